Source: an optimization exercise on an open RTL-to-GDS flow (aim: small area). Production flows keep margins and buffers that such runs may drop.
The RTL was checked by simulation tests, not by an equivalence proof against the original design.
Order is by start time. A run may have started before the one above it ended, and the first run may already hold edits.
Some runs may be left out. An edit can pass the tests and still lose a function that they never use.
Power is estimated from default activity; no workload was simulated.

--- flow/run.sh ---
#!/bin/bash
# synth_recipe.tcl (not shown) runs the flow's synth.tcl, then flattens the netlist and writes it again
# the make line also repeats each setting of config.mk as NAME=value (left out here)
make -C /OpenROAD-flow-scripts/flow DESIGN_CONFIG=/design/flow/config.mk WORK_HOME=/design/flow/orfs CLKGATE_MAP_FILE= SYNTH_SCRIPT=/design/flow/synth_recipe.tcl finish
--- flow/config.mk ---
export PLATFORM = sky130hd
export DESIGN_NAME = caption_overlay
export DESIGN_NICKNAME = caption_overlay
export VERILOG_FILES = /design/flow/design.v
export SDC_FILE = /design/flow/constraint.sdc
export NUM_CORES = 4
export LEC_CHECK = 0
export ABC_AREA = 1
export CAP_MARGIN = 20
export CORE_MARGIN = 2
export CORE_UTILIZATION = 40
export SLEW_MARGIN = 20
export SYNTH_MEMORY_MAX_BITS = 16384
--- flow/constraint.sdc ---
create_clock -name core_clock -period 10.0 [get_ports {clk}]
set_input_delay 2.0000 -clock core_clock [delete_from_list [all_inputs] [get_ports {clk}]]
set_output_delay 2.0000 -clock core_clock [all_outputs]
set_load 0.01 [all_outputs]
--- flow/design.v ---
module font_rom (
    input  logic [9:0] addr,    
    output logic [7:0] data
);
    always_comb begin
        case (addr)
            10'h108: data = 8'h18;
            10'h109: data = 8'h18;
            10'h10A: data = 8'h18;
            10'h10B: data = 8'h18;
            10'h10C: data = 8'h18;
            10'h10E: data = 8'h18;
            10'h110: data = 8'h6C;
            10'h111: data = 8'h6C;
            10'h112: data = 8'h24;
            10'h118: data = 8'h6C;
            10'h119: data = 8'h6C;
            10'h11A: data = 8'hFE;
            10'h11B: data = 8'h6C;
            10'h11C: data = 8'hFE;
            10'h11D: data = 8'h6C;
            10'h11E: data = 8'h6C;
            10'h164: data = 8'h30;
            10'h165: data = 8'h30;
            10'h166: data = 8'h20;
            10'h16B: data = 8'h7C;
            10'h175: data = 8'h30;
            10'h176: data = 8'h30;
            10'h179: data = 8'h06;
            10'h17A: data = 8'h0C;
            10'h17B: data = 8'h18;
            10'h17C: data = 8'h30;
            10'h17D: data = 8'h60;
            10'h17E: data = 8'hC0;
            10'h180: data = 8'h7C;
            10'h181: data = 8'hC6;
            10'h182: data = 8'hCE;
            10'h183: data = 8'hDE;
            10'h184: data = 8'hF6;
            10'h185: data = 8'hE6;
            10'h186: data = 8'h7C;
            10'h188: data = 8'h30;
            10'h189: data = 8'h70;
            10'h18A: data = 8'h30;
            10'h18B: data = 8'h30;
            10'h18C: data = 8'h30;
            10'h18D: data = 8'h30;
            10'h18E: data = 8'hFC;
            10'h190: data = 8'h78;
            10'h191: data = 8'hCC;
            10'h192: data = 8'h0C;
            10'h193: data = 8'h38;
            10'h194: data = 8'h60;
            10'h195: data = 8'hCC;
            10'h196: data = 8'hFC;
            10'h198: data = 8'h78;
            10'h199: data = 8'hCC;
            10'h19A: data = 8'h0C;
            10'h19B: data = 8'h38;
            10'h19C: data = 8'h0C;
            10'h19D: data = 8'hCC;
            10'h19E: data = 8'h78;
            10'h1A0: data = 8'h1C;
            10'h1A1: data = 8'h3C;
            10'h1A2: data = 8'h6C;
            10'h1A3: data = 8'hCC;
            10'h1A4: data = 8'hFE;
            10'h1A5: data = 8'h0C;
            10'h1A6: data = 8'h1E;
            10'h1A8: data = 8'hFC;
            10'h1A9: data = 8'hC0;
            10'h1AA: data = 8'hF8;
            10'h1AB: data = 8'h0C;
            10'h1AC: data = 8'h0C;
            10'h1AD: data = 8'hCC;
            10'h1AE: data = 8'h78;
            10'h1B0: data = 8'h38;
            10'h1B1: data = 8'h60;
            10'h1B2: data = 8'hC0;
            10'h1B3: data = 8'hF8;
            10'h1B4: data = 8'hCC;
            10'h1B5: data = 8'hCC;
            10'h1B6: data = 8'h78;
            10'h1B8: data = 8'hFC;
            10'h1B9: data = 8'hCC;
            10'h1BA: data = 8'h0C;
            10'h1BB: data = 8'h18;
            10'h1BC: data = 8'h30;
            10'h1BD: data = 8'h30;
            10'h1BE: data = 8'h30;
            10'h1C0: data = 8'h78;
            10'h1C1: data = 8'hCC;
            10'h1C2: data = 8'hCC;
            10'h1C3: data = 8'h78;
            10'h1C4: data = 8'hCC;
            10'h1C5: data = 8'hCC;
            10'h1C6: data = 8'h78;
            10'h1C8: data = 8'h78;
            10'h1C9: data = 8'hCC;
            10'h1CA: data = 8'hCC;
            10'h1CB: data = 8'h7C;
            10'h1CC: data = 8'h0C;
            10'h1CD: data = 8'h18;
            10'h1CE: data = 8'h70;
            10'h1D1: data = 8'h30;
            10'h1D2: data = 8'h30;
            10'h1D5: data = 8'h30;
            10'h1D6: data = 8'h30;
            10'h1F8: data = 8'h78;
            10'h1F9: data = 8'hCC;
            10'h1FA: data = 8'h0C;
            10'h1FB: data = 8'h18;
            10'h1FC: data = 8'h30;
            10'h1FE: data = 8'h30;
            10'h208: data = 8'h10;
            10'h209: data = 8'h38;
            10'h20A: data = 8'h6C;
            10'h20B: data = 8'hC6;
            10'h20C: data = 8'hFE;
            10'h20D: data = 8'hC6;
            10'h20E: data = 8'hC6;
            10'h210: data = 8'hFC;
            10'h211: data = 8'h66;
            10'h212: data = 8'h66;
            10'h213: data = 8'h7C;
            10'h214: data = 8'h66;
            10'h215: data = 8'h66;
            10'h216: data = 8'hFC;
            10'h218: data = 8'h3C;
            10'h219: data = 8'h66;
            10'h21A: data = 8'hC0;
            10'h21B: data = 8'hC0;
            10'h21C: data = 8'hC0;
            10'h21D: data = 8'h66;
            10'h21E: data = 8'h3C;
            10'h220: data = 8'hF8;
            10'h221: data = 8'h6C;
            10'h222: data = 8'h66;
            10'h223: data = 8'h66;
            10'h224: data = 8'h66;
            10'h225: data = 8'h6C;
            10'h226: data = 8'hF8;
            10'h228: data = 8'hFE;
            10'h229: data = 8'h62;
            10'h22A: data = 8'h68;
            10'h22B: data = 8'h78;
            10'h22C: data = 8'h68;
            10'h22D: data = 8'h62;
            10'h22E: data = 8'hFE;
            10'h230: data = 8'hFE;
            10'h231: data = 8'h62;
            10'h232: data = 8'h68;
            10'h233: data = 8'h78;
            10'h234: data = 8'h68;
            10'h235: data = 8'h60;
            10'h236: data = 8'hF0;
            10'h238: data = 8'h3C;
            10'h239: data = 8'h66;
            10'h23A: data = 8'hC0;
            10'h23B: data = 8'hC0;
            10'h23C: data = 8'hCE;
            10'h23D: data = 8'h66;
            10'h23E: data = 8'h3E;
            10'h240: data = 8'hC6;
            10'h241: data = 8'hC6;
            10'h242: data = 8'hC6;
            10'h243: data = 8'hFE;
            10'h244: data = 8'hC6;
            10'h245: data = 8'hC6;
            10'h246: data = 8'hC6;
            10'h248: data = 8'h3C;
            10'h249: data = 8'h18;
            10'h24A: data = 8'h18;
            10'h24B: data = 8'h18;
            10'h24C: data = 8'h18;
            10'h24D: data = 8'h18;
            10'h24E: data = 8'h3C;
            10'h250: data = 8'h1E;
            10'h251: data = 8'h0C;
            10'h252: data = 8'h0C;
            10'h253: data = 8'h0C;
            10'h254: data = 8'hCC;
            10'h255: data = 8'hCC;
            10'h256: data = 8'h78;
            10'h258: data = 8'hE6;
            10'h259: data = 8'h66;
            10'h25A: data = 8'h6C;
            10'h25B: data = 8'h78;
            10'h25C: data = 8'h6C;
            10'h25D: data = 8'h66;
            10'h25E: data = 8'hE6;
            10'h260: data = 8'hF0;
            10'h261: data = 8'h60;
            10'h262: data = 8'h60;
            10'h263: data = 8'h60;
            10'h264: data = 8'h62;
            10'h265: data = 8'h66;
            10'h266: data = 8'hFE;
            10'h268: data = 8'hC6;
            10'h269: data = 8'hEE;
            10'h26A: data = 8'hFE;
            10'h26B: data = 8'hFE;
            10'h26C: data = 8'hD6;
            10'h26D: data = 8'hC6;
            10'h26E: data = 8'hC6;
            10'h270: data = 8'hC6;
            10'h271: data = 8'hE6;
            10'h272: data = 8'hF6;
            10'h273: data = 8'hDE;
            10'h274: data = 8'hCE;
            10'h275: data = 8'hC6;
            10'h276: data = 8'hC6;
            10'h278: data = 8'h38;
            10'h279: data = 8'h6C;
            10'h27A: data = 8'hC6;
            10'h27B: data = 8'hC6;
            10'h27C: data = 8'hC6;
            10'h27D: data = 8'h6C;
            10'h27E: data = 8'h38;
            10'h280: data = 8'hFC;
            10'h281: data = 8'h66;
            10'h282: data = 8'h66;
            10'h283: data = 8'h7C;
            10'h284: data = 8'h60;
            10'h285: data = 8'h60;
            10'h286: data = 8'hF0;
            10'h288: data = 8'h78;
            10'h289: data = 8'hCC;
            10'h28A: data = 8'hCC;
            10'h28B: data = 8'hCC;
            10'h28C: data = 8'hDC;
            10'h28D: data = 8'h78;
            10'h28E: data = 8'h1C;
            10'h290: data = 8'hFC;
            10'h291: data = 8'h66;
            10'h292: data = 8'h66;
            10'h293: data = 8'h7C;
            10'h294: data = 8'h6C;
            10'h295: data = 8'h66;
            10'h296: data = 8'hE6;
            10'h298: data = 8'h78;
            10'h299: data = 8'hCC;
            10'h29A: data = 8'hE0;
            10'h29B: data = 8'h70;
            10'h29C: data = 8'h1C;
            10'h29D: data = 8'hCC;
            10'h29E: data = 8'h78;
            10'h2A0: data = 8'hFC;
            10'h2A1: data = 8'hB4;
            10'h2A2: data = 8'h30;
            10'h2A3: data = 8'h30;
            10'h2A4: data = 8'h30;
            10'h2A5: data = 8'h30;
            10'h2A6: data = 8'h78;
            10'h2A8: data = 8'hCC;
            10'h2A9: data = 8'hCC;
            10'h2AA: data = 8'hCC;
            10'h2AB: data = 8'hCC;
            10'h2AC: data = 8'hCC;
            10'h2AD: data = 8'hCC;
            10'h2AE: data = 8'hFC;
            10'h2B0: data = 8'hCC;
            10'h2B1: data = 8'hCC;
            10'h2B2: data = 8'hCC;
            10'h2B3: data = 8'hCC;
            10'h2B4: data = 8'hCC;
            10'h2B5: data = 8'h78;
            10'h2B6: data = 8'h30;
            10'h2B8: data = 8'hC6;
            10'h2B9: data = 8'hC6;
            10'h2BA: data = 8'hC6;
            10'h2BB: data = 8'hD6;
            10'h2BC: data = 8'hFE;
            10'h2BD: data = 8'hEE;
            10'h2BE: data = 8'hC6;
            10'h2C0: data = 8'hC6;
            10'h2C1: data = 8'hC6;
            10'h2C2: data = 8'h6C;
            10'h2C3: data = 8'h38;
            10'h2C4: data = 8'h38;
            10'h2C5: data = 8'h6C;
            10'h2C6: data = 8'hC6;
            10'h2C8: data = 8'hCC;
            10'h2C9: data = 8'hCC;
            10'h2CA: data = 8'hCC;
            10'h2CB: data = 8'h78;
            10'h2CC: data = 8'h30;
            10'h2CD: data = 8'h30;
            10'h2CE: data = 8'h78;
            10'h2D0: data = 8'hFE;
            10'h2D1: data = 8'hC6;
            10'h2D2: data = 8'h8C;
            10'h2D3: data = 8'h18;
            10'h2D4: data = 8'h32;
            10'h2D5: data = 8'h66;
            10'h2D6: data = 8'hFE;
            10'h30A: data = 8'h78;
            10'h30B: data = 8'h0C;
            10'h30C: data = 8'h7C;
            10'h30D: data = 8'hCC;
            10'h30E: data = 8'h76;
            10'h310: data = 8'hE0;
            10'h311: data = 8'h60;
            10'h312: data = 8'h60;
            10'h313: data = 8'h7C;
            10'h314: data = 8'h66;
            10'h315: data = 8'h66;
            10'h316: data = 8'hDC;
            10'h31A: data = 8'h78;
            10'h31B: data = 8'hCC;
            10'h31C: data = 8'hC0;
            10'h31D: data = 8'hCC;
            10'h31E: data = 8'h78;
            10'h320: data = 8'h1C;
            10'h321: data = 8'h0C;
            10'h322: data = 8'h0C;
            10'h323: data = 8'h7C;
            10'h324: data = 8'hCC;
            10'h325: data = 8'hCC;
            10'h326: data = 8'h76;
            10'h32A: data = 8'h78;
            10'h32B: data = 8'hCC;
            10'h32C: data = 8'hFC;
            10'h32D: data = 8'hC0;
            10'h32E: data = 8'h78;
            10'h330: data = 8'h38;
            10'h331: data = 8'h6C;
            10'h332: data = 8'h60;
            10'h333: data = 8'hF0;
            10'h334: data = 8'h60;
            10'h335: data = 8'h60;
            10'h336: data = 8'hF0;
            10'h33A: data = 8'h76;
            10'h33B: data = 8'hCC;
            10'h33C: data = 8'hCC;
            10'h33D: data = 8'h7C;
            10'h33E: data = 8'h0C;
            10'h33F: data = 8'hF8;
            10'h340: data = 8'hE0;
            10'h341: data = 8'h60;
            10'h342: data = 8'h6C;
            10'h343: data = 8'h76;
            10'h344: data = 8'h66;
            10'h345: data = 8'h66;
            10'h346: data = 8'hE6;
            10'h348: data = 8'h30;
            10'h34A: data = 8'h70;
            10'h34B: data = 8'h30;
            10'h34C: data = 8'h30;
            10'h34D: data = 8'h30;
            10'h34E: data = 8'h78;
            10'h350: data = 8'h0C;
            10'h352: data = 8'h0C;
            10'h353: data = 8'h0C;
            10'h354: data = 8'h0C;
            10'h355: data = 8'hCC;
            10'h356: data = 8'hCC;
            10'h357: data = 8'h78;
            10'h358: data = 8'hE0;
            10'h359: data = 8'h60;
            10'h35A: data = 8'h66;
            10'h35B: data = 8'h6C;
            10'h35C: data = 8'h78;
            10'h35D: data = 8'h6C;
            10'h35E: data = 8'hE6;
            10'h360: data = 8'h70;
            10'h361: data = 8'h30;
            10'h362: data = 8'h30;
            10'h363: data = 8'h30;
            10'h364: data = 8'h30;
            10'h365: data = 8'h30;
            10'h366: data = 8'h78;
            10'h36A: data = 8'hCC;
            10'h36B: data = 8'hFE;
            10'h36C: data = 8'hFE;
            10'h36D: data = 8'hD6;
            10'h36E: data = 8'hC6;
            10'h372: data = 8'hF8;
            10'h373: data = 8'hCC;
            10'h374: data = 8'hCC;
            10'h375: data = 8'hCC;
            10'h376: data = 8'hCC;
            10'h37A: data = 8'h78;
            10'h37B: data = 8'hCC;
            10'h37C: data = 8'hCC;
            10'h37D: data = 8'hCC;
            10'h37E: data = 8'h78;
            10'h382: data = 8'hDC;
            10'h383: data = 8'h66;
            10'h384: data = 8'h66;
            10'h385: data = 8'h7C;
            10'h386: data = 8'h60;
            10'h387: data = 8'hF0;
            10'h38A: data = 8'h76;
            10'h38B: data = 8'hCC;
            10'h38C: data = 8'hCC;
            10'h38D: data = 8'h7C;
            10'h38E: data = 8'h0C;
            10'h38F: data = 8'h1E;
            10'h392: data = 8'hDC;
            10'h393: data = 8'h76;
            10'h394: data = 8'h66;
            10'h395: data = 8'h60;
            10'h396: data = 8'hF0;
            10'h39A: data = 8'h7C;
            10'h39B: data = 8'hC0;
            10'h39C: data = 8'h78;
            10'h39D: data = 8'h0C;
            10'h39E: data = 8'hF8;
            10'h3A0: data = 8'h10;
            10'h3A1: data = 8'h30;
            10'h3A2: data = 8'h7C;
            10'h3A3: data = 8'h30;
            10'h3A4: data = 8'h30;
            10'h3A5: data = 8'h34;
            10'h3A6: data = 8'h18;
            10'h3AA: data = 8'hCC;
            10'h3AB: data = 8'hCC;
            10'h3AC: data = 8'hCC;
            10'h3AD: data = 8'hCC;
            10'h3AE: data = 8'h76;
            10'h3B2: data = 8'hCC;
            10'h3B3: data = 8'hCC;
            10'h3B4: data = 8'hCC;
            10'h3B5: data = 8'h78;
            10'h3B6: data = 8'h30;
            10'h3BA: data = 8'hC6;
            10'h3BB: data = 8'hD6;
            10'h3BC: data = 8'hFE;
            10'h3BD: data = 8'hFE;
            10'h3BE: data = 8'h6C;
            10'h3C2: data = 8'hC6;
            10'h3C3: data = 8'h6C;
            10'h3C4: data = 8'h38;
            10'h3C5: data = 8'h6C;
            10'h3C6: data = 8'hC6;
            10'h3CA: data = 8'hCC;
            10'h3CB: data = 8'hCC;
            10'h3CC: data = 8'hCC;
            10'h3CD: data = 8'h7C;
            10'h3CE: data = 8'h0C;
            10'h3CF: data = 8'hF8;
            10'h3D2: data = 8'hFC;
            10'h3D3: data = 8'h98;
            10'h3D4: data = 8'h30;
            10'h3D5: data = 8'h64;
            10'h3D6: data = 8'hFC;
            default: data = 8'h00;
        endcase
    end
endmodule
module caption_renderer (
    input  logic         clk,
    input  logic         rst_n,
    input  logic [7:0]   pixel_x,
    input  logic [7:0]   pixel_y,
    input  logic         text_load,       
    input  logic [255:0] text_string,
    input  logic [4:0]   text_length,
    input  logic [7:0]   cfg_y_position,
    output logic         box_d1,          
    output logic         lit_d1           
);
    localparam CHARS = 18;
    logic [6:0] line_buffer [0:CHARS-1];
    logic [4:0] line_length;
    always_ff @(posedge clk or negedge rst_n) begin
        if (!rst_n)
            line_length <= 5'd0;
        else if (text_load)
            line_length <= (text_length > 5'd18) ? 5'd18 : text_length;
    end
    always_ff @(posedge clk) begin
        if (text_load)
            for (int c = 0; c < CHARS; c++)
                line_buffer[c] <= text_string[254 - c*8 -: 7];
    end
    logic [8:0] y_off;
    assign y_off = {1'b0, pixel_y} - {1'b0, cfg_y_position};
    wire in_rows = ~y_off[8] & ~y_off[7] & ~y_off[6] & ~y_off[3] &
                   (~y_off[5] | (~y_off[4] & ~y_off[2]));
    wire [2:0] glyph_row = y_off[2:0];
    wire [2:0] start_q = 3'd4 - line_length[2:0];
    logic [6:0] rel;
    assign rel = {1'b0, pixel_x[7:2]} - {4'b0, start_q};
    wire [4:0] char_index = rel[5:1];
    wire in_x = ~rel[6] & (char_index < line_length);
    wire in_box = in_rows & in_x;
    logic [6:0] cur_char;
    always_comb begin
        cur_char = 7'd0;
        for (int c = 0; c < CHARS; c++)
            if (char_index == c[4:0]) cur_char = line_buffer[c];
        if (!in_box) cur_char = 7'd0;
    end
    logic [6:0] char_d1;
    logic [7:0] font_data;
    font_rom u_font_rom (
        .addr ({char_d1, glyph_row}),
        .data (font_data)
    );
    always_ff @(posedge clk) begin
        char_d1 <= cur_char;
        box_d1  <= in_box;
        lit_d1  <= in_box & font_data[~pixel_x[2:0]];
    end
endmodule
module alpha_blender (
    input  logic        clk,
    input  logic        rst_n,
    input  logic [14:0] vid_rgb_in,
    input  logic        vid_de_in,
    input  logic        vid_vs_in,
    input  logic        vid_hs_in,
    input  logic        overlay_alpha,
    input  logic        overlay_lit,
    input  logic [14:0] overlay_color,
    output logic [14:0] vid_rgb_out,
    output logic        vid_de_out,
    output logic        vid_vs_out,
    output logic        vid_hs_out,
    input  logic        cfg_enable
);
    logic [17:0] vid_d1, vid_d2;
    always_ff @(posedge clk) begin
        vid_d1 <= {vid_rgb_in, vid_de_in, vid_vs_in, vid_hs_in};
        vid_d2 <= vid_d1;
    end
    wire show_video = ~(cfg_enable & overlay_alpha);
    wire show_text  = cfg_enable & overlay_lit;
    always_ff @(posedge clk or negedge rst_n) begin
        if (!rst_n) begin
            vid_rgb_out <= 15'h0000;
            vid_de_out  <= 1'b0;
            vid_vs_out  <= 1'b0;
            vid_hs_out  <= 1'b0;
        end else begin
            vid_rgb_out <= ({15{show_text}} & overlay_color) |
                           ({15{show_video}} & vid_d2[17:3]);
            vid_de_out  <= vid_d2[2];
            vid_vs_out  <= vid_d2[1];
            vid_hs_out  <= vid_d2[0];
        end
    end
endmodule
`timescale 1ns / 1ps
module caption_overlay (
    input  logic         clk,
    input  logic         rst_n,
    input  logic [14:0]  vid_rgb_in,
    input  logic         vid_de_in,
    input  logic         vid_vs_in,
    input  logic         vid_hs_in,
    input  logic [7:0]   vid_x,
    input  logic [7:0]   vid_y,
    input  logic         text_valid,
    input  logic [255:0] text_string,
    input  logic [4:0]   text_length,
    input  logic         cfg_enable,
    input  logic         cfg_mode,
    input  logic [14:0]  cfg_caption_color,
    input  logic [7:0]   cfg_caption_y,
    output logic [14:0]  vid_rgb_out,
    output logic         vid_de_out,
    output logic         vid_vs_out,
    output logic         vid_hs_out
);
    wire caption_en = cfg_enable & cfg_mode;
    logic box_d1, lit_d1;
    caption_renderer u_caption_renderer (
        .clk            (clk),
        .rst_n          (rst_n),
        .pixel_x        (vid_x),
        .pixel_y        (vid_y),
        .text_load      (text_valid & caption_en),
        .text_string    (text_string),
        .text_length    (text_length),
        .cfg_y_position (cfg_caption_y),
        .box_d1         (box_d1),
        .lit_d1         (lit_d1)
    );
    logic        caption_alpha, caption_lit;
    logic [14:0] caption_color;
    always_ff @(posedge clk or negedge rst_n) begin
        if (!rst_n) begin
            caption_alpha <= 1'b0;
            caption_lit   <= 1'b0;
        end else begin
            caption_alpha <= caption_en & box_d1;
            caption_lit   <= caption_en & lit_d1;
        end
    end
    always_ff @(posedge clk)
        caption_color <= cfg_caption_color;
    alpha_blender u_alpha_blender (
        .clk           (clk),
        .rst_n         (rst_n),
        .vid_rgb_in    (vid_rgb_in),
        .vid_de_in     (vid_de_in),
        .vid_vs_in     (vid_vs_in),
        .vid_hs_in     (vid_hs_in),
        .overlay_alpha (caption_alpha),
        .overlay_lit   (caption_lit),
        .overlay_color (caption_color),
        .vid_rgb_out   (vid_rgb_out),
        .vid_de_out    (vid_de_out),
        .vid_vs_out    (vid_vs_out),
        .vid_hs_out    (vid_hs_out),
        .cfg_enable    (cfg_enable)
    );
endmodule
==> metrics.cfg, run 1 <==
[run_status]
status = no timing/DRC/antenna violations

[clock_tree]
clockBufferDepth = 3
path_clk_slew_ns = 0.06
cts_tree = yes
cts_buffers = 21
clock-root-buffer = clkbuf_16
cts-htree-levels = 1
cts.sink_count = 211
worstSkewPairLatency_ns = 0.50
cts_resized = 0
post_cts_buffers = 0
hold_buffers = 0

[timing]
fmax_mhz = 168
rsz0062_at_grt = false
final.setup.worst_slack_ns = 4.04
fin_setup_tns_ns = 0
period_share_pct = 59.6
relSlewSlack_pct = 22.2
finalCriticalPeriod_ns = 5.96
skew_ns = 0.00897
tightest_slew_ns = 1.16
drv_slew = 0
finalSetupViolations = 0
hold_violations = 0

[global_routing]
track_usage_pct = 31.0
grt_pass1_wl_um = 67000
grt_start_max_net_pins = 83
grt_pass1_vias = 11000
grt_overflow_total = 0
antenna_found_initial = 1

[synthesis]
ys_types = 48
synth_area_leaders = edfxtp_1 34%, nand2_1 12%, dfxtp_1 11%, dfrtp_1 5.6%, inv_1 4.1%
synthAdderAreaFrac_pct = 3.27
avgSynthCellArea_um2 = 8.21
synth_warnings = 5
synth_mux_area_share_pct = 0
ys_seq_area_share_pct = 50.1
synth_top_flop_cell = edfxtp_1
syn-num-nets = 1714
synth_area_leader_cell = edfxtp_1
syn-instance-count = 1363
synth_top_area_share_pct = 33.8
synthArstFlopShare_pct = 11.8
synth_top_family_by_area = simple AND/OR/NAND/NOR gates
yosys.area_share.xor_xnor_pct = 0.235
synth_compound_area_share_pct = 15.4
synth_area_um2 = 11200
yosys.area_share.simple_pct = 24.2
synth-seq-cells = 211
synth-edff-count = 126

[pwr]
p_comb_share_pct = 28.8
leakage_nw = 5.84
p_per_area_nw_per_um2 = 174
seqPwrFrac_pct = 39.4
ir_drop_v = 0.000151
clkPwrFrac_pct = 31.8
power.share.switching_pct = 33.0
total_power_mw = 2.50
switchingPower_mw = 0.824
intPower_mw = 1.68

[routing]
num_vias = 11200
routed_wl_um = 45500
dr.pass1.iters = 6
vias_per_cell = 5.71
drc_errors = 0
postRouteAntennaNets = 0
first_iter_violations = 1516
wl_per_cell_um = 23.3

[placement]
gp_congestion = 1.04
post-dp-hpwl_um = 34100
placed_cells = 1915
portBuffers = 210
pre_cts_ws_ns = 3.77

[cells_and_area]
mostFrequentLayoutCells = 359 x nand2_1, 210 x clkdlybuf4s50_1, 126 x edfxtp_1, 122 x inv_1, 119 x nor2_1
areaGrowthSynthToFinish_pct = 28.5
nNetsFinal = 1911
instances_no_fill = 1954
finalCoreUtilization_pct = 52.0
layout_commonest_cell = nand2_1
drive_gt1_share_pct = 5.08

[worst_setup_path]
worstPathMaxFanout = 10
critPathLaunchType = input port
end_kind = flip-flop
crit_chain = clkdlybuf4s50_1 > inv_1 > ha_1 > inv_1 > fa_1 > buf_4 > inv_1 > ha_1 > inv_1 > nand2_1 > nand2_1 > nand2_1 > nand2_1 > nand2_1 > nand3_1 > o311ai_1 > nand2_1 > o21ai_1 > nand3_1 > nand2_1 > a21oi_1 > nor2_1
critical_path_required_ns = 10.43
critPathArrivalTime_ns = 6.38
cp_common_cell = nand2_1
rrSetupSlack_ns = 6.05
worstSetupPathType = input port to flip-flop
cp_slowest_cell = clkdlybuf4s50_1
slowest_delay_ns = 0.45

[run]
cap_violations = 0

[die]
die_h_um = 171
start_util_pct = 40.5
io_pins = 341
row_count = 61
die_w_um = 171
core-area_um2 = 27600
dieArea_um2 = 29300

[hold_path]
hold_path_class = flip-flop to flip-flop

[power by group through the flow]
stage | Sequential [mW] | Clock [mW] | Combinational (mW)
after floorplan | 1.00 | 0 | 0.401
after global placement | 1.00 | 0 | 0.707
after detailed placement | 1.00 | 0 | 0.699
after CTS | 0.984 | 0.810 | 0.702
after global routing | 0.988 | 0.845 | 0.777
final | 0.984 | 0.796 | 0.720
[registers in the layout (all words and copies together), names as in the netlist, 5 cells and up]
register,count
u_caption_renderer.line_buffer,126
u_caption_renderer.line_length,5
u_alpha_blender.vid_d2,18
u_alpha_blender.vid_d1,18
caption_color,15
u_alpha_blender.vid_rgb_out,15
u_caption_renderer.char_d1,7
[cell usage after synthesis (all sizes together) (2+ instances only)]
cell type	n
a21oi	78
a22oi	4
a31oi	21
a32o	15
a41oi	2
buf	24
clkbuf	29
clkinv	4
dfrtp	25
dfxtp	60
edfxtp	126
fa	2
ha	26
inv	135
nand2	360
nand3	91
nand4	39
nor2	127
nor3	12
nor3b	4
nor4	4
o2111ai	12
o211ai	11
o21a	3
o21ai	107
o221ai	6
o22ai	12
o311ai	3
o31ai	7
or2	5
xnor2	2
[worst paths after layout]
path                                                        start                               to  cells after the start
worst max-delay path                                     vid_y[0]        u_caption_renderer.lit_d1                     22
worst min-delay path                   u_alpha_blender.vid_d1[17]       u_alpha_blender.vid_d2[17]                      0
worst max register to register  u_caption_renderer.line_length[0]    u_caption_renderer.char_d1[2]                     23
worst min register to register         u_alpha_blender.vid_d1[17]       u_alpha_blender.vid_d2[17]                      0
max in group asynchronous                                   rst_n  u_alpha_blender.vid_rgb_out[13]                      2
min in group asynchronous                                   rst_n   u_alpha_blender.vid_rgb_out[1]                      2
[layer usage]
layer / vias up / wire length (µm) / track usage (%)
li1: 5113 / - / -
met1: 5261 / 18400 / 40.4
met2: 632 / 20600 / 49.5
met3: 149 / 4110 / 6.03
met4: 0 / 2470 / 15.5
met5: - / 0 / 0
[logic make-up (layout without fill, tap and decap cells)]
group	after synthesis	count (layout)
AND/OR/NAND/NOR	642	642
AO/OA/AOI/OAI	287	287
flip-flops	211	211
buffers and inverters	192	404
adder cells (fa/ha/maj)	28	28
XOR/XNOR	3	3
other	0	1
[worst max-delay path, delay by kind of cell]
family,cells,cell delay [ns]
simple gates,10,1.41
buf+inv,6,1.30
fa+ha+maj,3,0.89
compound gates,3,0.78
[through the flow]
| stage | instance area, µm² | hold slack [ns] |
|---|---|---|
| finish | 14400 | 0.326 |
| global route | 14400 | 0.332 |
| CTS | 14400 | 0.327 |
| detailed placement | 13700 | 0.312 |
| global placement | 13700 | 0.310 |
| floorplan | 11200 | 0.310 |
[final cells by class]
type                    count  area [µm²]
repair buffers            227        2230
well taps                 378         473
multi-input cells         960        4820
fillers                  2682       13300
clock buffers              23         533
clock inverters            15         174
inverters                 139         524
flip-flops and latches    211        5610
diodes                      1        2.50
==> run 2, diff against run 1 <==
==> flow/design.v (replaced) <==
module font_rom (
    input  logic [6:0] code,
    input  logic [2:0] row,
    input  logic [2:0] col,
    output logic       pixel
);
    wire c5 = code[5];
    wire c2 = code[2];
    wire c6 = code[6];
    wire c3 = code[3];
    wire c4 = code[4];
    wire c0 = code[0];
    wire c1 = code[1];
    wire r2 = row[2];
    wire r1 = row[1];
    wire r0 = row[0];
    wire x1 = col[1];
    wire x2 = col[2];
    wire x0 = col[0];
    wire new_n15, new_n16, new_n17, new_n18, new_n19, new_n20, new_n21,
        new_n22, new_n23, new_n24, new_n25, new_n26, new_n27, new_n28, new_n29,
        new_n30, new_n31, new_n32, new_n33, new_n34, new_n35, new_n36, new_n37,
        new_n38, new_n39, new_n40, new_n41, new_n42, new_n43, new_n44, new_n45,
        new_n46, new_n47, new_n48, new_n49, new_n50, new_n51, new_n52, new_n53,
        new_n54, new_n55, new_n56, new_n57, new_n58, new_n59, new_n60, new_n61,
        new_n62, new_n63, new_n64, new_n65, new_n66, new_n67, new_n68, new_n69,
        new_n70, new_n71, new_n72, new_n73, new_n74, new_n75, new_n76, new_n77,
        new_n78, new_n79, new_n80, new_n81, new_n82, new_n83, new_n84, new_n85,
        new_n86, new_n87, new_n88, new_n89, new_n90, new_n91, new_n92, new_n93,
        new_n94, new_n95, new_n96, new_n97, new_n98, new_n99, new_n100,
        new_n101, new_n102, new_n103, new_n104, new_n105, new_n106, new_n107,
        new_n108, new_n109, new_n110, new_n111, new_n112, new_n113, new_n114,
        new_n115, new_n116, new_n117, new_n118, new_n119, new_n120, new_n121,
        new_n122, new_n123, new_n124, new_n125, new_n126, new_n127, new_n128,
        new_n129, new_n130, new_n131, new_n132, new_n133, new_n134, new_n135,
        new_n136, new_n137, new_n138, new_n139, new_n140, new_n141, new_n142,
        new_n143, new_n144, new_n145, new_n146, new_n147, new_n148, new_n149,
        new_n150, new_n151, new_n152, new_n153, new_n154, new_n155, new_n156,
        new_n157, new_n158, new_n159, new_n160, new_n161, new_n162, new_n163,
        new_n164, new_n165, new_n166, new_n167, new_n168, new_n169, new_n170,
        new_n171, new_n172, new_n173, new_n174, new_n175, new_n176, new_n177,
        new_n178, new_n179, new_n180, new_n181, new_n182, new_n183, new_n184,
        new_n185, new_n186, new_n187, new_n188, new_n189, new_n190, new_n191,
        new_n192, new_n193, new_n194, new_n195, new_n196, new_n197, new_n198,
        new_n199, new_n200, new_n201, new_n202, new_n203, new_n204, new_n205,
        new_n206, new_n207, new_n208, new_n209, new_n210, new_n211, new_n212,
        new_n213, new_n214, new_n215, new_n216, new_n217, new_n218, new_n219,
        new_n220, new_n221, new_n222, new_n223, new_n224, new_n225, new_n226,
        new_n227, new_n228, new_n229, new_n230, new_n231, new_n232, new_n233,
        new_n234, new_n235, new_n236, new_n237, new_n238, new_n239, new_n240,
        new_n241, new_n242, new_n243, new_n244, new_n245, new_n246, new_n247,
        new_n248, new_n249, new_n250, new_n251, new_n252, new_n253, new_n254,
        new_n255, new_n256, new_n257, new_n258, new_n259, new_n260, new_n261,
        new_n262, new_n263, new_n264, new_n265, new_n266, new_n267, new_n268,
        new_n269, new_n270, new_n271, new_n272, new_n273, new_n274, new_n275,
        new_n276, new_n277, new_n278, new_n279, new_n280, new_n281, new_n282,
        new_n283, new_n284, new_n285, new_n286, new_n287, new_n288, new_n289,
        new_n290, new_n291, new_n292, new_n293, new_n294, new_n295, new_n296,
        new_n297, new_n298, new_n299, new_n300, new_n301, new_n302, new_n303,
        new_n304, new_n305, new_n306, new_n307, new_n308, new_n309, new_n310,
        new_n311, new_n312, new_n313, new_n314, new_n315, new_n316, new_n317,
        new_n318, new_n319, new_n320, new_n321, new_n322, new_n323, new_n324,
        new_n325, new_n326, new_n327, new_n328, new_n329, new_n330, new_n331,
        new_n332, new_n333, new_n334, new_n335, new_n336, new_n337, new_n338,
        new_n339, new_n340, new_n341, new_n342, new_n343, new_n344, new_n345,
        new_n346, new_n347, new_n348, new_n349, new_n350, new_n351, new_n352,
        new_n353, new_n354, new_n355, new_n356, new_n357, new_n358, new_n359,
        new_n360, new_n361, new_n362, new_n363, new_n364, new_n365, new_n366,
        new_n367, new_n368, new_n369, new_n370, new_n371, new_n372, new_n373,
        new_n374, new_n375, new_n376, new_n377, new_n378, new_n379, new_n380,
        new_n381, new_n382, new_n383, new_n384, new_n385, new_n386, new_n387,
        new_n388, new_n389, new_n390, new_n391, new_n392, new_n393, new_n394,
        new_n395, new_n396, new_n397, new_n398, new_n399, new_n400, new_n401,
        new_n402, new_n403, new_n404, new_n405, new_n406, new_n407, new_n408,
        new_n409, new_n410, new_n411, new_n412, new_n413, new_n414, new_n415,
        new_n416, new_n417, new_n418, new_n419, new_n420, new_n421, new_n422,
        new_n423, new_n424, new_n425, new_n426, new_n427, new_n428, new_n429,
        new_n430, new_n431, new_n432, new_n433, new_n434, new_n435, new_n436,
        new_n437, new_n438, new_n439, new_n440, new_n441, new_n442, new_n443,
        new_n444, new_n445, new_n446, new_n447, new_n448, new_n449, new_n450,
        new_n451, new_n452, new_n453, new_n454, new_n455, new_n456, new_n457,
        new_n458, new_n459, new_n460, new_n461, new_n462, new_n463, new_n464,
        new_n465, new_n466, new_n467, new_n468, new_n469, new_n470, new_n471,
        new_n472, new_n473, new_n474, new_n475, new_n476, new_n477, new_n478,
        new_n479, new_n480, new_n481, new_n482, new_n483, new_n484, new_n485,
        new_n486, new_n487, new_n488, new_n489, new_n490, new_n491, new_n492,
        new_n493, new_n494, new_n495, new_n496, new_n497, new_n498, new_n499,
        new_n500, new_n501, new_n502, new_n503, new_n504, new_n505, new_n506,
        new_n507, new_n508, new_n509, new_n510, new_n511, new_n512, new_n513,
        new_n514, new_n515, new_n516, new_n517, new_n518, new_n519, new_n520,
        new_n521, new_n522, new_n523, new_n524, new_n525, new_n526, new_n527,
        new_n528, new_n529, new_n530, new_n531, new_n532, new_n533, new_n534,
        new_n535, new_n536, new_n537, new_n538, new_n539, new_n540, new_n541,
        new_n542, new_n543, new_n544, new_n545, new_n546, new_n547, new_n548,
        new_n549, new_n550, new_n551, new_n552, new_n553, new_n554, new_n555,
        new_n556, new_n557, new_n558, new_n559, new_n560, new_n561, new_n562,
        new_n563, new_n564, new_n565, new_n566, new_n567, new_n568, new_n569,
        new_n570, new_n571, new_n572, new_n573, new_n574, new_n575, new_n576,
        new_n577, new_n578, new_n579, new_n580, new_n581, new_n582, new_n583,
        new_n584, new_n585, new_n586, new_n587, new_n588, new_n589, new_n590,
        new_n591, new_n592, new_n593, new_n594, new_n595, new_n596, new_n597,
        new_n598, new_n599, new_n600, new_n601, new_n602, new_n603, new_n604,
        new_n605, new_n606, new_n607, new_n608, new_n609, new_n610, new_n611,
        new_n612, new_n613, new_n614, new_n615, new_n616, new_n617, new_n618,
        new_n619, new_n620, new_n621, new_n622, new_n623, new_n624, new_n625,
        new_n626, new_n627, new_n628, new_n629, new_n630, new_n631, new_n632,
        new_n633, new_n634, new_n635, new_n636, new_n637, new_n638, new_n639,
        new_n640, new_n641, new_n642, new_n643, new_n644, new_n645, new_n646,
        new_n647, new_n648, new_n649, new_n650, new_n651, new_n652, new_n653,
        new_n654, new_n655, new_n656, new_n657, new_n658, new_n659, new_n660,
        new_n661, new_n662, new_n663, new_n664, new_n665, new_n666, new_n667,
        new_n668, new_n669, new_n670, new_n671, new_n672, new_n673, new_n674,
        new_n675, new_n676, new_n677, new_n678, new_n679, new_n680, new_n681,
        new_n682, new_n683, new_n684, new_n685, new_n686, new_n687, new_n688,
        new_n689, new_n690, new_n691, new_n692, new_n693, new_n694, new_n695,
        new_n696, new_n697, new_n698, new_n699, new_n700, new_n701, new_n702,
        new_n703, new_n704, new_n705, new_n706, new_n707, new_n708, new_n709,
        new_n710, new_n711, new_n712, new_n713, new_n714, new_n715, new_n716,
        new_n717, new_n718, new_n719, new_n720, new_n721, new_n722, new_n723,
        new_n724, new_n725, new_n726, new_n727, new_n728, new_n729, new_n730,
        new_n731, new_n732, new_n733, new_n734, new_n735, new_n736, new_n737,
        new_n738, new_n739, new_n740, new_n741, new_n742, new_n743, new_n744,
        new_n745, new_n746, new_n747, new_n748, new_n749, new_n750, new_n751,
        new_n752, new_n753, new_n754, new_n755, new_n756, new_n757, new_n758,
        new_n759, new_n760, new_n761, new_n762, new_n763, new_n764, new_n765,
        new_n766, new_n767, new_n768, new_n769, new_n770, new_n771, new_n772,
        new_n773, new_n774, new_n775, new_n776, new_n777, new_n778, new_n779,
        new_n780, new_n781, new_n782, new_n783, new_n784, new_n785, new_n786,
        new_n787, new_n788, new_n789, new_n790, new_n791, new_n792, new_n793,
        new_n794, new_n795, new_n796, new_n797, new_n798, new_n799, new_n800,
        new_n801, new_n802, new_n803, new_n804, new_n805, new_n806, new_n807,
        new_n808, new_n809, new_n810, new_n811, new_n812, new_n813, new_n814,
        new_n815, new_n816, new_n817, new_n818, new_n819, new_n820, new_n821,
        new_n822, new_n823, new_n824, new_n825, new_n826, new_n827, new_n828,
        new_n829, new_n830, new_n831, new_n832, new_n833, new_n834, new_n835,
        new_n836, new_n837, new_n838, new_n839, new_n840, new_n841, new_n842,
        new_n843, new_n844, new_n845, new_n846, new_n847, new_n848, new_n849,
        new_n850, new_n851, new_n852, new_n853, new_n854, new_n855, new_n856,
        new_n857, new_n858, new_n859, new_n860, new_n861, new_n862, new_n863,
        new_n864, new_n865, new_n866, new_n867, new_n868, new_n869, new_n870,
        new_n871, new_n872, new_n873, new_n874, new_n875, new_n876, new_n877,
        new_n878, new_n879, new_n880, new_n881, new_n882, new_n883, new_n884,
        new_n885, new_n886, new_n887, new_n888, new_n889, new_n890, new_n891,
        new_n892, new_n893, new_n894, new_n895, new_n896, new_n897, new_n898,
        new_n899, new_n900, new_n901, new_n902, new_n903, new_n904, new_n905,
        new_n906, new_n907, new_n908, new_n909, new_n910, new_n911, new_n912,
        new_n913, new_n914, new_n915;
      assign new_n15 = x1 & x2;
      assign new_n16 = ~r0 & new_n15;
      assign new_n17 = ~r0 & ~new_n16;
      assign new_n18 = ~x1 & ~x2;
      assign new_n19 = ~x2 & ~new_n18;
      assign new_n20 = ~x0 & ~new_n19;
      assign new_n21 = x1 & x0;
      assign new_n22 = ~new_n20 & ~new_n21;
      assign new_n23 = ~r0 & ~new_n19;
      assign new_n24 = r0 & ~new_n22;
      assign new_n25 = ~new_n23 & ~new_n24;
      assign new_n26 = ~r1 & ~new_n25;
      assign new_n27 = r1 & ~new_n17;
      assign new_n28 = ~new_n26 & ~new_n27;
      assign new_n29 = x1 & ~x0;
      assign new_n30 = x0 & ~new_n19;
      assign new_n31 = ~new_n29 & ~new_n30;
      assign new_n32 = r0 & ~new_n31;
      assign new_n33 = ~new_n16 & ~new_n32;
      assign new_n34 = r1 & ~new_n33;
      assign new_n35 = r1 & ~new_n34;
      assign new_n36 = ~r2 & ~new_n35;
      assign new_n37 = r2 & ~new_n28;
      assign new_n38 = ~new_n36 & ~new_n37;
      assign new_n39 = ~c0 & ~new_n38;
      assign new_n40 = ~c0 & ~new_n39;
      assign new_n41 = ~x0 & new_n15;
      assign new_n42 = x2 & x0;
      assign new_n43 = ~new_n41 & ~new_n42;
      assign new_n44 = x2 & ~new_n15;
      assign new_n45 = ~r0 & ~new_n44;
      assign new_n46 = r0 & ~new_n43;
      assign new_n47 = ~new_n45 & ~new_n46;
      assign new_n48 = ~new_n15 & ~new_n18;
      assign new_n49 = ~x0 & ~new_n48;
      assign new_n50 = x0 & new_n15;
      assign new_n51 = ~new_n49 & ~new_n50;
      assign new_n52 = ~r0 & x1;
      assign new_n53 = r0 & ~new_n51;
      assign new_n54 = ~new_n52 & ~new_n53;
      assign new_n55 = ~r1 & ~new_n54;
      assign new_n56 = r1 & ~new_n47;
      assign new_n57 = ~new_n55 & ~new_n56;
      assign new_n58 = r1 & x1;
      assign new_n59 = r1 & ~new_n58;
      assign new_n60 = ~r2 & ~new_n59;
      assign new_n61 = r2 & ~new_n57;
      assign new_n62 = ~new_n60 & ~new_n61;
      assign new_n63 = ~x0 & new_n48;
      assign new_n64 = ~new_n21 & ~new_n63;
      assign new_n65 = ~r0 & ~new_n64;
      assign new_n66 = ~r0 & ~new_n65;
      assign new_n67 = ~new_n21 & ~new_n49;
      assign new_n68 = ~new_n30 & ~new_n49;
      assign new_n69 = ~r0 & ~new_n68;
      assign new_n70 = r0 & ~new_n67;
      assign new_n71 = ~new_n69 & ~new_n70;
      assign new_n72 = ~r1 & ~new_n71;
      assign new_n73 = r1 & ~new_n66;
      assign new_n74 = ~new_n72 & ~new_n73;
      assign new_n75 = ~new_n65 & ~new_n70;
      assign new_n76 = r1 & ~new_n75;
      assign new_n77 = r1 & ~new_n76;
      assign new_n78 = ~r2 & ~new_n77;
      assign new_n79 = r2 & ~new_n74;
      assign new_n80 = ~new_n78 & ~new_n79;
      assign new_n81 = ~c0 & ~new_n80;
      assign new_n82 = c0 & ~new_n62;
      assign new_n83 = ~new_n81 & ~new_n82;
      assign new_n84 = ~c1 & ~new_n83;
      assign new_n85 = c1 & ~new_n40;
      assign new_n86 = ~new_n84 & ~new_n85;
      assign new_n87 = ~c2 & ~new_n86;
      assign new_n88 = ~c2 & ~new_n87;
      assign new_n89 = ~r0 & ~new_n67;
      assign new_n90 = ~r0 & ~new_n89;
      assign new_n91 = ~r1 & new_n50;
      assign new_n92 = r1 & ~new_n90;
      assign new_n93 = ~new_n91 & ~new_n92;
      assign new_n94 = ~new_n50 & ~new_n63;
      assign new_n95 = r0 & ~new_n94;
      assign new_n96 = ~new_n65 & ~new_n95;
      assign new_n97 = r1 & ~new_n96;
      assign new_n98 = r1 & ~new_n97;
      assign new_n99 = ~r2 & ~new_n98;
      assign new_n100 = r2 & ~new_n93;
      assign new_n101 = ~new_n99 & ~new_n100;
      assign new_n102 = ~r0 & ~new_n23;
      assign new_n103 = ~new_n42 & ~new_n49;
      assign new_n104 = r0 & ~new_n103;
      assign new_n105 = ~new_n52 & ~new_n104;
      assign new_n106 = ~r1 & ~new_n105;
      assign new_n107 = r1 & ~new_n102;
      assign new_n108 = ~new_n106 & ~new_n107;
      assign new_n109 = r2 & ~new_n108;
      assign new_n110 = ~new_n60 & ~new_n109;
      assign new_n111 = ~c0 & ~new_n110;
      assign new_n112 = c0 & ~new_n101;
      assign new_n113 = ~new_n111 & ~new_n112;
      assign new_n114 = ~x1 & ~x0;
      assign new_n115 = ~new_n50 & ~new_n114;
      assign new_n116 = ~r0 & ~new_n115;
      assign new_n117 = ~r0 & ~new_n116;
      assign new_n118 = ~r1 & x1;
      assign new_n119 = r1 & ~new_n117;
      assign new_n120 = ~new_n118 & ~new_n119;
      assign new_n121 = r2 & ~new_n120;
      assign new_n122 = ~new_n60 & ~new_n121;
      assign new_n123 = ~x0 & ~new_n44;
      assign new_n124 = ~new_n30 & ~new_n123;
      assign new_n125 = ~r0 & ~new_n124;
      assign new_n126 = ~r0 & ~new_n125;
      assign new_n127 = x0 & ~new_n48;
      assign new_n128 = ~new_n20 & ~new_n127;
      assign new_n129 = r0 & ~new_n128;
      assign new_n130 = ~new_n23 & ~new_n129;
      assign new_n131 = ~r1 & ~new_n130;
      assign new_n132 = r1 & ~new_n126;
      assign new_n133 = ~new_n131 & ~new_n132;
      assign new_n134 = ~r0 & ~new_n51;
      assign new_n135 = r0 & ~new_n19;
      assign new_n136 = ~new_n134 & ~new_n135;
      assign new_n137 = x0 & ~new_n30;
      assign new_n138 = ~r0 & ~new_n137;
      assign new_n139 = ~new_n135 & ~new_n138;
      assign new_n140 = ~r1 & ~new_n139;
      assign new_n141 = r1 & ~new_n136;
      assign new_n142 = ~new_n140 & ~new_n141;
      assign new_n143 = ~r2 & ~new_n142;
      assign new_n144 = r2 & ~new_n133;
      assign new_n145 = ~new_n143 & ~new_n144;
      assign new_n146 = ~c0 & ~new_n145;
      assign new_n147 = c0 & ~new_n122;
      assign new_n148 = ~new_n146 & ~new_n147;
      assign new_n149 = ~c1 & ~new_n148;
      assign new_n150 = c1 & ~new_n113;
      assign new_n151 = ~new_n149 & ~new_n150;
      assign new_n152 = ~r0 & ~new_n43;
      assign new_n153 = ~r0 & ~new_n152;
      assign new_n154 = ~r0 & ~new_n103;
      assign new_n155 = r0 & ~new_n44;
      assign new_n156 = ~new_n154 & ~new_n155;
      assign new_n157 = ~r1 & ~new_n156;
      assign new_n158 = r1 & ~new_n153;
      assign new_n159 = ~new_n157 & ~new_n158;
      assign new_n160 = x1 & ~x2;
      assign new_n161 = ~x2 & ~new_n160;
      assign new_n162 = r0 & ~new_n161;
      assign new_n163 = ~new_n134 & ~new_n162;
      assign new_n164 = r1 & ~new_n163;
      assign new_n165 = r1 & ~new_n164;
      assign new_n166 = ~r2 & ~new_n165;
      assign new_n167 = r2 & ~new_n159;
      assign new_n168 = ~new_n166 & ~new_n167;
      assign new_n169 = ~r0 & x2;
      assign new_n170 = ~r0 & ~new_n169;
      assign new_n171 = x0 & ~new_n161;
      assign new_n172 = ~new_n20 & ~new_n171;
      assign new_n173 = ~new_n21 & ~new_n114;
      assign new_n174 = ~r0 & ~new_n173;
      assign new_n175 = r0 & ~new_n172;
      assign new_n176 = ~new_n174 & ~new_n175;
      assign new_n177 = ~r1 & ~new_n176;
      assign new_n178 = r1 & ~new_n170;
      assign new_n179 = ~new_n177 & ~new_n178;
      assign new_n180 = ~new_n29 & ~new_n50;
      assign new_n181 = ~r0 & ~new_n180;
      assign new_n182 = r0 & ~new_n115;
      assign new_n183 = ~new_n181 & ~new_n182;
      assign new_n184 = r1 & ~new_n183;
      assign new_n185 = r1 & ~new_n184;
      assign new_n186 = ~r2 & ~new_n185;
      assign new_n187 = r2 & ~new_n179;
      assign new_n188 = ~new_n186 & ~new_n187;
      assign new_n189 = ~c0 & ~new_n188;
      assign new_n190 = c0 & ~new_n168;
      assign new_n191 = ~new_n189 & ~new_n190;
      assign new_n192 = ~x2 & ~x0;
      assign new_n193 = ~new_n127 & ~new_n192;
      assign new_n194 = r0 & ~new_n193;
      assign new_n195 = ~new_n45 & ~new_n194;
      assign new_n196 = r1 & ~new_n195;
      assign new_n197 = ~new_n55 & ~new_n196;
      assign new_n198 = r0 & x1;
      assign new_n199 = ~new_n116 & ~new_n198;
      assign new_n200 = r1 & ~new_n199;
      assign new_n201 = r1 & ~new_n200;
      assign new_n202 = ~r2 & ~new_n201;
      assign new_n203 = r2 & ~new_n197;
      assign new_n204 = ~new_n202 & ~new_n203;
      assign new_n205 = ~r0 & ~new_n172;
      assign new_n206 = r0 & x2;
      assign new_n207 = ~new_n205 & ~new_n206;
      assign new_n208 = ~new_n53 & ~new_n174;
      assign new_n209 = ~r1 & ~new_n208;
      assign new_n210 = r1 & ~new_n207;
      assign new_n211 = ~new_n209 & ~new_n210;
      assign new_n212 = r0 & ~new_n173;
      assign new_n213 = ~new_n181 & ~new_n212;
      assign new_n214 = r1 & ~new_n213;
      assign new_n215 = r1 & ~new_n214;
      assign new_n216 = ~r2 & ~new_n215;
      assign new_n217 = r2 & ~new_n211;
      assign new_n218 = ~new_n216 & ~new_n217;
      assign new_n219 = ~c0 & ~new_n218;
      assign new_n220 = c0 & ~new_n204;
      assign new_n221 = ~new_n219 & ~new_n220;
      assign new_n222 = ~c1 & ~new_n221;
      assign new_n223 = c1 & ~new_n191;
      assign new_n224 = ~new_n222 & ~new_n223;
      assign new_n225 = ~c2 & ~new_n224;
      assign new_n226 = c2 & ~new_n151;
      assign new_n227 = ~new_n225 & ~new_n226;
      assign new_n228 = ~c3 & ~new_n227;
      assign new_n229 = c3 & ~new_n88;
      assign new_n230 = ~new_n228 & ~new_n229;
      assign new_n231 = ~r0 & ~new_n154;
      assign new_n232 = r1 & ~new_n231;
      assign new_n233 = ~new_n118 & ~new_n232;
      assign new_n234 = ~new_n154 & ~new_n198;
      assign new_n235 = r1 & ~new_n234;
      assign new_n236 = r1 & ~new_n235;
      assign new_n237 = ~r2 & ~new_n236;
      assign new_n238 = r2 & ~new_n233;
      assign new_n239 = ~new_n237 & ~new_n238;
      assign new_n240 = ~r0 & ~new_n52;
      assign new_n241 = r1 & ~new_n240;
      assign new_n242 = ~new_n118 & ~new_n241;
      assign new_n243 = ~new_n152 & ~new_n198;
      assign new_n244 = r1 & ~new_n243;
      assign new_n245 = r1 & ~new_n244;
      assign new_n246 = ~r2 & ~new_n245;
      assign new_n247 = r2 & ~new_n242;
      assign new_n248 = ~new_n246 & ~new_n247;
      assign new_n249 = ~c0 & ~new_n248;
      assign new_n250 = c0 & ~new_n239;
      assign new_n251 = ~new_n249 & ~new_n250;
      assign new_n252 = ~r0 & new_n50;
      assign new_n253 = ~new_n95 & ~new_n252;
      assign new_n254 = ~r1 & ~new_n253;
      assign new_n255 = ~new_n73 & ~new_n254;
      assign new_n256 = r0 & new_n50;
      assign new_n257 = ~new_n52 & ~new_n256;
      assign new_n258 = r1 & ~new_n257;
      assign new_n259 = r1 & ~new_n258;
      assign new_n260 = ~r2 & ~new_n259;
      assign new_n261 = r2 & ~new_n255;
      assign new_n262 = ~new_n260 & ~new_n261;
      assign new_n263 = ~r1 & ~new_n19;
      assign new_n264 = ~new_n232 & ~new_n263;
      assign new_n265 = ~new_n20 & ~new_n42;
      assign new_n266 = ~r0 & ~new_n265;
      assign new_n267 = ~new_n135 & ~new_n266;
      assign new_n268 = ~r1 & ~new_n267;
      assign new_n269 = r1 & ~new_n19;
      assign new_n270 = ~new_n268 & ~new_n269;
      assign new_n271 = ~r2 & ~new_n270;
      assign new_n272 = r2 & ~new_n264;
      assign new_n273 = ~new_n271 & ~new_n272;
      assign new_n274 = ~c0 & ~new_n273;
      assign new_n275 = c0 & ~new_n262;
      assign new_n276 = ~new_n274 & ~new_n275;
      assign new_n277 = ~c1 & ~new_n276;
      assign new_n278 = c1 & ~new_n251;
      assign new_n279 = ~new_n277 & ~new_n278;
      assign new_n280 = ~x0 & new_n44;
      assign new_n281 = ~new_n21 & ~new_n280;
      assign new_n282 = ~r0 & ~new_n281;
      assign new_n283 = ~r0 & ~new_n282;
      assign new_n284 = ~new_n70 & ~new_n154;
      assign new_n285 = ~r1 & ~new_n284;
      assign new_n286 = r1 & ~new_n283;
      assign new_n287 = ~new_n285 & ~new_n286;
      assign new_n288 = ~new_n70 & ~new_n174;
      assign new_n289 = x2 & ~x0;
      assign new_n290 = ~new_n171 & ~new_n289;
      assign new_n291 = ~r0 & ~new_n290;
      assign new_n292 = ~new_n175 & ~new_n291;
      assign new_n293 = ~r1 & ~new_n292;
      assign new_n294 = r1 & ~new_n288;
      assign new_n295 = ~new_n293 & ~new_n294;
      assign new_n296 = ~r2 & ~new_n295;
      assign new_n297 = r2 & ~new_n287;
      assign new_n298 = ~new_n296 & ~new_n297;
      assign new_n299 = ~new_n45 & ~new_n198;
      assign new_n300 = ~r1 & ~new_n299;
      assign new_n301 = r1 & ~new_n105;
      assign new_n302 = ~new_n300 & ~new_n301;
      assign new_n303 = ~r0 & ~new_n45;
      assign new_n304 = ~r1 & ~new_n303;
      assign new_n305 = r1 & ~new_n44;
      assign new_n306 = ~new_n304 & ~new_n305;
      assign new_n307 = ~r2 & ~new_n306;
      assign new_n308 = r2 & ~new_n302;
      assign new_n309 = ~new_n307 & ~new_n308;
      assign new_n310 = ~c0 & ~new_n309;
      assign new_n311 = c0 & ~new_n298;
      assign new_n312 = ~new_n310 & ~new_n311;
      assign new_n313 = ~r1 & ~new_n102;
      assign new_n314 = r1 & ~new_n267;
      assign new_n315 = ~new_n313 & ~new_n314;
      assign new_n316 = ~r2 & ~new_n315;
      assign new_n317 = ~new_n272 & ~new_n316;
      assign new_n318 = ~r1 & ~new_n173;
      assign new_n319 = ~new_n286 & ~new_n318;
      assign new_n320 = ~new_n89 & ~new_n182;
      assign new_n321 = r1 & ~new_n320;
      assign new_n322 = ~new_n293 & ~new_n321;
      assign new_n323 = ~r2 & ~new_n322;
      assign new_n324 = r2 & ~new_n319;
      assign new_n325 = ~new_n323 & ~new_n324;
      assign new_n326 = ~c0 & ~new_n325;
      assign new_n327 = c0 & ~new_n317;
      assign new_n328 = ~new_n326 & ~new_n327;
      assign new_n329 = ~c1 & ~new_n328;
      assign new_n330 = c1 & ~new_n312;
      assign new_n331 = ~new_n329 & ~new_n330;
      assign new_n332 = ~c2 & ~new_n331;
      assign new_n333 = c2 & ~new_n279;
      assign new_n334 = ~new_n332 & ~new_n333;
      assign new_n335 = ~new_n61 & ~new_n202;
      assign new_n336 = ~r1 & ~new_n172;
      assign new_n337 = ~new_n178 & ~new_n336;
      assign new_n338 = ~new_n72 & ~new_n210;
      assign new_n339 = ~r2 & ~new_n338;
      assign new_n340 = r2 & ~new_n337;
      assign new_n341 = ~new_n339 & ~new_n340;
      assign new_n342 = ~c0 & ~new_n341;
      assign new_n343 = c0 & ~new_n335;
      assign new_n344 = ~new_n342 & ~new_n343;
      assign new_n345 = ~new_n16 & ~new_n162;
      assign new_n346 = ~r1 & ~new_n345;
      assign new_n347 = ~new_n232 & ~new_n346;
      assign new_n348 = r2 & ~new_n347;
      assign new_n349 = ~new_n237 & ~new_n348;
      assign new_n350 = ~new_n45 & ~new_n53;
      assign new_n351 = ~new_n123 & ~new_n127;
      assign new_n352 = ~r0 & ~new_n351;
      assign new_n353 = ~new_n155 & ~new_n352;
      assign new_n354 = ~r1 & ~new_n353;
      assign new_n355 = r1 & ~new_n350;
      assign new_n356 = ~new_n354 & ~new_n355;
      assign new_n357 = ~r2 & ~new_n356;
      assign new_n358 = ~new_n121 & ~new_n357;
      assign new_n359 = ~c0 & ~new_n358;
      assign new_n360 = c0 & ~new_n349;
      assign new_n361 = ~new_n359 & ~new_n360;
      assign new_n362 = ~c1 & ~new_n361;
      assign new_n363 = c1 & ~new_n344;
      assign new_n364 = ~new_n362 & ~new_n363;
      assign new_n365 = ~r0 & ~new_n161;
      assign new_n366 = ~new_n198 & ~new_n365;
      assign new_n367 = ~r1 & ~new_n366;
      assign new_n368 = ~new_n232 & ~new_n367;
      assign new_n369 = r2 & ~new_n368;
      assign new_n370 = ~new_n237 & ~new_n369;
      assign new_n371 = ~r0 & ~new_n181;
      assign new_n372 = r1 & ~new_n371;
      assign new_n373 = ~new_n318 & ~new_n372;
      assign new_n374 = ~new_n53 & ~new_n205;
      assign new_n375 = r1 & ~new_n374;
      assign new_n376 = ~new_n293 & ~new_n375;
      assign new_n377 = ~r2 & ~new_n376;
      assign new_n378 = r2 & ~new_n373;
      assign new_n379 = ~new_n377 & ~new_n378;
      assign new_n380 = ~c0 & ~new_n379;
      assign new_n381 = c0 & ~new_n370;
      assign new_n382 = ~new_n380 & ~new_n381;
      assign new_n383 = ~new_n134 & ~new_n198;
      assign new_n384 = ~r1 & ~new_n383;
      assign new_n385 = ~new_n119 & ~new_n384;
      assign new_n386 = r1 & ~new_n156;
      assign new_n387 = r1 & ~new_n386;
      assign new_n388 = ~r2 & ~new_n387;
      assign new_n389 = r2 & ~new_n385;
      assign new_n390 = ~new_n388 & ~new_n389;
      assign new_n391 = c0 & ~new_n390;
      assign new_n392 = c0 & ~new_n391;
      assign new_n393 = ~c1 & ~new_n392;
      assign new_n394 = c1 & ~new_n382;
      assign new_n395 = ~new_n393 & ~new_n394;
      assign new_n396 = ~c2 & ~new_n395;
      assign new_n397 = c2 & ~new_n364;
      assign new_n398 = ~new_n396 & ~new_n397;
      assign new_n399 = ~c3 & ~new_n398;
      assign new_n400 = c3 & ~new_n334;
      assign new_n401 = ~new_n399 & ~new_n400;
      assign new_n402 = ~c4 & ~new_n401;
      assign new_n403 = c4 & ~new_n230;
      assign new_n404 = ~new_n402 & ~new_n403;
      assign new_n405 = ~r0 & ~new_n252;
      assign new_n406 = ~new_n30 & ~new_n114;
      assign new_n407 = ~r0 & ~new_n406;
      assign new_n408 = ~new_n212 & ~new_n407;
      assign new_n409 = ~r1 & ~new_n408;
      assign new_n410 = r1 & ~new_n405;
      assign new_n411 = ~new_n409 & ~new_n410;
      assign new_n412 = x0 & ~new_n44;
      assign new_n413 = ~new_n29 & ~new_n412;
      assign new_n414 = ~r0 & ~new_n413;
      assign new_n415 = r0 & ~new_n124;
      assign new_n416 = ~new_n414 & ~new_n415;
      assign new_n417 = r0 & ~new_n64;
      assign new_n418 = ~new_n252 & ~new_n417;
      assign new_n419 = ~r1 & ~new_n418;
      assign new_n420 = r1 & ~new_n416;
      assign new_n421 = ~new_n419 & ~new_n420;
      assign new_n422 = ~r2 & ~new_n421;
      assign new_n423 = r2 & ~new_n411;
      assign new_n424 = ~new_n422 & ~new_n423;
      assign new_n425 = ~c0 & ~new_n424;
      assign new_n426 = ~c0 & ~new_n425;
      assign new_n427 = ~new_n118 & ~new_n301;
      assign new_n428 = ~r2 & ~new_n427;
      assign new_n429 = ~new_n272 & ~new_n428;
      assign new_n430 = r0 & ~new_n68;
      assign new_n431 = ~new_n89 & ~new_n430;
      assign new_n432 = ~r1 & ~new_n64;
      assign new_n433 = r1 & ~new_n431;
      assign new_n434 = ~new_n432 & ~new_n433;
      assign new_n435 = ~r2 & ~new_n434;
      assign new_n436 = ~new_n79 & ~new_n435;
      assign new_n437 = ~c0 & ~new_n436;
      assign new_n438 = c0 & ~new_n429;
      assign new_n439 = ~new_n437 & ~new_n438;
      assign new_n440 = ~c1 & ~new_n439;
      assign new_n441 = c1 & ~new_n426;
      assign new_n442 = ~new_n440 & ~new_n441;
      assign new_n443 = ~c2 & ~new_n442;
      assign new_n444 = ~c2 & ~new_n443;
      assign new_n445 = r0 & new_n21;
      assign new_n446 = ~new_n252 & ~new_n445;
      assign new_n447 = ~r1 & ~new_n446;
      assign new_n448 = ~new_n73 & ~new_n447;
      assign new_n449 = ~new_n97 & ~new_n432;
      assign new_n450 = ~r2 & ~new_n449;
      assign new_n451 = r2 & ~new_n448;
      assign new_n452 = ~new_n450 & ~new_n451;
      assign new_n453 = ~r2 & x1;
      assign new_n454 = ~new_n109 & ~new_n453;
      assign new_n455 = ~c0 & ~new_n454;
      assign new_n456 = c0 & ~new_n452;
      assign new_n457 = ~new_n455 & ~new_n456;
      assign new_n458 = ~new_n27 & ~new_n118;
      assign new_n459 = r2 & ~new_n458;
      assign new_n460 = ~new_n453 & ~new_n459;
      assign new_n461 = ~new_n127 & ~new_n289;
      assign new_n462 = r0 & ~new_n461;
      assign new_n463 = ~new_n16 & ~new_n462;
      assign new_n464 = ~r1 & ~new_n463;
      assign new_n465 = ~new_n269 & ~new_n464;
      assign new_n466 = ~r2 & ~new_n465;
      assign new_n467 = ~new_n272 & ~new_n466;
      assign new_n468 = ~c0 & ~new_n467;
      assign new_n469 = c0 & ~new_n460;
      assign new_n470 = ~new_n468 & ~new_n469;
      assign new_n471 = ~c1 & ~new_n470;
      assign new_n472 = c1 & ~new_n457;
      assign new_n473 = ~new_n471 & ~new_n472;
      assign new_n474 = ~new_n198 & ~new_n352;
      assign new_n475 = ~r1 & ~new_n474;
      assign new_n476 = ~new_n232 & ~new_n475;
      assign new_n477 = r0 & ~new_n265;
      assign new_n478 = ~new_n291 & ~new_n477;
      assign new_n479 = ~r1 & ~new_n234;
      assign new_n480 = r1 & ~new_n478;
      assign new_n481 = ~new_n479 & ~new_n480;
      assign new_n482 = ~r2 & ~new_n481;
      assign new_n483 = r2 & ~new_n476;
      assign new_n484 = ~new_n482 & ~new_n483;
      assign new_n485 = ~new_n89 & ~new_n212;
      assign new_n486 = ~r1 & ~new_n485;
      assign new_n487 = ~new_n286 & ~new_n486;
      assign new_n488 = ~new_n16 & ~new_n212;
      assign new_n489 = ~r1 & ~new_n488;
      assign new_n490 = r1 & ~new_n208;
      assign new_n491 = ~new_n489 & ~new_n490;
      assign new_n492 = ~r2 & ~new_n491;
      assign new_n493 = r2 & ~new_n487;
      assign new_n494 = ~new_n492 & ~new_n493;
      assign new_n495 = ~c0 & ~new_n494;
      assign new_n496 = c0 & ~new_n484;
      assign new_n497 = ~new_n495 & ~new_n496;
      assign new_n498 = ~r0 & ~new_n352;
      assign new_n499 = ~new_n104 & ~new_n181;
      assign new_n500 = ~r1 & ~new_n499;
      assign new_n501 = r1 & ~new_n498;
      assign new_n502 = ~new_n500 & ~new_n501;
      assign new_n503 = ~new_n58 & ~new_n479;
      assign new_n504 = ~r2 & ~new_n503;
      assign new_n505 = r2 & ~new_n502;
      assign new_n506 = ~new_n504 & ~new_n505;
      assign new_n507 = ~new_n340 & ~new_n492;
      assign new_n508 = ~c0 & ~new_n507;
      assign new_n509 = c0 & ~new_n506;
      assign new_n510 = ~new_n508 & ~new_n509;
      assign new_n511 = ~c1 & ~new_n510;
      assign new_n512 = c1 & ~new_n497;
      assign new_n513 = ~new_n511 & ~new_n512;
      assign new_n514 = ~c2 & ~new_n513;
      assign new_n515 = c2 & ~new_n473;
      assign new_n516 = ~new_n514 & ~new_n515;
      assign new_n517 = ~c3 & ~new_n516;
      assign new_n518 = c3 & ~new_n444;
      assign new_n519 = ~new_n517 & ~new_n518;
      assign new_n520 = ~r0 & ~new_n69;
      assign new_n521 = ~r1 & ~new_n75;
      assign new_n522 = r1 & ~new_n520;
      assign new_n523 = ~new_n521 & ~new_n522;
      assign new_n524 = r1 & ~new_n64;
      assign new_n525 = ~new_n72 & ~new_n524;
      assign new_n526 = ~r2 & ~new_n525;
      assign new_n527 = r2 & ~new_n523;
      assign new_n528 = ~new_n526 & ~new_n527;
      assign new_n529 = ~x0 & new_n19;
      assign new_n530 = ~new_n21 & ~new_n529;
      assign new_n531 = ~r0 & ~new_n530;
      assign new_n532 = ~new_n417 & ~new_n531;
      assign new_n533 = ~r1 & ~new_n532;
      assign new_n534 = ~new_n73 & ~new_n533;
      assign new_n535 = ~new_n50 & ~new_n529;
      assign new_n536 = ~new_n50 & ~new_n280;
      assign new_n537 = ~r0 & ~new_n536;
      assign new_n538 = r0 & ~new_n535;
      assign new_n539 = ~new_n537 & ~new_n538;
      assign new_n540 = r0 & ~new_n281;
      assign new_n541 = ~new_n65 & ~new_n540;
      assign new_n542 = ~r1 & ~new_n541;
      assign new_n543 = r1 & ~new_n539;
      assign new_n544 = ~new_n542 & ~new_n543;
      assign new_n545 = ~r2 & ~new_n544;
      assign new_n546 = r2 & ~new_n534;
      assign new_n547 = ~new_n545 & ~new_n546;
      assign new_n548 = ~c0 & ~new_n547;
      assign new_n549 = c0 & ~new_n528;
      assign new_n550 = ~new_n548 & ~new_n549;
      assign new_n551 = ~r0 & ~new_n94;
      assign new_n552 = ~new_n417 & ~new_n551;
      assign new_n553 = ~r1 & ~new_n552;
      assign new_n554 = ~new_n73 & ~new_n553;
      assign new_n555 = ~new_n65 & ~new_n445;
      assign new_n556 = ~r1 & ~new_n555;
      assign new_n557 = r1 & new_n50;
      assign new_n558 = ~new_n556 & ~new_n557;
      assign new_n559 = ~r2 & ~new_n558;
      assign new_n560 = r2 & ~new_n554;
      assign new_n561 = ~new_n559 & ~new_n560;
      assign new_n562 = ~new_n114 & ~new_n171;
      assign new_n563 = ~r0 & ~new_n562;
      assign new_n564 = ~new_n212 & ~new_n563;
      assign new_n565 = ~r1 & ~new_n564;
      assign new_n566 = ~new_n410 & ~new_n565;
      assign new_n567 = ~new_n169 & ~new_n175;
      assign new_n568 = ~r1 & ~new_n567;
      assign new_n569 = r1 & ~new_n172;
      assign new_n570 = ~new_n568 & ~new_n569;
      assign new_n571 = ~r2 & ~new_n570;
      assign new_n572 = r2 & ~new_n566;
      assign new_n573 = ~new_n571 & ~new_n572;
      assign new_n574 = ~c0 & ~new_n573;
      assign new_n575 = c0 & ~new_n561;
      assign new_n576 = ~new_n574 & ~new_n575;
      assign new_n577 = ~c1 & ~new_n576;
      assign new_n578 = c1 & ~new_n550;
      assign new_n579 = ~new_n577 & ~new_n578;
      assign new_n580 = ~new_n89 & ~new_n104;
      assign new_n581 = ~new_n212 & ~new_n282;
      assign new_n582 = ~r1 & ~new_n581;
      assign new_n583 = r1 & ~new_n580;
      assign new_n584 = ~new_n582 & ~new_n583;
      assign new_n585 = ~r2 & ~new_n584;
      assign new_n586 = ~new_n493 & ~new_n585;
      assign new_n587 = ~r0 & ~new_n193;
      assign new_n588 = ~new_n155 & ~new_n587;
      assign new_n589 = ~r1 & ~new_n588;
      assign new_n590 = ~new_n305 & ~new_n589;
      assign new_n591 = ~r2 & ~new_n590;
      assign new_n592 = ~new_n238 & ~new_n591;
      assign new_n593 = ~c0 & ~new_n592;
      assign new_n594 = c0 & ~new_n586;
      assign new_n595 = ~new_n593 & ~new_n594;
      assign new_n596 = ~r0 & ~new_n48;
      assign new_n597 = ~r0 & ~new_n596;
      assign new_n598 = ~r1 & ~new_n124;
      assign new_n599 = r1 & ~new_n597;
      assign new_n600 = ~new_n598 & ~new_n599;
      assign new_n601 = ~new_n415 & ~new_n596;
      assign new_n602 = ~r1 & ~new_n601;
      assign new_n603 = r1 & ~new_n124;
      assign new_n604 = ~new_n602 & ~new_n603;
      assign new_n605 = ~r2 & ~new_n604;
      assign new_n606 = r2 & ~new_n600;
      assign new_n607 = ~new_n605 & ~new_n606;
      assign new_n608 = ~new_n73 & ~new_n432;
      assign new_n609 = ~new_n65 & ~new_n256;
      assign new_n610 = r1 & ~new_n609;
      assign new_n611 = ~new_n432 & ~new_n610;
      assign new_n612 = ~r2 & ~new_n611;
      assign new_n613 = r2 & ~new_n608;
      assign new_n614 = ~new_n612 & ~new_n613;
      assign new_n615 = ~c0 & ~new_n614;
      assign new_n616 = c0 & ~new_n607;
      assign new_n617 = ~new_n615 & ~new_n616;
      assign new_n618 = ~c1 & ~new_n617;
      assign new_n619 = c1 & ~new_n595;
      assign new_n620 = ~new_n618 & ~new_n619;
      assign new_n621 = ~c2 & ~new_n620;
      assign new_n622 = c2 & ~new_n579;
      assign new_n623 = ~new_n621 & ~new_n622;
      assign new_n624 = ~x0 & new_n161;
      assign new_n625 = ~new_n127 & ~new_n624;
      assign new_n626 = ~r0 & ~new_n625;
      assign new_n627 = ~r0 & ~new_n626;
      assign new_n628 = ~new_n212 & ~new_n531;
      assign new_n629 = ~r1 & ~new_n628;
      assign new_n630 = r1 & ~new_n627;
      assign new_n631 = ~new_n629 & ~new_n630;
      assign new_n632 = ~new_n212 & ~new_n596;
      assign new_n633 = ~r1 & ~new_n632;
      assign new_n634 = r1 & ~new_n161;
      assign new_n635 = ~new_n633 & ~new_n634;
      assign new_n636 = ~r2 & ~new_n635;
      assign new_n637 = r2 & ~new_n631;
      assign new_n638 = ~new_n636 & ~new_n637;
      assign new_n639 = ~new_n49 & ~new_n171;
      assign new_n640 = ~r0 & ~new_n639;
      assign new_n641 = ~new_n175 & ~new_n640;
      assign new_n642 = ~r1 & ~new_n641;
      assign new_n643 = ~new_n178 & ~new_n642;
      assign new_n644 = ~new_n104 & ~new_n640;
      assign new_n645 = r0 & ~new_n562;
      assign new_n646 = ~new_n252 & ~new_n645;
      assign new_n647 = ~r1 & ~new_n646;
      assign new_n648 = r1 & ~new_n644;
      assign new_n649 = ~new_n647 & ~new_n648;
      assign new_n650 = ~r2 & ~new_n649;
      assign new_n651 = r2 & ~new_n643;
      assign new_n652 = ~new_n650 & ~new_n651;
      assign new_n653 = ~c0 & ~new_n652;
      assign new_n654 = c0 & ~new_n638;
      assign new_n655 = ~new_n653 & ~new_n654;
      assign new_n656 = ~new_n640 & ~new_n645;
      assign new_n657 = ~r1 & ~new_n656;
      assign new_n658 = ~new_n410 & ~new_n657;
      assign new_n659 = r2 & ~new_n658;
      assign new_n660 = ~new_n650 & ~new_n659;
      assign new_n661 = ~r1 & ~new_n288;
      assign new_n662 = ~new_n158 & ~new_n661;
      assign new_n663 = ~new_n70 & ~new_n152;
      assign new_n664 = ~r1 & ~new_n663;
      assign new_n665 = r1 & ~new_n173;
      assign new_n666 = ~new_n664 & ~new_n665;
      assign new_n667 = ~r2 & ~new_n666;
      assign new_n668 = r2 & ~new_n662;
      assign new_n669 = ~new_n667 & ~new_n668;
      assign new_n670 = ~c0 & ~new_n669;
      assign new_n671 = c0 & ~new_n660;
      assign new_n672 = ~new_n670 & ~new_n671;
      assign new_n673 = ~c1 & ~new_n672;
      assign new_n674 = c1 & ~new_n655;
      assign new_n675 = ~new_n673 & ~new_n674;
      assign new_n676 = ~new_n212 & ~new_n365;
      assign new_n677 = ~r1 & ~new_n676;
      assign new_n678 = ~new_n599 & ~new_n677;
      assign new_n679 = r2 & ~new_n678;
      assign new_n680 = ~new_n636 & ~new_n679;
      assign new_n681 = ~new_n27 & ~new_n318;
      assign new_n682 = r2 & ~new_n681;
      assign new_n683 = ~new_n492 & ~new_n682;
      assign new_n684 = ~c0 & ~new_n683;
      assign new_n685 = c0 & ~new_n680;
      assign new_n686 = ~new_n684 & ~new_n685;
      assign new_n687 = ~new_n73 & ~new_n419;
      assign new_n688 = ~new_n89 & ~new_n417;
      assign new_n689 = ~new_n138 & ~new_n430;
      assign new_n690 = ~r1 & ~new_n689;
      assign new_n691 = r1 & ~new_n688;
      assign new_n692 = ~new_n690 & ~new_n691;
      assign new_n693 = ~r2 & ~new_n692;
      assign new_n694 = r2 & ~new_n687;
      assign new_n695 = ~new_n693 & ~new_n694;
      assign new_n696 = c0 & ~new_n695;
      assign new_n697 = c0 & ~new_n696;
      assign new_n698 = ~c1 & ~new_n697;
      assign new_n699 = c1 & ~new_n686;
      assign new_n700 = ~new_n698 & ~new_n699;
      assign new_n701 = ~c2 & ~new_n700;
      assign new_n702 = c2 & ~new_n675;
      assign new_n703 = ~new_n701 & ~new_n702;
      assign new_n704 = ~c3 & ~new_n703;
      assign new_n705 = c3 & ~new_n623;
      assign new_n706 = ~new_n704 & ~new_n705;
      assign new_n707 = ~c4 & ~new_n706;
      assign new_n708 = c4 & ~new_n519;
      assign new_n709 = ~new_n707 & ~new_n708;
      assign new_n710 = ~c5 & ~new_n709;
      assign new_n711 = c5 & ~new_n404;
      assign new_n712 = ~new_n710 & ~new_n711;
      assign new_n713 = ~new_n45 & ~new_n415;
      assign new_n714 = r1 & ~new_n713;
      assign new_n715 = ~new_n479 & ~new_n714;
      assign new_n716 = ~r2 & ~new_n715;
      assign new_n717 = r2 & ~new_n102;
      assign new_n718 = ~new_n716 & ~new_n717;
      assign new_n719 = c0 & ~new_n718;
      assign new_n720 = c0 & ~new_n719;
      assign new_n721 = c1 & ~new_n720;
      assign new_n722 = c1 & ~new_n721;
      assign new_n723 = r0 & ~new_n135;
      assign new_n724 = ~r1 & ~new_n723;
      assign new_n725 = ~new_n107 & ~new_n724;
      assign new_n726 = ~c0 & ~new_n725;
      assign new_n727 = ~c0 & ~new_n726;
      assign new_n728 = ~r0 & ~new_n266;
      assign new_n729 = ~r1 & ~new_n713;
      assign new_n730 = r1 & ~new_n728;
      assign new_n731 = ~new_n729 & ~new_n730;
      assign new_n732 = r1 & ~new_n54;
      assign new_n733 = ~new_n479 & ~new_n732;
      assign new_n734 = ~r2 & ~new_n733;
      assign new_n735 = r2 & ~new_n731;
      assign new_n736 = ~new_n734 & ~new_n735;
      assign new_n737 = ~new_n301 & ~new_n479;
      assign new_n738 = ~r2 & ~new_n737;
      assign new_n739 = ~new_n238 & ~new_n738;
      assign new_n740 = ~c0 & ~new_n739;
      assign new_n741 = c0 & ~new_n736;
      assign new_n742 = ~new_n740 & ~new_n741;
      assign new_n743 = ~c1 & ~new_n742;
      assign new_n744 = c1 & ~new_n727;
      assign new_n745 = ~new_n743 & ~new_n744;
      assign new_n746 = ~c2 & ~new_n745;
      assign new_n747 = c2 & ~new_n722;
      assign new_n748 = ~new_n746 & ~new_n747;
      assign new_n749 = ~new_n107 & ~new_n263;
      assign new_n750 = ~new_n16 & ~new_n198;
      assign new_n751 = ~r1 & ~new_n750;
      assign new_n752 = ~new_n714 & ~new_n751;
      assign new_n753 = ~r2 & ~new_n752;
      assign new_n754 = r2 & ~new_n749;
      assign new_n755 = ~new_n753 & ~new_n754;
      assign new_n756 = ~new_n46 & ~new_n365;
      assign new_n757 = ~new_n69 & ~new_n175;
      assign new_n758 = ~r1 & ~new_n757;
      assign new_n759 = r1 & ~new_n756;
      assign new_n760 = ~new_n758 & ~new_n759;
      assign new_n761 = ~r2 & ~new_n760;
      assign new_n762 = ~new_n238 & ~new_n761;
      assign new_n763 = ~c0 & ~new_n762;
      assign new_n764 = c0 & ~new_n755;
      assign new_n765 = ~new_n763 & ~new_n764;
      assign new_n766 = ~new_n232 & ~new_n300;
      assign new_n767 = ~new_n152 & ~new_n155;
      assign new_n768 = r1 & ~new_n767;
      assign new_n769 = ~new_n346 & ~new_n768;
      assign new_n770 = ~r2 & ~new_n769;
      assign new_n771 = r2 & ~new_n766;
      assign new_n772 = ~new_n770 & ~new_n771;
      assign new_n773 = ~r0 & ~new_n587;
      assign new_n774 = ~new_n155 & ~new_n252;
      assign new_n775 = ~r1 & ~new_n774;
      assign new_n776 = r1 & ~new_n773;
      assign new_n777 = ~new_n775 & ~new_n776;
      assign new_n778 = ~new_n89 & ~new_n198;
      assign new_n779 = r0 & ~new_n48;
      assign new_n780 = ~new_n352 & ~new_n779;
      assign new_n781 = ~r1 & ~new_n780;
      assign new_n782 = r1 & ~new_n778;
      assign new_n783 = ~new_n781 & ~new_n782;
      assign new_n784 = ~r2 & ~new_n783;
      assign new_n785 = r2 & ~new_n777;
      assign new_n786 = ~new_n784 & ~new_n785;
      assign new_n787 = ~c0 & ~new_n786;
      assign new_n788 = c0 & ~new_n772;
      assign new_n789 = ~new_n787 & ~new_n788;
      assign new_n790 = ~c1 & ~new_n789;
      assign new_n791 = c1 & ~new_n765;
      assign new_n792 = ~new_n790 & ~new_n791;
      assign new_n793 = ~new_n45 & ~new_n430;
      assign new_n794 = r1 & ~new_n793;
      assign new_n795 = ~new_n479 & ~new_n794;
      assign new_n796 = ~r2 & ~new_n795;
      assign new_n797 = ~new_n771 & ~new_n796;
      assign new_n798 = ~new_n198 & ~new_n205;
      assign new_n799 = ~r1 & ~new_n798;
      assign new_n800 = ~new_n27 & ~new_n799;
      assign new_n801 = r2 & ~new_n800;
      assign new_n802 = ~new_n796 & ~new_n801;
      assign new_n803 = ~c0 & ~new_n802;
      assign new_n804 = c0 & ~new_n797;
      assign new_n805 = ~new_n803 & ~new_n804;
      assign new_n806 = ~new_n27 & ~new_n263;
      assign new_n807 = ~new_n23 & ~new_n477;
      assign new_n808 = ~r1 & ~new_n807;
      assign new_n809 = ~new_n269 & ~new_n808;
      assign new_n810 = ~r2 & ~new_n809;
      assign new_n811 = r2 & ~new_n806;
      assign new_n812 = ~new_n810 & ~new_n811;
      assign new_n813 = ~r0 & ~new_n134;
      assign new_n814 = ~new_n537 & ~new_n540;
      assign new_n815 = ~r1 & ~new_n814;
      assign new_n816 = r1 & ~new_n813;
      assign new_n817 = ~new_n815 & ~new_n816;
      assign new_n818 = ~new_n531 & ~new_n538;
      assign new_n819 = ~new_n134 & ~new_n417;
      assign new_n820 = ~r1 & ~new_n819;
      assign new_n821 = r1 & ~new_n818;
      assign new_n822 = ~new_n820 & ~new_n821;
      assign new_n823 = ~r2 & ~new_n822;
      assign new_n824 = r2 & ~new_n817;
      assign new_n825 = ~new_n823 & ~new_n824;
      assign new_n826 = ~c0 & ~new_n825;
      assign new_n827 = c0 & ~new_n812;
      assign new_n828 = ~new_n826 & ~new_n827;
      assign new_n829 = ~c1 & ~new_n828;
      assign new_n830 = c1 & ~new_n805;
      assign new_n831 = ~new_n829 & ~new_n830;
      assign new_n832 = ~c2 & ~new_n831;
      assign new_n833 = c2 & ~new_n792;
      assign new_n834 = ~new_n832 & ~new_n833;
      assign new_n835 = ~c3 & ~new_n834;
      assign new_n836 = c3 & ~new_n748;
      assign new_n837 = ~new_n835 & ~new_n836;
      assign new_n838 = ~r0 & ~new_n365;
      assign new_n839 = ~new_n23 & ~new_n175;
      assign new_n840 = ~r1 & ~new_n839;
      assign new_n841 = r1 & ~new_n838;
      assign new_n842 = ~new_n840 & ~new_n841;
      assign new_n843 = ~x0 & ~new_n15;
      assign new_n844 = ~new_n412 & ~new_n843;
      assign new_n845 = r0 & ~new_n844;
      assign new_n846 = r0 & ~new_n845;
      assign new_n847 = ~r1 & ~new_n846;
      assign new_n848 = ~new_n714 & ~new_n847;
      assign new_n849 = ~r2 & ~new_n848;
      assign new_n850 = r2 & ~new_n842;
      assign new_n851 = ~new_n849 & ~new_n850;
      assign new_n852 = r2 & ~new_n725;
      assign new_n853 = r2 & ~new_n852;
      assign new_n854 = ~c0 & ~new_n853;
      assign new_n855 = c0 & ~new_n851;
      assign new_n856 = ~new_n854 & ~new_n855;
      assign new_n857 = r0 & ~new_n53;
      assign new_n858 = r1 & ~new_n857;
      assign new_n859 = r1 & ~new_n858;
      assign new_n860 = ~r2 & ~new_n859;
      assign new_n861 = ~r2 & ~new_n860;
      assign new_n862 = ~x0 & ~new_n20;
      assign new_n863 = ~r0 & ~new_n862;
      assign new_n864 = ~r0 & ~new_n863;
      assign new_n865 = r1 & ~new_n864;
      assign new_n866 = ~new_n263 & ~new_n865;
      assign new_n867 = r2 & ~new_n866;
      assign new_n868 = r2 & ~new_n867;
      assign new_n869 = ~c0 & ~new_n868;
      assign new_n870 = c0 & ~new_n861;
      assign new_n871 = ~new_n869 & ~new_n870;
      assign new_n872 = ~c1 & ~new_n871;
      assign new_n873 = c1 & ~new_n856;
      assign new_n874 = ~new_n872 & ~new_n873;
      assign new_n875 = c2 & ~new_n874;
      assign new_n876 = c2 & ~new_n875;
      assign new_n877 = ~new_n70 & ~new_n252;
      assign new_n878 = ~r1 & ~new_n877;
      assign new_n879 = ~new_n92 & ~new_n878;
      assign new_n880 = ~r1 & ~new_n67;
      assign new_n881 = r1 & ~new_n877;
      assign new_n882 = ~new_n880 & ~new_n881;
      assign new_n883 = ~r2 & ~new_n882;
      assign new_n884 = r2 & ~new_n879;
      assign new_n885 = ~new_n883 & ~new_n884;
      assign new_n886 = ~new_n20 & ~new_n412;
      assign new_n887 = ~r0 & ~new_n886;
      assign new_n888 = ~r0 & ~new_n887;
      assign new_n889 = r1 & ~new_n888;
      assign new_n890 = ~new_n880 & ~new_n889;
      assign new_n891 = ~r2 & ~new_n890;
      assign new_n892 = ~r2 & ~new_n891;
      assign new_n893 = ~c0 & ~new_n892;
      assign new_n894 = c0 & ~new_n885;
      assign new_n895 = ~new_n893 & ~new_n894;
      assign new_n896 = ~r2 & ~new_n124;
      assign new_n897 = r2 & ~new_n126;
      assign new_n898 = ~new_n896 & ~new_n897;
      assign new_n899 = c0 & ~new_n898;
      assign new_n900 = c0 & ~new_n899;
      assign new_n901 = ~c1 & ~new_n900;
      assign new_n902 = c1 & ~new_n895;
      assign new_n903 = ~new_n901 & ~new_n902;
      assign new_n904 = ~c2 & ~new_n903;
      assign new_n905 = ~c2 & ~new_n904;
      assign new_n906 = ~c3 & ~new_n905;
      assign new_n907 = c3 & ~new_n876;
      assign new_n908 = ~new_n906 & ~new_n907;
      assign new_n909 = ~c4 & ~new_n908;
      assign new_n910 = c4 & ~new_n837;
      assign new_n911 = ~new_n909 & ~new_n910;
      assign new_n912 = c5 & ~new_n911;
      assign new_n913 = c5 & ~new_n912;
      assign new_n914 = ~c6 & ~new_n913;
      assign new_n915 = c6 & ~new_n712;
      assign pixel = ~new_n914 & ~new_n915;
endmodule
module caption_renderer (
    input  logic         clk,
    input  logic         rst_n,
    input  logic [7:0]   pixel_x,
    input  logic [7:0]   pixel_y,
    input  logic         text_load,       
    input  logic [255:0] text_string,
    input  logic [4:0]   text_length,
    input  logic [7:0]   cfg_y_position,
    output logic         box_d1,          
    output logic         lit_d1           
);
    localparam CHARS = 18;
    logic [6:0] line_buffer [0:CHARS-1];
    logic [4:0] line_length;
    always_ff @(posedge clk or negedge rst_n) begin
        if (!rst_n)
            line_length <= 5'd0;
        else if (text_load)
            line_length <= (text_length > 5'd18) ? 5'd18 : text_length;
    end
    always_ff @(posedge clk) begin
        if (text_load)
            for (int c = 0; c < CHARS; c++)
                line_buffer[c] <= text_string[254 - c*8 -: 7];
    end
    logic [8:0] y_off;
    assign y_off = {1'b0, pixel_y} - {1'b0, cfg_y_position};
    wire in_rows = ~y_off[8] & ~y_off[7] & ~y_off[6] & ~y_off[3] &
                   (~y_off[5] | (~y_off[4] & ~y_off[2]));
    wire [2:0] glyph_row = y_off[2:0];
    wire [2:0] start_q = 3'd4 - line_length[2:0];
    logic [6:0] rel;
    assign rel = {1'b0, pixel_x[7:2]} - {4'b0, start_q};
    wire [4:0] char_index = rel[5:1];
    wire in_x = ~rel[6] & (char_index < line_length);
    wire in_box = in_rows & in_x;
    logic [6:0] cur_char;
    always_comb begin
        cur_char = 7'd0;
        for (int c = 0; c < CHARS; c++)
            if (char_index == c[4:0]) cur_char = line_buffer[c];
        if (!in_box) cur_char = 7'd0;
    end
    logic [6:0] char_d1;
    logic       glyph_pixel;
    font_rom u_font_rom (
        .code  (char_d1),
        .row   (glyph_row),
        .col   (pixel_x[2:0]),
        .pixel (glyph_pixel)
    );
    always_ff @(posedge clk) begin
        char_d1 <= cur_char;
        box_d1  <= in_box;
        lit_d1  <= in_box & glyph_pixel;
    end
endmodule
module alpha_blender (
    input  logic        clk,
    input  logic        rst_n,
    input  logic [14:0] vid_rgb_in,
    input  logic        vid_de_in,
    input  logic        vid_vs_in,
    input  logic        vid_hs_in,
    input  logic        overlay_alpha,
    input  logic        overlay_lit,
    input  logic [14:0] overlay_color,
    output logic [14:0] vid_rgb_out,
    output logic        vid_de_out,
    output logic        vid_vs_out,
    output logic        vid_hs_out,
    input  logic        cfg_enable
);
    logic [17:0] vid_d1, vid_d2;
    always_ff @(posedge clk) begin
        vid_d1 <= {vid_rgb_in, vid_de_in, vid_vs_in, vid_hs_in};
        vid_d2 <= vid_d1;
    end
    wire show_video = ~(cfg_enable & overlay_alpha);
    wire show_text  = cfg_enable & overlay_lit;
    always_ff @(posedge clk or negedge rst_n) begin
        if (!rst_n) begin
            vid_rgb_out <= 15'h0000;
            vid_de_out  <= 1'b0;
            vid_vs_out  <= 1'b0;
            vid_hs_out  <= 1'b0;
        end else begin
            vid_rgb_out <= ({15{show_text}} & overlay_color) |
                           ({15{show_video}} & vid_d2[17:3]);
            vid_de_out  <= vid_d2[2];
            vid_vs_out  <= vid_d2[1];
            vid_hs_out  <= vid_d2[0];
        end
    end
endmodule
`timescale 1ns / 1ps
module caption_overlay (
    input  logic         clk,
    input  logic         rst_n,
    input  logic [14:0]  vid_rgb_in,
    input  logic         vid_de_in,
    input  logic         vid_vs_in,
    input  logic         vid_hs_in,
    input  logic [7:0]   vid_x,
    input  logic [7:0]   vid_y,
    input  logic         text_valid,
    input  logic [255:0] text_string,
    input  logic [4:0]   text_length,
    input  logic         cfg_enable,
    input  logic         cfg_mode,
    input  logic [14:0]  cfg_caption_color,
    input  logic [7:0]   cfg_caption_y,
    output logic [14:0]  vid_rgb_out,
    output logic         vid_de_out,
    output logic         vid_vs_out,
    output logic         vid_hs_out
);
    wire caption_en = cfg_enable & cfg_mode;
    logic box_d1, lit_d1;
    caption_renderer u_caption_renderer (
        .clk            (clk),
        .rst_n          (rst_n),
        .pixel_x        (vid_x),
        .pixel_y        (vid_y),
        .text_load      (text_valid & caption_en),
        .text_string    (text_string),
        .text_length    (text_length),
        .cfg_y_position (cfg_caption_y),
        .box_d1         (box_d1),
        .lit_d1         (lit_d1)
    );
    logic        caption_alpha, caption_lit;
    logic [14:0] caption_color;
    always_ff @(posedge clk or negedge rst_n) begin
        if (!rst_n) begin
            caption_alpha <= 1'b0;
            caption_lit   <= 1'b0;
        end else begin
            caption_alpha <= caption_en & box_d1;
            caption_lit   <= caption_en & lit_d1;
        end
    end
    always_ff @(posedge clk)
        caption_color <= cfg_caption_color;
    alpha_blender u_alpha_blender (
        .clk           (clk),
        .rst_n         (rst_n),
        .vid_rgb_in    (vid_rgb_in),
        .vid_de_in     (vid_de_in),
        .vid_vs_in     (vid_vs_in),
        .vid_hs_in     (vid_hs_in),
        .overlay_alpha (caption_alpha),
        .overlay_lit   (caption_lit),
        .overlay_color (caption_color),
        .vid_rgb_out   (vid_rgb_out),
        .vid_de_out    (vid_de_out),
        .vid_vs_out    (vid_vs_out),
        .vid_hs_out    (vid_hs_out),
        .cfg_enable    (cfg_enable)
    );
endmodule
==> run 2 against run 1 <==
  * Synthesized area fell by 5.0%
  * Combinational power fell by 13%
  * Final cell count fell by 10%
  * Global-route usage fell by 6.1 points
  * First-iteration DRC count fell by 27%
  * Critical path type unchanged
  * Largest cell class unchanged
==> metrics.cfg, run 2 <==
[clock_tree]
clock-root-buffer = clkbuf_16
hold_buffers = 0
cts_tree = yes
clockBufferDepth = 3
cts.sink_count = 211
post_cts_buffers = 0
cts_resized = 0
worstSkewPairLatency_ns = 0.49
cts_buffers = 22
cts-htree-levels = 1
path_clk_slew_ns = 0.06

[synthesis]
yosys.area_share.simple_pct = 22.9
synth-edff-count = 126
synth_top_flop_cell = edfxtp_1
syn-num-nets = 1547
synth.most_common_cell = nand2_1
synth-seq-cells = 211
ys_seq_area_share_pct = 52.8
synthArstFlopShare_pct = 11.8
synth_common_cells = 282 x nand2_1, 126 x edfxtp_1, 111 x inv_1, 100 x nor2_1, 89 x a21oi_1
ys_types = 61
synth_compound_area_share_pct = 14.6
synth_area_leaders = edfxtp_1 36%, dfxtp_1 11%, nand2_1 10%, dfrtp_1 5.9%, a21oi_1 4.2%
synthAdderAreaFrac_pct = 2.61
avgSynthCellArea_um2 = 8.84
synth_top_area_share_pct = 35.6
synth_warnings = 4
synth_top_family_by_area = simple AND/OR/NAND/NOR gates
syn-instance-count = 1203
synth_area_um2 = 10600
synth_mux_area_share_pct = 0.0941
synth_area_leader_cell = edfxtp_1
yosys.area_share.xor_xnor_pct = 0.165

[placement]
portBuffers = 210
post-dp-hpwl_um = 26500
dpl-instance-area_um2 = 13000
gp_congestion = 1.04
placed_cells = 1713

[timing]
fmax_mhz = 171
skew_ns = 0.00693
rsz0062_at_grt = false
hold_violations = 0
fin_setup_tns_ns = 0
finalCriticalPeriod_ns = 5.84
hold_ws_ns = 0.323
drv_slew = 0
period_share_pct = 58.4
tightest_slew_ns = 0.855
finalSetupViolations = 0
relSlewSlack_pct = 42.8

[global_routing]
grt_pass1_wl_um = 54600
grt_pass1_vias = 9481
grt_start_max_net_pins = 68
antenna_found_initial = 1
grt_overflow_total = 0
track_usage_pct = 24.9

[cells_and_area]
nNetsFinal = 1746
largest_registers = u_caption_renderer.line_buffer x126, u_alpha_blender.vid_d1 x18, u_alpha_blender.vid_d2 x18
mostFrequentLayoutCells = 282 x nand2_1, 210 x clkdlybuf4s50_1, 126 x edfxtp_1, 110 x inv_1, 100 x nor2_1
largest_register_ffs = 126
instances_no_fill = 1753
areaGrowthSynthToFinish_pct = 29.3
layout_commonest_cell = nand2_1
diodes = 0
drive_gt1_share_pct = 6.98
finalCoreUtilization_pct = 52.8
design_area_um2 = 13800
top_register = u_caption_renderer.line_buffer
n_fill_cell = 2422

[worst_setup_path]
worstSetupPathType = input port to flip-flop
r2r_start = u_caption_renderer.line_length[0]
worstPathMaxFanout = 42
rr_worst_depth = 22
critPathLaunchType = input port
critPathArrivalTime_ns = 6.23
end_kind = flip-flop
rrSetupSlack_ns = 6.32
critical_path_required_ns = 10.39
r2r_end = u_caption_renderer.char_d1[5]

[hold_path]
hold_path.startpoint = u_alpha_blender.vid_d1[9]
hold_depth = 0
hold_end = u_alpha_blender.vid_d2[9]
hold_path_class = flip-flop to flip-flop

[pwr]
leakage_nw = 5.49
p_per_area_nw_per_um2 = 178
ir_drop_v = 0.000144

[die]
die_w_um = 167
die_h_um = 167
io_pins = 341
start_util_pct = 40.8
core-area_um2 = 26100
row_count = 59
dieArea_um2 = 27900

[routing]
dr.pass1.iters = 7
wl_per_cell_um = 20.3
postRouteAntennaNets = 0
num_vias = 9689
drc_errors = 0
vias_per_cell = 5.53
routed_wl_um = 35600
first_iter_violations = 1112

[run_status]
status = no timing/DRC/antenna violations

[run]
cap_violations = 0

==> run 2: cell type report <==
| class | count | area, µm² | share of cell area (%) |
|---|---|---|---|
| timing repair buffer | 221 | 2180 | 15.9 |
| inverter | 125 | 477 | 3.47 |
| clock buffer | 32 | 662 | 4.81 |
| sequential | 211 | 5610 | 40.8 |
| clock inverter | 8 | 98.8 | 0.719 |
| tap | 335 | 419 | 3.05 |
| multi-input combinational | 821 | 4300 | 31.3 |
==> run 2: logic make-up (layout without fill, tap and decap cells) <==
logic type,count (synthesis),count (layout)
AOI/OAI and AO/OA,255,255
xor gates and xnor gates,2,2
adders and majority gates,21,21
buffers and inverters,171,386
DFF,211,211
muxes,1,1
and+or+nand+nor,542,542
==> run 2: through the flow <==
stage                     power, mW  setup WS [ns]
after floorplan                1.38           4.59
after global placement         1.62           3.68
after detailed placement       1.62           3.79
after CTS                      2.46           4.30
after global routing           2.56           3.93
final                          2.45           4.16
==> run 2: layer usage <==
metal	global-route usage (%)	wire length (µm)	share of wire, %	vias to the layer above
li1	-	-	-	4578
met1	34.3	14900	42	4440
met2	38.2	15600	44	550
met3	4.87	3460	9.7	119
met4	11.0	1600	4.5	2
met5	0	12	0.034	-
==> run 2: how the worst max path moves through the flow <==
stage / startpoint / to / slack [ns]
floorplan: cfg_enable / u_caption_renderer.line_buffer[0][0] / 4.59
global placement: cfg_caption_y[0] / u_caption_renderer.lit_d1 / 3.68
detailed placement: cfg_caption_y[0] / u_caption_renderer.lit_d1 / 3.79
CTS: cfg_caption_y[0] / u_caption_renderer.lit_d1 / 4.30
global route: vid_y[0] / u_caption_renderer.lit_d1 / 3.93
finish: cfg_caption_y[0] / u_caption_renderer.lit_d1 / 4.16
==> run 2: report_power, final <==
| part | switching (mW) | leakage [nW] | internal, mW |
|---|---|---|---|
| Clock | 0.325 | 0.374 | 0.514 |
| Sequential | 0.0136 | 1.96 | 0.969 |
| Combinational | 0.408 | 3.15 | 0.220 |
| Total | 0.746 | 5.49 | 1.70 |
==> run 2: critical path, stage by stage <==
cell	delay [ns]
clkdlybuf4s50_1	0.46
ha_1	0.14
inv_1	0.06
fa_2	0.51
buf_4	0.43
inv_2	0.04
buf_4	0.28
nor2_1	0.43
buf_4	0.26
inv_1	0.11
o21ai_1	0.20
nor3_1	0.08
o311ai_0	0.56
nand3_1	0.17
nand3_1	0.16
a21oi_1	0.08
nand2_1	0.06
nand3_1	0.06
nand2_1	0.06
inv_1	0.03
==> run 3, diff against run 2 <==
==> flow/flow/run.sh (new file) <==
#!/bin/bash
# Own layout flow: the standard ORFS flow (standard.sh) with
#  - synthesis: the standard synthesis script, with an area-oriented ABC
#    mapping script (flow/abc_min_area.script);
#  - port buffers: buf_1 cells (every input and output port still gets one);
#  - CTS: smaller clock buffers, no dummy loads.
# Each tool's output is logged under orfs/logs (ORFS) and in flow_make.log.
set -euo pipefail
W=$(pwd)
export FLOW_WORK=$W
export FLOW_ABC_SCRIPT=$W/flow/abc_min_area.script
bash "$W/standard.sh" \
  SYNTH_SCRIPT="$W/flow/synth_area.tcl" \
  BUFFER_PORTS_ARGS="-buffer_cell sky130_fd_sc_hd__buf_1" \
  CTS_ARGS="-sink_clustering_enable -repair_clock_nets -dont_use_dummy_load -buf_list {sky130_fd_sc_hd__clkbuf_4 sky130_fd_sc_hd__clkbuf_8}" \
  finish > "$W/flow_make.log" 2>&1
==> flow/flow/abc_min_area.script (new file) <==
strash
dch
map -a
mfs2
strash
dch
map -a
topo
stime -c
==> flow/flow/synth_area.tcl (new file) <==
# The standard synthesis (synth_recipe.tcl, which ORFS's synth.tcl runs
# under), with one change: the final ABC technology mapping uses an
# area-oriented script instead of ORFS's delay-oriented one. Registers are
# mapped before ABC runs, so they are those of the standard synthesis.
proc abc {args} {
  set i [lsearch -exact $args -script]
  if { $i >= 0 } {
    lset args [expr { $i + 1 }] $::env(FLOW_ABC_SCRIPT)
  }
  yosys abc {*}$args
}
source $::env(FLOW_WORK)/synth_recipe.tcl
==> flow/standard.sh (new file) <==
#!/bin/bash
# synth_recipe.tcl (not shown) runs the flow's synth.tcl, then flattens the netlist and writes it again
# the make line also repeats each setting of config.mk as NAME=value (left out here)
make -C /OpenROAD-flow-scripts/flow DESIGN_CONFIG=/design/flow/config.mk WORK_HOME=/design/flow/orfs CLKGATE_MAP_FILE= SYNTH_SCRIPT=/design/flow/synth_recipe.tcl "${@:-finish}"
removed: flow/run.sh
==> run 3 against run 2 <==
  * Via count shrank 5.1%
  * Sequential power is essentially flat
  * Non-clock buffer count grew 8
  * Total power shrank 16%
  * Register-to-register slack lost 0.83 ns
  * Combinational power shrank 22%
  * Clock-buffer cell count grew 2
  * Clock power shrank about 30%
  * Global-route usage grew 2.7 points
  * Cell area shrank 16%
  * Critical endpoint unchanged
  * Largest cell class unchanged
  * Highest routed layer is now met4
==> metrics.cfg, run 3 <==
[clock_tree]
clockBufferDepth = 3
cts_tree = yes
cts_resized = 0
cts-htree-levels = 2
hold_buffers = 0
cts.sink_count = 211
cts_buffers = 34
post_cts_buffers = 0
worstSkewPairLatency_ns = 0.50
clock-root-buffer = clkbuf_8
path_clk_slew_ns = 0.06

[pwr]
ir_drop_v = 0.000144
power.share.switching_pct = 31.2
p_comb_share_pct = 23.9
clkPwrFrac_pct = 28.4
leakage_nw = 3.98
p_per_area_nw_per_um2 = 178
intPower_mw = 1.42
seqPwrFrac_pct = 47.8
switchingPower_mw = 0.643

[timing]
tightest_slew_ns = 0.909
rsz0062_at_grt = false
period_share_pct = 59.8
finalCriticalPeriod_ns = 5.98
skew_ns = 0.0480
drv_slew = 0
hold_violations = 0
fmax_mhz = 167
fin_setup_tns_ns = 0
finalSetupViolations = 0
relSlewSlack_pct = 38.9

[routing]
postRouteAntennaNets = 0
routed_wl_um = 35900
drc_errors = 0
wl_per_cell_um = 22.3
dr.pass1.iters = 5
first_iter_violations = 928
num_vias = 9194
vias_per_cell = 5.71

[global_routing]
grt_pass1_wl_um = 53700
grt_overflow_total = 0
track_usage_pct = 27.6
antenna_found_initial = 0
grt_pass1_vias = 8998
grt_start_max_net_pins = 52

[run]
cap_violations = 0

[hold_path]
hold_path_class = flip-flop to flip-flop

[worst_setup_path]
end_kind = flip-flop
critPathLaunchType = input port
critPathArrivalTime_ns = 6.31
worstSetupPathType = input port to flip-flop
critical_path_required_ns = 10.33
worstPathMaxFanout = 21

[synthesis]
synth_area_um2 = 9780
synth_area_leader_cell = edfxtp_1
syn-instance-count = 1023
synth_area_leaders = edfxtp_1 39%, dfxtp_1 12%, dfrtp_1 6.4%, nor2_1 6.2%, o21ai_0 5.9%
synth_warnings = 4
synth_common_cells = 161 x nor2_1, 126 x edfxtp_1, 121 x clkinv_1, 116 x o21ai_0, 104 x nand2_1
syn-num-nets = 1367
synth-edff-count = 126
synthArstFlopShare_pct = 11.8
synth-seq-cells = 211
ys_types = 41
avgSynthCellArea_um2 = 9.56
synth_top_flop_cell = edfxtp_1
synth_top_area_share_pct = 38.7
synth.most_common_cell = nor2_1
ys_seq_area_share_pct = 57.3

[cells_and_area]
areaGrowthSynthToFinish_pct = 18.5
top_register = u_caption_renderer.line_buffer
nNetsFinal = 1632
multi_input_area_um2 = 3720
design_area_um2 = 11600
mostFrequentLayoutCells = 210 x buf_1, 160 x nor2_1, 126 x edfxtp_1, 120 x clkinv_1, 116 x o21ai_0
largest_register_ffs = 126
layout_commonest_cell = buf_1
diodes = 0
n_fill_cell = 2393
seq_area_um2 = 5610
drive_gt1_share_pct = 4.98
largest_registers = u_caption_renderer.line_buffer x126, u_alpha_blender.vid_d1 x18, u_alpha_blender.vid_d2 x18

[die]
start_util_pct = 40.5
dieArea_um2 = 25700
row_count = 57
io_pins = 341
core-area_um2 = 24200
die_w_um = 160
die_h_um = 160

[run_status]
status = no timing/DRC/antenna violations

[placement]
dpl-instance-area_um2 = 11100
portBuffers = 210
post-dp-hpwl_um = 27400
gp_congestion = 0.991

run 3: changes by cell type after synthesis, moves of 33 or more:
cell,previous run,this run
nor2_1,100,161
nand2_1,282,104
a22oi_1,3,36
o21ai_0,64,116
inv_1,111,0
clkinv_1,1,121
run 3: final timing paths:
| path | startpoint | end | slack [ns] | cells after the start |
|---|---|---|---|---|
| worst max register to register | u_caption_renderer.line_length[0] | u_caption_renderer.char_d1[2] | 5.49 | 21 |
| worst min-delay path | u_alpha_blender.vid_d1[6] | u_alpha_blender.vid_d2[6] | 0.31 | 0 |
| worst min register to register | u_alpha_blender.vid_d1[6] | u_alpha_blender.vid_d2[6] | 0.31 | 0 |
| min in group asynchronous | rst_n | u_alpha_blender.vid_rgb_out[0] | 1.48 | 2 |
| max in group asynchronous | rst_n | u_alpha_blender.vid_rgb_out[7] | 8.22 | 2 |
| worst max-delay path | vid_y[0] | u_caption_renderer.lit_d1 | 4.02 | 18 |
run 3: per-stage QoR:
stage / setup slack [ns] / hold WS, ns / util, % / power [mW] / cells
3_3_place_gp: 3.57 / 0.310 / 46.0 / 1.49 / 1576
5_1_grt: 3.86 / 0.297 / 47.9 / 2.16 / 1610
6_report: 4.02 / 0.305 / 47.9 / 2.06 / 1610
4_1_cts: 4.17 / 0.295 / 47.9 / 2.07 / 1610
2_1_floorplan: 3.99 / 0.310 / - / 1.28 / 1023
3_5_place_dp: 3.67 / 0.313 / 46.0 / 1.48 / 1576
run 3: power by group through the flow:
stage / clock, mW / sequential [mW] / combinational [mW]
after detailed placement: 0 / 1.00 / 0.479
after global placement: 0 / 1.00 / 0.493
after floorplan: 0 / 1.00 / 0.278
final: 0.584 / 0.984 / 0.491
after global routing: 0.636 / 0.987 / 0.534
after CTS: 0.602 / 0.984 / 0.481
run 3: layout make-up:
class                      count  share of cell area (%)
tap                          324                    3.50
multi-input combinational    691                    32.1
inverter                     121                    3.94
sequential                   211                    48.4
clock buffer                  34                    4.04
timing repair buffer         229                    8.03
run 3: cell families (layout without fill, tap and decap cells):
family                   Yosys count  in the layout  synth area share (%)
buffers and inverters            121            384                  4.64
AO/OA/AOI/OAI                    331            331                  20.9
adder cells (fa/ha/maj)           21             21                  2.84
flip-flops                       211            211                  57.3
AND/OR/NAND/NOR                  337            337                  14.1
XOR/XNOR                           2              2                 0.179
run 3: critical path, cell delays in order:
cell,delay (ns)
buf_1,0.07
clkinv_1,0.05
ha_1,0.15
clkinv_1,0.09
fa_1,0.40
nor2_1,0.14
nor2_2,0.05
buf_4,0.22
nor2_1,0.62
clkinv_1,0.70
nor2_1,0.36
a221oi_1,0.15
nor4_1,0.42
a21oi_1,0.10
o311ai_0,0.47
nand2_1,0.10
a31oi_1,0.15
a211oi_1,0.06
run 3: layer usage:
layer | part of all wire, % | GRT usage (%)
met5 | 0 | 0
met4 | 5.2 | 14.3
met3 | 8.3 | 5.68
met2 | 48 | 45.3
met1 | 39 | 34.6
==> run 4, diff against run 3 <==
==> flow/design.v (replaced) <==
module font_rom (
    input  logic [6:0] code,
    input  logic [2:0] row,
    input  logic [2:0] col,
    output logic       pixel
);
    wire c5 = code[5];
    wire c2 = code[2];
    wire c6 = code[6];
    wire c3 = code[3];
    wire c4 = code[4];
    wire c0 = code[0];
    wire c1 = code[1];
    wire r2 = row[2];
    wire r1 = row[1];
    wire r0 = row[0];
    wire x1 = col[1];
    wire x2 = col[2];
    wire x0 = col[0];
    wire new_n15, new_n16, new_n17, new_n18, new_n19, new_n20, new_n21,
        new_n22, new_n23, new_n24, new_n25, new_n26, new_n27, new_n28, new_n29,
        new_n30, new_n31, new_n32, new_n33, new_n34, new_n35, new_n36, new_n37,
        new_n38, new_n39, new_n40, new_n41, new_n42, new_n43, new_n44, new_n45,
        new_n46, new_n47, new_n48, new_n49, new_n50, new_n51, new_n52, new_n53,
        new_n54, new_n55, new_n56, new_n57, new_n58, new_n59, new_n60, new_n61,
        new_n62, new_n63, new_n64, new_n65, new_n66, new_n67, new_n68, new_n69,
        new_n70, new_n71, new_n72, new_n73, new_n74, new_n75, new_n76, new_n77,
        new_n78, new_n79, new_n80, new_n81, new_n82, new_n83, new_n84, new_n85,
        new_n86, new_n87, new_n88, new_n89, new_n90, new_n91, new_n92, new_n93,
        new_n94, new_n95, new_n96, new_n97, new_n98, new_n99, new_n100,
        new_n101, new_n102, new_n103, new_n104, new_n105, new_n106, new_n107,
        new_n108, new_n109, new_n110, new_n111, new_n112, new_n113, new_n114,
        new_n115, new_n116, new_n117, new_n118, new_n119, new_n120, new_n121,
        new_n122, new_n123, new_n124, new_n125, new_n126, new_n127, new_n128,
        new_n129, new_n130, new_n131, new_n132, new_n133, new_n134, new_n135,
        new_n136, new_n137, new_n138, new_n139, new_n140, new_n141, new_n142,
        new_n143, new_n144, new_n145, new_n146, new_n147, new_n148, new_n149,
        new_n150, new_n151, new_n152, new_n153, new_n154, new_n155, new_n156,
        new_n157, new_n158, new_n159, new_n160, new_n161, new_n162, new_n163,
        new_n164, new_n165, new_n166, new_n167, new_n168, new_n169, new_n170,
        new_n171, new_n172, new_n173, new_n174, new_n175, new_n176, new_n177,
        new_n178, new_n179, new_n180, new_n181, new_n182, new_n183, new_n184,
        new_n185, new_n186, new_n187, new_n188, new_n189, new_n190, new_n191,
        new_n192, new_n193, new_n194, new_n195, new_n196, new_n197, new_n198,
        new_n199, new_n200, new_n201, new_n202, new_n203, new_n204, new_n205,
        new_n206, new_n207, new_n208, new_n209, new_n210, new_n211, new_n212,
        new_n213, new_n214, new_n215, new_n216, new_n217, new_n218, new_n219,
        new_n220, new_n221, new_n222, new_n223, new_n224, new_n225, new_n226,
        new_n227, new_n228, new_n229, new_n230, new_n231, new_n232, new_n233,
        new_n234, new_n235, new_n236, new_n237, new_n238, new_n239, new_n240,
        new_n241, new_n242, new_n243, new_n244, new_n245, new_n246, new_n247,
        new_n248, new_n249, new_n250, new_n251, new_n252, new_n253, new_n254,
        new_n255, new_n256, new_n257, new_n258, new_n259, new_n260, new_n261,
        new_n262, new_n263, new_n264, new_n265, new_n266, new_n267, new_n268,
        new_n269, new_n270, new_n271, new_n272, new_n273, new_n274, new_n275,
        new_n276, new_n277, new_n278, new_n279, new_n280, new_n281, new_n282,
        new_n283, new_n284, new_n285, new_n286, new_n287, new_n288, new_n289,
        new_n290, new_n291, new_n292, new_n293, new_n294, new_n295, new_n296,
        new_n297, new_n298, new_n299, new_n300, new_n301, new_n302, new_n303,
        new_n304, new_n305, new_n306, new_n307, new_n308, new_n309, new_n310,
        new_n311, new_n312, new_n313, new_n314, new_n315, new_n316, new_n317,
        new_n318, new_n319, new_n320, new_n321, new_n322, new_n323, new_n324,
        new_n325, new_n326, new_n327, new_n328, new_n329, new_n330, new_n331,
        new_n332, new_n333, new_n334, new_n335, new_n336, new_n337, new_n338,
        new_n339, new_n340, new_n341, new_n342, new_n343, new_n344, new_n345,
        new_n346, new_n347, new_n348, new_n349, new_n350, new_n351, new_n352,
        new_n353, new_n354, new_n355, new_n356, new_n357, new_n358, new_n359,
        new_n360, new_n361, new_n362, new_n363, new_n364, new_n365, new_n366,
        new_n367, new_n368, new_n369, new_n370, new_n371, new_n372, new_n373,
        new_n374, new_n375, new_n376, new_n377, new_n378, new_n379, new_n380,
        new_n381, new_n382, new_n383, new_n384, new_n385, new_n386, new_n387,
        new_n388, new_n389, new_n390, new_n391, new_n392, new_n393, new_n394,
        new_n395, new_n396, new_n397, new_n398, new_n399, new_n400, new_n401,
        new_n402, new_n403, new_n404, new_n405, new_n406, new_n407, new_n408,
        new_n409, new_n410, new_n411, new_n412, new_n413, new_n414, new_n415,
        new_n416, new_n417, new_n418, new_n419, new_n420, new_n421, new_n422,
        new_n423, new_n424, new_n425, new_n426, new_n427, new_n428, new_n429,
        new_n430, new_n431, new_n432, new_n433, new_n434, new_n435, new_n436,
        new_n437, new_n438, new_n439, new_n440, new_n441, new_n442, new_n443,
        new_n444, new_n445, new_n446, new_n447, new_n448, new_n449, new_n450,
        new_n451, new_n452, new_n453, new_n454, new_n455, new_n456, new_n457,
        new_n458, new_n459, new_n460, new_n461, new_n462, new_n463, new_n464,
        new_n465, new_n466, new_n467, new_n468, new_n469, new_n470, new_n471,
        new_n472, new_n473, new_n474, new_n475, new_n476, new_n477, new_n478,
        new_n479, new_n480, new_n481, new_n482, new_n483, new_n484, new_n485,
        new_n486, new_n487, new_n488, new_n489, new_n490, new_n491, new_n492,
        new_n493, new_n494, new_n495, new_n496, new_n497, new_n498, new_n499,
        new_n500, new_n501, new_n502, new_n503, new_n504, new_n505, new_n506,
        new_n507, new_n508, new_n509, new_n510, new_n511, new_n512, new_n513,
        new_n514, new_n515, new_n516, new_n517, new_n518, new_n519, new_n520,
        new_n521, new_n522, new_n523, new_n524, new_n525, new_n526, new_n527,
        new_n528, new_n529, new_n530, new_n531, new_n532, new_n533, new_n534,
        new_n535, new_n536, new_n537, new_n538, new_n539, new_n540, new_n541,
        new_n542, new_n543, new_n544, new_n545, new_n546, new_n547, new_n548,
        new_n549, new_n550, new_n551, new_n552, new_n553, new_n554, new_n555,
        new_n556, new_n557, new_n558, new_n559, new_n560, new_n561, new_n562;
      assign new_n15 = ~r2 & ~r1;
      assign new_n16 = c1 & ~c0;
      assign new_n17 = r1 & r0;
      assign new_n18 = x1 & ~new_n17;
      assign new_n19 = ~c0 & ~new_n18;
      assign new_n20 = ~r1 & ~r0;
      assign new_n21 = x1 & ~new_n16;
      assign new_n22 = new_n20 & ~new_n21;
      assign new_n23 = ~new_n19 & ~new_n22;
      assign new_n24 = x1 & x0;
      assign new_n25 = ~x2 & ~new_n24;
      assign new_n26 = ~x1 & ~x0;
      assign new_n27 = x2 & ~new_n26;
      assign new_n28 = ~new_n25 & ~new_n27;
      assign new_n29 = ~new_n24 & ~new_n26;
      assign new_n30 = ~x1 & ~x2;
      assign new_n31 = c1 & ~new_n30;
      assign new_n32 = ~new_n29 & ~new_n31;
      assign new_n33 = x1 & x2;
      assign new_n34 = ~new_n24 & ~new_n33;
      assign new_n35 = ~new_n32 & new_n34;
      assign new_n36 = ~c1 & new_n35;
      assign new_n37 = ~new_n28 & ~new_n36;
      assign new_n38 = new_n17 & ~new_n37;
      assign new_n39 = r2 & r1;
      assign new_n40 = ~new_n15 & ~new_n39;
      assign new_n41 = ~r2 & x2;
      assign new_n42 = r0 & x0;
      assign new_n43 = new_n41 & new_n42;
      assign new_n44 = ~r1 & r0;
      assign new_n45 = ~new_n25 & new_n44;
      assign new_n46 = ~x2 & x0;
      assign new_n47 = ~new_n30 & ~new_n33;
      assign new_n48 = ~new_n46 & ~new_n47;
      assign new_n49 = ~new_n45 & new_n48;
      assign new_n50 = ~new_n43 & ~new_n49;
      assign new_n51 = new_n40 & ~new_n50;
      assign new_n52 = x2 & ~x0;
      assign new_n53 = ~x1 & new_n52;
      assign new_n54 = ~new_n40 & new_n53;
      assign new_n55 = ~r0 & x1;
      assign new_n56 = ~new_n44 & ~new_n55;
      assign new_n57 = ~new_n29 & ~new_n56;
      assign new_n58 = ~new_n54 & ~new_n57;
      assign new_n59 = ~new_n51 & new_n58;
      assign new_n60 = c1 & c0;
      assign new_n61 = ~new_n20 & new_n60;
      assign new_n62 = ~new_n59 & new_n61;
      assign new_n63 = r2 & x2;
      assign new_n64 = ~r2 & ~x2;
      assign new_n65 = ~new_n63 & ~new_n64;
      assign new_n66 = ~c0 & r2;
      assign new_n67 = ~new_n60 & ~new_n66;
      assign new_n68 = new_n65 & ~new_n67;
      assign new_n69 = ~new_n62 & new_n68;
      assign new_n70 = ~new_n38 & ~new_n69;
      assign new_n71 = new_n23 & ~new_n70;
      assign new_n72 = ~x1 & ~new_n39;
      assign new_n73 = r2 & r0;
      assign new_n74 = ~new_n27 & ~new_n30;
      assign new_n75 = ~new_n46 & ~new_n74;
      assign new_n76 = new_n73 & new_n75;
      assign new_n77 = new_n72 & ~new_n76;
      assign new_n78 = ~new_n71 & ~new_n77;
      assign new_n79 = new_n16 & ~new_n78;
      assign new_n80 = c1 & ~new_n53;
      assign new_n81 = c1 & ~r2;
      assign new_n82 = ~x1 & ~new_n81;
      assign new_n83 = ~new_n80 & ~new_n82;
      assign new_n84 = x1 & ~new_n42;
      assign new_n85 = new_n64 & new_n84;
      assign new_n86 = ~new_n83 & ~new_n85;
      assign new_n87 = ~r0 & new_n15;
      assign new_n88 = ~new_n39 & ~new_n87;
      assign new_n89 = ~new_n35 & ~new_n88;
      assign new_n90 = new_n86 & new_n89;
      assign new_n91 = r1 & new_n73;
      assign new_n92 = x0 & new_n33;
      assign new_n93 = ~new_n91 & ~new_n92;
      assign new_n94 = c0 & new_n93;
      assign new_n95 = ~new_n86 & new_n88;
      assign new_n96 = new_n94 & ~new_n95;
      assign new_n97 = ~new_n90 & new_n96;
      assign new_n98 = ~new_n79 & ~new_n97;
      assign new_n99 = ~new_n15 & ~new_n98;
      assign new_n100 = ~x1 & new_n16;
      assign new_n101 = ~r2 & r1;
      assign new_n102 = ~new_n20 & ~new_n101;
      assign new_n103 = ~x2 & ~new_n102;
      assign new_n104 = new_n100 & ~new_n103;
      assign new_n105 = r0 & ~x0;
      assign new_n106 = ~new_n20 & ~new_n105;
      assign new_n107 = ~c1 & ~c0;
      assign new_n108 = new_n59 & new_n107;
      assign new_n109 = new_n29 & new_n60;
      assign new_n110 = ~new_n108 & ~new_n109;
      assign new_n111 = new_n106 & ~new_n110;
      assign new_n112 = ~new_n104 & ~new_n111;
      assign new_n113 = ~c1 & ~new_n39;
      assign new_n114 = ~new_n112 & ~new_n113;
      assign new_n115 = x1 & ~x2;
      assign new_n116 = ~x0 & ~new_n63;
      assign new_n117 = ~new_n27 & ~new_n116;
      assign new_n118 = ~new_n88 & new_n117;
      assign new_n119 = ~new_n115 & ~new_n118;
      assign new_n120 = new_n107 & ~new_n119;
      assign new_n121 = ~r2 & ~r0;
      assign new_n122 = ~x0 & new_n121;
      assign new_n123 = new_n120 & ~new_n122;
      assign new_n124 = new_n112 & ~new_n123;
      assign new_n125 = r1 & ~r0;
      assign new_n126 = new_n72 & ~new_n125;
      assign new_n127 = ~new_n63 & new_n126;
      assign new_n128 = ~new_n91 & ~new_n127;
      assign new_n129 = ~new_n124 & new_n128;
      assign new_n130 = ~new_n114 & new_n129;
      assign new_n131 = c4 & ~new_n130;
      assign new_n132 = ~new_n99 & new_n131;
      assign new_n133 = c6 & c5;
      assign new_n134 = r1 & new_n30;
      assign new_n135 = ~new_n55 & ~new_n134;
      assign new_n136 = r2 & ~new_n135;
      assign new_n137 = ~new_n24 & ~new_n105;
      assign new_n138 = ~new_n47 & ~new_n137;
      assign new_n139 = ~new_n136 & ~new_n138;
      assign new_n140 = ~new_n134 & ~new_n139;
      assign new_n141 = new_n39 & ~new_n52;
      assign new_n142 = r0 & ~x2;
      assign new_n143 = ~r0 & x2;
      assign new_n144 = x0 & new_n143;
      assign new_n145 = ~new_n142 & ~new_n144;
      assign new_n146 = new_n141 & new_n145;
      assign new_n147 = ~new_n140 & ~new_n146;
      assign new_n148 = ~r2 & x1;
      assign new_n149 = ~new_n122 & ~new_n148;
      assign new_n150 = ~new_n55 & ~new_n149;
      assign new_n151 = ~new_n15 & new_n60;
      assign new_n152 = ~new_n150 & new_n151;
      assign new_n153 = new_n147 & new_n152;
      assign new_n154 = new_n93 & new_n107;
      assign new_n155 = ~x2 & new_n17;
      assign new_n156 = ~new_n39 & ~new_n155;
      assign new_n157 = ~new_n26 & ~new_n156;
      assign new_n158 = x1 & ~x0;
      assign new_n159 = ~new_n25 & new_n87;
      assign new_n160 = ~new_n64 & new_n72;
      assign new_n161 = ~new_n159 & ~new_n160;
      assign new_n162 = ~new_n158 & ~new_n161;
      assign new_n163 = ~new_n157 & ~new_n162;
      assign new_n164 = new_n154 & ~new_n163;
      assign new_n165 = ~c4 & ~new_n164;
      assign new_n166 = ~new_n153 & new_n165;
      assign new_n167 = new_n47 & ~new_n88;
      assign new_n168 = new_n29 & new_n44;
      assign new_n169 = ~new_n167 & ~new_n168;
      assign new_n170 = ~new_n43 & ~new_n64;
      assign new_n171 = ~new_n169 & ~new_n170;
      assign new_n172 = new_n15 & new_n53;
      assign new_n173 = ~x1 & new_n15;
      assign new_n174 = new_n29 & ~new_n173;
      assign new_n175 = new_n156 & ~new_n174;
      assign new_n176 = ~x2 & ~new_n175;
      assign new_n177 = ~new_n172 & ~new_n176;
      assign new_n178 = ~new_n171 & new_n177;
      assign new_n179 = new_n16 & ~new_n91;
      assign new_n180 = ~new_n178 & new_n179;
      assign new_n181 = ~r0 & ~new_n75;
      assign new_n182 = ~new_n126 & ~new_n181;
      assign new_n183 = ~new_n15 & ~new_n182;
      assign new_n184 = ~c1 & c0;
      assign new_n185 = ~new_n45 & new_n184;
      assign new_n186 = new_n183 & new_n185;
      assign new_n187 = ~new_n180 & ~new_n186;
      assign new_n188 = new_n166 & new_n187;
      assign new_n189 = new_n133 & ~new_n188;
      assign new_n190 = ~new_n132 & new_n189;
      assign new_n191 = new_n40 & ~new_n73;
      assign new_n192 = new_n30 & new_n191;
      assign new_n193 = new_n169 & ~new_n192;
      assign new_n194 = new_n60 & ~new_n193;
      assign new_n195 = ~c4 & ~new_n194;
      assign new_n196 = ~x2 & ~new_n29;
      assign new_n197 = new_n20 & ~new_n29;
      assign new_n198 = x2 & ~new_n197;
      assign new_n199 = ~new_n196 & ~new_n198;
      assign new_n200 = x1 & new_n155;
      assign new_n201 = ~new_n199 & ~new_n200;
      assign new_n202 = ~new_n42 & ~new_n191;
      assign new_n203 = new_n74 & ~new_n202;
      assign new_n204 = ~new_n74 & new_n202;
      assign new_n205 = ~new_n203 & ~new_n204;
      assign new_n206 = x2 & ~new_n205;
      assign new_n207 = r2 & new_n16;
      assign new_n208 = c1 & r1;
      assign new_n209 = new_n64 & new_n208;
      assign new_n210 = ~new_n207 & ~new_n209;
      assign new_n211 = new_n59 & ~new_n210;
      assign new_n212 = new_n206 & ~new_n211;
      assign new_n213 = new_n201 & ~new_n212;
      assign new_n214 = ~new_n107 & ~new_n213;
      assign new_n215 = ~new_n16 & ~new_n184;
      assign new_n216 = ~new_n196 & new_n215;
      assign new_n217 = ~new_n206 & new_n216;
      assign new_n218 = ~r0 & ~x2;
      assign new_n219 = ~c0 & ~new_n218;
      assign new_n220 = new_n88 & new_n201;
      assign new_n221 = ~new_n219 & ~new_n220;
      assign new_n222 = ~new_n217 & ~new_n221;
      assign new_n223 = ~new_n214 & new_n222;
      assign new_n224 = ~r0 & new_n63;
      assign new_n225 = new_n60 & ~new_n224;
      assign new_n226 = ~new_n223 & ~new_n225;
      assign new_n227 = new_n195 & ~new_n226;
      assign new_n228 = ~new_n17 & ~new_n20;
      assign new_n229 = ~new_n15 & ~new_n228;
      assign new_n230 = ~x0 & new_n40;
      assign new_n231 = ~new_n229 & ~new_n230;
      assign new_n232 = c1 & ~r0;
      assign new_n233 = new_n74 & ~new_n232;
      assign new_n234 = new_n231 & new_n233;
      assign new_n235 = ~r1 & ~x1;
      assign new_n236 = r1 & new_n158;
      assign new_n237 = ~new_n235 & ~new_n236;
      assign new_n238 = c1 & ~new_n237;
      assign new_n239 = ~new_n231 & new_n238;
      assign new_n240 = ~new_n234 & ~new_n239;
      assign new_n241 = ~new_n88 & ~new_n240;
      assign new_n242 = new_n74 & new_n106;
      assign new_n243 = ~new_n101 & new_n242;
      assign new_n244 = c0 & ~new_n83;
      assign new_n245 = ~new_n243 & new_n244;
      assign new_n246 = ~new_n241 & ~new_n245;
      assign new_n247 = ~new_n85 & ~new_n246;
      assign new_n248 = new_n75 & new_n173;
      assign new_n249 = c4 & ~new_n248;
      assign new_n250 = ~new_n120 & new_n249;
      assign new_n251 = ~new_n247 & new_n250;
      assign new_n252 = ~new_n79 & new_n251;
      assign new_n253 = c6 & ~c5;
      assign new_n254 = new_n93 & new_n253;
      assign new_n255 = ~new_n252 & new_n254;
      assign new_n256 = ~new_n227 & new_n255;
      assign new_n257 = ~new_n190 & ~new_n256;
      assign new_n258 = ~c3 & ~new_n257;
      assign new_n259 = r1 & ~new_n221;
      assign new_n260 = new_n130 & ~new_n259;
      assign new_n261 = ~x2 & ~new_n229;
      assign new_n262 = ~new_n148 & ~new_n261;
      assign new_n263 = new_n107 & ~new_n262;
      assign new_n264 = ~new_n260 & new_n263;
      assign new_n265 = ~new_n136 & ~new_n150;
      assign new_n266 = new_n138 & new_n265;
      assign new_n267 = new_n29 & ~new_n73;
      assign new_n268 = ~c1 & new_n73;
      assign new_n269 = ~new_n121 & ~new_n268;
      assign new_n270 = ~new_n267 & new_n269;
      assign new_n271 = x2 & new_n39;
      assign new_n272 = ~new_n270 & ~new_n271;
      assign new_n273 = ~c0 & new_n272;
      assign new_n274 = ~new_n180 & ~new_n273;
      assign new_n275 = x1 & new_n122;
      assign new_n276 = ~new_n274 & ~new_n275;
      assign new_n277 = ~new_n266 & new_n276;
      assign new_n278 = ~x0 & ~new_n88;
      assign new_n279 = new_n272 & new_n278;
      assign new_n280 = new_n184 & ~new_n279;
      assign new_n281 = new_n265 & new_n280;
      assign new_n282 = ~new_n277 & ~new_n281;
      assign new_n283 = new_n41 & new_n228;
      assign new_n284 = ~new_n282 & new_n283;
      assign new_n285 = ~c1 & ~x2;
      assign new_n286 = new_n229 & new_n285;
      assign new_n287 = ~new_n17 & ~new_n33;
      assign new_n288 = ~new_n209 & new_n287;
      assign new_n289 = r2 & ~x1;
      assign new_n290 = c1 & new_n289;
      assign new_n291 = r0 & new_n148;
      assign new_n292 = ~new_n290 & ~new_n291;
      assign new_n293 = new_n288 & new_n292;
      assign new_n294 = ~new_n38 & ~new_n293;
      assign new_n295 = ~new_n286 & ~new_n294;
      assign new_n296 = ~new_n284 & new_n295;
      assign new_n297 = c0 & ~new_n296;
      assign new_n298 = r2 & ~new_n125;
      assign new_n299 = ~new_n75 & ~new_n298;
      assign new_n300 = new_n121 & ~new_n197;
      assign new_n301 = ~new_n278 & new_n300;
      assign new_n302 = ~new_n45 & ~new_n301;
      assign new_n303 = new_n299 & new_n302;
      assign new_n304 = ~c0 & ~new_n289;
      assign new_n305 = ~new_n134 & new_n304;
      assign new_n306 = ~new_n39 & ~new_n305;
      assign new_n307 = ~new_n154 & ~new_n306;
      assign new_n308 = ~new_n303 & new_n307;
      assign new_n309 = new_n20 & new_n75;
      assign new_n310 = new_n60 & ~new_n309;
      assign new_n311 = x1 & new_n73;
      assign new_n312 = ~c3 & ~new_n311;
      assign new_n313 = ~new_n310 & ~new_n312;
      assign new_n314 = c3 & new_n73;
      assign new_n315 = ~c6 & c5;
      assign new_n316 = c4 & new_n315;
      assign new_n317 = ~new_n314 & new_n316;
      assign new_n318 = ~new_n313 & new_n317;
      assign new_n319 = ~new_n308 & new_n318;
      assign new_n320 = ~new_n297 & new_n319;
      assign new_n321 = ~new_n264 & new_n320;
      assign new_n322 = x1 & ~new_n88;
      assign new_n323 = ~new_n276 & new_n322;
      assign new_n324 = new_n71 & ~new_n323;
      assign new_n325 = ~c6 & ~new_n324;
      assign new_n326 = c5 & ~new_n325;
      assign new_n327 = ~r0 & ~new_n158;
      assign new_n328 = new_n29 & ~new_n327;
      assign new_n329 = ~new_n39 & ~new_n328;
      assign new_n330 = ~new_n221 & new_n329;
      assign new_n331 = ~new_n41 & ~new_n330;
      assign new_n332 = new_n107 & ~new_n331;
      assign new_n333 = new_n59 & new_n290;
      assign new_n334 = ~r1 & ~new_n105;
      assign new_n335 = r2 & x0;
      assign new_n336 = new_n334 & ~new_n335;
      assign new_n337 = ~new_n39 & ~new_n73;
      assign new_n338 = ~new_n336 & new_n337;
      assign new_n339 = new_n23 & new_n338;
      assign new_n340 = new_n74 & ~new_n215;
      assign new_n341 = ~new_n339 & new_n340;
      assign new_n342 = ~new_n38 & new_n341;
      assign new_n343 = ~new_n333 & new_n342;
      assign new_n344 = new_n60 & ~new_n205;
      assign new_n345 = c6 & ~new_n344;
      assign new_n346 = ~new_n343 & new_n345;
      assign new_n347 = ~new_n332 & new_n346;
      assign new_n348 = ~new_n326 & ~new_n347;
      assign new_n349 = ~new_n66 & new_n208;
      assign new_n350 = ~new_n290 & ~new_n349;
      assign new_n351 = ~new_n182 & ~new_n350;
      assign new_n352 = ~new_n100 & ~new_n184;
      assign new_n353 = new_n74 & ~new_n334;
      assign new_n354 = r2 & ~new_n353;
      assign new_n355 = ~new_n55 & new_n101;
      assign new_n356 = ~new_n31 & new_n355;
      assign new_n357 = ~new_n354 & ~new_n356;
      assign new_n358 = ~new_n352 & ~new_n357;
      assign new_n359 = ~new_n120 & new_n133;
      assign new_n360 = ~new_n358 & new_n359;
      assign new_n361 = new_n93 & ~new_n360;
      assign new_n362 = ~new_n351 & ~new_n361;
      assign new_n363 = ~c4 & c3;
      assign new_n364 = ~new_n362 & new_n363;
      assign new_n365 = ~new_n348 & new_n364;
      assign new_n366 = c2 & ~new_n365;
      assign new_n367 = ~new_n321 & new_n366;
      assign new_n368 = ~new_n258 & new_n367;
      assign new_n369 = ~new_n148 & new_n184;
      assign new_n370 = new_n147 & new_n369;
      assign new_n371 = new_n16 & ~new_n33;
      assign new_n372 = ~new_n29 & new_n101;
      assign new_n373 = ~new_n125 & ~new_n372;
      assign new_n374 = new_n371 & ~new_n373;
      assign new_n375 = ~c0 & new_n240;
      assign new_n376 = new_n93 & ~new_n242;
      assign new_n377 = ~new_n74 & ~new_n106;
      assign new_n378 = ~new_n208 & ~new_n377;
      assign new_n379 = new_n376 & new_n378;
      assign new_n380 = new_n375 & new_n379;
      assign new_n381 = ~new_n374 & ~new_n380;
      assign new_n382 = ~new_n370 & new_n381;
      assign new_n383 = c3 & ~new_n382;
      assign new_n384 = ~new_n92 & ~new_n282;
      assign new_n385 = r2 & ~new_n145;
      assign new_n386 = new_n30 & new_n122;
      assign new_n387 = ~new_n30 & ~new_n287;
      assign new_n388 = ~new_n386 & ~new_n387;
      assign new_n389 = ~new_n385 & new_n388;
      assign new_n390 = new_n310 & new_n389;
      assign new_n391 = ~new_n384 & ~new_n390;
      assign new_n392 = c4 & ~c3;
      assign new_n393 = ~r1 & new_n138;
      assign new_n394 = new_n392 & ~new_n393;
      assign new_n395 = ~new_n391 & new_n394;
      assign new_n396 = ~new_n383 & ~new_n395;
      assign new_n397 = ~new_n15 & ~new_n396;
      assign new_n398 = ~new_n29 & new_n88;
      assign new_n399 = ~new_n303 & new_n398;
      assign new_n400 = ~new_n17 & new_n88;
      assign new_n401 = new_n33 & ~new_n400;
      assign new_n402 = ~c0 & ~new_n401;
      assign new_n403 = ~new_n399 & new_n402;
      assign new_n404 = c1 & new_n403;
      assign new_n405 = ~new_n15 & ~new_n121;
      assign new_n406 = ~new_n25 & ~new_n405;
      assign new_n407 = new_n39 & ~new_n327;
      assign new_n408 = ~new_n406 & ~new_n407;
      assign new_n409 = new_n404 & new_n408;
      assign new_n410 = ~c1 & ~new_n17;
      assign new_n411 = ~r0 & new_n26;
      assign new_n412 = new_n410 & ~new_n411;
      assign new_n413 = ~new_n39 & ~new_n285;
      assign new_n414 = ~new_n31 & new_n413;
      assign new_n415 = ~new_n412 & ~new_n414;
      assign new_n416 = c0 & ~new_n415;
      assign new_n417 = ~new_n61 & ~new_n416;
      assign new_n418 = ~c1 & new_n39;
      assign new_n419 = new_n29 & new_n418;
      assign new_n420 = ~new_n183 & ~new_n419;
      assign new_n421 = ~new_n417 & ~new_n420;
      assign new_n422 = ~c3 & ~new_n421;
      assign new_n423 = ~new_n409 & new_n422;
      assign new_n424 = ~c4 & ~new_n423;
      assign new_n425 = ~new_n397 & ~new_n424;
      assign new_n426 = r0 & ~new_n40;
      assign new_n427 = new_n117 & new_n125;
      assign new_n428 = ~new_n115 & ~new_n427;
      assign new_n429 = new_n184 & ~new_n428;
      assign new_n430 = new_n112 & ~new_n429;
      assign new_n431 = ~new_n426 & ~new_n430;
      assign new_n432 = new_n32 & new_n88;
      assign new_n433 = c1 & new_n27;
      assign new_n434 = new_n215 & ~new_n406;
      assign new_n435 = ~new_n433 & new_n434;
      assign new_n436 = ~new_n432 & new_n435;
      assign new_n437 = new_n376 & new_n436;
      assign new_n438 = new_n16 & new_n91;
      assign new_n439 = ~new_n75 & new_n438;
      assign new_n440 = new_n363 & ~new_n439;
      assign new_n441 = ~new_n437 & new_n440;
      assign new_n442 = ~new_n431 & new_n441;
      assign new_n443 = new_n133 & ~new_n442;
      assign new_n444 = ~new_n425 & new_n443;
      assign new_n445 = new_n59 & new_n60;
      assign new_n446 = ~new_n75 & new_n141;
      assign new_n447 = new_n80 & new_n161;
      assign new_n448 = ~new_n446 & new_n447;
      assign new_n449 = new_n74 & new_n410;
      assign new_n450 = ~c0 & ~new_n449;
      assign new_n451 = ~new_n448 & new_n450;
      assign new_n452 = ~new_n28 & ~new_n167;
      assign new_n453 = new_n184 & ~new_n452;
      assign new_n454 = ~c4 & ~new_n453;
      assign new_n455 = ~new_n451 & new_n454;
      assign new_n456 = ~new_n445 & new_n455;
      assign new_n457 = x1 & new_n228;
      assign new_n458 = ~new_n309 & ~new_n457;
      assign new_n459 = r0 & new_n75;
      assign new_n460 = ~new_n134 & ~new_n459;
      assign new_n461 = new_n458 & new_n460;
      assign new_n462 = c1 & ~new_n75;
      assign new_n463 = ~new_n459 & ~new_n462;
      assign new_n464 = new_n101 & ~new_n463;
      assign new_n465 = ~new_n461 & new_n464;
      assign new_n466 = ~r2 & ~x1;
      assign new_n467 = new_n184 & new_n466;
      assign new_n468 = ~new_n375 & ~new_n467;
      assign new_n469 = ~new_n74 & new_n107;
      assign new_n470 = ~new_n231 & new_n469;
      assign new_n471 = ~new_n468 & ~new_n470;
      assign new_n472 = ~new_n465 & new_n471;
      assign new_n473 = new_n405 & new_n429;
      assign new_n474 = c4 & ~new_n473;
      assign new_n475 = ~new_n472 & new_n474;
      assign new_n476 = ~new_n456 & ~new_n475;
      assign new_n477 = c3 & ~new_n476;
      assign new_n478 = x0 & new_n64;
      assign new_n479 = ~c1 & ~new_n478;
      assign new_n480 = c0 & new_n63;
      assign new_n481 = ~new_n102 & ~new_n480;
      assign new_n482 = ~new_n479 & ~new_n481;
      assign new_n483 = ~new_n182 & new_n482;
      assign new_n484 = r2 & ~new_n459;
      assign new_n485 = ~new_n31 & new_n466;
      assign new_n486 = ~new_n33 & new_n87;
      assign new_n487 = ~new_n485 & ~new_n486;
      assign new_n488 = ~new_n309 & ~new_n487;
      assign new_n489 = ~new_n484 & ~new_n488;
      assign new_n490 = ~new_n24 & new_n136;
      assign new_n491 = ~new_n489 & ~new_n490;
      assign new_n492 = ~new_n153 & new_n491;
      assign new_n493 = ~new_n483 & ~new_n492;
      assign new_n494 = c0 & ~new_n493;
      assign new_n495 = r2 & ~new_n285;
      assign new_n496 = new_n403 & ~new_n495;
      assign new_n497 = ~new_n211 & new_n392;
      assign new_n498 = ~new_n496 & new_n497;
      assign new_n499 = ~new_n494 & new_n498;
      assign new_n500 = ~new_n15 & ~new_n122;
      assign new_n501 = ~new_n74 & ~new_n500;
      assign new_n502 = ~new_n20 & new_n74;
      assign new_n503 = new_n500 & new_n502;
      assign new_n504 = ~new_n501 & ~new_n503;
      assign new_n505 = new_n280 & new_n504;
      assign new_n506 = ~c3 & new_n195;
      assign new_n507 = ~new_n505 & new_n506;
      assign new_n508 = ~new_n404 & new_n507;
      assign new_n509 = new_n254 & ~new_n508;
      assign new_n510 = ~new_n499 & new_n509;
      assign new_n511 = ~new_n477 & new_n510;
      assign new_n512 = ~new_n81 & ~new_n180;
      assign new_n513 = new_n461 & ~new_n512;
      assign new_n514 = new_n47 & ~new_n65;
      assign new_n515 = new_n88 & ~new_n514;
      assign new_n516 = ~x0 & ~new_n515;
      assign new_n517 = new_n240 & ~new_n516;
      assign new_n518 = ~new_n241 & ~new_n517;
      assign new_n519 = new_n154 & ~new_n518;
      assign new_n520 = ~new_n33 & ~new_n72;
      assign new_n521 = ~new_n91 & new_n520;
      assign new_n522 = ~new_n352 & new_n521;
      assign new_n523 = new_n392 & ~new_n522;
      assign new_n524 = ~new_n483 & new_n523;
      assign new_n525 = ~new_n519 & new_n524;
      assign new_n526 = ~new_n513 & new_n525;
      assign new_n527 = ~r1 & ~new_n459;
      assign new_n528 = new_n480 & ~new_n527;
      assign new_n529 = ~c1 & ~new_n528;
      assign new_n530 = ~r2 & ~new_n458;
      assign new_n531 = ~x2 & ~new_n45;
      assign new_n532 = c0 & ~new_n33;
      assign new_n533 = ~new_n531 & new_n532;
      assign new_n534 = ~c0 & new_n235;
      assign new_n535 = new_n405 & ~new_n534;
      assign new_n536 = ~new_n299 & new_n535;
      assign new_n537 = ~new_n533 & new_n536;
      assign new_n538 = ~new_n530 & ~new_n537;
      assign new_n539 = new_n529 & new_n538;
      assign new_n540 = new_n23 & new_n371;
      assign new_n541 = c3 & ~new_n540;
      assign new_n542 = ~new_n539 & new_n541;
      assign new_n543 = ~new_n15 & ~new_n94;
      assign new_n544 = new_n35 & ~new_n543;
      assign new_n545 = new_n40 & new_n94;
      assign new_n546 = ~r2 & new_n47;
      assign new_n547 = new_n29 & new_n546;
      assign new_n548 = ~new_n545 & ~new_n547;
      assign new_n549 = ~r0 & ~new_n548;
      assign new_n550 = ~new_n544 & ~new_n549;
      assign new_n551 = c1 & ~new_n550;
      assign new_n552 = ~new_n73 & new_n184;
      assign new_n553 = new_n28 & new_n552;
      assign new_n554 = ~c4 & ~new_n553;
      assign new_n555 = ~new_n551 & new_n554;
      assign new_n556 = new_n315 & ~new_n363;
      assign new_n557 = ~new_n555 & new_n556;
      assign new_n558 = ~new_n542 & new_n557;
      assign new_n559 = ~new_n526 & new_n558;
      assign new_n560 = ~c2 & ~new_n559;
      assign new_n561 = ~new_n511 & new_n560;
      assign new_n562 = ~new_n444 & new_n561;
      assign pixel = ~new_n368 & ~new_n562;
endmodule
module caption_renderer (
    input  logic         clk,
    input  logic         rst_n,
    input  logic [7:0]   pixel_x,
    input  logic [7:0]   pixel_y,
    input  logic         text_load,       
    input  logic [255:0] text_string,
    input  logic [4:0]   text_length,
    input  logic [7:0]   cfg_y_position,
    output logic         box_d1,          
    output logic         lit_d1           
);
    localparam CHARS = 18;
    logic [6:0] line_buffer [0:CHARS-1];
    logic [4:0] line_length;
    always_ff @(posedge clk or negedge rst_n) begin
        if (!rst_n)
            line_length <= 5'd0;
        else if (text_load)
            line_length <= (text_length > 5'd18) ? 5'd18 : text_length;
    end
    always_ff @(posedge clk) begin
        if (text_load)
            for (int c = 0; c < CHARS; c++)
                line_buffer[c] <= text_string[254 - c*8 -: 7];
    end
    logic [8:0] y_off;
    assign y_off = {1'b0, pixel_y} - {1'b0, cfg_y_position};
    wire in_rows = ~y_off[8] & ~y_off[7] & ~y_off[6] & ~y_off[3] &
                   (~y_off[5] | (~y_off[4] & ~y_off[2]));
    wire [2:0] glyph_row = y_off[2:0];
    wire [2:0] start_q = 3'd4 - line_length[2:0];
    logic [6:0] rel;
    assign rel = {1'b0, pixel_x[7:2]} - {4'b0, start_q};
    wire [4:0] char_index = rel[5:1];
    wire in_x = ~rel[6] & (char_index < line_length);
    wire in_box = in_rows & in_x;
    logic [6:0] cur_char;
    always_comb begin
        cur_char = 7'd0;
        for (int c = 0; c < CHARS; c++)
            if (char_index == c[4:0]) cur_char = line_buffer[c];
        if (!in_box) cur_char = 7'd0;
    end
    logic [6:0] char_d1;
    logic       glyph_pixel;
    font_rom u_font_rom (
        .code  (char_d1),
        .row   (glyph_row),
        .col   (pixel_x[2:0]),
        .pixel (glyph_pixel)
    );
    always_ff @(posedge clk) begin
        char_d1 <= cur_char;
        box_d1  <= in_box;
        lit_d1  <= in_box & glyph_pixel;
    end
endmodule
module alpha_blender (
    input  logic        clk,
    input  logic        rst_n,
    input  logic [14:0] vid_rgb_in,
    input  logic        vid_de_in,
    input  logic        vid_vs_in,
    input  logic        vid_hs_in,
    input  logic        overlay_alpha,
    input  logic        overlay_lit,
    input  logic [14:0] overlay_color,
    output logic [14:0] vid_rgb_out,
    output logic        vid_de_out,
    output logic        vid_vs_out,
    output logic        vid_hs_out,
    input  logic        cfg_enable
);
    logic [17:0] vid_d1, vid_d2;
    always_ff @(posedge clk) begin
        vid_d1 <= {vid_rgb_in, vid_de_in, vid_vs_in, vid_hs_in};
        vid_d2 <= vid_d1;
    end
    wire show_video = ~(cfg_enable & overlay_alpha);
    wire show_text  = cfg_enable & overlay_lit;
    always_ff @(posedge clk or negedge rst_n) begin
        if (!rst_n) begin
            vid_rgb_out <= 15'h0000;
            vid_de_out  <= 1'b0;
            vid_vs_out  <= 1'b0;
            vid_hs_out  <= 1'b0;
        end else begin
            vid_rgb_out <= ({15{show_text}} & overlay_color) |
                           ({15{show_video}} & vid_d2[17:3]);
            vid_de_out  <= vid_d2[2];
            vid_vs_out  <= vid_d2[1];
            vid_hs_out  <= vid_d2[0];
        end
    end
endmodule
`timescale 1ns / 1ps
module caption_overlay (
    input  logic         clk,
    input  logic         rst_n,
    input  logic [14:0]  vid_rgb_in,
    input  logic         vid_de_in,
    input  logic         vid_vs_in,
    input  logic         vid_hs_in,
    input  logic [7:0]   vid_x,
    input  logic [7:0]   vid_y,
    input  logic         text_valid,
    input  logic [255:0] text_string,
    input  logic [4:0]   text_length,
    input  logic         cfg_enable,
    input  logic         cfg_mode,
    input  logic [14:0]  cfg_caption_color,
    input  logic [7:0]   cfg_caption_y,
    output logic [14:0]  vid_rgb_out,
    output logic         vid_de_out,
    output logic         vid_vs_out,
    output logic         vid_hs_out
);
    wire caption_en = cfg_enable & cfg_mode;
    logic box_d1, lit_d1;
    caption_renderer u_caption_renderer (
        .clk            (clk),
        .rst_n          (rst_n),
        .pixel_x        (vid_x),
        .pixel_y        (vid_y),
        .text_load      (text_valid & caption_en),
        .text_string    (text_string),
        .text_length    (text_length),
        .cfg_y_position (cfg_caption_y),
        .box_d1         (box_d1),
        .lit_d1         (lit_d1)
    );
    logic        caption_alpha, caption_lit;
    logic [14:0] caption_color;
    always_ff @(posedge clk or negedge rst_n) begin
        if (!rst_n) begin
            caption_alpha <= 1'b0;
            caption_lit   <= 1'b0;
        end else begin
            caption_alpha <= caption_en & box_d1;
            caption_lit   <= caption_en & lit_d1;
        end
    end
    always_ff @(posedge clk)
        caption_color <= cfg_caption_color;
    alpha_blender u_alpha_blender (
        .clk           (clk),
        .rst_n         (rst_n),
        .vid_rgb_in    (vid_rgb_in),
        .vid_de_in     (vid_de_in),
        .vid_vs_in     (vid_vs_in),
        .vid_hs_in     (vid_hs_in),
        .overlay_alpha (caption_alpha),
        .overlay_lit   (caption_lit),
        .overlay_color (caption_color),
        .vid_rgb_out   (vid_rgb_out),
        .vid_de_out    (vid_de_out),
        .vid_vs_out    (vid_vs_out),
        .vid_hs_out    (vid_hs_out),
        .cfg_enable    (cfg_enable)
    );
endmodule
==> flow/flow/run.sh (replaced) <==
#!/bin/bash
# Own layout flow: the standard ORFS flow (standard.sh) with
#  - synthesis: the standard synthesis script, with an area-oriented ABC
#    mapping script (flow/abc_min_area.script);
#  - port buffers: buf_1 cells (every input and output port still gets one);
#  - CTS: clkbuf_4 clock buffers in clusters of at most 8 sinks, no dummy
#    loads.
# Each tool's output is logged under orfs/logs (ORFS) and in flow_make.log.
set -euo pipefail
W=$(pwd)
export FLOW_WORK=$W
export FLOW_ABC_SCRIPT=$W/flow/abc_min_area.script
bash "$W/standard.sh" \
  SYNTH_SCRIPT="$W/flow/synth_area.tcl" \
  BUFFER_PORTS_ARGS="-buffer_cell sky130_fd_sc_hd__buf_1" \
  CTS_ARGS="-sink_clustering_enable -repair_clock_nets -dont_use_dummy_load -buf_list {sky130_fd_sc_hd__clkbuf_4} -sink_clustering_size 8 -sink_clustering_max_diameter 50" \
  finish > "$W/flow_make.log" 2>&1
==> flow/flow/abc_min_area.script (replaced) <==
strash
dch
amap
mfs2
strash
dch
amap
mfs2
strash
dch
amap
topo
stime -c
--- a/flow/config.mk
+++ b/flow/config.mk
@@ -6,8 +6,9 @@
 export NUM_CORES = 4
 export LEC_CHECK = 0
 export ABC_AREA = 1
-export CAP_MARGIN = 20
+export CAP_MARGIN = 0
 export CORE_MARGIN = 2
 export CORE_UTILIZATION = 40
-export SLEW_MARGIN = 20
+export GPL_TIMING_DRIVEN = 0
+export SLEW_MARGIN = 0
 export SYNTH_MEMORY_MAX_BITS = 16384
==> run 4 against run 3 <==
  * First-iteration DRC count shrank 37%
  * Final cell count shrank 15%
  * Largest power group unchanged
  * Non-clock buffer count shrank 17
  * Synthesized area shrank 6.0%
  * Critical path depth grew 11
  * Cell area shrank 8.4%
  * Clock power shrank 33%
  * Setup slack lost 1.9 ns
  * Synthesized cell count shrank 18%
==> metrics.cfg, run 4 <==
[die]
core-area_um2 = 22600
row_count = 55
io_pins = 341
die_h_um = 156
die_w_um = 156
start_util_pct = 40.7
dieArea_um2 = 24200

[synthesis]
synth.most_common_cell = edfxtp_1
synth_top_area_share_pct = 41.2
ys_seq_area_share_pct = 61.0
syn-instance-count = 841
synth_compound_area_share_pct = 17.7
synth_area_leaders = edfxtp_1 41%, dfxtp_1 13%, dfrtp_1 6.8%, ha_1 4.6%, clkinv_1 4.5%
synth_warnings = 4
synthArstFlopShare_pct = 11.8
yosys.area_share.xor_xnor_pct = 0
synthAdderAreaFrac_pct = 5.06
synth-edff-count = 126
avgSynthCellArea_um2 = 10.9
synth-seq-cells = 211
synth_top_family_by_area = compound AO/OA/AOI/OAI gates
synth_area_leader_cell = edfxtp_1
synth_area_um2 = 9190
synth_common_cells = 126 x edfxtp_1, 110 x clkinv_1, 95 x nor2_1, 60 x dfxtp_1
yosys.area_share.simple_pct = 11.7
syn-num-nets = 1200
ys_types = 45
synth_top_flop_cell = edfxtp_1
synth_mux_area_share_pct = 0

[cells_and_area]
top_register = u_caption_renderer.line_buffer
drive_gt1_share_pct = 3.23
mostFrequentLayoutCells = 209 x buf_1, 126 x edfxtp_1, 109 x clkinv_1, 95 x nor2_1, 60 x dfxtp_1
largest_registers = u_caption_renderer.line_buffer x126, u_alpha_blender.vid_d1 x18, u_alpha_blender.vid_d2 x18
layout_commonest_cell = buf_1
nNetsFinal = 1445
areaGrowthSynthToFinish_pct = 15.5
largest_register_ffs = 126
design_area_um2 = 10600

[pwr]
clkPwrFrac_pct = 22.2
p_per_area_nw_per_um2 = 166
intPower_mw = 1.23
seqPwrFrac_pct = 55.7
leakage_nw = 3.55
p_comb_share_pct = 22.1
power.share.switching_pct = 29.9
switchingPower_mw = 0.527
total_power_mw = 1.76
ir_drop_v = 0.000113

[worst_setup_path]
worstSetupPathType = input port to flip-flop
cp_slowest_cell = fa_1
slowest_delay_ns = 0.82
crit_buf_inv = 6
critPathArrivalTime_ns = 8.36
end_kind = flip-flop
cp_common_cell = clkinv_1
critical_path_required_ns = 10.50
critical_path.top_delay_family = compound AO/OA/AOI/OAI gates
worstPathMaxFanout = 12
critPathLaunchType = input port

[run_status]
status = no timing/DRC/antenna violations

[clock_tree]
post_cts_buffers = 0
hold_buffers = 0
cts-htree-levels = 1
cts_resized = 0
worstSkewPairLatency_ns = 0.62
path_clk_slew_ns = 0.08
clockBufferDepth = 3
cts_tree = yes
cts_buffers = 31
clock-root-buffer = clkbuf_4
cts.sink_count = 211

[routing]
vias_per_cell = 5.64
wl_per_cell_um = 21.4
dr.pass1.iters = 5
routed_wl_um = 29300
first_iter_violations = 589
postRouteAntennaNets = 0
drc_errors = 0
num_vias = 7732

[global_routing]
grt_overflow_total = 0
antenna_found_initial = 2
grt_pass1_wl_um = 43700
grt_pass1_vias = 7571
grt_start_max_net_pins = 95
track_usage_pct = 24.0

[placement]
post-dp-hpwl_um = 22200
gp_congestion = 1.01
portBuffers = 210
dpl-instance-area_um2 = 10400

[timing]
hold_violations = 0
finalSetupViolations = 0
skew_ns = 0.0465
period_share_pct = 78.6
fmax_mhz = 127
drv_slew = 0
rsz0062_at_grt = false
relSlewSlack_pct = 13.6
fin_setup_tns_ns = 0
finalCriticalPeriod_ns = 7.86
tightest_slew_ns = 1.29

[hold_path]
hold_path_class = flip-flop to flip-flop

[run]
cap_violations = 0

## run 4: through the flow
| step | hold slack, ns | std cells | util [%] | setup slack [ns] |
|---|---|---|---|---|
| floorplan | 0.310 | 841 | - | 3.26 |
| CTS | 0.322 | 1369 | 47.0 | 2.50 |
| detailed placement | 0.312 | 1338 | 46.0 | 1.86 |
| global placement | 0.310 | 1336 | 45.8 | 0.151 |
| global route | 0.331 | 1371 | 47.1 | 2.05 |
| finish | 0.326 | 1371 | 47.1 | 2.14 |
## run 4: worst paths after layout
kind                                                endpoint  cells past startpoint                              start  slack, ns
max                                u_caption_renderer.lit_d1                     29                           vid_y[0]       2.14
min                                u_alpha_blender.vid_d2[3]                      0          u_alpha_blender.vid_d1[3]       0.33
max reg2reg                    u_caption_renderer.char_d1[3]                     12  u_caption_renderer.line_length[0]       4.99
min reg2reg                        u_alpha_blender.vid_d2[3]                      0          u_alpha_blender.vid_d1[3]       0.33
max in group asynchronous  u_caption_renderer.line_length[1]                      1                              rst_n       8.22
min in group asynchronous         u_alpha_blender.vid_de_out                      1                              rst_n       1.38
## run 4: worst reg2reg max path: stages, from the launching register on
cell and delay, ns:
dfrtp_1 0.36, clkinv_1 0.12, ha_1 0.31, clkinv_1 0.10, ha_1 0.29, a21o_1 0.10, a21oi_1 0.07, o21ai_0 0.88
clkinv_1 0.49, nor3_1 1.06, clkinv_1 0.51, o22ai_1 0.43, a41oi_1 0.16
## run 4: area by class of cell
cell class	instances	area [µm²]
fill	2182	12000
sequential	211	5610
multi-input combinational	520	3170
timing repair buffer	212	828
inverter	110	418
tap	285	357
clock buffer	31	233
antenna	2	5.00
## run 4: power by group through the flow
stage,sequential (mW),combinational [mW],clock (mW)
final,0.981,0.388,0.391
after floorplan,1.00,0.227,0
after global placement,1.00,0.385,0
after global routing,0.985,0.424,0.443
after detailed placement,1.00,0.379,0
after CTS,0.981,0.381,0.407
## run 4: kinds of logic after synthesis
kind of cell / after synthesis
compound gates: 245
fa+ha+maj: 36
simple gates: 239
flops: 211
buf+inv: 110
## run 4: layer usage
layer  wire (µm)  up-vias  GRT usage (%)
met5           0        -              0
met4        1670        0           12.5
met3        2450      111           4.89
met2       14300      407           41.0
met1       10900     3584           28.7
li1            -     3630              -
==> run 5, diff against run 4 <==
--- a/flow/design.v
+++ b/flow/design.v
@@ -657,13 +657,24 @@
     output logic         lit_d1           
 );
     localparam CHARS = 18;
+    function automatic logic [8:0] sub_ripple(input logic [7:0] a, input logic [7:0] b);
+        logic borrow;
+        borrow = 1'b0;
+        for (int i = 0; i < 8; i++) begin
+            sub_ripple[i] = a[i] ^ b[i] ^ borrow;
+            borrow = (~a[i] & b[i]) | (~(a[i] ^ b[i]) & borrow);
+        end
+        sub_ripple[8] = borrow;
+    endfunction
     logic [6:0] line_buffer [0:CHARS-1];
     logic [4:0] line_length;
     always_ff @(posedge clk or negedge rst_n) begin
         if (!rst_n)
             line_length <= 5'd0;
         else if (text_load)
-            line_length <= (text_length > 5'd18) ? 5'd18 : text_length;
+            line_length <= (text_length[4] & (text_length[3] | text_length[2] |
+                                              (text_length[1] & text_length[0])))
+                           ? 5'd18 : text_length;    
     end
     always_ff @(posedge clk) begin
         if (text_load)
@@ -671,22 +682,27 @@
                 line_buffer[c] <= text_string[254 - c*8 -: 7];
     end
     logic [8:0] y_off;
-    assign y_off = {1'b0, pixel_y} - {1'b0, cfg_y_position};
+    assign y_off = sub_ripple(pixel_y, cfg_y_position);
     wire in_rows = ~y_off[8] & ~y_off[7] & ~y_off[6] & ~y_off[3] &
                    (~y_off[5] | (~y_off[4] & ~y_off[2]));
     wire [2:0] glyph_row = y_off[2:0];
-    wire [2:0] start_q = 3'd4 - line_length[2:0];
-    logic [6:0] rel;
-    assign rel = {1'b0, pixel_x[7:2]} - {4'b0, start_q};
+    wire [2:0] start_q = {~(line_length[2] ^ (line_length[1] | line_length[0])),
+                          line_length[1] ^ line_length[0], line_length[0]};    
+    logic [8:0] rel;
+    assign rel = sub_ripple({2'b0, pixel_x[7:2]}, {5'b0, start_q});
     wire [4:0] char_index = rel[5:1];
-    wire in_x = ~rel[6] & (char_index < line_length);
+    logic [8:0] idx_cmp;
+    assign idx_cmp = sub_ripple({3'b0, char_index}, {3'b0, line_length});
+    wire in_x = ~rel[8] & idx_cmp[8];
     wire in_box = in_rows & in_x;
     logic [6:0] cur_char;
     always_comb begin
-        cur_char = 7'd0;
-        for (int c = 0; c < CHARS; c++)
-            if (char_index == c[4:0]) cur_char = line_buffer[c];
-        if (!in_box) cur_char = 7'd0;
+        if (!in_box)
+            cur_char = 7'd0;
+        else if (char_index[4])
+            cur_char = char_index[0] ? line_buffer[17] : line_buffer[16];
+        else
+            cur_char = line_buffer[char_index[3:0]];
     end
     logic [6:0] char_d1;
     logic       glyph_pixel;
@@ -723,8 +739,7 @@
         vid_d1 <= {vid_rgb_in, vid_de_in, vid_vs_in, vid_hs_in};
         vid_d2 <= vid_d1;
     end
-    wire show_video = ~(cfg_enable & overlay_alpha);
-    wire show_text  = cfg_enable & overlay_lit;
+    wire show_caption = cfg_enable & overlay_alpha;
     always_ff @(posedge clk or negedge rst_n) begin
         if (!rst_n) begin
             vid_rgb_out <= 15'h0000;
@@ -732,8 +747,8 @@
             vid_vs_out  <= 1'b0;
             vid_hs_out  <= 1'b0;
         end else begin
-            vid_rgb_out <= ({15{show_text}} & overlay_color) |
-                           ({15{show_video}} & vid_d2[17:3]);
+            vid_rgb_out <= show_caption ? (overlay_lit ? overlay_color : 15'h0000)
+                                        : vid_d2[17:3];
             vid_de_out  <= vid_d2[2];
             vid_vs_out  <= vid_d2[1];
             vid_hs_out  <= vid_d2[0];
--- a/flow/config.mk
+++ b/flow/config.mk
@@ -6,9 +6,9 @@
 export NUM_CORES = 4
 export LEC_CHECK = 0
 export ABC_AREA = 1
-export CAP_MARGIN = 0
+export CAP_MARGIN = 20
 export CORE_MARGIN = 2
 export CORE_UTILIZATION = 40
 export GPL_TIMING_DRIVEN = 0
-export SLEW_MARGIN = 0
+export SLEW_MARGIN = 20
 export SYNTH_MEMORY_MAX_BITS = 16384
==> run 5 against run 4 <==
  * Critical path depth down 7
  * Setup slack worse by 0.011 ns
  * Non-clock buffer count unchanged
  * Sequential cell count unchanged
  * Worst hold slack better by 0.0021 ns
  * Final cell count down 5.8%
  * Clock-buffer cell count down 1
  * Global-route usage up 1.6 points
  * Critical endpoint unchanged
  * Routed wire length up 3.4%
  * Largest power group unchanged
  * Clock power about the same
  * Sequential power about the same
==> metrics.cfg, run 5 <==
[worst_setup_path]
crit_buf_inv = 5
worstPathMaxFanout = 20
cp_slowest_cell = clkinv_1
end_kind = flip-flop
worstSetupPathType = input port to flip-flop
slowest_delay_ns = 0.85
critPathLaunchType = input port
critical_path.top_delay_family = buffers and inverters
critPathArrivalTime_ns = 8.38
critical_path_required_ns = 10.51
crit_chain = buf_1 > clkinv_1 > ha_1 > nor2_1 > clkinv_1 > o21ai_1 > clkinv_1 > nor2_1 > clkinv_1 > nor2_1 > a21oi_1 > nor2b_1 > nor2_1 > a21oi_1 > nor2_1 > a311oi_1 > or4_1 > nand3_1 > o31ai_1 > a31oi_1 > nor2_1 > nor2b_1
cp_common_cell = nor2_1

[die]
core-area_um2 = 22000
dieArea_um2 = 23700
io_pins = 341
row_count = 54
die_h_um = 154
die_w_um = 154
start_util_pct = 40.9

[timing]
tightest_slew_ns = 1.14
hold_ws_ns = 0.328
skew_ns = 0.0194
rsz0062_at_grt = false
drv_slew = 0
finalCriticalPeriod_ns = 7.87
hold_violations = 0
period_share_pct = 78.7
finalSetupViolations = 0
relSlewSlack_pct = 23.4
fin_setup_tns_ns = 0
fmax_mhz = 127

[clock_tree]
post_cts_buffers = 0
cts_tree = yes
clock-root-buffer = clkbuf_4
cts_resized = 0
worstSkewPairLatency_ns = 0.65
clockBufferDepth = 3
cts_buffers = 30
cts.sink_count = 211
path_clk_slew_ns = 0.09
cts-htree-levels = 1
hold_buffers = 0

[routing]
vias_per_cell = 5.83
wl_per_cell_um = 23.4
drc_errors = 0
num_vias = 7534
routed_wl_um = 30300
dr.pass1.iters = 5
postRouteAntennaNets = 0
first_iter_violations = 735

[synthesis]
synth-edff-count = 126
synth_area_leader_cell = edfxtp_1
ys_types = 47
syn-num-nets = 1127
synth_top_flop_cell = edfxtp_1
ys_seq_area_share_pct = 62.5
syn-instance-count = 769
synth_area_um2 = 8980
synth_common_cells = 126 x edfxtp_1, 110 x nor2_1, 81 x clkinv_1, 60 x dfxtp_1, 40 x a21oi_1
avgSynthCellArea_um2 = 11.7
synth_warnings = 4
synthArstFlopShare_pct = 11.8
synth_top_area_share_pct = 42.1
synth-seq-cells = 211
synth.most_common_cell = edfxtp_1
synth_area_leaders = edfxtp_1 42%, dfxtp_1 13%, dfrtp_1 7.0%, nor2_1 4.6%, ha_1 3.6%

[global_routing]
track_usage_pct = 25.6
antenna_found_initial = 1
grt_pass1_wl_um = 45600
grt_pass1_vias = 7727
grt_overflow_total = 0
grt_start_max_net_pins = 75

[placement]
post-dp-hpwl_um = 22700
gp_congestion = 0.982
portBuffers = 210

[cells_and_area]
n_fill_cell = 2066
largest_register_ffs = 126
nNetsFinal = 1371
largest_registers = u_caption_renderer.line_buffer x126, u_alpha_blender.vid_d1 x18, u_alpha_blender.vid_d2 x18
multi_input_area_um2 = 3090
finalCoreUtilization_pct = 47.4
areaGrowthSynthToFinish_pct = 15.9
top_register = u_caption_renderer.line_buffer
drive_gt1_share_pct = 3.86
layout_commonest_cell = buf_1
mostFrequentLayoutCells = 209 x buf_1, 126 x edfxtp_1, 109 x nor2_1, 80 x clkinv_1, 60 x dfxtp_1
seq_area_um2 = 5610

[pwr]
leakage_nw = 3.53
p_per_area_nw_per_um2 = 177
ir_drop_v = 0.0000991

[run_status]
status = no timing/DRC/antenna violations

[hold_path]
hold_path_class = flip-flop to flip-flop

[run]
cap_violations = 0

run 5: stage by stage:
step	area, µm²	std cells	setup WS (ns)	total power, mW
floorplan	8980	769	4.09	1.27
global placement	10100	1259	1.49	1.47
detailed placement	10200	1261	1.99	1.46
CTS	10400	1291	2.60	1.85
global route	10400	1292	1.91	1.94
finish	10400	1292	2.13	1.84
run 5: cells by family after synthesis:
| logic type | after synthesis | synth area share (%) |
|---|---|---|
| buffers and inverters | 81 | 3.39 |
| AND/OR/NAND/NOR | 218 | 10.6 |
| flip-flops | 211 | 62.5 |
| AO/OA/AOI/OAI | 224 | 17.9 |
| adder cells (fa/ha/maj) | 35 | 5.63 |
run 5: layout make-up:
class	count	share of cell area, %
flip-flops and latches	211	53.9
diodes	1	0.0240
multi-input cells	477	29.7
clock buffers	30	2.16
repair buffers	212	7.92
inverters	81	2.97
well taps	280	3.36
run 5: report_power, final:
part | switching [mW] | leakage, nW | internal (mW) | total (mW)
Sequential | 0.0138 | 1.96 | 0.967 | 0.981
Clock | 0.254 | 0.138 | 0.137 | 0.391
Combinational | 0.322 | 1.43 | 0.150 | 0.471
Total | 0.589 | 3.53 | 1.25 | 1.84
run 5: path summary, 6_finish.rpt:
| path | from | endpoint | slack (ns) | depth (start not counted) |
|---|---|---|---|---|
| setup / recovery | vid_x[1] | u_caption_renderer.lit_d1 | 2.13 | 22 |
| hold / removal | u_alpha_blender.vid_d1[5] | u_alpha_blender.vid_d2[5] | 0.33 | 0 |
| setup reg to reg | u_caption_renderer.char_d1[1] | u_caption_renderer.lit_d1 | 5.05 | 16 |
| hold reg to reg | u_alpha_blender.vid_d1[5] | u_alpha_blender.vid_d2[5] | 0.33 | 0 |
| max in group asynchronous | rst_n | u_alpha_blender.vid_de_out | 8.22 | 1 |
| min in group asynchronous | rst_n | u_alpha_blender.vid_rgb_out[9] | 1.37 | 1 |
run 5: per-layer routing:
layer	GRT usage [%]	up-vias	part of all wire, %
met5	0	-	0
met4	14.5	0	5.8
met3	4.68	120	8.1
met2	43.0	459	48
met1	31.2	3523	38
li1	-	3432	-
==> run 6, diff against run 5 <==
==> flow/design.v (replaced) <==
module font_rom (
    input  logic [6:0] code,
    input  logic [2:0] row,
    input  logic [2:0] col,
    output logic       pixel
);
    wire c5 = code[5];
    wire c2 = code[2];
    wire c6 = code[6];
    wire c3 = code[3];
    wire c4 = code[4];
    wire c0 = code[0];
    wire c1 = code[1];
    wire r2 = row[2];
    wire r1 = row[1];
    wire r0 = row[0];
    wire x1 = col[1];
    wire x2 = col[2];
    wire x0 = col[0];
    wire new_n15, new_n16, new_n17, new_n18, new_n19, new_n20, new_n21,
        new_n22, new_n23, new_n24, new_n25, new_n26, new_n27, new_n28, new_n29,
        new_n30, new_n31, new_n32, new_n33, new_n34, new_n35, new_n36, new_n37,
        new_n38, new_n39, new_n40, new_n41, new_n42, new_n43, new_n44, new_n45,
        new_n46, new_n47, new_n48, new_n49, new_n50, new_n51, new_n52, new_n53,
        new_n54, new_n55, new_n56, new_n57, new_n58, new_n59, new_n60, new_n61,
        new_n62, new_n63, new_n64, new_n65, new_n66, new_n67, new_n68, new_n69,
        new_n70, new_n71, new_n72, new_n73, new_n74, new_n75, new_n76, new_n77,
        new_n78, new_n79, new_n80, new_n81, new_n82, new_n83, new_n84, new_n85,
        new_n86, new_n87, new_n88, new_n89, new_n90, new_n91, new_n92, new_n93,
        new_n94, new_n95, new_n96, new_n97, new_n98, new_n99, new_n100,
        new_n101, new_n102, new_n103, new_n104, new_n105, new_n106, new_n107,
        new_n108, new_n109, new_n110, new_n111, new_n112, new_n113, new_n114,
        new_n115, new_n116, new_n117, new_n118, new_n119, new_n120, new_n121,
        new_n122, new_n123, new_n124, new_n125, new_n126, new_n127, new_n128,
        new_n129, new_n130, new_n131, new_n132, new_n133, new_n134, new_n135,
        new_n136, new_n137, new_n138, new_n139, new_n140, new_n141, new_n142,
        new_n143, new_n144, new_n145, new_n146, new_n147, new_n148, new_n149,
        new_n150, new_n151, new_n152, new_n153, new_n154, new_n155, new_n156,
        new_n157, new_n158, new_n159, new_n160, new_n161, new_n162, new_n163,
        new_n164, new_n165, new_n166, new_n167, new_n168, new_n169, new_n170,
        new_n171, new_n172, new_n173, new_n174, new_n175, new_n176, new_n177,
        new_n178, new_n179, new_n180, new_n181, new_n182, new_n183, new_n184,
        new_n185, new_n186, new_n187, new_n188, new_n189, new_n190, new_n191,
        new_n192, new_n193, new_n194, new_n195, new_n196, new_n197, new_n198,
        new_n199, new_n200, new_n201, new_n202, new_n203, new_n204, new_n205,
        new_n206, new_n207, new_n208, new_n209, new_n210, new_n211, new_n212,
        new_n213, new_n214, new_n215, new_n216, new_n217, new_n218, new_n219,
        new_n220, new_n221, new_n222, new_n223, new_n224, new_n225, new_n226,
        new_n227, new_n228, new_n229, new_n230, new_n231, new_n232, new_n233,
        new_n234, new_n235, new_n236, new_n237, new_n238, new_n239, new_n240,
        new_n241, new_n242, new_n243, new_n244, new_n245, new_n246, new_n247,
        new_n248, new_n249, new_n250, new_n251, new_n252, new_n253, new_n254,
        new_n255, new_n256, new_n257, new_n258, new_n259, new_n260, new_n261,
        new_n262, new_n263, new_n264, new_n265, new_n266, new_n267, new_n268,
        new_n269, new_n270, new_n271, new_n272, new_n273, new_n274, new_n275,
        new_n276, new_n277, new_n278, new_n279, new_n280, new_n281, new_n282,
        new_n283, new_n284, new_n285, new_n286, new_n287, new_n288, new_n289,
        new_n290, new_n291, new_n292, new_n293, new_n294, new_n295, new_n296,
        new_n297, new_n298, new_n299, new_n300, new_n301, new_n302, new_n303,
        new_n304, new_n305, new_n306, new_n307, new_n308, new_n309, new_n310,
        new_n311, new_n312, new_n313, new_n314, new_n315, new_n316, new_n317,
        new_n318, new_n319, new_n320, new_n321, new_n322, new_n323, new_n324,
        new_n325, new_n326, new_n327, new_n328, new_n329, new_n330, new_n331,
        new_n332, new_n333, new_n334, new_n335, new_n336, new_n337, new_n338,
        new_n339, new_n340, new_n341, new_n342, new_n343, new_n344, new_n345,
        new_n346, new_n347, new_n348, new_n349, new_n350, new_n351, new_n352,
        new_n353, new_n354, new_n355, new_n356, new_n357, new_n358, new_n359,
        new_n360, new_n361, new_n362, new_n363, new_n364, new_n365, new_n366,
        new_n367, new_n368, new_n369, new_n370, new_n371, new_n372, new_n373,
        new_n374, new_n375, new_n376, new_n377, new_n378, new_n379, new_n380,
        new_n381, new_n382, new_n383, new_n384, new_n385, new_n386, new_n387,
        new_n388, new_n389, new_n390, new_n391, new_n392, new_n393, new_n394,
        new_n395, new_n396, new_n397, new_n398, new_n399, new_n400, new_n401,
        new_n402, new_n403, new_n404, new_n405, new_n406, new_n407, new_n408,
        new_n409, new_n410, new_n411, new_n412, new_n413, new_n414, new_n415,
        new_n416, new_n417, new_n418, new_n419, new_n420, new_n421, new_n422,
        new_n423, new_n424, new_n425, new_n426, new_n427, new_n428, new_n429,
        new_n430, new_n431, new_n432, new_n433, new_n434, new_n435, new_n436,
        new_n437, new_n438, new_n439, new_n440, new_n441, new_n442, new_n443,
        new_n444, new_n445, new_n446, new_n447, new_n448, new_n449, new_n450,
        new_n451, new_n452, new_n453, new_n454, new_n455, new_n456, new_n457,
        new_n458, new_n459, new_n460, new_n461, new_n462, new_n463, new_n464,
        new_n465, new_n466, new_n467, new_n468, new_n469, new_n470, new_n471,
        new_n472, new_n473, new_n474, new_n475, new_n476, new_n477, new_n478,
        new_n479, new_n480, new_n481, new_n482, new_n483, new_n484, new_n485,
        new_n486, new_n487, new_n488, new_n489, new_n490, new_n491, new_n492,
        new_n493, new_n494, new_n495, new_n496, new_n497, new_n498, new_n499,
        new_n500, new_n501, new_n502, new_n503, new_n504, new_n505, new_n506,
        new_n507, new_n508, new_n509, new_n510, new_n511, new_n512, new_n513,
        new_n514, new_n515, new_n516, new_n517, new_n518, new_n519, new_n520,
        new_n521, new_n522, new_n523, new_n524, new_n525, new_n526, new_n527,
        new_n528, new_n529, new_n530, new_n531, new_n532, new_n533, new_n534,
        new_n535, new_n536, new_n537, new_n538, new_n539, new_n540, new_n541,
        new_n542, new_n543, new_n544, new_n545, new_n546, new_n547, new_n548,
        new_n549, new_n550, new_n551, new_n552, new_n553, new_n554, new_n555;
      assign new_n15 = ~r1 & r0;
      assign new_n16 = r2 & r1;
      assign new_n17 = ~x2 & ~new_n16;
      assign new_n18 = ~new_n15 & new_n17;
      assign new_n19 = c1 & ~c0;
      assign new_n20 = ~x1 & new_n19;
      assign new_n21 = ~new_n18 & new_n20;
      assign new_n22 = ~r1 & ~r0;
      assign new_n23 = r0 & ~x0;
      assign new_n24 = ~new_n22 & ~new_n23;
      assign new_n25 = r1 & r0;
      assign new_n26 = x1 & ~new_n25;
      assign new_n27 = x2 & new_n25;
      assign new_n28 = ~new_n26 & ~new_n27;
      assign new_n29 = x0 & ~new_n28;
      assign new_n30 = ~r2 & ~r1;
      assign new_n31 = ~r0 & new_n30;
      assign new_n32 = ~new_n16 & ~new_n31;
      assign new_n33 = x1 & ~x2;
      assign new_n34 = ~x1 & ~x0;
      assign new_n35 = x2 & new_n34;
      assign new_n36 = ~new_n33 & ~new_n35;
      assign new_n37 = new_n32 & new_n36;
      assign new_n38 = r2 & r0;
      assign new_n39 = ~new_n16 & ~new_n30;
      assign new_n40 = ~new_n38 & new_n39;
      assign new_n41 = ~new_n36 & ~new_n40;
      assign new_n42 = ~new_n37 & ~new_n41;
      assign new_n43 = ~new_n28 & ~new_n40;
      assign new_n44 = ~x0 & ~new_n43;
      assign new_n45 = ~new_n42 & new_n44;
      assign new_n46 = ~new_n29 & ~new_n45;
      assign new_n47 = ~c1 & ~c0;
      assign new_n48 = new_n46 & new_n47;
      assign new_n49 = x1 & ~x0;
      assign new_n50 = ~x1 & x0;
      assign new_n51 = ~new_n49 & ~new_n50;
      assign new_n52 = c1 & c0;
      assign new_n53 = ~new_n51 & new_n52;
      assign new_n54 = ~new_n48 & ~new_n53;
      assign new_n55 = new_n24 & ~new_n54;
      assign new_n56 = ~new_n21 & ~new_n55;
      assign new_n57 = ~x1 & ~new_n16;
      assign new_n58 = ~x2 & x0;
      assign new_n59 = new_n36 & ~new_n58;
      assign new_n60 = ~r2 & ~r0;
      assign new_n61 = ~new_n38 & ~new_n60;
      assign new_n62 = r1 & ~r0;
      assign new_n63 = ~new_n61 & ~new_n62;
      assign new_n64 = new_n59 & new_n63;
      assign new_n65 = r2 & ~r0;
      assign new_n66 = new_n49 & new_n65;
      assign new_n67 = ~new_n64 & ~new_n66;
      assign new_n68 = new_n57 & new_n67;
      assign new_n69 = r2 & new_n25;
      assign new_n70 = ~r0 & ~x0;
      assign new_n71 = new_n30 & new_n70;
      assign new_n72 = ~new_n69 & ~new_n71;
      assign new_n73 = new_n31 & new_n50;
      assign new_n74 = new_n57 & ~new_n73;
      assign new_n75 = new_n47 & ~new_n59;
      assign new_n76 = ~new_n74 & new_n75;
      assign new_n77 = new_n72 & new_n76;
      assign new_n78 = ~new_n68 & new_n77;
      assign new_n79 = new_n56 & new_n78;
      assign new_n80 = ~new_n16 & new_n47;
      assign new_n81 = r0 & new_n68;
      assign new_n82 = new_n80 & ~new_n81;
      assign new_n83 = ~new_n56 & new_n82;
      assign new_n84 = ~new_n79 & ~new_n83;
      assign new_n85 = new_n19 & new_n68;
      assign new_n86 = x1 & ~new_n19;
      assign new_n87 = new_n22 & ~new_n86;
      assign new_n88 = ~c0 & ~new_n26;
      assign new_n89 = ~new_n87 & ~new_n88;
      assign new_n90 = x1 & x2;
      assign new_n91 = new_n19 & ~new_n90;
      assign new_n92 = new_n89 & new_n91;
      assign new_n93 = r2 & new_n92;
      assign new_n94 = ~new_n85 & ~new_n93;
      assign new_n95 = r0 & x0;
      assign new_n96 = ~r2 & ~x2;
      assign new_n97 = ~new_n95 & new_n96;
      assign new_n98 = c1 & ~new_n97;
      assign new_n99 = x1 & ~new_n98;
      assign new_n100 = c1 & ~r2;
      assign new_n101 = new_n35 & new_n100;
      assign new_n102 = ~new_n99 & ~new_n101;
      assign new_n103 = ~x1 & ~x2;
      assign new_n104 = ~new_n90 & ~new_n103;
      assign new_n105 = ~new_n58 & new_n104;
      assign new_n106 = c1 & new_n105;
      assign new_n107 = ~new_n50 & ~new_n106;
      assign new_n108 = ~new_n32 & new_n107;
      assign new_n109 = new_n102 & new_n108;
      assign new_n110 = x1 & x0;
      assign new_n111 = x2 & new_n110;
      assign new_n112 = ~new_n69 & ~new_n111;
      assign new_n113 = c0 & new_n112;
      assign new_n114 = new_n32 & ~new_n102;
      assign new_n115 = new_n113 & ~new_n114;
      assign new_n116 = ~new_n109 & new_n115;
      assign new_n117 = new_n94 & ~new_n116;
      assign new_n118 = ~new_n30 & ~new_n117;
      assign new_n119 = c4 & ~new_n118;
      assign new_n120 = new_n84 & new_n119;
      assign new_n121 = c6 & c5;
      assign new_n122 = ~x2 & new_n34;
      assign new_n123 = new_n15 & new_n122;
      assign new_n124 = ~new_n111 & ~new_n123;
      assign new_n125 = x1 & new_n65;
      assign new_n126 = ~r0 & ~new_n34;
      assign new_n127 = ~r2 & x1;
      assign new_n128 = ~new_n60 & ~new_n127;
      assign new_n129 = ~new_n126 & ~new_n128;
      assign new_n130 = ~new_n125 & ~new_n129;
      assign new_n131 = new_n16 & new_n103;
      assign new_n132 = new_n130 & ~new_n131;
      assign new_n133 = ~r0 & ~new_n132;
      assign new_n134 = ~new_n28 & new_n36;
      assign new_n135 = ~new_n133 & ~new_n134;
      assign new_n136 = r2 & ~new_n135;
      assign new_n137 = new_n124 & ~new_n136;
      assign new_n138 = ~new_n30 & new_n52;
      assign new_n139 = new_n130 & new_n138;
      assign new_n140 = new_n137 & new_n139;
      assign new_n141 = ~new_n16 & ~new_n107;
      assign new_n142 = ~r0 & new_n39;
      assign new_n143 = ~new_n15 & ~new_n142;
      assign new_n144 = new_n72 & new_n143;
      assign new_n145 = ~new_n141 & ~new_n144;
      assign new_n146 = ~x1 & new_n30;
      assign new_n147 = x2 & ~new_n146;
      assign new_n148 = new_n19 & ~new_n147;
      assign new_n149 = ~new_n73 & new_n148;
      assign new_n150 = ~new_n145 & new_n149;
      assign new_n151 = ~c4 & ~new_n150;
      assign new_n152 = new_n47 & new_n112;
      assign new_n153 = ~x2 & ~new_n110;
      assign new_n154 = new_n31 & ~new_n153;
      assign new_n155 = new_n57 & ~new_n96;
      assign new_n156 = ~new_n154 & ~new_n155;
      assign new_n157 = ~new_n49 & ~new_n156;
      assign new_n158 = c1 & ~new_n51;
      assign new_n159 = new_n25 & ~new_n158;
      assign new_n160 = ~new_n90 & ~new_n122;
      assign new_n161 = new_n159 & new_n160;
      assign new_n162 = new_n16 & ~new_n34;
      assign new_n163 = ~new_n161 & ~new_n162;
      assign new_n164 = ~new_n157 & new_n163;
      assign new_n165 = new_n152 & ~new_n164;
      assign new_n166 = ~r0 & ~new_n59;
      assign new_n167 = ~x1 & ~new_n62;
      assign new_n168 = ~new_n16 & new_n167;
      assign new_n169 = ~new_n166 & ~new_n168;
      assign new_n170 = ~new_n30 & ~new_n169;
      assign new_n171 = ~c1 & c0;
      assign new_n172 = x2 & new_n15;
      assign new_n173 = new_n171 & ~new_n172;
      assign new_n174 = new_n170 & new_n173;
      assign new_n175 = ~new_n165 & ~new_n174;
      assign new_n176 = new_n151 & new_n175;
      assign new_n177 = ~new_n140 & new_n176;
      assign new_n178 = new_n121 & ~new_n177;
      assign new_n179 = ~new_n120 & new_n178;
      assign new_n180 = ~new_n32 & new_n104;
      assign new_n181 = new_n40 & new_n103;
      assign new_n182 = ~new_n180 & ~new_n181;
      assign new_n183 = new_n15 & ~new_n51;
      assign new_n184 = new_n182 & ~new_n183;
      assign new_n185 = new_n52 & ~new_n184;
      assign new_n186 = ~c4 & ~new_n185;
      assign new_n187 = x0 & new_n32;
      assign new_n188 = new_n46 & ~new_n187;
      assign new_n189 = ~new_n38 & ~new_n142;
      assign new_n190 = new_n15 & ~new_n153;
      assign new_n191 = ~new_n73 & ~new_n190;
      assign new_n192 = new_n189 & new_n191;
      assign new_n193 = ~new_n59 & new_n192;
      assign new_n194 = ~new_n188 & ~new_n193;
      assign new_n195 = c1 & ~new_n16;
      assign new_n196 = ~new_n38 & new_n195;
      assign new_n197 = ~c0 & ~new_n196;
      assign new_n198 = ~new_n194 & ~new_n197;
      assign new_n199 = new_n32 & new_n51;
      assign new_n200 = ~x2 & ~new_n199;
      assign new_n201 = ~new_n47 & ~new_n52;
      assign new_n202 = x2 & ~new_n201;
      assign new_n203 = ~new_n188 & new_n202;
      assign new_n204 = ~new_n200 & ~new_n203;
      assign new_n205 = ~new_n198 & new_n204;
      assign new_n206 = new_n198 & ~new_n204;
      assign new_n207 = new_n65 & ~new_n206;
      assign new_n208 = new_n52 & ~new_n207;
      assign new_n209 = ~new_n205 & ~new_n208;
      assign new_n210 = new_n186 & ~new_n209;
      assign new_n211 = ~r1 & ~new_n95;
      assign new_n212 = new_n41 & ~new_n211;
      assign new_n213 = c0 & new_n102;
      assign new_n214 = ~new_n212 & new_n213;
      assign new_n215 = r2 & new_n22;
      assign new_n216 = ~new_n25 & ~new_n215;
      assign new_n217 = ~x0 & new_n39;
      assign new_n218 = new_n216 & ~new_n217;
      assign new_n219 = c1 & ~r0;
      assign new_n220 = ~new_n36 & ~new_n219;
      assign new_n221 = new_n218 & new_n220;
      assign new_n222 = ~r1 & ~x1;
      assign new_n223 = r1 & new_n49;
      assign new_n224 = ~new_n222 & ~new_n223;
      assign new_n225 = c1 & ~new_n224;
      assign new_n226 = ~new_n218 & new_n225;
      assign new_n227 = ~new_n221 & ~new_n226;
      assign new_n228 = ~r0 & ~new_n127;
      assign new_n229 = ~new_n227 & new_n228;
      assign new_n230 = new_n59 & new_n146;
      assign new_n231 = c4 & ~new_n230;
      assign new_n232 = ~new_n76 & new_n231;
      assign new_n233 = ~new_n229 & new_n232;
      assign new_n234 = ~new_n214 & new_n233;
      assign new_n235 = new_n94 & new_n234;
      assign new_n236 = c6 & ~c5;
      assign new_n237 = new_n112 & new_n236;
      assign new_n238 = ~new_n235 & new_n237;
      assign new_n239 = ~new_n210 & new_n238;
      assign new_n240 = ~new_n179 & ~new_n239;
      assign new_n241 = ~c3 & ~new_n240;
      assign new_n242 = r1 & ~new_n70;
      assign new_n243 = ~new_n65 & new_n242;
      assign new_n244 = ~x2 & ~new_n243;
      assign new_n245 = new_n84 & ~new_n215;
      assign new_n246 = new_n244 & ~new_n245;
      assign new_n247 = ~new_n127 & ~new_n244;
      assign new_n248 = new_n47 & ~new_n247;
      assign new_n249 = ~new_n246 & new_n248;
      assign new_n250 = new_n49 & new_n60;
      assign new_n251 = ~c0 & ~new_n250;
      assign new_n252 = new_n51 & new_n61;
      assign new_n253 = c1 & new_n38;
      assign new_n254 = x2 & new_n16;
      assign new_n255 = ~new_n253 & ~new_n254;
      assign new_n256 = ~new_n252 & new_n255;
      assign new_n257 = ~new_n251 & new_n256;
      assign new_n258 = ~new_n150 & ~new_n256;
      assign new_n259 = ~new_n257 & ~new_n258;
      assign new_n260 = new_n122 & new_n132;
      assign new_n261 = new_n259 & ~new_n260;
      assign new_n262 = ~x0 & ~new_n32;
      assign new_n263 = new_n256 & new_n262;
      assign new_n264 = new_n171 & ~new_n263;
      assign new_n265 = new_n132 & new_n264;
      assign new_n266 = ~new_n261 & ~new_n265;
      assign new_n267 = ~r2 & x2;
      assign new_n268 = ~new_n143 & new_n267;
      assign new_n269 = ~new_n266 & new_n268;
      assign new_n270 = ~r2 & new_n15;
      assign new_n271 = x1 & new_n270;
      assign new_n272 = ~r2 & ~new_n25;
      assign new_n273 = c1 & ~x1;
      assign new_n274 = ~new_n272 & new_n273;
      assign new_n275 = c1 & r1;
      assign new_n276 = new_n96 & new_n275;
      assign new_n277 = ~new_n274 & ~new_n276;
      assign new_n278 = ~new_n271 & new_n277;
      assign new_n279 = ~new_n161 & ~new_n278;
      assign new_n280 = ~c1 & ~x2;
      assign new_n281 = ~new_n216 & new_n280;
      assign new_n282 = ~new_n90 & ~new_n281;
      assign new_n283 = ~new_n279 & new_n282;
      assign new_n284 = ~new_n269 & new_n283;
      assign new_n285 = c0 & ~new_n284;
      assign new_n286 = ~x1 & ~new_n30;
      assign new_n287 = ~new_n267 & new_n286;
      assign new_n288 = ~c0 & ~new_n287;
      assign new_n289 = ~new_n16 & ~new_n288;
      assign new_n290 = ~new_n152 & ~new_n289;
      assign new_n291 = ~new_n193 & new_n290;
      assign new_n292 = new_n22 & new_n59;
      assign new_n293 = new_n52 & ~new_n292;
      assign new_n294 = x1 & new_n38;
      assign new_n295 = ~c3 & ~new_n294;
      assign new_n296 = ~new_n293 & ~new_n295;
      assign new_n297 = c3 & new_n38;
      assign new_n298 = ~c6 & c5;
      assign new_n299 = c4 & new_n298;
      assign new_n300 = ~new_n297 & new_n299;
      assign new_n301 = ~new_n296 & new_n300;
      assign new_n302 = ~new_n291 & new_n301;
      assign new_n303 = ~new_n285 & new_n302;
      assign new_n304 = ~new_n249 & new_n303;
      assign new_n305 = x1 & ~new_n32;
      assign new_n306 = ~new_n259 & new_n305;
      assign new_n307 = ~new_n22 & new_n52;
      assign new_n308 = ~new_n46 & new_n307;
      assign new_n309 = r2 & ~x2;
      assign new_n310 = c0 & new_n267;
      assign new_n311 = ~new_n309 & ~new_n310;
      assign new_n312 = ~new_n171 & ~new_n311;
      assign new_n313 = ~new_n308 & new_n312;
      assign new_n314 = ~new_n161 & ~new_n313;
      assign new_n315 = new_n89 & ~new_n314;
      assign new_n316 = ~new_n306 & new_n315;
      assign new_n317 = ~c6 & ~new_n316;
      assign new_n318 = ~new_n100 & ~new_n273;
      assign new_n319 = ~new_n307 & new_n318;
      assign new_n320 = new_n170 & ~new_n319;
      assign new_n321 = ~new_n22 & ~new_n36;
      assign new_n322 = new_n211 & new_n321;
      assign new_n323 = new_n272 & ~new_n286;
      assign new_n324 = new_n201 & ~new_n323;
      assign new_n325 = ~new_n288 & new_n324;
      assign new_n326 = ~new_n322 & new_n325;
      assign new_n327 = ~new_n229 & new_n326;
      assign new_n328 = ~new_n76 & new_n121;
      assign new_n329 = ~new_n327 & new_n328;
      assign new_n330 = new_n112 & ~new_n329;
      assign new_n331 = ~new_n320 & ~new_n330;
      assign new_n332 = ~c1 & x0;
      assign new_n333 = ~new_n21 & ~new_n332;
      assign new_n334 = new_n215 & ~new_n333;
      assign new_n335 = ~new_n36 & ~new_n159;
      assign new_n336 = ~r1 & ~new_n23;
      assign new_n337 = new_n272 & ~new_n336;
      assign new_n338 = ~new_n21 & new_n337;
      assign new_n339 = new_n201 & ~new_n338;
      assign new_n340 = new_n335 & new_n339;
      assign new_n341 = ~new_n334 & new_n340;
      assign new_n342 = new_n15 & new_n107;
      assign new_n343 = ~new_n42 & ~new_n342;
      assign new_n344 = new_n52 & ~new_n343;
      assign new_n345 = ~r0 & ~new_n49;
      assign new_n346 = r2 & ~new_n51;
      assign new_n347 = ~new_n345 & new_n346;
      assign new_n348 = new_n80 & ~new_n347;
      assign new_n349 = ~new_n200 & new_n348;
      assign new_n350 = c6 & ~new_n349;
      assign new_n351 = ~new_n344 & new_n350;
      assign new_n352 = ~new_n341 & new_n351;
      assign new_n353 = ~c5 & ~new_n352;
      assign new_n354 = ~c4 & c3;
      assign new_n355 = ~new_n353 & new_n354;
      assign new_n356 = ~new_n331 & new_n355;
      assign new_n357 = ~new_n317 & new_n356;
      assign new_n358 = c2 & ~new_n357;
      assign new_n359 = ~new_n304 & new_n358;
      assign new_n360 = ~new_n241 & new_n359;
      assign new_n361 = new_n22 & ~new_n103;
      assign new_n362 = new_n52 & ~new_n361;
      assign new_n363 = ~new_n126 & ~new_n182;
      assign new_n364 = new_n171 & ~new_n363;
      assign new_n365 = ~new_n362 & ~new_n364;
      assign new_n366 = new_n170 & ~new_n365;
      assign new_n367 = new_n90 & new_n143;
      assign new_n368 = r0 & new_n122;
      assign new_n369 = new_n51 & ~new_n143;
      assign new_n370 = ~new_n368 & ~new_n369;
      assign new_n371 = ~new_n367 & new_n370;
      assign new_n372 = new_n19 & new_n371;
      assign new_n373 = ~new_n153 & new_n272;
      assign new_n374 = new_n16 & ~new_n345;
      assign new_n375 = ~new_n373 & ~new_n374;
      assign new_n376 = new_n372 & new_n375;
      assign new_n377 = new_n62 & new_n171;
      assign new_n378 = new_n346 & new_n377;
      assign new_n379 = ~c3 & ~new_n378;
      assign new_n380 = ~new_n376 & new_n379;
      assign new_n381 = ~new_n366 & new_n380;
      assign new_n382 = ~c4 & ~new_n381;
      assign new_n383 = ~new_n127 & new_n171;
      assign new_n384 = new_n137 & new_n383;
      assign new_n385 = ~r2 & new_n51;
      assign new_n386 = ~new_n62 & ~new_n385;
      assign new_n387 = new_n91 & ~new_n386;
      assign new_n388 = ~c0 & new_n227;
      assign new_n389 = ~new_n24 & new_n36;
      assign new_n390 = new_n24 & ~new_n36;
      assign new_n391 = new_n112 & ~new_n275;
      assign new_n392 = ~new_n390 & new_n391;
      assign new_n393 = ~new_n389 & new_n392;
      assign new_n394 = new_n388 & new_n393;
      assign new_n395 = ~new_n387 & ~new_n394;
      assign new_n396 = ~new_n384 & new_n395;
      assign new_n397 = c3 & ~new_n396;
      assign new_n398 = new_n16 & ~new_n59;
      assign new_n399 = new_n156 & ~new_n398;
      assign new_n400 = x2 & new_n399;
      assign new_n401 = ~new_n38 & ~new_n129;
      assign new_n402 = ~x2 & ~new_n401;
      assign new_n403 = ~new_n27 & ~new_n402;
      assign new_n404 = new_n293 & new_n403;
      assign new_n405 = ~new_n400 & new_n404;
      assign new_n406 = new_n266 & ~new_n405;
      assign new_n407 = c4 & ~c3;
      assign new_n408 = new_n15 & new_n90;
      assign new_n409 = new_n407 & ~new_n408;
      assign new_n410 = new_n124 & new_n409;
      assign new_n411 = ~new_n406 & new_n410;
      assign new_n412 = ~new_n397 & ~new_n411;
      assign new_n413 = ~new_n30 & ~new_n412;
      assign new_n414 = ~new_n382 & ~new_n413;
      assign new_n415 = new_n171 & ~new_n267;
      assign new_n416 = ~new_n59 & new_n415;
      assign new_n417 = ~new_n167 & new_n416;
      assign new_n418 = new_n56 & ~new_n417;
      assign new_n419 = ~new_n270 & ~new_n418;
      assign new_n420 = ~new_n59 & new_n62;
      assign new_n421 = ~new_n201 & ~new_n420;
      assign new_n422 = c1 & ~new_n103;
      assign new_n423 = ~new_n90 & new_n422;
      assign new_n424 = new_n199 & ~new_n423;
      assign new_n425 = ~new_n53 & ~new_n272;
      assign new_n426 = x2 & ~new_n425;
      assign new_n427 = ~x2 & new_n142;
      assign new_n428 = new_n110 & ~new_n427;
      assign new_n429 = ~new_n426 & ~new_n428;
      assign new_n430 = ~new_n424 & new_n429;
      assign new_n431 = new_n421 & new_n430;
      assign new_n432 = ~new_n419 & ~new_n431;
      assign new_n433 = ~new_n69 & ~new_n432;
      assign new_n434 = r2 & new_n19;
      assign new_n435 = new_n25 & new_n434;
      assign new_n436 = ~new_n59 & new_n435;
      assign new_n437 = new_n354 & ~new_n436;
      assign new_n438 = ~new_n433 & new_n437;
      assign new_n439 = new_n121 & ~new_n438;
      assign new_n440 = ~new_n414 & new_n439;
      assign new_n441 = new_n25 & ~new_n416;
      assign new_n442 = ~new_n47 & ~new_n441;
      assign new_n443 = new_n36 & ~new_n218;
      assign new_n444 = ~new_n442 & new_n443;
      assign new_n445 = new_n218 & new_n276;
      assign new_n446 = ~r2 & ~x1;
      assign new_n447 = new_n171 & new_n446;
      assign new_n448 = ~new_n388 & ~new_n447;
      assign new_n449 = ~new_n445 & ~new_n448;
      assign new_n450 = ~new_n444 & new_n449;
      assign new_n451 = ~new_n272 & new_n417;
      assign new_n452 = c3 & ~new_n451;
      assign new_n453 = ~new_n450 & new_n452;
      assign new_n454 = c0 & x2;
      assign new_n455 = ~r1 & ~new_n454;
      assign new_n456 = r2 & ~new_n455;
      assign new_n457 = ~new_n15 & ~new_n456;
      assign new_n458 = c1 & ~new_n457;
      assign new_n459 = new_n58 & new_n270;
      assign new_n460 = ~new_n458 & ~new_n459;
      assign new_n461 = ~new_n166 & ~new_n222;
      assign new_n462 = ~new_n460 & ~new_n461;
      assign new_n463 = ~new_n127 & ~new_n422;
      assign new_n464 = ~new_n22 & ~new_n463;
      assign new_n465 = ~new_n131 & ~new_n464;
      assign new_n466 = new_n67 & new_n465;
      assign new_n467 = ~new_n140 & new_n466;
      assign new_n468 = ~new_n462 & ~new_n467;
      assign new_n469 = c0 & ~new_n468;
      assign new_n470 = ~new_n276 & ~new_n434;
      assign new_n471 = new_n46 & ~new_n470;
      assign new_n472 = r2 & ~new_n280;
      assign new_n473 = ~c0 & ~new_n472;
      assign new_n474 = new_n371 & new_n473;
      assign new_n475 = ~c3 & ~new_n474;
      assign new_n476 = ~new_n471 & new_n475;
      assign new_n477 = ~new_n469 & new_n476;
      assign new_n478 = ~new_n453 & ~new_n477;
      assign new_n479 = c4 & ~new_n478;
      assign new_n480 = new_n46 & new_n52;
      assign new_n481 = new_n19 & ~new_n399;
      assign new_n482 = ~new_n36 & ~new_n49;
      assign new_n483 = ~new_n180 & ~new_n482;
      assign new_n484 = new_n171 & ~new_n483;
      assign new_n485 = new_n47 & ~new_n335;
      assign new_n486 = new_n354 & ~new_n485;
      assign new_n487 = ~new_n484 & new_n486;
      assign new_n488 = ~new_n481 & new_n487;
      assign new_n489 = ~new_n480 & new_n488;
      assign new_n490 = ~r2 & ~new_n242;
      assign new_n491 = new_n321 & ~new_n490;
      assign new_n492 = new_n36 & new_n490;
      assign new_n493 = ~new_n491 & ~new_n492;
      assign new_n494 = new_n264 & new_n493;
      assign new_n495 = ~c3 & ~new_n494;
      assign new_n496 = new_n186 & new_n495;
      assign new_n497 = ~new_n372 & new_n496;
      assign new_n498 = new_n237 & ~new_n497;
      assign new_n499 = ~new_n489 & new_n498;
      assign new_n500 = ~new_n479 & new_n499;
      assign new_n501 = ~new_n68 & new_n454;
      assign new_n502 = new_n272 & ~new_n466;
      assign new_n503 = c0 & new_n190;
      assign new_n504 = ~c0 & new_n222;
      assign new_n505 = ~new_n272 & ~new_n454;
      assign new_n506 = ~new_n504 & new_n505;
      assign new_n507 = ~new_n503 & new_n506;
      assign new_n508 = ~new_n193 & new_n507;
      assign new_n509 = ~c1 & ~new_n508;
      assign new_n510 = ~new_n502 & new_n509;
      assign new_n511 = ~new_n501 & new_n510;
      assign new_n512 = ~new_n92 & ~new_n511;
      assign new_n513 = new_n299 & ~new_n512;
      assign new_n514 = ~new_n30 & ~new_n113;
      assign new_n515 = ~new_n50 & ~new_n105;
      assign new_n516 = ~new_n142 & new_n515;
      assign new_n517 = ~new_n514 & ~new_n516;
      assign new_n518 = ~new_n51 & new_n104;
      assign new_n519 = new_n272 & new_n518;
      assign new_n520 = ~new_n517 & ~new_n519;
      assign new_n521 = c1 & ~new_n520;
      assign new_n522 = ~new_n38 & new_n171;
      assign new_n523 = new_n482 & new_n522;
      assign new_n524 = ~c4 & ~new_n523;
      assign new_n525 = ~new_n521 & new_n524;
      assign new_n526 = ~c3 & new_n298;
      assign new_n527 = ~new_n525 & new_n526;
      assign new_n528 = ~new_n513 & ~new_n527;
      assign new_n529 = ~new_n100 & ~new_n150;
      assign new_n530 = ~r1 & new_n166;
      assign new_n531 = r1 & ~new_n103;
      assign new_n532 = new_n28 & new_n531;
      assign new_n533 = ~new_n35 & ~new_n532;
      assign new_n534 = ~new_n530 & new_n533;
      assign new_n535 = ~new_n529 & ~new_n534;
      assign new_n536 = ~x0 & ~new_n309;
      assign new_n537 = ~new_n267 & new_n536;
      assign new_n538 = new_n104 & new_n537;
      assign new_n539 = new_n227 & ~new_n538;
      assign new_n540 = new_n262 & new_n539;
      assign new_n541 = new_n32 & ~new_n539;
      assign new_n542 = new_n152 & ~new_n541;
      assign new_n543 = ~new_n540 & new_n542;
      assign new_n544 = ~new_n16 & ~new_n86;
      assign new_n545 = ~new_n69 & ~new_n90;
      assign new_n546 = new_n201 & new_n545;
      assign new_n547 = ~new_n544 & new_n546;
      assign new_n548 = new_n407 & ~new_n547;
      assign new_n549 = ~new_n462 & new_n548;
      assign new_n550 = ~new_n543 & new_n549;
      assign new_n551 = ~new_n535 & new_n550;
      assign new_n552 = ~new_n528 & ~new_n551;
      assign new_n553 = ~c2 & ~new_n552;
      assign new_n554 = ~new_n500 & new_n553;
      assign new_n555 = ~new_n440 & new_n554;
      assign pixel = ~new_n360 & ~new_n555;
endmodule
module caption_renderer (
    input  logic         clk,
    input  logic         rst_n,
    input  logic [7:0]   pixel_x,
    input  logic [7:0]   pixel_y,
    input  logic         text_load,       
    input  logic [255:0] text_string,
    input  logic [4:0]   text_length,
    input  logic [7:0]   cfg_y_position,
    output logic         box_d1,          
    output logic         lit_d1           
);
    localparam CHARS = 18;
    function automatic logic [8:0] sub_ripple(input logic [7:0] a, input logic [7:0] b);
        logic borrow;
        borrow = 1'b0;
        for (int i = 0; i < 8; i++) begin
            sub_ripple[i] = a[i] ^ b[i] ^ borrow;
            borrow = (~a[i] & b[i]) | (~(a[i] ^ b[i]) & borrow);
        end
        sub_ripple[8] = borrow;
    endfunction
    logic [6:0] line_buffer [0:CHARS-1];
    logic [4:0] line_length;
    always_ff @(posedge clk or negedge rst_n) begin
        if (!rst_n)
            line_length <= 5'd0;
        else if (text_load)
            line_length <= (text_length[4] & (text_length[3] | text_length[2] |
                                              (text_length[1] & text_length[0])))
                           ? 5'd18 : text_length;    
    end
    always_ff @(posedge clk) begin
        if (text_load)
            for (int c = 0; c < CHARS; c++)
                line_buffer[c] <= text_string[254 - c*8 -: 7];
    end
    logic [8:0] y_off;
    assign y_off = sub_ripple(pixel_y, cfg_y_position);
    wire in_rows = ~y_off[8] & ~y_off[7] & ~y_off[6] & ~y_off[3] &
                   (~y_off[5] | (~y_off[4] & ~y_off[2]));
    wire [2:0] glyph_row = y_off[2:0];
    wire [2:0] start_q = {~(line_length[2] ^ (line_length[1] | line_length[0])),
                          line_length[1] ^ line_length[0], line_length[0]};    
    logic [8:0] rel;
    assign rel = sub_ripple({2'b0, pixel_x[7:2]}, {5'b0, start_q});
    wire [4:0] char_index = rel[5:1];
    logic [8:0] idx_cmp;
    assign idx_cmp = sub_ripple({3'b0, char_index}, {3'b0, line_length});
    wire in_x = ~rel[8] & idx_cmp[8];
    wire in_box = in_rows & in_x;
    logic [6:0] cur_char;
    always_comb begin
        if (!in_box)
            cur_char = 7'd0;
        else if (char_index[4])
            cur_char = char_index[0] ? line_buffer[17] : line_buffer[16];
        else
            cur_char = line_buffer[char_index[3:0]];
    end
    logic [6:0] char_d1;
    logic       glyph_pixel;
    font_rom u_font_rom (
        .code  (char_d1),
        .row   (glyph_row),
        .col   (pixel_x[2:0]),
        .pixel (glyph_pixel)
    );
    always_ff @(posedge clk) begin
        char_d1 <= cur_char;
        box_d1  <= in_box;
        lit_d1  <= in_box & glyph_pixel;
    end
endmodule
module alpha_blender (
    input  logic        clk,
    input  logic        rst_n,
    input  logic [14:0] vid_rgb_in,
    input  logic        vid_de_in,
    input  logic        vid_vs_in,
    input  logic        vid_hs_in,
    input  logic        overlay_alpha,
    input  logic        overlay_lit,
    input  logic [14:0] overlay_color,
    output logic [14:0] vid_rgb_out,
    output logic        vid_de_out,
    output logic        vid_vs_out,
    output logic        vid_hs_out,
    input  logic        cfg_enable
);
    logic [17:0] vid_d1, vid_d2;
    always_ff @(posedge clk) begin
        vid_d1 <= {vid_rgb_in, vid_de_in, vid_vs_in, vid_hs_in};
        vid_d2 <= vid_d1;
    end
    wire show_caption = cfg_enable & overlay_alpha;
    always_ff @(posedge clk or negedge rst_n) begin
        if (!rst_n) begin
            vid_rgb_out <= 15'h0000;
            vid_de_out  <= 1'b0;
            vid_vs_out  <= 1'b0;
            vid_hs_out  <= 1'b0;
        end else begin
            vid_rgb_out <= show_caption ? (overlay_lit ? overlay_color : 15'h0000)
                                        : vid_d2[17:3];
            vid_de_out  <= vid_d2[2];
            vid_vs_out  <= vid_d2[1];
            vid_hs_out  <= vid_d2[0];
        end
    end
endmodule
`timescale 1ns / 1ps
module caption_overlay (
    input  logic         clk,
    input  logic         rst_n,
    input  logic [14:0]  vid_rgb_in,
    input  logic         vid_de_in,
    input  logic         vid_vs_in,
    input  logic         vid_hs_in,
    input  logic [7:0]   vid_x,
    input  logic [7:0]   vid_y,
    input  logic         text_valid,
    input  logic [255:0] text_string,
    input  logic [4:0]   text_length,
    input  logic         cfg_enable,
    input  logic         cfg_mode,
    input  logic [14:0]  cfg_caption_color,
    input  logic [7:0]   cfg_caption_y,
    output logic [14:0]  vid_rgb_out,
    output logic         vid_de_out,
    output logic         vid_vs_out,
    output logic         vid_hs_out
);
    wire caption_en = cfg_enable & cfg_mode;
    logic box_d1, lit_d1;
    caption_renderer u_caption_renderer (
        .clk            (clk),
        .rst_n          (rst_n),
        .pixel_x        (vid_x),
        .pixel_y        (vid_y),
        .text_load      (text_valid & caption_en),
        .text_string    (text_string),
        .text_length    (text_length),
        .cfg_y_position (cfg_caption_y),
        .box_d1         (box_d1),
        .lit_d1         (lit_d1)
    );
    logic        caption_alpha, caption_lit;
    logic [14:0] caption_color;
    always_ff @(posedge clk or negedge rst_n) begin
        if (!rst_n) begin
            caption_alpha <= 1'b0;
            caption_lit   <= 1'b0;
        end else begin
            caption_alpha <= caption_en & box_d1;
            caption_lit   <= caption_en & lit_d1;
        end
    end
    always_ff @(posedge clk)
        caption_color <= cfg_caption_color;
    alpha_blender u_alpha_blender (
        .clk           (clk),
        .rst_n         (rst_n),
        .vid_rgb_in    (vid_rgb_in),
        .vid_de_in     (vid_de_in),
        .vid_vs_in     (vid_vs_in),
        .vid_hs_in     (vid_hs_in),
        .overlay_alpha (caption_alpha),
        .overlay_lit   (caption_lit),
        .overlay_color (caption_color),
        .vid_rgb_out   (vid_rgb_out),
        .vid_de_out    (vid_de_out),
        .vid_vs_out    (vid_vs_out),
        .vid_hs_out    (vid_hs_out),
        .cfg_enable    (cfg_enable)
    );
endmodule
==> run 6 against run 5 <==
  * Register-to-register slack improved by 0.19 ns
  * Via count is 2.1% lower
  * Clock power is essentially flat
  * Final cell count is 0.70% lower
  * Synthesized area down 0.70%
  * Maximum frequency fell by 6.0%
  * Sequential power hardly changed
==> metrics.cfg, run 6 <==
[run_status]
status = no timing/DRC/antenna violations

[clock_tree]
worstSkewPairLatency_ns = 0.65
cts.sink_count = 211
cts_resized = 0
clock-root-buffer = clkbuf_4
post_cts_buffers = 0
path_clk_slew_ns = 0.09
hold_buffers = 0
cts-htree-levels = 1
cts_tree = yes
cts_buffers = 30
clockBufferDepth = 3

[die]
dieArea_um2 = 23500
start_util_pct = 40.9
die_w_um = 153
core-area_um2 = 21800
io_pins = 341
row_count = 54
die_h_um = 153

[timing]
tightest_slew_ns = 1.11
skew_ns = 0.0547
finalSetupViolations = 0
fin_setup_tns_ns = 0
relSlewSlack_pct = 25.1
hold_ws_ns = 0.324
period_share_pct = 83.7
rsz0062_at_grt = false
drv_slew = 0
finalCriticalPeriod_ns = 8.37
fmax_mhz = 119
hold_violations = 0

[synthesis]
avgSynthCellArea_um2 = 11.7
synth-edff-count = 126
synth_top_flop_cell = edfxtp_1
synth_common_cells = 126 x edfxtp_1, 102 x nor2_1, 83 x clkinv_1, 60 x dfxtp_1, 46 x nand2_1
synthArstFlopShare_pct = 11.8
synth_warnings = 4
syn-instance-count = 760
ys_types = 51
syn-num-nets = 1116
synth.most_common_cell = edfxtp_1
synth-seq-cells = 211
synth_top_area_share_pct = 42.4
synth_area_um2 = 8920
synth_area_leader_cell = edfxtp_1
synth_area_leaders = edfxtp_1 42%, dfxtp_1 13%, dfrtp_1 7.0%, nor2_1 4.3%, clkinv_1 3.5%
ys_seq_area_share_pct = 62.9

[placement]
post-dp-hpwl_um = 22500
portBuffers = 210
gp_congestion = 0.990

[worst_setup_path]
critical_path_required_ns = 10.57
worstSetupPathType = input port to flip-flop
critPathLaunchType = input port
rr_worst_depth = 16
worstPathMaxFanout = 16
r2r_start = u_caption_renderer.char_d1[1]
r2r_end = u_caption_renderer.lit_d1
rrSetupSlack_ns = 5.24
end_kind = flip-flop
critPathArrivalTime_ns = 8.94

[cells_and_area]
areaGrowthSynthToFinish_pct = 16.0
nNetsFinal = 1359
largest_registers = u_caption_renderer.line_buffer x126, u_alpha_blender.vid_d1 x18, u_alpha_blender.vid_d2 x18
largest_register_ffs = 126
top_register = u_caption_renderer.line_buffer
drive_gt1_share_pct = 3.70
n_fill_cell = 2032
layout_commonest_cell = buf_1
mostFrequentLayoutCells = 209 x buf_1, 126 x edfxtp_1, 102 x nor2_1, 82 x clkinv_1, 60 x dfxtp_1

[routing]
routed_wl_um = 29500
wl_per_cell_um = 23.0
num_vias = 7377
postRouteAntennaNets = 0
drc_errors = 0
dr.pass1.iters = 6
vias_per_cell = 5.75
first_iter_violations = 706

[pwr]
p_per_area_nw_per_um2 = 177
leakage_nw = 3.48
ir_drop_v = 0.000113

[run]
cap_violations = 0

[global_routing]
grt_start_max_net_pins = 71
antenna_found_initial = 2
track_usage_pct = 24.9
grt_pass1_vias = 7528
grt_overflow_total = 0
grt_pass1_wl_um = 44600

[hold_path]
hold_end = u_alpha_blender.vid_d2[8]
hold_path_class = flip-flop to flip-flop
hold_path.startpoint = u_alpha_blender.vid_d1[8]
hold_depth = 0

-- run 6: cell count changes after synthesis, sizes merged, moves of 4 or more --
cell	delta
nand2	+15
a22oi	-11
o21ai	-9
nor2	-8
a211oi	-6
a31oi	-6
nor3	+6
a2111oi	+5
a21oi	-5
a311oi	-5
a41oi	+5
a22o	+4
-- run 6: final cells by class --
type | count | area (µm²) | share of cell area (%)
repair buffers | 211 | 817 | 7.90
diodes | 2 | 5.00 | 0.0484
clock buffers | 30 | 225 | 2.18
inverters | 83 | 317 | 3.06
well taps | 280 | 350 | 3.39
flip-flops and latches | 211 | 5610 | 54.3
multi-input cells | 466 | 3020 | 29.2
-- run 6: worst max-delay path: stages --
cell and delay [ns]:
buf_1 0.07, clkinv_1 0.06, ha_1 0.20, fa_1 0.38, fa_1 0.98, clkinv_1 0.66, ha_1 0.54, nor2_1 0.56
clkinv_1 0.34, o22ai_1 0.25, o21ai_0 0.13, o22ai_1 0.50, clkinv_1 0.34, a21oi_1 0.22, o21ai_0 0.20, o41ai_1 0.79
nor3_1 0.14, nor3_1 0.19, o21ai_0 0.09, nand4b_1 0.12, nand2_1 0.06, nor2b_1 0.10
-- run 6: metrics by stage --
stage	power, mW	std cells	instance area, µm²	utilization (%)	setup slack, ns
after floorplan	1.27	760	8920	-	3.58
after global placement	1.46	1250	10100	46.1	1.01
after detailed placement	1.45	1251	10100	46.3	1.34
after CTS	1.84	1281	10300	47.3	2.01
after global routing	1.93	1283	10300	47.4	1.35
final	1.83	1283	10300	47.4	1.63
-- run 6: logic make-up after synthesis --
group / count (synthesis) / synth area share, %
AO/OA/AOI/OAI: 205 / 17.1
adder cells (fa/ha/maj): 33 / 5.39
buffers and inverters: 83 / 3.49
flip-flops: 211 / 62.9
AND/OR/NAND/NOR: 228 / 11.1
-- run 6: worst max path at each step --
stage | start | endpoint | slack [ns]
4_1_cts | vid_y[0] | u_caption_renderer.lit_d1 | 2.01
5_1_grt | vid_y[0] | u_caption_renderer.lit_d1 | 1.35
2_1_floorplan | vid_y[0] | u_caption_renderer.lit_d1 | 3.58
3_5_place_dp | vid_y[0] | u_caption_renderer.lit_d1 | 1.34
6_report | vid_y[0] | u_caption_renderer.lit_d1 | 1.63
3_3_place_gp | vid_y[0] | u_caption_renderer.lit_d1 | 1.01
-- run 6: power breakdown --
| group | switching [mW] | internal [mW] |
|---|---|---|
| clock | 0.256 | 0.137 |
| sequential | 0.0145 | 0.967 |
| combinational | 0.313 | 0.145 |
-- run 6: metal layers --
metal	share of wire (%)	GRT usage, %	routed length [µm]	up-vias
met5	0	0	0	-
met4	5.4	13.8	1580	0
met3	7.8	4.00	2310	99
met2	49	41.6	14400	436
met1	38	30.9	11200	3453
li1	-	-	-	3389
==> run 7, diff against run 6 <==
--- a/flow/design.v
+++ b/flow/design.v
@@ -689,9 +689,7 @@
     wire in_box = in_rows & in_x;
     logic [6:0] cur_char;
     always_comb begin
-        if (!in_box)
-            cur_char = 7'd0;
-        else if (char_index[4])
+        if (char_index[4])
             cur_char = char_index[0] ? line_buffer[17] : line_buffer[16];
         else
             cur_char = line_buffer[char_index[3:0]];
@@ -707,7 +705,7 @@
     always_ff @(posedge clk) begin
         char_d1 <= cur_char;
         box_d1  <= in_box;
-        lit_d1  <= in_box & glyph_pixel;
+        lit_d1  <= in_box & box_d1 & glyph_pixel;
     end
 endmodule
 module alpha_blender (
==> run 7 against run 6 <==
  * Still clean
  * Clock skew down 0.0056 ns
  * Setup slack gained 0.37 ns
  * Combinational power grew 65%
  * Clock-buffer cell count increased by 1
  * Final cell count down 0.16%
  * Sequential power is 6% higher
  * Global-route usage grew 0.090 points
  * Critical endpoint unchanged
  * Largest cell class unchanged
  * Largest power group unchanged
  * Highest routed layer unchanged
==> metrics.cfg, run 7 <==
[pwr]
total_power_mw = 2.18
p_per_area_nw_per_um2 = 211
intPower_mw = 1.36
power.share.switching_pct = 37.6
p_comb_share_pct = 34.4
seqPwrFrac_pct = 47.4
clkPwrFrac_pct = 18.1
switchingPower_mw = 0.821
ir_drop_v = 0.000109
leakage_nw = 3.51

[die]
start_util_pct = 40.8
io_pins = 341
dieArea_um2 = 23400
row_count = 54
die_w_um = 153
core-area_um2 = 21800
die_h_um = 153

[clock_tree]
cts_tree = yes
cts-htree-levels = 1
clock-root-buffer = clkbuf_4
worstSkewPairLatency_ns = 0.63
hold_buffers = 0
clockBufferDepth = 3
cts.sink_count = 211
cts_buffers = 31
post_cts_buffers = 0
path_clk_slew_ns = 0.09
cts_resized = 0

[synthesis]
synth-seq-cells = 211
synth_top_area_share_pct = 42.5
synth_area_leaders = edfxtp_1 43%, dfxtp_1 14%, dfrtp_1 7.0%, nor2_1 4.2%, clkinv_1 3.7%
synth.most_common_cell = edfxtp_1
synth_common_cells = 126 x edfxtp_1, 99 x nor2_1, 88 x clkinv_1, 60 x dfxtp_1
synth_area_um2 = 8900
synth-edff-count = 126
synth_top_flop_cell = edfxtp_1
avgSynthCellArea_um2 = 11.8
syn-num-nets = 1110
syn-instance-count = 754
synth_warnings = 4
ys_types = 46
synth_area_leader_cell = edfxtp_1
ys_seq_area_share_pct = 63.1
synthArstFlopShare_pct = 11.8

[cells_and_area]
nNetsFinal = 1355
finalCoreUtilization_pct = 47.4
largest_register_ffs = 126
design_area_um2 = 10400
drive_gt1_share_pct = 4.21
layout_commonest_cell = buf_1
areaGrowthSynthToFinish_pct = 16.4
mostFrequentLayoutCells = 209 x buf_1, 126 x edfxtp_1, 99 x nor2_1, 87 x clkinv_1, 60 x dfxtp_1
largest_registers = u_caption_renderer.line_buffer x126, u_alpha_blender.vid_d1 x18, u_alpha_blender.vid_d2 x18
top_register = u_caption_renderer.line_buffer

[placement]
dpl-instance-area_um2 = 10100
post-dp-hpwl_um = 22300
portBuffers = 210
gp_congestion = 1.01

[timing]
finalCriticalPeriod_ns = 8.01
fmax_mhz = 125
hold_violations = 0
tightest_slew_ns = 1.09
finalSetupViolations = 0
rsz0062_at_grt = false
drv_slew = 0
fin_setup_tns_ns = 0
hold_ws_ns = 0.320
skew_ns = 0.0491
relSlewSlack_pct = 26.8
period_share_pct = 80.1

[worst_setup_path]
slowest_delay_ns = 1.03
r2r_start = u_caption_renderer.char_d1[1]
rr_worst_depth = 14
critical_path_required_ns = 10.58
r2r_end = u_caption_renderer.lit_d1
crit_chain = buf_1 > clkinv_1 > ha_1 > fa_1 > fa_1 > clkinv_1 > ha_1 > nor2_1 > a21oi_1 > o22ai_1 > clkinv_1 > a21oi_1 > o21ai_0 > o32ai_1 > nor3_1 > nor4_1 > a31oi_1 > o21ai_0 > nor2b_1 > and3_1
critPathLaunchType = input port
end_kind = flip-flop
critPathArrivalTime_ns = 8.59
cp_slowest_cell = fa_1
crit_path_end = u_caption_renderer.lit_d1
worstSetupPathType = input port to flip-flop
rrSetupSlack_ns = 4.95
startpoint = vid_y[0]
worstPathMaxFanout = 15
cp_common_cell = clkinv_1

[global_routing]
use_met2_pct = 41.9
top_usage_layer = met2
antenna_found_initial = 3
track_usage_pct = 25.0
met1_usage_pct = 30.6
grt_pass1_vias = 7394
grt_overflow_total = 0
grt_start_max_net_pins = 68
grt_use_met3_pct = 4.54
grt_pass1_wl_um = 44400

[routing]
drc_errors = 0
routed_wl_um = 29700
vias_per_cell = 5.73
num_vias = 7340
dr.pass1.iters = 5
wl_per_cell_um = 23.2
first_iter_violations = 584
postRouteAntennaNets = 0

[run]
cap_violations = 0

[hold_path]
hold_path_class = flip-flop to flip-flop

[run_status]
status = no timing/DRC/antenna violations

[run 7: cell count changes after synthesis, moves of 4 or more]
cell,change
nand4_1,+4
a41oi_1,-5
nor3_1,-9
nand3_1,-5
or2_0,+5
a2111oi_0,-6
clkinv_1,+5
nand2_1,-11
a31oi_1,+15
o21ai_0,+4
[run 7: worst min path at each step]
stage	start	to	slack (ns)	cells after the start
floorplan	u_alpha_blender.vid_d1[0]	u_alpha_blender.vid_d2[0]	0.31	0
global placement	u_alpha_blender.vid_d1[7]	u_alpha_blender.vid_d2[7]	0.31	0
detailed placement	u_alpha_blender.vid_d1[11]	u_alpha_blender.vid_d2[11]	0.31	0
CTS	u_alpha_blender.vid_d1[11]	u_alpha_blender.vid_d2[11]	0.32	0
global route	u_alpha_blender.vid_d1[10]	u_alpha_blender.vid_d2[10]	0.33	0
finish	u_alpha_blender.vid_d1[11]	u_alpha_blender.vid_d2[11]	0.32	0
[run 7: power by group through the flow]
stage | Sequential, mW | Combinational, mW | Clock (mW)
after floorplan | 1.03 | 0.453 | 0
after global placement | 1.06 | 0.741 | 0
after detailed placement | 1.05 | 0.722 | 0
after CTS | 1.03 | 0.726 | 0.407
after global routing | 1.04 | 0.819 | 0.444
final | 1.04 | 0.752 | 0.396
[run 7: area by class of cell]
| type | count | area (µm²) |
|---|---|---|
| antenna | 4 | 10.0 |
| clock buffer | 31 | 233 |
| fill | 2087 | 11500 |
| inverter | 88 | 335 |
| multi-input combinational | 455 | 2990 |
| sequential | 211 | 5610 |
| tap | 280 | 350 |
| timing repair buffer | 212 | 822 |
[run 7: logic make-up (layout without fill, tap and decap cells)]
family	count (synthesis)	in the layout	share of synthesized area, %
AOI/OAI and AO/OA	214	214	17.5
DFF	211	211	63.1
and+or+nand+nor	208	208	10.3
buffers and inverters	88	331	3.71
adders and majority gates	33	33	5.40
other	0	4	0
[run 7: worst max-delay path, delay by kind of cell]
kind                     cells  cell delay [ns]
AND/OR/NAND/NOR              5             1.62
adder cells (fa/ha/maj)      4             2.20
AO/OA/AOI/OAI                7             1.75
buffers and inverters        4             1.00
[run 7: layer usage]
layer | routed length, µm | vias up | part of all wire, %
met5 | 0 | - | 0
met4 | 1670 | 0 | 5.6
met1 | 11200 | 3457 | 38
met2 | 14400 | 400 | 49
met3 | 2360 | 111 | 7.9
li1 | - | 3372 | -
[run 7: metrics by stage]
stage	setup WS (ns)	instances
after floorplan	3.63	754
after global placement	1.23	1244
after detailed placement	1.58	1245
after CTS	2.26	1276
after global routing	1.77	1280
final	1.99	1281
==> run 8, diff against run 7 <==
==> flow/design.v (replaced) <==
module font_rom (
    input  logic [6:0] code,
    input  logic [2:0] row,
    input  logic [2:0] col,
    output logic       pixel
);
    wire c5 = code[5];
    wire c2 = code[2];
    wire c6 = code[6];
    wire c3 = code[3];
    wire c4 = code[4];
    wire c0 = code[0];
    wire c1 = code[1];
    wire r2 = row[2];
    wire r1 = row[1];
    wire r0 = row[0];
    wire x1 = col[1];
    wire x2 = col[2];
    wire x0 = col[0];
    wire new_n15, new_n16, new_n17, new_n18, new_n19, new_n20, new_n21,
        new_n22, new_n23, new_n24, new_n25, new_n26, new_n27, new_n28, new_n29,
        new_n30, new_n31, new_n32, new_n33, new_n34, new_n35, new_n36, new_n37,
        new_n38, new_n39, new_n40, new_n41, new_n42, new_n43, new_n44, new_n45,
        new_n46, new_n47, new_n48, new_n49, new_n50, new_n51, new_n52, new_n53,
        new_n54, new_n55, new_n56, new_n57, new_n58, new_n59, new_n60, new_n61,
        new_n62, new_n63, new_n64, new_n65, new_n66, new_n67, new_n68, new_n69,
        new_n70, new_n71, new_n72, new_n73, new_n74, new_n75, new_n76, new_n77,
        new_n78, new_n79, new_n80, new_n81, new_n82, new_n83, new_n84, new_n85,
        new_n86, new_n87, new_n88, new_n89, new_n90, new_n91, new_n92, new_n93,
        new_n94, new_n95, new_n96, new_n97, new_n98, new_n99, new_n100,
        new_n101, new_n102, new_n103, new_n104, new_n105, new_n106, new_n107,
        new_n108, new_n109, new_n110, new_n111, new_n112, new_n113, new_n114,
        new_n115, new_n116, new_n117, new_n118, new_n119, new_n120, new_n121,
        new_n122, new_n123, new_n124, new_n125, new_n126, new_n127, new_n128,
        new_n129, new_n130, new_n131, new_n132, new_n133, new_n134, new_n135,
        new_n136, new_n137, new_n138, new_n139, new_n140, new_n141, new_n142,
        new_n143, new_n144, new_n145, new_n146, new_n147, new_n148, new_n149,
        new_n150, new_n151, new_n152, new_n153, new_n154, new_n155, new_n156,
        new_n157, new_n158, new_n159, new_n160, new_n161, new_n162, new_n163,
        new_n164, new_n165, new_n166, new_n167, new_n168, new_n169, new_n170,
        new_n171, new_n172, new_n173, new_n174, new_n175, new_n176, new_n177,
        new_n178, new_n179, new_n180, new_n181, new_n182, new_n183, new_n184,
        new_n185, new_n186, new_n187, new_n188, new_n189, new_n190, new_n191,
        new_n192, new_n193, new_n194, new_n195, new_n196, new_n197, new_n198,
        new_n199, new_n200, new_n201, new_n202, new_n203, new_n204, new_n205,
        new_n206, new_n207, new_n208, new_n209, new_n210, new_n211, new_n212,
        new_n213, new_n214, new_n215, new_n216, new_n217, new_n218, new_n219,
        new_n220, new_n221, new_n222, new_n223, new_n224, new_n225, new_n226,
        new_n227, new_n228, new_n229, new_n230, new_n231, new_n232, new_n233,
        new_n234, new_n235, new_n236, new_n237, new_n238, new_n239, new_n240,
        new_n241, new_n242, new_n243, new_n244, new_n245, new_n246, new_n247,
        new_n248, new_n249, new_n250, new_n251, new_n252, new_n253, new_n254,
        new_n255, new_n256, new_n257, new_n258, new_n259, new_n260, new_n261,
        new_n262, new_n263, new_n264, new_n265, new_n266, new_n267, new_n268,
        new_n269, new_n270, new_n271, new_n272, new_n273, new_n274, new_n275,
        new_n276, new_n277, new_n278, new_n279, new_n280, new_n281, new_n282,
        new_n283, new_n284, new_n285, new_n286, new_n287, new_n288, new_n289,
        new_n290, new_n291, new_n292, new_n293, new_n294, new_n295, new_n296,
        new_n297, new_n298, new_n299, new_n300, new_n301, new_n302, new_n303,
        new_n304, new_n305, new_n306, new_n307, new_n308, new_n309, new_n310,
        new_n311, new_n312, new_n313, new_n314, new_n315, new_n316, new_n317,
        new_n318, new_n319, new_n320, new_n321, new_n322, new_n323, new_n324,
        new_n325, new_n326, new_n327, new_n328, new_n329, new_n330, new_n331,
        new_n332, new_n333, new_n334, new_n335, new_n336, new_n337, new_n338,
        new_n339, new_n340, new_n341, new_n342, new_n343, new_n344, new_n345,
        new_n346, new_n347, new_n348, new_n349, new_n350, new_n351, new_n352,
        new_n353, new_n354, new_n355, new_n356, new_n357, new_n358, new_n359,
        new_n360, new_n361, new_n362, new_n363, new_n364, new_n365, new_n366,
        new_n367, new_n368, new_n369, new_n370, new_n371, new_n372, new_n373,
        new_n374, new_n375, new_n376, new_n377, new_n378, new_n379, new_n380,
        new_n381, new_n382, new_n383, new_n384, new_n385, new_n386, new_n387,
        new_n388, new_n389, new_n390, new_n391, new_n392, new_n393, new_n394,
        new_n395, new_n396, new_n397, new_n398, new_n399, new_n400, new_n401,
        new_n402, new_n403, new_n404, new_n405, new_n406, new_n407, new_n408,
        new_n409, new_n410, new_n411, new_n412, new_n413, new_n414, new_n415,
        new_n416, new_n417, new_n418, new_n419, new_n420, new_n421, new_n422,
        new_n423, new_n424, new_n425, new_n426, new_n427, new_n428, new_n429,
        new_n430, new_n431, new_n432, new_n433, new_n434, new_n435, new_n436,
        new_n437, new_n438, new_n439, new_n440, new_n441, new_n442, new_n443,
        new_n444, new_n445, new_n446, new_n447, new_n448, new_n449, new_n450,
        new_n451, new_n452, new_n453, new_n454, new_n455, new_n456, new_n457,
        new_n458, new_n459, new_n460, new_n461, new_n462, new_n463, new_n464,
        new_n465, new_n466, new_n467, new_n468, new_n469, new_n470, new_n471,
        new_n472, new_n473, new_n474, new_n475, new_n476, new_n477, new_n478,
        new_n479, new_n480, new_n481, new_n482, new_n483, new_n484, new_n485,
        new_n486, new_n487, new_n488, new_n489, new_n490, new_n491, new_n492,
        new_n493, new_n494, new_n495, new_n496, new_n497, new_n498, new_n499,
        new_n500, new_n501, new_n502, new_n503, new_n504, new_n505, new_n506,
        new_n507, new_n508, new_n509, new_n510, new_n511, new_n512, new_n513,
        new_n514, new_n515, new_n516, new_n517, new_n518, new_n519, new_n520,
        new_n521, new_n522, new_n523, new_n524, new_n525, new_n526, new_n527,
        new_n528, new_n529, new_n530, new_n531, new_n532, new_n533, new_n534,
        new_n535, new_n536, new_n537, new_n538, new_n539, new_n540, new_n541,
        new_n542, new_n543, new_n544, new_n545, new_n546, new_n547, new_n548;
      assign new_n15 = ~r2 & ~r1;
      assign new_n16 = r1 & r0;
      assign new_n17 = r2 & ~r0;
      assign new_n18 = ~r1 & new_n17;
      assign new_n19 = ~new_n16 & ~new_n18;
      assign new_n20 = r2 & r0;
      assign new_n21 = ~r2 & r1;
      assign new_n22 = ~new_n18 & ~new_n21;
      assign new_n23 = ~new_n16 & ~new_n22;
      assign new_n24 = ~new_n20 & ~new_n23;
      assign new_n25 = ~x0 & ~new_n24;
      assign new_n26 = new_n19 & ~new_n25;
      assign new_n27 = c1 & ~r0;
      assign new_n28 = ~x1 & ~x0;
      assign new_n29 = x2 & new_n28;
      assign new_n30 = ~x2 & ~new_n28;
      assign new_n31 = ~new_n29 & ~new_n30;
      assign new_n32 = ~x1 & ~x2;
      assign new_n33 = ~new_n31 & ~new_n32;
      assign new_n34 = ~new_n27 & new_n33;
      assign new_n35 = new_n26 & new_n34;
      assign new_n36 = ~r1 & ~x1;
      assign new_n37 = x1 & ~x0;
      assign new_n38 = r1 & new_n37;
      assign new_n39 = ~new_n36 & ~new_n38;
      assign new_n40 = c1 & ~new_n39;
      assign new_n41 = ~new_n26 & new_n40;
      assign new_n42 = ~new_n35 & ~new_n41;
      assign new_n43 = ~c0 & new_n42;
      assign new_n44 = r0 & x0;
      assign new_n45 = r1 & ~r0;
      assign new_n46 = ~new_n44 & ~new_n45;
      assign new_n47 = new_n33 & new_n46;
      assign new_n48 = ~new_n33 & ~new_n46;
      assign new_n49 = ~new_n47 & ~new_n48;
      assign new_n50 = r1 & new_n20;
      assign new_n51 = x1 & x2;
      assign new_n52 = x0 & new_n51;
      assign new_n53 = ~new_n50 & ~new_n52;
      assign new_n54 = c1 & r1;
      assign new_n55 = new_n53 & ~new_n54;
      assign new_n56 = ~new_n49 & new_n55;
      assign new_n57 = new_n43 & new_n56;
      assign new_n58 = c1 & ~c0;
      assign new_n59 = ~new_n51 & new_n58;
      assign new_n60 = x1 & x0;
      assign new_n61 = ~new_n28 & ~new_n60;
      assign new_n62 = ~r2 & ~new_n61;
      assign new_n63 = ~new_n45 & ~new_n62;
      assign new_n64 = new_n59 & ~new_n63;
      assign new_n65 = r2 & r1;
      assign new_n66 = new_n32 & new_n65;
      assign new_n67 = ~r2 & ~r0;
      assign new_n68 = new_n28 & new_n67;
      assign new_n69 = ~new_n20 & ~new_n67;
      assign new_n70 = x1 & new_n69;
      assign new_n71 = ~new_n68 & ~new_n70;
      assign new_n72 = ~new_n66 & new_n71;
      assign new_n73 = ~r0 & ~new_n72;
      assign new_n74 = x2 & new_n16;
      assign new_n75 = x1 & ~new_n16;
      assign new_n76 = ~new_n74 & ~new_n75;
      assign new_n77 = new_n31 & ~new_n76;
      assign new_n78 = ~new_n73 & ~new_n77;
      assign new_n79 = r2 & ~new_n78;
      assign new_n80 = ~r1 & r0;
      assign new_n81 = new_n61 & new_n80;
      assign new_n82 = ~x2 & new_n28;
      assign new_n83 = ~new_n51 & ~new_n82;
      assign new_n84 = new_n80 & ~new_n83;
      assign new_n85 = ~new_n52 & ~new_n84;
      assign new_n86 = ~new_n81 & ~new_n85;
      assign new_n87 = ~new_n79 & ~new_n86;
      assign new_n88 = ~c1 & c0;
      assign new_n89 = ~r2 & x1;
      assign new_n90 = new_n88 & ~new_n89;
      assign new_n91 = new_n87 & new_n90;
      assign new_n92 = ~new_n64 & ~new_n91;
      assign new_n93 = ~new_n57 & new_n92;
      assign new_n94 = c3 & ~new_n93;
      assign new_n95 = ~r0 & new_n15;
      assign new_n96 = ~new_n65 & ~new_n95;
      assign new_n97 = ~x0 & ~new_n96;
      assign new_n98 = ~new_n61 & new_n69;
      assign new_n99 = x2 & new_n65;
      assign new_n100 = c1 & new_n20;
      assign new_n101 = ~new_n99 & ~new_n100;
      assign new_n102 = ~new_n98 & new_n101;
      assign new_n103 = new_n97 & new_n102;
      assign new_n104 = new_n88 & ~new_n103;
      assign new_n105 = new_n72 & new_n104;
      assign new_n106 = new_n72 & new_n82;
      assign new_n107 = new_n37 & new_n67;
      assign new_n108 = ~c0 & ~new_n107;
      assign new_n109 = new_n102 & ~new_n108;
      assign new_n110 = ~new_n32 & ~new_n51;
      assign new_n111 = c1 & new_n110;
      assign new_n112 = ~x0 & ~new_n111;
      assign new_n113 = ~new_n60 & ~new_n112;
      assign new_n114 = ~new_n65 & new_n113;
      assign new_n115 = ~new_n23 & ~new_n80;
      assign new_n116 = ~x0 & new_n95;
      assign new_n117 = ~new_n50 & ~new_n116;
      assign new_n118 = new_n115 & new_n117;
      assign new_n119 = ~new_n114 & ~new_n118;
      assign new_n120 = ~x1 & new_n15;
      assign new_n121 = x2 & ~new_n120;
      assign new_n122 = ~x1 & x0;
      assign new_n123 = new_n95 & new_n122;
      assign new_n124 = new_n58 & ~new_n123;
      assign new_n125 = ~new_n121 & new_n124;
      assign new_n126 = ~new_n119 & new_n125;
      assign new_n127 = ~new_n102 & ~new_n126;
      assign new_n128 = ~new_n109 & ~new_n127;
      assign new_n129 = ~new_n106 & new_n128;
      assign new_n130 = ~new_n105 & ~new_n129;
      assign new_n131 = ~x1 & ~new_n65;
      assign new_n132 = ~r2 & ~x2;
      assign new_n133 = new_n131 & ~new_n132;
      assign new_n134 = ~x2 & ~new_n60;
      assign new_n135 = new_n95 & ~new_n134;
      assign new_n136 = ~new_n133 & ~new_n135;
      assign new_n137 = ~new_n31 & new_n65;
      assign new_n138 = new_n136 & ~new_n137;
      assign new_n139 = x2 & new_n138;
      assign new_n140 = c1 & c0;
      assign new_n141 = ~r1 & ~r0;
      assign new_n142 = new_n31 & new_n141;
      assign new_n143 = new_n140 & ~new_n142;
      assign new_n144 = ~r2 & ~x1;
      assign new_n145 = r0 & ~new_n144;
      assign new_n146 = ~new_n68 & ~new_n145;
      assign new_n147 = ~x2 & ~new_n146;
      assign new_n148 = ~new_n74 & ~new_n147;
      assign new_n149 = new_n143 & new_n148;
      assign new_n150 = ~new_n139 & new_n149;
      assign new_n151 = new_n130 & ~new_n150;
      assign new_n152 = c4 & ~c3;
      assign new_n153 = new_n85 & new_n152;
      assign new_n154 = ~new_n151 & new_n153;
      assign new_n155 = ~new_n94 & ~new_n154;
      assign new_n156 = ~new_n15 & ~new_n155;
      assign new_n157 = new_n51 & new_n115;
      assign new_n158 = r0 & new_n82;
      assign new_n159 = ~new_n61 & ~new_n115;
      assign new_n160 = ~new_n158 & ~new_n159;
      assign new_n161 = ~new_n157 & new_n160;
      assign new_n162 = new_n58 & new_n161;
      assign new_n163 = ~r0 & ~new_n37;
      assign new_n164 = new_n65 & ~new_n163;
      assign new_n165 = ~r2 & ~new_n16;
      assign new_n166 = ~new_n134 & new_n165;
      assign new_n167 = ~new_n164 & ~new_n166;
      assign new_n168 = new_n162 & new_n167;
      assign new_n169 = ~r0 & ~new_n31;
      assign new_n170 = ~new_n45 & new_n131;
      assign new_n171 = ~new_n169 & ~new_n170;
      assign new_n172 = ~new_n15 & ~new_n171;
      assign new_n173 = ~new_n96 & new_n110;
      assign new_n174 = ~new_n22 & new_n32;
      assign new_n175 = ~new_n173 & ~new_n174;
      assign new_n176 = ~r0 & x0;
      assign new_n177 = ~new_n175 & ~new_n176;
      assign new_n178 = new_n172 & ~new_n177;
      assign new_n179 = r1 & new_n17;
      assign new_n180 = new_n61 & new_n179;
      assign new_n181 = ~new_n178 & ~new_n180;
      assign new_n182 = new_n88 & ~new_n181;
      assign new_n183 = ~new_n32 & new_n141;
      assign new_n184 = new_n140 & ~new_n183;
      assign new_n185 = new_n172 & new_n184;
      assign new_n186 = ~c3 & ~new_n185;
      assign new_n187 = ~new_n182 & new_n186;
      assign new_n188 = ~new_n168 & new_n187;
      assign new_n189 = ~c4 & ~new_n188;
      assign new_n190 = ~new_n156 & ~new_n189;
      assign new_n191 = ~x1 & ~new_n45;
      assign new_n192 = ~r2 & x2;
      assign new_n193 = new_n88 & ~new_n192;
      assign new_n194 = ~new_n31 & new_n193;
      assign new_n195 = ~new_n191 & new_n194;
      assign new_n196 = ~c1 & ~c0;
      assign new_n197 = x0 & ~new_n76;
      assign new_n198 = new_n22 & new_n33;
      assign new_n199 = ~new_n33 & new_n96;
      assign new_n200 = ~new_n198 & ~new_n199;
      assign new_n201 = new_n22 & ~new_n76;
      assign new_n202 = ~x0 & ~new_n201;
      assign new_n203 = ~new_n200 & new_n202;
      assign new_n204 = ~new_n197 & ~new_n203;
      assign new_n205 = new_n196 & new_n204;
      assign new_n206 = new_n61 & new_n140;
      assign new_n207 = ~new_n205 & ~new_n206;
      assign new_n208 = ~new_n46 & ~new_n207;
      assign new_n209 = ~new_n65 & ~new_n80;
      assign new_n210 = ~x2 & new_n209;
      assign new_n211 = c1 & ~x1;
      assign new_n212 = ~c0 & new_n211;
      assign new_n213 = ~new_n210 & new_n212;
      assign new_n214 = ~new_n208 & ~new_n213;
      assign new_n215 = ~new_n195 & new_n214;
      assign new_n216 = r0 & new_n15;
      assign new_n217 = ~new_n215 & ~new_n216;
      assign new_n218 = ~new_n140 & ~new_n196;
      assign new_n219 = ~new_n23 & new_n60;
      assign new_n220 = ~new_n218 & ~new_n219;
      assign new_n221 = ~new_n165 & ~new_n206;
      assign new_n222 = x2 & ~new_n221;
      assign new_n223 = r1 & new_n169;
      assign new_n224 = ~new_n61 & new_n96;
      assign new_n225 = ~new_n111 & new_n224;
      assign new_n226 = ~new_n223 & ~new_n225;
      assign new_n227 = ~new_n222 & new_n226;
      assign new_n228 = new_n220 & new_n227;
      assign new_n229 = ~new_n217 & ~new_n228;
      assign new_n230 = ~new_n50 & ~new_n229;
      assign new_n231 = ~c4 & c3;
      assign new_n232 = r2 & new_n58;
      assign new_n233 = new_n16 & new_n232;
      assign new_n234 = ~new_n31 & new_n233;
      assign new_n235 = new_n231 & ~new_n234;
      assign new_n236 = ~new_n230 & new_n235;
      assign new_n237 = c6 & c5;
      assign new_n238 = ~new_n236 & new_n237;
      assign new_n239 = ~new_n190 & new_n238;
      assign new_n240 = ~c1 & ~x2;
      assign new_n241 = r2 & ~new_n240;
      assign new_n242 = new_n161 & ~new_n241;
      assign new_n243 = ~c0 & ~new_n242;
      assign new_n244 = ~new_n20 & ~new_n95;
      assign new_n245 = new_n31 & ~new_n244;
      assign new_n246 = new_n17 & new_n37;
      assign new_n247 = ~new_n245 & ~new_n246;
      assign new_n248 = c1 & ~new_n32;
      assign new_n249 = ~new_n89 & ~new_n248;
      assign new_n250 = ~new_n141 & ~new_n249;
      assign new_n251 = ~new_n66 & ~new_n250;
      assign new_n252 = new_n247 & new_n251;
      assign new_n253 = ~new_n15 & new_n140;
      assign new_n254 = new_n71 & new_n253;
      assign new_n255 = new_n87 & new_n254;
      assign new_n256 = new_n252 & ~new_n255;
      assign new_n257 = ~new_n36 & ~new_n169;
      assign new_n258 = c0 & x2;
      assign new_n259 = r2 & new_n258;
      assign new_n260 = new_n209 & ~new_n259;
      assign new_n261 = c1 & ~new_n260;
      assign new_n262 = ~x2 & new_n44;
      assign new_n263 = new_n15 & new_n262;
      assign new_n264 = ~new_n261 & ~new_n263;
      assign new_n265 = ~new_n257 & ~new_n264;
      assign new_n266 = c0 & ~new_n265;
      assign new_n267 = ~new_n256 & new_n266;
      assign new_n268 = ~new_n243 & ~new_n267;
      assign new_n269 = new_n54 & new_n132;
      assign new_n270 = ~new_n232 & ~new_n269;
      assign new_n271 = new_n204 & ~new_n270;
      assign new_n272 = new_n152 & ~new_n271;
      assign new_n273 = ~new_n268 & new_n272;
      assign new_n274 = new_n88 & new_n144;
      assign new_n275 = ~new_n43 & ~new_n274;
      assign new_n276 = new_n26 & new_n269;
      assign new_n277 = new_n16 & ~new_n194;
      assign new_n278 = ~new_n196 & ~new_n277;
      assign new_n279 = ~new_n33 & ~new_n278;
      assign new_n280 = ~new_n26 & new_n279;
      assign new_n281 = ~new_n276 & ~new_n280;
      assign new_n282 = ~new_n275 & new_n281;
      assign new_n283 = ~new_n165 & new_n195;
      assign new_n284 = c4 & c3;
      assign new_n285 = ~new_n283 & new_n284;
      assign new_n286 = ~new_n282 & new_n285;
      assign new_n287 = ~new_n81 & new_n175;
      assign new_n288 = new_n140 & ~new_n287;
      assign new_n289 = ~c4 & ~new_n288;
      assign new_n290 = x0 & new_n21;
      assign new_n291 = new_n165 & ~new_n290;
      assign new_n292 = ~new_n33 & new_n291;
      assign new_n293 = ~new_n141 & ~new_n291;
      assign new_n294 = new_n33 & new_n293;
      assign new_n295 = ~new_n292 & ~new_n294;
      assign new_n296 = new_n104 & new_n295;
      assign new_n297 = ~c3 & ~new_n296;
      assign new_n298 = new_n289 & new_n297;
      assign new_n299 = ~new_n162 & new_n298;
      assign new_n300 = new_n140 & new_n204;
      assign new_n301 = c1 & new_n61;
      assign new_n302 = new_n16 & ~new_n301;
      assign new_n303 = new_n33 & ~new_n302;
      assign new_n304 = new_n196 & ~new_n303;
      assign new_n305 = new_n58 & ~new_n138;
      assign new_n306 = new_n88 & new_n110;
      assign new_n307 = new_n61 & new_n96;
      assign new_n308 = new_n306 & ~new_n307;
      assign new_n309 = new_n231 & ~new_n308;
      assign new_n310 = ~new_n305 & new_n309;
      assign new_n311 = ~new_n304 & new_n310;
      assign new_n312 = ~new_n300 & new_n311;
      assign new_n313 = c6 & ~c5;
      assign new_n314 = new_n53 & new_n313;
      assign new_n315 = ~new_n312 & new_n314;
      assign new_n316 = ~new_n299 & new_n315;
      assign new_n317 = ~new_n286 & new_n316;
      assign new_n318 = ~new_n273 & new_n317;
      assign new_n319 = r2 & ~x2;
      assign new_n320 = ~new_n62 & ~new_n319;
      assign new_n321 = new_n33 & new_n320;
      assign new_n322 = new_n42 & ~new_n321;
      assign new_n323 = new_n97 & new_n322;
      assign new_n324 = new_n96 & ~new_n322;
      assign new_n325 = new_n53 & new_n196;
      assign new_n326 = ~new_n324 & new_n325;
      assign new_n327 = ~new_n323 & new_n326;
      assign new_n328 = c1 & ~r2;
      assign new_n329 = ~new_n126 & ~new_n328;
      assign new_n330 = r1 & ~new_n32;
      assign new_n331 = new_n76 & new_n330;
      assign new_n332 = new_n30 & new_n141;
      assign new_n333 = ~new_n29 & ~new_n332;
      assign new_n334 = ~new_n331 & new_n333;
      assign new_n335 = ~new_n329 & ~new_n334;
      assign new_n336 = x1 & ~new_n58;
      assign new_n337 = ~new_n65 & ~new_n336;
      assign new_n338 = ~new_n51 & new_n218;
      assign new_n339 = ~new_n50 & new_n338;
      assign new_n340 = ~new_n337 & new_n339;
      assign new_n341 = new_n152 & ~new_n340;
      assign new_n342 = ~new_n265 & new_n341;
      assign new_n343 = ~new_n335 & new_n342;
      assign new_n344 = ~new_n327 & new_n343;
      assign new_n345 = ~c0 & ~new_n75;
      assign new_n346 = new_n141 & ~new_n336;
      assign new_n347 = ~new_n345 & ~new_n346;
      assign new_n348 = new_n59 & new_n347;
      assign new_n349 = new_n165 & ~new_n252;
      assign new_n350 = ~c1 & ~new_n349;
      assign new_n351 = new_n131 & new_n247;
      assign new_n352 = new_n258 & ~new_n351;
      assign new_n353 = new_n80 & ~new_n134;
      assign new_n354 = ~new_n31 & ~new_n123;
      assign new_n355 = ~new_n353 & new_n354;
      assign new_n356 = new_n24 & new_n355;
      assign new_n357 = ~x2 & ~new_n353;
      assign new_n358 = c0 & ~new_n357;
      assign new_n359 = ~c0 & new_n36;
      assign new_n360 = ~new_n165 & ~new_n359;
      assign new_n361 = ~new_n358 & new_n360;
      assign new_n362 = ~new_n356 & new_n361;
      assign new_n363 = ~new_n352 & ~new_n362;
      assign new_n364 = new_n350 & new_n363;
      assign new_n365 = ~new_n348 & ~new_n364;
      assign new_n366 = c4 & ~new_n365;
      assign new_n367 = c3 & ~new_n366;
      assign new_n368 = ~new_n23 & ~new_n83;
      assign new_n369 = c0 & new_n53;
      assign new_n370 = ~new_n15 & ~new_n369;
      assign new_n371 = ~new_n368 & ~new_n370;
      assign new_n372 = ~new_n219 & new_n371;
      assign new_n373 = new_n61 & new_n110;
      assign new_n374 = new_n165 & new_n373;
      assign new_n375 = ~new_n372 & ~new_n374;
      assign new_n376 = c1 & ~new_n375;
      assign new_n377 = ~new_n20 & ~new_n61;
      assign new_n378 = new_n306 & new_n377;
      assign new_n379 = ~c4 & ~new_n378;
      assign new_n380 = ~new_n376 & new_n379;
      assign new_n381 = ~c6 & c5;
      assign new_n382 = ~new_n380 & new_n381;
      assign new_n383 = ~new_n367 & new_n382;
      assign new_n384 = ~new_n344 & new_n383;
      assign new_n385 = ~c2 & ~new_n384;
      assign new_n386 = ~new_n318 & new_n385;
      assign new_n387 = ~new_n239 & new_n386;
      assign new_n388 = r0 & new_n351;
      assign new_n389 = ~new_n65 & new_n196;
      assign new_n390 = ~new_n388 & new_n389;
      assign new_n391 = ~new_n214 & new_n390;
      assign new_n392 = ~new_n123 & new_n131;
      assign new_n393 = ~new_n31 & new_n196;
      assign new_n394 = ~new_n392 & new_n393;
      assign new_n395 = new_n117 & new_n394;
      assign new_n396 = ~new_n351 & new_n395;
      assign new_n397 = new_n214 & new_n396;
      assign new_n398 = ~new_n391 & ~new_n397;
      assign new_n399 = new_n58 & new_n351;
      assign new_n400 = r2 & new_n348;
      assign new_n401 = ~new_n399 & ~new_n400;
      assign new_n402 = new_n29 & new_n328;
      assign new_n403 = ~new_n44 & new_n132;
      assign new_n404 = c1 & ~new_n403;
      assign new_n405 = x1 & ~new_n404;
      assign new_n406 = ~new_n402 & ~new_n405;
      assign new_n407 = ~new_n96 & ~new_n113;
      assign new_n408 = new_n406 & new_n407;
      assign new_n409 = new_n96 & ~new_n406;
      assign new_n410 = new_n369 & ~new_n409;
      assign new_n411 = ~new_n408 & new_n410;
      assign new_n412 = new_n401 & ~new_n411;
      assign new_n413 = ~new_n15 & ~new_n412;
      assign new_n414 = c4 & ~new_n413;
      assign new_n415 = new_n398 & new_n414;
      assign new_n416 = new_n83 & new_n302;
      assign new_n417 = ~new_n37 & ~new_n136;
      assign new_n418 = ~new_n28 & new_n65;
      assign new_n419 = ~new_n417 & ~new_n418;
      assign new_n420 = ~new_n416 & new_n419;
      assign new_n421 = new_n325 & ~new_n420;
      assign new_n422 = new_n88 & ~new_n353;
      assign new_n423 = new_n172 & new_n422;
      assign new_n424 = ~c4 & ~new_n423;
      assign new_n425 = ~new_n126 & new_n424;
      assign new_n426 = ~new_n421 & new_n425;
      assign new_n427 = ~new_n255 & new_n426;
      assign new_n428 = new_n237 & ~new_n427;
      assign new_n429 = ~new_n415 & new_n428;
      assign new_n430 = x0 & new_n96;
      assign new_n431 = new_n204 & ~new_n430;
      assign new_n432 = ~new_n356 & ~new_n431;
      assign new_n433 = c1 & ~new_n65;
      assign new_n434 = ~new_n20 & new_n433;
      assign new_n435 = ~c0 & ~new_n434;
      assign new_n436 = ~new_n432 & ~new_n435;
      assign new_n437 = ~x2 & ~new_n224;
      assign new_n438 = x2 & ~new_n218;
      assign new_n439 = ~new_n431 & new_n438;
      assign new_n440 = ~new_n437 & ~new_n439;
      assign new_n441 = ~new_n436 & new_n440;
      assign new_n442 = new_n436 & ~new_n440;
      assign new_n443 = new_n17 & ~new_n442;
      assign new_n444 = new_n140 & ~new_n443;
      assign new_n445 = ~new_n441 & ~new_n444;
      assign new_n446 = new_n289 & ~new_n445;
      assign new_n447 = ~r0 & ~new_n89;
      assign new_n448 = ~new_n42 & new_n447;
      assign new_n449 = ~r1 & ~new_n44;
      assign new_n450 = new_n198 & ~new_n449;
      assign new_n451 = c0 & new_n406;
      assign new_n452 = ~new_n450 & new_n451;
      assign new_n453 = new_n31 & new_n120;
      assign new_n454 = c4 & ~new_n453;
      assign new_n455 = ~new_n394 & new_n454;
      assign new_n456 = ~new_n452 & new_n455;
      assign new_n457 = new_n401 & new_n456;
      assign new_n458 = ~new_n448 & new_n457;
      assign new_n459 = new_n314 & ~new_n458;
      assign new_n460 = ~new_n446 & new_n459;
      assign new_n461 = ~new_n429 & ~new_n460;
      assign new_n462 = ~c3 & ~new_n461;
      assign new_n463 = ~x2 & ~new_n290;
      assign new_n464 = new_n19 & new_n463;
      assign new_n465 = ~new_n398 & new_n464;
      assign new_n466 = ~new_n89 & ~new_n464;
      assign new_n467 = new_n196 & ~new_n466;
      assign new_n468 = ~new_n465 & new_n467;
      assign new_n469 = ~new_n115 & new_n192;
      assign new_n470 = ~new_n130 & new_n469;
      assign new_n471 = ~new_n165 & new_n211;
      assign new_n472 = new_n80 & new_n89;
      assign new_n473 = ~new_n269 & ~new_n472;
      assign new_n474 = ~new_n471 & new_n473;
      assign new_n475 = ~new_n416 & ~new_n474;
      assign new_n476 = ~new_n19 & new_n240;
      assign new_n477 = ~new_n51 & ~new_n476;
      assign new_n478 = ~new_n475 & new_n477;
      assign new_n479 = ~new_n470 & new_n478;
      assign new_n480 = c0 & ~new_n479;
      assign new_n481 = ~x1 & ~new_n15;
      assign new_n482 = ~new_n192 & new_n481;
      assign new_n483 = ~c0 & ~new_n482;
      assign new_n484 = ~new_n65 & ~new_n483;
      assign new_n485 = ~new_n325 & ~new_n484;
      assign new_n486 = ~new_n356 & new_n485;
      assign new_n487 = x1 & new_n20;
      assign new_n488 = ~c3 & ~new_n487;
      assign new_n489 = ~new_n143 & ~new_n488;
      assign new_n490 = c3 & new_n20;
      assign new_n491 = c4 & new_n381;
      assign new_n492 = ~new_n490 & new_n491;
      assign new_n493 = ~new_n489 & new_n492;
      assign new_n494 = ~new_n486 & new_n493;
      assign new_n495 = ~new_n480 & new_n494;
      assign new_n496 = ~new_n468 & new_n495;
      assign new_n497 = x1 & ~new_n96;
      assign new_n498 = ~new_n128 & new_n497;
      assign new_n499 = new_n140 & ~new_n141;
      assign new_n500 = ~new_n204 & new_n499;
      assign new_n501 = c0 & new_n192;
      assign new_n502 = ~new_n319 & ~new_n501;
      assign new_n503 = ~new_n88 & ~new_n502;
      assign new_n504 = ~new_n500 & new_n503;
      assign new_n505 = ~new_n416 & ~new_n504;
      assign new_n506 = new_n347 & ~new_n505;
      assign new_n507 = ~new_n498 & new_n506;
      assign new_n508 = ~c6 & ~new_n507;
      assign new_n509 = ~new_n211 & ~new_n328;
      assign new_n510 = ~new_n499 & new_n509;
      assign new_n511 = new_n172 & ~new_n510;
      assign new_n512 = new_n47 & new_n80;
      assign new_n513 = new_n165 & ~new_n481;
      assign new_n514 = new_n218 & ~new_n513;
      assign new_n515 = ~new_n483 & new_n514;
      assign new_n516 = ~new_n512 & new_n515;
      assign new_n517 = ~new_n448 & new_n516;
      assign new_n518 = new_n237 & ~new_n394;
      assign new_n519 = ~new_n517 & new_n518;
      assign new_n520 = new_n53 & ~new_n519;
      assign new_n521 = ~new_n511 & ~new_n520;
      assign new_n522 = ~c1 & x0;
      assign new_n523 = ~new_n213 & ~new_n522;
      assign new_n524 = new_n18 & ~new_n523;
      assign new_n525 = ~new_n44 & ~new_n141;
      assign new_n526 = new_n165 & new_n525;
      assign new_n527 = ~new_n213 & new_n526;
      assign new_n528 = new_n218 & new_n303;
      assign new_n529 = ~new_n527 & new_n528;
      assign new_n530 = ~new_n524 & new_n529;
      assign new_n531 = new_n80 & ~new_n113;
      assign new_n532 = ~new_n200 & ~new_n531;
      assign new_n533 = new_n140 & ~new_n532;
      assign new_n534 = r2 & new_n37;
      assign new_n535 = new_n20 & new_n122;
      assign new_n536 = new_n389 & ~new_n535;
      assign new_n537 = ~new_n534 & new_n536;
      assign new_n538 = ~new_n437 & new_n537;
      assign new_n539 = c6 & ~new_n538;
      assign new_n540 = ~new_n533 & new_n539;
      assign new_n541 = ~new_n530 & new_n540;
      assign new_n542 = ~c5 & ~new_n541;
      assign new_n543 = new_n231 & ~new_n542;
      assign new_n544 = ~new_n521 & new_n543;
      assign new_n545 = ~new_n508 & new_n544;
      assign new_n546 = c2 & ~new_n545;
      assign new_n547 = ~new_n496 & new_n546;
      assign new_n548 = ~new_n462 & new_n547;
      assign pixel = ~new_n387 & ~new_n548;
endmodule
module caption_renderer (
    input  logic         clk,
    input  logic         rst_n,
    input  logic [7:0]   pixel_x,
    input  logic [7:0]   pixel_y,
    input  logic         text_load,       
    input  logic [255:0] text_string,
    input  logic [4:0]   text_length,
    input  logic [7:0]   cfg_y_position,
    output logic         box_d1,          
    output logic         lit_d1           
);
    localparam CHARS = 18;
    function automatic logic [8:0] sub_ripple(input logic [7:0] a, input logic [7:0] b);
        logic borrow;
        borrow = 1'b0;
        for (int i = 0; i < 8; i++) begin
            sub_ripple[i] = a[i] ^ b[i] ^ borrow;
            borrow = (~a[i] & b[i]) | (~(a[i] ^ b[i]) & borrow);
        end
        sub_ripple[8] = borrow;
    endfunction
    logic [6:0] line_buffer [0:CHARS-1];
    logic [4:0] line_length;
    always_ff @(posedge clk or negedge rst_n) begin
        if (!rst_n)
            line_length <= 5'd0;
        else if (text_load)
            line_length <= (text_length[4] & (text_length[3] | text_length[2] |
                                              (text_length[1] & text_length[0])))
                           ? 5'd18 : text_length;    
    end
    always_ff @(posedge clk) begin
        if (text_load)
            for (int c = 0; c < CHARS; c++)
                line_buffer[c] <= text_string[254 - c*8 -: 7];
    end
    logic [8:0] y_off;
    assign y_off = sub_ripple(pixel_y, cfg_y_position);
    wire in_rows = ~y_off[8] & ~y_off[7] & ~y_off[6] & ~y_off[3] &
                   (~y_off[5] | (~y_off[4] & ~y_off[2]));
    wire [2:0] glyph_row = y_off[2:0];
    wire [2:0] start_q = {~(line_length[2] ^ (line_length[1] | line_length[0])),
                          line_length[1] ^ line_length[0], line_length[0]};    
    logic [8:0] rel;
    assign rel = sub_ripple({2'b0, pixel_x[7:2]}, {5'b0, start_q});
    wire [4:0] char_index = rel[5:1];
    logic [8:0] idx_cmp;
    assign idx_cmp = sub_ripple({3'b0, char_index}, {3'b0, line_length});
    wire in_x = ~rel[8] & idx_cmp[8];
    wire in_box = in_rows & in_x;
    logic [6:0] cur_char;
    always_comb begin
        if (char_index[4])
            cur_char = char_index[0] ? line_buffer[17] : line_buffer[16];
        else
            cur_char = line_buffer[char_index[3:0]];
    end
    logic [6:0] char_d1;
    logic       glyph_pixel;
    font_rom u_font_rom (
        .code  (char_d1),
        .row   (glyph_row),
        .col   (pixel_x[2:0]),
        .pixel (glyph_pixel)
    );
    always_ff @(posedge clk) begin
        char_d1 <= cur_char;
        box_d1  <= in_box;
        lit_d1  <= in_box & box_d1 & glyph_pixel;
    end
endmodule
module alpha_blender (
    input  logic        clk,
    input  logic        rst_n,
    input  logic [14:0] vid_rgb_in,
    input  logic        vid_de_in,
    input  logic        vid_vs_in,
    input  logic        vid_hs_in,
    input  logic        overlay_alpha,
    input  logic        overlay_lit,
    input  logic [14:0] overlay_color,
    output logic [14:0] vid_rgb_out,
    output logic        vid_de_out,
    output logic        vid_vs_out,
    output logic        vid_hs_out,
    input  logic        cfg_enable
);
    logic [17:0] vid_d1, vid_d2;
    always_ff @(posedge clk) begin
        vid_d1 <= {vid_rgb_in, vid_de_in, vid_vs_in, vid_hs_in};
        vid_d2 <= vid_d1;
    end
    wire show_caption = cfg_enable & overlay_alpha;
    always_ff @(posedge clk or negedge rst_n) begin
        if (!rst_n) begin
            vid_rgb_out <= 15'h0000;
            vid_de_out  <= 1'b0;
            vid_vs_out  <= 1'b0;
            vid_hs_out  <= 1'b0;
        end else begin
            vid_rgb_out <= show_caption ? (overlay_lit ? overlay_color : 15'h0000)
                                        : vid_d2[17:3];
            vid_de_out  <= vid_d2[2];
            vid_vs_out  <= vid_d2[1];
            vid_hs_out  <= vid_d2[0];
        end
    end
endmodule
`timescale 1ns / 1ps
module caption_overlay (
    input  logic         clk,
    input  logic         rst_n,
    input  logic [14:0]  vid_rgb_in,
    input  logic         vid_de_in,
    input  logic         vid_vs_in,
    input  logic         vid_hs_in,
    input  logic [7:0]   vid_x,
    input  logic [7:0]   vid_y,
    input  logic         text_valid,
    input  logic [255:0] text_string,
    input  logic [4:0]   text_length,
    input  logic         cfg_enable,
    input  logic         cfg_mode,
    input  logic [14:0]  cfg_caption_color,
    input  logic [7:0]   cfg_caption_y,
    output logic [14:0]  vid_rgb_out,
    output logic         vid_de_out,
    output logic         vid_vs_out,
    output logic         vid_hs_out
);
    wire caption_en = cfg_enable & cfg_mode;
    logic box_d1, lit_d1;
    caption_renderer u_caption_renderer (
        .clk            (clk),
        .rst_n          (rst_n),
        .pixel_x        (vid_x),
        .pixel_y        (vid_y),
        .text_load      (text_valid & caption_en),
        .text_string    (text_string),
        .text_length    (text_length),
        .cfg_y_position (cfg_caption_y),
        .box_d1         (box_d1),
        .lit_d1         (lit_d1)
    );
    logic        caption_alpha, caption_lit;
    logic [14:0] caption_color;
    always_ff @(posedge clk or negedge rst_n) begin
        if (!rst_n) begin
            caption_alpha <= 1'b0;
            caption_lit   <= 1'b0;
        end else begin
            caption_alpha <= caption_en & box_d1;
            caption_lit   <= caption_en & lit_d1;
        end
    end
    always_ff @(posedge clk)
        caption_color <= cfg_caption_color;
    alpha_blender u_alpha_blender (
        .clk           (clk),
        .rst_n         (rst_n),
        .vid_rgb_in    (vid_rgb_in),
        .vid_de_in     (vid_de_in),
        .vid_vs_in     (vid_vs_in),
        .vid_hs_in     (vid_hs_in),
        .overlay_alpha (caption_alpha),
        .overlay_lit   (caption_lit),
        .overlay_color (caption_color),
        .vid_rgb_out   (vid_rgb_out),
        .vid_de_out    (vid_de_out),
        .vid_vs_out    (vid_vs_out),
        .vid_hs_out    (vid_hs_out),
        .cfg_enable    (cfg_enable)
    );
endmodule
==> flow/flow/run.sh (replaced) <==
#!/bin/bash
# Own layout flow: the standard ORFS flow (standard.sh) with
#  - synthesis: the standard synthesis script, with an area-oriented ABC
#    mapping script (flow/abc_min_area.script);
#  - port buffers: buf_1 cells (every input and output port still gets one);
#  - CTS: clkbuf_4 clock buffers in clusters of at most 10 sinks, no dummy
#    loads.
# Each tool's output is logged under orfs/logs (ORFS) and in flow_make.log.
set -euo pipefail
W=$(pwd)
export FLOW_WORK=$W
export FLOW_ABC_SCRIPT=$W/flow/abc_min_area.script
bash "$W/standard.sh" \
  SYNTH_SCRIPT="$W/flow/synth_area.tcl" \
  BUFFER_PORTS_ARGS="-buffer_cell sky130_fd_sc_hd__buf_1" \
  CTS_ARGS="-sink_clustering_enable -repair_clock_nets -dont_use_dummy_load -buf_list {sky130_fd_sc_hd__clkbuf_4} -sink_clustering_size 10 -sink_clustering_max_diameter 50" \
  finish > "$W/flow_make.log" 2>&1
--- a/flow/config.mk
+++ b/flow/config.mk
@@ -8,7 +8,7 @@
 export ABC_AREA = 1
 export CAP_MARGIN = 20
 export CORE_MARGIN = 2
-export CORE_UTILIZATION = 40
+export CORE_UTILIZATION = 50
 export GPL_TIMING_DRIVEN = 0
 export SLEW_MARGIN = 20
 export SYNTH_MEMORY_MAX_BITS = 16384
==> run 8 against run 7 <==
  * Cell area fell by 1.2%
  * Synthesized cell count decreased by 1.9%
  * Routed wire length down 3.0%
  * Non-clock buffer count stayed put
  * Sequential share of layout area increased by 0.66 points
  * Die area decreased by 20%
  * Total power shrank 2.1%
  * Synthesized area about the same
  * Clock-buffer cell count shrank 5
  * Utilization increased by 11 points
  * Maximum frequency decreased by 3.5%
  * Critical endpoint unchanged
  * Largest cell class unchanged
  * Largest power group unchanged
  * Highest routed layer unchanged
==> metrics.cfg, run 8 <==
[run_status]
status = no timing/DRC/antenna violations

[synthesis]
synth_top_flop_cell = edfxtp_1
synth_common_cells = 126 x edfxtp_1, 85 x nor2_1, 83 x clkinv_1, 60 x dfxtp_1
synth_area_leaders = edfxtp_1 43%, dfxtp_1 14%, dfrtp_1 7.0%, ha_1 3.7%, nor2_1 3.6%
ys_types = 50
synth_area_um2 = 8890
synth-edff-count = 126
ys_seq_area_share_pct = 63.1
avgSynthCellArea_um2 = 12.0
synth-seq-cells = 211
synth_area_leader_cell = edfxtp_1
synth_warnings = 4
synth_top_area_share_pct = 42.5
syn-num-nets = 1098
syn-instance-count = 740
synthArstFlopShare_pct = 11.8
synth.most_common_cell = edfxtp_1

[worst_setup_path]
crit_buf_inv = 8
cp_common_cell = clkinv_1
cp_slowest_cell = fa_1
r2r_start = u_caption_renderer.char_d1[1]
slowest_delay_ns = 0.90
worstPathMaxFanout = 16
critPathLaunchType = input port
end_kind = flip-flop
critical_path_required_ns = 10.55
startpoint = vid_y[0]
worstSetupPathType = input port to flip-flop
critPathArrivalTime_ns = 8.84
critical_path.top_delay_family = compound AO/OA/AOI/OAI gates

[cells_and_area]
largest_register_ffs = 126
layout_commonest_cell = buf_1
nNetsFinal = 1338
seq_area_um2 = 5610
top_register = u_caption_renderer.line_buffer
mostFrequentLayoutCells = 209 x buf_1, 126 x edfxtp_1, 85 x nor2_1, 82 x clkinv_1, 60 x dfxtp_1
n_fill_cell = 1424
design_area_um2 = 10200
areaGrowthSynthToFinish_pct = 15.0
multi_input_area_um2 = 3000
largest_registers = u_caption_renderer.line_buffer x126, u_alpha_blender.vid_d1 x18, u_alpha_blender.vid_d2 x18
drive_gt1_share_pct = 3.58

[global_routing]
grt_pass1_wl_um = 42500
grt_pass1_vias = 7602
track_usage_pct = 30.5
grt_overflow_total = 0
antenna_found_initial = 1
grt_start_max_net_pins = 99

[clock_tree]
cts-htree-levels = 1
worstSkewPairLatency_ns = 0.64
cts_tree = yes
cts.sink_count = 211
hold_buffers = 0
clockBufferDepth = 3
cts_buffers = 26
cts_resized = 0
clock-root-buffer = clkbuf_4
post_cts_buffers = 0
path_clk_slew_ns = 0.10

[timing]
period_share_pct = 83.0
drv_slew = 0
fmax_mhz = 121
relSlewSlack_pct = 18.7
fin_setup_tns_ns = 0
tightest_slew_ns = 1.21
finalSetupViolations = 0
hold_violations = 0
rsz0062_at_grt = false
skew_ns = 0.0889
finalCriticalPeriod_ns = 8.30

[placement]
dpl-instance-area_um2 = 10000
portBuffers = 210
gp_congestion = 0.982
post-dp-hpwl_um = 21800

[routing]
vias_per_cell = 6.27
postRouteAntennaNets = 0
routed_wl_um = 28800
dr.pass1.iters = 6
num_vias = 7552
wl_per_cell_um = 23.9
drc_errors = 0
first_iter_violations = 828

[die]
row_count = 48
dieArea_um2 = 18900
die_h_um = 137
die_w_um = 137
io_pins = 341
core-area_um2 = 17400
start_util_pct = 51.2

[pwr]
total_power_mw = 2.14
leakage_nw = 3.48
ir_drop_v = 0.000148
p_per_area_nw_per_um2 = 209

[hold_path]
hold_path.startpoint = u_alpha_blender.vid_d1[16]
hold_path_class = flip-flop to flip-flop

[run]
cap_violations = 0

==> run 8: changes by cell type after synthesis, sizes merged, moves of 7 or more <==
| cell | delta |
|---|---|
| a221oi | +7 |
| a21oi | -8 |
| a31oi | -8 |
| a22o | +7 |
| nor2 | -14 |
==> run 8: cells by family (layout without fill, tap and decap cells) <==
kind of cell / after synthesis / count (layout) / synth area share (%)
AND/OR/NAND/NOR: 208 / 208 / 10.5
AO/OA/AOI/OAI: 203 / 203 / 17.2
buffers and inverters: 83 / 321 / 3.50
flip-flops: 211 / 211 / 63.1
adder cells (fa/ha/maj): 35 / 35 / 5.68
other: 0 / 1 / 0
==> run 8: path summary, 6_finish.rpt <==
kind	to	slack (ns)	cells past startpoint
worst min register to register	u_alpha_blender.vid_d2[16]	0.32	0
worst max-delay path	u_caption_renderer.lit_d1	1.70	30
max in group asynchronous	u_alpha_blender.vid_rgb_out[6]	8.24	1
worst max register to register	u_caption_renderer.lit_d1	4.99	18
worst min-delay path	u_alpha_blender.vid_d2[16]	0.32	0
min in group asynchronous	u_alpha_blender.vid_rgb_out[1]	1.35	1
==> run 8: per-stage QoR <==
step / hold slack, ns / utilization (%) / cells / setup slack [ns]
2_1_floorplan: 0.310 / - / 740 / 3.30
5_1_grt: 0.330 / 58.9 / 1204 / 1.59
4_1_cts: 0.327 / 58.8 / 1202 / 2.04
6_report: 0.325 / 58.9 / 1204 / 1.70
3_3_place_gp: 0.310 / 57.4 / 1175 / 1.10
3_5_place_dp: 0.312 / 57.7 / 1176 / 1.35
==> run 8: area by class of cell <==
cell class                      count  share of cell area (%)
Sequential cell                   211                    54.9
Multi-Input combinational cell    446                    29.3
Timing Repair Buffer              212                    8.04
Inverter                           83                    3.10
Tap cell                          225                    2.75
Clock buffer                       26                    1.91
Antenna cell                        1                  0.0245
==> run 8: layer usage <==
layer / routed length, µm / part of all wire [%] / track usage (%)
met5: 0 / 0 / 0
met3: 3400 / 12 / 8.50
met4: 1090 / 3.8 / 12.7
met1: 10900 / 38 / 40.2
met2: 13400 / 46 / 47.8
==> run 8: worst reg2reg max path, cell delays in order (launching register included) <==
cell and delay, ns:
dfxtp_1 0.74, clkinv_1 0.69, nor2_1 0.33, clkinv_1 0.16, o22ai_1 0.51, a21oi_1 0.14
or4_1 0.63, o32ai_1 0.24, o21ai_0 0.15, o21a_1 0.18, nor3_1 0.25, nor3_1 0.09
a21oi_1 0.22, nor3_1 0.12, nor2_1 0.12, o41a_1 0.15, and2_0 0.13, nand3b_1 0.11
nor2b_1 0.05
==> run 8: power breakdown <==
group	internal (mW)	switching, mW	leakage [nW]
clock	0.120	0.247	0.120
combinational	0.240	0.495	1.40
sequential	0.982	0.0551	1.96
==> run 9, diff against run 8 <==
==> flow/design.v (replaced) <==
module font_rom (
    input  logic [6:0] code,
    input  logic [2:0] row,
    input  logic [2:0] col,
    output logic       pixel
);
    wire c5 = code[5];
    wire c2 = code[2];
    wire c6 = code[6];
    wire c3 = code[3];
    wire c4 = code[4];
    wire c0 = code[0];
    wire c1 = code[1];
    wire r2 = row[2];
    wire r1 = row[1];
    wire r0 = row[0];
    wire x1 = col[1];
    wire x2 = col[2];
    wire x0 = col[0];
    wire new_n15, new_n16, new_n17, new_n18, new_n19, new_n20, new_n21,
        new_n22, new_n23, new_n24, new_n25, new_n26, new_n27, new_n28, new_n29,
        new_n30, new_n31, new_n32, new_n33, new_n34, new_n35, new_n36, new_n37,
        new_n38, new_n39, new_n40, new_n41, new_n42, new_n43, new_n44, new_n45,
        new_n46, new_n47, new_n48, new_n49, new_n50, new_n51, new_n52, new_n53,
        new_n54, new_n55, new_n56, new_n57, new_n58, new_n59, new_n60, new_n61,
        new_n62, new_n63, new_n64, new_n65, new_n66, new_n67, new_n68, new_n69,
        new_n70, new_n71, new_n72, new_n73, new_n74, new_n75, new_n76, new_n77,
        new_n78, new_n79, new_n80, new_n81, new_n82, new_n83, new_n84, new_n85,
        new_n86, new_n87, new_n88, new_n89, new_n90, new_n91, new_n92, new_n93,
        new_n94, new_n95, new_n96, new_n97, new_n98, new_n99, new_n100,
        new_n101, new_n102, new_n103, new_n104, new_n105, new_n106, new_n107,
        new_n108, new_n109, new_n110, new_n111, new_n112, new_n113, new_n114,
        new_n115, new_n116, new_n117, new_n118, new_n119, new_n120, new_n121,
        new_n122, new_n123, new_n124, new_n125, new_n126, new_n127, new_n128,
        new_n129, new_n130, new_n131, new_n132, new_n133, new_n134, new_n135,
        new_n136, new_n137, new_n138, new_n139, new_n140, new_n141, new_n142,
        new_n143, new_n144, new_n145, new_n146, new_n147, new_n148, new_n149,
        new_n150, new_n151, new_n152, new_n153, new_n154, new_n155, new_n156,
        new_n157, new_n158, new_n159, new_n160, new_n161, new_n162, new_n163,
        new_n164, new_n165, new_n166, new_n167, new_n168, new_n169, new_n170,
        new_n171, new_n172, new_n173, new_n174, new_n175, new_n176, new_n177,
        new_n178, new_n179, new_n180, new_n181, new_n182, new_n183, new_n184,
        new_n185, new_n186, new_n187, new_n188, new_n189, new_n190, new_n191,
        new_n192, new_n193, new_n194, new_n195, new_n196, new_n197, new_n198,
        new_n199, new_n200, new_n201, new_n202, new_n203, new_n204, new_n205,
        new_n206, new_n207, new_n208, new_n209, new_n210, new_n211, new_n212,
        new_n213, new_n214, new_n215, new_n216, new_n217, new_n218, new_n219,
        new_n220, new_n221, new_n222, new_n223, new_n224, new_n225, new_n226,
        new_n227, new_n228, new_n229, new_n230, new_n231, new_n232, new_n233,
        new_n234, new_n235, new_n236, new_n237, new_n238, new_n239, new_n240,
        new_n241, new_n242, new_n243, new_n244, new_n245, new_n246, new_n247,
        new_n248, new_n249, new_n250, new_n251, new_n252, new_n253, new_n254,
        new_n255, new_n256, new_n257, new_n258, new_n259, new_n260, new_n261,
        new_n262, new_n263, new_n264, new_n265, new_n266, new_n267, new_n268,
        new_n269, new_n270, new_n271, new_n272, new_n273, new_n274, new_n275,
        new_n276, new_n277, new_n278, new_n279, new_n280, new_n281, new_n282,
        new_n283, new_n284, new_n285, new_n286, new_n287, new_n288, new_n289,
        new_n290, new_n291, new_n292, new_n293, new_n294, new_n295, new_n296,
        new_n297, new_n298, new_n299, new_n300, new_n301, new_n302, new_n303,
        new_n304, new_n305, new_n306, new_n307, new_n308, new_n309, new_n310,
        new_n311, new_n312, new_n313, new_n314, new_n315, new_n316, new_n317,
        new_n318, new_n319, new_n320, new_n321, new_n322, new_n323, new_n324,
        new_n325, new_n326, new_n327, new_n328, new_n329, new_n330, new_n331,
        new_n332, new_n333, new_n334, new_n335, new_n336, new_n337, new_n338,
        new_n339, new_n340, new_n341, new_n342, new_n343, new_n344, new_n345,
        new_n346, new_n347, new_n348, new_n349, new_n350, new_n351, new_n352,
        new_n353, new_n354, new_n355, new_n356, new_n357, new_n358, new_n359,
        new_n360, new_n361, new_n362, new_n363, new_n364, new_n365, new_n366,
        new_n367, new_n368, new_n369, new_n370, new_n371, new_n372, new_n373,
        new_n374, new_n375, new_n376, new_n377, new_n378, new_n379, new_n380,
        new_n381, new_n382, new_n383, new_n384, new_n385, new_n386, new_n387,
        new_n388, new_n389, new_n390, new_n391, new_n392, new_n393, new_n394,
        new_n395, new_n396, new_n397, new_n398, new_n399, new_n400, new_n401,
        new_n402, new_n403, new_n404, new_n405, new_n406, new_n407, new_n408,
        new_n409, new_n410, new_n411, new_n412, new_n413, new_n414, new_n415,
        new_n416, new_n417, new_n418, new_n419, new_n420, new_n421, new_n422,
        new_n423, new_n424, new_n425, new_n426, new_n427, new_n428, new_n429,
        new_n430, new_n431, new_n432, new_n433, new_n434, new_n435, new_n436,
        new_n437, new_n438, new_n439, new_n440, new_n441, new_n442, new_n443,
        new_n444, new_n445, new_n446, new_n447, new_n448, new_n449, new_n450,
        new_n451, new_n452, new_n453, new_n454, new_n455, new_n456, new_n457,
        new_n458, new_n459, new_n460, new_n461, new_n462, new_n463, new_n464,
        new_n465, new_n466, new_n467, new_n468, new_n469, new_n470, new_n471,
        new_n472, new_n473, new_n474, new_n475, new_n476, new_n477, new_n478,
        new_n479, new_n480, new_n481, new_n482, new_n483, new_n484, new_n485,
        new_n486, new_n487, new_n488, new_n489, new_n490, new_n491, new_n492,
        new_n493, new_n494, new_n495, new_n496, new_n497, new_n498, new_n499,
        new_n500, new_n501, new_n502, new_n503, new_n504, new_n505, new_n506,
        new_n507, new_n508, new_n509, new_n510, new_n511, new_n512, new_n513,
        new_n514, new_n515, new_n516, new_n517, new_n518, new_n519, new_n520,
        new_n521, new_n522, new_n523, new_n524, new_n525, new_n526, new_n527,
        new_n528, new_n529, new_n530, new_n531, new_n532, new_n533, new_n534,
        new_n535, new_n536, new_n537, new_n538, new_n539, new_n540, new_n541,
        new_n542, new_n543, new_n544, new_n545;
      assign new_n15 = r2 & r0;
      assign new_n16 = r1 & r0;
      assign new_n17 = ~r2 & ~r1;
      assign new_n18 = r2 & r1;
      assign new_n19 = ~r1 & r0;
      assign new_n20 = ~new_n18 & ~new_n19;
      assign new_n21 = ~new_n17 & new_n20;
      assign new_n22 = ~new_n16 & new_n21;
      assign new_n23 = ~new_n15 & ~new_n22;
      assign new_n24 = ~x1 & x0;
      assign new_n25 = x2 & new_n24;
      assign new_n26 = x1 & x2;
      assign new_n27 = ~x1 & ~x2;
      assign new_n28 = ~x0 & new_n27;
      assign new_n29 = ~new_n26 & ~new_n28;
      assign new_n30 = ~new_n25 & new_n29;
      assign new_n31 = ~x1 & new_n17;
      assign new_n32 = ~r0 & x0;
      assign new_n33 = new_n31 & new_n32;
      assign new_n34 = x1 & x0;
      assign new_n35 = ~x2 & ~new_n34;
      assign new_n36 = new_n19 & ~new_n35;
      assign new_n37 = ~new_n33 & ~new_n36;
      assign new_n38 = new_n30 & new_n37;
      assign new_n39 = new_n23 & new_n38;
      assign new_n40 = x2 & new_n16;
      assign new_n41 = x1 & ~new_n16;
      assign new_n42 = ~new_n40 & ~new_n41;
      assign new_n43 = x0 & ~new_n42;
      assign new_n44 = ~r0 & new_n17;
      assign new_n45 = ~new_n18 & ~new_n44;
      assign new_n46 = ~new_n26 & ~new_n27;
      assign new_n47 = ~new_n25 & new_n46;
      assign new_n48 = ~new_n45 & ~new_n47;
      assign new_n49 = new_n21 & new_n47;
      assign new_n50 = ~new_n48 & ~new_n49;
      assign new_n51 = ~new_n21 & ~new_n42;
      assign new_n52 = ~x0 & ~new_n51;
      assign new_n53 = new_n50 & new_n52;
      assign new_n54 = ~new_n43 & ~new_n53;
      assign new_n55 = x0 & new_n45;
      assign new_n56 = new_n54 & ~new_n55;
      assign new_n57 = ~new_n39 & ~new_n56;
      assign new_n58 = ~r1 & ~r0;
      assign new_n59 = r2 & ~new_n58;
      assign new_n60 = c1 & ~new_n59;
      assign new_n61 = ~c0 & ~new_n60;
      assign new_n62 = ~new_n57 & ~new_n61;
      assign new_n63 = ~x1 & ~x0;
      assign new_n64 = ~new_n34 & ~new_n63;
      assign new_n65 = new_n45 & ~new_n64;
      assign new_n66 = ~x2 & ~new_n65;
      assign new_n67 = c1 & c0;
      assign new_n68 = ~c1 & ~c0;
      assign new_n69 = ~new_n67 & ~new_n68;
      assign new_n70 = x2 & ~new_n69;
      assign new_n71 = ~new_n56 & new_n70;
      assign new_n72 = ~new_n66 & ~new_n71;
      assign new_n73 = ~new_n62 & new_n72;
      assign new_n74 = r2 & ~r0;
      assign new_n75 = new_n62 & ~new_n72;
      assign new_n76 = new_n74 & ~new_n75;
      assign new_n77 = new_n67 & ~new_n76;
      assign new_n78 = ~new_n73 & ~new_n77;
      assign new_n79 = ~new_n45 & new_n46;
      assign new_n80 = new_n21 & new_n27;
      assign new_n81 = ~new_n79 & ~new_n80;
      assign new_n82 = new_n67 & ~new_n81;
      assign new_n83 = new_n64 & new_n67;
      assign new_n84 = new_n19 & new_n83;
      assign new_n85 = ~c4 & ~new_n84;
      assign new_n86 = ~new_n82 & new_n85;
      assign new_n87 = ~new_n78 & new_n86;
      assign new_n88 = r2 & new_n58;
      assign new_n89 = ~new_n16 & ~new_n88;
      assign new_n90 = ~x0 & ~new_n23;
      assign new_n91 = new_n89 & ~new_n90;
      assign new_n92 = c1 & ~r0;
      assign new_n93 = new_n47 & ~new_n92;
      assign new_n94 = new_n91 & new_n93;
      assign new_n95 = ~r1 & ~x1;
      assign new_n96 = x1 & ~x0;
      assign new_n97 = r1 & new_n96;
      assign new_n98 = ~new_n95 & ~new_n97;
      assign new_n99 = c1 & ~new_n98;
      assign new_n100 = ~new_n91 & new_n99;
      assign new_n101 = ~new_n94 & ~new_n100;
      assign new_n102 = ~r2 & x1;
      assign new_n103 = ~r0 & ~new_n102;
      assign new_n104 = ~new_n101 & new_n103;
      assign new_n105 = c1 & ~c0;
      assign new_n106 = ~x1 & ~new_n18;
      assign new_n107 = ~new_n15 & ~new_n44;
      assign new_n108 = ~new_n30 & ~new_n107;
      assign new_n109 = new_n74 & new_n96;
      assign new_n110 = ~new_n108 & ~new_n109;
      assign new_n111 = new_n106 & new_n110;
      assign new_n112 = new_n105 & new_n111;
      assign new_n113 = ~new_n26 & new_n105;
      assign new_n114 = ~c0 & ~new_n41;
      assign new_n115 = x1 & ~new_n105;
      assign new_n116 = new_n58 & ~new_n115;
      assign new_n117 = ~new_n114 & ~new_n116;
      assign new_n118 = new_n113 & new_n117;
      assign new_n119 = r2 & new_n118;
      assign new_n120 = ~new_n112 & ~new_n119;
      assign new_n121 = ~r2 & ~x2;
      assign new_n122 = r0 & x0;
      assign new_n123 = new_n121 & ~new_n122;
      assign new_n124 = c1 & ~new_n123;
      assign new_n125 = x1 & ~new_n124;
      assign new_n126 = ~r2 & x2;
      assign new_n127 = c1 & new_n46;
      assign new_n128 = ~x0 & new_n127;
      assign new_n129 = new_n126 & new_n128;
      assign new_n130 = ~new_n125 & ~new_n129;
      assign new_n131 = r1 & ~r0;
      assign new_n132 = ~new_n122 & ~new_n131;
      assign new_n133 = new_n47 & ~new_n132;
      assign new_n134 = ~new_n21 & new_n133;
      assign new_n135 = c0 & ~new_n134;
      assign new_n136 = new_n130 & new_n135;
      assign new_n137 = ~new_n33 & new_n106;
      assign new_n138 = new_n30 & new_n68;
      assign new_n139 = ~new_n137 & new_n138;
      assign new_n140 = ~new_n30 & new_n31;
      assign new_n141 = c4 & ~new_n140;
      assign new_n142 = ~new_n139 & new_n141;
      assign new_n143 = ~new_n136 & new_n142;
      assign new_n144 = new_n120 & new_n143;
      assign new_n145 = ~new_n104 & new_n144;
      assign new_n146 = r1 & new_n15;
      assign new_n147 = x2 & new_n34;
      assign new_n148 = ~new_n146 & ~new_n147;
      assign new_n149 = c6 & ~c5;
      assign new_n150 = new_n148 & new_n149;
      assign new_n151 = ~new_n145 & new_n150;
      assign new_n152 = ~new_n87 & new_n151;
      assign new_n153 = new_n54 & new_n68;
      assign new_n154 = ~new_n83 & ~new_n153;
      assign new_n155 = ~new_n132 & ~new_n154;
      assign new_n156 = ~x2 & new_n20;
      assign new_n157 = c1 & ~x1;
      assign new_n158 = ~c0 & new_n157;
      assign new_n159 = ~new_n156 & new_n158;
      assign new_n160 = ~new_n155 & ~new_n159;
      assign new_n161 = ~new_n18 & new_n68;
      assign new_n162 = r0 & new_n111;
      assign new_n163 = new_n161 & ~new_n162;
      assign new_n164 = ~new_n160 & new_n163;
      assign new_n165 = ~x0 & new_n44;
      assign new_n166 = ~new_n146 & ~new_n165;
      assign new_n167 = new_n139 & new_n166;
      assign new_n168 = ~new_n111 & new_n167;
      assign new_n169 = new_n160 & new_n168;
      assign new_n170 = ~new_n164 & ~new_n169;
      assign new_n171 = ~new_n24 & ~new_n128;
      assign new_n172 = ~new_n45 & new_n171;
      assign new_n173 = new_n130 & new_n172;
      assign new_n174 = c0 & new_n148;
      assign new_n175 = new_n45 & ~new_n130;
      assign new_n176 = new_n174 & ~new_n175;
      assign new_n177 = ~new_n173 & new_n176;
      assign new_n178 = new_n120 & ~new_n177;
      assign new_n179 = ~new_n17 & ~new_n178;
      assign new_n180 = c4 & ~new_n179;
      assign new_n181 = new_n170 & new_n180;
      assign new_n182 = c6 & c5;
      assign new_n183 = ~r0 & new_n30;
      assign new_n184 = ~new_n95 & ~new_n183;
      assign new_n185 = ~r2 & ~x1;
      assign new_n186 = r0 & new_n185;
      assign new_n187 = new_n184 & ~new_n186;
      assign new_n188 = ~new_n17 & ~new_n187;
      assign new_n189 = ~c1 & c0;
      assign new_n190 = ~new_n36 & new_n189;
      assign new_n191 = new_n188 & new_n190;
      assign new_n192 = ~new_n19 & ~new_n22;
      assign new_n193 = new_n166 & new_n192;
      assign new_n194 = ~new_n18 & ~new_n171;
      assign new_n195 = ~new_n193 & ~new_n194;
      assign new_n196 = x2 & ~new_n31;
      assign new_n197 = ~new_n33 & new_n105;
      assign new_n198 = ~new_n196 & new_n197;
      assign new_n199 = ~new_n195 & new_n198;
      assign new_n200 = ~c4 & ~new_n199;
      assign new_n201 = new_n18 & new_n27;
      assign new_n202 = ~r2 & ~r0;
      assign new_n203 = new_n63 & new_n202;
      assign new_n204 = ~new_n15 & ~new_n202;
      assign new_n205 = x1 & new_n204;
      assign new_n206 = ~new_n203 & ~new_n205;
      assign new_n207 = ~new_n201 & new_n206;
      assign new_n208 = new_n74 & ~new_n207;
      assign new_n209 = r2 & ~new_n42;
      assign new_n210 = ~new_n30 & new_n209;
      assign new_n211 = new_n19 & ~new_n29;
      assign new_n212 = ~new_n147 & ~new_n211;
      assign new_n213 = ~new_n210 & new_n212;
      assign new_n214 = ~new_n208 & new_n213;
      assign new_n215 = ~new_n17 & new_n67;
      assign new_n216 = new_n206 & new_n215;
      assign new_n217 = new_n214 & new_n216;
      assign new_n218 = new_n68 & new_n148;
      assign new_n219 = ~new_n35 & new_n44;
      assign new_n220 = new_n106 & ~new_n121;
      assign new_n221 = ~new_n219 & ~new_n220;
      assign new_n222 = ~new_n96 & ~new_n221;
      assign new_n223 = c1 & new_n64;
      assign new_n224 = new_n16 & ~new_n223;
      assign new_n225 = new_n29 & new_n224;
      assign new_n226 = new_n18 & ~new_n63;
      assign new_n227 = ~new_n225 & ~new_n226;
      assign new_n228 = ~new_n222 & new_n227;
      assign new_n229 = new_n218 & ~new_n228;
      assign new_n230 = ~new_n217 & ~new_n229;
      assign new_n231 = new_n200 & new_n230;
      assign new_n232 = ~new_n191 & new_n231;
      assign new_n233 = new_n182 & ~new_n232;
      assign new_n234 = ~new_n181 & new_n233;
      assign new_n235 = ~new_n152 & ~new_n234;
      assign new_n236 = ~c3 & ~new_n235;
      assign new_n237 = ~r2 & r1;
      assign new_n238 = x0 & new_n237;
      assign new_n239 = ~x2 & ~new_n238;
      assign new_n240 = new_n89 & new_n239;
      assign new_n241 = ~new_n170 & new_n240;
      assign new_n242 = ~new_n102 & ~new_n240;
      assign new_n243 = new_n68 & ~new_n242;
      assign new_n244 = ~new_n241 & new_n243;
      assign new_n245 = ~x0 & ~new_n45;
      assign new_n246 = ~new_n64 & new_n204;
      assign new_n247 = c1 & new_n15;
      assign new_n248 = x2 & new_n18;
      assign new_n249 = ~new_n247 & ~new_n248;
      assign new_n250 = ~new_n246 & new_n249;
      assign new_n251 = new_n245 & new_n250;
      assign new_n252 = new_n189 & ~new_n251;
      assign new_n253 = new_n207 & new_n252;
      assign new_n254 = new_n28 & new_n207;
      assign new_n255 = new_n96 & new_n202;
      assign new_n256 = ~c0 & ~new_n255;
      assign new_n257 = new_n250 & ~new_n256;
      assign new_n258 = ~new_n199 & ~new_n250;
      assign new_n259 = ~new_n257 & ~new_n258;
      assign new_n260 = ~new_n254 & new_n259;
      assign new_n261 = ~new_n253 & ~new_n260;
      assign new_n262 = new_n126 & ~new_n192;
      assign new_n263 = ~new_n261 & new_n262;
      assign new_n264 = ~r2 & ~new_n16;
      assign new_n265 = new_n157 & ~new_n264;
      assign new_n266 = c1 & r1;
      assign new_n267 = new_n121 & new_n266;
      assign new_n268 = new_n19 & new_n102;
      assign new_n269 = ~new_n267 & ~new_n268;
      assign new_n270 = ~new_n265 & new_n269;
      assign new_n271 = ~new_n225 & ~new_n270;
      assign new_n272 = ~c1 & ~x2;
      assign new_n273 = ~new_n89 & new_n272;
      assign new_n274 = ~new_n26 & ~new_n273;
      assign new_n275 = ~new_n271 & new_n274;
      assign new_n276 = ~new_n263 & new_n275;
      assign new_n277 = c0 & ~new_n276;
      assign new_n278 = ~new_n30 & new_n58;
      assign new_n279 = new_n67 & ~new_n278;
      assign new_n280 = ~new_n15 & new_n279;
      assign new_n281 = c3 & ~new_n280;
      assign new_n282 = ~x1 & ~new_n17;
      assign new_n283 = ~new_n126 & new_n282;
      assign new_n284 = ~c0 & ~new_n283;
      assign new_n285 = ~new_n18 & ~new_n284;
      assign new_n286 = ~new_n218 & ~new_n285;
      assign new_n287 = ~new_n39 & new_n286;
      assign new_n288 = x1 & new_n15;
      assign new_n289 = ~new_n279 & new_n288;
      assign new_n290 = ~c6 & c5;
      assign new_n291 = c4 & new_n290;
      assign new_n292 = ~new_n289 & new_n291;
      assign new_n293 = ~new_n287 & new_n292;
      assign new_n294 = ~new_n281 & new_n293;
      assign new_n295 = ~new_n277 & new_n294;
      assign new_n296 = ~new_n244 & new_n295;
      assign new_n297 = ~new_n58 & new_n67;
      assign new_n298 = c1 & ~r2;
      assign new_n299 = ~new_n157 & ~new_n298;
      assign new_n300 = ~new_n297 & new_n299;
      assign new_n301 = new_n188 & ~new_n300;
      assign new_n302 = new_n264 & ~new_n282;
      assign new_n303 = ~x0 & new_n19;
      assign new_n304 = new_n46 & new_n303;
      assign new_n305 = new_n69 & ~new_n304;
      assign new_n306 = ~new_n302 & new_n305;
      assign new_n307 = ~new_n284 & new_n306;
      assign new_n308 = ~new_n104 & new_n307;
      assign new_n309 = ~new_n139 & new_n182;
      assign new_n310 = ~new_n308 & new_n309;
      assign new_n311 = new_n148 & ~new_n310;
      assign new_n312 = ~new_n301 & ~new_n311;
      assign new_n313 = x1 & ~new_n45;
      assign new_n314 = ~new_n259 & new_n313;
      assign new_n315 = ~new_n54 & new_n297;
      assign new_n316 = c0 & x2;
      assign new_n317 = new_n298 & new_n316;
      assign new_n318 = r2 & ~x2;
      assign new_n319 = ~new_n189 & new_n318;
      assign new_n320 = ~new_n317 & ~new_n319;
      assign new_n321 = ~new_n315 & ~new_n320;
      assign new_n322 = ~new_n225 & ~new_n321;
      assign new_n323 = new_n117 & ~new_n322;
      assign new_n324 = ~new_n314 & new_n323;
      assign new_n325 = ~c6 & ~new_n324;
      assign new_n326 = ~c1 & x0;
      assign new_n327 = ~new_n159 & ~new_n326;
      assign new_n328 = new_n88 & ~new_n327;
      assign new_n329 = ~new_n131 & ~new_n303;
      assign new_n330 = ~r2 & ~new_n329;
      assign new_n331 = ~new_n159 & new_n330;
      assign new_n332 = new_n47 & ~new_n224;
      assign new_n333 = new_n69 & new_n332;
      assign new_n334 = ~new_n331 & new_n333;
      assign new_n335 = ~new_n328 & new_n334;
      assign new_n336 = new_n19 & new_n171;
      assign new_n337 = new_n50 & ~new_n336;
      assign new_n338 = new_n67 & ~new_n337;
      assign new_n339 = new_n15 & new_n24;
      assign new_n340 = r2 & new_n96;
      assign new_n341 = new_n161 & ~new_n340;
      assign new_n342 = ~new_n339 & new_n341;
      assign new_n343 = ~new_n66 & new_n342;
      assign new_n344 = c6 & ~new_n343;
      assign new_n345 = ~new_n338 & new_n344;
      assign new_n346 = ~new_n335 & new_n345;
      assign new_n347 = ~c5 & ~new_n346;
      assign new_n348 = ~c4 & c3;
      assign new_n349 = ~new_n347 & new_n348;
      assign new_n350 = ~new_n325 & new_n349;
      assign new_n351 = ~new_n312 & new_n350;
      assign new_n352 = c2 & ~new_n351;
      assign new_n353 = ~new_n296 & new_n352;
      assign new_n354 = ~new_n236 & new_n353;
      assign new_n355 = ~c0 & new_n101;
      assign new_n356 = ~new_n47 & new_n132;
      assign new_n357 = new_n148 & ~new_n266;
      assign new_n358 = ~new_n133 & new_n357;
      assign new_n359 = ~new_n356 & new_n358;
      assign new_n360 = new_n355 & new_n359;
      assign new_n361 = ~r2 & ~new_n64;
      assign new_n362 = ~new_n131 & ~new_n361;
      assign new_n363 = new_n113 & ~new_n362;
      assign new_n364 = ~new_n102 & new_n189;
      assign new_n365 = new_n214 & new_n364;
      assign new_n366 = ~new_n363 & ~new_n365;
      assign new_n367 = ~new_n360 & new_n366;
      assign new_n368 = c3 & ~new_n367;
      assign new_n369 = new_n18 & new_n30;
      assign new_n370 = new_n221 & ~new_n369;
      assign new_n371 = x2 & new_n370;
      assign new_n372 = r0 & ~new_n185;
      assign new_n373 = ~new_n203 & ~new_n372;
      assign new_n374 = ~x2 & ~new_n373;
      assign new_n375 = ~new_n40 & ~new_n374;
      assign new_n376 = new_n279 & new_n375;
      assign new_n377 = ~new_n371 & new_n376;
      assign new_n378 = new_n261 & ~new_n377;
      assign new_n379 = c4 & ~c3;
      assign new_n380 = new_n212 & new_n379;
      assign new_n381 = ~new_n378 & new_n380;
      assign new_n382 = ~new_n368 & ~new_n381;
      assign new_n383 = ~new_n17 & ~new_n382;
      assign new_n384 = new_n26 & new_n192;
      assign new_n385 = r0 & new_n28;
      assign new_n386 = ~new_n64 & ~new_n192;
      assign new_n387 = ~new_n385 & ~new_n386;
      assign new_n388 = ~new_n384 & new_n387;
      assign new_n389 = new_n105 & new_n388;
      assign new_n390 = ~r0 & ~new_n96;
      assign new_n391 = new_n18 & ~new_n390;
      assign new_n392 = ~new_n35 & new_n264;
      assign new_n393 = ~new_n391 & ~new_n392;
      assign new_n394 = new_n389 & new_n393;
      assign new_n395 = ~new_n32 & ~new_n81;
      assign new_n396 = new_n189 & ~new_n395;
      assign new_n397 = ~new_n27 & new_n58;
      assign new_n398 = new_n67 & ~new_n397;
      assign new_n399 = ~new_n396 & ~new_n398;
      assign new_n400 = new_n188 & ~new_n399;
      assign new_n401 = r2 & new_n189;
      assign new_n402 = new_n131 & new_n401;
      assign new_n403 = new_n64 & new_n402;
      assign new_n404 = ~c3 & ~new_n403;
      assign new_n405 = ~new_n400 & new_n404;
      assign new_n406 = ~new_n394 & new_n405;
      assign new_n407 = ~c4 & ~new_n406;
      assign new_n408 = ~new_n383 & ~new_n407;
      assign new_n409 = ~new_n126 & new_n189;
      assign new_n410 = new_n30 & new_n409;
      assign new_n411 = ~x1 & ~new_n131;
      assign new_n412 = new_n410 & ~new_n411;
      assign new_n413 = new_n160 & ~new_n412;
      assign new_n414 = ~r2 & new_n19;
      assign new_n415 = ~new_n413 & ~new_n414;
      assign new_n416 = ~new_n22 & new_n34;
      assign new_n417 = ~new_n69 & ~new_n416;
      assign new_n418 = new_n65 & ~new_n127;
      assign new_n419 = new_n30 & new_n131;
      assign new_n420 = ~new_n83 & ~new_n264;
      assign new_n421 = x2 & ~new_n420;
      assign new_n422 = ~new_n419 & ~new_n421;
      assign new_n423 = ~new_n418 & new_n422;
      assign new_n424 = new_n417 & new_n423;
      assign new_n425 = ~new_n415 & ~new_n424;
      assign new_n426 = ~new_n146 & ~new_n425;
      assign new_n427 = r2 & new_n105;
      assign new_n428 = new_n16 & new_n427;
      assign new_n429 = new_n30 & new_n428;
      assign new_n430 = new_n348 & ~new_n429;
      assign new_n431 = ~new_n426 & new_n430;
      assign new_n432 = new_n182 & ~new_n431;
      assign new_n433 = ~new_n408 & new_n432;
      assign new_n434 = c1 & ~new_n27;
      assign new_n435 = ~new_n102 & ~new_n434;
      assign new_n436 = ~new_n58 & ~new_n435;
      assign new_n437 = ~new_n201 & ~new_n436;
      assign new_n438 = new_n110 & new_n437;
      assign new_n439 = new_n264 & ~new_n438;
      assign new_n440 = ~new_n111 & new_n316;
      assign new_n441 = ~x2 & ~new_n36;
      assign new_n442 = c0 & ~new_n441;
      assign new_n443 = ~c0 & new_n95;
      assign new_n444 = ~new_n264 & ~new_n443;
      assign new_n445 = ~new_n442 & new_n444;
      assign new_n446 = ~new_n39 & new_n445;
      assign new_n447 = ~c1 & ~new_n446;
      assign new_n448 = ~new_n440 & new_n447;
      assign new_n449 = ~new_n439 & new_n448;
      assign new_n450 = ~new_n118 & ~new_n449;
      assign new_n451 = new_n291 & ~new_n450;
      assign new_n452 = ~new_n22 & ~new_n29;
      assign new_n453 = ~new_n17 & ~new_n174;
      assign new_n454 = ~new_n452 & ~new_n453;
      assign new_n455 = ~new_n416 & new_n454;
      assign new_n456 = new_n46 & new_n64;
      assign new_n457 = new_n264 & new_n456;
      assign new_n458 = ~new_n455 & ~new_n457;
      assign new_n459 = c1 & ~new_n458;
      assign new_n460 = new_n46 & new_n189;
      assign new_n461 = ~new_n15 & ~new_n64;
      assign new_n462 = new_n460 & new_n461;
      assign new_n463 = ~c4 & ~new_n462;
      assign new_n464 = ~new_n459 & new_n463;
      assign new_n465 = ~c3 & new_n290;
      assign new_n466 = ~new_n464 & new_n465;
      assign new_n467 = ~new_n451 & ~new_n466;
      assign new_n468 = new_n47 & ~new_n98;
      assign new_n469 = new_n101 & ~new_n468;
      assign new_n470 = new_n45 & ~new_n469;
      assign new_n471 = new_n245 & new_n469;
      assign new_n472 = new_n218 & ~new_n471;
      assign new_n473 = ~new_n470 & new_n472;
      assign new_n474 = ~new_n199 & ~new_n298;
      assign new_n475 = ~x2 & ~new_n58;
      assign new_n476 = new_n30 & ~new_n475;
      assign new_n477 = r1 & ~new_n27;
      assign new_n478 = new_n42 & new_n477;
      assign new_n479 = ~new_n476 & ~new_n478;
      assign new_n480 = ~new_n474 & ~new_n479;
      assign new_n481 = r2 & new_n316;
      assign new_n482 = new_n20 & ~new_n481;
      assign new_n483 = c1 & ~new_n482;
      assign new_n484 = ~r1 & new_n121;
      assign new_n485 = new_n122 & new_n484;
      assign new_n486 = ~new_n483 & ~new_n485;
      assign new_n487 = ~new_n184 & ~new_n486;
      assign new_n488 = ~new_n18 & ~new_n115;
      assign new_n489 = ~new_n26 & ~new_n146;
      assign new_n490 = new_n69 & new_n489;
      assign new_n491 = ~new_n488 & new_n490;
      assign new_n492 = new_n379 & ~new_n491;
      assign new_n493 = ~new_n487 & new_n492;
      assign new_n494 = ~new_n480 & new_n493;
      assign new_n495 = ~new_n473 & new_n494;
      assign new_n496 = ~new_n467 & ~new_n495;
      assign new_n497 = new_n185 & new_n189;
      assign new_n498 = ~new_n355 & ~new_n497;
      assign new_n499 = new_n91 & new_n267;
      assign new_n500 = new_n16 & ~new_n410;
      assign new_n501 = ~new_n68 & ~new_n500;
      assign new_n502 = ~new_n47 & ~new_n91;
      assign new_n503 = ~new_n501 & new_n502;
      assign new_n504 = ~new_n499 & ~new_n503;
      assign new_n505 = ~new_n498 & new_n504;
      assign new_n506 = ~new_n264 & new_n412;
      assign new_n507 = c4 & c3;
      assign new_n508 = ~new_n506 & new_n507;
      assign new_n509 = ~new_n505 & new_n508;
      assign new_n510 = ~new_n217 & new_n438;
      assign new_n511 = ~new_n487 & ~new_n510;
      assign new_n512 = c0 & ~new_n511;
      assign new_n513 = r2 & ~new_n272;
      assign new_n514 = ~c0 & ~new_n513;
      assign new_n515 = new_n388 & new_n514;
      assign new_n516 = ~new_n267 & ~new_n427;
      assign new_n517 = new_n54 & ~new_n516;
      assign new_n518 = new_n379 & ~new_n517;
      assign new_n519 = ~new_n515 & new_n518;
      assign new_n520 = ~new_n512 & new_n519;
      assign new_n521 = ~new_n238 & new_n264;
      assign new_n522 = ~new_n47 & new_n521;
      assign new_n523 = new_n47 & ~new_n58;
      assign new_n524 = ~new_n521 & new_n523;
      assign new_n525 = ~new_n522 & ~new_n524;
      assign new_n526 = new_n252 & new_n525;
      assign new_n527 = ~c3 & new_n86;
      assign new_n528 = ~new_n526 & new_n527;
      assign new_n529 = ~new_n389 & new_n528;
      assign new_n530 = new_n54 & new_n67;
      assign new_n531 = new_n105 & ~new_n370;
      assign new_n532 = new_n68 & ~new_n332;
      assign new_n533 = new_n45 & new_n64;
      assign new_n534 = new_n460 & ~new_n533;
      assign new_n535 = new_n348 & ~new_n534;
      assign new_n536 = ~new_n532 & new_n535;
      assign new_n537 = ~new_n531 & new_n536;
      assign new_n538 = ~new_n530 & new_n537;
      assign new_n539 = new_n150 & ~new_n538;
      assign new_n540 = ~new_n529 & new_n539;
      assign new_n541 = ~new_n520 & new_n540;
      assign new_n542 = ~new_n509 & new_n541;
      assign new_n543 = ~c2 & ~new_n542;
      assign new_n544 = ~new_n496 & new_n543;
      assign new_n545 = ~new_n433 & new_n544;
      assign pixel = ~new_n354 & ~new_n545;
endmodule
module caption_renderer (
    input  logic         clk,
    input  logic         rst_n,
    input  logic [7:0]   pixel_x,
    input  logic [7:0]   pixel_y,
    input  logic         text_load,       
    input  logic [255:0] text_string,
    input  logic [4:0]   text_length,
    input  logic [7:0]   cfg_y_position,
    output logic         box_d1,          
    output logic         lit_d1           
);
    localparam CHARS = 18;
    function automatic logic [8:0] sub_ripple(input logic [7:0] a, input logic [7:0] b);
        logic borrow;
        borrow = 1'b0;
        for (int i = 0; i < 8; i++) begin
            sub_ripple[i] = a[i] ^ b[i] ^ borrow;
            borrow = (~a[i] & b[i]) | (~(a[i] ^ b[i]) & borrow);
        end
        sub_ripple[8] = borrow;
    endfunction
    logic [6:0] line_buffer [0:CHARS-1];
    logic [4:0] line_length;
    always_ff @(posedge clk or negedge rst_n) begin
        if (!rst_n)
            line_length <= 5'd0;
        else if (text_load)
            line_length <= (text_length[4] & (text_length[3] | text_length[2] |
                                              (text_length[1] & text_length[0])))
                           ? 5'd18 : text_length;    
    end
    always_ff @(posedge clk) begin
        if (text_load)
            for (int c = 0; c < CHARS; c++)
                line_buffer[c] <= text_string[254 - c*8 -: 7];
    end
    logic [8:0] y_off;
    assign y_off = sub_ripple(pixel_y, cfg_y_position);
    wire in_rows = ~y_off[8] & ~y_off[7] & ~y_off[6] & ~y_off[3] &
                   (~y_off[5] | (~y_off[4] & ~y_off[2]));
    wire [2:0] glyph_row = y_off[2:0];
    wire [2:0] start_q = {~(line_length[2] ^ (line_length[1] | line_length[0])),
                          line_length[1] ^ line_length[0], line_length[0]};    
    logic [8:0] rel;
    assign rel = sub_ripple({2'b0, pixel_x[7:2]}, {5'b0, start_q});
    wire [4:0] char_index = rel[5:1];
    logic [8:0] idx_cmp;
    assign idx_cmp = sub_ripple({3'b0, char_index}, {3'b0, line_length});
    wire in_x = ~rel[8] & idx_cmp[8];
    wire in_box = in_rows & in_x;
    logic [6:0] cur_char;
    always_comb begin
        if (char_index[4])
            cur_char = char_index[0] ? line_buffer[17] : line_buffer[16];
        else
            cur_char = line_buffer[char_index[3:0]];
    end
    logic [6:0] char_d1;
    logic       glyph_pixel;
    font_rom u_font_rom (
        .code  (char_d1),
        .row   (glyph_row),
        .col   (pixel_x[2:0]),
        .pixel (glyph_pixel)
    );
    always_ff @(posedge clk) begin
        char_d1 <= cur_char;
        box_d1  <= in_box;
        lit_d1  <= in_box & box_d1 & glyph_pixel;
    end
endmodule
module alpha_blender (
    input  logic        clk,
    input  logic        rst_n,
    input  logic [14:0] vid_rgb_in,
    input  logic        vid_de_in,
    input  logic        vid_vs_in,
    input  logic        vid_hs_in,
    input  logic        overlay_alpha,
    input  logic        overlay_lit,
    input  logic [14:0] overlay_color,
    output logic [14:0] vid_rgb_out,
    output logic        vid_de_out,
    output logic        vid_vs_out,
    output logic        vid_hs_out,
    input  logic        cfg_enable
);
    logic [17:0] vid_d1, vid_d2;
    always_ff @(posedge clk) begin
        vid_d1 <= {vid_rgb_in, vid_de_in, vid_vs_in, vid_hs_in};
        vid_d2 <= vid_d1;
    end
    wire show_caption = cfg_enable & overlay_alpha;
    always_ff @(posedge clk or negedge rst_n) begin
        if (!rst_n) begin
            vid_rgb_out <= 15'h0000;
            vid_de_out  <= 1'b0;
            vid_vs_out  <= 1'b0;
            vid_hs_out  <= 1'b0;
        end else begin
            vid_rgb_out <= show_caption ? (overlay_lit ? overlay_color : 15'h0000)
                                        : vid_d2[17:3];
            vid_de_out  <= vid_d2[2];
            vid_vs_out  <= vid_d2[1];
            vid_hs_out  <= vid_d2[0];
        end
    end
endmodule
`timescale 1ns / 1ps
module caption_overlay (
    input  logic         clk,
    input  logic         rst_n,
    input  logic [14:0]  vid_rgb_in,
    input  logic         vid_de_in,
    input  logic         vid_vs_in,
    input  logic         vid_hs_in,
    input  logic [7:0]   vid_x,
    input  logic [7:0]   vid_y,
    input  logic         text_valid,
    input  logic [255:0] text_string,
    input  logic [4:0]   text_length,
    input  logic         cfg_enable,
    input  logic         cfg_mode,
    input  logic [14:0]  cfg_caption_color,
    input  logic [7:0]   cfg_caption_y,
    output logic [14:0]  vid_rgb_out,
    output logic         vid_de_out,
    output logic         vid_vs_out,
    output logic         vid_hs_out
);
    wire caption_en = cfg_enable & cfg_mode;
    logic box_d1, lit_d1;
    caption_renderer u_caption_renderer (
        .clk            (clk),
        .rst_n          (rst_n),
        .pixel_x        (vid_x),
        .pixel_y        (vid_y),
        .text_load      (text_valid & caption_en),
        .text_string    (text_string),
        .text_length    (text_length),
        .cfg_y_position (cfg_caption_y),
        .box_d1         (box_d1),
        .lit_d1         (lit_d1)
    );
    logic        caption_alpha, caption_lit;
    logic [14:0] caption_color;
    always_ff @(posedge clk or negedge rst_n) begin
        if (!rst_n) begin
            caption_alpha <= 1'b0;
            caption_lit   <= 1'b0;
        end else begin
            caption_alpha <= caption_en & box_d1;
            caption_lit   <= caption_en & lit_d1;
        end
    end
    always_ff @(posedge clk)
        caption_color <= cfg_caption_color;
    alpha_blender u_alpha_blender (
        .clk           (clk),
        .rst_n         (rst_n),
        .vid_rgb_in    (vid_rgb_in),
        .vid_de_in     (vid_de_in),
        .vid_vs_in     (vid_vs_in),
        .vid_hs_in     (vid_hs_in),
        .overlay_alpha (caption_alpha),
        .overlay_lit   (caption_lit),
        .overlay_color (caption_color),
        .vid_rgb_out   (vid_rgb_out),
        .vid_de_out    (vid_de_out),
        .vid_vs_out    (vid_vs_out),
        .vid_hs_out    (vid_hs_out),
        .cfg_enable    (cfg_enable)
    );
endmodule
==> run 9 against run 8 <==
  * Setup slack got worse by 0.29 ns
  * Total power about the same
  * Synthesized cell count decreased by 0.14%
  * Cell area decreased by 0.42%
  * Sequential power about the same
  * Clock-buffer cell count decreased by 1
  * Synthesized area decreased by 0.45%
  * First-iteration DRC count increased by 15%
  * Critical endpoint unchanged
  * Largest cell class unchanged
==> metrics.cfg, run 9 <==
[run_status]
status = no timing/DRC/antenna violations

[cells_and_area]
largest_register_ffs = 126
layout_commonest_cell = buf_1
instances_no_fill = 1202
top_register = u_caption_renderer.line_buffer
design_area_um2 = 10200
areaGrowthSynthToFinish_pct = 15.0
nNetsFinal = 1332
n_fill_cell = 1454
seq_area_um2 = 5610
mostFrequentLayoutCells = 209 x buf_1, 126 x edfxtp_1, 89 x nor2_1, 84 x clkinv_1, 60 x dfxtp_1
multi_input_area_um2 = 2960
largest_registers = u_caption_renderer.line_buffer x126, u_alpha_blender.vid_d1 x18, u_alpha_blender.vid_d2 x18
drive_gt1_share_pct = 3.59

[die]
row_count = 48
io_pins = 341
dieArea_um2 = 18800
core-area_um2 = 17300
die_h_um = 137
die_w_um = 137
start_util_pct = 51.2

[synthesis]
ys_seq_area_share_pct = 63.4
synthAdderAreaFrac_pct = 5.14
syn-num-nets = 1093
synth-edff-count = 126
ys_types = 47
synth-seq-cells = 211
synthArstFlopShare_pct = 11.8
synth_top_flop_cell = edfxtp_1
synth_mux_area_share_pct = 0
synth_area_leader_cell = edfxtp_1
synth_top_area_share_pct = 42.7
yosys.area_share.simple_pct = 10.4
synth.most_common_cell = edfxtp_1
avgSynthCellArea_um2 = 12.0
synth_top_family_by_area = compound AO/OA/AOI/OAI gates
synth_compound_area_share_pct = 17.5
synth_common_cells = 126 x edfxtp_1, 89 x nor2_1, 85 x clkinv_1, 60 x dfxtp_1, 42 x nor3_1
syn-instance-count = 739
synth_warnings = 4
synth_area_leaders = edfxtp_1 43%, dfxtp_1 14%, dfrtp_1 7.1%, nor2_1 3.8%, clkinv_1 3.6%
synth_area_um2 = 8850
yosys.area_share.xor_xnor_pct = 0

[routing]
routed_wl_um = 28300
first_iter_violations = 953
num_vias = 7568
postRouteAntennaNets = 0
drc_errors = 0
vias_per_cell = 6.30
wl_per_cell_um = 23.5
dr.pass1.iters = 11

[timing]
rsz0062_at_grt = false
period_share_pct = 85.9
skew_ns = 0.0729
final.setup.worst_slack_ns = 1.41
hold_violations = 0
finalSetupViolations = 0
tightest_slew_ns = 1.16
fmax_mhz = 116
finalCriticalPeriod_ns = 8.59
fin_setup_tns_ns = 0
hold_ws_ns = 0.330
drv_slew = 0
relSlewSlack_pct = 21.8

[worst_setup_path]
worstPathMaxFanout = 20
end_kind = flip-flop
r2r_end = u_caption_renderer.lit_d1
critPathLaunchType = input port
r2r_start = u_caption_renderer.char_d1[1]
slowest_delay_ns = 0.84
rrSetupSlack_ns = 5.16
cp_slowest_cell = fa_1
rr_worst_depth = 19
critical_path_required_ns = 10.55
cp_common_cell = nor2_1
worstSetupPathType = input port to flip-flop
critPathArrivalTime_ns = 9.14

[pwr]
leakage_nw = 3.43
intPower_mw = 1.33
switchingPower_mw = 0.810
clkPwrFrac_pct = 17.0
seqPwrFrac_pct = 48.1
power.share.switching_pct = 37.9
p_per_area_nw_per_um2 = 210
ir_drop_v = 0.000166
p_comb_share_pct = 34.9

[placement]
gp_congestion = 1.07
dpl-instance-area_um2 = 9970
post-dp-hpwl_um = 21200
placed_cells = 1175
pre_cts_ws_ns = 1.08
portBuffers = 210

[global_routing]
antenna_found_initial = 1
track_usage_pct = 29.7
grt_start_max_net_pins = 69
grt_overflow_total = 0
grt_pass1_wl_um = 41400
grt_pass1_vias = 7490

[hold_path]
hold_depth = 0
hold_end = u_alpha_blender.vid_d2[6]
hold_path.startpoint = u_alpha_blender.vid_d1[6]
hold_path_class = flip-flop to flip-flop

[clock_tree]
cts.sink_count = 211
cts-htree-levels = 1
post_cts_buffers = 0
clock-root-buffer = clkbuf_4
cts_buffers = 25
worstSkewPairLatency_ns = 0.66
cts_tree = yes
path_clk_slew_ns = 0.10
cts_resized = 0
hold_buffers = 0
clockBufferDepth = 3

[run]
cap_violations = 0

[run 9: cell count changes in the layout (fill, tap and decap cells not counted), sizes merged, moves of 3 or more]
cell and change:
ha -4, o32a -4, a22o -4, a22oi +6
a21oi +8, nor2 +4, o21ai -5, nor3 +3
nor4 +4, nand2 -10
[run 9: how the worst max path moves through the flow]
stage	startpoint	to	depth (start not counted)
after global placement	vid_y[0]	u_caption_renderer.lit_d1	30
after detailed placement	vid_y[0]	u_caption_renderer.lit_d1	30
after CTS	vid_y[0]	u_caption_renderer.lit_d1	30
after global routing	vid_y[0]	u_caption_renderer.lit_d1	30
after floorplan	vid_y[0]	u_caption_renderer.lit_d1	29
final	vid_y[0]	u_caption_renderer.lit_d1	30
[run 9: worst max-delay path: cells and delay by family]
family	cells	cell delay, ns
AND/OR/NAND/NOR	12	2.13
AO/OA/AOI/OAI	8	1.89
buffers and inverters	7	1.69
adder cells (fa/ha/maj)	3	1.43
[run 9: power groups by stage]
stage / sequential [mW] / clock [mW] / combinational, mW
after CTS: 1.03 / 0.375 / 0.711
after floorplan: 1.03 / 0 / 0.439
after detailed placement: 1.05 / 0 / 0.707
after global routing: 1.03 / 0.407 / 0.792
after global placement: 1.05 / 0 / 0.718
final: 1.03 / 0.364 / 0.746
[run 9: stage by stage]
step / util [%] / power (mW)
floorplan: - / 1.47
global placement: 57.4 / 1.77
detailed placement: 57.6 / 1.75
CTS: 58.7 / 2.11
global route: 58.9 / 2.23
finish: 58.9 / 2.14
[run 9: routing by layer]
| metal | wire length (µm) | vias to the layer above | GRT usage, % |
|---|---|---|---|
| met5 | 0 | - | 0 |
| met2 | 12800 | 534 | 45.6 |
| met3 | 3250 | 97 | 8.44 |
| met4 | 1240 | 0 | 13.3 |
| met1 | 11000 | 3613 | 39.3 |
| li1 | - | 3324 | - |
[run 9: kinds of logic (layout without fill, tap and decap cells)]
logic type / count (synthesis) / in the layout
simple gates: 203 / 203
flops: 211 / 211
compound gates: 209 / 209
fa+ha+maj: 31 / 31
other cells: 0 / 1
buf+inv: 85 / 322
[run 9: cell type report]
cell class                      count  share of cell area, %
Antenna cell                        1                 0.0246
Clock buffer                       25                   1.84
Inverter                           85                   3.18
Multi-Input combinational cell    443                   29.0
Sequential cell                   211                   55.1
Tap cell                          225                   2.76
Timing Repair Buffer              212                   8.07

[afterwards: timing with drivers on the ports]
The results above use ideal ports. As a check the final layouts listed here were re-extracted and re-timed, cells and wires unchanged. Step 1 sets driving cells, clkbuf_16 on the clock port and buf_2 on the other inputs (assumed; they add their load-dependent delay and slew). Step 2, shift: input delay + t, output delay - t, t = (earliest + latest rising clock arrival at the registers) / 2. This alone moves slack from input paths to output paths. Three values: ideal, step 1, step 2; two values: the first two.
run | t, ns | setup slack, ns | worst setup path after step 2 | worst register clock-pin slew, ns
run 1 | 0.537 | 4.043 / 4.063 / 3.526 | input to register | 0.07 / 0.07
run 2 | 0.533 | 4.162 / 4.182 / 3.649 | input to register | 0.06 / 0.06
run 3 | 0.522 | 4.021 / 4.042 / 3.520 | input to register | 0.06 / 0.06
run 4 | 0.635 | 2.139 / 2.157 / 1.522 | input to register | 0.10 / 0.10
run 5 | 0.672 | 2.128 / 2.132 / 1.460 | input to register | 0.09 / 0.09
run 6 | 0.665 | 1.626 / 1.641 / 0.976 | input to register | 0.10 / 0.10
run 7 | 0.647 | 1.994 / 2.012 / 1.364 | input to register | 0.09 / 0.09
run 8 | 0.638 | 1.704 / 1.718 / 1.080 | input to register | 0.11 / 0.11
run 9 | 0.656 | 1.413 / 1.424 / 0.768 | input to register | 0.11 / 0.11
After both steps setup and hold are still met in every run listed. The setup slack of run 5, which loses most, moves by +0.004 ns with the drivers and by -0.668 ns with both steps.
